This is an optimization exercise on Yosys and OpenROAD, whose aim is small area and a short achievable clock period, not a production implementation.
At most, simulation tests tie the RTL to the original design; equivalence was not proved.
Runs are listed by start time; runs that overlapped did not see each other's results, and the first one shown may already differ from the original design.
The series may have gaps, and a smaller design here may also do less where the tests do not look.
Function not checked in runs 14, 19, 23, 29 and 30: the RTL went through the layout flow alone.
Power and IR drop assume default switching activity.

**flow/config.mk**
```make
export PLATFORM = sky130hd
export DESIGN_NAME = IOTDF
export DESIGN_NICKNAME = IOTDF
export VERILOG_FILES = /design/flow/design.v
export SDC_FILE = /design/flow/constraint.sdc
export NUM_CORES = 4
export LEC_CHECK = 0
export CAP_MARGIN = 20
export CORE_MARGIN = 2
export CORE_UTILIZATION = 40
export PLACE_DENSITY = 0.6
export SLEW_MARGIN = 20
```
**flow/constraint.sdc**
```tcl
create_clock -name core_clock -period 8.0 [get_ports {clk}]
set_input_delay 1.6000 -clock core_clock [delete_from_list [all_inputs] [get_ports {clk}]]
set_output_delay 1.6000 -clock core_clock [all_outputs]
set_load 0.01 [all_outputs]
```
**flow/design.v**
```verilog
`timescale 1ns/10ps
module IOTDF( clk, rst, in_en, iot_in, fn_sel, busy, valid, iot_out);
input          clk;
input          rst;
input          in_en;
input  [7:0]   iot_in;
input  [2:0]   fn_sel;
output         busy;
output         valid;
output [127:0] iot_out;
parameter IDLE = 2'b00;
parameter FET = 2'b01;
parameter WB = 2'b10;
parameter iot_in_WIDTH = 8;
parameter LOW_EXT = 128'h6FFF_FFFF_FFFF_FFFF_FFFF_FFFF_FFFF_FFFF;
parameter HIGH_EXT = 128'hAFFF_FFFF_FFFF_FFFF_FFFF_FFFF_FFFF_FFFF;
parameter LOW_EXC = 128'h7FFF_FFFF_FFFF_FFFF_FFFF_FFFF_FFFF_FFFF;
parameter HIGH_EXC = 128'hBFFF_FFFF_FFFF_FFFF_FFFF_FFFF_FFFF_FFFF;
reg [ 1 : 0 ] state, state_n;
reg busy_r, valid_r;
reg [ 130 : 0 ] iot_out_r;
reg [ 3 : 0 ] cnt;
reg [ 2 : 0 ] p_cnt;
wire [ 6 : 0 ] digit_start;
reg [ 130 : 0 ] tmp;
wire [127:0] max_min_data;
wire [130:0] avg_data;
wire [127:0] ext_exc_data;
reg peak_standard_stored;
reg [127:0] peak_data;
assign busy = busy_r;
assign valid = valid_r;
assign iot_out = (cnt==0 && p_cnt==0) ? ((fn_sel==1 || fn_sel==2) ? iot_out_r : ((fn_sel==3) ? avg_data[127:0] : 
((fn_sel==6 || fn_sel==7) ? peak_data : ((fn_sel==4 || fn_sel==5) ? ext_exc_data : 0)))) : 0;
assign digit_start = 127 - (cnt<<3);
assign max_min_data = (cnt==0 && p_cnt==1 && state==FET) ? tmp[127:0] :
(((fn_sel==1 || fn_sel==6) ? ((cnt==0 && tmp[127:0]>iot_out_r[127:0]) ? tmp[127:0] : iot_out_r[127:0] ) : 
((cnt==0 && tmp[127:0]<iot_out_r[127:0]) ? tmp[127:0] : iot_out_r[127:0] )));
assign avg_data = (p_cnt==0 && cnt==0) ? iot_out_r>>3 : 0;
assign ext_exc_data = (cnt==0) ? ((fn_sel==3'd4) ? ((HIGH_EXT>tmp[127:0] && tmp[127:0]>LOW_EXT) ? tmp[127:0] : 0 ) : 
((tmp[127:0]>HIGH_EXC || LOW_EXC>tmp[127:0]) ? tmp[127:0] : 0 ) ) : 0;
always@(*)begin
    case(state)
        IDLE: state_n = FET;
        FET: state_n = ( cnt==4'd15 ) ? WB : FET;
        WB: state_n = FET;
        default: state_n = IDLE;
    endcase
end
always@(posedge clk)begin
    if(rst)begin
        busy_r <= 0;
        valid_r <= 0;
        iot_out_r <= 0;
        state <= IDLE;
        tmp <= 0;
        cnt <= 0;
        p_cnt <= 0;
        peak_standard_stored <= 0;
        peak_data <= 0;
    end
    else begin
        state <= state_n;
        case (state)
           FET:begin
               tmp[digit_start -: iot_in_WIDTH] <= iot_in;
               cnt <= (cnt==4'd15) ? 0 : cnt + 1'b1;
               busy_r <= (cnt==4'd14) ? 1'b1 : 1'b0;
               valid_r <= 0;
               if(fn_sel==3'b011)
               iot_out_r <= (cnt==0 && p_cnt==0)? 0 : iot_out_r;
               else
               iot_out_r <= (cnt==0) ? max_min_data : iot_out_r;
           end 
           WB:begin
               if(fn_sel==3'b001||fn_sel==3'b010)begin
                   iot_out_r[127:0] <= max_min_data;
                   p_cnt <= (p_cnt==3'd7) ? 0 : p_cnt + 1'b1;
                   valid_r <= p_cnt==3'd7 ? 1'b1 : 1'b0;
                   tmp <= (p_cnt==3'd7) ? 0 : tmp;
               end
               if(fn_sel==3'b011)begin
                   iot_out_r <= iot_out_r + tmp;
                   p_cnt <= (p_cnt==3'd7) ? 0 : p_cnt + 1'b1;
                   valid_r <= p_cnt==3'd7 ? 1'b1 : 1'b0;
                   tmp <= (p_cnt==3'd7) ? 0 : tmp;
               end
               if(fn_sel==3'b100||fn_sel==3'b101)begin
                   valid_r <= ext_exc_data>0 ? 1'b1 : 1'b0;
                   tmp <= p_cnt==3'd7 ? 0 : tmp;
               end
               if(fn_sel==3'b110)begin
                   iot_out_r[127:0] <= max_min_data;
                   p_cnt <= (p_cnt==3'd7) ? 0 : p_cnt + 1'b1;
                   if(peak_standard_stored==0 && p_cnt==3'd7)
                   valid_r <= 1'b1;
                   else
                   valid_r <= (p_cnt==7 && max_min_data>peak_data) ? 1'b1 : 1'b0;
                   peak_data <= (p_cnt==7 && max_min_data>peak_data) ? max_min_data : peak_data;
                   tmp <= (p_cnt==3'd7) ? 0 : tmp;
                   if(p_cnt==3'd7)
                   peak_standard_stored <= 1'b1;
               end
               if(fn_sel==3'b111)begin
                   iot_out_r[127:0] <= max_min_data;
                   p_cnt <= (p_cnt==3'd7) ? 0 : p_cnt + 1'b1;
                   if(peak_standard_stored==0 && p_cnt==3'd7)
                       valid_r <= 1'b1;
                   else
                   valid_r <= (p_cnt==7 && max_min_data<peak_data) ? 1'b1 : 1'b0;
                   peak_data <= (p_cnt==3'd7 && peak_standard_stored==0) ? max_min_data : 
                   ((p_cnt==7 && max_min_data<peak_data) ? max_min_data : peak_data);
                   tmp <= (p_cnt==3'd7) ? 0 : tmp;
                   if(p_cnt==3'd7)
                   peak_standard_stored <= 1'b1;
               end
           end
        endcase
    end
end
endmodule
```
**flow/run.sh**
```bash
#!/bin/bash
# synth_recipe.tcl (not shown) runs the flow's synth.tcl, then flattens the netlist and writes it again
# the make line also repeats each setting of config.mk as NAME=value (left out here)
make -C /OpenROAD-flow-scripts/flow DESIGN_CONFIG=/design/flow/config.mk WORK_HOME=/design/flow/orfs CLKGATE_MAP_FILE= SYNTH_SCRIPT=/design/flow/synth_recipe.tcl finish
```
==> results of run 1 <==
-- logic make-up (layout without fill, tap and decap cells) --
kind of cell / Yosys count / in the layout / share of synthesized area (%)
adders and majority gates: 399 / 399 / 13.60
buffers and inverters: 840 / 1247 / 8.868
muxes: 132 / 132 / 3.597
and+or+nand+nor: 1518 / 1518 / 18.76
DFF: 402 / 402 / 21.89
xor gates and xnor gates: 123 / 123 / 2.930
AOI/OAI and AO/OA: 1768 / 1768 / 30.35
-- routing by layer --
layer	track usage, %	vias to the layer above
met5	0	-
met4	12.01	4
met3	5.216	292
met2	49.92	1897
met1	45.76	19493
li1	-	19314
-- power by group through the flow --
stage               Combinational (mW)  Clock [mW]  Sequential, mW
global route                      2.63        2.79            2.16
detailed placement                2.37           0            2.19
finish                            2.45        2.71            2.15
floorplan                         1.33           0            2.17
CTS                               2.38        2.73            2.15
global placement                  2.36           0            2.19
-- state kept, by name (all words and copies together), names as in the netlist --
name,count
state,2
busy_r,1
p_cnt,3
peak_standard_stored,1
peak_data,128
valid_r,1
cnt,4
iot_out_r,131
tmp,131
-- worst max path at each step --
stage                      to  slack [ns]  cells past startpoint
6_report       peak_data[119]        0.30                     34
5_1_grt         peak_data[88]        0.03                     35
4_1_cts        peak_data[119]        0.04                     33
3_5_place_dp   peak_data[119]        0.08                     33
3_3_place_gp   peak_data[122]        0.04                     33
2_1_floorplan  peak_data[117]        1.59                     33
-- through the flow --
stage | cell area [um2] | setup slack (ns) | util, %
after CTS | 44310 | 0.03961 | 48.49
after global placement | 42390 | 0.03988 | 46.39
after floorplan | 36770 | 1.591 | -
after global routing | 44410 | 0.02642 | 48.60
after detailed placement | 42400 | 0.08195 | 46.39
final | 44410 | 0.3034 | 48.60
-- cell type report --
type	count	share of cell area [%]
clock buffer	69	3.375
inverter	496	4.192
sequential	402	18.12
tap	1186	3.341
multi-input combinational	3940	57.68
clock inverter	30	0.9354
timing repair buffer	652	12.35
-- repair_timing --
item | CTS | global route
buffers inserted | 0 | 1
endpoints found under the setup margin | 0 | 129
resized for setup | 0 | 22
hold buffers | 0 | 0
-- synth_stat cells (all sizes together) (44+ instances only) --
cell type	number
a21oi	531
buf	61
xnor2	112
mux2i	131
o31ai	60
clkbuf	283
a22oi	129
inv	494
nor2	572
nand4	113
a21o	60
o21ai	491
o221ai	90
o21bai	70
nor3	44
nand3	84
nor4	107
nand2	442
a211oi	131
ha	398
dfxtp	402
-- critical path: cells and delay by family (launching register included) --
| kind | cells | cell delay, ns |
|---|---|---|
| AND/OR/NAND/NOR | 8 | 1.77 |
| AO/OA/AOI/OAI | 13 | 2.53 |
| adder cells (fa/ha/maj) | 2 | 0.65 |
| buffers and inverters | 9 | 1.67 |
| multiplexers | 2 | 0.47 |
| flip-flops | 1 | 0.42 |
==> results.py, run 1 <==
metrics = {
    "synthesis": {
        "synth.lib_cells_used.distinct": 99,
        "count_of_flip_flops_with_a_built_in_enable_after_synthesis": 0,
        "netlist_area_mm2": 0.03677,
        "synth_largest_area_cell": "sky130_fd_sc_hd__dfxtp_1",
        "synthTopCellsByArea": "sky130_fd_sc_hd__dfxtp_1 (22%), sky130_fd_sc_hd__ha_1 (14%), sky130_fd_sc_hd__a21oi_1 (7.2%), sky130_fd_sc_hd__o21ai_0 (6.0%), sky130_fd_sc_hd__nor2_1 (5.8%)",
        "ys.flop_type": "sky130_fd_sc_hd__dfxtp_1",
        "synth-async-reset-ratio_pct": 0,
        "synth.ff_latch_count": 402,
        "syn-num-nets": 5595,
        "gate_count_after_technology_mapping": 5182,
        "number_of_warnings_reported_in_the_yosys_synthesis_log": 1,
        "synth_seq_area_share_pct": 21.89,
        "yosysTopAreaCellShare_pct": 21.89,
        "mean_syn_cell_area_um2": 7.095,
    },
    "cts": {
        "worst_skew_pair.late_latency_ns": 0.65,
        "cts_inserted_buffers": 53,
        "clkSlewWorstSetupHoldPaths_ns": 0.06,
        "cts_num_sinks": 402,
        "htree_num_levels": 2,
        "max-clock-path-buffers": 3,
        "cts_tree": "done",
        "ctsRootBufferMaster": "sky130_fd_sc_hd__clkbuf_16",
    },
    "routing": {
        "drt-initial-drc-count": 4809,
        "detail_route.first_pass.iterations": 6,
        "met1_routed_length_mm": 69.84,
        "routed-wl-met3_mm": 14.15,
        "drcViolationCount": 0,
        "wire_per_inst_um": 23.45,
        "via_count": 41000,
        "top_layer_used": "met5",
        "detail_route.vias_per_cell": 6.052,
        "finalWirelength_mm": 158.8,
        "final_antenna_net_count": 0,
        "met2_wirelength_mm": 68.84,
    },
    "grt": {
        "globalRouteOverflowTotal": 0,
        "grt_start_max_net_pins": 142,
        "vias_in_the_first_global_route": 38080,
        "grt_util_all_layers_pct": 32.56,
        "grt_first_pass_wirelength_mm": 238.9,
        "grt_antenna_before_repair": 2,
    },
    "floorplan": {
        "floorplan.core_area_mm2": 0.09139,
        "rows": 111,
        "start_util_pct": 40.23,
        "fp.dieArea_mm2": 0.09436,
        "floorplan.die.height_um": 307.2,
        "chipWidth_um": 307.2,
        "io_pins": 144,
    },
    "power_and_ir_drop": {
        "ir_worst_vdd_mv": 0.1522,
        "cellLeakagePower_nw": 18.50,
        "share_clk_of_total_power_pct": 37.0,
        "cellPowerDensity_mw_per_mm2": 164.5,
        "cell_internal_pwr_mw": 4.693,
        "power.combinational.fraction_pct": 33.5,
        "power_switching_share_pct": 35.78,
        "p_total_mw": 7.308,
        "seq_power_share_pct": 29.4,
        "power.switching_mw": 2.615,
    },
    "sta": {
        "period_share_pct": 96.21,
        "smallest_hold_slack_ns": 0.4902,
        "final-setup-viol-count": 0,
        "finalSetupTns_ns": 0,
        "grt_setup_unrepaired": "no",
        "report.final.hold_viol_count": 0,
        "fin_worst_skew_ns": 0.03426,
        "maxSlewViolCount": 0,
        "fin_crit_ns": 7.697,
        "max_freq_mhz": 129.9,
        "timing.max_slew.rel_slack_pct": 12.93,
        "tightestPinTransition_ns": 1.294,
    },
    "worst_setup_path": {
        "required_ns": 8.50,
        "critPathArrivalTime_ns": 8.19,
        "cp_max_fo": 16,
        "cell_with_the_most_instances_on_the_worst_path": "sky130_fd_sc_hd__a21o_1",
        "critical_path.startpoint": "iot_out_r[84]",
        "worst-setup-path-type": "flop to flop",
        "cp_slowest_stage_delay_ns": 0.59,
        "reg2reg_slack_ns": 0.30,
        "critPathLaunchType": "flop",
        "worstSetupEndpointType": "flop",
        "worstReg2RegStart": "iot_out_r[84]",
        "reg2reg_to": "peak_data[119]",
        "cp_slowest_cell": "sky130_fd_sc_hd__or4_4",
        "rr_worst_depth": 34,
    },
    "layout": {
        "sequential_cell_area_mm2": 0.008048,
        "fillCellCount": 9221,
        "most-common-layout-cells": "sky130_fd_sc_hd__nor2_1 (571), sky130_fd_sc_hd__a21oi_1 (528), sky130_fd_sc_hd__buf_4 (491)",
        "num-nets-final": 5958,
        "mostFrequentLayoutCell": "sky130_fd_sc_hd__nor2_1",
        "final_cells": 6775,
        "multi_input_comb_area_mm2": 0.02562,
        "diodes": 0,
        "share_of_layout_cells_above_drive_strength_1_pct": 12.06,
        "areaGrowthSynthToFinish_pct": 20.79,
    },
    "worst_hold_path": {
        "holdCritPathClass": "flop to flop",
        "hold_start": "peak_data[74]",
        "hold_path_end": "peak_data[74]",
        "hold_path_stages": 2,
    },
    "outcome": {
        "status": "finished clean",
    },
    "place": {
        "place.detailed.instances": 6675,
        "place_hpwl_mm": 120.1,
        "finalWeightedCongestion": 1.007,
        "number_of_buffer_cells_added_on_primary_ports": 142,
    },
    "job": {
        "max_cap_violations": 0,
    },
}
==> run 2, diff against run 1 <==
==> flow/design.v (replaced) <==
`timescale 1ns/10ps
module IOTDF( clk, rst, in_en, iot_in, fn_sel, busy, valid, iot_out);
input          clk;
input          rst;
input          in_en;
input  [7:0]   iot_in;
input  [2:0]   fn_sel;
output         busy;
output         valid;
output [127:0] iot_out;
reg  [135:0] ring;
reg  [4:0]   c;         
reg  [2:0]   p;         
reg          busy_r, valid_r;
reg          win, lose;  
reg          exc;       
reg          first;     
reg          g;         
reg          k1, k2, ones, nz;  
assign busy    = busy_r;
assign valid   = valid_r;
assign iot_out = ring[135:8];
wire byte_cyc = ~c[4];
wire gap      = c[4] & ~c[0];
wire last     = (p == 3'd7);
wire m_max  = (fn_sel == 3'd1) | (fn_sel == 3'd6);
wire m_rnd  = (fn_sel == 3'd1) | (fn_sel == 3'd2);
wire m_peak = (fn_sel == 3'd6) | (fn_sel == 3'd7);
wire m_mm   = m_rnd | m_peak;
wire m_avg  = (fn_sel == 3'd3);
wire m_flt  = (fn_sel == 3'd4) | (fn_sel == 3'd5);
wire [7:0] rb  = ring[135:128];
wire gt        = iot_in > rb;
wire lt        = iot_in < rb;
wire better    = m_max ? gt : lt;
wire worse     = m_max ? lt : gt;
wire eq_st     = ~win & ~lose;
wire load      = m_flt | ((m_rnd | (m_peak & first)) & (p == 3'd0));
wire dwr       = byte_cyc & (load | (m_mm & (win | (eq_st & ~worse))));
wire       fresh  = m_avg & (p == 3'd0);
wire       addon  = m_avg & byte_cyc;
wire [7:0] wold   = fresh ? 8'd0 : ring[132:125];
wire [8:0] asum   = addon ? {1'b0, wold} + {1'b0, iot_in} : {1'b0, wold};
wire [122:0] cv = ring[127:5];
wire [122:0] t;
assign t[0] = g;
genvar i;
generate
  for (i = 1; i < 123; i = i + 1) begin : inc
    assign t[i] = t[i-1] & cv[i-1];
  end
endgenerate
wire top_in  = fn_sel[0] ? ((iot_in >= 8'hC0) | (iot_in < 8'h7F))
                         : ((iot_in >= 8'h70) & (iot_in < 8'hAF));
wire top_bnd = fn_sel[0] ? (iot_in == 8'h7F) : (iot_in == 8'hAF);
wire v_next = m_flt ? (nz & (k1 | (k2 & ~ones)))
                    : (last & (m_avg | m_rnd | (m_peak & (first | exc))));
always @(posedge clk) begin
    ring[7:0]     <= dwr ? iot_in : {ring[135:133], asum[7:3]};
    ring[12:8]    <= ring[4:0];
    ring[132:13]  <= cv[119:0] ^ t[119:0];
    ring[135:133] <= asum[2:0] ^ t[122:120];
    g <= addon & asum[8];
    if (~byte_cyc) begin
        win  <= 1'b0;
        lose <= 1'b0;
    end else if (eq_st) begin
        win  <= better;
        lose <= worse;
    end
    if (c == 5'd0) begin
        k1   <= top_in;
        k2   <= top_bnd;
        nz   <= |iot_in;
        ones <= 1'b1;
    end else begin
        nz   <= nz | (|iot_in);
        ones <= ones & (&iot_in);
    end
    if (rst) begin
        c       <= 5'd17;
        p       <= 3'd0;
        busy_r  <= 1'b0;
        valid_r <= 1'b0;
        first   <= 1'b1;
    end else begin
        c       <= c[4] ? 5'd0 : c + 5'd1;
        busy_r  <= (c == 5'd14);
        valid_r <= gap & v_next;
        if (gap) begin
            p <= p + 3'd1;
            if (last) first <= 1'b0;
        end
    end
    if (gap & last)
        exc <= 1'b0;
    else if (byte_cyc & eq_st & better & ~load)
        exc <= 1'b1;
end
endmodule
==> results.py, run 2 <==
metrics = {
    "outcome": {
        "status": "finished with violations",
        "so_faults": "negative setup slack",
    },
    "floorplan": {
        "io_pins": 144,
        "start_util_pct": 40.61,
        "rows": 48,
        "floorplan.core_area_mm2": 0.01712,
        "fp.dieArea_mm2": 0.01845,
        "chipWidth_um": 135.8,
        "floorplan.die.height_um": 135.8,
    },
    "worst_setup_path": {
        "cell_with_the_most_instances_on_the_worst_path": "sky130_fd_sc_hd__ha_4",
        "worst-setup-path-type": "flop to flop",
        "cp_slowest_cell": "sky130_fd_sc_hd__dfxtp_2",
        "rr_worst_depth": 122,
        "required_ns": 8.31,
        "cell_depth_of_the_worst_setup_path": 122,
        "cp_top_family": "adder cells",
        "crit_buf_inv": 0,
        "critPathLaunchType": "flop",
        "worstReg2RegStart": "g",
        "critPathArrivalTime_ns": 19.48,
        "cp_max_fo": 3,
        "cp_slowest_stage_delay_ns": 0.33,
        "reg2reg_to": "ring[135]",
        "reg2reg_slack_ns": -11.17,
        "worstSetupEndpointType": "flop",
    },
    "synthesis": {
        "synth_largest_area_cell": "sky130_fd_sc_hd__dfxtp_1",
        "ys.flop_type": "sky130_fd_sc_hd__dfxtp_1",
        "syn-num-nets": 764,
        "gate_count_after_technology_mapping": 607,
        "synth.lib_cells_used.distinct": 47,
        "synth_common_cells": "sky130_fd_sc_hd__dfxtp_1 (153), sky130_fd_sc_hd__ha_1 (142), sky130_fd_sc_hd__buf_4 (128)",
        "synthTopCellsByArea": "sky130_fd_sc_hd__dfxtp_1 (44%), sky130_fd_sc_hd__ha_1 (26%), sky130_fd_sc_hd__buf_4 (14%), sky130_fd_sc_hd__o21ai_0 (1.5%), sky130_fd_sc_hd__inv_1 (1.3%)",
        "mean_syn_cell_area_um2": 11.45,
        "yosysTopAreaCellShare_pct": 44.06,
        "count_of_flip_flops_with_a_built_in_enable_after_synthesis": 2,
        "netlist_area_mm2": 0.006952,
        "synth.ff_latch_count": 155,
        "number_of_warnings_reported_in_the_yosys_synthesis_log": 1,
        "synth.most_common_cell": "sky130_fd_sc_hd__dfxtp_1",
        "synth-async-reset-ratio_pct": 0,
        "synth_seq_area_share_pct": 44.92,
    },
    "cts": {
        "clkSlewWorstSetupHoldPaths_ns": 0.06,
        "cts_tree": "done",
        "cts_setup_buffers": 0,
        "htree_num_levels": 4,
        "cts_num_sinks": 155,
        "max-clock-path-buffers": 2,
        "cts_inserted_buffers": 17,
        "ctsRootBufferMaster": "sky130_fd_sc_hd__clkbuf_16",
        "worst_skew_pair.late_latency_ns": 0.42,
        "cts_hold_buf": 0,
    },
    "sta": {
        "maxSlewViolCount": 0,
        "timing.max_slew.rel_slack_pct": 56.97,
        "max_freq_mhz": 52.17,
        "final-setup-viol-count": 75,
        "grt_setup_unrepaired": "yes",
        "fin_worst_skew_ns": 0.01512,
        "tightestPinTransition_ns": 0.6373,
        "period_share_pct": 239.6,
        "report.final.hold_viol_count": 0,
        "finalSetupTns_ns": -432.26,
        "fin_crit_ns": 19.17,
        "final_critical_path_setup_slack_ns": -11.17,
    },
    "worst_hold_path": {
        "holdCritPathClass": "flop to flop",
        "hold_path_end": "ring[11]",
        "hold_start": "ring[3]",
        "hold_path_stages": 0,
    },
    "grt": {
        "grt_first_pass_wirelength_mm": 22.26,
        "vias_in_the_first_global_route": 4451,
        "globalRouteOverflowTotal": 0,
        "grt_util_all_layers_pct": 15.92,
        "grt_start_max_net_pins": 17,
        "grt_antenna_before_repair": 0,
    },
    "power_and_ir_drop": {
        "cell_internal_pwr_mw": 1.872,
        "cellLeakagePower_nw": 3.898,
        "power.switching_uw": 747.1,
        "ir_worst_vdd_mv": 0.1475,
        "share_clk_of_total_power_pct": 32.7,
        "power.combinational.fraction_pct": 24.9,
        "power_switching_share_pct": 28.52,
        "cellPowerDensity_mw_per_mm2": 259.5,
        "seq_power_share_pct": 42.4,
    },
    "layout": {
        "most-common-layout-cells": "sky130_fd_sc_hd__dfxtp_1 (151), sky130_fd_sc_hd__clkdlybuf4s50_1 (142), sky130_fd_sc_hd__ha_4 (120)",
        "multi_input_comb_area_mm2": 0.004257,
        "final_cells": 908,
        "sequential_cell_area_mm2": 0.003126,
        "share_of_layout_cells_above_drive_strength_1_pct": 29.87,
        "top_register": "ring",
        "num-nets-final": 828,
        "top_regs": "ring x136, c x5, p x3",
        "fillCellCount": 1351,
        "areaGrowthSynthToFinish_pct": 45.18,
        "final_design_area_no_fill_mm2": 0.01009,
        "flip_flop_count_of_the_largest_register_after_layout": 136,
        "postLayoutCoreUtil_pct": 58.96,
        "diodes": 0,
        "mostFrequentLayoutCell": "sky130_fd_sc_hd__dfxtp_1",
    },
    "routing": {
        "drt-initial-drc-count": 107,
        "wire_per_inst_um": 15.27,
        "detail_route.first_pass.iterations": 4,
        "final_antenna_net_count": 0,
        "drcViolationCount": 0,
        "finalWirelength_mm": 13.86,
        "detail_route.vias_per_cell": 4.620,
        "via_count": 4195,
    },
    "place": {
        "placed_area_mm2": 0.009442,
        "number_of_buffer_cells_added_on_primary_ports": 142,
        "place_hpwl_mm": 10.94,
        "place.detailed.instances": 877,
        "finalWeightedCongestion": 0.8052,
    },
    "job": {
        "max_cap_violations": 0,
    },
}
run 2: changes by cell type after synthesis, moves of 106 or more:
cell / before / now
sky130_fd_sc_hd__a22oi_1: 129 / 0
sky130_fd_sc_hd__mux2i_1: 131 / 4
sky130_fd_sc_hd__dfxtp_1: 402 / 153
sky130_fd_sc_hd__xnor2_1: 112 / 6
sky130_fd_sc_hd__buf_4: 3 / 128
sky130_fd_sc_hd__clkbuf_1: 283 / 6
sky130_fd_sc_hd__nor2_1: 572 / 12
sky130_fd_sc_hd__nand4_1: 113 / 5
sky130_fd_sc_hd__a211oi_1: 129 / 1
sky130_fd_sc_hd__a21oi_1: 530 / 13
sky130_fd_sc_hd__ha_1: 398 / 142
sky130_fd_sc_hd__inv_1: 489 / 25
sky130_fd_sc_hd__o21ai_0: 444 / 21
sky130_fd_sc_hd__nand2_1: 442 / 14
run 2: metal layers:
| metal | routed length [um] | GRT usage (%) |
|---|---|---|
| met1 | 6499 | 20.25 |
| met2 | 6446 | 25.65 |
| met3 | 606 | 3.617 |
| met4 | 310 | 7.523 |
| met5 | 0 | 0 |
run 2: per-stage QoR:
stage               power, mW  worst slack, ns  hold slack, ns
finish                  2.619           -11.17          0.3263
global route            2.778           -11.61          0.3286
CTS                     2.665           -11.28          0.3265
detailed placement      1.787           -11.22          0.3121
global placement        1.777           -11.06          0.3169
floorplan               1.520           -10.66          0.3096
run 2: worst max path at each step:
stage,from,end,slack [ns]
floorplan,g,ring[135],-10.66
global placement,g,ring[134],-11.06
detailed placement,g,ring[134],-11.22
CTS,ring[5],ring[135],-11.28
global route,ring[5],ring[135],-11.61
finish,g,ring[135],-11.17
run 2: what timing repair did:
item	4_1_cts	5_1_grt
endpoints found under the setup margin	75	76
resized for setup	3	2
pin swaps	4	3
run 2: final cells by class:
class	instances	share of cell area, %
inverter	25	0.9298
clock inverter	12	1.835
sequential	155	30.97
multi-input combinational	292	42.18
tap	225	2.789
clock buffer	19	4.389
timing repair buffer	180	16.91
run 2: power groups by stage:
| stage | Clock, mW | Combinational [mW] | Sequential (mW) |
|---|---|---|---|
| after global placement | 0 | 0.647 | 1.13 |
| after global routing | 0.914 | 0.728 | 1.14 |
| after detailed placement | 0 | 0.655 | 1.13 |
| final | 0.857 | 0.651 | 1.11 |
| after floorplan | 0 | 0.432 | 1.09 |
| after CTS | 0.878 | 0.668 | 1.12 |
run 2: cell families after synthesis:
logic type                 count (synthesis)  synth area share [%]
buffers and inverters                    160                 15.66
adders and majority gates                143                 25.85
and+or+nand+nor                           69                 5.184
AOI/OAI and AO/OA                         59                 5.454
DFF                                      155                 44.92
xor gates and xnor gates                  11                 1.386
muxes                                     10                 1.548
==> run 3, diff against run 2 <==
==> flow/design.v (replaced) <==
`timescale 1ns/10ps
module IOTDF( clk, rst, in_en, iot_in, fn_sel, busy, valid, iot_out);
input          clk;
input          rst;
input          in_en;
input  [7:0]   iot_in;
input  [2:0]   fn_sel;
output         busy;
output         valid;
output [127:0] iot_out;
reg  [135:0] ring;
reg  [7:0]   ib;        
reg          g;         
reg          gt, lt;    
reg  [2:0]   fs;        
reg  [4:0]   c;         
reg  [2:0]   p;         
reg          busy_r, valid_r;
reg          win, lose;  
reg          exc;       
reg          first;     
reg          k1, k2, ones, nz;  
assign busy    = busy_r;
assign valid   = valid_r;
assign iot_out = ring[127:0];
wire proc  = (c != 5'd0) & (c != 5'd17);
wire gap   = (c == 5'd16);
wire lane0 = (c == 5'd1);
wire last  = (p == 3'd7);
wire m_max  = (fs == 3'd1) | (fs == 3'd6);
wire m_rnd  = (fs == 3'd1) | (fs == 3'd2);
wire m_peak = (fs == 3'd6) | (fs == 3'd7);
wire m_mm   = m_rnd | m_peak;
wire m_avg  = (fs == 3'd3);
wire m_flt  = (fs == 3'd4) | (fs == 3'd5);
wire better    = m_max ? gt : lt;
wire worse     = m_max ? lt : gt;
wire eq_st     = ~win & ~lose;
wire load      = m_flt | ((m_rnd | (m_peak & first)) & (p == 3'd0));
wire dwr       = proc & (load | (m_mm & (win | (eq_st & ~worse))));
wire beat      = proc & eq_st & better & ~load;
wire       fresh  = m_avg & (p == 3'd0);
wire       addon  = m_avg & proc;
wire [7:0] wold   = fresh ? 8'd0 : ring[132:125];
wire [7:0] asum   = addon ? ib : wold;
wire [7:0] nrb    = ring[127:120];
wire [7:0] nwold  = fresh ? 8'd0 : ring[124:117];
wire [8:0] nsum   = {1'b0, nwold} + {1'b0, iot_in};
wire [122:0] cv = {ring[119:0], ring[135:133]};
wire [122:0] t;
wire [122:0] wg;
wire [15:0]  pg;
wire [15:0]  q;
genvar i;
generate
  for (i = 0; i < 123; i = i + 1) begin : inc
    if (i % 8 == 0) begin : lo
      assign wg[i] = 1'b1;
    end else begin : hi
      assign wg[i] = &cv[i-1:8*(i/8)];
    end
    assign t[i] = g & q[i/8] & wg[i];
  end
  for (i = 0; i < 15; i = i + 1) begin : grp
    assign pg[i] = &cv[8*i+7:8*i];
  end
  assign pg[15] = 1'b0;
  assign q[0] = 1'b1;
  for (i = 1; i < 16; i = i + 1) begin : pre
    assign q[i] = &pg[i-1:0];
  end
endgenerate
wire [122:0] cn = cv ^ t;
wire top_in  = fs[0] ? ((ib >= 8'hC0) | (ib < 8'h7F))
                     : ((ib >= 8'h70) & (ib < 8'hAF));
wire top_bnd = fs[0] ? (ib == 8'h7F) : (ib == 8'hAF);
wire ones_f  = ones & (&ib);
wire nz_f    = nz | (|ib);
wire v_next = m_flt ? (nz_f & (k1 | (k2 & ~ones_f)))
                    : (last & (m_avg | m_rnd | (m_peak & (first | exc | beat))));
always @(posedge clk) begin
    ib <= m_avg ? nsum[7:0] : iot_in;
    g  <= m_avg & ~c[4] & nsum[8];
    gt <= iot_in > nrb;
    lt <= iot_in < nrb;
    fs <= fn_sel;
    ring[4:0]     <= dwr ? ib[4:0] : asum[7:3];
    ring[7:5]     <= dwr ? ib[7:5] : cn[2:0];
    ring[127:8]   <= cn[122:3];
    ring[132:128] <= ring[124:120];
    ring[135:133] <= asum[2:0];
    if (~proc) begin
        win  <= 1'b0;
        lose <= 1'b0;
    end else if (eq_st) begin
        win  <= better;
        lose <= worse;
    end
    if (lane0) begin
        k1   <= top_in;
        k2   <= top_bnd;
        nz   <= |ib;
        ones <= 1'b1;
    end else begin
        nz   <= nz_f;
        ones <= ones_f;
    end
    if (rst) begin
        c       <= 5'd17;
        p       <= 3'd0;
        busy_r  <= 1'b0;
        valid_r <= 1'b0;
        first   <= 1'b1;
    end else begin
        c       <= c[4] ? 5'd0 : c + 5'd1;
        busy_r  <= (c == 5'd14);
        valid_r <= gap & v_next;
        if (gap) begin
            p <= p + 3'd1;
            if (last) first <= 1'b0;
        end
    end
    if (gap & last)
        exc <= 1'b0;
    else if (beat)
        exc <= 1'b1;
end
endmodule
==> results.py, run 3 <==
metrics = {
    "sta": {
        "finalSetupTns_ns": 0,
        "period_share_pct": 43.14,
        "maxSlewViolCount": 0,
        "final-setup-viol-count": 0,
        "final_critical_path_setup_slack_ns": 4.549,
        "grt_setup_unrepaired": "no",
        "fin_crit_ns": 3.451,
        "fin_worst_skew_ns": 0.01242,
        "report.final.hold_viol_count": 0,
        "timing.max_slew.rel_slack_pct": 39.65,
        "tightestPinTransition_ns": 0.8970,
        "max_freq_mhz": 289.8,
    },
    "place": {
        "number_of_buffer_cells_added_on_primary_ports": 142,
        "place.detailed.instances": 1155,
        "finalWeightedCongestion": 0.8225,
        "place_hpwl_mm": 13.30,
        "dpl_worst_slack_ns": 4.259,
    },
    "grt": {
        "globalRouteOverflowTotal": 0,
        "grt_antenna_before_repair": 0,
        "grt_util_all_layers_pct": 16.72,
        "grt_start_max_net_pins": 24,
        "grt_first_pass_wirelength_mm": 29.10,
        "vias_in_the_first_global_route": 5445,
    },
    "routing": {
        "via_count": 5814,
        "routed-wl-met3_mm": 1.309,
        "met2_wirelength_mm": 7.798,
        "detail_route.vias_per_cell": 4.902,
        "top_layer_used": "met4",
        "detail_route.first_pass.iterations": 5,
        "drcViolationCount": 0,
        "final_antenna_net_count": 0,
        "finalWirelength_mm": 17.90,
        "wire_per_inst_um": 15.09,
        "drt-initial-drc-count": 215,
        "met1_routed_length_mm": 8.616,
    },
    "cts": {
        "cts_tree": "done",
        "cts_repair_resize_count": 0,
        "clkSlewWorstSetupHoldPaths_ns": 0.07,
        "cts_hold_buf": 0,
        "htree_num_levels": 4,
        "max-clock-path-buffers": 2,
        "cts_setup_buffers": 0,
        "worst_skew_pair.late_latency_ns": 0.42,
        "cts_inserted_buffers": 17,
        "cts_num_sinks": 168,
        "ctsRootBufferMaster": "sky130_fd_sc_hd__clkbuf_16",
    },
    "synthesis": {
        "synth.lib_cells_used.distinct": 51,
        "synth.ff_latch_count": 168,
        "synthTopCellsByArea": "sky130_fd_sc_hd__dfxtp_1 (40%), sky130_fd_sc_hd__buf_4 (12%), sky130_fd_sc_hd__xor2_1 (6.6%), sky130_fd_sc_hd__ha_1 (5.9%), sky130_fd_sc_hd__xnor2_1 (5.7%)",
        "synth_seq_area_share_pct": 40.83,
        "synth.most_common_cell": "sky130_fd_sc_hd__dfxtp_1",
        "gate_count_after_technology_mapping": 894,
        "synth_common_cells": "sky130_fd_sc_hd__dfxtp_1 (166), sky130_fd_sc_hd__buf_4 (128), sky130_fd_sc_hd__nand2_1 (65)",
        "mean_syn_cell_area_um2": 9.268,
        "synth-async-reset-ratio_pct": 0,
        "synth_largest_area_cell": "sky130_fd_sc_hd__dfxtp_1",
        "ys.flop_type": "sky130_fd_sc_hd__dfxtp_1",
        "netlist_area_mm2": 0.008285,
        "syn-num-nets": 948,
        "number_of_warnings_reported_in_the_yosys_synthesis_log": 1,
        "yosysTopAreaCellShare_pct": 40.11,
        "count_of_flip_flops_with_a_built_in_enable_after_synthesis": 2,
    },
    "worst_setup_path": {
        "critPathLaunchType": "flop",
        "worst-setup-path-type": "flop to flop",
        "worstSetupEndpointType": "flop",
        "critPathArrivalTime_ns": 3.81,
        "required_ns": 8.36,
        "cp_max_fo": 12,
    },
    "layout": {
        "multi_input_comb_area_mm2": 0.003671,
        "mostFrequentLayoutCell": "sky130_fd_sc_hd__dfxtp_1",
        "top_regs": "ring x136, ib x8, c x5",
        "top_register": "ring",
        "share_of_layout_cells_above_drive_strength_1_pct": 5.786,
        "fillCellCount": 1956,
        "sequential_cell_area_mm2": 0.003383,
        "final_cells": 1186,
        "areaGrowthSynthToFinish_pct": 15.34,
        "flip_flop_count_of_the_largest_register_after_layout": 136,
        "num-nets-final": 958,
        "most-common-layout-cells": "sky130_fd_sc_hd__dfxtp_1 (166), sky130_fd_sc_hd__clkdlybuf4s50_1 (142), sky130_fd_sc_hd__nand2_1 (65)",
        "diodes": 0,
    },
    "worst_hold_path": {
        "holdCritPathClass": "flop to flop",
    },
    "floorplan": {
        "rows": 52,
        "floorplan.core_area_mm2": 0.02030,
        "chipWidth_um": 147.9,
        "start_util_pct": 40.82,
        "fp.dieArea_mm2": 0.02188,
        "io_pins": 144,
        "floorplan.die.height_um": 147.9,
    },
    "outcome": {
        "status": "finished clean",
    },
    "job": {
        "max_cap_violations": 0,
    },
    "power_and_ir_drop": {
        "cellPowerDensity_mw_per_mm2": 327.7,
        "ir_worst_vdd_mv": 0.1371,
        "cellLeakagePower_nw": 3.830,
    },
}
## run 3: cell types whose count changed in the layout (fill, tap and decap cells not counted), moves of 16 or more
cell	change
sky130_fd_sc_hd__nand2_1	+52
sky130_fd_sc_hd__nand3_1	+31
sky130_fd_sc_hd__ha_4	-120
sky130_fd_sc_hd__nand4_1	+27
sky130_fd_sc_hd__nor3_1	+26
sky130_fd_sc_hd__buf_4	-38
sky130_fd_sc_hd__nor4_1	+18
sky130_fd_sc_hd__xor2_1	+57
sky130_fd_sc_hd__ha_1	+17
sky130_fd_sc_hd__inv_1	+16
sky130_fd_sc_hd__xnor2_1	+49
sky130_fd_sc_hd__nor2_1	+28
## run 3: cell type report
class / instances / area share [%]
Tap cell: 270 / 3.535
Clock inverter: 10 / 1.244
Inverter: 41 / 1.610
Multi-Input combinational cell: 534 / 38.41
Sequential cell: 168 / 35.40
Timing Repair Buffer: 142 / 14.87
Clock buffer: 21 / 4.923
## run 3: cells by family (layout without fill, tap and decap cells)
family                     Yosys count  in the layout  share of synthesized area (%)
buffers and inverters              192            214                          14.86
xor gates and xnor gates           116            116                          12.26
muxes                                9              9                          1.163
and+or+nand+nor                    301            301                          19.51
adders and majority gates           40             40                          6.131
DFF                                168            168                          40.83
AOI/OAI and AO/OA                   68             68                          5.240
## run 3: stage by stage
| stage | utilization, % | total power, mW | area, um2 | hold slack (ns) |
|---|---|---|---|---|
| after floorplan | - | 2.023 | 8285 | 0.3513 |
| after global placement | 44.18 | 2.326 | 8967 | 0.3694 |
| after detailed placement | 44.18 | 2.324 | 8967 | 0.3751 |
| after CTS | 47.08 | 3.162 | 9557 | 0.3836 |
| after global routing | 47.08 | 3.319 | 9557 | 0.3842 |
| final | 47.08 | 3.131 | 9557 | 0.3780 |
## run 3: final timing paths
check | from | to | slack [ns] | cells past startpoint
max reg2reg | ring[7] | ring[126] | 4.55 | 8
max | ring[7] | ring[126] | 4.55 | 8
min | ring[123] | ring[131] | 0.38 | 0
min reg2reg | ring[123] | ring[131] | 0.38 | 0
## run 3: routing by layer
metal | global-route usage (%) | up-vias
met5 | 0 | -
li1 | - | 2932
met3 | 5.247 | 12
met1 | 23.13 | 2706
met4 | 4.381 | 0
met2 | 25.35 | 164
## run 3: power breakdown
part           internal, mW  total [mW]  switching (mW)
clock                 0.484       0.819           0.335
combinational         0.535       0.916           0.381
sequential             1.08        1.40           0.314
## run 3: worst max-delay path, stage by stage (launching register included)
cell and delay (ns):
sky130_fd_sc_hd__dfxtp_1 0.45, sky130_fd_sc_hd__nand4_1 0.16, sky130_fd_sc_hd__nor4_1 0.54, sky130_fd_sc_hd__and4_1 0.54, sky130_fd_sc_hd__nand4_1 0.63, sky130_fd_sc_hd__nor3_1 0.54
sky130_fd_sc_hd__and3_1 0.23, sky130_fd_sc_hd__ha_1 0.15, sky130_fd_sc_hd__xor2_1 0.13
==> run 4, diff against run 3 <==
--- a/flow/config.mk
+++ b/flow/config.mk
@@ -9,4 +9,5 @@
 export CORE_MARGIN = 2
 export CORE_UTILIZATION = 40
 export PLACE_DENSITY = 0.6
+export SETUP_SLACK_MARGIN = 5
 export SLEW_MARGIN = 20
==> results.py, run 4 <==
metrics = {
    "outcome": {
        "status": "finished clean",
    },
    "grt": {
        "globalRouteOverflowTotal": 0,
        "grt_util_all_layers_pct": 16.81,
        "grt_start_max_net_pins": 24,
        "grt_antenna_before_repair": 0,
        "vias_in_the_first_global_route": 5477,
        "grt_first_pass_wirelength_mm": 29.27,
    },
    "floorplan": {
        "rows": 52,
        "start_util_pct": 40.82,
        "chipWidth_um": 147.9,
        "floorplan.core_area_mm2": 0.02030,
        "io_pins": 144,
        "fp.dieArea_mm2": 0.02188,
        "floorplan.die.height_um": 147.9,
    },
    "sta": {
        "fin_crit_ns": 2.967,
        "smallest_hold_slack_ns": 0.3759,
        "final-setup-viol-count": 0,
        "period_share_pct": 37.09,
        "tightestPinTransition_ns": 0.8753,
        "max_freq_mhz": 337.0,
        "grt_setup_unrepaired": "no",
        "timing.max_slew.rel_slack_pct": 41.11,
        "fin_worst_skew_ns": 0.01208,
        "report.final.hold_viol_count": 0,
        "finalSetupTns_ns": 0,
        "maxSlewViolCount": 0,
    },
    "power_and_ir_drop": {
        "ir_worst_vdd_mv": 0.1316,
        "cellLeakagePower_nw": 4.236,
        "p_total_mw": 3.099,
        "cellPowerDensity_mw_per_mm2": 317.7,
    },
    "routing": {
        "finalWirelength_mm": 18.06,
        "wire_per_inst_um": 15.16,
        "drcViolationCount": 0,
        "detail_route.vias_per_cell": 4.887,
        "final_antenna_net_count": 0,
        "detail_route.first_pass.iterations": 5,
        "via_count": 5820,
        "drt-initial-drc-count": 220,
    },
    "worst_setup_path": {
        "cp_top_family": "buffers and inverters",
        "cp_slowest_stage_delay_ns": 0.56,
        "critPathArrivalTime_ns": 1.37,
        "cp_slowest_cell": "sky130_fd_sc_hd__clkdlybuf4s50_1",
        "worstSetupEndpointType": "output port",
        "path_cells": "clkdlybuf4s50_1",
        "worst-setup-path-type": "flop to output port",
        "required_ns": 6.40,
        "cp_max_fo": 4,
        "critPathLaunchType": "flop",
        "crit_buf_inv": 1,
    },
    "synthesis": {
        "syn-num-nets": 948,
        "synthTopCellsByArea": "sky130_fd_sc_hd__dfxtp_1 (40%), sky130_fd_sc_hd__buf_4 (12%), sky130_fd_sc_hd__xor2_1 (6.6%), sky130_fd_sc_hd__ha_1 (5.9%), sky130_fd_sc_hd__xnor2_1 (5.7%)",
        "synth-async-reset-ratio_pct": 0,
        "number_of_warnings_reported_in_the_yosys_synthesis_log": 1,
        "count_of_flip_flops_with_a_built_in_enable_after_synthesis": 2,
        "synth.most_common_cell": "sky130_fd_sc_hd__dfxtp_1",
        "mean_syn_cell_area_um2": 9.268,
        "synth_largest_area_cell": "sky130_fd_sc_hd__dfxtp_1",
        "synth_common_cells": "sky130_fd_sc_hd__dfxtp_1 (166), sky130_fd_sc_hd__buf_4 (128), sky130_fd_sc_hd__nand2_1 (65)",
        "ys.flop_type": "sky130_fd_sc_hd__dfxtp_1",
        "synth.ff_latch_count": 168,
        "yosysTopAreaCellShare_pct": 40.11,
        "synth.lib_cells_used.distinct": 51,
        "synth_seq_area_share_pct": 40.83,
        "netlist_area_mm2": 0.008285,
        "gate_count_after_technology_mapping": 894,
    },
    "cts": {
        "cts_inserted_buffers": 17,
        "cts_tree": "done",
        "cts_hold_buf": 0,
        "ctsRootBufferMaster": "sky130_fd_sc_hd__clkbuf_16",
        "clkSlewWorstSetupHoldPaths_ns": 0.06,
        "cts_num_sinks": 168,
        "htree_num_levels": 4,
        "worst_skew_pair.late_latency_ns": 0.42,
        "max-clock-path-buffers": 2,
    },
    "layout": {
        "flip_flop_count_of_the_largest_register_after_layout": 136,
        "most-common-layout-cells": "sky130_fd_sc_hd__dfxtp_1 (110), sky130_fd_sc_hd__clkdlybuf4s50_1 (67), sky130_fd_sc_hd__nand2_1 (65)",
        "mostFrequentLayoutCell": "sky130_fd_sc_hd__dfxtp_1",
        "areaGrowthSynthToFinish_pct": 17.73,
        "num-nets-final": 963,
        "top_regs": "ring x136, ib x8, c x5",
        "top_register": "ring",
        "share_of_layout_cells_above_drive_strength_1_pct": 13.79,
        "diodes": 0,
    },
    "place": {
        "number_of_buffer_cells_added_on_primary_ports": 142,
        "place_hpwl_mm": 13.30,
        "finalWeightedCongestion": 0.8225,
    },
    "worst_hold_path": {
        "holdCritPathClass": "flop to flop",
    },
    "job": {
        "max_cap_violations": 0,
    },
}
## run 4: cell counts after synthesis
No cell type changed its count.
## run 4: final timing paths
path / startpoint / end / slack, ns / depth (start not counted)
worst max-delay path: ring[18] / iot_out[18] / 5.03 / 1
worst min-delay path: ring[123] / ring[131] / 0.38 / 0
worst max register to register: g / ring[127] / 5.19 / 7
worst min register to register: ring[123] / ring[131] / 0.38 / 0
## run 4: power breakdown
part	leakage (nW)	total [mW]	switching, mW	internal [mW]
registers	1.42	1.41	0.309	1.10
clock network	0.278	0.819	0.335	0.484
logic	2.54	0.867	0.387	0.480
## run 4: cell families (layout without fill, tap and decap cells)
logic type	Yosys count	in the layout	synth area share, %
buffers and inverters	192	219	14.86
XOR/XNOR	116	116	12.26
multiplexers	9	9	1.163
flip-flops	168	168	40.83
AND/OR/NAND/NOR	301	301	19.51
adder cells (fa/ha/maj)	40	40	6.131
AO/OA/AOI/OAI	68	68	5.240
## run 4: per-stage QoR
step | util, % | setup WS [ns] | cell area, um2 | instances
2_1_floorplan | - | 5.023 | 8285 | 894
3_3_place_gp | 44.18 | 4.329 | 8967 | 1155
3_5_place_dp | 44.18 | 4.259 | 8967 | 1155
4_1_cts | 47.39 | 4.999 | 9619 | 1191
5_1_grt | 48.05 | 4.999 | 9754 | 1191
6_report | 48.05 | 5.033 | 9754 | 1191
## run 4: what timing repair did
item,in CTS,in global routing
gates resized for setup,103,45
setup buffers,5,0
pin swaps,3,1
endpoints found under the setup margin,123,55
## run 4: metal layers
layer,vias to the layer above,part of all wire [%],GRT usage [%]
met3,12,6.8,5.185
met2,149,44,25.74
met4,0,0.95,4.381
met1,2716,48,23.11
li1,2943,-,-
met5,-,0,0
## run 4: layout make-up
| class | instances | area [um2] |
|---|---|---|
| Tap cell | 270 | 337.8 |
| Multi-Input combinational cell | 534 | 3742 |
| Inverter | 41 | 153.9 |
| Clock buffer | 21 | 470.5 |
| Fill cell | 1942 | 10550 |
| Sequential cell | 168 | 3453 |
| Timing Repair Buffer | 147 | 1478 |
| Clock inverter | 10 | 118.9 |
==> run 5, diff against run 4 <==
==> flow/flow/run.sh (new file) <==
#!/bin/bash
# Standard ORFS layout, with plain buffers (not delay cells) on the ports and
# a tighter setup target for the repair steps. Synthesis is the standard one.
set -euo pipefail
bash standard.sh synth > synth.log 2>&1
export BUFFER_PORTS_ARGS="-buffer_cell sky130_fd_sc_hd__buf_2"
export SETUP_SLACK_MARGIN=${MARGIN:-5}
export DONT_USE_CELLS="sky130_fd_sc_hd__clkdlybuf4s15_1 sky130_fd_sc_hd__clkdlybuf4s15_2 sky130_fd_sc_hd__clkdlybuf4s18_1 sky130_fd_sc_hd__clkdlybuf4s18_2 sky130_fd_sc_hd__clkdlybuf4s25_1 sky130_fd_sc_hd__clkdlybuf4s25_2 sky130_fd_sc_hd__clkdlybuf4s50_1 sky130_fd_sc_hd__clkdlybuf4s50_2 sky130_fd_sc_hd__dlygate4sd1_1 sky130_fd_sc_hd__dlygate4sd2_1 sky130_fd_sc_hd__dlygate4sd3_1 sky130_fd_sc_hd__dlymetal6s2s_1 sky130_fd_sc_hd__dlymetal6s4s_1 sky130_fd_sc_hd__dlymetal6s6s_1"
bash standard.sh > layout.log 2>&1
==> flow/standard.sh (new file) <==
#!/bin/bash
# synth_recipe.tcl (not shown) runs the flow's synth.tcl, then flattens the netlist and writes it again
# the make line also repeats each setting of config.mk as NAME=value (left out here)
make -C /OpenROAD-flow-scripts/flow DESIGN_CONFIG=/design/flow/config.mk WORK_HOME=/design/flow/orfs CLKGATE_MAP_FILE= SYNTH_SCRIPT=/design/flow/synth_recipe.tcl "${@:-finish}"
--- a/flow/config.mk
+++ b/flow/config.mk
@@ -9,5 +9,4 @@
 export CORE_MARGIN = 2
 export CORE_UTILIZATION = 40
 export PLACE_DENSITY = 0.6
-export SETUP_SLACK_MARGIN = 5
 export SLEW_MARGIN = 20
removed: flow/run.sh
==> results.py, run 5 <==
metrics = {
    "outcome": {
        "status": "finished clean",
    },
    "worst_setup_path": {
        "critPathArrivalTime_ns": 3.14,
        "required_ns": 8.29,
        "worstSetupEndpointType": "flop",
        "cp_max_fo": 3,
        "path_cells": "buf_2, ha_1, inv_1, fa_2, nor2b_1, o21a_1, o21ai_1, a21oi_1, nor3_1, nor4_1",
        "worst-setup-path-type": "primary input to flop",
        "cp_slowest_cell": "sky130_fd_sc_hd__fa_2",
        "critPathLaunchType": "primary input",
        "cp_slowest_stage_delay_ns": 0.35,
    },
    "synthesis": {
        "synth.lib_cells_used.distinct": 51,
        "synth-async-reset-ratio_pct": 0,
        "netlist_area_mm2": 0.008285,
        "count_of_flip_flops_with_a_built_in_enable_after_synthesis": 2,
        "synth_seq_area_share_pct": 40.83,
        "synth.ff_latch_count": 168,
        "gate_count_after_technology_mapping": 894,
        "synth_common_cells": "sky130_fd_sc_hd__dfxtp_1 (166), sky130_fd_sc_hd__buf_4 (128), sky130_fd_sc_hd__nand2_1 (65)",
        "synth.most_common_cell": "sky130_fd_sc_hd__dfxtp_1",
        "yosysTopAreaCellShare_pct": 40.11,
        "synthTopCellsByArea": "sky130_fd_sc_hd__dfxtp_1 (40%), sky130_fd_sc_hd__buf_4 (12%), sky130_fd_sc_hd__xor2_1 (6.6%), sky130_fd_sc_hd__ha_1 (5.9%), sky130_fd_sc_hd__xnor2_1 (5.7%)",
        "number_of_warnings_reported_in_the_yosys_synthesis_log": 1,
        "mean_syn_cell_area_um2": 9.268,
        "ys.flop_type": "sky130_fd_sc_hd__dfxtp_1",
        "syn-num-nets": 948,
        "synth_largest_area_cell": "sky130_fd_sc_hd__dfxtp_1",
    },
    "floorplan": {
        "chipWidth_um": 147.9,
        "io_pins": 144,
        "floorplan.core_area_mm2": 0.02030,
        "start_util_pct": 40.82,
        "floorplan.die.height_um": 147.9,
        "rows": 52,
        "fp.dieArea_mm2": 0.02188,
    },
    "routing": {
        "via_count": 5792,
        "finalWirelength_mm": 17.50,
        "final_antenna_net_count": 0,
        "detail_route.first_pass.iterations": 5,
        "drcViolationCount": 0,
        "drt-initial-drc-count": 280,
        "wire_per_inst_um": 14.73,
        "detail_route.vias_per_cell": 4.875,
    },
    "cts": {
        "htree_num_levels": 4,
        "cts_tree": "done",
        "worst_skew_pair.late_latency_ns": 0.42,
        "max-clock-path-buffers": 2,
        "clkSlewWorstSetupHoldPaths_ns": 0.06,
        "ctsRootBufferMaster": "sky130_fd_sc_hd__clkbuf_16",
        "cts_hold_buf": 0,
        "cts_inserted_buffers": 17,
        "cts_num_sinks": 168,
    },
    "power_and_ir_drop": {
        "power_switching_share_pct": 34.23,
        "cell_internal_pwr_mw": 1.924,
        "ir_worst_vdd_mv": 0.1468,
        "share_clk_of_total_power_pct": 28.2,
        "power.combinational.fraction_pct": 24.6,
        "cellPowerDensity_mw_per_mm2": 327.5,
        "seq_power_share_pct": 47.2,
        "power.switching_mw": 1.001,
        "cellLeakagePower_nw": 3.907,
    },
    "sta": {
        "period_share_pct": 35.68,
        "fin_worst_skew_ns": 0.01105,
        "finalSetupTns_ns": 0,
        "final-setup-viol-count": 0,
        "max_freq_mhz": 350.4,
        "grt_setup_unrepaired": "no",
        "timing.max_slew.rel_slack_pct": 36.45,
        "report.final.hold_viol_count": 0,
        "final_critical_path_setup_slack_ns": 5.146,
        "tightestPinTransition_ns": 0.9446,
        "fin_crit_ns": 2.854,
        "maxSlewViolCount": 0,
    },
    "job": {
        "max_cap_violations": 0,
    },
    "grt": {
        "grt_util_met1_pct": 22.48,
        "grt_antenna_before_repair": 0,
        "vias_in_the_first_global_route": 5483,
        "grt_use_met3_pct": 4.599,
        "grt_util_all_layers_pct": 16.28,
        "grt_first_pass_wirelength_mm": 28.30,
        "grt.busiest_layer": "met2",
        "grt_start_max_net_pins": 24,
        "gr-usage-met2_pct": 24.00,
        "globalRouteOverflowTotal": 0,
    },
    "layout": {
        "top_regs": "ring x136, ib x8, c x5",
        "sequential_cell_area_mm2": 0.003385,
        "top_register": "ring",
        "mostFrequentLayoutCell": "sky130_fd_sc_hd__dfxtp_1",
        "multi_input_comb_area_mm2": 0.003729,
        "fillCellCount": 2016,
        "most-common-layout-cells": "sky130_fd_sc_hd__dfxtp_1 (165), sky130_fd_sc_hd__buf_2 (142), sky130_fd_sc_hd__nand2_1 (65)",
        "share_of_layout_cells_above_drive_strength_1_pct": 22.22,
        "flip_flop_count_of_the_largest_register_after_layout": 136,
        "areaGrowthSynthToFinish_pct": 7.792,
        "num-nets-final": 962,
        "diodes": 0,
    },
    "worst_hold_path": {
        "holdCritPathClass": "flop to flop",
    },
    "place": {
        "finalWeightedCongestion": 0.8283,
        "dpl_worst_slack_ns": 4.558,
        "place_hpwl_mm": 13.14,
        "number_of_buffer_cells_added_on_primary_ports": 142,
    },
}
-- run 5: cell counts after synthesis --
Identical to the previous run, type by type.
-- run 5: metal layers --
| metal | wire length (um) | vias to the layer above |
|---|---|---|
| li1 | - | 2949 |
| met1 | 8533 | 2677 |
| met2 | 7598 | 147 |
| met3 | 1101 | 19 |
| met4 | 271 | 0 |
| met5 | 0 | - |
-- run 5: final cells by class --
class,instances,area share (%)
Multi-Input combinational cell,534,41.75
Tap cell,270,3.783
Clock buffer,21,5.170
Clock inverter,8,1.387
Sequential cell,168,37.90
Timing Repair Buffer,146,8.294
Inverter,41,1.723
-- run 5: cells by family after synthesis --
group,share of synthesized area [%]
xor+xnor,12.26
flops,40.83
fa+ha+maj,6.131
buf+inv,14.86
mux,1.163
compound gates,5.240
simple gates,19.51
-- run 5: through the flow --
stage / instances / cell area (um2) / util [%] / hold WS (ns) / power [mW]
6_report: 1188 / 8931 / 44.00 / 0.3952 / 2.925
5_1_grt: 1188 / 8931 / 44.00 / 0.4156 / 3.107
4_1_cts: 1186 / 8867 / 43.68 / 0.4068 / 2.950
3_5_place_dp: 1155 / 8257 / 40.67 / 0.3988 / 2.113
3_3_place_gp: 1155 / 8257 / 40.67 / 0.3938 / 2.113
2_1_floorplan: 894 / 8285 / - / 0.3513 / 2.023
-- run 5: worst paths after layout --
check	slack, ns	startpoint	to	cells past startpoint
worst max-delay path	5.15	iot_in[0]	g	10
worst min-delay path	0.40	ring[121]	ring[129]	0
worst max register to register	5.21	ring[135]	ring[71]	6
worst min register to register	0.40	ring[121]	ring[129]	0
-- run 5: power groups by stage --
| stage | registers [mW] | clock network, mW | logic, mW |
|---|---|---|---|
| finish | 1.38 | 0.824 | 0.720 |
| global route | 1.43 | 0.881 | 0.801 |
| detailed placement | 1.39 | 0 | 0.721 |
| global placement | 1.40 | 0 | 0.717 |
| CTS | 1.38 | 0.844 | 0.727 |
| floorplan | 1.30 | 0 | 0.725 |
-- run 5: worst max-delay path, delay by kind of cell --
kind | cells | cell delay [ns]
adder cells (fa/ha/maj) | 2 | 0.51
AND/OR/NAND/NOR | 3 | 0.44
AO/OA/AOI/OAI | 3 | 0.43
buffers and inverters | 2 | 0.16
-- run 5: timing repair --
| action | 4_1_cts | 5_1_grt |
|---|---|---|
| endpoints found under the setup margin | 23 | 44 |
| resized for setup | 3 | 11 |
| pin swaps | 2 | 3 |
| buffers inserted | 2 | 2 |
==> run 6, diff against run 5 <==
--- a/flow/flow/run.sh
+++ b/flow/flow/run.sh
@@ -4,6 +4,6 @@
 set -euo pipefail
 bash standard.sh synth > synth.log 2>&1
 export BUFFER_PORTS_ARGS="-buffer_cell sky130_fd_sc_hd__buf_2"
-export SETUP_SLACK_MARGIN=${MARGIN:-5}
+export SETUP_SLACK_MARGIN=${MARGIN:-5.5}
 export DONT_USE_CELLS="sky130_fd_sc_hd__clkdlybuf4s15_1 sky130_fd_sc_hd__clkdlybuf4s15_2 sky130_fd_sc_hd__clkdlybuf4s18_1 sky130_fd_sc_hd__clkdlybuf4s18_2 sky130_fd_sc_hd__clkdlybuf4s25_1 sky130_fd_sc_hd__clkdlybuf4s25_2 sky130_fd_sc_hd__clkdlybuf4s50_1 sky130_fd_sc_hd__clkdlybuf4s50_2 sky130_fd_sc_hd__dlygate4sd1_1 sky130_fd_sc_hd__dlygate4sd2_1 sky130_fd_sc_hd__dlygate4sd3_1 sky130_fd_sc_hd__dlymetal6s2s_1 sky130_fd_sc_hd__dlymetal6s4s_1 sky130_fd_sc_hd__dlymetal6s6s_1"
 bash standard.sh > layout.log 2>&1
==> results.py, run 6 <==
metrics = {
    "layout": {
        "final_design_area_no_fill_mm2": 0.01164,
        "share_of_layout_cells_above_drive_strength_1_pct": 50.14,
        "most-common-layout-cells": "sky130_fd_sc_hd__buf_4 (147), sky130_fd_sc_hd__buf_6 (134), sky130_fd_sc_hd__dfxtp_2 (78)",
        "flip_flop_count_of_the_largest_register_after_layout": 136,
        "top_regs": "ring x136, ib x8, c x5",
        "mostFrequentLayoutCell": "sky130_fd_sc_hd__buf_4",
        "areaGrowthSynthToFinish_pct": 40.47,
        "fillCellCount": 1656,
        "top_register": "ring",
        "num-nets-final": 1118,
        "diodes": 0,
    },
    "routing": {
        "wire_per_inst_um": 16.14,
        "drt-initial-drc-count": 252,
        "via_count": 6658,
        "detail_route.vias_per_cell": 4.943,
        "drcViolationCount": 0,
        "finalWirelength_mm": 21.75,
        "final_antenna_net_count": 0,
        "detail_route.first_pass.iterations": 4,
    },
    "sta": {
        "fin_worst_skew_ns": 0.01421,
        "timing.max_slew.rel_slack_pct": 35.25,
        "smallest_hold_slack_ns": 0.3885,
        "fin_crit_ns": 2.625,
        "period_share_pct": 32.82,
        "max_freq_mhz": 380.9,
        "final-setup-viol-count": 0,
        "finalSetupTns_ns": 0,
        "maxSlewViolCount": 0,
        "grt_setup_unrepaired": "yes",
        "tightestPinTransition_ns": 0.9624,
        "report.final.hold_viol_count": 0,
    },
    "floorplan": {
        "chipWidth_um": 147.9,
        "floorplan.die.height_um": 147.9,
        "start_util_pct": 40.82,
        "fp.dieArea_mm2": 0.02188,
        "io_pins": 144,
        "floorplan.core_area_mm2": 0.02030,
        "rows": 52,
    },
    "power_and_ir_drop": {
        "cellLeakagePower_nw": 5.178,
        "cellPowerDensity_mw_per_mm2": 320.3,
        "ir_worst_vdd_mv": 0.1612,
    },
    "job": {
        "max_cap_violations": 0,
    },
    "worst_setup_path": {
        "rr_worst_depth": 8,
        "reg2reg_to": "ring[106]",
        "worstReg2RegStart": "ring[76]",
        "cp_max_fo": 2,
        "worst-setup-path-type": "primary input to flop",
        "worstSetupEndpointType": "flop",
        "critPathArrivalTime_ns": 2.94,
        "reg2reg_slack_ns": 5.46,
        "critPathLaunchType": "primary input",
        "required_ns": 8.31,
    },
    "synthesis": {
        "synth-async-reset-ratio_pct": 0,
        "synth_xor_area_share_pct": 12.26,
        "synth_seq_area_share_pct": 40.83,
        "gate_count_after_technology_mapping": 894,
        "synth.ff_latch_count": 168,
        "post_synthesis_adder_cell_area_fraction_pct": 6.131,
        "post_synth_mux_area_share_pct": 1.163,
        "synth-simple-area-share_pct": 19.51,
        "largest_family_of_logic_cells_by_synthesized_area": "simple AND/OR/NAND/NOR gates",
        "synth_common_cells": "sky130_fd_sc_hd__dfxtp_1 (166), sky130_fd_sc_hd__buf_4 (128), sky130_fd_sc_hd__nand2_1 (65)",
        "count_of_flip_flops_with_a_built_in_enable_after_synthesis": 2,
        "ys.flop_type": "sky130_fd_sc_hd__dfxtp_1",
        "yosysTopAreaCellShare_pct": 40.11,
        "syn-num-nets": 948,
        "synthTopCellsByArea": "sky130_fd_sc_hd__dfxtp_1 (40%), sky130_fd_sc_hd__buf_4 (12%), sky130_fd_sc_hd__xor2_1 (6.6%), sky130_fd_sc_hd__ha_1 (5.9%), sky130_fd_sc_hd__xnor2_1 (5.7%)",
        "mean_syn_cell_area_um2": 9.268,
        "synth.lib_cells_used.distinct": 51,
        "synth_largest_area_cell": "sky130_fd_sc_hd__dfxtp_1",
        "synth.most_common_cell": "sky130_fd_sc_hd__dfxtp_1",
        "number_of_warnings_reported_in_the_yosys_synthesis_log": 1,
        "synth_compound_area_share_pct": 5.240,
        "netlist_area_mm2": 0.008285,
    },
    "grt": {
        "grt.busiest_layer": "met2",
        "grt_util_all_layers_pct": 19.09,
        "grt_first_pass_wirelength_mm": 33.21,
        "grt_util_met1_pct": 24.87,
        "grt_start_max_net_pins": 24,
        "gr-usage-met2_pct": 30.74,
        "grt_antenna_before_repair": 0,
        "globalRouteOverflowTotal": 0,
        "grt_use_met3_pct": 4.753,
        "vias_in_the_first_global_route": 6497,
    },
    "cts": {
        "htree_num_levels": 4,
        "cts_inserted_buffers": 17,
        "worst_skew_pair.late_latency_ns": 0.43,
        "cts_num_sinks": 168,
        "clkSlewWorstSetupHoldPaths_ns": 0.06,
        "ctsRootBufferMaster": "sky130_fd_sc_hd__clkbuf_16",
        "max-clock-path-buffers": 2,
        "cts_tree": "done",
        "cts_hold_buf": 0,
    },
    "place": {
        "placed_area_mm2": 0.008346,
        "finalWeightedCongestion": 0.7824,
        "place_hpwl_mm": 12.89,
        "number_of_buffer_cells_added_on_primary_ports": 142,
    },
    "worst_hold_path": {
        "hold_path_end": "ring[132]",
        "holdCritPathClass": "flop to flop",
        "hold_path_stages": 0,
        "hold_start": "ring[124]",
    },
    "outcome": {
        "status": "finished clean",
    },
}
## run 6: where the power goes
| part | leakage [nW] | internal (mW) | switching [mW] |
|---|---|---|---|
| combinational | 3.43 | 0.838 | 0.636 |
| sequential | 1.44 | 1.16 | 0.224 |
| clock | 0.306 | 0.528 | 0.345 |
## run 6: worst max path at each step
stage               from  to  slack, ns  depth (start not counted)
6_report       iot_in[0]   g       5.37                         10
5_1_grt        iot_in[0]   g       5.30                         10
4_1_cts        iot_in[0]   g       5.31                         10
3_5_place_dp   iot_in[0]   g       4.61                         10
3_3_place_gp   iot_in[0]   g       4.60                         10
2_1_floorplan  iot_in[0]   g       5.11                          9
## run 6: area by class of cell
| class | instances | area [um2] | area share (%) |
|---|---|---|---|
| clock inverters | 10 | 138.9 | 1.193 |
| repair buffers | 301 | 2738 | 23.52 |
| flip-flops and latches | 168 | 3680 | 31.62 |
| clock buffers | 22 | 485.5 | 4.171 |
| inverters | 41 | 153.9 | 1.322 |
| multi-input cells | 535 | 4105 | 35.27 |
| well taps | 270 | 337.8 | 2.903 |
## run 6: cell families after synthesis
kind of cell | count (synthesis)
AND/OR/NAND/NOR | 301
buffers and inverters | 192
flip-flops | 168
XOR/XNOR | 116
AO/OA/AOI/OAI | 68
adder cells (fa/ha/maj) | 40
multiplexers | 9
## run 6: critical path, stage by stage
cell and delay (ns):
sky130_fd_sc_hd__buf_8 0.08, sky130_fd_sc_hd__ha_4 0.13, sky130_fd_sc_hd__inv_2 0.03, sky130_fd_sc_hd__fa_2 0.33, sky130_fd_sc_hd__nor2b_1 0.12, sky130_fd_sc_hd__o21a_1 0.16
sky130_fd_sc_hd__o21ai_2 0.08, sky130_fd_sc_hd__a21oi_2 0.16, sky130_fd_sc_hd__nor3_2 0.06, sky130_fd_sc_hd__nor4_2 0.19
## run 6: what timing repair did
item	CTS	global route
gates cloned	1	0
buffers inserted	137	22
gates resized for setup	310	85
pin swaps	18	25
setup endpoints to repair	206	178
## run 6: layer usage
metal,wire length [um],vias to the layer above,part of all wire (%)
li1,-,3267,-
met1,9855,3186,45
met2,10420,172,48
met3,1007,33,4.6
met4,464,0,2.1
met5,0,-,0
## run 6: through the flow
stage | utilization (%) | worst slack [ns] | power (mW) | std cells
after floorplan | - | 5.105 | 2.038 | 894
after global placement | 41.11 | 4.598 | 2.128 | 1155
after detailed placement | 41.11 | 4.608 | 2.127 | 1155
after CTS | 54.31 | 5.308 | 3.578 | 1325
after global routing | 57.33 | 5.296 | 3.920 | 1347
final | 57.33 | 5.375 | 3.728 | 1347
==> run 7, diff against run 6 <==
--- a/flow/design.v
+++ b/flow/design.v
@@ -11,6 +11,7 @@
 reg  [135:0] ring;
 reg  [7:0]   ib;        
 reg          g;         
+reg          nadd;      
 reg          gt, lt;    
 reg  [2:0]   fs;        
 reg  [4:0]   c;         
@@ -44,33 +45,64 @@
 wire [7:0] wold   = fresh ? 8'd0 : ring[132:125];
 wire [7:0] asum   = addon ? ib : wold;
 wire [7:0] nrb    = ring[127:120];
-wire [7:0] nwold  = fresh ? 8'd0 : ring[124:117];
-wire [8:0] nsum   = {1'b0, nwold} + {1'b0, iot_in};
+wire [7:0] nwold  = nadd ? ring[124:117] : 8'd0;
+wire [7:0] ag = iot_in & nwold;
+wire [7:0] ap = iot_in | nwold;
+wire [8:0] ac;
+assign ac[0] = 1'b0;
+genvar j, k;
+generate
+  for (j = 1; j < 9; j = j + 1) begin : cla
+    wire [j-1:0] terms;
+    for (k = 0; k < j; k = k + 1) begin : tm
+      if (k == j - 1) begin : last
+        assign terms[k] = ag[k];
+      end else begin : mid
+        assign terms[k] = ag[k] & (&ap[j-1:k+1]);
+      end
+    end
+    assign ac[j] = |terms;
+  end
+endgenerate
+wire [8:0] nsum = {ac[8], iot_in ^ nwold ^ ac[7:0]};
+wire [7:0] cg = iot_in & ~nrb;      
+wire [7:0] cl = ~iot_in & nrb;
+wire [7:0] ce = ~(cg | cl);
+wire [7:0] gtt, ltt;
+generate
+  for (j = 0; j < 8; j = j + 1) begin : cmp
+    if (j == 7) begin : msb
+      assign gtt[j] = cg[j];
+      assign ltt[j] = cl[j];
+    end else begin : oth
+      assign gtt[j] = cg[j] & (&ce[7:j+1]);
+      assign ltt[j] = cl[j] & (&ce[7:j+1]);
+    end
+  end
+endgenerate
+wire ngt = |gtt;
+wire nlt = |ltt;
 wire [122:0] cv = {ring[119:0], ring[135:133]};
-wire [122:0] t;
-wire [122:0] wg;
-wire [15:0]  pg;
-wire [15:0]  q;
+wire [122:0] cn;
+wire [30:0]  pg;
+wire [30:0]  q;
 genvar i;
 generate
-  for (i = 0; i < 123; i = i + 1) begin : inc
-    if (i % 8 == 0) begin : lo
-      assign wg[i] = 1'b1;
-    end else begin : hi
-      assign wg[i] = &cv[i-1:8*(i/8)];
+  for (i = 0; i < 31; i = i + 1) begin : grp
+    if (i < 30) begin : full
+      assign pg[i] = &cv[4*i+3:4*i];
+      assign cn[4*i+3:4*i] = cv[4*i+3:4*i] + {3'd0, g & q[i]};
+    end else begin : top
+      assign pg[i] = 1'b0;
+      assign cn[122:120] = cv[122:120] + {2'd0, g & q[i]};
     end
-    assign t[i] = g & q[i/8] & wg[i];
-  end
-  for (i = 0; i < 15; i = i + 1) begin : grp
-    assign pg[i] = &cv[8*i+7:8*i];
-  end
-  assign pg[15] = 1'b0;
-  assign q[0] = 1'b1;
-  for (i = 1; i < 16; i = i + 1) begin : pre
-    assign q[i] = &pg[i-1:0];
+    if (i == 0) begin : q0
+      assign q[i] = 1'b1;
+    end else begin : qi
+      assign q[i] = &pg[i-1:0];
+    end
   end
 endgenerate
-wire [122:0] cn = cv ^ t;
 wire top_in  = fs[0] ? ((ib >= 8'hC0) | (ib < 8'h7F))
                      : ((ib >= 8'h70) & (ib < 8'hAF));
 wire top_bnd = fs[0] ? (ib == 8'h7F) : (ib == 8'hAF);
@@ -79,10 +111,11 @@
 wire v_next = m_flt ? (nz_f & (k1 | (k2 & ~ones_f)))
                     : (last & (m_avg | m_rnd | (m_peak & (first | exc | beat))));
 always @(posedge clk) begin
-    ib <= m_avg ? nsum[7:0] : iot_in;
-    g  <= m_avg & ~c[4] & nsum[8];
-    gt <= iot_in > nrb;
-    lt <= iot_in < nrb;
+    ib <= nsum[7:0];
+    g  <= nsum[8];
+    nadd <= ~rst & m_avg & (c != 5'd15) & ~(gap ? last : (p == 3'd0));
+    gt <= ngt;
+    lt <= nlt;
     fs <= fn_sel;
     ring[4:0]     <= dwr ? ib[4:0] : asum[7:3];
     ring[7:5]     <= dwr ? ib[7:5] : cn[2:0];
--- a/flow/flow/run.sh
+++ b/flow/flow/run.sh
@@ -4,6 +4,6 @@
 set -euo pipefail
 bash standard.sh synth > synth.log 2>&1
 export BUFFER_PORTS_ARGS="-buffer_cell sky130_fd_sc_hd__buf_2"
-export SETUP_SLACK_MARGIN=${MARGIN:-5.5}
+export SETUP_SLACK_MARGIN=${MARGIN:-5}
 export DONT_USE_CELLS="sky130_fd_sc_hd__clkdlybuf4s15_1 sky130_fd_sc_hd__clkdlybuf4s15_2 sky130_fd_sc_hd__clkdlybuf4s18_1 sky130_fd_sc_hd__clkdlybuf4s18_2 sky130_fd_sc_hd__clkdlybuf4s25_1 sky130_fd_sc_hd__clkdlybuf4s25_2 sky130_fd_sc_hd__clkdlybuf4s50_1 sky130_fd_sc_hd__clkdlybuf4s50_2 sky130_fd_sc_hd__dlygate4sd1_1 sky130_fd_sc_hd__dlygate4sd2_1 sky130_fd_sc_hd__dlygate4sd3_1 sky130_fd_sc_hd__dlymetal6s2s_1 sky130_fd_sc_hd__dlymetal6s4s_1 sky130_fd_sc_hd__dlymetal6s6s_1"
 bash standard.sh > layout.log 2>&1
==> results.py, run 7 <==
metrics = {
    "grt": {
        "grt_antenna_before_repair": 0,
        "globalRouteOverflowTotal": 0,
        "grt_start_max_net_pins": 17,
        "grt_util_all_layers_pct": 15.34,
        "grt_first_pass_wirelength_mm": 25.85,
        "vias_in_the_first_global_route": 4968,
    },
    "layout": {
        "postLayoutCoreUtil_pct": 44.52,
        "final_design_area_no_fill_mm2": 0.008721,
        "num-nets-final": 933,
        "diodes": 0,
        "share_of_layout_cells_above_drive_strength_1_pct": 24.01,
        "fillCellCount": 1915,
        "top_regs": "ring x136, ib x8, c x5",
        "flip_flop_count_of_the_largest_register_after_layout": 136,
        "top_register": "ring",
        "final_cells": 1098,
        "areaGrowthSynthToFinish_pct": 8.398,
        "mostFrequentLayoutCell": "sky130_fd_sc_hd__dfxtp_1",
        "most-common-layout-cells": "sky130_fd_sc_hd__dfxtp_1 (167), sky130_fd_sc_hd__buf_2 (142), sky130_fd_sc_hd__ha_1 (98)",
    },
    "sta": {
        "final-setup-viol-count": 0,
        "max_freq_mhz": 345.8,
        "fin_worst_skew_ns": 0.01118,
        "grt_setup_unrepaired": "yes",
        "timing.max_slew.rel_slack_pct": 61.45,
        "maxSlewViolCount": 0,
        "report.final.hold_viol_count": 0,
        "finalSetupTns_ns": 0,
        "fin_crit_ns": 2.892,
        "period_share_pct": 36.15,
        "tightestPinTransition_ns": 0.5739,
    },
    "synthesis": {
        "yosysTopAreaCellShare_pct": 41.56,
        "gate_count_after_technology_mapping": 797,
        "synth.lib_cells_used.distinct": 50,
        "synth-async-reset-ratio_pct": 0,
        "number_of_warnings_reported_in_the_yosys_synthesis_log": 1,
        "synth.ff_latch_count": 169,
        "synth_common_cells": "sky130_fd_sc_hd__dfxtp_1 (167), sky130_fd_sc_hd__buf_4 (128), sky130_fd_sc_hd__ha_1 (98)",
        "syn-num-nets": 910,
        "synth.most_common_cell": "sky130_fd_sc_hd__dfxtp_1",
        "count_of_flip_flops_with_a_built_in_enable_after_synthesis": 2,
        "netlist_area_mm2": 0.008045,
        "ys.flop_type": "sky130_fd_sc_hd__dfxtp_1",
        "synth_seq_area_share_pct": 42.30,
        "synthTopCellsByArea": "sky130_fd_sc_hd__dfxtp_1 (42%), sky130_fd_sc_hd__ha_1 (15%), sky130_fd_sc_hd__buf_4 (12%), sky130_fd_sc_hd__xnor2_1 (3.8%), sky130_fd_sc_hd__xor2_1 (3.8%)",
        "synth_largest_area_cell": "sky130_fd_sc_hd__dfxtp_1",
        "mean_syn_cell_area_um2": 10.09,
    },
    "worst_setup_path": {
        "rr_worst_depth": 8,
        "worstSetupEndpointType": "flop",
        "cp_slowest_stage_delay_ns": 0.58,
        "path_cells": "nand3_1, or4_4, or3_4, or3_4, nor4_4, ha_1, ha_1, xor2_1",
        "critPathArrivalTime_ns": 3.24,
        "worstReg2RegStart": "ring[0]",
        "cp_max_fo": 7,
        "reg2reg_slack_ns": 5.11,
        "cp_top_family": "simple AND/OR/NAND/NOR gates",
        "worst-setup-path-type": "flop to flop",
        "crit_buf_inv": 0,
        "cp_slowest_cell": "sky130_fd_sc_hd__or4_4",
        "required_ns": 8.35,
        "reg2reg_to": "ring[91]",
        "critPathLaunchType": "flop",
    },
    "power_and_ir_drop": {
        "share_clk_of_total_power_pct": 31.1,
        "cellPowerDensity_mw_per_mm2": 302.9,
        "power_switching_share_pct": 32.75,
        "seq_power_share_pct": 49.0,
        "cell_internal_pwr_mw": 1.776,
        "ir_worst_vdd_mv": 0.1628,
        "cellLeakagePower_nw": 4.178,
        "power.combinational.fraction_pct": 20.0,
        "p_total_mw": 2.641,
        "power.switching_uw": 865.1,
    },
    "cts": {
        "cts_tree": "done",
        "cts_num_sinks": 169,
        "cts_inserted_buffers": 17,
        "max-clock-path-buffers": 2,
        "clkSlewWorstSetupHoldPaths_ns": 0.07,
        "ctsRootBufferMaster": "sky130_fd_sc_hd__clkbuf_16",
        "worst_skew_pair.late_latency_ns": 0.42,
        "htree_num_levels": 4,
    },
    "worst_hold_path": {
        "hold_path_stages": 0,
        "hold_path_end": "ring[129]",
        "holdCritPathClass": "flop to flop",
        "hold_start": "ring[121]",
    },
    "routing": {
        "detail_route.vias_per_cell": 4.659,
        "wire_per_inst_um": 14.69,
        "detail_route.first_pass.iterations": 4,
        "finalWirelength_mm": 16.13,
        "final_antenna_net_count": 0,
        "drcViolationCount": 0,
        "drt-initial-drc-count": 216,
        "via_count": 5116,
    },
    "floorplan": {
        "start_util_pct": 41.07,
        "floorplan.die.height_um": 145.8,
        "rows": 51,
        "fp.dieArea_mm2": 0.02126,
        "io_pins": 144,
        "floorplan.core_area_mm2": 0.01959,
        "chipWidth_um": 145.8,
    },
    "place": {
        "finalWeightedCongestion": 0.8146,
        "place.detailed.instances": 1064,
        "place_hpwl_mm": 12.43,
        "number_of_buffer_cells_added_on_primary_ports": 142,
        "placed_area_mm2": 0.008070,
    },
    "job": {
        "max_cap_violations": 0,
    },
    "outcome": {
        "status": "finished clean",
    },
}
-- run 7: worst register-to-register path: cells and delay by family (launching register included) --
family | cells | cell delay, ns
adders and majority gates | 2 | 0.37
xor gates and xnor gates | 1 | 0.15
DFF | 1 | 0.39
and+or+nand+nor | 5 | 1.92
-- run 7: per-stage QoR --
step / hold WS [ns] / worst slack (ns)
after global placement: 0.4399 / 4.801
after detailed placement: 0.4515 / 4.795
final: 0.4540 / 5.108
after global routing: 0.4623 / 4.991
after floorplan: 0.3762 / 5.196
after CTS: 0.4619 / 5.024
-- run 7: kinds of logic (layout without fill, tap and decap cells) --
logic type | after synthesis | after routing | synth area share [%]
adder cells (fa/ha/maj) | 99 | 99 | 15.49
AO/OA/AOI/OAI | 54 | 54 | 4.168
AND/OR/NAND/NOR | 212 | 212 | 14.35
flip-flops | 169 | 169 | 42.30
buffers and inverters | 183 | 219 | 14.70
XOR/XNOR | 70 | 70 | 7.620
multiplexers | 10 | 10 | 1.369
-- run 7: timing repair --
item,CTS,global route
pin swaps,0,1
hold buffers,0,0
endpoints found under the setup margin,24,32
setup buffers,0,2
gates resized for setup,3,5
-- run 7: power groups by stage --
stage | combinational, mW | clock, mW | sequential [mW]
after detailed placement | 0.533 | 0 | 1.31
after global placement | 0.529 | 0 | 1.31
final | 0.528 | 0.820 | 1.29
after global routing | 0.587 | 0.879 | 1.33
after CTS | 0.540 | 0.839 | 1.30
after floorplan | 0.542 | 0 | 1.24
-- run 7: layout make-up --
cell class	count	area (um2)	area share, %
multi-input combinational	445	3506	40.20
clock buffer	18	429.2	4.921
timing repair buffer	145	733.2	8.407
tap	265	331.6	3.802
sequential	169	3403	39.02
inverter	42	157.7	1.808
clock inverter	14	160.2	1.836
-- run 7: layer usage --
layer | wire (um) | vias to the layer above | global-route usage [%]
met5 | 0 | - | 0
met4 | 297 | 0 | 5.735
met3 | 774 | 22 | 3.981
met2 | 7010 | 107 | 23.80
met1 | 8046 | 2352 | 20.53
li1 | - | 2635 | -
-- run 7: how the worst max path moves through the flow --
stage | from | endpoint | slack (ns) | cells after the start
2_1_floorplan | ring[0] | ring[115] | 5.20 | 10
3_3_place_gp | ring[24] | ring[111] | 4.80 | 8
3_5_place_dp | ring[24] | ring[119] | 4.79 | 8
4_1_cts | ring[24] | ring[95] | 5.02 | 8
5_1_grt | ring[0] | ring[91] | 4.99 | 8
6_report | ring[0] | ring[91] | 5.11 | 8
==> run 8, diff against run 7 <==
==> flow/flow/run.sh (replaced) <==
#!/bin/bash
# Standard ORFS layout, with plain buffers (not delay cells) on the ports and
# a tighter setup target for the repair steps. Synthesis is the standard one.
set -euo pipefail
bash standard.sh synth > synth.log 2>&1
export BUFFER_PORTS_ARGS="-buffer_cell sky130_fd_sc_hd__buf_1"
export SETUP_SLACK_MARGIN=${MARGIN:-5}
export DONT_USE_CELLS="sky130_fd_sc_hd__clkdlybuf4s15_1 sky130_fd_sc_hd__clkdlybuf4s15_2 sky130_fd_sc_hd__clkdlybuf4s18_1 sky130_fd_sc_hd__clkdlybuf4s18_2 sky130_fd_sc_hd__clkdlybuf4s25_1 sky130_fd_sc_hd__clkdlybuf4s25_2 sky130_fd_sc_hd__clkdlybuf4s50_1 sky130_fd_sc_hd__clkdlybuf4s50_2 sky130_fd_sc_hd__dlygate4sd1_1 sky130_fd_sc_hd__dlygate4sd2_1 sky130_fd_sc_hd__dlygate4sd3_1 sky130_fd_sc_hd__dlymetal6s2s_1 sky130_fd_sc_hd__dlymetal6s4s_1 sky130_fd_sc_hd__dlymetal6s6s_1"
bash standard.sh > layout.log 2>&1
==> results.py, run 8 <==
metrics = {
    "outcome": {
        "status": "finished clean",
    },
    "grt": {
        "vias_in_the_first_global_route": 4928,
        "grt_util_all_layers_pct": 15.21,
        "grt_start_max_net_pins": 17,
        "globalRouteOverflowTotal": 0,
        "grt_antenna_before_repair": 0,
        "grt_first_pass_wirelength_mm": 25.94,
    },
    "worst_hold_path": {
        "hold_start": "ring[120]",
        "holdCritPathClass": "flop to flop",
    },
    "worst_setup_path": {
        "critical_path.startpoint": "ring[32]",
        "worstReg2RegStart": "ring[32]",
        "required_ns": 8.34,
        "worst-setup-path-type": "flop to flop",
        "critPathLaunchType": "flop",
        "cp_max_fo": 4,
        "critPathArrivalTime_ns": 3.24,
        "worstSetupEndpointType": "flop",
    },
    "cts": {
        "cts_num_sinks": 169,
        "cts_inserted_buffers": 17,
        "ctsRootBufferMaster": "sky130_fd_sc_hd__clkbuf_16",
        "cts_tree": "done",
        "clkSlewWorstSetupHoldPaths_ns": 0.06,
        "worst_skew_pair.late_latency_ns": 0.41,
        "cts_hold_buf": 0,
        "htree_num_levels": 4,
        "max-clock-path-buffers": 2,
    },
    "layout": {
        "most-common-layout-cells": "sky130_fd_sc_hd__dfxtp_1 (167), sky130_fd_sc_hd__buf_1 (142), sky130_fd_sc_hd__ha_1 (98)",
        "top_register": "ring",
        "diodes": 0,
        "flip_flop_count_of_the_largest_register_after_layout": 136,
        "top_regs": "ring x136, ib x8, c x5",
        "mostFrequentLayoutCell": "sky130_fd_sc_hd__dfxtp_1",
        "num-nets-final": 933,
        "areaGrowthSynthToFinish_pct": 6.718,
        "share_of_layout_cells_above_drive_strength_1_pct": 6.603,
        "postLayoutCoreUtil_pct": 43.83,
    },
    "synthesis": {
        "syn-num-nets": 910,
        "mean_syn_cell_area_um2": 10.09,
        "netlist_area_mm2": 0.008045,
        "ys.flop_type": "sky130_fd_sc_hd__dfxtp_1",
        "synthTopCellsByArea": "sky130_fd_sc_hd__dfxtp_1 (42%), sky130_fd_sc_hd__ha_1 (15%), sky130_fd_sc_hd__buf_4 (12%), sky130_fd_sc_hd__xnor2_1 (3.8%), sky130_fd_sc_hd__xor2_1 (3.8%)",
        "synth.ff_latch_count": 169,
        "synth_largest_area_cell": "sky130_fd_sc_hd__dfxtp_1",
        "number_of_warnings_reported_in_the_yosys_synthesis_log": 1,
        "synth_common_cells": "sky130_fd_sc_hd__dfxtp_1 (167), sky130_fd_sc_hd__buf_4 (128), sky130_fd_sc_hd__ha_1 (98)",
        "synth.lib_cells_used.distinct": 50,
        "synth_seq_area_share_pct": 42.30,
        "gate_count_after_technology_mapping": 797,
        "synth.most_common_cell": "sky130_fd_sc_hd__dfxtp_1",
        "count_of_flip_flops_with_a_built_in_enable_after_synthesis": 2,
        "yosysTopAreaCellShare_pct": 41.56,
        "synth-async-reset-ratio_pct": 0,
    },
    "floorplan": {
        "fp.dieArea_mm2": 0.02126,
        "start_util_pct": 41.07,
        "io_pins": 144,
        "rows": 51,
        "floorplan.die.height_um": 145.8,
        "floorplan.core_area_mm2": 0.01959,
        "chipWidth_um": 145.8,
    },
    "routing": {
        "via_count": 5091,
        "wire_per_inst_um": 14.54,
        "drcViolationCount": 0,
        "detail_route.first_pass.iterations": 4,
        "final_antenna_net_count": 0,
        "finalWirelength_mm": 15.97,
        "drt-initial-drc-count": 160,
        "detail_route.vias_per_cell": 4.637,
    },
    "sta": {
        "finalSetupTns_ns": 0,
        "final-setup-viol-count": 0,
        "max_freq_mhz": 344.7,
        "report.final.hold_viol_count": 0,
        "maxSlewViolCount": 0,
        "grt_setup_unrepaired": "yes",
        "fin_worst_skew_ns": 0.01170,
        "timing.max_slew.rel_slack_pct": 60.14,
        "period_share_pct": 36.26,
        "tightestPinTransition_ns": 0.5929,
        "fin_crit_ns": 2.901,
    },
    "power_and_ir_drop": {
        "power_switching_share_pct": 31.62,
        "cellPowerDensity_mw_per_mm2": 309.7,
        "cellLeakagePower_nw": 3.752,
        "p_total_mw": 2.659,
        "share_clk_of_total_power_pct": 33.2,
        "power.combinational.fraction_pct": 18.0,
        "power.switching_uw": 840.7,
        "cell_internal_pwr_mw": 1.818,
        "seq_power_share_pct": 48.8,
        "ir_worst_vdd_mv": 0.1747,
    },
    "place": {
        "finalWeightedCongestion": 0.8145,
        "place_hpwl_mm": 12.44,
        "number_of_buffer_cells_added_on_primary_ports": 142,
    },
    "job": {
        "max_cap_violations": 0,
    },
}
## run 8: layout make-up
cell class	instances	area, um2
clock inverter	10	163.9
fill	1924	11000
clock buffer	22	485.5
sequential	169	3403
tap	265	331.6
inverter	42	157.7
timing repair buffer	145	555.5
multi-input combinational	445	3488
## run 8: what timing repair did
action / CTS / global route
buffers inserted: 0 / 2
endpoints found under the setup margin: 27 / 24
gates resized for setup: 4 / 1
pin swaps: 0 / 1
## run 8: final timing paths
path,endpoint,slack (ns),cells after the start
worst max-delay path,ring[127],5.10,8
worst min-delay path,ring[128],0.44,0
worst max register to register,ring[127],5.10,8
worst min register to register,ring[128],0.44,0
## run 8: logic make-up after synthesis
kind of cell               count (synthesis)  share of synthesized area, %
and+or+nand+nor                          212                         14.35
buffers and inverters                    183                         14.70
DFF                                      169                         42.30
adders and majority gates                 99                         15.49
xor gates and xnor gates                  70                         7.620
AOI/OAI and AO/OA                         54                         4.168
muxes                                     10                         1.369
## run 8: per-layer routing
metal	vias up	wire [um]	global-route usage, %
li1	2630	-	-
met1	2355	7935	20.74
met2	94	7045	23.16
met3	12	794	4.984
met4	0	191	4.069
met5	-	0	0
## run 8: metrics by stage
step | std cells | hold slack (ns) | worst slack [ns] | cell area [um2]
floorplan | 797 | 0.3762 | 5.196 | 8045
global placement | 1064 | 0.4394 | 4.787 | 7893
detailed placement | 1064 | 0.4413 | 4.790 | 7893
CTS | 1096 | 0.4455 | 5.046 | 8566
global route | 1098 | 0.4525 | 4.944 | 8586
finish | 1098 | 0.4355 | 5.099 | 8586
## run 8: power groups by stage
stage	clock (mW)	sequential (mW)	combinational, mW
after global placement	0	1.32	0.481
after global routing	0.936	1.34	0.538
after floorplan	0	1.24	0.542
final	0.883	1.30	0.478
after CTS	0.901	1.30	0.491
after detailed placement	0	1.32	0.485
## run 8: worst max-delay path, cell delays in order, from the launching register on
cell                      delay (ns)
sky130_fd_sc_hd__dfxtp_1        0.40
sky130_fd_sc_hd__nand4_1        0.15
sky130_fd_sc_hd__or4_1          0.57
sky130_fd_sc_hd__or4_1          0.70
sky130_fd_sc_hd__nor4_2         0.37
sky130_fd_sc_hd__and2_1         0.18
sky130_fd_sc_hd__ha_1           0.14
sky130_fd_sc_hd__ha_1           0.15
sky130_fd_sc_hd__xor2_1         0.16
==> run 9, diff against run 8 <==
--- a/flow/design.v
+++ b/flow/design.v
@@ -12,7 +12,6 @@
 reg  [7:0]   ib;        
 reg          g;         
 reg          nadd;      
-reg          gt, lt;    
 reg  [2:0]   fs;        
 reg  [4:0]   c;         
 reg  [2:0]   p;         
@@ -20,7 +19,7 @@
 reg          win, lose;  
 reg          exc;       
 reg          first;     
-reg          k1, k2, ones, nz;  
+reg          kz;        
 assign busy    = busy_r;
 assign valid   = valid_r;
 assign iot_out = ring[127:0];
@@ -44,7 +43,6 @@
 wire       addon  = m_avg & proc;
 wire [7:0] wold   = fresh ? 8'd0 : ring[132:125];
 wire [7:0] asum   = addon ? ib : wold;
-wire [7:0] nrb    = ring[127:120];
 wire [7:0] nwold  = nadd ? ring[124:117] : 8'd0;
 wire [7:0] ag = iot_in & nwold;
 wire [7:0] ap = iot_in | nwold;
@@ -65,8 +63,9 @@
   end
 endgenerate
 wire [8:0] nsum = {ac[8], iot_in ^ nwold ^ ac[7:0]};
-wire [7:0] cg = iot_in & ~nrb;      
-wire [7:0] cl = ~iot_in & nrb;
+wire [7:0] rb = ring[135:128];
+wire [7:0] cg = ib & ~rb;      
+wire [7:0] cl = ~ib & rb;
 wire [7:0] ce = ~(cg | cl);
 wire [7:0] gtt, ltt;
 generate
@@ -80,8 +79,8 @@
     end
   end
 endgenerate
-wire ngt = |gtt;
-wire nlt = |ltt;
+wire gt = |gtt;
+wire lt = |ltt;
 wire [122:0] cv = {ring[119:0], ring[135:133]};
 wire [122:0] cn;
 wire [30:0]  pg;
@@ -103,19 +102,16 @@
     end
   end
 endgenerate
-wire top_in  = fs[0] ? ((ib >= 8'hC0) | (ib < 8'h7F))
+wire top_in  = fs[0] ? ((ib >= 8'hC0) | ((ib < 8'h7F) & (ib != 8'h00)))
                      : ((ib >= 8'h70) & (ib < 8'hAF));
-wire top_bnd = fs[0] ? (ib == 8'h7F) : (ib == 8'hAF);
-wire ones_f  = ones & (&ib);
-wire nz_f    = nz | (|ib);
-wire v_next = m_flt ? (nz_f & (k1 | (k2 & ~ones_f)))
+wire top_pnd = fs[0] ? ((ib == 8'h7F) | (ib == 8'h00)) : (ib == 8'hAF);
+wire nek     = kz ? (|ib) : ~(&ib);
+wire v_next = m_flt ? (win | (lose & nek))
                     : (last & (m_avg | m_rnd | (m_peak & (first | exc | beat))));
 always @(posedge clk) begin
     ib <= nsum[7:0];
     g  <= nsum[8];
     nadd <= ~rst & m_avg & (c != 5'd15) & ~(gap ? last : (p == 3'd0));
-    gt <= ngt;
-    lt <= nlt;
     fs <= fn_sel;
     ring[4:0]     <= dwr ? ib[4:0] : asum[7:3];
     ring[7:5]     <= dwr ? ib[7:5] : cn[2:0];
@@ -125,18 +121,18 @@
     if (~proc) begin
         win  <= 1'b0;
         lose <= 1'b0;
+    end else if (m_flt) begin
+        if (lane0) begin
+            win  <= top_in;
+            lose <= top_pnd;
+            kz   <= ~(|ib);
+        end else if (lose & nek) begin
+            win  <= 1'b1;
+            lose <= 1'b0;
+        end
     end else if (eq_st) begin
         win  <= better;
         lose <= worse;
-    end
-    if (lane0) begin
-        k1   <= top_in;
-        k2   <= top_bnd;
-        nz   <= |ib;
-        ones <= 1'b1;
-    end else begin
-        nz   <= nz_f;
-        ones <= ones_f;
     end
     if (rst) begin
         c       <= 5'd17;
==> results.py, run 9 <==
metrics = {
    "sta": {
        "report.final.hold_viol_count": 0,
        "fin_crit_ns": 2.799,
        "finalSetupTns_ns": 0,
        "grt_setup_unrepaired": "no",
        "maxSlewViolCount": 0,
        "tightestPinTransition_ns": 0.6875,
        "fin_worst_skew_ns": 0.01375,
        "period_share_pct": 34.99,
        "final-setup-viol-count": 0,
        "timing.max_slew.rel_slack_pct": 53.75,
        "max_freq_mhz": 357.2,
    },
    "layout": {
        "top_regs": "ring x136, ib x8, c x5",
        "sequential_cell_area_mm2": 0.003293,
        "final_cells": 1073,
        "flip_flop_count_of_the_largest_register_after_layout": 136,
        "mostFrequentLayoutCell": "sky130_fd_sc_hd__dfxtp_1",
        "areaGrowthSynthToFinish_pct": 6.461,
        "fillCellCount": 1916,
        "multi_input_comb_area_mm2": 0.003382,
        "most-common-layout-cells": "sky130_fd_sc_hd__dfxtp_1 (163), sky130_fd_sc_hd__buf_1 (142), sky130_fd_sc_hd__ha_1 (98)",
        "share_of_layout_cells_above_drive_strength_1_pct": 5.204,
        "num-nets-final": 908,
        "postLayoutCoreUtil_pct": 43.01,
        "top_register": "ring",
    },
    "routing": {
        "met1_routed_length_mm": 7.127,
        "top_layer_used": "met4",
        "finalWirelength_mm": 15.25,
        "wire_per_inst_um": 14.22,
        "via_count": 4959,
        "routed-wl-met3_um": 990,
        "detail_route.first_pass.iterations": 5,
        "drt-initial-drc-count": 148,
        "detail_route.vias_per_cell": 4.622,
        "drcViolationCount": 0,
        "met2_wirelength_mm": 6.986,
        "final_antenna_net_count": 0,
    },
    "power_and_ir_drop": {
        "power.combinational.fraction_pct": 21.9,
        "cellPowerDensity_mw_per_mm2": 338.7,
        "power.switching_uw": 990.9,
        "p_total_mw": 2.807,
        "share_clk_of_total_power_pct": 28.1,
        "cellLeakagePower_nw": 3.655,
        "seq_power_share_pct": 50.0,
        "cell_internal_pwr_mw": 1.817,
        "power_switching_share_pct": 35.30,
        "ir_worst_vdd_mv": 0.1795,
    },
    "worst_setup_path": {
        "worstSetupEndpointType": "flop",
        "critPathLaunchType": "flop",
        "critPathArrivalTime_ns": 3.15,
        "worst-setup-path-type": "flop to flop",
        "rr_worst_depth": 9,
        "reg2reg_to": "ring[99]",
        "worstReg2RegStart": "ring[135]",
        "cp_max_fo": 9,
        "required_ns": 8.35,
        "reg2reg_slack_ns": 5.20,
    },
    "grt": {
        "grt_start_max_net_pins": 17,
        "grt_antenna_before_repair": 1,
        "vias_in_the_first_global_route": 4818,
        "globalRouteOverflowTotal": 0,
        "grt_util_all_layers_pct": 15.05,
        "grt_first_pass_wirelength_mm": 23.96,
    },
    "cts": {
        "ctsRootBufferMaster": "sky130_fd_sc_hd__clkbuf_16",
        "cts_num_sinks": 164,
        "htree_num_levels": 4,
        "cts_inserted_buffers": 17,
        "cts_tree": "done",
        "worst_skew_pair.late_latency_ns": 0.42,
        "clkSlewWorstSetupHoldPaths_ns": 0.06,
        "cts_setup_buffers": 0,
        "max-clock-path-buffers": 2,
    },
    "floorplan": {
        "chipWidth_um": 143.5,
        "floorplan.core_area_mm2": 0.01927,
        "rows": 51,
        "io_pins": 144,
        "start_util_pct": 40.40,
        "fp.dieArea_mm2": 0.02059,
        "floorplan.die.height_um": 143.5,
    },
    "synthesis": {
        "gate_count_after_technology_mapping": 762,
        "synth.lib_cells_used.distinct": 56,
        "synth.ff_latch_count": 164,
        "mean_syn_cell_area_um2": 10.22,
        "number_of_warnings_reported_in_the_yosys_synthesis_log": 1,
        "synth_common_cells": "sky130_fd_sc_hd__dfxtp_1 (163), sky130_fd_sc_hd__buf_4 (120), sky130_fd_sc_hd__ha_1 (98)",
        "synth_seq_area_share_pct": 42.30,
        "synth_largest_area_cell": "sky130_fd_sc_hd__dfxtp_1",
        "synth-async-reset-ratio_pct": 0,
        "synth.most_common_cell": "sky130_fd_sc_hd__dfxtp_1",
        "syn-num-nets": 875,
        "yosysTopAreaCellShare_pct": 41.92,
        "synthTopCellsByArea": "sky130_fd_sc_hd__dfxtp_1 (42%), sky130_fd_sc_hd__ha_1 (16%), sky130_fd_sc_hd__buf_4 (12%), sky130_fd_sc_hd__xnor2_1 (4.2%), sky130_fd_sc_hd__xor2_1 (3.8%)",
        "ys.flop_type": "sky130_fd_sc_hd__dfxtp_1",
        "count_of_flip_flops_with_a_built_in_enable_after_synthesis": 1,
        "netlist_area_mm2": 0.007785,
    },
    "job": {
        "max_cap_violations": 0,
    },
    "place": {
        "finalWeightedCongestion": 0.8094,
        "number_of_buffer_cells_added_on_primary_ports": 142,
        "place_hpwl_mm": 11.82,
        "place.detailed.instances": 1041,
    },
    "outcome": {
        "status": "finished clean",
    },
    "worst_hold_path": {
        "hold_path_stages": 0,
        "hold_start": "ring[121]",
        "holdCritPathClass": "flop to flop",
        "hold_path_end": "ring[129]",
    },
}
run 9: metrics by stage:
stage | setup WS [ns] | instance area, um2 | hold slack, ns
after global placement | 4.858 | 7710 | 0.3881
final | 5.201 | 8288 | 0.3966
after CTS | 5.127 | 8275 | 0.4016
after detailed placement | 4.840 | 7710 | 0.3897
after global routing | 5.003 | 8285 | 0.4050
after floorplan | 5.172 | 7785 | 0.3933
run 9: worst max path at each step:
stage	start	endpoint
floorplan	iot_in[1]	ib[7]
global placement	iot_in[1]	ib[7]
detailed placement	iot_in[1]	ib[7]
CTS	ring[31]	ring[99]
global route	ring[135]	ring[99]
finish	ring[135]	ring[99]
run 9: per-layer routing:
layer | vias to the layer above | global-route usage (%)
li1 | 2547 | -
met1 | 2293 | 18.86
met2 | 108 | 24.36
met3 | 11 | 5.365
met4 | 0 | 4.438
met5 | - | 0
run 9: cells by family (layout without fill, tap and decap cells):
family / after synthesis / count (layout) / share of synthesized area [%]
AND/OR/NAND/NOR: 187 / 187 / 13.12
adder cells (fa/ha/maj): 99 / 99 / 16.01
other: 0 / 1 / 0
buffers and inverters: 176 / 221 / 14.38
XOR/XNOR: 71 / 71 / 7.988
flip-flops: 164 / 164 / 42.30
AO/OA/AOI/OAI: 55 / 55 / 4.854
multiplexers: 10 / 10 / 1.350
run 9: worst max-delay path, cell delays in order, from the launching register on:
cell,delay (ns)
sky130_fd_sc_hd__dfxtp_1,0.46
sky130_fd_sc_hd__nand2_2,0.12
sky130_fd_sc_hd__nor4_4,0.45
sky130_fd_sc_hd__nand4_4,0.26
sky130_fd_sc_hd__or3_4,0.41
sky130_fd_sc_hd__or2_1,0.34
sky130_fd_sc_hd__nor3_4,0.21
sky130_fd_sc_hd__ha_1,0.19
sky130_fd_sc_hd__ha_1,0.16
sky130_fd_sc_hd__xor2_1,0.13
run 9: repair_timing:
item,4_1_cts,5_1_grt
hold buffers,0,0
resized for setup,0,2
endpoints found under the setup margin,0,2
run 9: layout make-up:
class                      count  area share [%]
tap                          265           4.001
clock inverter                11           1.555
antenna                        1         0.03019
multi-input combinational    422           40.81
sequential                   164           39.73
clock buffer                  20           5.269
timing repair buffer         142           6.431
inverter                      48           2.174
run 9: power groups by stage:
stage / logic (mW) / registers, mW / clock network (mW)
after floorplan: 0.689 / 1.32 / 0
after global placement: 0.624 / 1.42 / 0
after detailed placement: 0.623 / 1.42 / 0
after CTS: 0.631 / 1.41 / 0.807
after global routing: 0.702 / 1.45 / 0.842
final: 0.614 / 1.41 / 0.788
==> run 10, diff against run 9 <==
--- a/flow/flow/run.sh
+++ b/flow/flow/run.sh
@@ -4,6 +4,6 @@
 set -euo pipefail
 bash standard.sh synth > synth.log 2>&1
 export BUFFER_PORTS_ARGS="-buffer_cell sky130_fd_sc_hd__buf_1"
-export SETUP_SLACK_MARGIN=${MARGIN:-5}
+export SETUP_SLACK_MARGIN=${MARGIN:-5.35}
 export DONT_USE_CELLS="sky130_fd_sc_hd__clkdlybuf4s15_1 sky130_fd_sc_hd__clkdlybuf4s15_2 sky130_fd_sc_hd__clkdlybuf4s18_1 sky130_fd_sc_hd__clkdlybuf4s18_2 sky130_fd_sc_hd__clkdlybuf4s25_1 sky130_fd_sc_hd__clkdlybuf4s25_2 sky130_fd_sc_hd__clkdlybuf4s50_1 sky130_fd_sc_hd__clkdlybuf4s50_2 sky130_fd_sc_hd__dlygate4sd1_1 sky130_fd_sc_hd__dlygate4sd2_1 sky130_fd_sc_hd__dlygate4sd3_1 sky130_fd_sc_hd__dlymetal6s2s_1 sky130_fd_sc_hd__dlymetal6s4s_1 sky130_fd_sc_hd__dlymetal6s6s_1"
 bash standard.sh > layout.log 2>&1
==> results.py, run 10 <==
metrics = {
    "floorplan": {
        "fp.dieArea_mm2": 0.02059,
        "rows": 51,
        "start_util_pct": 40.40,
        "floorplan.core_area_mm2": 0.01927,
        "io_pins": 144,
        "chipWidth_um": 143.5,
        "floorplan.die.height_um": 143.5,
    },
    "grt": {
        "globalRouteOverflowTotal": 0,
        "grt_util_met1_pct": 19.12,
        "grt.busiest_layer": "met2",
        "gr-usage-met2_pct": 23.81,
        "grt_use_met3_pct": 5.098,
        "grt_util_all_layers_pct": 15.00,
        "grt_antenna_before_repair": 0,
        "vias_in_the_first_global_route": 4729,
        "grt_start_max_net_pins": 17,
        "grt_first_pass_wirelength_mm": 23.92,
    },
    "worst_setup_path": {
        "critPathLaunchType": "flop",
        "crit_buf_inv": 1,
        "worst-setup-path-type": "flop to output port",
        "path_cells": "buf_1",
        "cp_top_family": "flip-flops",
        "reg2reg_slack_ns": 5.42,
        "cp_slowest_cell": "sky130_fd_sc_hd__dfxtp_1",
        "critPathArrivalTime_ns": 1.00,
        "worstSetupEndpointType": "output port",
        "cp_slowest_stage_delay_ns": 0.41,
        "required_ns": 6.40,
        "cp_max_fo": 4,
    },
    "cts": {
        "max-clock-path-buffers": 2,
        "ctsRootBufferMaster": "sky130_fd_sc_hd__clkbuf_16",
        "htree_num_levels": 4,
        "worst_skew_pair.late_latency_ns": 0.42,
        "cts_inserted_buffers": 17,
        "cts_num_sinks": 164,
        "cts_hold_buf": 0,
        "clkSlewWorstSetupHoldPaths_ns": 0.07,
        "cts_tree": "done",
    },
    "power_and_ir_drop": {
        "cellLeakagePower_nw": 3.867,
        "cellPowerDensity_mw_per_mm2": 334.1,
        "ir_worst_vdd_mv": 0.1991,
    },
    "synthesis": {
        "synth.most_common_cell": "sky130_fd_sc_hd__dfxtp_1",
        "ys.flop_type": "sky130_fd_sc_hd__dfxtp_1",
        "synth_common_cells": "sky130_fd_sc_hd__dfxtp_1 (163), sky130_fd_sc_hd__buf_4 (120), sky130_fd_sc_hd__ha_1 (98)",
        "synth_xor_area_share_pct": 7.988,
        "synthTopCellsByArea": "sky130_fd_sc_hd__dfxtp_1 (42%), sky130_fd_sc_hd__ha_1 (16%), sky130_fd_sc_hd__buf_4 (12%), sky130_fd_sc_hd__xnor2_1 (4.2%), sky130_fd_sc_hd__xor2_1 (3.8%)",
        "yosysTopAreaCellShare_pct": 41.92,
        "netlist_area_mm2": 0.007785,
        "synth-async-reset-ratio_pct": 0,
        "synth.ff_latch_count": 164,
        "post_synthesis_adder_cell_area_fraction_pct": 16.01,
        "synth_seq_area_share_pct": 42.30,
        "count_of_flip_flops_with_a_built_in_enable_after_synthesis": 1,
        "post_synth_mux_area_share_pct": 1.350,
        "synth_compound_area_share_pct": 4.854,
        "number_of_warnings_reported_in_the_yosys_synthesis_log": 1,
        "synth-simple-area-share_pct": 13.11,
        "syn-num-nets": 875,
        "largest_family_of_logic_cells_by_synthesized_area": "adder cells",
        "synth.lib_cells_used.distinct": 56,
        "mean_syn_cell_area_um2": 10.22,
        "gate_count_after_technology_mapping": 762,
        "synth_largest_area_cell": "sky130_fd_sc_hd__dfxtp_1",
    },
    "routing": {
        "detail_route.vias_per_cell": 4.632,
        "wire_per_inst_um": 14.03,
        "detail_route.first_pass.iterations": 4,
        "via_count": 5044,
        "drt-initial-drc-count": 224,
        "final_antenna_net_count": 0,
        "finalWirelength_mm": 15.28,
        "drcViolationCount": 0,
    },
    "layout": {
        "areaGrowthSynthToFinish_pct": 11.12,
        "share_of_layout_cells_above_drive_strength_1_pct": 17.96,
        "top_regs": "ring x136, ib x8, c x5",
        "postLayoutCoreUtil_pct": 44.89,
        "flip_flop_count_of_the_largest_register_after_layout": 136,
        "diodes": 0,
        "most-common-layout-cells": "sky130_fd_sc_hd__dfxtp_1 (117), sky130_fd_sc_hd__buf_1 (117), sky130_fd_sc_hd__ha_1 (94)",
        "top_register": "ring",
        "num-nets-final": 924,
    },
    "sta": {
        "max_freq_mhz": 384.9,
        "finalSetupTns_ns": 0,
        "final_critical_path_setup_slack_ns": 5.402,
        "report.final.hold_viol_count": 0,
        "final-setup-viol-count": 0,
        "grt_setup_unrepaired": "yes",
        "tightestPinTransition_ns": 0.6399,
        "period_share_pct": 32.48,
        "timing.max_slew.rel_slack_pct": 57.25,
        "fin_crit_ns": 2.598,
        "maxSlewViolCount": 0,
        "fin_worst_skew_ns": 0.01142,
    },
    "job": {
        "max_cap_violations": 0,
    },
    "place": {
        "finalWeightedCongestion": 0.8239,
        "dpl_worst_slack_ns": 4.776,
        "place_hpwl_mm": 11.72,
        "number_of_buffer_cells_added_on_primary_ports": 142,
    },
    "outcome": {
        "status": "finished clean",
    },
    "worst_hold_path": {
        "holdCritPathClass": "flop to flop",
    },
}
## run 10: cell counts after synthesis
Identical to the previous run, type by type.
## run 10: cell type report
cell class              instances  area [um2]
repair buffers                158       684.4
multi-input cells             422        3492
clock buffers                  19       442.9
well taps                     265       331.6
fillers                      1918       10620
inverters                      48       192.7
flip-flops and latches        164        3366
clock inverters                13       141.4
## run 10: path summary, 6_finish.rpt
path / startpoint / endpoint / cells after the start
setup reg to reg: ring[133] / ring[98] / 9
setup / recovery: ring[43] / iot_out[43] / 1
hold reg to reg: ring[124] / ring[132] / 0
hold / removal: ring[124] / ring[132] / 0
## run 10: per-stage QoR
| stage | cell area (um2) | power [mW] | hold WS, ns | std cells |
|---|---|---|---|---|
| floorplan | 7821 | 2.015 | 0.3933 | 762 |
| global placement | 7746 | 2.044 | 0.3708 | 1041 |
| detailed placement | 7746 | 2.048 | 0.3690 | 1041 |
| CTS | 8391 | 2.873 | 0.3726 | 1076 |
| global route | 8651 | 3.084 | 0.3832 | 1089 |
| finish | 8651 | 2.890 | 0.3715 | 1089 |
## run 10: report_power, final
group          leakage (nW)  internal [mW]  switching [mW]
registers              1.39           1.12           0.306
logic                  2.19          0.285           0.372
clock network         0.290          0.450           0.355
total                  3.87           1.86            1.03
## run 10: worst reg2reg max path, cell delays in order (launching register included)
cell and delay (ns):
sky130_fd_sc_hd__dfxtp_4 0.38, sky130_fd_sc_hd__nand3_4 0.09, sky130_fd_sc_hd__nor4_4 0.26, sky130_fd_sc_hd__buf_4 0.17, sky130_fd_sc_hd__nand4_4 0.17, sky130_fd_sc_hd__or3_4 0.46, sky130_fd_sc_hd__or2_4 0.30, sky130_fd_sc_hd__nor3_4 0.16
sky130_fd_sc_hd__ha_2 0.22, sky130_fd_sc_hd__ha_2 0.26
## run 10: logic make-up after synthesis
logic type / Yosys count
AND/OR/NAND/NOR: 187
AO/OA/AOI/OAI: 55
XOR/XNOR: 71
flip-flops: 164
adder cells (fa/ha/maj): 99
buffers and inverters: 176
multiplexers: 10
## run 10: repair_timing
action	in CTS	in global routing
endpoints found under the setup margin	39	63
pin swaps	4	20
buffers inserted	3	13
gates resized for setup	16	79
## run 10: layer usage
metal | part of all wire, % | wire length, um
met1 | 46 | 7075
met2 | 48 | 7272
met3 | 5.3 | 803
met4 | 0.83 | 127
met5 | 0 | 0
==> run 11, diff against run 10 <==
--- a/flow/flow/run.sh
+++ b/flow/flow/run.sh
@@ -6,4 +6,5 @@
 export BUFFER_PORTS_ARGS="-buffer_cell sky130_fd_sc_hd__buf_1"
 export SETUP_SLACK_MARGIN=${MARGIN:-5.35}
 export DONT_USE_CELLS="sky130_fd_sc_hd__clkdlybuf4s15_1 sky130_fd_sc_hd__clkdlybuf4s15_2 sky130_fd_sc_hd__clkdlybuf4s18_1 sky130_fd_sc_hd__clkdlybuf4s18_2 sky130_fd_sc_hd__clkdlybuf4s25_1 sky130_fd_sc_hd__clkdlybuf4s25_2 sky130_fd_sc_hd__clkdlybuf4s50_1 sky130_fd_sc_hd__clkdlybuf4s50_2 sky130_fd_sc_hd__dlygate4sd1_1 sky130_fd_sc_hd__dlygate4sd2_1 sky130_fd_sc_hd__dlygate4sd3_1 sky130_fd_sc_hd__dlymetal6s2s_1 sky130_fd_sc_hd__dlymetal6s4s_1 sky130_fd_sc_hd__dlymetal6s6s_1"
+export CTS_ARGS="-sink_clustering_enable -repair_clock_nets -dont_use_dummy_load"
 bash standard.sh > layout.log 2>&1
==> results.py, run 11 <==
metrics = {
    "synthesis": {
        "synth_common_cells": "sky130_fd_sc_hd__dfxtp_1 (163), sky130_fd_sc_hd__buf_4 (120), sky130_fd_sc_hd__ha_1 (98)",
        "synth-async-reset-ratio_pct": 0,
        "synthTopCellsByArea": "sky130_fd_sc_hd__dfxtp_1 (42%), sky130_fd_sc_hd__ha_1 (16%), sky130_fd_sc_hd__buf_4 (12%), sky130_fd_sc_hd__xnor2_1 (4.2%), sky130_fd_sc_hd__xor2_1 (3.8%)",
        "netlist_area_mm2": 0.007785,
        "yosysTopAreaCellShare_pct": 41.92,
        "syn-num-nets": 875,
        "synth.ff_latch_count": 164,
        "ys.flop_type": "sky130_fd_sc_hd__dfxtp_1",
        "gate_count_after_technology_mapping": 762,
        "count_of_flip_flops_with_a_built_in_enable_after_synthesis": 1,
        "number_of_warnings_reported_in_the_yosys_synthesis_log": 1,
        "synth_seq_area_share_pct": 42.30,
        "synth_largest_area_cell": "sky130_fd_sc_hd__dfxtp_1",
        "mean_syn_cell_area_um2": 10.22,
        "synth.most_common_cell": "sky130_fd_sc_hd__dfxtp_1",
        "synth.lib_cells_used.distinct": 56,
    },
    "routing": {
        "via_count": 4993,
        "detail_route.first_pass.iterations": 4,
        "detail_route.vias_per_cell": 4.684,
        "finalWirelength_mm": 15.11,
        "drcViolationCount": 0,
        "final_antenna_net_count": 0,
        "drt-initial-drc-count": 204,
        "wire_per_inst_um": 14.18,
    },
    "layout": {
        "mostFrequentLayoutCell": "sky130_fd_sc_hd__dfxtp_1",
        "top_regs": "ring x136, ib x8, c x5",
        "most-common-layout-cells": "sky130_fd_sc_hd__dfxtp_1 (135), sky130_fd_sc_hd__buf_1 (126), sky130_fd_sc_hd__ha_1 (93)",
        "diodes": 0,
        "num-nets-final": 916,
        "areaGrowthSynthToFinish_pct": 7.875,
        "postLayoutCoreUtil_pct": 43.58,
        "top_register": "ring",
        "final_cells": 1066,
        "share_of_layout_cells_above_drive_strength_1_pct": 12.61,
        "flip_flop_count_of_the_largest_register_after_layout": 136,
    },
    "power_and_ir_drop": {
        "cellLeakagePower_nw": 3.702,
        "cellPowerDensity_mw_per_mm2": 322.6,
        "ir_worst_vdd_mv": 0.1927,
    },
    "floorplan": {
        "floorplan.die.height_um": 143.5,
        "start_util_pct": 40.40,
        "chipWidth_um": 143.5,
        "rows": 51,
        "floorplan.core_area_mm2": 0.01927,
        "io_pins": 144,
        "fp.dieArea_mm2": 0.02059,
    },
    "sta": {
        "period_share_pct": 32.56,
        "finalSetupTns_ns": 0,
        "grt_setup_unrepaired": "yes",
        "max_freq_mhz": 383.9,
        "fin_crit_ns": 2.605,
        "maxSlewViolCount": 0,
        "final-setup-viol-count": 0,
        "report.final.hold_viol_count": 0,
        "smallest_hold_slack_ns": 0.3724,
        "timing.max_slew.rel_slack_pct": 58.49,
        "tightestPinTransition_ns": 0.6214,
        "fin_worst_skew_ns": 0.02809,
    },
    "place": {
        "finalWeightedCongestion": 0.8239,
        "place_hpwl_mm": 11.72,
        "number_of_buffer_cells_added_on_primary_ports": 142,
        "place.detailed.instances": 1041,
    },
    "worst_setup_path": {
        "cp_max_fo": 4,
        "path_cells": "buf_1",
        "required_ns": 6.40,
        "cp_slowest_stage_delay_ns": 0.43,
        "critPathLaunchType": "flop",
        "critPathArrivalTime_ns": 1.00,
        "worstSetupEndpointType": "output port",
        "cp_top_family": "flip-flops",
        "rr_worst_depth": 9,
        "crit_buf_inv": 1,
        "worst-setup-path-type": "flop to output port",
        "cell_depth_of_the_worst_setup_path": 1,
        "cp_slowest_cell": "sky130_fd_sc_hd__dfxtp_1",
    },
    "cts": {
        "worst_skew_pair.late_latency_ns": 0.42,
        "clkSlewWorstSetupHoldPaths_ns": 0.05,
        "ctsRootBufferMaster": "sky130_fd_sc_hd__clkbuf_16",
        "cts_tree": "done",
        "htree_num_levels": 4,
        "max-clock-path-buffers": 2,
        "cts_num_sinks": 164,
        "cts_inserted_buffers": 17,
    },
    "worst_hold_path": {
        "holdCritPathClass": "flop to flop",
        "hold_path_stages": 0,
    },
    "grt": {
        "grt_first_pass_wirelength_mm": 23.71,
        "grt_antenna_before_repair": 0,
        "grt_util_all_layers_pct": 14.88,
        "vias_in_the_first_global_route": 4698,
        "globalRouteOverflowTotal": 0,
        "grt_start_max_net_pins": 17,
    },
    "outcome": {
        "status": "finished clean",
    },
    "job": {
        "max_cap_violations": 0,
    },
}
## run 11: path summary, 6_finish.rpt
check	from	slack [ns]	to
setup reg to reg	ring[32]	5.42	ring[99]
setup / recovery	ring[90]	5.40	iot_out[90]
hold reg to reg	ring[124]	0.37	ring[132]
hold / removal	ring[124]	0.37	ring[132]
## run 11: kinds of logic after synthesis
family | synth area share (%)
and+or+nand+nor | 13.12
buffers and inverters | 14.38
DFF | 42.30
adders and majority gates | 16.01
xor gates and xnor gates | 7.988
AOI/OAI and AO/OA | 4.854
muxes | 1.350
## run 11: final cells by class
cell class / count / area [um2]
clock buffers: 17 / 425.4
fillers: 1939 / 10870
inverters: 48 / 192.7
multi-input cells: 422 / 3502
flip-flops and latches: 164 / 3331
well taps: 265 / 331.6
repair buffers: 150 / 615.6
## run 11: repair_timing
item,CTS,global route
endpoints found under the setup margin,35,60
hold buffers,0,0
buffers inserted,3,5
gates resized for setup,9,57
pin swaps,5,13
## run 11: worst reg2reg max path: stages, from the launching register on
cell,delay [ns]
sky130_fd_sc_hd__dfxtp_2,0.35
sky130_fd_sc_hd__nand4_1,0.21
sky130_fd_sc_hd__nor3_2,0.28
sky130_fd_sc_hd__nand4_1,0.25
sky130_fd_sc_hd__or3_4,0.46
sky130_fd_sc_hd__or2_4,0.30
sky130_fd_sc_hd__nor3_4,0.21
sky130_fd_sc_hd__ha_4,0.19
sky130_fd_sc_hd__ha_4,0.13
sky130_fd_sc_hd__xor2_1,0.13
## run 11: metal layers
layer	vias up	global-route usage [%]	part of all wire, %
met5	-	0	0
met4	0	4.438	1.1
met3	12	5.298	5.7
met2	94	23.71	46
met1	2345	18.97	47
li1	2542	-	-
## run 11: where the power goes
part           switching (mW)  internal, mW  total, mW
registers               0.309          1.11       1.42
logic                   0.367         0.272      0.639
clock network           0.280         0.368      0.648
total                   0.955          1.75       2.71
## run 11: per-stage QoR
stage / area, um2 / setup WS, ns / power (mW)
2_1_floorplan: 7821 / 5.291 / 2.015
3_3_place_gp: 7746 / 4.789 / 2.044
3_5_place_dp: 7746 / 4.776 / 2.048
4_1_cts: 8218 / 5.341 / 2.710
5_1_grt: 8398 / 5.256 / 2.897
6_report: 8398 / 5.395 / 2.709
==> run 12, diff against run 11 <==
--- a/flow/flow/run.sh
+++ b/flow/flow/run.sh
@@ -6,5 +6,5 @@
 export BUFFER_PORTS_ARGS="-buffer_cell sky130_fd_sc_hd__buf_1"
 export SETUP_SLACK_MARGIN=${MARGIN:-5.35}
 export DONT_USE_CELLS="sky130_fd_sc_hd__clkdlybuf4s15_1 sky130_fd_sc_hd__clkdlybuf4s15_2 sky130_fd_sc_hd__clkdlybuf4s18_1 sky130_fd_sc_hd__clkdlybuf4s18_2 sky130_fd_sc_hd__clkdlybuf4s25_1 sky130_fd_sc_hd__clkdlybuf4s25_2 sky130_fd_sc_hd__clkdlybuf4s50_1 sky130_fd_sc_hd__clkdlybuf4s50_2 sky130_fd_sc_hd__dlygate4sd1_1 sky130_fd_sc_hd__dlygate4sd2_1 sky130_fd_sc_hd__dlygate4sd3_1 sky130_fd_sc_hd__dlymetal6s2s_1 sky130_fd_sc_hd__dlymetal6s4s_1 sky130_fd_sc_hd__dlymetal6s6s_1"
-export CTS_ARGS="-sink_clustering_enable -repair_clock_nets -dont_use_dummy_load"
+export CTS_ARGS="-sink_clustering_enable -repair_clock_nets -dont_use_dummy_load -buf_list sky130_fd_sc_hd__clkbuf_8 -sink_clustering_size 24"
 bash standard.sh > layout.log 2>&1
==> results.py, run 12 <==
metrics = {
    "grt": {
        "grt_util_all_layers_pct": 14.90,
        "grt.busiest_layer": "met2",
        "grt_antenna_before_repair": 0,
        "vias_in_the_first_global_route": 4688,
        "gr-usage-met2_pct": 23.73,
        "grt_util_met1_pct": 18.99,
        "grt_use_met3_pct": 5.298,
        "grt_start_max_net_pins": 17,
        "grt_first_pass_wirelength_mm": 23.76,
        "globalRouteOverflowTotal": 0,
    },
    "cts": {
        "cts_tree": "done",
        "worst_skew_pair.late_latency_ns": 0.45,
        "clkSlewWorstSetupHoldPaths_ns": 0.08,
        "cts_num_sinks": 164,
        "cts_hold_buf": 0,
        "ctsRootBufferMaster": "sky130_fd_sc_hd__clkbuf_8",
        "max-clock-path-buffers": 2,
        "htree_num_levels": 4,
        "cts_inserted_buffers": 17,
    },
    "sta": {
        "fin_worst_skew_ns": 0.03949,
        "final_critical_path_setup_slack_ns": 5.391,
        "grt_setup_unrepaired": "yes",
        "max_freq_mhz": 383.3,
        "period_share_pct": 32.61,
        "finalSetupTns_ns": 0,
        "fin_crit_ns": 2.609,
        "maxSlewViolCount": 0,
        "final-setup-viol-count": 0,
        "smallest_hold_slack_ns": 0.3702,
        "report.final.hold_viol_count": 0,
        "tightestPinTransition_ns": 0.6492,
        "timing.max_slew.rel_slack_pct": 56.63,
    },
    "synthesis": {
        "number_of_warnings_reported_in_the_yosys_synthesis_log": 1,
        "gate_count_after_technology_mapping": 762,
        "synth.most_common_cell": "sky130_fd_sc_hd__dfxtp_1",
        "synthTopCellsByArea": "sky130_fd_sc_hd__dfxtp_1 (42%), sky130_fd_sc_hd__ha_1 (16%), sky130_fd_sc_hd__buf_4 (12%), sky130_fd_sc_hd__xnor2_1 (4.2%), sky130_fd_sc_hd__xor2_1 (3.8%)",
        "syn-num-nets": 875,
        "mean_syn_cell_area_um2": 10.22,
        "synth.lib_cells_used.distinct": 56,
        "synth_common_cells": "sky130_fd_sc_hd__dfxtp_1 (163), sky130_fd_sc_hd__buf_4 (120), sky130_fd_sc_hd__ha_1 (98)",
        "netlist_area_mm2": 0.007785,
        "ys.flop_type": "sky130_fd_sc_hd__dfxtp_1",
        "synth_seq_area_share_pct": 42.30,
        "synth_largest_area_cell": "sky130_fd_sc_hd__dfxtp_1",
        "yosysTopAreaCellShare_pct": 41.92,
        "synth.ff_latch_count": 164,
        "count_of_flip_flops_with_a_built_in_enable_after_synthesis": 1,
        "synth-async-reset-ratio_pct": 0,
    },
    "layout": {
        "mostFrequentLayoutCell": "sky130_fd_sc_hd__ha_1",
        "num-nets-final": 916,
        "top_regs": "ring x136, ib x8, c x5",
        "most-common-layout-cells": "sky130_fd_sc_hd__ha_1 (91), sky130_fd_sc_hd__dfxtp_2 (87), sky130_fd_sc_hd__buf_1 (76)",
        "diodes": 0,
        "flip_flop_count_of_the_largest_register_after_layout": 136,
        "fillCellCount": 1959,
        "postLayoutCoreUtil_pct": 43.31,
        "areaGrowthSynthToFinish_pct": 7.200,
        "share_of_layout_cells_above_drive_strength_1_pct": 26.59,
        "top_register": "ring",
    },
    "floorplan": {
        "chipWidth_um": 143.5,
        "fp.dieArea_mm2": 0.02059,
        "start_util_pct": 40.40,
        "rows": 51,
        "floorplan.core_area_mm2": 0.01927,
        "floorplan.die.height_um": 143.5,
        "io_pins": 144,
    },
    "worst_setup_path": {
        "worstSetupEndpointType": "output port",
        "cp_max_fo": 3,
        "critical_path.startpoint": "ring[60]",
        "worst-setup-path-type": "flop to output port",
        "rr_worst_depth": 9,
        "cp_top_family": "flip-flops",
        "cp_slowest_stage_delay_ns": 0.39,
        "critPathLaunchType": "flop",
        "worstReg2RegStart": "ring[31]",
        "crit_buf_inv": 1,
        "path_cells": "buf_1",
        "cp_slowest_cell": "sky130_fd_sc_hd__dfxtp_1",
        "reg2reg_to": "ring[99]",
        "critPathArrivalTime_ns": 1.01,
        "required_ns": 6.40,
        "reg2reg_slack_ns": 5.39,
    },
    "routing": {
        "detail_route.vias_per_cell": 4.668,
        "via_count": 4976,
        "wire_per_inst_um": 14.24,
        "detail_route.first_pass.iterations": 4,
        "drt-initial-drc-count": 197,
        "drcViolationCount": 0,
        "finalWirelength_mm": 15.18,
        "final_antenna_net_count": 0,
    },
    "job": {
        "max_cap_violations": 0,
    },
    "place": {
        "dpl_worst_slack_ns": 4.776,
        "number_of_buffer_cells_added_on_primary_ports": 142,
        "finalWeightedCongestion": 0.8239,
        "place_hpwl_mm": 11.72,
    },
    "outcome": {
        "status": "finished clean",
    },
    "worst_hold_path": {
        "holdCritPathClass": "flop to flop",
        "hold_path_stages": 0,
        "hold_path_end": "ring[132]",
        "hold_start": "ring[124]",
    },
    "power_and_ir_drop": {
        "ir_worst_vdd_mv": 0.1830,
        "cellPowerDensity_mw_per_mm2": 306.3,
        "p_total_mw": 2.556,
        "cellLeakagePower_nw": 3.768,
    },
}
run 12: per-stage QoR:
stage	std cells	cell area (um2)
floorplan	762	7821
global placement	1041	7746
detailed placement	1041	7746
CTS	1061	8077
global route	1066	8346
finish	1066	8346
run 12: worst max path at each step:
stage | end | slack [ns] | cells past startpoint
finish | iot_out[60] | 5.39 | 1
CTS | ring[99] | 5.33 | 10
global placement | ib[7] | 4.79 | 9
global route | ring[107] | 5.24 | 9
detailed placement | ib[7] | 4.78 | 9
floorplan | ib[7] | 5.29 | 8
run 12: layout make-up:
type / count / area (um2) / area share, %
Multi-Input combinational cell: 422 / 3506 / 42.01
Sequential cell: 164 / 3406 / 40.81
Timing Repair Buffer: 150 / 675.6 / 8.096
Tap cell: 265 / 331.6 / 3.973
Clock buffer: 17 / 234.0 / 2.804
Inverter: 48 / 192.7 / 2.309
run 12: what timing repair did:
action	4_1_cts	5_1_grt
endpoints found under the setup margin	74	119
gates cloned	0	0
resized for setup	45	132
hold endpoints to repair	0	0
pin swaps	5	11
buffers inserted	3	5
run 12: metal layers:
| metal | part of all wire [%] | up-vias |
|---|---|---|
| met4 | 0.77 | 0 |
| li1 | - | 2544 |
| met3 | 5.7 | 5 |
| met5 | 0 | - |
| met2 | 47 | 94 |
| met1 | 46 | 2333 |
run 12: cells by family after synthesis:
family                     synth area share, %
buffers and inverters                    14.38
muxes                                    1.350
adders and majority gates                16.01
DFF                                      42.30
AOI/OAI and AO/OA                        4.854
xor gates and xnor gates                 7.988
and+or+nand+nor                          13.12
run 12: where the power goes:
part           internal [mW]  leakage (nW)  switching, mW
combinational          0.298          2.26          0.368
clock                  0.188         0.122          0.255
sequential              1.14          1.39          0.308
total                   1.62          3.77          0.931
==> run 13, diff against run 12 <==
==> flow/flow/run.sh (replaced) <==
#!/bin/bash
# Standard ORFS layout, with plain buffers (not delay cells) on the ports and
# a tighter setup target for the repair steps. Synthesis is the standard one.
set -euo pipefail
bash standard.sh synth > synth.log 2>&1
export BUFFER_PORTS_ARGS="-buffer_cell sky130_fd_sc_hd__buf_1"
export SETUP_SLACK_MARGIN=${MARGIN:-5.45}
export DONT_USE_CELLS="sky130_fd_sc_hd__clkdlybuf4s15_1 sky130_fd_sc_hd__clkdlybuf4s15_2 sky130_fd_sc_hd__clkdlybuf4s18_1 sky130_fd_sc_hd__clkdlybuf4s18_2 sky130_fd_sc_hd__clkdlybuf4s25_1 sky130_fd_sc_hd__clkdlybuf4s25_2 sky130_fd_sc_hd__clkdlybuf4s50_1 sky130_fd_sc_hd__clkdlybuf4s50_2 sky130_fd_sc_hd__dlygate4sd1_1 sky130_fd_sc_hd__dlygate4sd2_1 sky130_fd_sc_hd__dlygate4sd3_1 sky130_fd_sc_hd__dlymetal6s2s_1 sky130_fd_sc_hd__dlymetal6s4s_1 sky130_fd_sc_hd__dlymetal6s6s_1"
export CTS_ARGS="-sink_clustering_enable -repair_clock_nets -dont_use_dummy_load"
bash standard.sh > layout.log 2>&1
==> results.py, run 13 <==
metrics = {
    "synthesis": {
        "ys.flop_type": "sky130_fd_sc_hd__dfxtp_1",
        "synth-async-reset-ratio_pct": 0,
        "synthTopCellsByArea": "sky130_fd_sc_hd__dfxtp_1 (42%), sky130_fd_sc_hd__ha_1 (16%), sky130_fd_sc_hd__buf_4 (12%), sky130_fd_sc_hd__xnor2_1 (4.2%), sky130_fd_sc_hd__xor2_1 (3.8%)",
        "syn-num-nets": 875,
        "synth.lib_cells_used.distinct": 56,
        "synth.ff_latch_count": 164,
        "synth_largest_area_cell": "sky130_fd_sc_hd__dfxtp_1",
        "netlist_area_mm2": 0.007785,
        "number_of_warnings_reported_in_the_yosys_synthesis_log": 1,
        "synth_seq_area_share_pct": 42.30,
        "gate_count_after_technology_mapping": 762,
        "synth.most_common_cell": "sky130_fd_sc_hd__dfxtp_1",
        "yosysTopAreaCellShare_pct": 41.92,
        "count_of_flip_flops_with_a_built_in_enable_after_synthesis": 1,
        "synth_common_cells": "sky130_fd_sc_hd__dfxtp_1 (163), sky130_fd_sc_hd__buf_4 (120), sky130_fd_sc_hd__ha_1 (98)",
        "mean_syn_cell_area_um2": 10.22,
    },
    "cts": {
        "clkSlewWorstSetupHoldPaths_ns": 0.06,
        "cts_tree": "done",
        "ctsRootBufferMaster": "sky130_fd_sc_hd__clkbuf_16",
        "cts_hold_buf": 0,
        "worst_skew_pair.late_latency_ns": 0.41,
        "max-clock-path-buffers": 2,
        "cts_num_sinks": 164,
        "htree_num_levels": 4,
        "cts_inserted_buffers": 17,
    },
    "routing": {
        "drcViolationCount": 0,
        "final_antenna_net_count": 0,
        "drt-initial-drc-count": 182,
        "detail_route.first_pass.iterations": 4,
        "via_count": 5106,
        "wire_per_inst_um": 14.59,
        "finalWirelength_mm": 15.84,
        "detail_route.vias_per_cell": 4.702,
    },
    "layout": {
        "most-common-layout-cells": "sky130_fd_sc_hd__buf_2 (99), sky130_fd_sc_hd__dfxtp_2 (95), sky130_fd_sc_hd__ha_1 (90)",
        "num-nets-final": 936,
        "diodes": 0,
        "final_design_area_no_fill_mm2": 0.009032,
        "fillCellCount": 1871,
        "share_of_layout_cells_above_drive_strength_1_pct": 41.78,
        "top_register": "ring",
        "top_regs": "ring x136, ib x8, c x5",
        "mostFrequentLayoutCell": "sky130_fd_sc_hd__buf_2",
        "flip_flop_count_of_the_largest_register_after_layout": 136,
        "areaGrowthSynthToFinish_pct": 16.02,
    },
    "worst_setup_path": {
        "cp_slowest_cell": "sky130_fd_sc_hd__dfxtp_4",
        "cell_with_the_most_instances_on_the_worst_path": "sky130_fd_sc_hd__buf_6",
        "cp_max_fo": 3,
        "worst-setup-path-type": "flop to output port",
        "path_cells": "buf_6, buf_6",
        "worstSetupEndpointType": "output port",
        "critPathArrivalTime_ns": 0.98,
        "cp_slowest_stage_delay_ns": 0.35,
        "required_ns": 6.40,
        "critPathLaunchType": "flop",
    },
    "power_and_ir_drop": {
        "seq_power_share_pct": 50.8,
        "share_clk_of_total_power_pct": 22.1,
        "power.switching_uw": 964.5,
        "cell_internal_pwr_mw": 1.954,
        "cellPowerDensity_mw_per_mm2": 323.1,
        "power_switching_share_pct": 33.05,
        "power.combinational.fraction_pct": 27.2,
        "cellLeakagePower_nw": 4.215,
        "ir_worst_vdd_mv": 0.1832,
    },
    "place": {
        "number_of_buffer_cells_added_on_primary_ports": 142,
        "finalWeightedCongestion": 0.8244,
        "place_hpwl_mm": 11.80,
        "placed_area_mm2": 0.007746,
    },
    "worst_hold_path": {
        "holdCritPathClass": "flop to flop",
    },
    "sta": {
        "fin_worst_skew_ns": 0.02225,
        "fin_crit_ns": 2.579,
        "period_share_pct": 32.24,
        "timing.max_slew.rel_slack_pct": 55.27,
        "maxSlewViolCount": 0,
        "final-setup-viol-count": 0,
        "report.final.hold_viol_count": 0,
        "max_freq_mhz": 387.7,
        "finalSetupTns_ns": 0,
        "grt_setup_unrepaired": "yes",
        "tightestPinTransition_ns": 0.6696,
    },
    "floorplan": {
        "chipWidth_um": 143.5,
        "start_util_pct": 40.40,
        "io_pins": 144,
        "floorplan.core_area_mm2": 0.01927,
        "floorplan.die.height_um": 143.5,
        "rows": 51,
        "fp.dieArea_mm2": 0.02059,
    },
    "grt": {
        "grt_start_max_net_pins": 17,
        "globalRouteOverflowTotal": 0,
        "vias_in_the_first_global_route": 4834,
        "grt_util_all_layers_pct": 15.30,
        "grt_first_pass_wirelength_mm": 24.56,
        "grt_antenna_before_repair": 0,
    },
    "outcome": {
        "status": "finished clean",
    },
    "job": {
        "max_cap_violations": 0,
    },
}
-- run 13: cells by family after synthesis --
group	synth area share (%)
compound gates	4.854
xor+xnor	7.988
fa+ha+maj	16.01
buf+inv	14.38
flops	42.30
mux	1.350
simple gates	13.12
-- run 13: layout make-up --
| type | count | area, um2 | share of cell area, % |
|---|---|---|---|
| sequential | 164 | 3543 | 39.23 |
| multi-input combinational | 422 | 3535 | 39.13 |
| timing repair buffer | 170 | 1005 | 11.12 |
| clock buffer | 17 | 425.4 | 4.710 |
| tap | 265 | 331.6 | 3.671 |
| inverter | 48 | 192.7 | 2.133 |
-- run 13: per-stage QoR --
stage / worst slack (ns) / instances / total power, mW / util (%) / hold WS, ns
after floorplan: 5.291 / 762 / 2.015 / - / 0.3933
after global placement: 4.790 / 1041 / 2.044 / 40.20 / 0.3705
after detailed placement: 4.779 / 1041 / 2.046 / 40.20 / 0.3690
after CTS: 5.414 / 1064 / 2.824 / 44.43 / 0.3652
after global routing: 5.316 / 1086 / 3.113 / 46.87 / 0.3774
final: 5.421 / 1086 / 2.918 / 46.87 / 0.3634
-- run 13: worst paths after layout --
check | startpoint | endpoint | slack, ns | cells after the start
worst max-delay path | ring[31] | iot_out[31] | 5.42 | 2
worst min-delay path | ring[124] | ring[132] | 0.36 | 0
worst max register to register | ring[38] | ring[99] | 5.45 | 10
worst min register to register | ring[124] | ring[132] | 0.36 | 0
-- run 13: repair_timing --
action | in CTS | in global routing
pin swaps | 11 | 17
setup endpoints to repair | 167 | 120
resized for setup | 235 | 112
buffers inserted | 6 | 22
-- run 13: per-layer routing --
metal	track usage [%]	vias up	routed length (um)
met1	19.40	2399	7151
met4	4.696	0	176
met2	24.79	102	7731
li1	-	2594	-
met5	0	-	0
met3	4.965	11	784
-- run 13: power by group through the flow --
stage | Sequential [mW] | Clock [mW] | Combinational (mW)
2_1_floorplan | 1.32 | 0 | 0.690
3_3_place_gp | 1.42 | 0 | 0.622
3_5_place_dp | 1.42 | 0 | 0.625
4_1_cts | 1.45 | 0.664 | 0.708
5_1_grt | 1.53 | 0.700 | 0.886
6_report | 1.48 | 0.644 | 0.793
-- run 13: critical path: cells and delay by family (launching register included) --
kind,cells,cell delay (ns)
buffers and inverters,2,0.22
flip-flops,1,0.35
==> run 14, diff against run 13 <==
--- a/flow/design.v
+++ b/flow/design.v
@@ -64,23 +64,8 @@
 endgenerate
 wire [8:0] nsum = {ac[8], iot_in ^ nwold ^ ac[7:0]};
 wire [7:0] rb = ring[135:128];
-wire [7:0] cg = ib & ~rb;      
-wire [7:0] cl = ~ib & rb;
-wire [7:0] ce = ~(cg | cl);
-wire [7:0] gtt, ltt;
-generate
-  for (j = 0; j < 8; j = j + 1) begin : cmp
-    if (j == 7) begin : msb
-      assign gtt[j] = cg[j];
-      assign ltt[j] = cl[j];
-    end else begin : oth
-      assign gtt[j] = cg[j] & (&ce[7:j+1]);
-      assign ltt[j] = cl[j] & (&ce[7:j+1]);
-    end
-  end
-endgenerate
-wire gt = |gtt;
-wire lt = |ltt;
+wire gt = ib > rb;
+wire lt = ib < rb;
 wire [122:0] cv = {ring[119:0], ring[135:133]};
 wire [122:0] cn;
 wire [30:0]  pg;
--- a/flow/flow/run.sh
+++ b/flow/flow/run.sh
@@ -4,7 +4,7 @@
 set -euo pipefail
 bash standard.sh synth > synth.log 2>&1
 export BUFFER_PORTS_ARGS="-buffer_cell sky130_fd_sc_hd__buf_1"
-export SETUP_SLACK_MARGIN=${MARGIN:-5.45}
+export SETUP_SLACK_MARGIN=${MARGIN:-5.35}
 export DONT_USE_CELLS="sky130_fd_sc_hd__clkdlybuf4s15_1 sky130_fd_sc_hd__clkdlybuf4s15_2 sky130_fd_sc_hd__clkdlybuf4s18_1 sky130_fd_sc_hd__clkdlybuf4s18_2 sky130_fd_sc_hd__clkdlybuf4s25_1 sky130_fd_sc_hd__clkdlybuf4s25_2 sky130_fd_sc_hd__clkdlybuf4s50_1 sky130_fd_sc_hd__clkdlybuf4s50_2 sky130_fd_sc_hd__dlygate4sd1_1 sky130_fd_sc_hd__dlygate4sd2_1 sky130_fd_sc_hd__dlygate4sd3_1 sky130_fd_sc_hd__dlymetal6s2s_1 sky130_fd_sc_hd__dlymetal6s4s_1 sky130_fd_sc_hd__dlymetal6s6s_1"
 export CTS_ARGS="-sink_clustering_enable -repair_clock_nets -dont_use_dummy_load"
 bash standard.sh > layout.log 2>&1
==> results.py, run 14 <==
metrics = {
    "layout": {
        "top_regs": "ring x136, ib x8, c x5",
        "final_design_area_no_fill_mm2": 0.008401,
        "areaGrowthSynthToFinish_pct": 9.313,
        "flip_flop_count_of_the_largest_register_after_layout": 136,
        "mostFrequentLayoutCell": "sky130_fd_sc_hd__dfxtp_1",
        "fillCellCount": 1827,
        "most-common-layout-cells": "sky130_fd_sc_hd__dfxtp_1 (127), sky130_fd_sc_hd__buf_1 (126), sky130_fd_sc_hd__ha_1 (85)",
        "share_of_layout_cells_above_drive_strength_1_pct": 17.38,
        "top_register": "ring",
        "postLayoutCoreUtil_pct": 44.76,
        "num-nets-final": 909,
    },
    "worst_setup_path": {
        "critPathArrivalTime_ns": 1.03,
        "worstSetupEndpointType": "output port",
        "cp_slowest_stage_delay_ns": 0.43,
        "cp_slowest_cell": "sky130_fd_sc_hd__dfxtp_1",
        "crit_buf_inv": 1,
        "rr_worst_depth": 10,
        "worstReg2RegStart": "ring[134]",
        "cp_top_family": "flip-flops",
        "worst-setup-path-type": "flop to output port",
        "path_cells": "buf_1",
        "reg2reg_slack_ns": 5.41,
        "required_ns": 6.40,
        "cp_max_fo": 4,
        "critPathLaunchType": "flop",
        "reg2reg_to": "ring[127]",
    },
    "place": {
        "finalWeightedCongestion": 0.8207,
        "placed_area_mm2": 0.007627,
        "number_of_buffer_cells_added_on_primary_ports": 142,
        "place_hpwl_mm": 11.45,
        "dpl_worst_slack_ns": 4.712,
    },
    "cts": {
        "max-clock-path-buffers": 2,
        "cts_tree": "done",
        "worst_skew_pair.late_latency_ns": 0.42,
        "cts_hold_buf": 0,
        "cts_num_sinks": 164,
        "ctsRootBufferMaster": "sky130_fd_sc_hd__clkbuf_16",
        "htree_num_levels": 4,
        "cts_inserted_buffers": 17,
        "clkSlewWorstSetupHoldPaths_ns": 0.05,
    },
    "floorplan": {
        "chipWidth_um": 142.6,
        "floorplan.core_area_mm2": 0.01877,
        "start_util_pct": 40.95,
        "rows": 50,
        "floorplan.die.height_um": 142.6,
        "io_pins": 144,
        "fp.dieArea_mm2": 0.02034,
    },
    "power_and_ir_drop": {
        "cellLeakagePower_nw": 3.803,
        "cellPowerDensity_mw_per_mm2": 294.3,
        "power.combinational.fraction_pct": 21.6,
        "p_total_mw": 2.473,
        "power.switching_uw": 815.3,
        "share_clk_of_total_power_pct": 26.3,
        "power_switching_share_pct": 32.97,
        "cell_internal_pwr_mw": 1.657,
        "seq_power_share_pct": 52.2,
        "ir_worst_vdd_mv": 0.1491,
    },
    "sta": {
        "fin_crit_ns": 2.630,
        "final_critical_path_setup_slack_ns": 5.370,
        "tightestPinTransition_ns": 0.5427,
        "maxSlewViolCount": 0,
        "max_freq_mhz": 380.2,
        "report.final.hold_viol_count": 0,
        "timing.max_slew.rel_slack_pct": 63.36,
        "final-setup-viol-count": 0,
        "period_share_pct": 32.88,
        "grt_setup_unrepaired": "yes",
        "fin_worst_skew_ns": 0.02679,
        "finalSetupTns_ns": 0,
    },
    "synthesis": {
        "synth_seq_area_share_pct": 42.85,
        "syn-num-nets": 854,
        "synthTopCellsByArea": "sky130_fd_sc_hd__dfxtp_1 (42%), sky130_fd_sc_hd__ha_1 (15%), sky130_fd_sc_hd__buf_4 (12%), sky130_fd_sc_hd__xnor2_1 (4.1%), sky130_fd_sc_hd__xor2_1 (3.9%)",
        "netlist_area_mm2": 0.007685,
        "synth-async-reset-ratio_pct": 0,
        "synth_largest_area_cell": "sky130_fd_sc_hd__dfxtp_1",
        "count_of_flip_flops_with_a_built_in_enable_after_synthesis": 1,
        "synth.most_common_cell": "sky130_fd_sc_hd__dfxtp_1",
        "number_of_warnings_reported_in_the_yosys_synthesis_log": 1,
        "mean_syn_cell_area_um2": 10.29,
        "synth.ff_latch_count": 164,
        "ys.flop_type": "sky130_fd_sc_hd__dfxtp_1",
        "gate_count_after_technology_mapping": 747,
        "yosysTopAreaCellShare_pct": 42.46,
        "synth_common_cells": "sky130_fd_sc_hd__dfxtp_1 (163), sky130_fd_sc_hd__buf_4 (120), sky130_fd_sc_hd__ha_1 (92)",
        "synth.lib_cells_used.distinct": 54,
    },
    "worst_hold_path": {
        "hold_start": "ring[121]",
        "hold_path_end": "ring[129]",
        "holdCritPathClass": "flop to flop",
        "hold_path_stages": 0,
    },
    "grt": {
        "grt_antenna_before_repair": 1,
        "vias_in_the_first_global_route": 4840,
        "globalRouteOverflowTotal": 0,
        "grt_start_max_net_pins": 17,
        "grt_util_all_layers_pct": 14.97,
        "grt_first_pass_wirelength_mm": 23.91,
    },
    "routing": {
        "detail_route.first_pass.iterations": 4,
        "detail_route.vias_per_cell": 4.839,
        "wire_per_inst_um": 14.45,
        "drcViolationCount": 0,
        "via_count": 5008,
        "finalWirelength_mm": 14.96,
        "final_antenna_net_count": 0,
        "drt-initial-drc-count": 201,
    },
    "outcome": {
        "status": "finished clean",
    },
    "job": {
        "max_cap_violations": 0,
    },
}
==> run 14: worst max path at each step <==
| stage | from | slack (ns) | depth (start not counted) | to |
|---|---|---|---|---|
| 2_1_floorplan | iot_in[1] | 5.21 | 9 | ib[7] |
| 5_1_grt | ring[70] | 5.20 | 10 | ring[127] |
| 3_3_place_gp | iot_in[1] | 4.72 | 10 | ib[7] |
| 3_5_place_dp | iot_in[1] | 4.71 | 10 | ib[7] |
| 6_report | ring[114] | 5.37 | 1 | iot_out[114] |
| 4_1_cts | ring[35] | 5.35 | 2 | iot_out[35] |
==> run 14: stage by stage <==
step / std cells / hold slack (ns)
2_1_floorplan: 747 / 0.3933
3_3_place_gp: 995 / 0.3912
3_5_place_dp: 995 / 0.3891
4_1_cts: 1030 / 0.3904
5_1_grt: 1034 / 0.4035
6_report: 1035 / 0.3859
==> run 14: timing repair <==
action | in CTS | in global routing
resized for setup | 30 | 45
setup buffers | 18 | 4
pin swaps | 22 | 11
setup endpoints to repair | 35 | 60
==> run 14: cell families (layout without fill, tap and decap cells) <==
kind of cell               Yosys count  after routing  synth area share (%)
DFF                                164            164                 42.85
xor gates and xnor gates            70             70                 7.978
and+or+nand+nor                    188            188                 13.90
muxes                               11             11                 1.547
adders and majority gates           93             93                 15.24
other                                0              1                     0
buffers and inverters              169            222                 14.23
AOI/OAI and AO/OA                   52             52                 4.250
==> run 14: cell type report <==
type | instances | area (um2) | area share [%]
clock buffers | 17 | 425.4 | 5.064
inverters | 41 | 170.2 | 2.026
diodes | 1 | 2.502 | 0.02979
well taps | 234 | 292.8 | 3.485
flip-flops and latches | 164 | 3341 | 39.77
multi-input cells | 414 | 3445 | 41.00
repair buffers | 164 | 724.4 | 8.624
==> run 14: power groups by stage <==
| stage | Combinational [mW] | Clock [mW] | Sequential [mW] |
|---|---|---|---|
| floorplan | 0.549 | 0 | 1.22 |
| global placement | 0.494 | 0 | 1.30 |
| detailed placement | 0.496 | 0 | 1.30 |
| CTS | 0.528 | 0.675 | 1.28 |
| global route | 0.600 | 0.703 | 1.32 |
| finish | 0.533 | 0.649 | 1.29 |
==> run 14: metal layers <==
metal	track usage, %	up-vias	routed length [um]
met2	24.04	99	6977
met4	4.638	0	218
met1	19.17	2348	7067
met3	4.845	17	697
met5	0	-	0
li1	-	2544	-
==> run 15, diff against run 14 <==
--- a/flow/design.v
+++ b/flow/design.v
@@ -64,8 +64,23 @@
 endgenerate
 wire [8:0] nsum = {ac[8], iot_in ^ nwold ^ ac[7:0]};
 wire [7:0] rb = ring[135:128];
-wire gt = ib > rb;
-wire lt = ib < rb;
+wire [7:0] cg = ib & ~rb;      
+wire [7:0] cl = ~ib & rb;
+wire [7:0] ce = ~(cg | cl);
+wire [7:0] gtt, ltt;
+generate
+  for (j = 0; j < 8; j = j + 1) begin : cmp
+    if (j == 7) begin : msb
+      assign gtt[j] = cg[j];
+      assign ltt[j] = cl[j];
+    end else begin : oth
+      assign gtt[j] = cg[j] & (&ce[7:j+1]);
+      assign ltt[j] = cl[j] & (&ce[7:j+1]);
+    end
+  end
+endgenerate
+wire gt = |gtt;
+wire lt = |ltt;
 wire [122:0] cv = {ring[119:0], ring[135:133]};
 wire [122:0] cn;
 wire [30:0]  pg;
--- a/flow/flow/run.sh
+++ b/flow/flow/run.sh
@@ -4,7 +4,7 @@
 set -euo pipefail
 bash standard.sh synth > synth.log 2>&1
 export BUFFER_PORTS_ARGS="-buffer_cell sky130_fd_sc_hd__buf_1"
-export SETUP_SLACK_MARGIN=${MARGIN:-5.35}
+export SETUP_SLACK_MARGIN=${MARGIN:-5.25}
 export DONT_USE_CELLS="sky130_fd_sc_hd__clkdlybuf4s15_1 sky130_fd_sc_hd__clkdlybuf4s15_2 sky130_fd_sc_hd__clkdlybuf4s18_1 sky130_fd_sc_hd__clkdlybuf4s18_2 sky130_fd_sc_hd__clkdlybuf4s25_1 sky130_fd_sc_hd__clkdlybuf4s25_2 sky130_fd_sc_hd__clkdlybuf4s50_1 sky130_fd_sc_hd__clkdlybuf4s50_2 sky130_fd_sc_hd__dlygate4sd1_1 sky130_fd_sc_hd__dlygate4sd2_1 sky130_fd_sc_hd__dlygate4sd3_1 sky130_fd_sc_hd__dlymetal6s2s_1 sky130_fd_sc_hd__dlymetal6s4s_1 sky130_fd_sc_hd__dlymetal6s6s_1"
 export CTS_ARGS="-sink_clustering_enable -repair_clock_nets -dont_use_dummy_load"
 bash standard.sh > layout.log 2>&1
==> results.py, run 15 <==
metrics = {
    "synthesis": {
        "synth.lib_cells_used.distinct": 56,
        "number_of_warnings_reported_in_the_yosys_synthesis_log": 1,
        "synth_compound_area_share_pct": 4.854,
        "post_synth_mux_area_share_pct": 1.350,
        "synthTopCellsByArea": "sky130_fd_sc_hd__dfxtp_1 (42%), sky130_fd_sc_hd__ha_1 (16%), sky130_fd_sc_hd__buf_4 (12%), sky130_fd_sc_hd__xnor2_1 (4.2%), sky130_fd_sc_hd__xor2_1 (3.8%)",
        "count_of_flip_flops_with_a_built_in_enable_after_synthesis": 1,
        "mean_syn_cell_area_um2": 10.22,
        "synth_common_cells": "sky130_fd_sc_hd__dfxtp_1 (163), sky130_fd_sc_hd__buf_4 (120), sky130_fd_sc_hd__ha_1 (98)",
        "largest_family_of_logic_cells_by_synthesized_area": "adder cells",
        "synth-async-reset-ratio_pct": 0,
        "yosysTopAreaCellShare_pct": 41.92,
        "ys.flop_type": "sky130_fd_sc_hd__dfxtp_1",
        "synth_xor_area_share_pct": 7.988,
        "netlist_area_mm2": 0.007785,
        "post_synthesis_adder_cell_area_fraction_pct": 16.01,
        "synth_largest_area_cell": "sky130_fd_sc_hd__dfxtp_1",
        "synth_seq_area_share_pct": 42.30,
        "syn-num-nets": 875,
        "synth.most_common_cell": "sky130_fd_sc_hd__dfxtp_1",
        "gate_count_after_technology_mapping": 762,
        "synth-simple-area-share_pct": 13.11,
        "synth.ff_latch_count": 164,
    },
    "power_and_ir_drop": {
        "cellPowerDensity_mw_per_mm2": 325.1,
        "ir_worst_vdd_mv": 0.1517,
        "cellLeakagePower_nw": 3.665,
        "p_total_mw": 2.699,
    },
    "worst_setup_path": {
        "path_cells": "buf_1",
        "reg2reg_slack_ns": 5.37,
        "cp_max_fo": 4,
        "critPathLaunchType": "flop",
        "crit_buf_inv": 1,
        "cp_top_family": "flip-flops",
        "worst-setup-path-type": "flop to output port",
        "worstReg2RegStart": "ring[5]",
        "rr_worst_depth": 9,
        "critPathArrivalTime_ns": 1.04,
        "worstSetupEndpointType": "output port",
        "required_ns": 6.40,
        "cp_slowest_cell": "sky130_fd_sc_hd__dfxtp_1",
        "reg2reg_to": "ring[99]",
        "cp_slowest_stage_delay_ns": 0.41,
    },
    "grt": {
        "globalRouteOverflowTotal": 0,
        "vias_in_the_first_global_route": 4768,
        "grt_util_all_layers_pct": 15.01,
        "grt_first_pass_wirelength_mm": 24.03,
        "grt_start_max_net_pins": 17,
        "grt_antenna_before_repair": 0,
    },
    "cts": {
        "worst_skew_pair.late_latency_ns": 0.42,
        "cts_hold_buf": 0,
        "cts_num_sinks": 164,
        "htree_num_levels": 4,
        "cts_inserted_buffers": 17,
        "clkSlewWorstSetupHoldPaths_ns": 0.06,
        "cts_tree": "done",
        "ctsRootBufferMaster": "sky130_fd_sc_hd__clkbuf_16",
        "max-clock-path-buffers": 2,
    },
    "layout": {
        "most-common-layout-cells": "sky130_fd_sc_hd__dfxtp_1 (152), sky130_fd_sc_hd__buf_1 (142), sky130_fd_sc_hd__ha_1 (96)",
        "fillCellCount": 1986,
        "final_design_area_no_fill_mm2": 0.008300,
        "top_register": "ring",
        "diodes": 0,
        "final_cells": 1070,
        "mostFrequentLayoutCell": "sky130_fd_sc_hd__dfxtp_1",
        "share_of_layout_cells_above_drive_strength_1_pct": 7.702,
        "areaGrowthSynthToFinish_pct": 6.622,
        "postLayoutCoreUtil_pct": 43.07,
        "num-nets-final": 920,
        "top_regs": "ring x136, ib x8, c x5",
        "flip_flop_count_of_the_largest_register_after_layout": 136,
    },
    "sta": {
        "period_share_pct": 32.99,
        "tightestPinTransition_ns": 0.7948,
        "finalSetupTns_ns": 0,
        "final-setup-viol-count": 0,
        "max_freq_mhz": 378.9,
        "report.final.hold_viol_count": 0,
        "fin_worst_skew_ns": 0.02290,
        "final_critical_path_setup_slack_ns": 5.361,
        "fin_crit_ns": 2.639,
        "smallest_hold_slack_ns": 0.4018,
        "timing.max_slew.rel_slack_pct": 46.53,
        "maxSlewViolCount": 0,
        "grt_setup_unrepaired": "yes",
    },
    "outcome": {
        "status": "finished clean",
    },
    "place": {
        "place_hpwl_mm": 11.78,
        "place.detailed.instances": 1041,
        "number_of_buffer_cells_added_on_primary_ports": 142,
        "dpl_worst_slack_ns": 4.970,
        "placed_area_mm2": 0.007724,
        "finalWeightedCongestion": 0.8443,
    },
    "floorplan": {
        "io_pins": 144,
        "floorplan.core_area_mm2": 0.01927,
        "rows": 51,
        "floorplan.die.height_um": 143.5,
        "start_util_pct": 40.40,
        "fp.dieArea_mm2": 0.02059,
        "chipWidth_um": 143.5,
    },
    "routing": {
        "drcViolationCount": 0,
        "finalWirelength_mm": 15.31,
        "drt-initial-drc-count": 173,
        "final_antenna_net_count": 0,
        "detail_route.vias_per_cell": 4.677,
        "detail_route.first_pass.iterations": 4,
        "via_count": 5004,
        "wire_per_inst_um": 14.31,
    },
    "worst_hold_path": {
        "hold_path_stages": 0,
        "hold_start": "ring[120]",
        "holdCritPathClass": "flop to flop",
        "hold_path_end": "ring[128]",
    },
    "job": {
        "max_cap_violations": 0,
    },
}
run 15: layout make-up:
type / count / area (um2) / area share, %
clock buffers: 17 / 425.4 / 5.125
inverters: 48 / 180.2 / 2.171
multi-input cells: 422 / 3428 / 41.30
flip-flops and latches: 164 / 3312 / 39.90
well taps: 265 / 331.6 / 3.995
repair buffers: 154 / 623.1 / 7.507
run 15: what timing repair did:
item / CTS / global route
pin swaps: 2 / 13
setup buffers: 1 / 11
endpoints found under the setup margin: 17 / 29
resized for setup: 1 / 20
run 15: power breakdown:
group	switching [mW]	total, mW	internal, mW
combinational	0.373	0.640	0.267
sequential	0.303	1.41	1.11
clock	0.281	0.649	0.369
run 15: cell families after synthesis:
group,after synthesis
buf+inv,176
xor+xnor,71
simple gates,187
flops,164
mux,10
fa+ha+maj,99
compound gates,55
run 15: per-layer routing:
layer | wire [um] | global-route usage [%] | vias up
li1 | - | - | 2562
met1 | 6987 | 19.04 | 2338
met2 | 7399 | 24.66 | 93
met3 | 790 | 4.765 | 11
met4 | 133 | 4.025 | 0
met5 | 0 | 0 | -
run 15: worst max-delay path by stage:
stage	start	endpoint	cells after the start
finish	ring[19]	iot_out[19]	1
global route	ring[7]	ring[127]	10
CTS	ring[11]	ring[99]	9
detailed placement	iot_in[1]	ib[7]	9
global placement	iot_in[1]	ib[7]	9
floorplan	iot_in[1]	ib[7]	8
==> run 16, diff against run 15 <==
--- a/flow/flow/run.sh
+++ b/flow/flow/run.sh
@@ -4,7 +4,7 @@
 set -euo pipefail
 bash standard.sh synth > synth.log 2>&1
 export BUFFER_PORTS_ARGS="-buffer_cell sky130_fd_sc_hd__buf_1"
-export SETUP_SLACK_MARGIN=${MARGIN:-5.25}
+export SETUP_SLACK_MARGIN=${MARGIN:-5.35}
 export DONT_USE_CELLS="sky130_fd_sc_hd__clkdlybuf4s15_1 sky130_fd_sc_hd__clkdlybuf4s15_2 sky130_fd_sc_hd__clkdlybuf4s18_1 sky130_fd_sc_hd__clkdlybuf4s18_2 sky130_fd_sc_hd__clkdlybuf4s25_1 sky130_fd_sc_hd__clkdlybuf4s25_2 sky130_fd_sc_hd__clkdlybuf4s50_1 sky130_fd_sc_hd__clkdlybuf4s50_2 sky130_fd_sc_hd__dlygate4sd1_1 sky130_fd_sc_hd__dlygate4sd2_1 sky130_fd_sc_hd__dlygate4sd3_1 sky130_fd_sc_hd__dlymetal6s2s_1 sky130_fd_sc_hd__dlymetal6s4s_1 sky130_fd_sc_hd__dlymetal6s6s_1"
 export CTS_ARGS="-sink_clustering_enable -repair_clock_nets -dont_use_dummy_load"
 bash standard.sh > layout.log 2>&1
--- a/flow/config.mk
+++ b/flow/config.mk
@@ -7,6 +7,6 @@
 export LEC_CHECK = 0
 export CAP_MARGIN = 20
 export CORE_MARGIN = 2
-export CORE_UTILIZATION = 40
-export PLACE_DENSITY = 0.6
+export CORE_UTILIZATION = 65
+export PLACE_DENSITY = 0.75
 export SLEW_MARGIN = 20
==> results.py, run 16 <==
metrics = {
    "sta": {
        "period_share_pct": 32.61,
        "report.final.hold_viol_count": 0,
        "max_freq_mhz": 383.4,
        "maxSlewViolCount": 0,
        "fin_crit_ns": 2.608,
        "fin_worst_skew_ns": 0.02070,
        "timing.max_slew.rel_slack_pct": 40.56,
        "finalSetupTns_ns": 0,
        "grt_setup_unrepaired": "yes",
        "final-setup-viol-count": 0,
        "tightestPinTransition_ns": 0.8834,
    },
    "routing": {
        "finalWirelength_mm": 15.57,
        "wire_per_inst_um": 16.37,
        "drt-initial-drc-count": 349,
        "detail_route.first_pass.iterations": 4,
        "drcViolationCount": 0,
        "final_antenna_net_count": 0,
        "via_count": 5225,
        "detail_route.vias_per_cell": 5.494,
    },
    "grt": {
        "vias_in_the_first_global_route": 5170,
        "grt_util_all_layers_pct": 24.55,
        "grt_antenna_before_repair": 0,
        "grt_start_max_net_pins": 17,
        "globalRouteOverflowTotal": 0,
        "grt_first_pass_wirelength_mm": 24.84,
    },
    "cts": {
        "max-clock-path-buffers": 2,
        "cts_tree": "done",
        "worst_skew_pair.late_latency_ns": 0.42,
        "cts_hold_buf": 0,
        "cts_num_sinks": 164,
        "htree_num_levels": 4,
        "ctsRootBufferMaster": "sky130_fd_sc_hd__clkbuf_16",
        "clkSlewWorstSetupHoldPaths_ns": 0.06,
        "cts_inserted_buffers": 17,
    },
    "worst_setup_path": {
        "required_ns": 6.40,
        "cp_max_fo": 4,
        "crit_buf_inv": 1,
        "path_cells": "buf_1",
        "worst-setup-path-type": "flop to output port",
        "cp_slowest_stage_delay_ns": 0.40,
        "cp_slowest_cell": "sky130_fd_sc_hd__dfxtp_1",
        "worstSetupEndpointType": "output port",
        "critPathArrivalTime_ns": 1.01,
        "critPathLaunchType": "flop",
        "cp_top_family": "flip-flops",
    },
    "worst_hold_path": {
        "holdCritPathClass": "flop to flop",
    },
    "synthesis": {
        "syn-num-nets": 875,
        "synth.ff_latch_count": 164,
        "synth.most_common_cell": "sky130_fd_sc_hd__dfxtp_1",
        "synth_common_cells": "sky130_fd_sc_hd__dfxtp_1 (163), sky130_fd_sc_hd__buf_4 (120), sky130_fd_sc_hd__ha_1 (98)",
        "ys.flop_type": "sky130_fd_sc_hd__dfxtp_1",
        "gate_count_after_technology_mapping": 762,
        "synth-async-reset-ratio_pct": 0,
        "yosysTopAreaCellShare_pct": 41.92,
        "synth.lib_cells_used.distinct": 56,
        "synth_seq_area_share_pct": 42.30,
        "netlist_area_mm2": 0.007785,
        "synthTopCellsByArea": "sky130_fd_sc_hd__dfxtp_1 (42%), sky130_fd_sc_hd__ha_1 (16%), sky130_fd_sc_hd__buf_4 (12%), sky130_fd_sc_hd__xnor2_1 (4.2%), sky130_fd_sc_hd__xor2_1 (3.8%)",
        "count_of_flip_flops_with_a_built_in_enable_after_synthesis": 1,
        "mean_syn_cell_area_um2": 10.22,
        "synth_largest_area_cell": "sky130_fd_sc_hd__dfxtp_1",
        "number_of_warnings_reported_in_the_yosys_synthesis_log": 1,
    },
    "layout": {
        "share_of_layout_cells_above_drive_strength_1_pct": 11.14,
        "final_cells": 951,
        "diodes": 0,
        "fillCellCount": 875,
        "flip_flop_count_of_the_largest_register_after_layout": 136,
        "num-nets-final": 923,
        "top_regs": "ring x136, ib x8, c x5",
        "mostFrequentLayoutCell": "sky130_fd_sc_hd__dfxtp_1",
        "areaGrowthSynthToFinish_pct": 5.882,
        "most-common-layout-cells": "sky130_fd_sc_hd__dfxtp_1 (143), sky130_fd_sc_hd__buf_1 (133), sky130_fd_sc_hd__ha_1 (95)",
        "top_register": "ring",
    },
    "floorplan": {
        "chipWidth_um": 113.4,
        "io_pins": 144,
        "rows": 39,
        "floorplan.core_area_mm2": 0.01156,
        "floorplan.die.height_um": 113.4,
        "fp.dieArea_mm2": 0.01287,
        "start_util_pct": 67.32,
    },
    "outcome": {
        "status": "finished clean",
    },
    "power_and_ir_drop": {
        "power.switching_uw": 962.0,
        "ir_worst_vdd_mv": 0.2407,
        "seq_power_share_pct": 52.3,
        "cell_internal_pwr_mw": 1.754,
        "cellPowerDensity_mw_per_mm2": 329.5,
        "share_clk_of_total_power_pct": 23.8,
        "cellLeakagePower_nw": 3.711,
        "power_switching_share_pct": 35.42,
        "power.combinational.fraction_pct": 23.9,
    },
    "place": {
        "place.detailed.instances": 919,
        "number_of_buffer_cells_added_on_primary_ports": 142,
        "place_hpwl_mm": 11.47,
        "finalWeightedCongestion": 0.8801,
    },
    "job": {
        "max_cap_violations": 0,
    },
}
run 16: worst reg2reg max path: cells and delay by family (launching register included):
family                     cells  cell delay, ns
and+or+nand+nor                4            1.22
DFF                            1            0.50
adders and majority gates      1            0.34
AOI/OAI and AO/OA              2            0.32
buffers and inverters          1            0.10
run 16: metrics by stage:
| step | area [um2] | hold slack, ns | utilization (%) | total power [mW] | setup WS [ns] |
|---|---|---|---|---|---|
| floorplan | 7821 | 0.3933 | - | 2.015 | 5.291 |
| global placement | 7594 | 0.3962 | 65.66 | 2.009 | 4.790 |
| detailed placement | 7594 | 0.3939 | 65.66 | 2.037 | 4.775 |
| CTS | 8093 | 0.4114 | 69.98 | 2.700 | 5.354 |
| global route | 8243 | 0.4210 | 71.28 | 2.868 | 5.300 |
| finish | 8243 | 0.4166 | 71.28 | 2.716 | 5.392 |
run 16: logic make-up (layout without fill, tap and decap cells):
logic type                 Yosys count  after routing  synth area share [%]
and+or+nand+nor                    187            187                 13.12
buffers and inverters              176            222                 14.38
DFF                                164            164                 42.30
adders and majority gates           99             99                 16.01
xor gates and xnor gates            71             71                 7.988
AOI/OAI and AO/OA                   55             55                 4.854
muxes                               10             10                 1.350
run 16: layout make-up:
type / count / area (um2) / area share, %
Clock buffer: 17 / 425.4 / 5.161
Multi-Input combinational cell: 422 / 3471 / 42.11
Inverter: 48 / 192.7 / 2.338
Sequential cell: 164 / 3318 / 40.25
Timing Repair Buffer: 157 / 656.9 / 7.969
Tap cell: 143 / 178.9 / 2.171
run 16: routing by layer:
layer | GRT usage, % | vias up | routed length (um) | part of all wire (%)
met4 | 9.350 | 0 | 352 | 2.3
met5 | 0 | - | 0 | 0
met2 | 41.68 | 137 | 7890 | 51
li1 | - | 2566 | - | -
met1 | 29.80 | 2494 | 6516 | 42
met3 | 6.801 | 28 | 813 | 5.2
run 16: path summary, 6_finish.rpt:
kind                  start          end  slack (ns)  cells past startpoint
hold reg to reg   ring[120]    ring[128]        0.42                      0
hold / removal    ring[120]    ring[128]        0.42                      0
setup reg to reg      ib[6]      valid_r        5.42                      8
setup / recovery   ring[23]  iot_out[23]        5.39                      1
run 16: power by group through the flow:
stage / registers (mW) / logic, mW / clock network, mW
2_1_floorplan: 1.32 / 0.690 / 0
3_3_place_gp: 1.40 / 0.613 / 0
3_5_place_dp: 1.41 / 0.626 / 0
4_1_cts: 1.40 / 0.639 / 0.660
5_1_grt: 1.46 / 0.717 / 0.691
6_report: 1.42 / 0.649 / 0.648
run 16: what timing repair did:
| action | 4_1_cts | 5_1_grt |
|---|---|---|
| gates cloned | 0 | 0 |
| setup buffers | 4 | 11 |
| endpoints found under the setup margin | 28 | 46 |
| pin swaps | 4 | 9 |
| resized for setup | 10 | 34 |
==> run 17, diff against run 16 <==
--- a/flow/flow/run.sh
+++ b/flow/flow/run.sh
@@ -6,5 +6,5 @@
 export BUFFER_PORTS_ARGS="-buffer_cell sky130_fd_sc_hd__buf_1"
 export SETUP_SLACK_MARGIN=${MARGIN:-5.35}
 export DONT_USE_CELLS="sky130_fd_sc_hd__clkdlybuf4s15_1 sky130_fd_sc_hd__clkdlybuf4s15_2 sky130_fd_sc_hd__clkdlybuf4s18_1 sky130_fd_sc_hd__clkdlybuf4s18_2 sky130_fd_sc_hd__clkdlybuf4s25_1 sky130_fd_sc_hd__clkdlybuf4s25_2 sky130_fd_sc_hd__clkdlybuf4s50_1 sky130_fd_sc_hd__clkdlybuf4s50_2 sky130_fd_sc_hd__dlygate4sd1_1 sky130_fd_sc_hd__dlygate4sd2_1 sky130_fd_sc_hd__dlygate4sd3_1 sky130_fd_sc_hd__dlymetal6s2s_1 sky130_fd_sc_hd__dlymetal6s4s_1 sky130_fd_sc_hd__dlymetal6s6s_1"
-export CTS_ARGS="-sink_clustering_enable -repair_clock_nets -dont_use_dummy_load"
+export CTS_ARGS="-sink_clustering_enable -repair_clock_nets -dont_use_dummy_load -buf_list {sky130_fd_sc_hd__clkbuf_4 sky130_fd_sc_hd__clkbuf_8}"
 bash standard.sh > layout.log 2>&1
==> results.py, run 17 <==
metrics = {
    "synthesis": {
        "synth-async-reset-ratio_pct": 0,
        "synth_largest_area_cell": "sky130_fd_sc_hd__dfxtp_1",
        "count_of_flip_flops_with_a_built_in_enable_after_synthesis": 1,
        "netlist_area_mm2": 0.007785,
        "synth_seq_area_share_pct": 42.30,
        "synthTopCellsByArea": "sky130_fd_sc_hd__dfxtp_1 (42%), sky130_fd_sc_hd__ha_1 (16%), sky130_fd_sc_hd__buf_4 (12%), sky130_fd_sc_hd__xnor2_1 (4.2%), sky130_fd_sc_hd__xor2_1 (3.8%)",
        "number_of_warnings_reported_in_the_yosys_synthesis_log": 1,
        "synth.lib_cells_used.distinct": 56,
        "syn-num-nets": 875,
        "yosysTopAreaCellShare_pct": 41.92,
        "ys.flop_type": "sky130_fd_sc_hd__dfxtp_1",
        "synth.most_common_cell": "sky130_fd_sc_hd__dfxtp_1",
        "mean_syn_cell_area_um2": 10.22,
        "gate_count_after_technology_mapping": 762,
        "synth_common_cells": "sky130_fd_sc_hd__dfxtp_1 (163), sky130_fd_sc_hd__buf_4 (120), sky130_fd_sc_hd__ha_1 (98)",
        "synth.ff_latch_count": 164,
    },
    "worst_setup_path": {
        "worst-setup-path-type": "flop to output port",
        "crit_buf_inv": 1,
        "worstSetupEndpointType": "output port",
        "cp_slowest_stage_delay_ns": 0.40,
        "cp_max_fo": 4,
        "required_ns": 6.40,
        "cp_top_family": "flip-flops",
        "cp_slowest_cell": "sky130_fd_sc_hd__dfxtp_1",
        "critPathLaunchType": "flop",
        "critPathArrivalTime_ns": 1.02,
        "reg2reg_to": "valid_r",
        "worstReg2RegStart": "ib[6]",
        "reg2reg_slack_ns": 5.42,
        "path_cells": "clkbuf_2",
        "rr_worst_depth": 8,
    },
    "sta": {
        "timing.max_slew.rel_slack_pct": 40.86,
        "tightestPinTransition_ns": 0.8791,
        "report.final.hold_viol_count": 0,
        "final-setup-viol-count": 0,
        "period_share_pct": 32.73,
        "finalSetupTns_ns": 0,
        "grt_setup_unrepaired": "yes",
        "fin_worst_skew_ns": 0.02672,
        "fin_crit_ns": 2.619,
        "max_freq_mhz": 381.9,
        "maxSlewViolCount": 0,
    },
    "worst_hold_path": {
        "holdCritPathClass": "flop to flop",
        "hold_path_end": "ring[132]",
        "hold_start": "ring[124]",
        "hold_path_stages": 0,
    },
    "floorplan": {
        "chipWidth_um": 113.4,
        "rows": 39,
        "floorplan.die.height_um": 113.4,
        "fp.dieArea_mm2": 0.01287,
        "start_util_pct": 67.32,
        "floorplan.core_area_mm2": 0.01156,
        "io_pins": 144,
    },
    "routing": {
        "finalWirelength_mm": 15.29,
        "wire_per_inst_um": 16.10,
        "detail_route.first_pass.iterations": 5,
        "final_antenna_net_count": 0,
        "drt-initial-drc-count": 379,
        "via_count": 5235,
        "drcViolationCount": 0,
        "detail_route.vias_per_cell": 5.511,
    },
    "layout": {
        "diodes": 0,
        "most-common-layout-cells": "sky130_fd_sc_hd__buf_1 (108), sky130_fd_sc_hd__dfxtp_1 (99), sky130_fd_sc_hd__ha_1 (96)",
        "mostFrequentLayoutCell": "sky130_fd_sc_hd__buf_1",
        "num-nets-final": 922,
        "flip_flop_count_of_the_largest_register_after_layout": 136,
        "share_of_layout_cells_above_drive_strength_1_pct": 19.21,
        "areaGrowthSynthToFinish_pct": 4.307,
        "top_register": "ring",
        "fillCellCount": 889,
        "top_regs": "ring x136, ib x8, c x5",
        "postLayoutCoreUtil_pct": 70.22,
    },
    "grt": {
        "grt_first_pass_wirelength_mm": 24.47,
        "grt_antenna_before_repair": 0,
        "grt_util_all_layers_pct": 24.06,
        "vias_in_the_first_global_route": 5161,
        "globalRouteOverflowTotal": 0,
        "grt_start_max_net_pins": 17,
    },
    "power_and_ir_drop": {
        "cellPowerDensity_mw_per_mm2": 311.8,
        "cellLeakagePower_nw": 3.702,
        "p_total_mw": 2.532,
        "ir_worst_vdd_mv": 0.2505,
    },
    "place": {
        "number_of_buffer_cells_added_on_primary_ports": 142,
        "place_hpwl_mm": 11.47,
        "finalWeightedCongestion": 0.8801,
    },
    "cts": {
        "htree_num_levels": 4,
        "cts_num_sinks": 164,
        "max-clock-path-buffers": 2,
        "ctsRootBufferMaster": "sky130_fd_sc_hd__clkbuf_8",
        "cts_tree": "done",
        "clkSlewWorstSetupHoldPaths_ns": 0.09,
        "worst_skew_pair.late_latency_ns": 0.45,
        "cts_hold_buf": 0,
        "cts_inserted_buffers": 17,
    },
    "job": {
        "max_cap_violations": 0,
    },
    "outcome": {
        "status": "finished clean",
    },
}
run 17: cell type report:
type	instances	area, um2	area share (%)
multi-input cells	422	3458	42.59
flip-flops and latches	164	3376	41.57
repair buffers	156	680.7	8.382
clock buffers	17	234.0	2.881
inverters	48	192.7	2.373
well taps	143	178.9	2.203
run 17: worst max path at each step:
stage	from	end	cells past startpoint
after floorplan	iot_in[1]	ib[7]	8
after global placement	iot_in[1]	ib[7]	9
after detailed placement	iot_in[1]	ib[7]	9
after CTS	ring[133]	ring[99]	9
after global routing	ring[2]	ring[103]	9
final	ring[87]	iot_out[87]	1
run 17: stage by stage:
step                      instance area, um2  hold slack (ns)  worst slack (ns)  instances
after floorplan                         7821           0.3933             5.291        762
after global placement                  7594           0.3962             4.790        919
after detailed placement                7594           0.3939             4.775        919
after CTS                               7905           0.4187             5.336        939
after global routing                    8120           0.4209             5.322        950
final                                   8120           0.4081             5.381        950
run 17: logic make-up after synthesis:
family                     synth area share [%]
AOI/OAI and AO/OA                         4.854
xor gates and xnor gates                  7.988
adders and majority gates                 16.01
buffers and inverters                     14.38
DFF                                       42.30
muxes                                     1.350
and+or+nand+nor                           13.12
run 17: repair_timing:
item | 4_1_cts | 5_1_grt
resized for setup | 29 | 82
setup endpoints to repair | 48 | 98
buffers inserted | 3 | 11
pin swaps | 4 | 10
run 17: per-layer routing:
layer	track usage (%)	share of wire (%)	vias to the layer above
li1	-	-	2560
met1	29.36	41	2511
met2	40.64	51	140
met3	7.226	6.1	24
met4	8.374	1.9	0
met5	0	0	-
run 17: where the power goes:
part / leakage (nW) / internal, mW / total [mW] / switching (mW)
sequential: 1.39 / 1.13 / 1.43 / 0.304
clock: 0.122 / 0.188 / 0.440 / 0.253
combinational: 2.19 / 0.289 / 0.660 / 0.370
==> run 18, diff against run 17 <==
--- a/flow/flow/run.sh
+++ b/flow/flow/run.sh
@@ -6,5 +6,5 @@
 export BUFFER_PORTS_ARGS="-buffer_cell sky130_fd_sc_hd__buf_1"
 export SETUP_SLACK_MARGIN=${MARGIN:-5.35}
 export DONT_USE_CELLS="sky130_fd_sc_hd__clkdlybuf4s15_1 sky130_fd_sc_hd__clkdlybuf4s15_2 sky130_fd_sc_hd__clkdlybuf4s18_1 sky130_fd_sc_hd__clkdlybuf4s18_2 sky130_fd_sc_hd__clkdlybuf4s25_1 sky130_fd_sc_hd__clkdlybuf4s25_2 sky130_fd_sc_hd__clkdlybuf4s50_1 sky130_fd_sc_hd__clkdlybuf4s50_2 sky130_fd_sc_hd__dlygate4sd1_1 sky130_fd_sc_hd__dlygate4sd2_1 sky130_fd_sc_hd__dlygate4sd3_1 sky130_fd_sc_hd__dlymetal6s2s_1 sky130_fd_sc_hd__dlymetal6s4s_1 sky130_fd_sc_hd__dlymetal6s6s_1"
-export CTS_ARGS="-sink_clustering_enable -repair_clock_nets -dont_use_dummy_load -buf_list {sky130_fd_sc_hd__clkbuf_4 sky130_fd_sc_hd__clkbuf_8}"
+export CTS_ARGS="-sink_clustering_enable -repair_clock_nets -dont_use_dummy_load -buf_list sky130_fd_sc_hd__clkbuf_8 -sink_clustering_size 30 -sink_clustering_max_diameter 80"
 bash standard.sh > layout.log 2>&1
==> results.py, run 18 <==
metrics = {
    "worst_hold_path": {
        "hold_start": "ring[124]",
        "holdCritPathClass": "flop to flop",
    },
    "sta": {
        "fin_crit_ns": 2.619,
        "grt_setup_unrepaired": "yes",
        "tightestPinTransition_ns": 0.8791,
        "finalSetupTns_ns": 0,
        "max_freq_mhz": 381.9,
        "maxSlewViolCount": 0,
        "final-setup-viol-count": 0,
        "final_critical_path_setup_slack_ns": 5.381,
        "period_share_pct": 32.73,
        "timing.max_slew.rel_slack_pct": 40.86,
        "report.final.hold_viol_count": 0,
        "fin_worst_skew_ns": 0.02672,
    },
    "synthesis": {
        "ys.flop_type": "sky130_fd_sc_hd__dfxtp_1",
        "yosysTopAreaCellShare_pct": 41.92,
        "synth.ff_latch_count": 164,
        "synth_largest_area_cell": "sky130_fd_sc_hd__dfxtp_1",
        "count_of_flip_flops_with_a_built_in_enable_after_synthesis": 1,
        "netlist_area_mm2": 0.007785,
        "synth.lib_cells_used.distinct": 56,
        "synth.most_common_cell": "sky130_fd_sc_hd__dfxtp_1",
        "synth_seq_area_share_pct": 42.30,
        "synthTopCellsByArea": "sky130_fd_sc_hd__dfxtp_1 (42%), sky130_fd_sc_hd__ha_1 (16%), sky130_fd_sc_hd__buf_4 (12%), sky130_fd_sc_hd__xnor2_1 (4.2%), sky130_fd_sc_hd__xor2_1 (3.8%)",
        "gate_count_after_technology_mapping": 762,
        "number_of_warnings_reported_in_the_yosys_synthesis_log": 1,
        "syn-num-nets": 875,
        "synth-async-reset-ratio_pct": 0,
        "mean_syn_cell_area_um2": 10.22,
        "synth_common_cells": "sky130_fd_sc_hd__dfxtp_1 (163), sky130_fd_sc_hd__buf_4 (120), sky130_fd_sc_hd__ha_1 (98)",
    },
    "place": {
        "finalWeightedCongestion": 0.8801,
        "place_hpwl_mm": 11.47,
        "number_of_buffer_cells_added_on_primary_ports": 142,
        "dpl_worst_slack_ns": 4.775,
        "placed_area_mm2": 0.007594,
    },
    "routing": {
        "drt-initial-drc-count": 379,
        "met1_routed_length_mm": 6.314,
        "finalWirelength_mm": 15.29,
        "top_layer_used": "met4",
        "drcViolationCount": 0,
        "via_count": 5235,
        "detail_route.vias_per_cell": 5.511,
        "final_antenna_net_count": 0,
        "met2_wirelength_mm": 7.759,
        "detail_route.first_pass.iterations": 5,
        "wire_per_inst_um": 16.10,
        "routed-wl-met3_um": 930,
    },
    "grt": {
        "grt_util_all_layers_pct": 24.06,
        "grt_antenna_before_repair": 0,
        "grt_first_pass_wirelength_mm": 24.47,
        "grt_start_max_net_pins": 17,
        "vias_in_the_first_global_route": 5161,
        "globalRouteOverflowTotal": 0,
    },
    "worst_setup_path": {
        "cp_slowest_cell": "sky130_fd_sc_hd__dfxtp_1",
        "critPathLaunchType": "flop",
        "cp_top_family": "flip-flops",
        "crit_buf_inv": 1,
        "cp_slowest_stage_delay_ns": 0.40,
        "worstSetupEndpointType": "output port",
        "required_ns": 6.40,
        "worst-setup-path-type": "flop to output port",
        "cp_max_fo": 4,
        "path_cells": "clkbuf_2",
        "critPathArrivalTime_ns": 1.02,
        "worstReg2RegStart": "ib[6]",
        "critical_path.startpoint": "ring[87]",
    },
    "layout": {
        "sequential_cell_area_mm2": 0.003376,
        "fillCellCount": 889,
        "num-nets-final": 922,
        "areaGrowthSynthToFinish_pct": 4.307,
        "mostFrequentLayoutCell": "sky130_fd_sc_hd__buf_1",
        "multi_input_comb_area_mm2": 0.003458,
        "diodes": 0,
        "postLayoutCoreUtil_pct": 70.22,
        "most-common-layout-cells": "sky130_fd_sc_hd__buf_1 (108), sky130_fd_sc_hd__dfxtp_1 (99), sky130_fd_sc_hd__ha_1 (96)",
        "flip_flop_count_of_the_largest_register_after_layout": 136,
        "top_regs": "ring x136, ib x8, c x5",
        "final_design_area_no_fill_mm2": 0.008120,
        "top_register": "ring",
        "share_of_layout_cells_above_drive_strength_1_pct": 19.21,
    },
    "cts": {
        "cts_tree": "done",
        "worst_skew_pair.late_latency_ns": 0.45,
        "max-clock-path-buffers": 2,
        "cts_num_sinks": 164,
        "cts_inserted_buffers": 17,
        "cts_hold_buf": 0,
        "ctsRootBufferMaster": "sky130_fd_sc_hd__clkbuf_8",
        "htree_num_levels": 4,
        "clkSlewWorstSetupHoldPaths_ns": 0.09,
    },
    "floorplan": {
        "start_util_pct": 67.32,
        "io_pins": 144,
        "floorplan.core_area_mm2": 0.01156,
        "fp.dieArea_mm2": 0.01287,
        "chipWidth_um": 113.4,
        "floorplan.die.height_um": 113.4,
        "rows": 39,
    },
    "power_and_ir_drop": {
        "p_total_mw": 2.532,
        "cellLeakagePower_nw": 3.702,
        "cellPowerDensity_mw_per_mm2": 311.8,
        "ir_worst_vdd_mv": 0.2505,
    },
    "outcome": {
        "status": "finished clean",
    },
    "job": {
        "max_cap_violations": 0,
    },
}
[run 18: cell counts after synthesis]
No cell type changed its count.
[run 18: layer usage]
metal | up-vias | GRT usage (%)
met5 | - | 0
met4 | 0 | 8.374
met3 | 24 | 7.226
met2 | 140 | 40.64
met1 | 2511 | 29.36
li1 | 2560 | -
[run 18: timing repair]
item | 4_1_cts | 5_1_grt
setup endpoints to repair | 48 | 98
setup buffers | 3 | 11
cloned | 0 | 0
resized for setup | 29 | 82
pin swaps | 4 | 10
[run 18: worst paths after layout]
path,end,slack (ns),cells past startpoint
min reg2reg,ring[132],0.41,0
max,iot_out[87],5.38,1
max reg2reg,valid_r,5.42,8
min,ring[132],0.41,0
[run 18: power by group]
group | switching (mW) | internal (mW)
registers | 0.304 | 1.13
logic | 0.370 | 0.289
clock network | 0.253 | 0.188
[run 18: layout make-up]
type,instances,share of cell area (%)
multi-input combinational,422,42.59
sequential,164,41.57
timing repair buffer,156,8.382
clock buffer,17,2.881
inverter,48,2.373
tap,143,2.203
[run 18: stage by stage]
| stage | cells | hold WS, ns |
|---|---|---|
| 2_1_floorplan | 762 | 0.3933 |
| 3_3_place_gp | 919 | 0.3962 |
| 3_5_place_dp | 919 | 0.3939 |
| 4_1_cts | 939 | 0.4187 |
| 5_1_grt | 950 | 0.4209 |
| 6_report | 950 | 0.4081 |
[run 18: logic make-up (layout without fill, tap and decap cells)]
| logic type | Yosys count | in the layout | share of synthesized area [%] |
|---|---|---|---|
| XOR/XNOR | 71 | 71 | 7.988 |
| adder cells (fa/ha/maj) | 99 | 99 | 16.01 |
| flip-flops | 164 | 164 | 42.30 |
| AND/OR/NAND/NOR | 187 | 187 | 13.12 |
| AO/OA/AOI/OAI | 55 | 55 | 4.854 |
| multiplexers | 10 | 10 | 1.350 |
| buffers and inverters | 176 | 221 | 14.38 |
==> run 19, diff against run 18 <==
--- a/flow/design.v
+++ b/flow/design.v
@@ -64,23 +64,8 @@
 endgenerate
 wire [8:0] nsum = {ac[8], iot_in ^ nwold ^ ac[7:0]};
 wire [7:0] rb = ring[135:128];
-wire [7:0] cg = ib & ~rb;      
-wire [7:0] cl = ~ib & rb;
-wire [7:0] ce = ~(cg | cl);
-wire [7:0] gtt, ltt;
-generate
-  for (j = 0; j < 8; j = j + 1) begin : cmp
-    if (j == 7) begin : msb
-      assign gtt[j] = cg[j];
-      assign ltt[j] = cl[j];
-    end else begin : oth
-      assign gtt[j] = cg[j] & (&ce[7:j+1]);
-      assign ltt[j] = cl[j] & (&ce[7:j+1]);
-    end
-  end
-endgenerate
-wire gt = |gtt;
-wire lt = |ltt;
+wire gt = ib > rb;
+wire lt = ib < rb;
 wire [122:0] cv = {ring[119:0], ring[135:133]};
 wire [122:0] cn;
 wire [30:0]  pg;
==> flow/flow/run.sh (replaced) <==
#!/bin/bash
# Standard ORFS layout, with plain buffers (not delay cells) on the ports and
# a tighter setup target for the repair steps. Synthesis is the standard one.
set -euo pipefail
bash standard.sh synth > synth.log 2>&1
export BUFFER_PORTS_ARGS="-buffer_cell sky130_fd_sc_hd__buf_1"
export SETUP_SLACK_MARGIN=${MARGIN:-5.35}
export DONT_USE_CELLS="sky130_fd_sc_hd__clkdlybuf4s15_1 sky130_fd_sc_hd__clkdlybuf4s15_2 sky130_fd_sc_hd__clkdlybuf4s18_1 sky130_fd_sc_hd__clkdlybuf4s18_2 sky130_fd_sc_hd__clkdlybuf4s25_1 sky130_fd_sc_hd__clkdlybuf4s25_2 sky130_fd_sc_hd__clkdlybuf4s50_1 sky130_fd_sc_hd__clkdlybuf4s50_2 sky130_fd_sc_hd__dlygate4sd1_1 sky130_fd_sc_hd__dlygate4sd2_1 sky130_fd_sc_hd__dlygate4sd3_1 sky130_fd_sc_hd__dlymetal6s2s_1 sky130_fd_sc_hd__dlymetal6s4s_1 sky130_fd_sc_hd__dlymetal6s6s_1"
export CTS_ARGS="-sink_clustering_enable -repair_clock_nets -dont_use_dummy_load -buf_list {sky130_fd_sc_hd__clkbuf_4 sky130_fd_sc_hd__clkbuf_8}"
bash standard.sh > layout.log 2>&1
==> results.py, run 19 <==
metrics = {
    "outcome": {
        "status": "finished clean",
    },
    "worst_setup_path": {
        "required_ns": 6.40,
        "cp_max_fo": 3,
        "critPathArrivalTime_ns": 1.02,
        "worstReg2RegStart": "ring[28]",
        "critPathLaunchType": "flop",
        "crit_buf_inv": 1,
        "cp_slowest_cell": "sky130_fd_sc_hd__dfxtp_1",
        "path_cells": "buf_1",
        "critical_path.startpoint": "ring[118]",
        "cp_slowest_stage_delay_ns": 0.41,
        "worst-setup-path-type": "flop to output port",
        "cp_top_family": "flip-flops",
        "worstSetupEndpointType": "output port",
    },
    "layout": {
        "final_design_area_no_fill_mm2": 0.008100,
        "num-nets-final": 903,
        "postLayoutCoreUtil_pct": 70.64,
        "sequential_cell_area_mm2": 0.003368,
        "mostFrequentLayoutCell": "sky130_fd_sc_hd__buf_1",
        "diodes": 0,
        "areaGrowthSynthToFinish_pct": 5.405,
        "top_register": "ring",
        "fillCellCount": 868,
        "flip_flop_count_of_the_largest_register_after_layout": 136,
        "share_of_layout_cells_above_drive_strength_1_pct": 22.04,
        "most-common-layout-cells": "sky130_fd_sc_hd__buf_1 (109), sky130_fd_sc_hd__dfxtp_1 (103), sky130_fd_sc_hd__ha_1 (84)",
        "top_regs": "ring x136, ib x8, c x5",
        "multi_input_comb_area_mm2": 0.003448,
    },
    "sta": {
        "finalSetupTns_ns": 0,
        "timing.max_slew.rel_slack_pct": 61.28,
        "max_freq_mhz": 381.4,
        "final_critical_path_setup_slack_ns": 5.378,
        "final-setup-viol-count": 0,
        "maxSlewViolCount": 0,
        "fin_crit_ns": 2.622,
        "report.final.hold_viol_count": 0,
        "fin_worst_skew_ns": 0.01998,
        "grt_setup_unrepaired": "yes",
        "tightestPinTransition_ns": 0.5735,
        "period_share_pct": 32.77,
        "smallest_hold_slack_ns": 0.3755,
    },
    "cts": {
        "cts_num_sinks": 164,
        "clkSlewWorstSetupHoldPaths_ns": 0.08,
        "max-clock-path-buffers": 2,
        "cts_inserted_buffers": 17,
        "cts_tree": "done",
        "cts_hold_buf": 0,
        "ctsRootBufferMaster": "sky130_fd_sc_hd__clkbuf_8",
        "htree_num_levels": 4,
        "worst_skew_pair.late_latency_ns": 0.44,
    },
    "floorplan": {
        "start_util_pct": 67.02,
        "fp.dieArea_mm2": 0.01271,
        "floorplan.core_area_mm2": 0.01147,
        "rows": 39,
        "chipWidth_um": 112.7,
        "floorplan.die.height_um": 112.7,
        "io_pins": 144,
    },
    "synthesis": {
        "synth_seq_area_share_pct": 42.85,
        "netlist_area_mm2": 0.007685,
        "synth.most_common_cell": "sky130_fd_sc_hd__dfxtp_1",
        "synth-async-reset-ratio_pct": 0,
        "number_of_warnings_reported_in_the_yosys_synthesis_log": 1,
        "gate_count_after_technology_mapping": 747,
        "ys.flop_type": "sky130_fd_sc_hd__dfxtp_1",
        "count_of_flip_flops_with_a_built_in_enable_after_synthesis": 1,
        "synth.ff_latch_count": 164,
        "syn-num-nets": 854,
        "synth_common_cells": "sky130_fd_sc_hd__dfxtp_1 (163), sky130_fd_sc_hd__buf_4 (120), sky130_fd_sc_hd__ha_1 (92)",
        "mean_syn_cell_area_um2": 10.29,
        "synthTopCellsByArea": "sky130_fd_sc_hd__dfxtp_1 (42%), sky130_fd_sc_hd__ha_1 (15%), sky130_fd_sc_hd__buf_4 (12%), sky130_fd_sc_hd__xnor2_1 (4.1%), sky130_fd_sc_hd__xor2_1 (3.9%)",
        "synth_largest_area_cell": "sky130_fd_sc_hd__dfxtp_1",
        "yosysTopAreaCellShare_pct": 42.46,
        "synth.lib_cells_used.distinct": 54,
    },
    "power_and_ir_drop": {
        "cellPowerDensity_mw_per_mm2": 279.4,
        "cellLeakagePower_nw": 3.721,
        "ir_worst_vdd_mv": 0.1998,
    },
    "worst_hold_path": {
        "holdCritPathClass": "flop to flop",
        "hold_start": "ring[124]",
    },
    "routing": {
        "detail_route.first_pass.iterations": 5,
        "detail_route.vias_per_cell": 5.365,
        "finalWirelength_mm": 14.36,
        "via_count": 5027,
        "wire_per_inst_um": 15.32,
        "drcViolationCount": 0,
        "drt-initial-drc-count": 329,
        "final_antenna_net_count": 0,
    },
    "place": {
        "placed_area_mm2": 0.007513,
        "number_of_buffer_cells_added_on_primary_ports": 142,
        "dpl_worst_slack_ns": 4.706,
        "finalWeightedCongestion": 0.8614,
        "place_hpwl_mm": 10.56,
    },
    "grt": {
        "vias_in_the_first_global_route": 4844,
        "grt_antenna_before_repair": 0,
        "grt_util_all_layers_pct": 22.79,
        "grt_start_max_net_pins": 17,
        "globalRouteOverflowTotal": 0,
        "grt_first_pass_wirelength_mm": 23.26,
    },
    "job": {
        "max_cap_violations": 0,
    },
}
## run 19: cell types whose count changed after synthesis, sizes merged, moves of 4 or more
cell	change
ha	-6
nand3	+10
and3	+9
nor3	-5
and4	+4
nand2	+6
nor2b	-4
nor2	-10
o21ai	+4
inv	-7
nand4	-5
## run 19: kinds of logic after synthesis
kind of cell / after synthesis / synth area share [%]
fa+ha+maj: 93 / 15.24
flops: 164 / 42.85
compound gates: 52 / 4.250
simple gates: 188 / 13.90
xor+xnor: 70 / 7.978
mux: 11 / 1.547
buf+inv: 169 / 14.23
## run 19: routing by layer
layer	wire (um)	track usage (%)
met3	897	6.695
met4	175	7.724
met5	0	0
met2	6948	36.65
met1	6336	29.56
## run 19: metrics by stage
step	total power [mW]	std cells
2_1_floorplan	1.768	747
3_3_place_gp	1.759	904
3_5_place_dp	1.780	904
4_1_cts	2.237	930
5_1_grt	2.399	937
6_report	2.263	937
## run 19: path summary, 6_finish.rpt
path                                endpoint  slack, ns  depth (start not counted)
worst max-delay path            iot_out[118]       5.38                          1
worst min-delay path               ring[132]       0.38                          0
worst min register to register     ring[132]       0.38                          0
worst max register to register     ring[124]       5.39                         10
## run 19: timing repair
action / 4_1_cts / 5_1_grt
endpoints found under the setup margin: 36 / 100
buffers inserted: 9 / 7
hold endpoints to repair: 0 / 0
pin swaps: 14 / 15
gates resized for setup: 27 / 91
## run 19: cell type report
type / instances / share of cell area [%]
Timing Repair Buffer: 158 / 8.650
Clock buffer: 17 / 2.888
Tap cell: 143 / 2.209
Sequential cell: 164 / 41.58
Inverter: 41 / 2.101
Multi-Input combinational cell: 414 / 42.57
## run 19: power breakdown
part | leakage, nW | internal, mW | total (mW) | switching [mW]
sequential | 1.39 | 1.06 | 1.29 | 0.230
combinational | 2.21 | 0.238 | 0.538 | 0.301
clock | 0.122 | 0.187 | 0.433 | 0.245
total | 3.72 | 1.49 | 2.26 | 0.776
==> run 20, diff against run 19 <==
--- a/flow/design.v
+++ b/flow/design.v
@@ -64,8 +64,23 @@
 endgenerate
 wire [8:0] nsum = {ac[8], iot_in ^ nwold ^ ac[7:0]};
 wire [7:0] rb = ring[135:128];
-wire gt = ib > rb;
-wire lt = ib < rb;
+wire [7:0] cg = ib & ~rb;      
+wire [7:0] cl = ~ib & rb;
+wire [7:0] ce = ~(cg | cl);
+wire [7:0] gtt, ltt;
+generate
+  for (j = 0; j < 8; j = j + 1) begin : cmp
+    if (j == 7) begin : msb
+      assign gtt[j] = cg[j];
+      assign ltt[j] = cl[j];
+    end else begin : oth
+      assign gtt[j] = cg[j] & (&ce[7:j+1]);
+      assign ltt[j] = cl[j] & (&ce[7:j+1]);
+    end
+  end
+endgenerate
+wire gt = |gtt;
+wire lt = |ltt;
 wire [122:0] cv = {ring[119:0], ring[135:133]};
 wire [122:0] cn;
 wire [30:0]  pg;
--- a/flow/flow/run.sh
+++ b/flow/flow/run.sh
@@ -4,7 +4,7 @@
 set -euo pipefail
 bash standard.sh synth > synth.log 2>&1
 export BUFFER_PORTS_ARGS="-buffer_cell sky130_fd_sc_hd__buf_1"
-export SETUP_SLACK_MARGIN=${MARGIN:-5.35}
+export SETUP_SLACK_MARGIN=${MARGIN:-5.4}
 export DONT_USE_CELLS="sky130_fd_sc_hd__clkdlybuf4s15_1 sky130_fd_sc_hd__clkdlybuf4s15_2 sky130_fd_sc_hd__clkdlybuf4s18_1 sky130_fd_sc_hd__clkdlybuf4s18_2 sky130_fd_sc_hd__clkdlybuf4s25_1 sky130_fd_sc_hd__clkdlybuf4s25_2 sky130_fd_sc_hd__clkdlybuf4s50_1 sky130_fd_sc_hd__clkdlybuf4s50_2 sky130_fd_sc_hd__dlygate4sd1_1 sky130_fd_sc_hd__dlygate4sd2_1 sky130_fd_sc_hd__dlygate4sd3_1 sky130_fd_sc_hd__dlymetal6s2s_1 sky130_fd_sc_hd__dlymetal6s4s_1 sky130_fd_sc_hd__dlymetal6s6s_1"
 export CTS_ARGS="-sink_clustering_enable -repair_clock_nets -dont_use_dummy_load -buf_list {sky130_fd_sc_hd__clkbuf_4 sky130_fd_sc_hd__clkbuf_8}"
 bash standard.sh > layout.log 2>&1
==> results.py, run 20 <==
metrics = {
    "synthesis": {
        "yosysTopAreaCellShare_pct": 41.92,
        "synth_largest_area_cell": "sky130_fd_sc_hd__dfxtp_1",
        "post_synth_mux_area_share_pct": 1.350,
        "synth_seq_area_share_pct": 42.30,
        "synth_common_cells": "sky130_fd_sc_hd__dfxtp_1 (163), sky130_fd_sc_hd__buf_4 (120), sky130_fd_sc_hd__ha_1 (98)",
        "netlist_area_mm2": 0.007785,
        "synth-simple-area-share_pct": 13.11,
        "synthTopCellsByArea": "sky130_fd_sc_hd__dfxtp_1 (42%), sky130_fd_sc_hd__ha_1 (16%), sky130_fd_sc_hd__buf_4 (12%), sky130_fd_sc_hd__xnor2_1 (4.2%), sky130_fd_sc_hd__xor2_1 (3.8%)",
        "post_synthesis_adder_cell_area_fraction_pct": 16.01,
        "number_of_warnings_reported_in_the_yosys_synthesis_log": 1,
        "synth.most_common_cell": "sky130_fd_sc_hd__dfxtp_1",
        "synth.ff_latch_count": 164,
        "largest_family_of_logic_cells_by_synthesized_area": "adder cells",
        "synth_xor_area_share_pct": 7.988,
        "ys.flop_type": "sky130_fd_sc_hd__dfxtp_1",
        "synth.lib_cells_used.distinct": 56,
        "count_of_flip_flops_with_a_built_in_enable_after_synthesis": 1,
        "gate_count_after_technology_mapping": 762,
        "syn-num-nets": 875,
        "synth_compound_area_share_pct": 4.854,
        "mean_syn_cell_area_um2": 10.22,
        "synth-async-reset-ratio_pct": 0,
    },
    "worst_setup_path": {
        "crit_buf_inv": 2,
        "endpoint": "iot_out[7]",
        "worstReg2RegStart": "ring[7]",
        "critPathArrivalTime_ns": 1.04,
        "reg2reg_to": "ring[99]",
        "cp_max_fo": 3,
        "cp_slowest_cell": "sky130_fd_sc_hd__dfxtp_4",
        "critPathLaunchType": "flop",
        "critical_path.startpoint": "ring[7]",
        "worstSetupEndpointType": "output port",
        "rr_worst_depth": 9,
        "cp_top_family": "flip-flops",
        "cell_depth_of_the_worst_setup_path": 2,
        "reg2reg_slack_ns": 5.39,
        "worst-setup-path-type": "flop to output port",
        "cp_slowest_stage_delay_ns": 0.36,
        "path_cells": "buf_4, buf_6",
        "required_ns": 6.40,
    },
    "sta": {
        "fin_worst_skew_ns": 0.02572,
        "fin_crit_ns": 2.642,
        "smallest_hold_slack_ns": 0.3991,
        "finalSetupTns_ns": 0,
        "report.final.hold_viol_count": 0,
        "tightestPinTransition_ns": 0.6893,
        "grt_setup_unrepaired": "yes",
        "max_freq_mhz": 378.5,
        "maxSlewViolCount": 0,
        "period_share_pct": 33.03,
        "timing.max_slew.rel_slack_pct": 53.95,
        "final-setup-viol-count": 0,
    },
    "routing": {
        "drt-initial-drc-count": 356,
        "drcViolationCount": 0,
        "final_antenna_net_count": 0,
        "via_count": 5278,
        "wire_per_inst_um": 16.89,
        "finalWirelength_mm": 16.14,
        "detail_route.first_pass.iterations": 5,
        "detail_route.vias_per_cell": 5.521,
    },
    "grt": {
        "grt_util_all_layers_pct": 24.80,
        "grt_antenna_before_repair": 0,
        "grt_start_max_net_pins": 17,
        "grt_first_pass_wirelength_mm": 25.27,
        "globalRouteOverflowTotal": 0,
        "vias_in_the_first_global_route": 5238,
    },
    "cts": {
        "clkSlewWorstSetupHoldPaths_ns": 0.07,
        "cts_num_sinks": 164,
        "cts_hold_buf": 0,
        "max-clock-path-buffers": 2,
        "cts_tree": "done",
        "htree_num_levels": 4,
        "worst_skew_pair.late_latency_ns": 0.44,
        "cts_inserted_buffers": 17,
        "ctsRootBufferMaster": "sky130_fd_sc_hd__clkbuf_8",
    },
    "layout": {
        "top_register": "ring",
        "final_cells": 956,
        "share_of_layout_cells_above_drive_strength_1_pct": 39.61,
        "flip_flop_count_of_the_largest_register_after_layout": 136,
        "num-nets-final": 928,
        "top_regs": "ring x136, ib x8, c x5",
        "most-common-layout-cells": "sky130_fd_sc_hd__dfxtp_2 (101), sky130_fd_sc_hd__buf_2 (101), sky130_fd_sc_hd__ha_1 (90)",
        "postLayoutCoreUtil_pct": 73.59,
        "areaGrowthSynthToFinish_pct": 9.322,
        "diodes": 0,
        "fillCellCount": 850,
    },
    "floorplan": {
        "rows": 39,
        "floorplan.core_area_mm2": 0.01156,
        "chipWidth_um": 113.4,
        "floorplan.die.height_um": 113.4,
        "fp.dieArea_mm2": 0.01287,
        "io_pins": 144,
        "start_util_pct": 67.32,
    },
    "power_and_ir_drop": {
        "ir_worst_vdd_mv": 0.2489,
        "cellPowerDensity_mw_per_mm2": 315.3,
        "p_total_mw": 2.684,
        "cellLeakagePower_nw": 4.048,
    },
    "outcome": {
        "status": "finished clean",
    },
    "place": {
        "number_of_buffer_cells_added_on_primary_ports": 142,
        "place.detailed.instances": 919,
        "place_hpwl_mm": 11.57,
        "finalWeightedCongestion": 0.8799,
    },
    "worst_hold_path": {
        "holdCritPathClass": "flop to flop",
    },
    "job": {
        "max_cap_violations": 0,
    },
}
## run 20: logic make-up after synthesis
kind of cell | count (synthesis)
and+or+nand+nor | 187
buffers and inverters | 176
DFF | 164
adders and majority gates | 99
xor gates and xnor gates | 71
AOI/OAI and AO/OA | 55
muxes | 10
## run 20: power breakdown
part | internal (mW) | switching [mW]
logic | 0.378 | 0.393
registers | 1.17 | 0.302
clock network | 0.188 | 0.257
total | 1.73 | 0.952
## run 20: cell type report
type,count,area [um2],area share (%)
clock buffer,17,234.0,2.749
tap,143,178.9,2.102
timing repair buffer,162,894.6,10.51
multi-input combinational,422,3516,41.31
inverter,48,192.7,2.264
sequential,164,3495,41.06
## run 20: routing by layer
metal	vias up	wire length, um	global-route usage (%)
li1	2561	-	-
met1	2538	6645	30.02
met2	157	8366	42.75
met3	22	877	7.014
met4	0	255	8.130
met5	-	0	0
## run 20: worst min path at each step
stage	start	end	slack (ns)	cells after the start
floorplan	ring[120]	ring[128]	0.39	0
global placement	ring[124]	ring[132]	0.40	0
detailed placement	ring[122]	ring[130]	0.40	0
CTS	ring[120]	ring[128]	0.40	0
global route	ring[120]	ring[128]	0.40	0
finish	ring[120]	ring[128]	0.40	0
## run 20: stage by stage
stage / setup slack, ns / instance area (um2)
after floorplan: 5.291 / 7821
after global placement: 4.790 / 7594
after detailed placement: 4.756 / 7594
after CTS: 5.387 / 8163
after global routing: 5.290 / 8511
final: 5.358 / 8511
## run 20: what timing repair did
action,CTS,global route
gates resized for setup,215,90
cloned,0,0
buffers inserted,2,18
endpoints found under the setup margin,156,99
pin swaps,4,16
==> run 21, diff against run 20 <==
--- a/flow/flow/run.sh
+++ b/flow/flow/run.sh
@@ -4,7 +4,7 @@
 set -euo pipefail
 bash standard.sh synth > synth.log 2>&1
 export BUFFER_PORTS_ARGS="-buffer_cell sky130_fd_sc_hd__buf_1"
-export SETUP_SLACK_MARGIN=${MARGIN:-5.4}
+export SETUP_SLACK_MARGIN=${MARGIN:-5.2}
 export DONT_USE_CELLS="sky130_fd_sc_hd__clkdlybuf4s15_1 sky130_fd_sc_hd__clkdlybuf4s15_2 sky130_fd_sc_hd__clkdlybuf4s18_1 sky130_fd_sc_hd__clkdlybuf4s18_2 sky130_fd_sc_hd__clkdlybuf4s25_1 sky130_fd_sc_hd__clkdlybuf4s25_2 sky130_fd_sc_hd__clkdlybuf4s50_1 sky130_fd_sc_hd__clkdlybuf4s50_2 sky130_fd_sc_hd__dlygate4sd1_1 sky130_fd_sc_hd__dlygate4sd2_1 sky130_fd_sc_hd__dlygate4sd3_1 sky130_fd_sc_hd__dlymetal6s2s_1 sky130_fd_sc_hd__dlymetal6s4s_1 sky130_fd_sc_hd__dlymetal6s6s_1"
 export CTS_ARGS="-sink_clustering_enable -repair_clock_nets -dont_use_dummy_load -buf_list {sky130_fd_sc_hd__clkbuf_4 sky130_fd_sc_hd__clkbuf_8}"
 bash standard.sh > layout.log 2>&1
==> results.py, run 21 <==
metrics = {
    "cts": {
        "worst_skew_pair.late_latency_ns": 0.44,
        "ctsRootBufferMaster": "sky130_fd_sc_hd__clkbuf_8",
        "max-clock-path-buffers": 2,
        "clkSlewWorstSetupHoldPaths_ns": 0.06,
        "cts_hold_buf": 0,
        "htree_num_levels": 4,
        "cts_num_sinks": 164,
        "cts_inserted_buffers": 17,
        "cts_tree": "done",
    },
    "sta": {
        "period_share_pct": 34.23,
        "maxSlewViolCount": 0,
        "finalSetupTns_ns": 0,
        "final_critical_path_setup_slack_ns": 5.261,
        "final-setup-viol-count": 0,
        "fin_worst_skew_ns": 0.04041,
        "report.final.hold_viol_count": 0,
        "fin_crit_ns": 2.739,
        "max_freq_mhz": 365.2,
        "timing.max_slew.rel_slack_pct": 54.35,
        "grt_setup_unrepaired": "yes",
        "tightestPinTransition_ns": 0.6834,
    },
    "floorplan": {
        "floorplan.die.height_um": 113.4,
        "start_util_pct": 67.32,
        "floorplan.core_area_mm2": 0.01156,
        "chipWidth_um": 113.4,
        "rows": 39,
        "io_pins": 144,
        "fp.dieArea_mm2": 0.01287,
    },
    "layout": {
        "multi_input_comb_area_mm2": 0.003413,
        "postLayoutCoreUtil_pct": 67.92,
        "final_cells": 939,
        "sequential_cell_area_mm2": 0.003293,
        "top_regs": "ring x136, ib x8, c x5",
        "share_of_layout_cells_above_drive_strength_1_pct": 4.899,
        "fillCellCount": 924,
        "diodes": 0,
        "mostFrequentLayoutCell": "sky130_fd_sc_hd__dfxtp_1",
        "num-nets-final": 911,
        "top_register": "ring",
        "areaGrowthSynthToFinish_pct": 0.9000,
        "most-common-layout-cells": "sky130_fd_sc_hd__dfxtp_1 (163), sky130_fd_sc_hd__buf_1 (142), sky130_fd_sc_hd__ha_1 (98)",
        "flip_flop_count_of_the_largest_register_after_layout": 136,
    },
    "worst_setup_path": {
        "reg2reg_to": "ring[99]",
        "rr_worst_depth": 10,
        "reg2reg_slack_ns": 5.37,
        "worstSetupEndpointType": "flop",
        "required_ns": 8.33,
        "critPathArrivalTime_ns": 3.07,
        "worstReg2RegStart": "ring[0]",
        "critPathLaunchType": "primary input",
        "worst-setup-path-type": "primary input to flop",
        "cp_max_fo": 2,
    },
    "synthesis": {
        "synth.most_common_cell": "sky130_fd_sc_hd__dfxtp_1",
        "number_of_warnings_reported_in_the_yosys_synthesis_log": 1,
        "synth-async-reset-ratio_pct": 0,
        "mean_syn_cell_area_um2": 10.22,
        "ys.flop_type": "sky130_fd_sc_hd__dfxtp_1",
        "netlist_area_mm2": 0.007785,
        "syn-num-nets": 875,
        "synthTopCellsByArea": "sky130_fd_sc_hd__dfxtp_1 (42%), sky130_fd_sc_hd__ha_1 (16%), sky130_fd_sc_hd__buf_4 (12%), sky130_fd_sc_hd__xnor2_1 (4.2%), sky130_fd_sc_hd__xor2_1 (3.8%)",
        "synth.lib_cells_used.distinct": 56,
        "synth.ff_latch_count": 164,
        "yosysTopAreaCellShare_pct": 41.92,
        "synth_seq_area_share_pct": 42.30,
        "synth_common_cells": "sky130_fd_sc_hd__dfxtp_1 (163), sky130_fd_sc_hd__buf_4 (120), sky130_fd_sc_hd__ha_1 (98)",
        "synth_largest_area_cell": "sky130_fd_sc_hd__dfxtp_1",
        "gate_count_after_technology_mapping": 762,
        "count_of_flip_flops_with_a_built_in_enable_after_synthesis": 1,
    },
    "routing": {
        "detail_route.vias_per_cell": 5.417,
        "drt-initial-drc-count": 195,
        "final_antenna_net_count": 0,
        "wire_per_inst_um": 15.76,
        "detail_route.first_pass.iterations": 4,
        "via_count": 5087,
        "drcViolationCount": 0,
        "finalWirelength_mm": 14.80,
    },
    "power_and_ir_drop": {
        "share_clk_of_total_power_pct": 17.6,
        "cellPowerDensity_mw_per_mm2": 312.7,
        "power_switching_share_pct": 37.06,
        "ir_worst_vdd_mv": 0.2357,
        "power.switching_uw": 910.4,
        "seq_power_share_pct": 57.0,
        "cellLeakagePower_nw": 3.535,
        "power.combinational.fraction_pct": 25.5,
        "cell_internal_pwr_mw": 1.546,
    },
    "place": {
        "place.detailed.instances": 919,
        "finalWeightedCongestion": 0.8734,
        "number_of_buffer_cells_added_on_primary_ports": 142,
        "place_hpwl_mm": 11.60,
        "dpl_worst_slack_ns": 4.807,
    },
    "outcome": {
        "status": "finished clean",
    },
    "worst_hold_path": {
        "hold_path_stages": 0,
        "hold_path_end": "ring[131]",
        "hold_start": "ring[123]",
        "holdCritPathClass": "flop to flop",
    },
    "grt": {
        "globalRouteOverflowTotal": 0,
        "grt_first_pass_wirelength_mm": 24.16,
        "vias_in_the_first_global_route": 5166,
        "grt_start_max_net_pins": 17,
        "grt_antenna_before_repair": 0,
        "grt_util_all_layers_pct": 23.67,
    },
    "job": {
        "max_cap_violations": 0,
    },
}
==> run 21: cell counts after synthesis <==
Identical to the previous run, type by type.
==> run 21: power groups by stage <==
stage          Clock, mW  Combinational (mW)  Sequential (mW)
3_3_place_gp           0               0.614             1.40
2_1_floorplan          0               0.690             1.32
6_report           0.431               0.626             1.40
3_5_place_dp           0               0.627             1.41
5_1_grt            0.477               0.697             1.44
4_1_cts            0.444               0.634             1.40
==> run 21: kinds of logic (layout without fill, tap and decap cells) <==
family / after synthesis / after routing / synth area share (%)
AND/OR/NAND/NOR: 187 / 187 / 13.12
AO/OA/AOI/OAI: 55 / 55 / 4.854
multiplexers: 10 / 10 / 1.350
buffers and inverters: 176 / 210 / 14.38
flip-flops: 164 / 164 / 42.30
XOR/XNOR: 71 / 71 / 7.988
adder cells (fa/ha/maj): 99 / 99 / 16.01
==> run 21: metrics by stage <==
stage               hold WS (ns)  cell area, um2  power (mW)
global route              0.4107            7855       2.613
global placement          0.3882            7561       2.011
finish                    0.4014            7855       2.457
floorplan                 0.3933            7789       2.014
CTS                       0.3929            7826       2.476
detailed placement        0.3888            7561       2.038
==> run 21: cell type report <==
class,instances,area share [%]
multi-input combinational,422,43.45
sequential,164,41.92
timing repair buffer,145,7.072
clock buffer,17,2.979
inverter,48,2.294
tap,143,2.278
==> run 21: what timing repair did <==
| action | CTS | global route |
|---|---|---|
| cloned | 0 | 0 |
| endpoints found under the setup margin | 17 | 17 |
| resized for setup | 3 | 4 |
| pin swaps | 1 | 2 |
| setup buffers | 2 | 1 |
==> run 21: worst max-delay path, cell delays in order <==
cell	delay, ns
sky130_fd_sc_hd__buf_1	0.09
sky130_fd_sc_hd__inv_1	0.08
sky130_fd_sc_hd__ha_1	0.19
sky130_fd_sc_hd__nand2b_1	0.14
sky130_fd_sc_hd__a21oi_2	0.20
sky130_fd_sc_hd__o21ai_1	0.11
sky130_fd_sc_hd__a32oi_1	0.30
sky130_fd_sc_hd__a21oi_1	0.15
sky130_fd_sc_hd__o21bai_1	0.20
==> run 21: routing by layer <==
layer | global-route usage [%] | part of all wire, % | vias up
met2 | 40.12 | 50 | 144
met5 | 0 | 0 | -
li1 | - | - | 2537
met4 | 7.724 | 1.1 | 0
met3 | 7.545 | 6.5 | 14
met1 | 28.70 | 42 | 2392
==> run 21: worst max-delay path by stage <==
stage | slack, ns | cells after the start | from | endpoint
floorplan | 5.21 | 8 | iot_in[1] | ib[7]
global placement | 4.84 | 9 | iot_in[1] | g
detailed placement | 4.81 | 9 | iot_in[1] | g
CTS | 5.21 | 9 | ring[11] | ring[99]
global route | 5.19 | 9 | ring[35] | ring[99]
finish | 5.26 | 9 | iot_in[1] | g
==> run 22, diff against run 21 <==
--- a/flow/flow/run.sh
+++ b/flow/flow/run.sh
@@ -4,7 +4,7 @@
 set -euo pipefail
 bash standard.sh synth > synth.log 2>&1
 export BUFFER_PORTS_ARGS="-buffer_cell sky130_fd_sc_hd__buf_1"
-export SETUP_SLACK_MARGIN=${MARGIN:-5.2}
+export SETUP_SLACK_MARGIN=${MARGIN:-5.25}
 export DONT_USE_CELLS="sky130_fd_sc_hd__clkdlybuf4s15_1 sky130_fd_sc_hd__clkdlybuf4s15_2 sky130_fd_sc_hd__clkdlybuf4s18_1 sky130_fd_sc_hd__clkdlybuf4s18_2 sky130_fd_sc_hd__clkdlybuf4s25_1 sky130_fd_sc_hd__clkdlybuf4s25_2 sky130_fd_sc_hd__clkdlybuf4s50_1 sky130_fd_sc_hd__clkdlybuf4s50_2 sky130_fd_sc_hd__dlygate4sd1_1 sky130_fd_sc_hd__dlygate4sd2_1 sky130_fd_sc_hd__dlygate4sd3_1 sky130_fd_sc_hd__dlymetal6s2s_1 sky130_fd_sc_hd__dlymetal6s4s_1 sky130_fd_sc_hd__dlymetal6s6s_1"
 export CTS_ARGS="-sink_clustering_enable -repair_clock_nets -dont_use_dummy_load -buf_list {sky130_fd_sc_hd__clkbuf_4 sky130_fd_sc_hd__clkbuf_8}"
 bash standard.sh > layout.log 2>&1
==> results.py, run 22 <==
metrics = {
    "cts": {
        "ctsRootBufferMaster": "sky130_fd_sc_hd__clkbuf_8",
        "cts_tree": "done",
        "clkSlewWorstSetupHoldPaths_ns": 0.05,
        "worst_skew_pair.late_latency_ns": 0.44,
        "htree_num_levels": 4,
        "max-clock-path-buffers": 2,
        "cts_inserted_buffers": 17,
        "cts_num_sinks": 164,
        "cts_hold_buf": 0,
    },
    "synthesis": {
        "synth.most_common_cell": "sky130_fd_sc_hd__dfxtp_1",
        "mean_syn_cell_area_um2": 10.22,
        "synthTopCellsByArea": "sky130_fd_sc_hd__dfxtp_1 (42%), sky130_fd_sc_hd__ha_1 (16%), sky130_fd_sc_hd__buf_4 (12%), sky130_fd_sc_hd__xnor2_1 (4.2%), sky130_fd_sc_hd__xor2_1 (3.8%)",
        "synth-async-reset-ratio_pct": 0,
        "netlist_area_mm2": 0.007785,
        "synth.lib_cells_used.distinct": 56,
        "synth_largest_area_cell": "sky130_fd_sc_hd__dfxtp_1",
        "number_of_warnings_reported_in_the_yosys_synthesis_log": 1,
        "synth.ff_latch_count": 164,
        "ys.flop_type": "sky130_fd_sc_hd__dfxtp_1",
        "yosysTopAreaCellShare_pct": 41.92,
        "gate_count_after_technology_mapping": 762,
        "count_of_flip_flops_with_a_built_in_enable_after_synthesis": 1,
        "syn-num-nets": 875,
        "synth_seq_area_share_pct": 42.30,
        "synth_common_cells": "sky130_fd_sc_hd__dfxtp_1 (163), sky130_fd_sc_hd__buf_4 (120), sky130_fd_sc_hd__ha_1 (98)",
    },
    "sta": {
        "tightestPinTransition_ns": 0.6764,
        "grt_setup_unrepaired": "no",
        "maxSlewViolCount": 0,
        "report.final.hold_viol_count": 0,
        "max_freq_mhz": 369.2,
        "finalSetupTns_ns": 0,
        "fin_worst_skew_ns": 0.03035,
        "timing.max_slew.rel_slack_pct": 54.81,
        "final-setup-viol-count": 0,
        "fin_crit_ns": 2.708,
        "period_share_pct": 33.85,
    },
    "floorplan": {
        "fp.dieArea_mm2": 0.01287,
        "floorplan.die.height_um": 113.4,
        "start_util_pct": 67.32,
        "rows": 39,
        "floorplan.core_area_mm2": 0.01156,
        "io_pins": 144,
        "chipWidth_um": 113.4,
    },
    "power_and_ir_drop": {
        "ir_worst_vdd_mv": 0.2013,
        "power.switching_uw": 911.6,
        "cellPowerDensity_mw_per_mm2": 311.9,
        "cell_internal_pwr_mw": 1.548,
        "cellLeakagePower_nw": 3.537,
        "share_clk_of_total_power_pct": 17.6,
        "power.combinational.fraction_pct": 25.4,
        "seq_power_share_pct": 56.9,
        "power_switching_share_pct": 37.06,
    },
    "layout": {
        "share_of_layout_cells_above_drive_strength_1_pct": 6.008,
        "areaGrowthSynthToFinish_pct": 1.302,
        "top_regs": "ring x136, ib x8, c x5",
        "fillCellCount": 927,
        "top_register": "ring",
        "num-nets-final": 914,
        "most-common-layout-cells": "sky130_fd_sc_hd__dfxtp_1 (160), sky130_fd_sc_hd__buf_1 (142), sky130_fd_sc_hd__ha_1 (97)",
        "diodes": 0,
        "postLayoutCoreUtil_pct": 68.19,
        "flip_flop_count_of_the_largest_register_after_layout": 136,
        "mostFrequentLayoutCell": "sky130_fd_sc_hd__dfxtp_1",
    },
    "routing": {
        "final_antenna_net_count": 0,
        "wire_per_inst_um": 15.95,
        "detail_route.vias_per_cell": 5.481,
        "detail_route.first_pass.iterations": 4,
        "finalWirelength_mm": 15.02,
        "via_count": 5163,
        "drcViolationCount": 0,
        "drt-initial-drc-count": 196,
    },
    "place": {
        "finalWeightedCongestion": 0.8686,
        "place_hpwl_mm": 11.57,
        "number_of_buffer_cells_added_on_primary_ports": 142,
    },
    "grt": {
        "grt_util_all_layers_pct": 23.84,
        "grt_first_pass_wirelength_mm": 24.20,
        "globalRouteOverflowTotal": 0,
        "vias_in_the_first_global_route": 5109,
        "grt_antenna_before_repair": 0,
        "grt_start_max_net_pins": 17,
    },
    "worst_hold_path": {
        "holdCritPathClass": "flop to flop",
        "hold_path_end": "ring[131]",
        "hold_start": "ring[123]",
        "hold_path_stages": 0,
    },
    "outcome": {
        "status": "finished clean",
    },
    "worst_setup_path": {
        "worstSetupEndpointType": "flop",
        "rr_worst_depth": 9,
        "critPathLaunchType": "primary input",
        "critPathArrivalTime_ns": 3.04,
        "required_ns": 8.33,
        "reg2reg_slack_ns": 5.36,
        "worst-setup-path-type": "primary input to flop",
        "cp_max_fo": 2,
        "reg2reg_to": "ring[99]",
        "worstReg2RegStart": "ring[1]",
    },
    "job": {
        "max_cap_violations": 0,
    },
}
run 22: cells by family after synthesis:
group	Yosys count	share of synthesized area, %
buf+inv	176	14.38
simple gates	187	13.12
flops	164	42.30
xor+xnor	71	7.988
fa+ha+maj	99	16.01
compound gates	55	4.854
mux	10	1.350
run 22: per-stage QoR:
stage	worst slack [ns]	power (mW)	cells	instance area, um2	hold slack (ns)
after global placement	4.879	2.010	919	7571	0.3891
after floorplan	5.260	2.015	762	7799	0.3933
after CTS	5.282	2.481	937	7823	0.3967
final	5.292	2.460	942	7886	0.4009
after detailed placement	4.841	2.036	919	7571	0.3935
after global routing	5.214	2.622	942	7886	0.4128
run 22: worst max-delay path, cell delays in order:
cell,delay [ns]
sky130_fd_sc_hd__buf_1,0.13
sky130_fd_sc_hd__inv_2,0.07
sky130_fd_sc_hd__ha_2,0.16
sky130_fd_sc_hd__nand2b_4,0.13
sky130_fd_sc_hd__a21oi_2,0.19
sky130_fd_sc_hd__o21ai_1,0.13
sky130_fd_sc_hd__a32oi_2,0.28
sky130_fd_sc_hd__a21oi_1,0.14
sky130_fd_sc_hd__xnor2_1,0.22
run 22: repair_timing:
action                     CTS  global route
buffers inserted             1             5
pin swaps                    1             6
resized for setup            2             7
setup endpoints to repair    6            26
run 22: worst max-delay path by stage:
| stage | startpoint | endpoint | slack, ns | depth (start not counted) |
|---|---|---|---|---|
| finish | iot_in[1] | ib[7] | 5.29 | 9 |
| global route | ring[79] | ring[127] | 5.21 | 9 |
| CTS | ring[3] | ring[99] | 5.28 | 9 |
| detailed placement | iot_in[1] | g | 4.84 | 9 |
| global placement | iot_in[1] | g | 4.88 | 9 |
| floorplan | iot_in[1] | ib[7] | 5.26 | 8 |
run 22: power by group through the flow:
stage / clock network (mW) / logic (mW) / registers [mW]
3_5_place_dp: 0 / 0.627 / 1.41
4_1_cts: 0.450 / 0.635 / 1.40
2_1_floorplan: 0 / 0.690 / 1.32
5_1_grt: 0.485 / 0.696 / 1.44
6_report: 0.434 / 0.626 / 1.40
3_3_place_gp: 0 / 0.616 / 1.39
run 22: layout make-up:
class / instances / area, um2 / area share (%)
Inverter: 48 / 180.2 / 2.285
Timing Repair Buffer: 148 / 578.1 / 7.330
Multi-Input combinational cell: 422 / 3418 / 43.34
Clock buffer: 17 / 234.0 / 2.967
Sequential cell: 164 / 3297 / 41.81
Tap cell: 143 / 178.9 / 2.269
run 22: per-layer routing:
metal | vias to the layer above | global-route usage, % | part of all wire (%)
li1 | 2545 | - | -
met1 | 2463 | 28.40 | 43
met2 | 134 | 41.16 | 50
met3 | 21 | 7.386 | 5.8
met4 | 0 | 7.805 | 1.4
met5 | - | 0 | 0
==> run 23, diff against run 22 <==
--- a/flow/design.v
+++ b/flow/design.v
@@ -64,23 +64,8 @@
 endgenerate
 wire [8:0] nsum = {ac[8], iot_in ^ nwold ^ ac[7:0]};
 wire [7:0] rb = ring[135:128];
-wire [7:0] cg = ib & ~rb;      
-wire [7:0] cl = ~ib & rb;
-wire [7:0] ce = ~(cg | cl);
-wire [7:0] gtt, ltt;
-generate
-  for (j = 0; j < 8; j = j + 1) begin : cmp
-    if (j == 7) begin : msb
-      assign gtt[j] = cg[j];
-      assign ltt[j] = cl[j];
-    end else begin : oth
-      assign gtt[j] = cg[j] & (&ce[7:j+1]);
-      assign ltt[j] = cl[j] & (&ce[7:j+1]);
-    end
-  end
-endgenerate
-wire gt = |gtt;
-wire lt = |ltt;
+wire gt = ib > rb;
+wire lt = ib < rb;
 wire [122:0] cv = {ring[119:0], ring[135:133]};
 wire [122:0] cn;
 wire [30:0]  pg;
--- a/flow/flow/run.sh
+++ b/flow/flow/run.sh
@@ -4,7 +4,7 @@
 set -euo pipefail
 bash standard.sh synth > synth.log 2>&1
 export BUFFER_PORTS_ARGS="-buffer_cell sky130_fd_sc_hd__buf_1"
-export SETUP_SLACK_MARGIN=${MARGIN:-5.25}
+export SETUP_SLACK_MARGIN=${MARGIN:-5.3}
 export DONT_USE_CELLS="sky130_fd_sc_hd__clkdlybuf4s15_1 sky130_fd_sc_hd__clkdlybuf4s15_2 sky130_fd_sc_hd__clkdlybuf4s18_1 sky130_fd_sc_hd__clkdlybuf4s18_2 sky130_fd_sc_hd__clkdlybuf4s25_1 sky130_fd_sc_hd__clkdlybuf4s25_2 sky130_fd_sc_hd__clkdlybuf4s50_1 sky130_fd_sc_hd__clkdlybuf4s50_2 sky130_fd_sc_hd__dlygate4sd1_1 sky130_fd_sc_hd__dlygate4sd2_1 sky130_fd_sc_hd__dlygate4sd3_1 sky130_fd_sc_hd__dlymetal6s2s_1 sky130_fd_sc_hd__dlymetal6s4s_1 sky130_fd_sc_hd__dlymetal6s6s_1"
 export CTS_ARGS="-sink_clustering_enable -repair_clock_nets -dont_use_dummy_load -buf_list {sky130_fd_sc_hd__clkbuf_4 sky130_fd_sc_hd__clkbuf_8}"
 bash standard.sh > layout.log 2>&1
==> results.py, run 23 <==
metrics = {
    "outcome": {
        "status": "finished clean",
    },
    "cts": {
        "ctsRootBufferMaster": "sky130_fd_sc_hd__clkbuf_8",
        "max-clock-path-buffers": 2,
        "cts_num_sinks": 164,
        "worst_skew_pair.late_latency_ns": 0.45,
        "htree_num_levels": 4,
        "clkSlewWorstSetupHoldPaths_ns": 0.07,
        "cts_hold_buf": 0,
        "cts_inserted_buffers": 17,
        "cts_tree": "done",
    },
    "sta": {
        "max_freq_mhz": 374.6,
        "report.final.hold_viol_count": 0,
        "maxSlewViolCount": 0,
        "grt_setup_unrepaired": "yes",
        "tightestPinTransition_ns": 0.5707,
        "fin_crit_ns": 2.669,
        "smallest_hold_slack_ns": 0.3773,
        "finalSetupTns_ns": 0,
        "timing.max_slew.rel_slack_pct": 61.47,
        "period_share_pct": 33.37,
        "final-setup-viol-count": 0,
        "fin_worst_skew_ns": 0.02394,
        "final_critical_path_setup_slack_ns": 5.331,
    },
    "routing": {
        "via_count": 4982,
        "wire_per_inst_um": 15.12,
        "final_antenna_net_count": 0,
        "finalWirelength_mm": 14.05,
        "detail_route.vias_per_cell": 5.363,
        "drt-initial-drc-count": 343,
        "drcViolationCount": 0,
        "detail_route.first_pass.iterations": 4,
    },
    "worst_setup_path": {
        "rr_worst_depth": 10,
        "cp_slowest_stage_delay_ns": 0.45,
        "cp_max_fo": 4,
        "worstReg2RegStart": "ring[7]",
        "path_cells": "buf_1",
        "required_ns": 6.40,
        "reg2reg_slack_ns": 5.36,
        "cp_top_family": "flip-flops",
        "crit_buf_inv": 1,
        "reg2reg_to": "ring[124]",
        "cp_slowest_cell": "sky130_fd_sc_hd__dfxtp_1",
        "critPathLaunchType": "flop",
        "worstSetupEndpointType": "output port",
        "worst-setup-path-type": "flop to output port",
        "critPathArrivalTime_ns": 1.07,
    },
    "floorplan": {
        "fp.dieArea_mm2": 0.01271,
        "floorplan.core_area_mm2": 0.01147,
        "start_util_pct": 67.02,
        "rows": 39,
        "io_pins": 144,
        "chipWidth_um": 112.7,
        "floorplan.die.height_um": 112.7,
    },
    "grt": {
        "vias_in_the_first_global_route": 4819,
        "grt_first_pass_wirelength_mm": 22.98,
        "grt_util_all_layers_pct": 22.48,
        "globalRouteOverflowTotal": 0,
        "grt_antenna_before_repair": 0,
        "grt_start_max_net_pins": 17,
    },
    "layout": {
        "top_regs": "ring x136, ib x8, c x5",
        "mostFrequentLayoutCell": "sky130_fd_sc_hd__dfxtp_1",
        "fillCellCount": 901,
        "num-nets-final": 895,
        "top_register": "ring",
        "diodes": 0,
        "most-common-layout-cells": "sky130_fd_sc_hd__dfxtp_1 (144), sky130_fd_sc_hd__buf_1 (138), sky130_fd_sc_hd__ha_1 (86)",
        "final_design_area_no_fill_mm2": 0.007940,
        "areaGrowthSynthToFinish_pct": 3.321,
        "share_of_layout_cells_above_drive_strength_1_pct": 11.96,
        "flip_flop_count_of_the_largest_register_after_layout": 136,
        "postLayoutCoreUtil_pct": 69.24,
    },
    "synthesis": {
        "synth_common_cells": "sky130_fd_sc_hd__dfxtp_1 (163), sky130_fd_sc_hd__buf_4 (120), sky130_fd_sc_hd__ha_1 (92)",
        "synth.ff_latch_count": 164,
        "synth.most_common_cell": "sky130_fd_sc_hd__dfxtp_1",
        "ys.flop_type": "sky130_fd_sc_hd__dfxtp_1",
        "number_of_warnings_reported_in_the_yosys_synthesis_log": 1,
        "synth_seq_area_share_pct": 42.85,
        "synth.lib_cells_used.distinct": 54,
        "yosysTopAreaCellShare_pct": 42.46,
        "netlist_area_mm2": 0.007685,
        "syn-num-nets": 854,
        "count_of_flip_flops_with_a_built_in_enable_after_synthesis": 1,
        "synth-async-reset-ratio_pct": 0,
        "synthTopCellsByArea": "sky130_fd_sc_hd__dfxtp_1 (42%), sky130_fd_sc_hd__ha_1 (15%), sky130_fd_sc_hd__buf_4 (12%), sky130_fd_sc_hd__xnor2_1 (4.1%), sky130_fd_sc_hd__xor2_1 (3.9%)",
        "gate_count_after_technology_mapping": 747,
        "mean_syn_cell_area_um2": 10.29,
        "synth_largest_area_cell": "sky130_fd_sc_hd__dfxtp_1",
    },
    "place": {
        "placed_area_mm2": 0.007513,
        "number_of_buffer_cells_added_on_primary_ports": 142,
        "place_hpwl_mm": 10.56,
        "dpl_worst_slack_ns": 4.706,
        "finalWeightedCongestion": 0.8614,
    },
    "power_and_ir_drop": {
        "ir_worst_vdd_mv": 0.1993,
        "cellPowerDensity_mw_per_mm2": 280.1,
        "cellLeakagePower_nw": 3.604,
    },
    "job": {
        "max_cap_violations": 0,
    },
    "worst_hold_path": {
        "hold_start": "ring[124]",
        "holdCritPathClass": "flop to flop",
        "hold_path_end": "ring[132]",
        "hold_path_stages": 0,
    },
}
==> run 23: kinds of logic after synthesis <==
| logic type | synth area share (%) |
|---|---|
| compound gates | 4.250 |
| xor+xnor | 7.978 |
| fa+ha+maj | 15.24 |
| buf+inv | 14.23 |
| flops | 42.85 |
| mux | 1.547 |
| simple gates | 13.90 |
==> run 23: repair_timing <==
| item | in CTS | in global routing |
|---|---|---|
| buffers inserted | 4 | 4 |
| gates resized for setup | 11 | 34 |
| pin swaps | 7 | 16 |
| endpoints found under the setup margin | 25 | 37 |
==> run 23: layout make-up <==
class / count / area, um2 / area share (%)
multi-input cells: 414 / 3437 / 43.29
flip-flops and latches: 164 / 3319 / 41.81
repair buffers: 150 / 600.6 / 7.564
clock buffers: 17 / 234.0 / 2.947
well taps: 143 / 178.9 / 2.253
inverters: 41 / 170.2 / 2.143
==> run 23: power breakdown <==
| part | leakage [nW] | internal (mW) | switching [mW] |
|---|---|---|---|
| clock network | 0.122 | 0.187 | 0.246 |
| logic | 2.10 | 0.216 | 0.294 |
| registers | 1.38 | 1.05 | 0.233 |
==> run 23: layer usage <==
| layer | GRT usage (%) | up-vias | part of all wire (%) |
|---|---|---|---|
| li1 | - | 2495 | - |
| met1 | 29.12 | 2345 | 44 |
| met2 | 36.09 | 129 | 48 |
| met3 | 6.695 | 13 | 6.3 |
| met4 | 7.724 | 0 | 1.1 |
| met5 | 0 | - | 0 |
==> run 23: stage by stage <==
step / instances / power [mW]
2_1_floorplan: 747 / 1.768
3_3_place_gp: 904 / 1.759
3_5_place_dp: 904 / 1.780
4_1_cts: 925 / 2.224
5_1_grt: 929 / 2.361
6_report: 929 / 2.224
==> run 23: worst max-delay path by stage <==
stage	from	end	slack (ns)	cells after the start
after detailed placement	iot_in[1]	ib[7]	4.71	10
after global placement	iot_in[1]	ib[7]	4.73	10
after global routing	ring[7]	ring[127]	5.17	10
final	ring[106]	iot_out[106]	5.33	1
after floorplan	iot_in[1]	ib[7]	5.21	9
after CTS	ring[29]	ring[127]	5.25	10
==> run 24, diff against run 23 <==
--- a/flow/design.v
+++ b/flow/design.v
@@ -64,8 +64,23 @@
 endgenerate
 wire [8:0] nsum = {ac[8], iot_in ^ nwold ^ ac[7:0]};
 wire [7:0] rb = ring[135:128];
-wire gt = ib > rb;
-wire lt = ib < rb;
+wire [7:0] cg = ib & ~rb;      
+wire [7:0] cl = ~ib & rb;
+wire [7:0] ce = ~(cg | cl);
+wire [7:0] gtt, ltt;
+generate
+  for (j = 0; j < 8; j = j + 1) begin : cmp
+    if (j == 7) begin : msb
+      assign gtt[j] = cg[j];
+      assign ltt[j] = cl[j];
+    end else begin : oth
+      assign gtt[j] = cg[j] & (&ce[7:j+1]);
+      assign ltt[j] = cl[j] & (&ce[7:j+1]);
+    end
+  end
+endgenerate
+wire gt = |gtt;
+wire lt = |ltt;
 wire [122:0] cv = {ring[119:0], ring[135:133]};
 wire [122:0] cn;
 wire [30:0]  pg;
--- a/flow/config.mk
+++ b/flow/config.mk
@@ -10,3 +10,4 @@
 export CORE_UTILIZATION = 65
 export PLACE_DENSITY = 0.75
 export SLEW_MARGIN = 20
+export TNS_END_PERCENT = 0
==> results.py, run 24 <==
metrics = {
    "worst_setup_path": {
        "worstSetupEndpointType": "output port",
        "cp_max_fo": 4,
        "cp_top_family": "flip-flops",
        "cp_slowest_stage_delay_ns": 0.46,
        "critPathArrivalTime_ns": 1.08,
        "worst-setup-path-type": "flop to output port",
        "path_cells": "buf_1",
        "crit_buf_inv": 1,
        "cp_slowest_cell": "sky130_fd_sc_hd__dfxtp_1",
        "required_ns": 6.40,
        "critPathLaunchType": "flop",
    },
    "power_and_ir_drop": {
        "p_total_mw": 2.472,
        "cellPowerDensity_mw_per_mm2": 313.0,
        "cellLeakagePower_nw": 3.541,
        "ir_worst_vdd_mv": 0.2497,
    },
    "routing": {
        "detail_route.vias_per_cell": 5.510,
        "drt-initial-drc-count": 384,
        "via_count": 5185,
        "finalWirelength_mm": 15.08,
        "wire_per_inst_um": 16.02,
        "drcViolationCount": 0,
        "detail_route.first_pass.iterations": 5,
        "final_antenna_net_count": 0,
    },
    "layout": {
        "top_regs": "ring x136, ib x8, c x5",
        "top_register": "ring",
        "multi_input_comb_area_mm2": 0.003428,
        "fillCellCount": 918,
        "mostFrequentLayoutCell": "sky130_fd_sc_hd__dfxtp_1",
        "final_design_area_no_fill_mm2": 0.007899,
        "areaGrowthSynthToFinish_pct": 1.463,
        "diodes": 0,
        "postLayoutCoreUtil_pct": 68.30,
        "share_of_layout_cells_above_drive_strength_1_pct": 5.514,
        "flip_flop_count_of_the_largest_register_after_layout": 136,
        "sequential_cell_area_mm2": 0.003293,
        "num-nets-final": 913,
        "most-common-layout-cells": "sky130_fd_sc_hd__dfxtp_1 (163), sky130_fd_sc_hd__buf_1 (141), sky130_fd_sc_hd__ha_1 (97)",
    },
    "sta": {
        "max_freq_mhz": 372.8,
        "tightestPinTransition_ns": 0.8317,
        "report.final.hold_viol_count": 0,
        "period_share_pct": 33.53,
        "timing.max_slew.rel_slack_pct": 44.04,
        "finalSetupTns_ns": 0,
        "final-setup-viol-count": 0,
        "fin_crit_ns": 2.683,
        "maxSlewViolCount": 0,
        "fin_worst_skew_ns": 0.02581,
        "smallest_hold_slack_ns": 0.4181,
        "grt_setup_unrepaired": "yes",
    },
    "place": {
        "place_hpwl_mm": 11.47,
        "finalWeightedCongestion": 0.8801,
        "number_of_buffer_cells_added_on_primary_ports": 142,
        "placed_area_mm2": 0.007594,
    },
    "floorplan": {
        "chipWidth_um": 113.4,
        "rows": 39,
        "io_pins": 144,
        "start_util_pct": 67.32,
        "fp.dieArea_mm2": 0.01287,
        "floorplan.core_area_mm2": 0.01156,
        "floorplan.die.height_um": 113.4,
    },
    "grt": {
        "grt_start_max_net_pins": 17,
        "globalRouteOverflowTotal": 0,
        "grt_antenna_before_repair": 0,
        "grt_util_all_layers_pct": 23.91,
        "grt_first_pass_wirelength_mm": 24.36,
        "vias_in_the_first_global_route": 5136,
    },
    "cts": {
        "cts_tree": "done",
        "max-clock-path-buffers": 2,
        "cts_num_sinks": 164,
        "ctsRootBufferMaster": "sky130_fd_sc_hd__clkbuf_8",
        "htree_num_levels": 4,
        "cts_inserted_buffers": 17,
        "clkSlewWorstSetupHoldPaths_ns": 0.08,
        "worst_skew_pair.late_latency_ns": 0.44,
    },
    "synthesis": {
        "synth.most_common_cell": "sky130_fd_sc_hd__dfxtp_1",
        "ys.flop_type": "sky130_fd_sc_hd__dfxtp_1",
        "synth-async-reset-ratio_pct": 0,
        "synth_common_cells": "sky130_fd_sc_hd__dfxtp_1 (163), sky130_fd_sc_hd__buf_4 (120), sky130_fd_sc_hd__ha_1 (98)",
        "netlist_area_mm2": 0.007785,
        "gate_count_after_technology_mapping": 762,
        "synth.lib_cells_used.distinct": 56,
        "number_of_warnings_reported_in_the_yosys_synthesis_log": 1,
        "count_of_flip_flops_with_a_built_in_enable_after_synthesis": 1,
        "synth_largest_area_cell": "sky130_fd_sc_hd__dfxtp_1",
        "mean_syn_cell_area_um2": 10.22,
        "yosysTopAreaCellShare_pct": 41.92,
        "synthTopCellsByArea": "sky130_fd_sc_hd__dfxtp_1 (42%), sky130_fd_sc_hd__ha_1 (16%), sky130_fd_sc_hd__buf_4 (12%), sky130_fd_sc_hd__xnor2_1 (4.2%), sky130_fd_sc_hd__xor2_1 (3.8%)",
        "synth.ff_latch_count": 164,
        "synth_seq_area_share_pct": 42.30,
        "syn-num-nets": 875,
    },
    "outcome": {
        "status": "finished clean",
    },
    "worst_hold_path": {
        "holdCritPathClass": "flop to flop",
    },
    "job": {
        "max_cap_violations": 0,
    },
}
-- run 24: cell types whose count changed in the layout (fill, tap and decap cells not counted), moves of 6 or more --
| cell | previous run | this run |
|---|---|---|
| sky130_fd_sc_hd__inv_1 | 40 | 47 |
| sky130_fd_sc_hd__and3_1 | 7 | 1 |
| sky130_fd_sc_hd__dfxtp_2 | 18 | 0 |
| sky130_fd_sc_hd__ha_1 | 86 | 97 |
| sky130_fd_sc_hd__dfxtp_1 | 144 | 163 |
| sky130_fd_sc_hd__nand2_1 | 34 | 28 |
| sky130_fd_sc_hd__nor3_1 | 8 | 14 |
| sky130_fd_sc_hd__nand3_1 | 48 | 41 |
| sky130_fd_sc_hd__nor2_1 | 20 | 30 |
-- run 24: cell type report --
type	instances	area share [%]
inverters	48	2.439
repair buffers	147	7.239
flip-flops and latches	164	41.69
multi-input cells	422	43.40
well taps	143	2.265
clock buffers	17	2.962
-- run 24: logic make-up after synthesis --
family / Yosys count / share of synthesized area, %
and+or+nand+nor: 187 / 13.12
xor gates and xnor gates: 71 / 7.988
muxes: 10 / 1.350
buffers and inverters: 176 / 14.38
DFF: 164 / 42.30
AOI/OAI and AO/OA: 55 / 4.854
adders and majority gates: 99 / 16.01
-- run 24: what timing repair did --
action	in CTS	in global routing
setup endpoints to repair	23	49
resized for setup	3	4
pin swaps	1	5
hold buffers	0	0
setup buffers	1	4
-- run 24: layer usage --
metal  track usage [%]  part of all wire [%]
met2             40.24                    50
met5                 0                     0
met4             8.293                   1.7
met1             29.30                    43
met3             7.226                   5.9
-- run 24: where the power goes --
| group | internal [mW] | switching [mW] | total, mW | leakage, nW |
|---|---|---|---|---|
| clock network | 0.188 | 0.253 | 0.441 | 0.122 |
| logic | 0.262 | 0.367 | 0.629 | 2.04 |
| registers | 1.10 | 0.304 | 1.40 | 1.38 |
-- run 24: worst paths after layout --
kind	startpoint	end	slack (ns)	cells past startpoint
max	ring[75]	iot_out[75]	5.32	1
min	ring[120]	ring[128]	0.42	0
max reg2reg	ring[35]	ring[99]	5.36	9
min reg2reg	ring[120]	ring[128]	0.42	0
-- run 24: stage by stage --
| stage | cells | setup WS [ns] |
|---|---|---|
| floorplan | 762 | 5.291 |
| global placement | 919 | 4.790 |
| detailed placement | 919 | 4.775 |
| CTS | 937 | 5.259 |
| global route | 941 | 5.186 |
| finish | 941 | 5.317 |
==> run 25, diff against run 24 <==
--- a/flow/flow/run.sh
+++ b/flow/flow/run.sh
@@ -4,7 +4,7 @@
 set -euo pipefail
 bash standard.sh synth > synth.log 2>&1
 export BUFFER_PORTS_ARGS="-buffer_cell sky130_fd_sc_hd__buf_1"
-export SETUP_SLACK_MARGIN=${MARGIN:-5.3}
+export SETUP_SLACK_MARGIN=${MARGIN:-5.45}
 export DONT_USE_CELLS="sky130_fd_sc_hd__clkdlybuf4s15_1 sky130_fd_sc_hd__clkdlybuf4s15_2 sky130_fd_sc_hd__clkdlybuf4s18_1 sky130_fd_sc_hd__clkdlybuf4s18_2 sky130_fd_sc_hd__clkdlybuf4s25_1 sky130_fd_sc_hd__clkdlybuf4s25_2 sky130_fd_sc_hd__clkdlybuf4s50_1 sky130_fd_sc_hd__clkdlybuf4s50_2 sky130_fd_sc_hd__dlygate4sd1_1 sky130_fd_sc_hd__dlygate4sd2_1 sky130_fd_sc_hd__dlygate4sd3_1 sky130_fd_sc_hd__dlymetal6s2s_1 sky130_fd_sc_hd__dlymetal6s4s_1 sky130_fd_sc_hd__dlymetal6s6s_1"
 export CTS_ARGS="-sink_clustering_enable -repair_clock_nets -dont_use_dummy_load -buf_list {sky130_fd_sc_hd__clkbuf_4 sky130_fd_sc_hd__clkbuf_8}"
 bash standard.sh > layout.log 2>&1
==> results.py, run 25 <==
metrics = {
    "sta": {
        "period_share_pct": 32.65,
        "fin_worst_skew_ns": 0.02871,
        "grt_setup_unrepaired": "yes",
        "max_freq_mhz": 382.9,
        "timing.max_slew.rel_slack_pct": 40.32,
        "final_critical_path_setup_slack_ns": 5.388,
        "tightestPinTransition_ns": 0.8870,
        "fin_crit_ns": 2.612,
        "maxSlewViolCount": 0,
        "finalSetupTns_ns": 0,
        "report.final.hold_viol_count": 0,
        "final-setup-viol-count": 0,
    },
    "worst_setup_path": {
        "critPathLaunchType": "flop",
        "cp_max_fo": 4,
        "critPathArrivalTime_ns": 1.01,
        "worstSetupEndpointType": "output port",
        "cp_slowest_cell": "sky130_fd_sc_hd__dfxtp_1",
        "cp_top_family": "flip-flops",
        "path_cells": "buf_2",
        "worst-setup-path-type": "flop to output port",
        "cp_slowest_stage_delay_ns": 0.41,
        "crit_buf_inv": 1,
        "required_ns": 6.40,
    },
    "grt": {
        "globalRouteOverflowTotal": 0,
        "vias_in_the_first_global_route": 5225,
        "grt_start_max_net_pins": 17,
        "grt_first_pass_wirelength_mm": 25.02,
        "grt_antenna_before_repair": 0,
        "grt_util_all_layers_pct": 24.60,
    },
    "routing": {
        "via_count": 5210,
        "drt-initial-drc-count": 380,
        "detail_route.first_pass.iterations": 5,
        "drcViolationCount": 0,
        "finalWirelength_mm": 15.38,
        "detail_route.vias_per_cell": 5.502,
        "wire_per_inst_um": 16.24,
        "final_antenna_net_count": 0,
    },
    "floorplan": {
        "start_util_pct": 67.32,
        "floorplan.die.height_um": 113.4,
        "io_pins": 144,
        "fp.dieArea_mm2": 0.01287,
        "chipWidth_um": 113.4,
        "floorplan.core_area_mm2": 0.01156,
        "rows": 39,
    },
    "cts": {
        "max-clock-path-buffers": 2,
        "worst_skew_pair.late_latency_ns": 0.45,
        "cts_tree": "done",
        "ctsRootBufferMaster": "sky130_fd_sc_hd__clkbuf_8",
        "cts_inserted_buffers": 17,
        "cts_num_sinks": 164,
        "htree_num_levels": 4,
        "clkSlewWorstSetupHoldPaths_ns": 0.08,
    },
    "synthesis": {
        "gate_count_after_technology_mapping": 762,
        "synth-async-reset-ratio_pct": 0,
        "netlist_area_mm2": 0.007785,
        "synth_common_cells": "sky130_fd_sc_hd__dfxtp_1 (163), sky130_fd_sc_hd__buf_4 (120), sky130_fd_sc_hd__ha_1 (98)",
        "synth.ff_latch_count": 164,
        "ys.flop_type": "sky130_fd_sc_hd__dfxtp_1",
        "count_of_flip_flops_with_a_built_in_enable_after_synthesis": 1,
        "synth_seq_area_share_pct": 42.30,
        "syn-num-nets": 875,
        "mean_syn_cell_area_um2": 10.22,
        "number_of_warnings_reported_in_the_yosys_synthesis_log": 1,
        "synth_largest_area_cell": "sky130_fd_sc_hd__dfxtp_1",
        "synth.lib_cells_used.distinct": 56,
        "synth.most_common_cell": "sky130_fd_sc_hd__dfxtp_1",
        "synthTopCellsByArea": "sky130_fd_sc_hd__dfxtp_1 (42%), sky130_fd_sc_hd__ha_1 (16%), sky130_fd_sc_hd__buf_4 (12%), sky130_fd_sc_hd__xnor2_1 (4.2%), sky130_fd_sc_hd__xor2_1 (3.8%)",
        "yosysTopAreaCellShare_pct": 41.92,
    },
    "job": {
        "max_cap_violations": 0,
    },
    "power_and_ir_drop": {
        "cellPowerDensity_mw_per_mm2": 314.1,
        "seq_power_share_pct": 55.7,
        "cellLeakagePower_nw": 3.898,
        "power_switching_share_pct": 36.06,
        "cell_internal_pwr_mw": 1.644,
        "ir_worst_vdd_mv": 0.2393,
        "power.switching_uw": 926.9,
        "share_clk_of_total_power_pct": 17.2,
        "power.combinational.fraction_pct": 27.1,
    },
    "place": {
        "finalWeightedCongestion": 0.8801,
        "dpl_worst_slack_ns": 4.775,
        "place_hpwl_mm": 11.47,
        "number_of_buffer_cells_added_on_primary_ports": 142,
    },
    "layout": {
        "areaGrowthSynthToFinish_pct": 5.127,
        "mostFrequentLayoutCell": "sky130_fd_sc_hd__buf_2",
        "top_regs": "ring x136, ib x8, c x5",
        "most-common-layout-cells": "sky130_fd_sc_hd__buf_2 (101), sky130_fd_sc_hd__ha_1 (96), sky130_fd_sc_hd__dfxtp_1 (93)",
        "num-nets-final": 919,
        "fillCellCount": 875,
        "share_of_layout_cells_above_drive_strength_1_pct": 27.74,
        "postLayoutCoreUtil_pct": 70.77,
        "flip_flop_count_of_the_largest_register_after_layout": 136,
        "diodes": 0,
        "top_register": "ring",
    },
    "outcome": {
        "status": "finished clean",
    },
    "worst_hold_path": {
        "holdCritPathClass": "flop to flop",
    },
}
[run 25: final cells by class]
type	instances	area, um2	share of cell area [%]
tap	143	178.9	2.186
timing repair buffer	153	745.7	9.112
clock buffer	17	234.0	2.859
multi-input combinational	422	3445	42.09
inverter	48	192.7	2.354
sequential	164	3388	41.40
[run 25: logic make-up after synthesis]
group                      Yosys count  synth area share (%)
adders and majority gates           99                 16.01
and+or+nand+nor                    187                 13.12
AOI/OAI and AO/OA                   55                 4.854
xor gates and xnor gates            71                 7.988
muxes                               10                 1.350
buffers and inverters              176                 14.38
DFF                                164                 42.30
[run 25: power groups by stage]
stage	Clock (mW)	Sequential [mW]	Combinational, mW
global route	0.486	1.47	0.767
detailed placement	0	1.41	0.626
floorplan	0	1.32	0.690
CTS	0.453	1.42	0.692
finish	0.443	1.43	0.696
global placement	0	1.40	0.613
[run 25: timing repair]
item,in CTS,in global routing
gates resized for setup,182,3
cloned,0,0
endpoints found under the setup margin,166,171
pin swaps,4,7
setup buffers,3,8
hold endpoints to repair,0,0
hold buffers,0,0
[run 25: metal layers]
metal,GRT usage (%),part of all wire (%),vias up
met1,29.52,42,2489
met3,7.173,5.4,25
met2,42.24,50,144
met5,0,0,-
met4,8.699,2.1,0
li1,-,-,2552
[run 25: final timing paths]
path / from / end / slack (ns) / cells past startpoint
min reg2reg: ring[120] / ring[128] / 0.40 / 0
min: ring[120] / ring[128] / 0.40 / 0
max reg2reg: ib[6] / ring[0] / 5.42 / 7
max: ring[22] / iot_out[22] / 5.39 / 1
[run 25: per-stage QoR]
stage          std cells  power (mW)  area [um2]  hold slack, ns
2_1_floorplan        762       2.015        7821          0.3933
3_3_place_gp         919       2.009        7594          0.3962
3_5_place_dp         919       2.037        7594          0.3939
4_1_cts              939       2.570        8109          0.4043
5_1_grt              947       2.726        8184          0.4115
6_report             947       2.571        8184          0.4031
[run 25: worst reg2reg max path: stages, from the launching register on]
cell and delay (ns):
sky130_fd_sc_hd__dfxtp_1 0.51, sky130_fd_sc_hd__inv_1 0.10, sky130_fd_sc_hd__ha_1 0.34, sky130_fd_sc_hd__a21oi_1 0.14, sky130_fd_sc_hd__nor2_1 0.06, sky130_fd_sc_hd__nor4_1 0.76, sky130_fd_sc_hd__a21oi_4 0.23, sky130_fd_sc_hd__mux2_2 0.34
==> run 26, diff against run 25 <==
--- a/flow/flow/run.sh
+++ b/flow/flow/run.sh
@@ -4,7 +4,7 @@
 set -euo pipefail
 bash standard.sh synth > synth.log 2>&1
 export BUFFER_PORTS_ARGS="-buffer_cell sky130_fd_sc_hd__buf_1"
-export SETUP_SLACK_MARGIN=${MARGIN:-5.45}
+export SETUP_SLACK_MARGIN=${MARGIN:-5.3}
 export DONT_USE_CELLS="sky130_fd_sc_hd__clkdlybuf4s15_1 sky130_fd_sc_hd__clkdlybuf4s15_2 sky130_fd_sc_hd__clkdlybuf4s18_1 sky130_fd_sc_hd__clkdlybuf4s18_2 sky130_fd_sc_hd__clkdlybuf4s25_1 sky130_fd_sc_hd__clkdlybuf4s25_2 sky130_fd_sc_hd__clkdlybuf4s50_1 sky130_fd_sc_hd__clkdlybuf4s50_2 sky130_fd_sc_hd__dlygate4sd1_1 sky130_fd_sc_hd__dlygate4sd2_1 sky130_fd_sc_hd__dlygate4sd3_1 sky130_fd_sc_hd__dlymetal6s2s_1 sky130_fd_sc_hd__dlymetal6s4s_1 sky130_fd_sc_hd__dlymetal6s6s_1"
 export CTS_ARGS="-sink_clustering_enable -repair_clock_nets -dont_use_dummy_load -buf_list {sky130_fd_sc_hd__clkbuf_4 sky130_fd_sc_hd__clkbuf_8}"
 bash standard.sh > layout.log 2>&1
--- a/flow/config.mk
+++ b/flow/config.mk
@@ -10,4 +10,3 @@
 export CORE_UTILIZATION = 65
 export PLACE_DENSITY = 0.75
 export SLEW_MARGIN = 20
-export TNS_END_PERCENT = 0
==> results.py, run 26 <==
metrics = {
    "outcome": {
        "status": "finished clean",
    },
    "layout": {
        "fillCellCount": 915,
        "postLayoutCoreUtil_pct": 69.08,
        "sequential_cell_area_mm2": 0.003317,
        "most-common-layout-cells": "sky130_fd_sc_hd__dfxtp_1 (144), sky130_fd_sc_hd__buf_1 (136), sky130_fd_sc_hd__ha_1 (96)",
        "share_of_layout_cells_above_drive_strength_1_pct": 9.465,
        "flip_flop_count_of_the_largest_register_after_layout": 136,
        "num-nets-final": 918,
        "multi_input_comb_area_mm2": 0.003451,
        "diodes": 0,
        "top_regs": "ring x136, ib x8, c x5",
        "mostFrequentLayoutCell": "sky130_fd_sc_hd__dfxtp_1",
        "top_register": "ring",
        "areaGrowthSynthToFinish_pct": 2.620,
        "final_design_area_no_fill_mm2": 0.007989,
    },
    "synthesis": {
        "synth-async-reset-ratio_pct": 0,
        "synth_seq_area_share_pct": 42.30,
        "yosysTopAreaCellShare_pct": 41.92,
        "gate_count_after_technology_mapping": 762,
        "synth_largest_area_cell": "sky130_fd_sc_hd__dfxtp_1",
        "ys.flop_type": "sky130_fd_sc_hd__dfxtp_1",
        "synth.most_common_cell": "sky130_fd_sc_hd__dfxtp_1",
        "synth.ff_latch_count": 164,
        "mean_syn_cell_area_um2": 10.22,
        "netlist_area_mm2": 0.007785,
        "count_of_flip_flops_with_a_built_in_enable_after_synthesis": 1,
        "synthTopCellsByArea": "sky130_fd_sc_hd__dfxtp_1 (42%), sky130_fd_sc_hd__ha_1 (16%), sky130_fd_sc_hd__buf_4 (12%), sky130_fd_sc_hd__xnor2_1 (4.2%), sky130_fd_sc_hd__xor2_1 (3.8%)",
        "synth_common_cells": "sky130_fd_sc_hd__dfxtp_1 (163), sky130_fd_sc_hd__buf_4 (120), sky130_fd_sc_hd__ha_1 (98)",
        "synth.lib_cells_used.distinct": 56,
        "syn-num-nets": 875,
        "number_of_warnings_reported_in_the_yosys_synthesis_log": 1,
    },
    "floorplan": {
        "start_util_pct": 67.32,
        "floorplan.core_area_mm2": 0.01156,
        "io_pins": 144,
        "fp.dieArea_mm2": 0.01287,
        "rows": 39,
        "chipWidth_um": 113.4,
        "floorplan.die.height_um": 113.4,
    },
    "power_and_ir_drop": {
        "power.combinational.fraction_pct": 25.6,
        "seq_power_share_pct": 56.7,
        "power_switching_share_pct": 37.25,
        "cellLeakagePower_nw": 3.592,
        "power.switching_uw": 927.9,
        "ir_worst_vdd_mv": 0.2501,
        "cellPowerDensity_mw_per_mm2": 311.8,
        "share_clk_of_total_power_pct": 17.7,
        "cell_internal_pwr_mw": 1.563,
    },
    "sta": {
        "timing.max_slew.rel_slack_pct": 42.98,
        "max_freq_mhz": 378.3,
        "report.final.hold_viol_count": 0,
        "finalSetupTns_ns": 0,
        "final-setup-viol-count": 0,
        "tightestPinTransition_ns": 0.8474,
        "smallest_hold_slack_ns": 0.4200,
        "grt_setup_unrepaired": "yes",
        "fin_crit_ns": 2.643,
        "period_share_pct": 33.04,
        "fin_worst_skew_ns": 0.02602,
        "maxSlewViolCount": 0,
    },
    "worst_setup_path": {
        "worst-setup-path-type": "flop to output port",
        "required_ns": 6.40,
        "cp_slowest_cell": "sky130_fd_sc_hd__dfxtp_1",
        "worstSetupEndpointType": "output port",
        "critPathLaunchType": "flop",
        "critPathArrivalTime_ns": 1.04,
        "cp_slowest_stage_delay_ns": 0.42,
        "path_cells": "buf_1",
        "cp_top_family": "flip-flops",
        "cp_max_fo": 4,
        "crit_buf_inv": 1,
    },
    "grt": {
        "grt_util_met1_pct": 29.30,
        "vias_in_the_first_global_route": 5137,
        "grt.busiest_layer": "met2",
        "grt_first_pass_wirelength_mm": 24.43,
        "gr-usage-met2_pct": 40.68,
        "grt_antenna_before_repair": 0,
        "grt_start_max_net_pins": 17,
        "globalRouteOverflowTotal": 0,
        "grt_util_all_layers_pct": 24.02,
        "grt_use_met3_pct": 7.279,
    },
    "routing": {
        "final_antenna_net_count": 0,
        "via_count": 5194,
        "detail_route.first_pass.iterations": 4,
        "detail_route.vias_per_cell": 5.490,
        "finalWirelength_mm": 15.19,
        "wire_per_inst_um": 16.06,
        "drt-initial-drc-count": 352,
        "drcViolationCount": 0,
    },
    "cts": {
        "worst_skew_pair.late_latency_ns": 0.44,
        "max-clock-path-buffers": 2,
        "cts_tree": "done",
        "ctsRootBufferMaster": "sky130_fd_sc_hd__clkbuf_8",
        "cts_inserted_buffers": 17,
        "clkSlewWorstSetupHoldPaths_ns": 0.08,
        "cts_hold_buf": 0,
        "cts_num_sinks": 164,
        "htree_num_levels": 4,
    },
    "place": {
        "placed_area_mm2": 0.007594,
        "place_hpwl_mm": 11.47,
        "number_of_buffer_cells_added_on_primary_ports": 142,
        "finalWeightedCongestion": 0.8801,
    },
    "job": {
        "max_cap_violations": 0,
    },
    "worst_hold_path": {
        "holdCritPathClass": "flop to flop",
    },
}
## run 26: cell counts after synthesis
No cell type changed its count.
## run 26: area by class of cell
cell class	count	share of cell area, %
clock buffers	17	2.929
repair buffers	152	7.706
flip-flops and latches	164	41.52
multi-input cells	422	43.20
inverters	48	2.412
well taps	143	2.240
## run 26: timing repair
item	4_1_cts	5_1_grt
endpoints found under the setup margin	23	48
buffers inserted	2	8
resized for setup	5	30
pin swaps	2	11
## run 26: power groups by stage
stage / logic [mW] / registers [mW] / clock network (mW)
after floorplan: 0.690 / 1.32 / 0
after global placement: 0.613 / 1.40 / 0
after detailed placement: 0.626 / 1.41 / 0
after CTS: 0.635 / 1.40 / 0.453
after global routing: 0.707 / 1.45 / 0.484
final: 0.638 / 1.41 / 0.441
## run 26: cells by family (layout without fill, tap and decap cells)
group                      after synthesis  after routing  share of synthesized area [%]
xor gates and xnor gates                71             71                          7.988
adders and majority gates               99             99                          16.01
DFF                                    164            164                          42.30
muxes                                   10             10                          1.350
buffers and inverters                  176            217                          14.38
AOI/OAI and AO/OA                       55             55                          4.854
and+or+nand+nor                        187            187                          13.12
## run 26: stage by stage
step,instances,total power [mW],worst slack [ns]
finish,946,2.491,5.357
global route,946,2.643,5.280
CTS,938,2.485,5.287
detailed placement,919,2.037,4.775
global placement,919,2.009,4.790
floorplan,762,2.015,5.291
## run 26: worst paths after layout
kind                   from          end  slack (ns)  cells past startpoint
setup reg to reg    ring[5]     ring[99]        5.42                      9
hold reg to reg   ring[120]    ring[128]        0.42                      0
hold / removal    ring[120]    ring[128]        0.42                      0
setup / recovery   ring[18]  iot_out[18]        5.36                      1
## run 26: per-layer routing
layer	share of wire (%)	wire (um)
met1	42	6440
met2	50	7669
met3	5.4	821
met4	1.7	263
met5	0	0
==> run 27, diff against run 26 <==
--- a/flow/config.mk
+++ b/flow/config.mk
@@ -5,6 +5,7 @@
 export SDC_FILE = /design/flow/constraint.sdc
 export NUM_CORES = 4
 export LEC_CHECK = 0
+export ABC_AREA = 1
 export CAP_MARGIN = 20
 export CORE_MARGIN = 2
 export CORE_UTILIZATION = 65
==> results.py, run 27 <==
metrics = {
    "cts": {
        "clkSlewWorstSetupHoldPaths_ns": 0.08,
        "cts_repair_resize_count": 3,
        "cts_inserted_buffers": 17,
        "cts_hold_buf": 0,
        "worst_skew_pair.late_latency_ns": 0.44,
        "htree_num_levels": 4,
        "ctsRootBufferMaster": "sky130_fd_sc_hd__clkbuf_8",
        "cts_tree": "done",
        "cts_num_sinks": 164,
        "cts_setup_buffers": 0,
        "max-clock-path-buffers": 2,
    },
    "place": {
        "place_hpwl_mm": 11.30,
        "number_of_buffer_cells_added_on_primary_ports": 142,
        "finalWeightedCongestion": 0.8854,
        "dpl_worst_slack_ns": 4.813,
    },
    "grt": {
        "globalRouteOverflowTotal": 0,
        "grt_first_pass_wirelength_mm": 23.49,
        "vias_in_the_first_global_route": 5095,
        "grt_start_max_net_pins": 17,
        "grt_antenna_before_repair": 0,
        "grt_util_all_layers_pct": 22.39,
    },
    "layout": {
        "sequential_cell_area_mm2": 0.003298,
        "num-nets-final": 1038,
        "diodes": 0,
        "most-common-layout-cells": "sky130_fd_sc_hd__dfxtp_1 (159), sky130_fd_sc_hd__buf_1 (140), sky130_fd_sc_hd__nand2_1 (100)",
        "top_register": "ring",
        "flip_flop_count_of_the_largest_register_after_layout": 136,
        "multi_input_comb_area_mm2": 0.003515,
        "fillCellCount": 1050,
        "mostFrequentLayoutCell": "sky130_fd_sc_hd__dfxtp_1",
        "share_of_layout_cells_above_drive_strength_1_pct": 7.042,
        "areaGrowthSynthToFinish_pct": 1.647,
        "top_regs": "ring x136, ib x8, c x5",
    },
    "worst_setup_path": {
        "critPathArrivalTime_ns": 1.03,
        "cp_slowest_cell": "sky130_fd_sc_hd__dfxtp_1",
        "cp_max_fo": 4,
        "critPathLaunchType": "flop",
        "worstSetupEndpointType": "output port",
        "path_cells": "buf_1",
        "required_ns": 6.40,
        "cp_top_family": "flip-flops",
        "worst-setup-path-type": "flop to output port",
        "cp_slowest_stage_delay_ns": 0.42,
        "crit_buf_inv": 1,
    },
    "sta": {
        "fin_worst_skew_ns": 0.03080,
        "grt_setup_unrepaired": "no",
        "tightestPinTransition_ns": 0.4849,
        "final-setup-viol-count": 0,
        "final_critical_path_setup_slack_ns": 5.367,
        "report.final.hold_viol_count": 0,
        "period_share_pct": 32.91,
        "maxSlewViolCount": 0,
        "fin_crit_ns": 2.633,
        "timing.max_slew.rel_slack_pct": 66.84,
        "finalSetupTns_ns": 0,
        "max_freq_mhz": 379.8,
    },
    "floorplan": {
        "chipWidth_um": 115.3,
        "start_util_pct": 66.77,
        "fp.dieArea_mm2": 0.01330,
        "floorplan.die.height_um": 115.3,
        "floorplan.core_area_mm2": 0.01206,
        "rows": 40,
        "io_pins": 144,
    },
    "routing": {
        "finalWirelength_mm": 14.29,
        "drt-initial-drc-count": 231,
        "detail_route.first_pass.iterations": 4,
        "drcViolationCount": 0,
        "wire_per_inst_um": 13.10,
        "final_antenna_net_count": 0,
        "detail_route.vias_per_cell": 4.941,
        "via_count": 5391,
    },
    "synthesis": {
        "synthTopCellsByArea": "sky130_fd_sc_hd__dfxtp_1 (41%), sky130_fd_sc_hd__ha_1 (15%), sky130_fd_sc_hd__buf_4 (11%), sky130_fd_sc_hd__xor2_1 (5.4%), sky130_fd_sc_hd__nand3_1 (5.2%)",
        "gate_count_after_technology_mapping": 887,
        "synth.ff_latch_count": 164,
        "syn-num-nets": 1000,
        "netlist_area_mm2": 0.008054,
        "synth_seq_area_share_pct": 40.89,
        "synth.lib_cells_used.distinct": 38,
        "synth_common_cells": "sky130_fd_sc_hd__dfxtp_1 (163), sky130_fd_sc_hd__buf_4 (120), sky130_fd_sc_hd__nand2_1 (101)",
        "count_of_flip_flops_with_a_built_in_enable_after_synthesis": 1,
        "synth-async-reset-ratio_pct": 0,
        "number_of_warnings_reported_in_the_yosys_synthesis_log": 1,
        "synth.most_common_cell": "sky130_fd_sc_hd__dfxtp_1",
        "synth_largest_area_cell": "sky130_fd_sc_hd__dfxtp_1",
        "ys.flop_type": "sky130_fd_sc_hd__dfxtp_1",
        "mean_syn_cell_area_um2": 9.080,
        "yosysTopAreaCellShare_pct": 40.52,
    },
    "job": {
        "max_cap_violations": 0,
    },
    "worst_hold_path": {
        "holdCritPathClass": "flop to flop",
    },
    "outcome": {
        "status": "finished clean",
    },
    "power_and_ir_drop": {
        "cellLeakagePower_nw": 3.839,
        "cellPowerDensity_mw_per_mm2": 280.4,
        "ir_worst_vdd_mv": 0.2188,
    },
}
[run 27: cell count changes after synthesis, moves of 8 or more]
cell                      delta
sky130_fd_sc_hd__xor2_1     +16
sky130_fd_sc_hd__inv_1      +44
sky130_fd_sc_hd__nand3_1    +42
sky130_fd_sc_hd__nand4_1     -9
sky130_fd_sc_hd__xnor2_1    -21
sky130_fd_sc_hd__nand2_1    +73
sky130_fd_sc_hd__nor2_1     +16
sky130_fd_sc_hd__nor3_2      +8
[run 27: routing by layer]
metal  GRT usage, %  vias to the layer above  part of all wire, %  routed length (um)
li1               -                     2830                    -                   -
met1          30.12                     2411                   48                6896
met2          34.15                      131                   44                6317
met3          6.431                       19                  6.0                 862
met4          8.594                        0                  1.5                 212
met5              0                        -                    0                   0
[run 27: where the power goes]
| part | switching [mW] | total (mW) | internal, mW |
|---|---|---|---|
| Combinational | 0.354 | 0.571 | 0.217 |
| Sequential | 0.239 | 1.29 | 1.06 |
| Clock | 0.242 | 0.429 | 0.188 |
[run 27: final timing paths]
| kind | cells past startpoint | end | slack [ns] | startpoint |
|---|---|---|---|---|
| hold / removal | 0 | ring[130] | 0.37 | ring[122] |
| setup / recovery | 1 | iot_out[102] | 5.37 | ring[102] |
| hold reg to reg | 0 | ring[130] | 0.37 | ring[122] |
| setup reg to reg | 16 | ring[1] | 5.71 | ib[7] |
[run 27: area by class of cell]
cell class	instances	area share (%)
repair buffers	142	6.541
inverters	101	4.814
multi-input cells	499	42.93
clock buffers	17	2.858
well taps	168	2.568
flip-flops and latches	164	40.29
[run 27: through the flow]
step,cells,total power [mW],utilization [%],instance area (um2),hold WS [ns]
2_1_floorplan,887,1.864,-,8113,0.3933
3_3_place_gp,1074,1.870,65.84,7941,0.3574
3_5_place_dp,1074,1.880,65.84,7941,0.3629
4_1_cts,1091,2.316,67.83,8182,0.3669
5_1_grt,1091,2.454,67.87,8187,0.3843
6_report,1091,2.296,67.87,8187,0.3674
[run 27: logic make-up (layout without fill, tap and decap cells)]
family                   Yosys count  in the layout  synth area share (%)
buffers and inverters            224            260                 16.06
AO/OA/AOI/OAI                     40             40                 2.750
AND/OR/NAND/NOR                  294            294                 17.65
XOR/XNOR                          66             66                 7.177
flip-flops                       164            164                 40.89
adder cells (fa/ha/maj)           99             99                 15.47
==> run 28, diff against run 27 <==
==> flow/config.mk (replaced) <==
export PLATFORM = sky130hd
export DESIGN_NAME = IOTDF
export DESIGN_NICKNAME = IOTDF
export VERILOG_FILES = /design/flow/design.v
export SDC_FILE = /design/flow/constraint.sdc
export NUM_CORES = 4
export LEC_CHECK = 0
export CAP_MARGIN = 20
export CORE_MARGIN = 2
export CORE_UTILIZATION = 50
export PLACE_DENSITY = 0.65
export SLEW_MARGIN = 20
==> results.py, run 28 <==
metrics = {
    "synthesis": {
        "synth_largest_area_cell": "sky130_fd_sc_hd__dfxtp_1",
        "gate_count_after_technology_mapping": 762,
        "synth.most_common_cell": "sky130_fd_sc_hd__dfxtp_1",
        "synth_common_cells": "sky130_fd_sc_hd__dfxtp_1 (163), sky130_fd_sc_hd__buf_4 (120), sky130_fd_sc_hd__ha_1 (98)",
        "mean_syn_cell_area_um2": 10.22,
        "netlist_area_mm2": 0.007785,
        "synthTopCellsByArea": "sky130_fd_sc_hd__dfxtp_1 (42%), sky130_fd_sc_hd__ha_1 (16%), sky130_fd_sc_hd__buf_4 (12%), sky130_fd_sc_hd__xnor2_1 (4.2%), sky130_fd_sc_hd__xor2_1 (3.8%)",
        "syn-num-nets": 875,
        "synth.lib_cells_used.distinct": 56,
        "synth_seq_area_share_pct": 42.30,
        "synth-async-reset-ratio_pct": 0,
        "synth.ff_latch_count": 164,
        "ys.flop_type": "sky130_fd_sc_hd__dfxtp_1",
        "yosysTopAreaCellShare_pct": 41.92,
        "count_of_flip_flops_with_a_built_in_enable_after_synthesis": 1,
        "number_of_warnings_reported_in_the_yosys_synthesis_log": 1,
    },
    "sta": {
        "timing.max_slew.rel_slack_pct": 57.34,
        "fin_crit_ns": 2.639,
        "final_critical_path_setup_slack_ns": 5.361,
        "maxSlewViolCount": 0,
        "final-setup-viol-count": 0,
        "period_share_pct": 32.99,
        "grt_setup_unrepaired": "yes",
        "tightestPinTransition_ns": 0.6385,
        "finalSetupTns_ns": 0,
        "max_freq_mhz": 378.9,
        "smallest_hold_slack_ns": 0.3881,
        "fin_worst_skew_ns": 0.02396,
        "report.final.hold_viol_count": 0,
    },
    "grt": {
        "vias_in_the_first_global_route": 5218,
        "globalRouteOverflowTotal": 0,
        "grt_start_max_net_pins": 17,
        "grt_util_all_layers_pct": 18.91,
        "grt_first_pass_wirelength_mm": 24.62,
        "grt_antenna_before_repair": 0,
    },
    "cts": {
        "htree_num_levels": 4,
        "worst_skew_pair.late_latency_ns": 0.45,
        "cts_inserted_buffers": 17,
        "clkSlewWorstSetupHoldPaths_ns": 0.08,
        "cts_tree": "done",
        "cts_num_sinks": 164,
        "ctsRootBufferMaster": "sky130_fd_sc_hd__clkbuf_8",
        "max-clock-path-buffers": 2,
    },
    "worst_hold_path": {
        "holdCritPathClass": "flop to flop",
    },
    "routing": {
        "detail_route.first_pass.iterations": 4,
        "wire_per_inst_um": 15.26,
        "via_count": 5132,
        "final_antenna_net_count": 0,
        "detail_route.vias_per_cell": 5.173,
        "finalWirelength_mm": 15.14,
        "drt-initial-drc-count": 191,
        "drcViolationCount": 0,
    },
    "floorplan": {
        "start_util_pct": 51.21,
        "rows": 45,
        "fp.dieArea_mm2": 0.01658,
        "floorplan.core_area_mm2": 0.01520,
        "io_pins": 144,
        "floorplan.die.height_um": 128.8,
        "chipWidth_um": 128.8,
    },
    "layout": {
        "top_regs": "ring x136, ib x8, c x5",
        "final_cells": 992,
        "final_design_area_no_fill_mm2": 0.008060,
        "share_of_layout_cells_above_drive_strength_1_pct": 9.701,
        "mostFrequentLayoutCell": "sky130_fd_sc_hd__dfxtp_1",
        "most-common-layout-cells": "sky130_fd_sc_hd__dfxtp_1 (145), sky130_fd_sc_hd__buf_1 (134), sky130_fd_sc_hd__ha_1 (97)",
        "diodes": 0,
        "fillCellCount": 1387,
        "postLayoutCoreUtil_pct": 53.02,
        "flip_flop_count_of_the_largest_register_after_layout": 136,
        "top_register": "ring",
        "num-nets-final": 919,
        "areaGrowthSynthToFinish_pct": 3.536,
    },
    "place": {
        "place.detailed.instances": 964,
        "place_hpwl_mm": 11.60,
        "number_of_buffer_cells_added_on_primary_ports": 142,
        "placed_area_mm2": 0.007650,
        "dpl_worst_slack_ns": 4.735,
        "finalWeightedCongestion": 0.8687,
    },
    "worst_setup_path": {
        "worst-setup-path-type": "flop to output port",
        "rr_worst_depth": 9,
        "required_ns": 6.40,
        "cell_depth_of_the_worst_setup_path": 1,
        "reg2reg_slack_ns": 5.43,
        "critPathArrivalTime_ns": 1.04,
        "critPathLaunchType": "flop",
        "path_cells": "buf_1",
        "worstSetupEndpointType": "output port",
        "cp_slowest_stage_delay_ns": 0.40,
        "endpoint": "iot_out[59]",
        "crit_buf_inv": 1,
        "cp_max_fo": 4,
        "worstReg2RegStart": "ring[8]",
        "cp_top_family": "flip-flops",
        "cp_slowest_cell": "sky130_fd_sc_hd__dfxtp_1",
        "critical_path.startpoint": "ring[59]",
        "reg2reg_to": "ring[99]",
    },
    "power_and_ir_drop": {
        "power_switching_share_pct": 37.00,
        "cellLeakagePower_nw": 3.613,
        "power.combinational.fraction_pct": 25.7,
        "share_clk_of_total_power_pct": 17.5,
        "power.switching_uw": 920.5,
        "cell_internal_pwr_mw": 1.567,
        "p_total_mw": 2.488,
        "cellPowerDensity_mw_per_mm2": 308.6,
        "ir_worst_vdd_mv": 0.1980,
        "seq_power_share_pct": 56.8,
    },
    "outcome": {
        "status": "finished clean",
    },
    "job": {
        "max_cap_violations": 0,
    },
}
run 28: layout make-up:
type                            instances  area (um2)  area share (%)
Timing Repair Buffer                  153       625.6           7.762
Clock buffer                           17       234.0           2.903
Inverter                               48       192.7           2.391
Tap cell                              188       235.2           2.918
Multi-Input combinational cell        422        3457           42.89
Sequential cell                       164        3316           41.14
run 28: repair_timing:
action | in CTS | in global routing
setup endpoints to repair | 31 | 56
resized for setup | 5 | 31
hold buffers | 0 | 0
pin swaps | 3 | 6
setup buffers | 4 | 7
run 28: cell families after synthesis:
group,count (synthesis),synth area share (%)
AND/OR/NAND/NOR,187,13.12
buffers and inverters,176,14.38
AO/OA/AOI/OAI,55,4.854
adder cells (fa/ha/maj),99,16.01
flip-flops,164,42.30
XOR/XNOR,71,7.988
multiplexers,10,1.350
run 28: worst min path at each step:
stage                     startpoint        end  slack [ns]  cells past startpoint
after floorplan            ring[120]  ring[128]        0.39                      0
after global placement     ring[123]  ring[131]        0.38                      0
after detailed placement   ring[123]  ring[131]        0.38                      0
after CTS                  ring[122]  ring[130]        0.39                      0
after global routing       ring[122]  ring[130]        0.39                      0
final                      ring[122]  ring[130]        0.39                      0
run 28: routing by layer:
metal	up-vias	track usage, %	routed length (um)
met3	29	6.320	929
met2	143	31.78	7431
met1	2410	22.05	6456
met4	0	8.184	318
met5	-	0	0
li1	2550	-	-
run 28: power groups by stage:
| stage | Clock [mW] | Combinational (mW) | Sequential, mW |
|---|---|---|---|
| CTS | 0.452 | 0.633 | 1.40 |
| floorplan | 0 | 0.690 | 1.32 |
| global route | 0.486 | 0.717 | 1.46 |
| finish | 0.435 | 0.639 | 1.41 |
| detailed placement | 0 | 0.624 | 1.42 |
| global placement | 0 | 0.615 | 1.40 |
==> run 29, diff against run 28 <==
--- a/flow/design.v
+++ b/flow/design.v
@@ -44,22 +44,13 @@
 wire [7:0] wold   = fresh ? 8'd0 : ring[132:125];
 wire [7:0] asum   = addon ? ib : wold;
 wire [7:0] nwold  = nadd ? ring[124:117] : 8'd0;
-wire [7:0] ag = iot_in & nwold;
-wire [7:0] ap = iot_in | nwold;
+wire [7:0] nlo = ~nwold;
 wire [8:0] ac;
 assign ac[0] = 1'b0;
-genvar j, k;
+genvar j;
 generate
   for (j = 1; j < 9; j = j + 1) begin : cla
-    wire [j-1:0] terms;
-    for (k = 0; k < j; k = k + 1) begin : tm
-      if (k == j - 1) begin : last
-        assign terms[k] = ag[k];
-      end else begin : mid
-        assign terms[k] = ag[k] & (&ap[j-1:k+1]);
-      end
-    end
-    assign ac[j] = |terms;
+    assign ac[j] = iot_in[j-1:0] > nlo[j-1:0];
   end
 endgenerate
 wire [8:0] nsum = {ac[8], iot_in ^ nwold ^ ac[7:0]};
--- a/flow/config.mk
+++ b/flow/config.mk
@@ -7,6 +7,6 @@
 export LEC_CHECK = 0
 export CAP_MARGIN = 20
 export CORE_MARGIN = 2
-export CORE_UTILIZATION = 50
-export PLACE_DENSITY = 0.65
+export CORE_UTILIZATION = 65
+export PLACE_DENSITY = 0.75
 export SLEW_MARGIN = 20
==> results.py, run 29 <==
metrics = {
    "power_and_ir_drop": {
        "ir_worst_vdd_mv": 0.2215,
        "cellPowerDensity_mw_per_mm2": 275.4,
        "power_switching_share_pct": 36.64,
        "power.combinational.fraction_pct": 24.6,
        "cell_internal_pwr_mw": 1.497,
        "seq_power_share_pct": 56.6,
        "share_clk_of_total_power_pct": 18.8,
        "cellLeakagePower_nw": 3.595,
        "power.switching_uw": 865.4,
    },
    "floorplan": {
        "fp.dieArea_mm2": 0.01270,
        "floorplan.core_area_mm2": 0.01147,
        "io_pins": 144,
        "start_util_pct": 66.95,
        "floorplan.die.height_um": 112.7,
        "rows": 39,
        "chipWidth_um": 112.7,
    },
    "worst_hold_path": {
        "holdCritPathClass": "flop to flop",
    },
    "layout": {
        "top_register": "ring",
        "mostFrequentLayoutCell": "sky130_fd_sc_hd__buf_1",
        "final_cells": 942,
        "flip_flop_count_of_the_largest_register_after_layout": 136,
        "diodes": 0,
        "top_regs": "ring x136, ib x8, c x5",
        "share_of_layout_cells_above_drive_strength_1_pct": 21.90,
        "areaGrowthSynthToFinish_pct": 11.70,
        "most-common-layout-cells": "sky130_fd_sc_hd__buf_1 (130), sky130_fd_sc_hd__dfxtp_1 (126), sky130_fd_sc_hd__ha_1 (57)",
        "fillCellCount": 773,
        "num-nets-final": 907,
    },
    "synthesis": {
        "synth_seq_area_share_pct": 42.89,
        "mean_syn_cell_area_um2": 10.29,
        "synth.ff_latch_count": 164,
        "synth_largest_area_cell": "sky130_fd_sc_hd__dfxtp_1",
        "netlist_area_mm2": 0.007677,
        "synthTopCellsByArea": "sky130_fd_sc_hd__dfxtp_1 (43%), sky130_fd_sc_hd__ha_1 (15%), sky130_fd_sc_hd__buf_4 (12%), sky130_fd_sc_hd__xnor2_1 (4.3%), sky130_fd_sc_hd__xor2_1 (3.9%)",
        "synth.lib_cells_used.distinct": 54,
        "synth-async-reset-ratio_pct": 0,
        "syn-num-nets": 852,
        "number_of_warnings_reported_in_the_yosys_synthesis_log": 1,
        "count_of_flip_flops_with_a_built_in_enable_after_synthesis": 1,
        "gate_count_after_technology_mapping": 746,
        "yosysTopAreaCellShare_pct": 42.50,
        "synth.most_common_cell": "sky130_fd_sc_hd__dfxtp_1",
        "ys.flop_type": "sky130_fd_sc_hd__dfxtp_1",
        "synth_common_cells": "sky130_fd_sc_hd__dfxtp_1 (163), sky130_fd_sc_hd__buf_4 (120), sky130_fd_sc_hd__ha_1 (92)",
    },
    "sta": {
        "grt_setup_unrepaired": "yes",
        "fin_crit_ns": 3.115,
        "fin_worst_skew_ns": 0.02182,
        "maxSlewViolCount": 0,
        "final-setup-viol-count": 0,
        "period_share_pct": 38.94,
        "tightestPinTransition_ns": 0.5906,
        "max_freq_mhz": 321.0,
        "finalSetupTns_ns": 0,
        "timing.max_slew.rel_slack_pct": 60.12,
        "report.final.hold_viol_count": 0,
    },
    "place": {
        "place_hpwl_mm": 11.06,
        "number_of_buffer_cells_added_on_primary_ports": 142,
        "finalWeightedCongestion": 0.9016,
        "place.detailed.instances": 904,
    },
    "outcome": {
        "status": "finished clean",
    },
    "cts": {
        "ctsRootBufferMaster": "sky130_fd_sc_hd__clkbuf_8",
        "cts_inserted_buffers": 17,
        "worst_skew_pair.late_latency_ns": 0.46,
        "htree_num_levels": 4,
        "cts_num_sinks": 164,
        "cts_tree": "done",
        "clkSlewWorstSetupHoldPaths_ns": 0.08,
        "max-clock-path-buffers": 2,
    },
    "worst_setup_path": {
        "cell_depth_of_the_worst_setup_path": 10,
        "reg2reg_slack_ns": 4.88,
        "cp_top_family": "simple AND/OR/NAND/NOR gates",
        "path_cells": "nand3_2, or4_4, or4b_4, or2_4, buf_4, buf_12, nor3_1, ha_1, ha_1, xor2_1",
        "critPathLaunchType": "flop",
        "cp_slowest_cell": "sky130_fd_sc_hd__or4b_4",
        "cell_with_the_most_instances_on_the_worst_path": "sky130_fd_sc_hd__ha_1",
        "critPathArrivalTime_ns": 3.48,
        "endpoint": "ring[91]",
        "critical_path.startpoint": "ring[0]",
        "required_ns": 8.37,
        "worstSetupEndpointType": "flop",
        "worst-setup-path-type": "flop to flop",
        "reg2reg_to": "ring[91]",
        "cp_max_fo": 8,
        "cp_slowest_stage_delay_ns": 0.57,
        "worstReg2RegStart": "ring[0]",
        "crit_buf_inv": 2,
        "rr_worst_depth": 10,
    },
    "routing": {
        "detail_route.first_pass.iterations": 4,
        "finalWirelength_mm": 16.24,
        "wire_per_inst_um": 17.24,
        "drt-initial-drc-count": 297,
        "detail_route.vias_per_cell": 5.591,
        "via_count": 5267,
        "drcViolationCount": 0,
        "final_antenna_net_count": 0,
    },
    "grt": {
        "grt_first_pass_wirelength_mm": 25.41,
        "vias_in_the_first_global_route": 5370,
        "grt_antenna_before_repair": 0,
        "grt_util_all_layers_pct": 25.23,
        "globalRouteOverflowTotal": 0,
        "grt_start_max_net_pins": 17,
    },
    "job": {
        "max_cap_violations": 0,
    },
}
[run 29: final cells by class]
class | instances | area, um2 | share of cell area [%]
clock buffer | 17 | 234.0 | 2.728
inverter | 37 | 146.4 | 1.707
multi-input combinational | 418 | 3935 | 45.89
sequential | 164 | 3344 | 39.00
tap | 143 | 178.9 | 2.086
timing repair buffer | 163 | 737.0 | 8.594
[run 29: cell families (layout without fill, tap and decap cells)]
logic type      count (synthesis)  in the layout  share of synthesized area (%)
buf+inv                       164            217                          14.00
flops                         164            164                          42.89
fa+ha+maj                      92             92                          14.99
compound gates                 60             60                          5.231
xor+xnor                       72             72                          8.214
simple gates                  181            181                          12.92
mux                            13             13                          1.744
[run 29: metal layers]
layer	up-vias	part of all wire, %	track usage (%)
li1	2542	-	-
met1	2522	42	28.95
met2	169	50	43.27
met3	34	6.0	8.045
met4	0	2.4	10.81
met5	-	0	0
[run 29: per-stage QoR]
stage	instance area [um2]	hold slack, ns	power, mW	setup WS, ns	util [%]
5_1_grt	8576	0.3810	2.488	4.729	74.78
6_report	8576	0.3759	2.362	4.885	74.78
3_3_place_gp	7561	0.3735	1.804	4.809	65.94
2_1_floorplan	7784	0.3891	1.804	5.067	-
3_5_place_dp	7561	0.3788	1.821	4.750	65.94
4_1_cts	8280	0.3794	2.312	4.956	72.21
[run 29: worst reg2reg max path, delay by kind of cell (launching register included)]
family | cells | cell delay [ns]
buffers and inverters | 2 | 0.29
and+or+nand+nor | 5 | 1.76
adders and majority gates | 2 | 0.43
xor gates and xnor gates | 1 | 0.20
DFF | 1 | 0.34
[run 29: worst min path at each step]
stage	start	end	slack (ns)	depth (start not counted)
finish	ring[124]	ring[132]	0.38	0
global route	ring[122]	ring[130]	0.38	0
CTS	ring[124]	ring[132]	0.38	0
detailed placement	ring[124]	ring[132]	0.38	0
global placement	ring[124]	ring[132]	0.37	0
floorplan	ring[120]	ring[128]	0.39	0
[run 29: power by group through the flow]
stage / sequential, mW / clock (mW) / combinational [mW]
5_1_grt: 1.36 / 0.483 / 0.641
3_3_place_gp: 1.29 / 0 / 0.512
4_1_cts: 1.30 / 0.450 / 0.561
2_1_floorplan: 1.24 / 0 / 0.565
3_5_place_dp: 1.30 / 0 / 0.519
6_report: 1.34 / 0.445 / 0.581
[run 29: repair_timing]
action                     4_1_cts  5_1_grt
gates cloned                     0        0
resized for setup               73       76
hold buffers                     0        0
setup buffers                   17        4
setup endpoints to repair       73      111
pin swaps                       11       18
==> run 30, diff against run 29 <==
--- a/flow/design.v
+++ b/flow/design.v
@@ -44,13 +44,22 @@
 wire [7:0] wold   = fresh ? 8'd0 : ring[132:125];
 wire [7:0] asum   = addon ? ib : wold;
 wire [7:0] nwold  = nadd ? ring[124:117] : 8'd0;
-wire [7:0] nlo = ~nwold;
+wire [7:0] ag = iot_in & nwold;
+wire [7:0] ap = iot_in | nwold;
 wire [8:0] ac;
 assign ac[0] = 1'b0;
-genvar j;
+genvar j, k;
 generate
   for (j = 1; j < 9; j = j + 1) begin : cla
-    assign ac[j] = iot_in[j-1:0] > nlo[j-1:0];
+    wire [j-1:0] terms;
+    for (k = 0; k < j; k = k + 1) begin : tm
+      if (k == j - 1) begin : last
+        assign terms[k] = ag[k];
+      end else begin : mid
+        assign terms[k] = ag[k] & (&ap[j-1:k+1]);
+      end
+    end
+    assign ac[j] = |terms;
   end
 endgenerate
 wire [8:0] nsum = {ac[8], iot_in ^ nwold ^ ac[7:0]};
@@ -74,22 +83,21 @@
 wire lt = |ltt;
 wire [122:0] cv = {ring[119:0], ring[135:133]};
 wire [122:0] cn;
-wire [30:0]  pg;
-wire [30:0]  q;
+wire [14:0]  p8;
+wire [15:0]  q8;
 genvar i;
 generate
-  for (i = 0; i < 31; i = i + 1) begin : grp
-    if (i < 30) begin : full
-      assign pg[i] = &cv[4*i+3:4*i];
-      assign cn[4*i+3:4*i] = cv[4*i+3:4*i] + {3'd0, g & q[i]};
+  for (i = 0; i < 16; i = i + 1) begin : lane
+    if (i < 15) begin : full
+      assign p8[i] = &cv[8*i+7:8*i];
+      assign cn[8*i+7:8*i] = cv[8*i+7:8*i] + {7'd0, g & q8[i]};
     end else begin : top
-      assign pg[i] = 1'b0;
-      assign cn[122:120] = cv[122:120] + {2'd0, g & q[i]};
+      assign cn[122:120] = cv[122:120] + {2'd0, g & q8[i]};
     end
     if (i == 0) begin : q0
-      assign q[i] = 1'b1;
+      assign q8[i] = 1'b1;
     end else begin : qi
-      assign q[i] = &pg[i-1:0];
+      assign q8[i] = &p8[i-1:0];
     end
   end
 endgenerate
==> results.py, run 30 <==
metrics = {
    "outcome": {
        "status": "finished clean",
    },
    "synthesis": {
        "count_of_flip_flops_with_a_built_in_enable_after_synthesis": 1,
        "netlist_area_mm2": 0.007968,
        "synth-async-reset-ratio_pct": 0,
        "mean_syn_cell_area_um2": 9.669,
        "yosysTopAreaCellShare_pct": 40.95,
        "synth_common_cells": "sky130_fd_sc_hd__dfxtp_1 (163), sky130_fd_sc_hd__buf_4 (120), sky130_fd_sc_hd__ha_1 (68)",
        "synth.most_common_cell": "sky130_fd_sc_hd__dfxtp_1",
        "ys.flop_type": "sky130_fd_sc_hd__dfxtp_1",
        "synth.lib_cells_used.distinct": 56,
        "gate_count_after_technology_mapping": 824,
        "synth_largest_area_cell": "sky130_fd_sc_hd__dfxtp_1",
        "number_of_warnings_reported_in_the_yosys_synthesis_log": 1,
        "synth.ff_latch_count": 164,
        "synth_seq_area_share_pct": 41.33,
        "syn-num-nets": 907,
        "synthTopCellsByArea": "sky130_fd_sc_hd__dfxtp_1 (41%), sky130_fd_sc_hd__buf_4 (11%), sky130_fd_sc_hd__ha_1 (11%), sky130_fd_sc_hd__xnor2_1 (5.6%), sky130_fd_sc_hd__xor2_1 (5.3%)",
    },
    "cts": {
        "max-clock-path-buffers": 2,
        "cts_num_sinks": 164,
        "ctsRootBufferMaster": "sky130_fd_sc_hd__clkbuf_8",
        "worst_skew_pair.late_latency_ns": 0.45,
        "clkSlewWorstSetupHoldPaths_ns": 0.07,
        "cts_tree": "done",
        "cts_inserted_buffers": 17,
        "htree_num_levels": 4,
    },
    "layout": {
        "diodes": 0,
        "top_register": "ring",
        "final_cells": 1006,
        "share_of_layout_cells_above_drive_strength_1_pct": 8.498,
        "mostFrequentLayoutCell": "sky130_fd_sc_hd__buf_1",
        "areaGrowthSynthToFinish_pct": 1.994,
        "num-nets-final": 944,
        "most-common-layout-cells": "sky130_fd_sc_hd__buf_1 (141), sky130_fd_sc_hd__dfxtp_1 (134), sky130_fd_sc_hd__ha_1 (67)",
        "top_regs": "ring x136, ib x8, c x5",
        "fillCellCount": 962,
        "flip_flop_count_of_the_largest_register_after_layout": 136,
    },
    "grt": {
        "grt_util_all_layers_pct": 22.64,
        "grt_antenna_before_repair": 1,
        "globalRouteOverflowTotal": 0,
        "vias_in_the_first_global_route": 5201,
        "grt_first_pass_wirelength_mm": 23.72,
        "grt_start_max_net_pins": 17,
    },
    "worst_setup_path": {
        "cp_max_fo": 6,
        "reg2reg_slack_ns": 5.44,
        "critPathLaunchType": "flop",
        "cp_top_family": "flip-flops",
        "crit_buf_inv": 1,
        "worstReg2RegStart": "ring[33]",
        "rr_worst_depth": 10,
        "cp_slowest_stage_delay_ns": 0.44,
        "endpoint": "iot_out[111]",
        "required_ns": 6.40,
        "cell_depth_of_the_worst_setup_path": 1,
        "critPathArrivalTime_ns": 1.05,
        "worstSetupEndpointType": "output port",
        "critical_path.startpoint": "ring[111]",
        "cp_slowest_cell": "sky130_fd_sc_hd__dfxtp_1",
        "worst-setup-path-type": "flop to output port",
        "path_cells": "buf_1",
        "reg2reg_to": "ring[123]",
    },
    "sta": {
        "tightestPinTransition_ns": 0.4850,
        "finalSetupTns_ns": 0,
        "max_freq_mhz": 377.0,
        "period_share_pct": 33.16,
        "fin_worst_skew_ns": 0.02305,
        "maxSlewViolCount": 0,
        "report.final.hold_viol_count": 0,
        "timing.max_slew.rel_slack_pct": 67.37,
        "grt_setup_unrepaired": "no",
        "fin_crit_ns": 2.652,
        "final-setup-viol-count": 0,
        "final_critical_path_setup_slack_ns": 5.348,
    },
    "power_and_ir_drop": {
        "cellLeakagePower_nw": 3.520,
        "cellPowerDensity_mw_per_mm2": 273.7,
        "share_clk_of_total_power_pct": 19.4,
        "cell_internal_pwr_mw": 1.442,
        "power.combinational.fraction_pct": 22.6,
        "power.switching_uw": 782.0,
        "seq_power_share_pct": 58.0,
        "p_total_mw": 2.225,
        "ir_worst_vdd_mv": 0.1967,
        "power_switching_share_pct": 35.16,
    },
    "routing": {
        "drt-initial-drc-count": 189,
        "via_count": 5492,
        "finalWirelength_mm": 14.93,
        "detail_route.vias_per_cell": 5.459,
        "drcViolationCount": 0,
        "detail_route.first_pass.iterations": 4,
        "wire_per_inst_um": 14.84,
        "final_antenna_net_count": 0,
    },
    "floorplan": {
        "floorplan.die.height_um": 114.7,
        "chipWidth_um": 114.7,
        "floorplan.core_area_mm2": 0.01201,
        "start_util_pct": 66.33,
        "io_pins": 144,
        "rows": 40,
        "fp.dieArea_mm2": 0.01316,
    },
    "place": {
        "place_hpwl_mm": 11.38,
        "place.detailed.instances": 985,
        "number_of_buffer_cells_added_on_primary_ports": 142,
        "dpl_worst_slack_ns": 4.784,
        "finalWeightedCongestion": 0.8510,
    },
    "job": {
        "max_cap_violations": 0,
    },
    "worst_hold_path": {
        "holdCritPathClass": "flop to flop",
    },
}
## run 30: changes by cell type after synthesis, moves of 7 or more
cell and change:
sky130_fd_sc_hd__nand2_1 +31, sky130_fd_sc_hd__nor2_1 +29, sky130_fd_sc_hd__ha_1 -24, sky130_fd_sc_hd__nand3_1 +18, sky130_fd_sc_hd__xor2_1 +14, sky130_fd_sc_hd__xnor2_1 +13
sky130_fd_sc_hd__and3_1 +10, sky130_fd_sc_hd__nor3_1 -8, sky130_fd_sc_hd__inv_1 +7, sky130_fd_sc_hd__mux2_1 +7
## run 30: cells by family (layout without fill, tap and decap cells)
kind of cell,after synthesis,count (layout),synth area share (%)
simple gates,261,261,17.16
buf+inv,171,206,13.77
flops,164,164,41.33
xor+xnor,99,99,10.88
fa+ha+maj,69,69,10.93
compound gates,48,48,4.240
mux,12,12,1.680
## run 30: cell type report
class | count | area, um2 | area share, %
flip-flops and latches | 164 | 3329 | 40.97
inverters | 43 | 173.9 | 2.140
multi-input cells | 489 | 3641 | 44.80
repair buffers | 146 | 564.3 | 6.944
well taps | 147 | 183.9 | 2.263
clock buffers | 17 | 234.0 | 2.879
## run 30: power by group through the flow
| stage | clock (mW) | combinational [mW] | sequential, mW |
|---|---|---|---|
| 2_1_floorplan | 0 | 0.552 | 1.22 |
| 3_3_place_gp | 0 | 0.492 | 1.28 |
| 3_5_place_dp | 0 | 0.497 | 1.29 |
| 4_1_cts | 0.444 | 0.504 | 1.27 |
| 5_1_grt | 0.474 | 0.561 | 1.32 |
| 6_report | 0.432 | 0.503 | 1.29 |
## run 30: layer usage
metal	routed length (um)	vias up	GRT usage [%]
li1	-	2708	-
met1	6543	2609	27.73
met2	7441	148	39.01
met3	703	25	5.717
met4	220	2	7.711
met5	17	-	0
## run 30: how the worst min path moves through the flow
stage,start,to,slack [ns],depth (start not counted)
after floorplan,ring[120],ring[128],0.39,0
after global placement,ring[123],ring[131],0.40,0
after detailed placement,ring[120],ring[128],0.40,0
after CTS,ring[122],ring[130],0.40,0
after global routing,ring[122],ring[130],0.41,0
final,ring[122],ring[130],0.40,0
## run 30: through the flow
stage | utilization (%) | hold WS [ns] | instance area, um2
floorplan | - | 0.3933 | 8004
global placement | 64.81 | 0.4021 | 7785
detailed placement | 64.81 | 0.3973 | 7785
CTS | 66.90 | 0.4045 | 8035
global route | 67.66 | 0.4071 | 8127
finish | 67.66 | 0.4038 | 8127
## run 30: repair_timing
item / in CTS / in global routing
buffers inserted: 1 / 3
resized for setup: 3 / 35
pin swaps: 1 / 9
hold buffers: 0 / 0
setup endpoints to repair: 7 / 40

-- static timing again, ports no longer ideal --
How much do the figures lean on ideal ports? The routed layouts below were timed once more, with nothing changed but the port constraints.
Step 1 sets driving cells, clkbuf_16 on the clock port and buf_2 on the other inputs (assumed; they add their load-dependent delay and slew).
Step 2 adds t to the input delays and takes it off the output delays; t is the mean of the earliest and latest rising clock arrival at the registers after step 1. Input paths then give back, and output paths get back, about the clock's delay inside the block.
Slacks: ideal ports / drivers / drivers and shift; pairs: ideal ports / drivers.
run | shift t [ns] | setup WS [ns] | pins driven straight from the clock port
run 1 | 0.706 | 0.303 / 0.303 / 0.303 | 1
run 2 | 0.460 | -11.169 / -11.169 / -11.169 | 1
run 3 | 0.461 | 4.549 / 4.549 / 4.243 | 1
run 4 | 0.461 | 5.033 / 4.988 / 4.690 | 1
run 5 | 0.454 | 5.146 / 5.159 / 4.705 | 1
run 6 | 0.466 | 5.375 / 5.368 / 4.902 | 1
run 7 | 0.459 | 5.108 / 5.108 / 4.860 | 1
run 8 | 0.449 | 5.099 / 5.099 / 4.814 | 1
run 9 | 0.459 | 5.201 / 5.201 / 4.755 | 1
run 10 | 0.458 | 5.402 / 5.358 / 5.030 | 1
run 11 | 0.451 | 5.395 / 5.351 / 5.022 | 1
run 12 | 0.469 | 5.391 / 5.352 / 4.990 | 1
run 13 | 0.449 | 5.421 / 5.375 / 5.053 | 1
run 14 | 0.451 | 5.370 / 5.328 / 4.961 | 1
run 15 | 0.452 | 5.361 / 5.318 / 5.005 | 1
run 16 | 0.446 | 5.392 / 5.352 / 4.942 | 1
run 17 | 0.465 | 5.381 / 5.347 / 4.919 | 1
run 18 | 0.465 | 5.381 / 5.347 / 4.919 | 1
run 19 | 0.466 | 5.378 / 5.344 / 4.959 | 1
run 20 | 0.468 | 5.358 / 5.322 / 4.983 | 1
run 21 | 0.458 | 5.261 / 5.259 / 4.801 | 1
run 22 | 0.456 | 5.292 / 5.289 / 4.833 | 1
run 23 | 0.469 | 5.331 / 5.297 / 4.911 | 1
run 24 | 0.461 | 5.317 / 5.284 / 4.855 | 1
run 25 | 0.467 | 5.388 / 5.354 / 4.920 | 1
run 26 | 0.463 | 5.357 / 5.322 / 4.896 | 1
run 27 | 0.462 | 5.367 / 5.334 / 5.008 | 1
run 28 | 0.469 | 5.361 / 5.325 / 4.928 | 1
run 29 | 0.488 | 4.885 / 4.885 / 4.885 | 1
run 30 | 0.473 | 5.348 / 5.312 / 4.932 | 1
For run 6, which loses most, drivers alone change the setup slack by -0.007 ns; drivers and shift together by -0.473 ns.
